Context: an optimization exercise on an open-source flow, tuned for small area, a short achievable clock period and few clock cycles per item. The choices shown serve that exercise and are no tape-out recipe. RTL that was checked went through simulation tests only; none was proved equivalent to the original. Runs are listed by start time; runs that overlapped did not see each other's results, and the first one shown may already differ from the original design. The series may have gaps, and a smaller design here may also do less where the tests do not look. The RTL of runs 3 to 7, 25 to 27, 30 and 31 was laid out without a check of its function.

File: flow/config.mk
export PLATFORM = sky130hd
export DESIGN_NAME = phase_ctrl
export DESIGN_NICKNAME = phase_ctrl
export VERILOG_FILES = /design/flow/design.v
export SDC_FILE = /design/flow/constraint.sdc
export NUM_CORES = 4
export LEC_CHECK = 0
export CAP_MARGIN = 20
export CORE_MARGIN = 2
export CORE_UTILIZATION = 40
export SLEW_MARGIN = 20
File: flow/constraint.sdc
create_clock -name core_clock -period 8.0 [get_ports {clk}]
set_input_delay 1.6000 -clock core_clock [delete_from_list [all_inputs] [get_ports {clk}]]
set_output_delay 1.6000 -clock core_clock [all_outputs]
set_load 0.01 [all_outputs]
File: flow/design.v
`timescale 1 ns / 1 ps
module multiplier_mod_signed (Clock, ClkEn, Aclr, DataA, DataB, Result);
    input wire Clock;
    input wire ClkEn;
    input wire Aclr;
    input wire [15:0] DataA;
    input wire [15:0] DataB;
    output wire [31:0] Result;
    reg signed [15:0] rega;
    reg signed [15:0] regb;
    reg signed [31:0] regp;
    reg signed [31:0] rego;
    always @(posedge Clock) begin
        if (Aclr) begin
            rega <= 16'h0;
            regb <= 16'h0;
            regp <= 32'h0;
            rego <= 32'h0;
        end
        else if (ClkEn) begin
            rega <= DataA;
            regb <= DataB;
            regp <= rega * regb;
            rego <= regp;
        end
    end
    assign Result = Aclr ? 32'h0 : rego;
endmodule
`timescale 1ns/1ps
module phase_ctrl(
                  input             clk,
                  input             resetn,
                  input             i2c_wr,
                  input  [15:0]     i2c_wdata,
                  input  [3:0]      i2c_addr,
                  input             fifo_empty,
                  input  [17:0]     fifo_rdata,
                  output reg        fifo_rden,
                  output reg [17:0] fifo_wdata,
                  output reg        fifo_wren,
                  input             fifo_almost_full
                 );
reg signed [15:0]    a;
reg signed [15:0]    b;
reg signed [31:0]    v1;
reg signed [31:0]    v2;
reg signed [31:0]    v3;
reg        [15:0]    v4;
reg signed [31:0]    v5;
reg signed [31:0]    v6;
reg signed [15:0]    last_v1;
reg signed [15:0]    last_v2;
reg signed [15:0]    last_v3;
reg signed [15:0]    last_v5;
reg signed [15:0]    last_v6;
reg signed [15:0]    temp1;
reg signed [15:0]    temp2;
wire signed [31:0]    result1;
wire signed [31:0]    result2;
reg           aclr;
reg           multiplier_valid;
reg           multiplier_valid_r;
reg           multiplier_valid_r1;
reg           multiplier_valid_r2;
reg           multiplier_valid_r3;
reg          fifo_rden_r;
reg [6:0]    cs_state;
reg [6:0]    ns_state;
parameter     IDLE    =  7'b000_0001,
	      V1_PROC =  7'b000_0010,
	      V2_PROC =  7'b000_0100,
	      V3_PROC =  7'b000_1000,
	      V4_PROC =  7'b001_0000,
	      V5_PROC =  7'b010_0000,
	      V6_PROC =  7'b100_0000;
always@(posedge clk or negedge resetn)begin
      if(resetn == 1'b0)
        cs_state <= IDLE;
      else
        cs_state <= ns_state;
end
always@(*)begin
   ns_state = cs_state;
   case(cs_state)
        IDLE      :   begin
                          if(!fifo_empty && !fifo_almost_full)
                             ns_state = V1_PROC;
                          else
                             ns_state = IDLE;
                      end
         V1_PROC  :   begin
                          if(multiplier_valid)
                             ns_state = V2_PROC;
                          else
                             ns_state = V1_PROC;
                      end
         V2_PROC  :   begin
                          if(multiplier_valid)
                             ns_state = V3_PROC;
                          else
                             ns_state = V2_PROC;
                      end            
         V3_PROC  :   begin
                          if(multiplier_valid)
                             ns_state = V4_PROC;
                          else
                             ns_state = V3_PROC;
                      end       
         V4_PROC  :   begin
                          ns_state = V5_PROC;
                      end   
         V5_PROC  :   begin
                          if(multiplier_valid)
                             ns_state = V6_PROC;
                          else
                             ns_state = V5_PROC;
                      end     
         V6_PROC  :   begin
                          if(multiplier_valid)
                             ns_state = IDLE;
                          else
                             ns_state = V6_PROC;
                      end                                            
   endcase
end
always@(posedge clk or negedge resetn)begin
      if(resetn == 1'b0)
         fifo_rden <= 1'b0;
      else if(cs_state == IDLE && ns_state == V1_PROC)
         fifo_rden <= 1'b1;
      else if(cs_state == V1_PROC && ns_state == V2_PROC)
         fifo_rden <= 1'b1;
      else if(cs_state == V2_PROC && ns_state == V3_PROC)
         fifo_rden <= 1'b1;
      else if(cs_state == V3_PROC && ns_state == V4_PROC)
         fifo_rden <= 1'b1;
      else if(cs_state == V4_PROC && ns_state == V5_PROC)
         fifo_rden <= 1'b1;
      else if(cs_state == V5_PROC && ns_state == V6_PROC)
         fifo_rden <= 1'b1;
      else 
         fifo_rden <= 1'b0;
end
always@(posedge clk or negedge resetn)begin
      if(resetn == 1'b0)begin
          a <= 16'h100;
          b <= 16'h100;
      end
      else if(i2c_wr)begin
          case(i2c_addr)
            4'b0000  : a <= i2c_wdata;
            4'b0001  : b <= i2c_wdata;
            default : begin
                      a <= a;
                      b <= b;
	      end
          endcase
      end     
end
always@(posedge clk or negedge resetn)begin
      if(resetn == 1'b0)
	 v1 <= 32'h0;
      else if(cs_state == V1_PROC && ns_state == V2_PROC)
	 v1 <= result1 - result2;
end
always@(posedge clk or negedge resetn)begin
      if(resetn == 1'b0)
	 v2 <= 32'h0;
      else if(cs_state == V2_PROC && ns_state == V3_PROC)
	 v2 <= result1 - result2;
end
always@(posedge clk or negedge resetn)begin
      if(resetn == 1'b0)
	 v3 <= 32'h0;
      else if(cs_state == V3_PROC && ns_state == V4_PROC)
	 v3 <= result1 - result2;
end
always@(posedge clk or negedge resetn)begin
      if(resetn == 1'b0)
	 v5 <= 32'h0;
      else if(cs_state == V5_PROC && ns_state == V6_PROC)
	 v5 <= result1 - result2;
end
always@(posedge clk or negedge resetn)begin
      if(resetn == 1'b0)
	 v6 <= 32'h0;
      else if(cs_state == V6_PROC && multiplier_valid_r3)
	 v6 <= result1 - result2;
end
always@(posedge clk or negedge resetn)begin
      if(resetn == 1'b0)
         temp1 <= 16'h0;
      else if(cs_state == V1_PROC)
         temp1 <= fifo_rdata; 
      else if(cs_state == V2_PROC)
         temp1 <= fifo_rdata; 
      else if(cs_state == V3_PROC)
         temp1 <= fifo_rdata; 
      else if(cs_state == V5_PROC)
         temp1 <= fifo_rdata; 
      else if(cs_state == V6_PROC)
         temp1 <= fifo_rdata; 
end
always@(posedge clk or negedge resetn)begin
      if(resetn == 1'b0)
        temp2 <= 16'h0;
      else if(cs_state == IDLE && ns_state == V1_PROC)
        temp2 <= last_v1;
      else if(cs_state == V1_PROC && ns_state == V2_PROC)
        temp2 <= last_v2;
      else if(cs_state == V2_PROC && ns_state == V3_PROC)
        temp2 <= last_v3;
      else if(cs_state == V4_PROC && ns_state == V5_PROC)
        temp2 <= last_v5;
      else if(cs_state == V5_PROC && ns_state == V6_PROC)
        temp2 <= last_v6;
end
always@(posedge clk or negedge resetn)begin
      if(resetn == 1'b0)
	 fifo_rden_r <= 1'b0;
      else
	 fifo_rden_r <= fifo_rden;
end
always@(posedge clk or negedge resetn)begin
      if(resetn == 1'b0)
        aclr <= 1'b0;
      else if(cs_state == V1_PROC)
        aclr <= fifo_rden_r;
      else if(cs_state == V2_PROC)
        aclr <= fifo_rden_r;
      else if(cs_state == V3_PROC)
        aclr <= fifo_rden_r;
      else if(cs_state == V5_PROC)
        aclr <= fifo_rden_r&!aclr;
      else if(cs_state == V6_PROC)
        aclr <= fifo_rden_r;
      else
        aclr <= 1'b0;
end
always@(posedge clk or negedge resetn)begin
      if(resetn == 1'b0)begin
	 multiplier_valid <= 1'b0;
         multiplier_valid_r <= 1'b0; 
         multiplier_valid_r1 <= 1'b0; 
         multiplier_valid_r2 <= 1'b0; 
         multiplier_valid_r3 <= 1'b0;
      end 
      else begin
        multiplier_valid_r <= aclr;
	multiplier_valid_r1 <= multiplier_valid_r;
	multiplier_valid_r2 <= multiplier_valid_r1;
	multiplier_valid_r3 <= multiplier_valid_r2;
	multiplier_valid <= multiplier_valid_r3;
      end 
end
always@(posedge clk or negedge resetn)begin
      if(resetn == 1'b0)
	  fifo_wren <= 1'b0;
      else if(cs_state == V5_PROC && aclr)
	  fifo_wren <= 1'b1;
      else if(cs_state == V5_PROC && multiplier_valid_r)
	  fifo_wren <= 1'b1;
      else if(cs_state == V5_PROC && multiplier_valid_r1)
	  fifo_wren <= 1'b1;
      else if(cs_state == V5_PROC && multiplier_valid_r2)
	  fifo_wren <= 1'b1;
      else if(cs_state == V6_PROC && aclr)
	  fifo_wren <= 1'b1;
      else if(cs_state == V6_PROC && ns_state == IDLE)
	  fifo_wren <= 1'b1;
      else 
	  fifo_wren <= 1'b0;
end
always@(posedge clk or negedge resetn)begin
      if(resetn == 1'b0)
	  fifo_wdata <= 18'h0;
      else if(cs_state == V5_PROC && aclr)
	  fifo_wdata <= {2'b01,v4};
      else if(cs_state == V5_PROC && multiplier_valid_r)
	  fifo_wdata <= {2'b00,v1[23:8]};
      else if(cs_state == V5_PROC && multiplier_valid_r1)
	  fifo_wdata <= {2'b00,v2[23:8]};
      else if(cs_state == V5_PROC && multiplier_valid_r2)
	  fifo_wdata <= {2'b00,v3[23:8]};
      else if(cs_state == V6_PROC && aclr)
          fifo_wdata <= {2'b00,v5[23:8]};
      else if(cs_state == V6_PROC && ns_state == IDLE)
	  fifo_wdata <= {2'b10,v6[23:8]}; 
end
always@(posedge clk or negedge resetn)begin
      if(resetn == 1'b0)
         last_v1 <= 16'h0;
      else if(cs_state == V1_PROC && ns_state == V2_PROC)
         last_v1 <= temp1;
end  
always@(posedge clk or negedge resetn)begin
      if(resetn == 1'b0)
         last_v2 <= 16'h0;
      else if(cs_state == V2_PROC && ns_state == V3_PROC)
         last_v2 <= temp1;
end 
always@(posedge clk or negedge resetn)begin
      if(resetn == 1'b0)
         last_v3 <= 16'h0;
      else if(cs_state == V3_PROC && ns_state == V4_PROC)
         last_v3 <= temp1;
end 
always@(posedge clk or negedge resetn)begin
      if(resetn == 1'b0)
         v4 <= 16'h0;
      else if(cs_state == V5_PROC && fifo_rden_r && !aclr)
         v4 <= fifo_rdata;
end 
always@(posedge clk or negedge resetn)begin
      if(resetn == 1'b0)
         last_v5 <= 16'h0;
      else if(cs_state == V5_PROC && ns_state == V6_PROC)
         last_v5 <= temp1;
end 
always@(posedge clk or negedge resetn)begin
      if(resetn == 1'b0)
         last_v6 <= 16'h0;
      else if(cs_state == V6_PROC && ns_state == IDLE)
         last_v6 <= temp1;
end 
multiplier_mod_signed  multiplier_1
                (.Clock(clk), 
                 .ClkEn(1'b1), 
                 .Aclr(aclr), 
                 .DataA(a), 
                 .DataB(temp1), 
                 .Result(result1)
                 );
multiplier_mod_signed  multiplier_2
                (.Clock(clk), 
                 .ClkEn(1'b1), 
                 .Aclr(aclr), 
                 .DataA(b), 
                 .DataB(temp2), 
                 .Result(result2)
                 );                 
endmodule
File: flow/run.sh
#!/bin/bash
# synth_recipe.tcl (not shown) runs the flow's synth.tcl, then flattens the netlist and writes it again
# the make line also repeats each setting of config.mk as NAME=value (left out here)
make -C /OpenROAD-flow-scripts/flow DESIGN_CONFIG=/design/flow/config.mk WORK_HOME=/design/flow/orfs CLKGATE_MAP_FILE= SYNTH_SCRIPT=/design/flow/synth_recipe.tcl finish
==> summary.txt, run 1 <==
Floorplan
  – Die Y-Extent: about 290 microns
  – Die area: 82530 sq um
  – Starting density of the core: between 40% and 50%
  – Core ar.: 79260 sq um
  – I/O Pins: 63
  – Cell row count: about 100
  – DIE WIDTH: approximately 290 microns

Global routing
  – Total track usage: slightly below 20%
  – Largest net degree at the start of global routing: ~160
  – First-pass GRT wire length: ~130 mm
  – Initial antenna violation count: 4
  – Vias in the first global route: about 23000
  – Total global routing overflow: 0

Placement
  – Post-DP HPWL: 55.32 mm
  – Port Buffer Count: 60
  – Place WS: 1.120 ns
  – Global placement routability congestion: between 0.8 and 0.9

Worst setup path
  – Endpoint class of the critical path: flip-flop
  – Critical path peak fanout: 16
  – Critical path class: flip-flop to flip-flop
  – Critical path data arrival time: 7.42 ns
  – Critical Path RT: ~8.5 ns
  – Startpoint types: flip-flop

Timing
  – Final Worst Setup Slack: 1.058 ns
  – Relative slew margins: ~31%
  – Final min period: between 6 and 7 ns
  – Fmax: 144.1 MHz
  – Worst-margin pin slew: about 1.0 ns
  – Final setup TNS: 0 ns
  – Max Clock Skew: around 0.016 ns
  – RSZ-0062 raised after global routing: no
  – Fin crit share: approximately 87%
  – Final hold vios: 0
  – # setup viols final: 0
  – Pins Over Slew Limit: 0

CTS
  – TritonCTS Buffers: between 40 and 50
  – H-tree levels: 2
  – CTS root buffer: clkbuf_16
  – CTS tree: built
  – Clock network latency to the later pin of the worst-skew pair: 0.59 ns
  – Reg clk slew, reported paths: 0.07 ns
  – Number of gates resized after CTS: 0
  – Clk buf depth: 3
  – Hold buffer count at CTS: 0
  – Clock sinks: between 400 and 500
  – # Post-CTS Setup Buffers: 0

Synth
  – FF+latch count, synth: 434
  – Most used flip-flop cell after synthesis: dfrtp_1
  – Yosys cell types: 64
  – Yosys top cell area share: 23.32%
  – Most instantiated cells after synthesis: inv_1, nand2_1, fa_1
  – Sequential area share after synthesis: between 30% and 40%
  – Top post-synthesis cells by area: fa_1, dfrtp_1, dfxtp_1
  – Post-synthesis cell area: between 30000 and 40000 sq um
  – EDFF count, synth: 0
  – Async SR Flop Fraction: between 60 and 70%
  – Net count after synthesis: 3875
  – Largest area contributor in the netlist: fa_1
  – Count leader, synth: inv_1
  – Mean Syn Cell Area: around 9.8 sq um
  – Syn Inst Count: between 3000 and 4000
  – Warnings, synthesis: 2

Layout
  – NumNets Final: about 3900
  – Share of cells above drive strength 1: 8.298%
  – Storage cell area: 10070 sq um
  – Area growth, synth to finish: 9.814%
  – FILL cells: 7716
  – Final core utilization: approximately 44%
  – Multi-input gate area: 19610 sq um

Route
  – Routed Antenna Nets: 0
  – WL final: roughly 77 mm
  – Vias post-DR: around 22000
  – Vias per Instance: approximately 5
  – Initial DRT Pass Iterations: 5
  – Drt initial violations: 1381
  – Routed WL per cell: ~18 microns
  – # DRC: 0

Run
  – Max cap viols: 0

Hold path
  – HP Class: flip-flop to flip-flop

Outcome
  – Status: no timing/DRC/antenna violations
[state kept, by name (all words and copies together) (netlist names), 18 cells and up]
signal / cells
fifo_wdata: 18
multiplier_1.rego: 24
multiplier_2.regp: 24
multiplier_1.regp: 24
multiplier_2.rego: 24
[final cells by class]
cell class	instances	area share, %
clock buffer	65	3.663
timing repair buffer	95	2.591
antenna	1	0.007099
tap	1050	3.727
inverter	491	5.228
clock inverter	18	0.6069
sequential	434	28.56
multi-input combinational	2211	55.62
[cell families (layout without fill, tap and decap cells)]
kind of cell,Yosys count,after routing,share of synthesized area [%]
simple gates,1100,1100,16.86
buf+inv,645,669,7.647
fa+ha+maj,542,542,29.87
flops,434,434,31.35
compound gates,307,307,5.874
mux,170,170,5.889
xor+xnor,92,92,2.510
other cells,0,1,0
[final timing paths]
kind	end	startpoint	slack, ns	cells past startpoint
worst min register to register	multiplier_valid_r3	multiplier_valid_r2	0.41	0
worst max register to register	multiplier_1.regp[20]	multiplier_1.regb[1]	1.06	20
max in group asynchronous	b[4]	resetn	5.90	2
worst max-delay path	multiplier_1.regp[20]	multiplier_1.regb[1]	1.06	20
min in group asynchronous	fifo_wdata[11]	resetn	0.92	1
worst min-delay path	multiplier_valid_r3	multiplier_valid_r2	0.41	0
[cell usage in the layout, fill, tap and decap left out, types with 149 or more instances in the layout]
cell	Yosys	final
and2_1	233	233
dfrtp_1	271	270
dfxtp_1	160	160
fa_1	374	374
ha_1	168	168
inv_1	490	490
mux2_2	151	151
nand2_1	441	441
nor2_1	157	156
nor2b_1	149	149
[critical path: stages, from the launching register on]
cell and delay, ns:
dfxtp_1 0.92, nand2_1 0.18, fa_1 0.54, fa_1 0.60
fa_1 0.46, fa_1 0.55, inv_1 0.05, fa_1 0.48
inv_1 0.05, fa_1 0.49, inv_1 0.05, ha_1 0.31
and3_1 0.22, a221oi_1 0.26, nand2_1 0.08, a31oi_1 0.31
a21oi_1 0.23, a211o_1 0.37, a21o_1 0.20, a211o_1 0.27
and3b_1 0.18
[stage by stage]
| step | hold slack [ns] | instance area, sq um | instances |
|---|---|---|---|
| 2_1_floorplan | 0.3519 | 32100 | 3290 |
| 3_3_place_gp | 0.3718 | 33720 | 4280 |
| 3_5_place_dp | 0.3847 | 33720 | 4280 |
| 4_1_cts | 0.4019 | 35220 | 4363 |
| 5_1_grt | 0.4185 | 35250 | 4364 |
| 6_report | 0.4051 | 35250 | 4365 |
[metal layers]
metal / wire (microns) / track usage, % / up-vias
li1: - / - / 10190
met2: 34170 / 30.64 / 470
met5: 0 / 0 / -
met3: 4101 / 2.762 / 95
met1: 37360 / 28.84 / 10880
met4: 1683 / 4.518 / 0
Testbench counts, summed over its fixed seeds: cycles 15,752, frames 384.
Power of run 1 is not shown: the default activity estimate is doubtful for this run.
==> run 2, diff against run 1 <==
==> flow/design.v (replaced) <==
`timescale 1 ns / 1 ps
module multiplier_mod_signed (Clock, ClkEn, Aclr, DataA, DataB, Result);
    input wire Clock;
    input wire ClkEn;
    input wire Aclr;
    input wire [15:0] DataA;
    input wire [15:0] DataB;
    output wire [31:0] Result;
    reg signed [15:0] rega;
    reg signed [15:0] regb;
    reg signed [31:0] regp;
    reg signed [31:0] rego;
    always @(posedge Clock) begin
        if (Aclr) begin
            rega <= 16'h0;
            regb <= 16'h0;
            regp <= 32'h0;
            rego <= 32'h0;
        end
        else if (ClkEn) begin
            rega <= DataA;
            regb <= DataB;
            regp <= rega * regb;
            rego <= regp;
        end
    end
    assign Result = Aclr ? 32'h0 : rego;
endmodule
`timescale 1ns/1ps
module phase_ctrl(
                  input             clk,
                  input             resetn,
                  input             i2c_wr,
                  input  [15:0]     i2c_wdata,
                  input  [3:0]      i2c_addr,
                  input             fifo_empty,
                  input  [17:0]     fifo_rdata,
                  output            fifo_rden,
                  output reg [17:0] fifo_wdata,
                  output            fifo_wren,
                  input             fifo_almost_full
                 );
reg signed [15:0] a;
reg signed [15:0] b;
always @(posedge clk or negedge resetn) begin
    if (!resetn) begin
        a <= 16'h0100;
        b <= 16'h0100;
    end else if (i2c_wr) begin
        if (i2c_addr == 4'd0) a <= i2c_wdata;
        if (i2c_addr == 4'd1) b <= i2c_wdata;
    end
end
reg [8:0] sr;
reg       wv;            
reg [2:0] credit;        
reg       hv;            
wire mid = |sr[4:0];
wire can_wr = |credit;
wire adv = ~wv | can_wr;
wire idle = ~wv & ~|sr;
assign fifo_rden = adv & (mid | ~fifo_empty);
assign fifo_wren = wv & can_wr;
always @(posedge clk or negedge resetn) begin
    if (!resetn) begin
        sr <= 9'd0;
        wv <= 1'b0;
        hv <= 1'b0;
    end else if (adv) begin
        sr <= {sr[7:0], ~mid & ~fifo_empty};
        wv <= |sr[8:3];
        if (sr[6]) hv <= 1'b1;
    end
end
always @(posedge clk or negedge resetn) begin
    if (!resetn)
        credit <= 3'd0;
    else
        credit <= (fifo_almost_full ? (idle ? 3'd0 : credit) : 3'd6) - {2'b00, fifo_wren};
end
reg  signed [15:0] W;
reg  [15:0] H0, H1, H2, H3, H4;
reg  [23:0] PA, PB;
reg  [15:0] Y, D;
wire        rot = sr[1] | sr[2] | sr[3] | sr[5] | sr[6];
wire signed [15:0] P = hv ? H0 : 16'd0;
wire signed [31:0] pa_full = a * W;
wire signed [31:0] pb_full = b * P;
wire [23:0] diff = PA - PB;
always @(posedge clk) begin
    if (adv) begin
        W  <= fifo_rdata[15:0];
        PA <= pa_full[23:0];
        PB <= pb_full[23:0];
        Y  <= diff[23:8];
        D  <= Y;
        if (rot) begin
            H0 <= H1;
            H1 <= H2;
            H2 <= H3;
            H3 <= H4;
            H4 <= W;
        end
        if (sr[3])
            fifo_wdata <= {2'b01, fifo_rdata[15:0]};
        else if (sr[4] | sr[5] | sr[6])
            fifo_wdata <= {2'b00, D};
        else if (sr[7])
            fifo_wdata <= {2'b00, Y};
        else
            fifo_wdata <= {2'b10, Y};
    end
end
endmodule
==> run 2 against run 1 <==
  * Critical path type unchanged
  * Die area shrank 24%
  * Non-clock buffer count shrank 21
  * Largest cell class unchanged
  * Critical endpoint is now PB[22]
  * First-iteration DRC count shrank 33%
==> summary.txt, run 2 <==
Outcome
  – Status: no timing/DRC/antenna violations

Timing
  – # setup viols final: 0
  – Max Clock Skew: between 0.01 and 0.015 ns
  – RSZ-0062 raised after global routing: no
  – Worst-margin pin slew: 1.040 ns
  – Final hold vios: 0
  – Fmax: around 140 MHz
  – Final min period: 7.037 ns
  – Final setup TNS: 0 ns
  – Relative slew margins: about 31%
  – Pins Over Slew Limit: 0
  – Fin crit share: just under 90%

Layout
  – Storage cell area: ~7000 sq um
  – Multi-input gate area: ~15000 sq um
  – FILL cells: 5661
  – Share of cells above drive strength 1: around 4.3%
  – Area growth, synth to finish: 8.850%
  – Most frequent cells in the layout: inv_1, fa_1, nand2_1
  – Diodes inserted: 0
  – NumNets Final: 2917
  – Most common cell after layout, fill and taps aside: inv_1
  – Largest regs: PA (24), PB (24), fifo_wdata (18)

Worst setup path
  – Startpoint types: flip-flop
  – R2R depth: 19
  – Slowest stage delay, CP: between 0.8 and 0.9 ns
  – Worst Path Buf+Inv: 4
  – Critical path class: flip-flop to flip-flop
  – Delay-heaviest family, CP: adder cells
  – Worst path most repeated cell: fa_1
  – Critical path data arrival time: 7.38 ns
  – Crit. path cell count: 19
  – Critical-path top delay cell: dfrtp_2
  – Critical path peak fanout: 53
  – Endpoint class of the critical path: flip-flop
  – CP cell instances: buf_4 -> and2_1 -> nand2_1 -> fa_1 -> inv_1 -> fa_1 -> fa_1 -> fa_1 -> fa_1 -> inv_1 -> fa_1 -> inv_1 -> ha_1 -> a21o_1 -> a21o_1 -> a21oi_1 -> a41oi_1 -> and4b_1 -> nor4_1
  – Critical Path RT: about 8.3 ns

Placement
  – Port Buffer Count: 60
  – Post-DP HPWL: between 40 and 50 mm
  – Global placement routability congestion: roughly 0.86

Synth
  – FF+latch count, synth: between 200 and 250
  – EDFF count, synth: approximately 190
  – Mean Syn Cell Area: around 11 sq um
  – Count leader, synth: inv_1
  – Yosys cell types: 66
  – Yosys top cell area share: 30.65%
  – Largest area contributor in the netlist: fa_1
  – Warnings, synthesis: 1
  – Sequential area share after synthesis: between 20% and 30%
  – Most used flip-flop cell after synthesis: edfxtp_1
  – Async SR Flop Fraction: a little under a fifth
  – Most instantiated cells after synthesis: inv_1, fa_1, nand2_1
  – Net count after synthesis: between 2000 and 3000
  – Post-synthesis cell area: ~24000 sq um
  – Syn Inst Count: approximately 2300
  – Top post-synthesis cells by area: fa_1, edfxtp_1, ha_1

Route
  – WL final: about 56 mm
  – Vias post-DR: approximately 16000
  – Drt initial violations: slightly above 900
  – Vias per Instance: between 5 and 6
  – Routed Antenna Nets: 0
  – Routed WL per cell: approximately 18 microns
  – Initial DRT Pass Iterations: 5
  – # DRC: 0

Floorplan
  – Core ar.: roughly 60000 sq um
  – Starting density of the core: about 40%
  – Cell row count: 90
  – DIE WIDTH: 251.1 microns
  – Die area: around 63000 sq um
  – Die Y-Extent: approximately 250 microns
  – I/O Pins: 63

Global routing
  – Vias in the first global route: around 17000
  – Largest net degree at the start of global routing: 81
  – Total track usage: between 15 and 20%
  – Total global routing overflow: 0
  – First-pass GRT wire length: just over 90 mm
  – Initial antenna violation count: 0

CTS
  – Clock network latency to the later pin of the worst-skew pair: between 0.5 and 0.6 ns
  – Clk buf depth: 3
  – H-tree levels: 1
  – CTS tree: built
  – # Post-CTS Setup Buffers: 0
  – Hold buffer count at CTS: 0
  – CTS root buffer: clkbuf_16
  – Clock sinks: 240
  – Reg clk slew, reported paths: ~0.06 ns
  – TritonCTS Buffers: 25
  – Number of gates resized after CTS: 0

Hold path
  – HP Class: flip-flop to flip-flop
  – Hold Crit Depth: 0

Run
  – Max cap viols: 0
==> run 2: cell types whose count changed in the layout (fill, tap and decap cells not counted), sizes merged, moves of 110 or more <==
cell,change
nor2b,-144
mux2,-119
nor2,-114
and3,+110
nand2,-188
dfxtp,-160
dfrtp,-227
edfxtp,+194
==> run 2: cell type report <==
type	instances	area share, %
clock buffer	29	2.447
clock inverter	17	0.5176
inverter	514	7.265
multi-input combinational	1475	57.21
sequential	240	26.25
tap	782	3.679
timing repair buffer	74	2.635
==> run 2: stage by stage <==
step | setup WS (ns) | area, sq um | instances | hold WS (ns) | util [%]
5_1_grt | 0.5736 | 26590 | 3131 | 0.4200 | 44.06
3_3_place_gp | 1.176 | 25800 | 3085 | 0.4005 | 42.75
2_1_floorplan | 1.887 | 24430 | 2318 | 0.4003 | -
4_1_cts | 0.9916 | 26590 | 3131 | 0.4147 | 44.06
6_report | 0.9625 | 26590 | 3131 | 0.4124 | 44.06
3_5_place_dp | 1.074 | 25800 | 3085 | 0.4045 | 42.75
==> run 2: final timing paths <==
path / start / end / slack, ns
worst min register to register: H1[7] / H0[7] / 0.41
min in group asynchronous: resetn / sr[8] / 1.16
max in group asynchronous: resetn / hv / 6.37
worst max register to register: hv / PB[22] / 0.96
worst min-delay path: H1[7] / H0[7] / 0.41
worst max-delay path: hv / PB[22] / 0.96
==> run 2: per-layer routing <==
metal | wire (microns) | GRT usage [%]
met2 | 26590 | 30.57
met5 | 0 | 0
met1 | 24430 | 25.11
met3 | 3172 | 2.589
met4 | 1542 | 5.748
==> run 2: logic make-up (layout without fill, tap and decap cells) <==
group	Yosys count	after routing	share of synthesized area, %
AND/OR/NAND/NOR	630	630	12.99
adder cells (fa/ha/maj)	544	544	39.35
multiplexers	52	52	2.295
buffers and inverters	603	634	9.270
AO/OA/AOI/OAI	159	159	4.297
flip-flops	240	240	28.57
XOR/XNOR	90	90	3.227
Testbench counts for the RTL of run 2, summed over its fixed seeds: cycles 2,344, frames 384.
Power of run 2 is not shown: default switching activity piles up to over one toggle a cycle in this logic, so the estimate is an artifact.
==> run 3, diff against run 2 <==
--- a/flow/design.v
+++ b/flow/design.v
@@ -1,30 +1,743 @@
-`timescale 1 ns / 1 ps
-module multiplier_mod_signed (Clock, ClkEn, Aclr, DataA, DataB, Result);
-    input wire Clock;
-    input wire ClkEn;
-    input wire Aclr;
-    input wire [15:0] DataA;
-    input wire [15:0] DataB;
-    output wire [31:0] Result;
-    reg signed [15:0] rega;
-    reg signed [15:0] regb;
-    reg signed [31:0] regp;
-    reg signed [31:0] rego;
-    always @(posedge Clock) begin
-        if (Aclr) begin
-            rega <= 16'h0;
-            regb <= 16'h0;
-            regp <= 32'h0;
-            rego <= 32'h0;
-        end
-        else if (ClkEn) begin
-            rega <= DataA;
-            regb <= DataB;
-            regp <= rega * regb;
-            rego <= regp;
-        end
-    end
-    assign Result = Aclr ? 32'h0 : rego;
+module mac_cs(input [15:0] a, input [15:0] b, input [15:0] W, input [15:0] P,
+              output [23:0] s, output [23:0] c);
+wire t0 = a[0] ^ 1'b0;
+wire t1 = (a[1] & ~a[0] & ~1'b0) | (~a[1] & a[0] & 1'b0);
+wire t2 = a[1];
+wire t3 = ((t0 & W[0])) ^ t2;
+wire t4 = ((t0 & W[1]) | (t1 & W[0])) ^ t2;
+wire t5 = ((t0 & W[2]) | (t1 & W[1])) ^ t2;
+wire t6 = ((t0 & W[3]) | (t1 & W[2])) ^ t2;
+wire t7 = ((t0 & W[4]) | (t1 & W[3])) ^ t2;
+wire t8 = ((t0 & W[5]) | (t1 & W[4])) ^ t2;
+wire t9 = ((t0 & W[6]) | (t1 & W[5])) ^ t2;
+wire t10 = ((t0 & W[7]) | (t1 & W[6])) ^ t2;
+wire t11 = ((t0 & W[8]) | (t1 & W[7])) ^ t2;
+wire t12 = ((t0 & W[9]) | (t1 & W[8])) ^ t2;
+wire t13 = ((t0 & W[10]) | (t1 & W[9])) ^ t2;
+wire t14 = ((t0 & W[11]) | (t1 & W[10])) ^ t2;
+wire t15 = ((t0 & W[12]) | (t1 & W[11])) ^ t2;
+wire t16 = ((t0 & W[13]) | (t1 & W[12])) ^ t2;
+wire t17 = ((t0 & W[14]) | (t1 & W[13])) ^ t2;
+wire t18 = ((t0 & W[15]) | (t1 & W[14])) ^ t2;
+wire t19 = ~(((t0 & W[15]) | (t1 & W[15])) ^ t2);
+wire t20 = a[2] ^ a[1];
+wire t21 = (a[3] & ~a[2] & ~a[1]) | (~a[3] & a[2] & a[1]);
+wire t22 = a[3];
+wire t23 = ((t20 & W[0])) ^ t22;
+wire t24 = ((t20 & W[1]) | (t21 & W[0])) ^ t22;
+wire t25 = ((t20 & W[2]) | (t21 & W[1])) ^ t22;
+wire t26 = ((t20 & W[3]) | (t21 & W[2])) ^ t22;
+wire t27 = ((t20 & W[4]) | (t21 & W[3])) ^ t22;
+wire t28 = ((t20 & W[5]) | (t21 & W[4])) ^ t22;
+wire t29 = ((t20 & W[6]) | (t21 & W[5])) ^ t22;
+wire t30 = ((t20 & W[7]) | (t21 & W[6])) ^ t22;
+wire t31 = ((t20 & W[8]) | (t21 & W[7])) ^ t22;
+wire t32 = ((t20 & W[9]) | (t21 & W[8])) ^ t22;
+wire t33 = ((t20 & W[10]) | (t21 & W[9])) ^ t22;
+wire t34 = ((t20 & W[11]) | (t21 & W[10])) ^ t22;
+wire t35 = ((t20 & W[12]) | (t21 & W[11])) ^ t22;
+wire t36 = ((t20 & W[13]) | (t21 & W[12])) ^ t22;
+wire t37 = ((t20 & W[14]) | (t21 & W[13])) ^ t22;
+wire t38 = ((t20 & W[15]) | (t21 & W[14])) ^ t22;
+wire t39 = ~(((t20 & W[15]) | (t21 & W[15])) ^ t22);
+wire t40 = a[4] ^ a[3];
+wire t41 = (a[5] & ~a[4] & ~a[3]) | (~a[5] & a[4] & a[3]);
+wire t42 = a[5];
+wire t43 = ((t40 & W[0])) ^ t42;
+wire t44 = ((t40 & W[1]) | (t41 & W[0])) ^ t42;
+wire t45 = ((t40 & W[2]) | (t41 & W[1])) ^ t42;
+wire t46 = ((t40 & W[3]) | (t41 & W[2])) ^ t42;
+wire t47 = ((t40 & W[4]) | (t41 & W[3])) ^ t42;
+wire t48 = ((t40 & W[5]) | (t41 & W[4])) ^ t42;
+wire t49 = ((t40 & W[6]) | (t41 & W[5])) ^ t42;
+wire t50 = ((t40 & W[7]) | (t41 & W[6])) ^ t42;
+wire t51 = ((t40 & W[8]) | (t41 & W[7])) ^ t42;
+wire t52 = ((t40 & W[9]) | (t41 & W[8])) ^ t42;
+wire t53 = ((t40 & W[10]) | (t41 & W[9])) ^ t42;
+wire t54 = ((t40 & W[11]) | (t41 & W[10])) ^ t42;
+wire t55 = ((t40 & W[12]) | (t41 & W[11])) ^ t42;
+wire t56 = ((t40 & W[13]) | (t41 & W[12])) ^ t42;
+wire t57 = ((t40 & W[14]) | (t41 & W[13])) ^ t42;
+wire t58 = ((t40 & W[15]) | (t41 & W[14])) ^ t42;
+wire t59 = ~(((t40 & W[15]) | (t41 & W[15])) ^ t42);
+wire t60 = a[6] ^ a[5];
+wire t61 = (a[7] & ~a[6] & ~a[5]) | (~a[7] & a[6] & a[5]);
+wire t62 = a[7];
+wire t63 = ((t60 & W[0])) ^ t62;
+wire t64 = ((t60 & W[1]) | (t61 & W[0])) ^ t62;
+wire t65 = ((t60 & W[2]) | (t61 & W[1])) ^ t62;
+wire t66 = ((t60 & W[3]) | (t61 & W[2])) ^ t62;
+wire t67 = ((t60 & W[4]) | (t61 & W[3])) ^ t62;
+wire t68 = ((t60 & W[5]) | (t61 & W[4])) ^ t62;
+wire t69 = ((t60 & W[6]) | (t61 & W[5])) ^ t62;
+wire t70 = ((t60 & W[7]) | (t61 & W[6])) ^ t62;
+wire t71 = ((t60 & W[8]) | (t61 & W[7])) ^ t62;
+wire t72 = ((t60 & W[9]) | (t61 & W[8])) ^ t62;
+wire t73 = ((t60 & W[10]) | (t61 & W[9])) ^ t62;
+wire t74 = ((t60 & W[11]) | (t61 & W[10])) ^ t62;
+wire t75 = ((t60 & W[12]) | (t61 & W[11])) ^ t62;
+wire t76 = ((t60 & W[13]) | (t61 & W[12])) ^ t62;
+wire t77 = ((t60 & W[14]) | (t61 & W[13])) ^ t62;
+wire t78 = ((t60 & W[15]) | (t61 & W[14])) ^ t62;
+wire t79 = ~(((t60 & W[15]) | (t61 & W[15])) ^ t62);
+wire t80 = a[8] ^ a[7];
+wire t81 = (a[9] & ~a[8] & ~a[7]) | (~a[9] & a[8] & a[7]);
+wire t82 = a[9];
+wire t83 = ((t80 & W[0])) ^ t82;
+wire t84 = ((t80 & W[1]) | (t81 & W[0])) ^ t82;
+wire t85 = ((t80 & W[2]) | (t81 & W[1])) ^ t82;
+wire t86 = ((t80 & W[3]) | (t81 & W[2])) ^ t82;
+wire t87 = ((t80 & W[4]) | (t81 & W[3])) ^ t82;
+wire t88 = ((t80 & W[5]) | (t81 & W[4])) ^ t82;
+wire t89 = ((t80 & W[6]) | (t81 & W[5])) ^ t82;
+wire t90 = ((t80 & W[7]) | (t81 & W[6])) ^ t82;
+wire t91 = ((t80 & W[8]) | (t81 & W[7])) ^ t82;
+wire t92 = ((t80 & W[9]) | (t81 & W[8])) ^ t82;
+wire t93 = ((t80 & W[10]) | (t81 & W[9])) ^ t82;
+wire t94 = ((t80 & W[11]) | (t81 & W[10])) ^ t82;
+wire t95 = ((t80 & W[12]) | (t81 & W[11])) ^ t82;
+wire t96 = ((t80 & W[13]) | (t81 & W[12])) ^ t82;
+wire t97 = ((t80 & W[14]) | (t81 & W[13])) ^ t82;
+wire t98 = ((t80 & W[15]) | (t81 & W[14])) ^ t82;
+wire t99 = a[10] ^ a[9];
+wire t100 = (a[11] & ~a[10] & ~a[9]) | (~a[11] & a[10] & a[9]);
+wire t101 = a[11];
+wire t102 = ((t99 & W[0])) ^ t101;
+wire t103 = ((t99 & W[1]) | (t100 & W[0])) ^ t101;
+wire t104 = ((t99 & W[2]) | (t100 & W[1])) ^ t101;
+wire t105 = ((t99 & W[3]) | (t100 & W[2])) ^ t101;
+wire t106 = ((t99 & W[4]) | (t100 & W[3])) ^ t101;
+wire t107 = ((t99 & W[5]) | (t100 & W[4])) ^ t101;
+wire t108 = ((t99 & W[6]) | (t100 & W[5])) ^ t101;
+wire t109 = ((t99 & W[7]) | (t100 & W[6])) ^ t101;
+wire t110 = ((t99 & W[8]) | (t100 & W[7])) ^ t101;
+wire t111 = ((t99 & W[9]) | (t100 & W[8])) ^ t101;
+wire t112 = ((t99 & W[10]) | (t100 & W[9])) ^ t101;
+wire t113 = ((t99 & W[11]) | (t100 & W[10])) ^ t101;
+wire t114 = ((t99 & W[12]) | (t100 & W[11])) ^ t101;
+wire t115 = ((t99 & W[13]) | (t100 & W[12])) ^ t101;
+wire t116 = a[12] ^ a[11];
+wire t117 = (a[13] & ~a[12] & ~a[11]) | (~a[13] & a[12] & a[11]);
+wire t118 = a[13];
+wire t119 = ((t116 & W[0])) ^ t118;
+wire t120 = ((t116 & W[1]) | (t117 & W[0])) ^ t118;
+wire t121 = ((t116 & W[2]) | (t117 & W[1])) ^ t118;
+wire t122 = ((t116 & W[3]) | (t117 & W[2])) ^ t118;
+wire t123 = ((t116 & W[4]) | (t117 & W[3])) ^ t118;
+wire t124 = ((t116 & W[5]) | (t117 & W[4])) ^ t118;
+wire t125 = ((t116 & W[6]) | (t117 & W[5])) ^ t118;
+wire t126 = ((t116 & W[7]) | (t117 & W[6])) ^ t118;
+wire t127 = ((t116 & W[8]) | (t117 & W[7])) ^ t118;
+wire t128 = ((t116 & W[9]) | (t117 & W[8])) ^ t118;
+wire t129 = ((t116 & W[10]) | (t117 & W[9])) ^ t118;
+wire t130 = ((t116 & W[11]) | (t117 & W[10])) ^ t118;
+wire t131 = a[14] ^ a[13];
+wire t132 = (a[15] & ~a[14] & ~a[13]) | (~a[15] & a[14] & a[13]);
+wire t133 = a[15];
+wire t134 = ((t131 & W[0])) ^ t133;
+wire t135 = ((t131 & W[1]) | (t132 & W[0])) ^ t133;
+wire t136 = ((t131 & W[2]) | (t132 & W[1])) ^ t133;
+wire t137 = ((t131 & W[3]) | (t132 & W[2])) ^ t133;
+wire t138 = ((t131 & W[4]) | (t132 & W[3])) ^ t133;
+wire t139 = ((t131 & W[5]) | (t132 & W[4])) ^ t133;
+wire t140 = ((t131 & W[6]) | (t132 & W[5])) ^ t133;
+wire t141 = ((t131 & W[7]) | (t132 & W[6])) ^ t133;
+wire t142 = ((t131 & W[8]) | (t132 & W[7])) ^ t133;
+wire t143 = ((t131 & W[9]) | (t132 & W[8])) ^ t133;
+wire t144 = b[0] ^ 1'b0;
+wire t145 = (b[1] & ~b[0] & ~1'b0) | (~b[1] & b[0] & 1'b0);
+wire t146 = ~b[1];
+wire t147 = ((t144 & P[0])) ^ t146;
+wire t148 = ((t144 & P[1]) | (t145 & P[0])) ^ t146;
+wire t149 = ((t144 & P[2]) | (t145 & P[1])) ^ t146;
+wire t150 = ((t144 & P[3]) | (t145 & P[2])) ^ t146;
+wire t151 = ((t144 & P[4]) | (t145 & P[3])) ^ t146;
+wire t152 = ((t144 & P[5]) | (t145 & P[4])) ^ t146;
+wire t153 = ((t144 & P[6]) | (t145 & P[5])) ^ t146;
+wire t154 = ((t144 & P[7]) | (t145 & P[6])) ^ t146;
+wire t155 = ((t144 & P[8]) | (t145 & P[7])) ^ t146;
+wire t156 = ((t144 & P[9]) | (t145 & P[8])) ^ t146;
+wire t157 = ((t144 & P[10]) | (t145 & P[9])) ^ t146;
+wire t158 = ((t144 & P[11]) | (t145 & P[10])) ^ t146;
+wire t159 = ((t144 & P[12]) | (t145 & P[11])) ^ t146;
+wire t160 = ((t144 & P[13]) | (t145 & P[12])) ^ t146;
+wire t161 = ((t144 & P[14]) | (t145 & P[13])) ^ t146;
+wire t162 = ((t144 & P[15]) | (t145 & P[14])) ^ t146;
+wire t163 = ~(((t144 & P[15]) | (t145 & P[15])) ^ t146);
+wire t164 = b[2] ^ b[1];
+wire t165 = (b[3] & ~b[2] & ~b[1]) | (~b[3] & b[2] & b[1]);
+wire t166 = ~b[3];
+wire t167 = ((t164 & P[0])) ^ t166;
+wire t168 = ((t164 & P[1]) | (t165 & P[0])) ^ t166;
+wire t169 = ((t164 & P[2]) | (t165 & P[1])) ^ t166;
+wire t170 = ((t164 & P[3]) | (t165 & P[2])) ^ t166;
+wire t171 = ((t164 & P[4]) | (t165 & P[3])) ^ t166;
+wire t172 = ((t164 & P[5]) | (t165 & P[4])) ^ t166;
+wire t173 = ((t164 & P[6]) | (t165 & P[5])) ^ t166;
+wire t174 = ((t164 & P[7]) | (t165 & P[6])) ^ t166;
+wire t175 = ((t164 & P[8]) | (t165 & P[7])) ^ t166;
+wire t176 = ((t164 & P[9]) | (t165 & P[8])) ^ t166;
+wire t177 = ((t164 & P[10]) | (t165 & P[9])) ^ t166;
+wire t178 = ((t164 & P[11]) | (t165 & P[10])) ^ t166;
+wire t179 = ((t164 & P[12]) | (t165 & P[11])) ^ t166;
+wire t180 = ((t164 & P[13]) | (t165 & P[12])) ^ t166;
+wire t181 = ((t164 & P[14]) | (t165 & P[13])) ^ t166;
+wire t182 = ((t164 & P[15]) | (t165 & P[14])) ^ t166;
+wire t183 = ~(((t164 & P[15]) | (t165 & P[15])) ^ t166);
+wire t184 = b[4] ^ b[3];
+wire t185 = (b[5] & ~b[4] & ~b[3]) | (~b[5] & b[4] & b[3]);
+wire t186 = ~b[5];
+wire t187 = ((t184 & P[0])) ^ t186;
+wire t188 = ((t184 & P[1]) | (t185 & P[0])) ^ t186;
+wire t189 = ((t184 & P[2]) | (t185 & P[1])) ^ t186;
+wire t190 = ((t184 & P[3]) | (t185 & P[2])) ^ t186;
+wire t191 = ((t184 & P[4]) | (t185 & P[3])) ^ t186;
+wire t192 = ((t184 & P[5]) | (t185 & P[4])) ^ t186;
+wire t193 = ((t184 & P[6]) | (t185 & P[5])) ^ t186;
+wire t194 = ((t184 & P[7]) | (t185 & P[6])) ^ t186;
+wire t195 = ((t184 & P[8]) | (t185 & P[7])) ^ t186;
+wire t196 = ((t184 & P[9]) | (t185 & P[8])) ^ t186;
+wire t197 = ((t184 & P[10]) | (t185 & P[9])) ^ t186;
+wire t198 = ((t184 & P[11]) | (t185 & P[10])) ^ t186;
+wire t199 = ((t184 & P[12]) | (t185 & P[11])) ^ t186;
+wire t200 = ((t184 & P[13]) | (t185 & P[12])) ^ t186;
+wire t201 = ((t184 & P[14]) | (t185 & P[13])) ^ t186;
+wire t202 = ((t184 & P[15]) | (t185 & P[14])) ^ t186;
+wire t203 = ~(((t184 & P[15]) | (t185 & P[15])) ^ t186);
+wire t204 = b[6] ^ b[5];
+wire t205 = (b[7] & ~b[6] & ~b[5]) | (~b[7] & b[6] & b[5]);
+wire t206 = ~b[7];
+wire t207 = ((t204 & P[0])) ^ t206;
+wire t208 = ((t204 & P[1]) | (t205 & P[0])) ^ t206;
+wire t209 = ((t204 & P[2]) | (t205 & P[1])) ^ t206;
+wire t210 = ((t204 & P[3]) | (t205 & P[2])) ^ t206;
+wire t211 = ((t204 & P[4]) | (t205 & P[3])) ^ t206;
+wire t212 = ((t204 & P[5]) | (t205 & P[4])) ^ t206;
+wire t213 = ((t204 & P[6]) | (t205 & P[5])) ^ t206;
+wire t214 = ((t204 & P[7]) | (t205 & P[6])) ^ t206;
+wire t215 = ((t204 & P[8]) | (t205 & P[7])) ^ t206;
+wire t216 = ((t204 & P[9]) | (t205 & P[8])) ^ t206;
+wire t217 = ((t204 & P[10]) | (t205 & P[9])) ^ t206;
+wire t218 = ((t204 & P[11]) | (t205 & P[10])) ^ t206;
+wire t219 = ((t204 & P[12]) | (t205 & P[11])) ^ t206;
+wire t220 = ((t204 & P[13]) | (t205 & P[12])) ^ t206;
+wire t221 = ((t204 & P[14]) | (t205 & P[13])) ^ t206;
+wire t222 = ((t204 & P[15]) | (t205 & P[14])) ^ t206;
+wire t223 = ~(((t204 & P[15]) | (t205 & P[15])) ^ t206);
+wire t224 = b[8] ^ b[7];
+wire t225 = (b[9] & ~b[8] & ~b[7]) | (~b[9] & b[8] & b[7]);
+wire t226 = ~b[9];
+wire t227 = ((t224 & P[0])) ^ t226;
+wire t228 = ((t224 & P[1]) | (t225 & P[0])) ^ t226;
+wire t229 = ((t224 & P[2]) | (t225 & P[1])) ^ t226;
+wire t230 = ((t224 & P[3]) | (t225 & P[2])) ^ t226;
+wire t231 = ((t224 & P[4]) | (t225 & P[3])) ^ t226;
+wire t232 = ((t224 & P[5]) | (t225 & P[4])) ^ t226;
+wire t233 = ((t224 & P[6]) | (t225 & P[5])) ^ t226;
+wire t234 = ((t224 & P[7]) | (t225 & P[6])) ^ t226;
+wire t235 = ((t224 & P[8]) | (t225 & P[7])) ^ t226;
+wire t236 = ((t224 & P[9]) | (t225 & P[8])) ^ t226;
+wire t237 = ((t224 & P[10]) | (t225 & P[9])) ^ t226;
+wire t238 = ((t224 & P[11]) | (t225 & P[10])) ^ t226;
+wire t239 = ((t224 & P[12]) | (t225 & P[11])) ^ t226;
+wire t240 = ((t224 & P[13]) | (t225 & P[12])) ^ t226;
+wire t241 = ((t224 & P[14]) | (t225 & P[13])) ^ t226;
+wire t242 = ((t224 & P[15]) | (t225 & P[14])) ^ t226;
+wire t243 = b[10] ^ b[9];
+wire t244 = (b[11] & ~b[10] & ~b[9]) | (~b[11] & b[10] & b[9]);
+wire t245 = ~b[11];
+wire t246 = ((t243 & P[0])) ^ t245;
+wire t247 = ((t243 & P[1]) | (t244 & P[0])) ^ t245;
+wire t248 = ((t243 & P[2]) | (t244 & P[1])) ^ t245;
+wire t249 = ((t243 & P[3]) | (t244 & P[2])) ^ t245;
+wire t250 = ((t243 & P[4]) | (t244 & P[3])) ^ t245;
+wire t251 = ((t243 & P[5]) | (t244 & P[4])) ^ t245;
+wire t252 = ((t243 & P[6]) | (t244 & P[5])) ^ t245;
+wire t253 = ((t243 & P[7]) | (t244 & P[6])) ^ t245;
+wire t254 = ((t243 & P[8]) | (t244 & P[7])) ^ t245;
+wire t255 = ((t243 & P[9]) | (t244 & P[8])) ^ t245;
+wire t256 = ((t243 & P[10]) | (t244 & P[9])) ^ t245;
+wire t257 = ((t243 & P[11]) | (t244 & P[10])) ^ t245;
+wire t258 = ((t243 & P[12]) | (t244 & P[11])) ^ t245;
+wire t259 = ((t243 & P[13]) | (t244 & P[12])) ^ t245;
+wire t260 = b[12] ^ b[11];
+wire t261 = (b[13] & ~b[12] & ~b[11]) | (~b[13] & b[12] & b[11]);
+wire t262 = ~b[13];
+wire t263 = ((t260 & P[0])) ^ t262;
+wire t264 = ((t260 & P[1]) | (t261 & P[0])) ^ t262;
+wire t265 = ((t260 & P[2]) | (t261 & P[1])) ^ t262;
+wire t266 = ((t260 & P[3]) | (t261 & P[2])) ^ t262;
+wire t267 = ((t260 & P[4]) | (t261 & P[3])) ^ t262;
+wire t268 = ((t260 & P[5]) | (t261 & P[4])) ^ t262;
+wire t269 = ((t260 & P[6]) | (t261 & P[5])) ^ t262;
+wire t270 = ((t260 & P[7]) | (t261 & P[6])) ^ t262;
+wire t271 = ((t260 & P[8]) | (t261 & P[7])) ^ t262;
+wire t272 = ((t260 & P[9]) | (t261 & P[8])) ^ t262;
+wire t273 = ((t260 & P[10]) | (t261 & P[9])) ^ t262;
+wire t274 = ((t260 & P[11]) | (t261 & P[10])) ^ t262;
+wire t275 = b[14] ^ b[13];
+wire t276 = (b[15] & ~b[14] & ~b[13]) | (~b[15] & b[14] & b[13]);
+wire t277 = ~b[15];
+wire t278 = ((t275 & P[0])) ^ t277;
+wire t279 = ((t275 & P[1]) | (t276 & P[0])) ^ t277;
+wire t280 = ((t275 & P[2]) | (t276 & P[1])) ^ t277;
+wire t281 = ((t275 & P[3]) | (t276 & P[2])) ^ t277;
+wire t282 = ((t275 & P[4]) | (t276 & P[3])) ^ t277;
+wire t283 = ((t275 & P[5]) | (t276 & P[4])) ^ t277;
+wire t284 = ((t275 & P[6]) | (t276 & P[5])) ^ t277;
+wire t285 = ((t275 & P[7]) | (t276 & P[6])) ^ t277;
+wire t286 = ((t275 & P[8]) | (t276 & P[7])) ^ t277;
+wire t287 = ((t275 & P[9]) | (t276 & P[8])) ^ t277;
+wire t288 = t13 ^ t31;
+wire t289 = t13 & t31;
+wire t290 = t15 ^ t33 ^ t51;
+wire t291 = (t15 & t33) | (t15 & t51) | (t33 & t51);
+wire t292 = t69 ^ t87;
+wire t293 = t69 & t87;
+wire t294 = t16 ^ t34 ^ t52;
+wire t295 = (t16 & t34) | (t16 & t52) | (t34 & t52);
+wire t296 = t70 ^ t88;
+wire t297 = t70 & t88;
+wire t298 = t17 ^ t35 ^ t53;
+wire t299 = (t17 & t35) | (t17 & t53) | (t35 & t53);
+wire t300 = t71 ^ t89 ^ t106;
+wire t301 = (t71 & t89) | (t71 & t106) | (t89 & t106);
+wire t302 = t121 ^ t134 ^ t133;
+wire t303 = (t121 & t134) | (t121 & t133) | (t134 & t133);
+wire t304 = t161 ^ t179;
+wire t305 = t161 & t179;
+wire t306 = t18 ^ t36 ^ t54;
+wire t307 = (t18 & t36) | (t18 & t54) | (t36 & t54);
+wire t308 = t72 ^ t90 ^ t107;
+wire t309 = (t72 & t90) | (t72 & t107) | (t90 & t107);
+wire t310 = t122 ^ t135 ^ t162;
+wire t311 = (t122 & t135) | (t122 & t162) | (t135 & t162);
+wire t312 = t180 ^ t198;
+wire t313 = t180 & t198;
+wire t314 = t19 ^ t37 ^ t55;
+wire t315 = (t19 & t37) | (t19 & t55) | (t37 & t55);
+wire t316 = t73 ^ t91 ^ t108;
+wire t317 = (t73 & t91) | (t73 & t108) | (t91 & t108);
+wire t318 = t123 ^ t136 ^ t163;
+wire t319 = (t123 & t136) | (t123 & t163) | (t136 & t163);
+wire t320 = t181 ^ t199;
+wire t321 = t181 & t199;
+wire t322 = t38 ^ t56 ^ t74;
+wire t323 = (t38 & t56) | (t38 & t74) | (t56 & t74);
+wire t324 = t92 ^ t109 ^ t124;
+wire t325 = (t92 & t109) | (t92 & t124) | (t109 & t124);
+wire t326 = t137 ^ t182 ^ t200;
+wire t327 = (t137 & t182) | (t137 & t200) | (t182 & t200);
+wire t328 = t39 ^ t57 ^ t75;
+wire t329 = (t39 & t57) | (t39 & t75) | (t57 & t75);
+wire t330 = t93 ^ t110 ^ t125;
+wire t331 = (t93 & t110) | (t93 & t125) | (t110 & t125);
+wire t332 = t138 ^ t183;
+wire t333 = t138 & t183;
+wire t334 = t58 ^ t76 ^ t94;
+wire t335 = (t58 & t76) | (t58 & t94) | (t76 & t94);
+wire t336 = t59 ^ t77;
+wire t337 = t59 & t77;
+wire t338 = t9 ^ t27;
+wire t339 = t9 & t27;
+wire t340 = t11 ^ t29 ^ t47;
+wire t341 = (t11 & t29) | (t11 & t47) | (t29 & t47);
+wire t342 = t65 ^ t83;
+wire t343 = t65 & t83;
+wire t344 = t12 ^ t30 ^ t48;
+wire t345 = (t12 & t30) | (t12 & t48) | (t30 & t48);
+wire t346 = t66 ^ t84;
+wire t347 = t66 & t84;
+wire t348 = t288 ^ t49 ^ t67;
+wire t349 = (t288 & t49) | (t288 & t67) | (t49 & t67);
+wire t350 = t85 ^ t102 ^ t101;
+wire t351 = (t85 & t102) | (t85 & t101) | (t102 & t101);
+wire t352 = t157 ^ t175 ^ t193;
+wire t353 = (t157 & t175) | (t157 & t193) | (t175 & t193);
+wire t354 = t289 ^ t14 ^ t32;
+wire t355 = (t289 & t14) | (t289 & t32) | (t14 & t32);
+wire t356 = t50 ^ t68 ^ t86;
+wire t357 = (t50 & t68) | (t50 & t86) | (t68 & t86);
+wire t358 = t103 ^ t158 ^ t176;
+wire t359 = (t103 & t158) | (t103 & t176) | (t158 & t176);
+wire t360 = t194 ^ t212;
+wire t361 = t194 & t212;
+wire t362 = t290 ^ t292 ^ t104;
+wire t363 = (t290 & t292) | (t290 & t104) | (t292 & t104);
+wire t364 = t119 ^ t118 ^ t159;
+wire t365 = (t119 & t118) | (t119 & t159) | (t118 & t159);
+wire t366 = t177 ^ t195 ^ t213;
+wire t367 = (t177 & t195) | (t177 & t213) | (t195 & t213);
+wire t368 = t231 ^ t248 ^ t263;
+wire t369 = (t231 & t248) | (t231 & t263) | (t248 & t263);
+wire t370 = t291 ^ t293 ^ t294;
+wire t371 = (t291 & t293) | (t291 & t294) | (t293 & t294);
+wire t372 = t296 ^ t105 ^ t120;
+wire t373 = (t296 & t105) | (t296 & t120) | (t105 & t120);
+wire t374 = t160 ^ t178 ^ t196;
+wire t375 = (t160 & t178) | (t160 & t196) | (t178 & t196);
+wire t376 = t214 ^ t232 ^ t249;
+wire t377 = (t214 & t232) | (t214 & t249) | (t232 & t249);
+wire t378 = t295 ^ t297 ^ t298;
+wire t379 = (t295 & t297) | (t295 & t298) | (t297 & t298);
+wire t380 = t300 ^ t302 ^ t304;
+wire t381 = (t300 & t302) | (t300 & t304) | (t302 & t304);
+wire t382 = t197 ^ t215 ^ t233;
+wire t383 = (t197 & t215) | (t197 & t233) | (t215 & t233);
+wire t384 = t250 ^ t265 ^ t278;
+wire t385 = (t250 & t265) | (t250 & t278) | (t265 & t278);
+wire t386 = t299 ^ t301 ^ t303;
+wire t387 = (t299 & t301) | (t299 & t303) | (t301 & t303);
+wire t388 = t305 ^ t306 ^ t308;
+wire t389 = (t305 & t306) | (t305 & t308) | (t306 & t308);
+wire t390 = t310 ^ t312 ^ t216;
+wire t391 = (t310 & t312) | (t310 & t216) | (t312 & t216);
+wire t392 = t234 ^ t251 ^ t266;
+wire t393 = (t234 & t251) | (t234 & t266) | (t251 & t266);
+wire t394 = t307 ^ t309 ^ t311;
+wire t395 = (t307 & t309) | (t307 & t311) | (t309 & t311);
+wire t396 = t313 ^ t314 ^ t316;
+wire t397 = (t313 & t314) | (t313 & t316) | (t314 & t316);
+wire t398 = t318 ^ t320 ^ t217;
+wire t399 = (t318 & t320) | (t318 & t217) | (t320 & t217);
+wire t400 = t235 ^ t252 ^ t267;
+wire t401 = (t235 & t252) | (t235 & t267) | (t252 & t267);
+wire t402 = t315 ^ t317 ^ t319;
+wire t403 = (t315 & t317) | (t315 & t319) | (t317 & t319);
+wire t404 = t321 ^ t322 ^ t324;
+wire t405 = (t321 & t322) | (t321 & t324) | (t322 & t324);
+wire t406 = t326 ^ t218 ^ t236;
+wire t407 = (t326 & t218) | (t326 & t236) | (t218 & t236);
+wire t408 = t253 ^ t268 ^ t281;
+wire t409 = (t253 & t268) | (t253 & t281) | (t268 & t281);
+wire t410 = t323 ^ t325 ^ t327;
+wire t411 = (t323 & t325) | (t323 & t327) | (t325 & t327);
+wire t412 = t328 ^ t330 ^ t332;
+wire t413 = (t328 & t330) | (t328 & t332) | (t330 & t332);
+wire t414 = t201 ^ t219 ^ t237;
+wire t415 = (t201 & t219) | (t201 & t237) | (t219 & t237);
+wire t416 = t254 ^ t269 ^ t282;
+wire t417 = (t254 & t269) | (t254 & t282) | (t269 & t282);
+wire t418 = t329 ^ t331 ^ t333;
+wire t419 = (t329 & t331) | (t329 & t333) | (t331 & t333);
+wire t420 = t334 ^ t111 ^ t126;
+wire t421 = (t334 & t111) | (t334 & t126) | (t111 & t126);
+wire t422 = t139 ^ t202 ^ t220;
+wire t423 = (t139 & t202) | (t139 & t220) | (t202 & t220);
+wire t424 = t238 ^ t255 ^ t270;
+wire t425 = (t238 & t255) | (t238 & t270) | (t255 & t270);
+wire t426 = t335 ^ t336 ^ t95;
+wire t427 = (t335 & t336) | (t335 & t95) | (t336 & t95);
+wire t428 = t112 ^ t127 ^ t140;
+wire t429 = (t112 & t127) | (t112 & t140) | (t127 & t140);
+wire t430 = t203 ^ t221 ^ t239;
+wire t431 = (t203 & t221) | (t203 & t239) | (t221 & t239);
+wire t432 = t256 ^ t271 ^ t284;
+wire t433 = (t256 & t271) | (t256 & t284) | (t271 & t284);
+wire t434 = t337 ^ t78 ^ t96;
+wire t435 = (t337 & t78) | (t337 & t96) | (t78 & t96);
+wire t436 = t113 ^ t128 ^ t141;
+wire t437 = (t113 & t128) | (t113 & t141) | (t128 & t141);
+wire t438 = t222 ^ t240 ^ t257;
+wire t439 = (t222 & t240) | (t222 & t257) | (t240 & t257);
+wire t440 = t79 ^ t97 ^ t114;
+wire t441 = (t79 & t97) | (t79 & t114) | (t97 & t114);
+wire t442 = t129 ^ t142 ^ t223;
+wire t443 = (t129 & t142) | (t129 & t223) | (t142 & t223);
+wire t444 = t241 ^ t258;
+wire t445 = t241 & t258;
+wire t446 = t98 ^ t115 ^ t130;
+wire t447 = (t98 & t115) | (t98 & t130) | (t115 & t130);
+wire t448 = t7 ^ t25 ^ t43;
+wire t449 = (t7 & t25) | (t7 & t43) | (t25 & t43);
+wire t450 = t8 ^ t26;
+wire t451 = t8 & t26;
+wire t452 = t338 ^ t45 ^ t63;
+wire t453 = (t338 & t45) | (t338 & t63) | (t45 & t63);
+wire t454 = t62 ^ t153 ^ t171;
+wire t455 = (t62 & t153) | (t62 & t171) | (t153 & t171);
+wire t456 = t339 ^ t10 ^ t28;
+wire t457 = (t339 & t10) | (t339 & t28) | (t10 & t28);
+wire t458 = t46 ^ t64 ^ t154;
+wire t459 = (t46 & t64) | (t46 & t154) | (t64 & t154);
+wire t460 = t172 ^ t190;
+wire t461 = t172 & t190;
+wire t462 = t340 ^ t342 ^ t82;
+wire t463 = (t340 & t342) | (t340 & t82) | (t342 & t82);
+wire t464 = t155 ^ t173 ^ t191;
+wire t465 = (t155 & t173) | (t155 & t191) | (t173 & t191);
+wire t466 = t209 ^ t227 ^ t226;
+wire t467 = (t209 & t227) | (t209 & t226) | (t227 & t226);
+wire t468 = t341 ^ t343 ^ t344;
+wire t469 = (t341 & t343) | (t341 & t344) | (t343 & t344);
+wire t470 = t346 ^ t156 ^ t174;
+wire t471 = (t346 & t156) | (t346 & t174) | (t156 & t174);
+wire t472 = t192 ^ t210 ^ t228;
+wire t473 = (t192 & t210) | (t192 & t228) | (t210 & t228);
+wire t474 = t345 ^ t347 ^ t348;
+wire t475 = (t345 & t347) | (t345 & t348) | (t347 & t348);
+wire t476 = t350 ^ t352 ^ t211;
+wire t477 = (t350 & t352) | (t350 & t211) | (t352 & t211);
+wire t478 = t229 ^ t246 ^ t245;
+wire t479 = (t229 & t246) | (t229 & t245) | (t246 & t245);
+wire t480 = t349 ^ t351 ^ t353;
+wire t481 = (t349 & t351) | (t349 & t353) | (t351 & t353);
+wire t482 = t354 ^ t356 ^ t358;
+wire t483 = (t354 & t356) | (t354 & t358) | (t356 & t358);
+wire t484 = t360 ^ t230 ^ t247;
+wire t485 = (t360 & t230) | (t360 & t247) | (t230 & t247);
+wire t486 = t355 ^ t357 ^ t359;
+wire t487 = (t355 & t357) | (t355 & t359) | (t357 & t359);
+wire t488 = t361 ^ t362 ^ t364;
+wire t489 = (t361 & t362) | (t361 & t364) | (t362 & t364);
+wire t490 = t366 ^ t368 ^ t262;
+wire t491 = (t366 & t368) | (t366 & t262) | (t368 & t262);
+wire t492 = t363 ^ t365 ^ t367;
+wire t493 = (t363 & t365) | (t363 & t367) | (t365 & t367);
+wire t494 = t369 ^ t370 ^ t372;
+wire t495 = (t369 & t370) | (t369 & t372) | (t370 & t372);
+wire t496 = t374 ^ t376 ^ t264;
+wire t497 = (t374 & t376) | (t374 & t264) | (t376 & t264);
+wire t498 = t371 ^ t373 ^ t375;
+wire t499 = (t371 & t373) | (t371 & t375) | (t373 & t375);
+wire t500 = t377 ^ t378 ^ t380;
+wire t501 = (t377 & t378) | (t377 & t380) | (t378 & t380);
+wire t502 = t382 ^ t384 ^ t277;
+wire t503 = (t382 & t384) | (t382 & t277) | (t384 & t277);
+wire t504 = t379 ^ t381 ^ t383;
+wire t505 = (t379 & t381) | (t379 & t383) | (t381 & t383);
+wire t506 = t385 ^ t386 ^ t388;
+wire t507 = (t385 & t386) | (t385 & t388) | (t386 & t388);
+wire t508 = t390 ^ t392 ^ t279;
+wire t509 = (t390 & t392) | (t390 & t279) | (t392 & t279);
+wire t510 = t387 ^ t389 ^ t391;
+wire t511 = (t387 & t389) | (t387 & t391) | (t389 & t391);
+wire t512 = t393 ^ t394 ^ t396;
+wire t513 = (t393 & t394) | (t393 & t396) | (t394 & t396);
+wire t514 = t398 ^ t400 ^ t280;
+wire t515 = (t398 & t400) | (t398 & t280) | (t400 & t280);
+wire t516 = t395 ^ t397 ^ t399;
+wire t517 = (t395 & t397) | (t395 & t399) | (t397 & t399);
+wire t518 = t401 ^ t402 ^ t404;
+wire t519 = (t401 & t402) | (t401 & t404) | (t402 & t404);
+wire t520 = t406 ^ t408 ^ 1'b1;
+wire t521 = (t406 & t408) | (t406 & 1'b1) | (t408 & 1'b1);
+wire t522 = t403 ^ t405 ^ t407;
+wire t523 = (t403 & t405) | (t403 & t407) | (t405 & t407);
+wire t524 = t409 ^ t410 ^ t412;
+wire t525 = (t409 & t410) | (t409 & t412) | (t410 & t412);
+wire t526 = t414 ^ t416 ^ 1'b1;
+wire t527 = (t414 & t416) | (t414 & 1'b1) | (t416 & 1'b1);
+wire t528 = t411 ^ t413 ^ t415;
+wire t529 = (t411 & t413) | (t411 & t415) | (t413 & t415);
+wire t530 = t417 ^ t418 ^ t420;
+wire t531 = (t417 & t418) | (t417 & t420) | (t418 & t420);
+wire t532 = t422 ^ t424 ^ t283;
+wire t533 = (t422 & t424) | (t422 & t283) | (t424 & t283);
+wire t534 = t419 ^ t421 ^ t423;
+wire t535 = (t419 & t421) | (t419 & t423) | (t421 & t423);
+wire t536 = t425 ^ t426 ^ t428;
+wire t537 = (t425 & t426) | (t425 & t428) | (t426 & t428);
+wire t538 = t430 ^ t432 ^ 1'b1;
+wire t539 = (t430 & t432) | (t430 & 1'b1) | (t432 & 1'b1);
+wire t540 = t427 ^ t429 ^ t431;
+wire t541 = (t427 & t429) | (t427 & t431) | (t429 & t431);
+wire t542 = t433 ^ t434 ^ t436;
+wire t543 = (t433 & t434) | (t433 & t436) | (t434 & t436);
+wire t544 = t438 ^ t272 ^ t285;
+wire t545 = (t438 & t272) | (t438 & t285) | (t272 & t285);
+wire t546 = t435 ^ t437 ^ t439;
+wire t547 = (t435 & t437) | (t435 & t439) | (t437 & t439);
+wire t548 = t440 ^ t442 ^ t444;
+wire t549 = (t440 & t442) | (t440 & t444) | (t442 & t444);
+wire t550 = t273 ^ t286 ^ 1'b1;
+wire t551 = (t273 & t286) | (t273 & 1'b1) | (t286 & 1'b1);
+wire t552 = t441 ^ t443 ^ t445;
+wire t553 = (t441 & t443) | (t441 & t445) | (t443 & t445);
+wire t554 = t446 ^ t143 ^ t242;
+wire t555 = (t446 & t143) | (t446 & t242) | (t143 & t242);
+wire t556 = t259 ^ t274 ^ t287;
+wire t557 = (t259 & t274) | (t259 & t287) | (t274 & t287);
+wire t558 = t5 ^ t23 ^ t22;
+wire t559 = (t5 & t23) | (t5 & t22) | (t23 & t22);
+wire t560 = t6 ^ t24;
+wire t561 = t6 & t24;
+wire t562 = t448 ^ t42 ^ t151;
+wire t563 = (t448 & t42) | (t448 & t151) | (t42 & t151);
+wire t564 = t169 ^ t187;
+wire t565 = t169 & t187;
+wire t566 = t449 ^ t450 ^ t44;
+wire t567 = (t449 & t450) | (t449 & t44) | (t450 & t44);
+wire t568 = t152 ^ t170 ^ t188;
+wire t569 = (t152 & t170) | (t152 & t188) | (t170 & t188);
+wire t570 = t451 ^ t452 ^ t454;
+wire t571 = (t451 & t452) | (t451 & t454) | (t452 & t454);
+wire t572 = t189 ^ t207 ^ t206;
+wire t573 = (t189 & t207) | (t189 & t206) | (t207 & t206);
+wire t574 = t453 ^ t455 ^ t456;
+wire t575 = (t453 & t455) | (t453 & t456) | (t455 & t456);
+wire t576 = t458 ^ t460 ^ t208;
+wire t577 = (t458 & t460) | (t458 & t208) | (t460 & t208);
+wire t578 = t457 ^ t459 ^ t461;
+wire t579 = (t457 & t459) | (t457 & t461) | (t459 & t461);
+wire t580 = t462 ^ t464 ^ t466;
+wire t581 = (t462 & t464) | (t462 & t466) | (t464 & t466);
+wire t582 = t463 ^ t465 ^ t467;
+wire t583 = (t463 & t465) | (t463 & t467) | (t465 & t467);
+wire t584 = t468 ^ t470 ^ t472;
+wire t585 = (t468 & t470) | (t468 & t472) | (t470 & t472);
+wire t586 = t469 ^ t471 ^ t473;
+wire t587 = (t469 & t471) | (t469 & t473) | (t471 & t473);
+wire t588 = t474 ^ t476 ^ t478;
+wire t589 = (t474 & t476) | (t474 & t478) | (t476 & t478);
+wire t590 = t475 ^ t477 ^ t479;
+wire t591 = (t475 & t477) | (t475 & t479) | (t477 & t479);
+wire t592 = t480 ^ t482 ^ t484;
+wire t593 = (t480 & t482) | (t480 & t484) | (t482 & t484);
+wire t594 = t481 ^ t483 ^ t485;
+wire t595 = (t481 & t483) | (t481 & t485) | (t483 & t485);
+wire t596 = t486 ^ t488 ^ t490;
+wire t597 = (t486 & t488) | (t486 & t490) | (t488 & t490);
+wire t598 = t487 ^ t489 ^ t491;
+wire t599 = (t487 & t489) | (t487 & t491) | (t489 & t491);
+wire t600 = t492 ^ t494 ^ t496;
+wire t601 = (t492 & t494) | (t492 & t496) | (t494 & t496);
+wire t602 = t493 ^ t495 ^ t497;
+wire t603 = (t493 & t495) | (t493 & t497) | (t495 & t497);
+wire t604 = t498 ^ t500 ^ t502;
+wire t605 = (t498 & t500) | (t498 & t502) | (t500 & t502);
+wire t606 = t499 ^ t501 ^ t503;
+wire t607 = (t499 & t501) | (t499 & t503) | (t501 & t503);
+wire t608 = t504 ^ t506 ^ t508;
+wire t609 = (t504 & t506) | (t504 & t508) | (t506 & t508);
+wire t610 = t505 ^ t507 ^ t509;
+wire t611 = (t505 & t507) | (t505 & t509) | (t507 & t509);
+wire t612 = t510 ^ t512 ^ t514;
+wire t613 = (t510 & t512) | (t510 & t514) | (t512 & t514);
+wire t614 = t511 ^ t513 ^ t515;
+wire t615 = (t511 & t513) | (t511 & t515) | (t513 & t515);
+wire t616 = t516 ^ t518 ^ t520;
+wire t617 = (t516 & t518) | (t516 & t520) | (t518 & t520);
+wire t618 = t517 ^ t519 ^ t521;
+wire t619 = (t517 & t519) | (t517 & t521) | (t519 & t521);
+wire t620 = t522 ^ t524 ^ t526;
+wire t621 = (t522 & t524) | (t522 & t526) | (t524 & t526);
+wire t622 = t523 ^ t525 ^ t527;
+wire t623 = (t523 & t525) | (t523 & t527) | (t525 & t527);
+wire t624 = t528 ^ t530 ^ t532;
+wire t625 = (t528 & t530) | (t528 & t532) | (t530 & t532);
+wire t626 = t529 ^ t531 ^ t533;
+wire t627 = (t529 & t531) | (t529 & t533) | (t531 & t533);
+wire t628 = t534 ^ t536 ^ t538;
+wire t629 = (t534 & t536) | (t534 & t538) | (t536 & t538);
+wire t630 = t535 ^ t537 ^ t539;
+wire t631 = (t535 & t537) | (t535 & t539) | (t537 & t539);
+wire t632 = t540 ^ t542 ^ t544;
+wire t633 = (t540 & t542) | (t540 & t544) | (t542 & t544);
+wire t634 = t541 ^ t543 ^ t545;
+wire t635 = (t541 & t543) | (t541 & t545) | (t543 & t545);
+wire t636 = t546 ^ t548 ^ t550;
+wire t637 = (t546 & t548) | (t546 & t550) | (t548 & t550);
+wire t638 = t547 ^ t549 ^ t551;
+wire t639 = (t547 & t549) | (t547 & t551) | (t549 & t551);
+wire t640 = t552 ^ t554 ^ t556;
+wire t641 = (t552 & t554) | (t552 & t556) | (t554 & t556);
+wire t642 = t3 ^ t2;
+wire t643 = t3 & t2;
+wire t644 = t558 ^ t149;
+wire t645 = t558 & t149;
+wire t646 = t559 ^ t560 ^ t150;
+wire t647 = (t559 & t560) | (t559 & t150) | (t560 & t150);
+wire t648 = t561 ^ t562 ^ t564;
+wire t649 = (t561 & t562) | (t561 & t564) | (t562 & t564);
+wire t650 = t563 ^ t565 ^ t566;
+wire t651 = (t563 & t565) | (t563 & t566) | (t565 & t566);
+wire t652 = t567 ^ t569 ^ t570;
+wire t653 = (t567 & t569) | (t567 & t570) | (t569 & t570);
+wire t654 = t571 ^ t573 ^ t574;
+wire t655 = (t571 & t573) | (t571 & t574) | (t573 & t574);
+wire t656 = t575 ^ t577 ^ t578;
+wire t657 = (t575 & t577) | (t575 & t578) | (t577 & t578);
+wire t658 = t579 ^ t581 ^ t582;
+wire t659 = (t579 & t581) | (t579 & t582) | (t581 & t582);
+wire t660 = t583 ^ t585 ^ t586;
+wire t661 = (t583 & t585) | (t583 & t586) | (t585 & t586);
+wire t662 = t587 ^ t589 ^ t590;
+wire t663 = (t587 & t589) | (t587 & t590) | (t589 & t590);
+wire t664 = t591 ^ t593 ^ t594;
+wire t665 = (t591 & t593) | (t591 & t594) | (t593 & t594);
+wire t666 = t595 ^ t597 ^ t598;
+wire t667 = (t595 & t597) | (t595 & t598) | (t597 & t598);
+wire t668 = t599 ^ t601 ^ t602;
+wire t669 = (t599 & t601) | (t599 & t602) | (t601 & t602);
+wire t670 = t603 ^ t605 ^ t606;
+wire t671 = (t603 & t605) | (t603 & t606) | (t605 & t606);
+wire t672 = t607 ^ t609 ^ t610;
+wire t673 = (t607 & t609) | (t607 & t610) | (t609 & t610);
+wire t674 = t611 ^ t613 ^ t614;
+wire t675 = (t611 & t613) | (t611 & t614) | (t613 & t614);
+wire t676 = t615 ^ t617 ^ t618;
+wire t677 = (t615 & t617) | (t615 & t618) | (t617 & t618);
+wire t678 = t619 ^ t621 ^ t622;
+wire t679 = (t619 & t621) | (t619 & t622) | (t621 & t622);
+wire t680 = t623 ^ t625 ^ t626;
+wire t681 = (t623 & t625) | (t623 & t626) | (t625 & t626);
+wire t682 = t627 ^ t629 ^ t630;
+wire t683 = (t627 & t629) | (t627 & t630) | (t629 & t630);
+wire t684 = t631 ^ t633 ^ t634;
+wire t685 = (t631 & t633) | (t631 & t634) | (t633 & t634);
+wire t686 = t635 ^ t637 ^ t638;
+wire t687 = (t635 & t637) | (t635 & t638) | (t637 & t638);
+wire t688 = t642 ^ t147;
+wire t689 = t642 & t147;
+wire t690 = t643 ^ t4 ^ t148;
+wire t691 = (t643 & t4) | (t643 & t148) | (t4 & t148);
+wire t692 = t644 ^ t167 ^ t166;
+wire t693 = (t644 & t167) | (t644 & t166) | (t167 & t166);
+wire t694 = t645 ^ t646 ^ t168;
+wire t695 = (t645 & t646) | (t645 & t168) | (t646 & t168);
+wire t696 = t647 ^ t648 ^ t186;
+wire t697 = (t647 & t648) | (t647 & t186) | (t648 & t186);
+wire t698 = t649 ^ t650 ^ t568;
+wire t699 = (t649 & t650) | (t649 & t568) | (t650 & t568);
+wire t700 = t651 ^ t652 ^ t572;
+wire t701 = (t651 & t652) | (t651 & t572) | (t652 & t572);
+wire t702 = t653 ^ t654 ^ t576;
+wire t703 = (t653 & t654) | (t653 & t576) | (t654 & t576);
+wire t704 = t655 ^ t656 ^ t580;
+wire t705 = (t655 & t656) | (t655 & t580) | (t656 & t580);
+wire t706 = t657 ^ t658 ^ t584;
+wire t707 = (t657 & t658) | (t657 & t584) | (t658 & t584);
+wire t708 = t659 ^ t660 ^ t588;
+wire t709 = (t659 & t660) | (t659 & t588) | (t660 & t588);
+wire t710 = t661 ^ t662 ^ t592;
+wire t711 = (t661 & t662) | (t661 & t592) | (t662 & t592);
+wire t712 = t663 ^ t664 ^ t596;
+wire t713 = (t663 & t664) | (t663 & t596) | (t664 & t596);
+wire t714 = t665 ^ t666 ^ t600;
+wire t715 = (t665 & t666) | (t665 & t600) | (t666 & t600);
+wire t716 = t667 ^ t668 ^ t604;
+wire t717 = (t667 & t668) | (t667 & t604) | (t668 & t604);
+wire t718 = t669 ^ t670 ^ t608;
+wire t719 = (t669 & t670) | (t669 & t608) | (t670 & t608);
+wire t720 = t671 ^ t672 ^ t612;
+wire t721 = (t671 & t672) | (t671 & t612) | (t672 & t612);
+wire t722 = t673 ^ t674 ^ t616;
+wire t723 = (t673 & t674) | (t673 & t616) | (t674 & t616);
+wire t724 = t675 ^ t676 ^ t620;
+wire t725 = (t675 & t676) | (t675 & t620) | (t676 & t620);
+wire t726 = t677 ^ t678 ^ t624;
+wire t727 = (t677 & t678) | (t677 & t624) | (t678 & t624);
+wire t728 = t679 ^ t680 ^ t628;
+wire t729 = (t679 & t680) | (t679 & t628) | (t680 & t628);
+wire t730 = t681 ^ t682 ^ t632;
+wire t731 = (t681 & t682) | (t681 & t632) | (t682 & t632);
+wire t732 = t683 ^ t684 ^ t636;
+wire t733 = (t683 & t684) | (t683 & t636) | (t684 & t636);
+wire t734 = t685 ^ t686 ^ t640;
+wire t735 = (t685 & t686) | (t685 & t640) | (t686 & t640);
+assign s = {t733, t731, t729, t727, t725, t723, t721, t719, t717, t715, t713, t711, t709, t707, t705, t703, t701, t699, t697, t695, t693, t691, t689, t688};
+assign c = {t734, t732, t730, t728, t726, t724, t722, t720, t718, t716, t714, t712, t710, t708, t706, t704, t702, t700, t698, t696, t694, t692, t690, t146};
 endmodule
 `timescale 1ns/1ps
 module phase_ctrl(
@@ -80,18 +793,18 @@
 end
 reg  signed [15:0] W;
 reg  [15:0] H0, H1, H2, H3, H4;
-reg  [23:0] PA, PB;
+reg  [23:0] S, C;
+wire [23:0] s_n, c_n;
 reg  [15:0] Y, D;
 wire        rot = sr[1] | sr[2] | sr[3] | sr[5] | sr[6];
 wire signed [15:0] P = hv ? H0 : 16'd0;
-wire signed [31:0] pa_full = a * W;
-wire signed [31:0] pb_full = b * P;
-wire [23:0] diff = PA - PB;
+wire [23:0] diff = S + C;
+mac_cs mac(.a(a), .b(b), .W(W), .P(P), .s(s_n), .c(c_n));
 always @(posedge clk) begin
     if (adv) begin
         W  <= fifo_rdata[15:0];
-        PA <= pa_full[23:0];
-        PB <= pb_full[23:0];
+        S  <= s_n;
+        C  <= c_n;
         Y  <= diff[23:8];
         D  <= Y;
         if (rot) begin
--- a/flow/config.mk
+++ b/flow/config.mk
@@ -8,4 +8,5 @@
 export CAP_MARGIN = 20
 export CORE_MARGIN = 2
 export CORE_UTILIZATION = 40
+export SETUP_SLACK_MARGIN = 4.0
 export SLEW_MARGIN = 20
==> run 3 against run 2 <==
  * Hold slack gained 0.0022 ns
  * Core utilization grew 6.1 points
  * Cell count grew 13%
  * Critical path depth shrank 4
  * Critical endpoint is now C[20]
==> summary.txt, run 3 <==
Outcome
  – Status: no timing/DRC/antenna violations

Floorplan
  – I/O Pins: 63
  – Core ar.: 57590 sq um
  – Die area: 60060 sq um
  – DIE WIDTH: ~250 microns
  – Die Y-Extent: 245.1 microns
  – Cell row count: 88
  – Starting density of the core: 40.37%

Layout
  – Share of cells above drive strength 1: ~25%
  – Area growth, synth to finish: 24.22%
  – Largest regs: C (24), S (24), fifo_wdata (18)
  – Most common cell after layout, fill and taps aside: nand2_1
  – NumNets Final: about 3000
  – Cell Count, Final, Fillers Out: approximately 3500
  – Most frequent cells in the layout: nand2_1, a21oi_1, o21ai_0

Worst setup path
  – Critical Path RT: 8.30 ns
  – Worst R2R Setup Slack: between 3 and 4 ns
  – Endpoint class of the critical path: flip-flop
  – Critical path class: flip-flop to flip-flop
  – Startpoint types: flip-flop
  – Critical path data arrival time: 4.97 ns
  – Critical path peak fanout: 5

Global routing
  – Initial antenna violation count: 2
  – Total global routing overflow: 0
  – Largest net degree at the start of global routing: slightly below 90
  – First-pass GRT wire length: ~120 mm
  – Vias in the first global route: between 15000 and 20000
  – Total track usage: about a quarter

Placement
  – Post-DP HPWL: between 50 and 60 mm
  – Global placement routability congestion: about 0.91
  – Port Buffer Count: 60
  – Place WS: between 2 and 3 ns
  – Placed insts: 3268

Route
  – # DRC: 0
  – Routed Antenna Nets: 0
  – Vias per Instance: 6.141
  – WL final: roughly 85 mm
  – Routed WL per cell: roughly 24 microns
  – Initial DRT Pass Iterations: 8
  – Drt initial violations: ~2900
  – Vias post-DR: approximately 22000

CTS
  – Hold buffer count at CTS: 0
  – Reg clk slew, reported paths: around 0.070 ns
  – H-tree levels: 1
  – CTS tree: built
  – TritonCTS Buffers: 28
  – CTS root buffer: clkbuf_16
  – Clock sinks: 240
  – Clock network latency to the later pin of the worst-skew pair: ~0.6 ns
  – Clk buf depth: 3

Synth
  – Largest area contributor in the netlist: edfxtp_1
  – Yosys cell types: 65
  – Top post-synthesis cells by area: edfxtp_1, fa_1, a21oi_1
  – Mean Syn Cell Area: just under 9 sq um
  – Sequential area share after synthesis: about 30%
  – Async SR Flop Fraction: between 10% and 20%
  – Most used flip-flop cell after synthesis: edfxtp_1
  – Most instantiated cells after synthesis: a21oi_1, nand2_1, o21ai_0
  – Yosys top cell area share: roughly 25%
  – Post-synthesis cell area: approximately 23000 sq um
  – FF+latch count, synth: 240
  – Warnings, synthesis: 1
  – Syn Inst Count: around 2700
  – Net count after synthesis: 2954
  – EDFF count, synth: 194

Timing
  – Worst-margin pin slew: 1.029 ns
  – Max Clock Skew: between 0.03 and 0.04 ns
  – Fmax: ~210 MHz
  – Final setup TNS: 0 ns
  – Final Worst Setup Slack: around 3.3 ns
  – Fin crit share: approximately three fifths
  – # setup viols final: 0
  – Final hold vios: 0
  – Final min period: between 4 and 5 ns
  – Relative slew margins: around 31%
  – RSZ-0062 raised after global routing: yes
  – Pins Over Slew Limit: 0

Hold path
  – HP Class: flip-flop to flip-flop

Run
  – Max cap viols: 0
==> run 3: worst paths after layout <==
kind | to | startpoint | cells after the start
worst max-delay path | C[20] | a[5] | 15
worst min-delay path | H1[7] | H2[7] | 0
worst max register to register | C[20] | a[5] | 15
worst min register to register | H1[7] | H2[7] | 0
max in group asynchronous | hv | resetn | 2
min in group asynchronous | a[3] | resetn | 2
==> run 3: metrics by stage <==
stage               hold WS (ns)  util [%]  instance area [sq um]
CTS                       0.4143     47.84                  27550
finish                    0.4146     50.14                  28880
floorplan                 0.4003         -                  23770
detailed placement        0.4045     42.33                  24370
global route              0.4208     50.14                  28870
global placement          0.4004     42.33                  24370
==> run 3: critical path, stage by stage, from the launching register on <==
cell and delay (ns):
dfrtp_4 0.52, buf_4 0.17, inv_8 0.06, nand2_1 0.07, o21ai_0 0.25, a21oi_2 0.13, fa_2 0.58, inv_2 0.07
fa_2 0.55, inv_1 0.05, fa_2 0.53, inv_2 0.04, fa_2 0.33, fa_2 0.53, inv_1 0.05, fa_2 0.45
==> run 3: repair_timing <==
action | in CTS | in global routing
endpoints found under the setup margin | 38 | 36
pin swaps | 67 | 119
setup buffers | 142 | 65
gates cloned | 8 | 8
resized for setup | 246 | 165
==> run 3: layout make-up <==
type / instances / area, sq um
Antenna cell: 1 / 2.502
Clock buffer: 34 / 733.2
Clock inverter: 18 / 188.9
Fill cell: 5182 / 28710
Inverter: 224 / 909.6
Multi-Input combinational cell: 1923 / 15370
Sequential cell: 240 / 7036
Tap cell: 765 / 957.2
Timing Repair Buffer: 337 / 3667
Timing Repair inverter: 2 / 12.51
==> run 3: per-layer routing <==
metal / track usage (%) / vias up / share of wire (%)
li1: - / 9618 / -
met4: 12.86 / 0 / 6.3
met2: 42.29 / 1364 / 45
met5: 0 / - / 0
met3: 4.002 / 257 / 9.6
met1: 35.72 / 10530 / 39
==> run 3: logic make-up after synthesis <==
logic type      after synthesis  synth area share, %
compound gates              919                24.69
xor+xnor                     67                2.524
fa+ha+maj                   270                20.06
buf+inv                     518                8.650
flops                       240                30.02
mux                          64                2.934
simple gates                602                11.13
Power of run 3 is left out for the same reason.
==> run 4, diff against run 3 <==
--- a/flow/config.mk
+++ b/flow/config.mk
@@ -5,6 +5,7 @@
 export SDC_FILE = /design/flow/constraint.sdc
 export NUM_CORES = 4
 export LEC_CHECK = 0
+export ABC_AREA = 1
 export CAP_MARGIN = 20
 export CORE_MARGIN = 2
 export CORE_UTILIZATION = 40
==> run 4 against run 3 <==
  * Synthesized cell count is 29% lower
  * Core utilization is 0.37 points lower
  * Register-to-register slack barely moved
  * Sequential share of layout area rose by 5.4 points
  * Critical path depth decreased by 1
  * Area after synthesis is 18% lower
  * Cell area down 18%
  * Global-route usage decreased by 3.5 points
  * Hold slack about the same
  * Clock skew down 0.014 ns
  * First-iteration DRC count down 50%
  * Critical endpoint is now C[19]
  * Highest routed layer unchanged
==> summary.txt, run 4 <==
Synth
  – FF+latch count, synth: 240
  – Net count after synthesis: ~2200
  – Warnings, synthesis: 1
  – Top post-synthesis cells by area: edfxtp_1, fa_1, xor2_1
  – Count leader, synth: inv_1
  – Mean Syn Cell Area: between 9 and 10 sq um
  – Yosys top cell area share: 30.55%
  – Largest area contributor in the netlist: edfxtp_1
  – EDFF count, synth: 194
  – Most instantiated cells after synthesis: inv_1, nand2_1, xor2_1
  – Sequential area share after synthesis: approximately 37%
  – Yosys cell types: 46
  – Post-synthesis cell area: between 15000 and 20000 sq um
  – Syn Inst Count: ~1900
  – Async SR Flop Fraction: 19.17%
  – Most used flip-flop cell after synthesis: edfxtp_1

Route
  – Vias per Instance: 5.440
  – WL final: a little under 60 mm
  – Initial DRT Pass Iterations: 5
  – Drt initial violations: about 1500
  – Vias post-DR: 14770
  – # DRC: 0
  – Routed WL per cell: between 20 and 25 microns
  – Routed Antenna Nets: 0

Layout
  – Largest regs: C (24), S (24), fifo_wdata (18)
  – NumNets Final: between 2000 and 2500
  – Cell Count, Final, Fillers Out: roughly 2700
  – FILL cells: ~4300
  – Area growth, synth to finish: 23.83%
  – Diodes inserted: 0
  – Most frequent cells in the layout: inv_1, nand2_1, xor2_1
  – Share of cells above drive strength 1: between 20% and 30%
  – Most common cell after layout, fill and taps aside: inv_1

Floorplan
  – Die Y-Extent: 222.4 microns
  – I/O Pins: 63
  – Core ar.: approximately 47000 sq um
  – Starting density of the core: 40.20%
  – Cell row count: 80
  – DIE WIDTH: around 220 microns
  – Die area: 49440 sq um

Worst setup path
  – FF-to-FF End: C[19]
  – Startpoint types: flip-flop
  – Crit path launch: a[3]
  – Crit path capture: C[19]
  – Worst path most repeated cell: fa_2
  – Crit. path cell count: 14
  – Worst reg2reg startpoint: a[3]
  – R2R depth: 14
  – Critical path peak fanout: 4
  – Critical Path RT: between 8 and 9 ns
  – Critical path class: flip-flop to flip-flop
  – Critical path data arrival time: 4.98 ns
  – Slowest stage delay, CP: between 0.5 and 0.6 ns
  – CP cell instances: buf_12 -> buf_4 -> a211oi_2 -> a21oi_2 -> fa_2 -> inv_1 -> fa_2 -> inv_1 -> fa_2 -> inv_2 -> fa_2 -> fa_1 -> inv_1 -> fa_2
  – Delay-heaviest family, CP: adder cells
  – Worst Path Buf+Inv: 6
  – Worst R2R Setup Slack: roughly 3.3 ns
  – Critical-path top delay cell: fa_2
  – Endpoint class of the critical path: flip-flop

Placement
  – Post-DP HPWL: about 40 mm
  – Port Buffer Count: 60
  – Placed insts: between 2000 and 2500
  – Global placement routability congestion: 0.8908

Global routing
  – Largest net degree at the start of global routing: slightly above 80
  – Total global routing overflow: 0
  – Vias in the first global route: 14870
  – Initial antenna violation count: 0
  – First-pass GRT wire length: 87.85 mm
  – Total track usage: between 20% and 30%

Timing
  – Final min period: 4.665 ns
  – # setup viols final: 0
  – Max Clock Skew: roughly 0.023 ns
  – Fmax: about 210 MHz
  – Relative slew margins: between 30% and 40%
  – Worst-margin pin slew: roughly 0.95 ns
  – RSZ-0062 raised after global routing: yes
  – Hold WS: roughly 0.41 ns
  – Final setup TNS: 0 ns
  – Fin crit share: between 50 and 60%
  – Final hold vios: 0
  – Pins Over Slew Limit: 0

CTS
  – Clock sinks: 240
  – Clk buf depth: 3
  – TritonCTS Buffers: 28
  – Reg clk slew, reported paths: roughly 0.060 ns
  – CTS root buffer: clkbuf_16
  – Hold buffer count at CTS: 0
  – Clock network latency to the later pin of the worst-skew pair: between 0.5 and 0.6 ns
  – CTS tree: built
  – H-tree levels: 1

Outcome
  – Status: no timing/DRC/antenna violations

Hold path
  – HP Class: flip-flop to flip-flop

Run
  – Max cap viols: 0
-- run 4: cell type report --
| type | instances | area [sq um] | share of cell area [%] |
|---|---|---|---|
| multi-input cells | 1249 | 11390 | 48.21 |
| clock inverters | 16 | 157.7 | 0.6676 |
| clock buffers | 36 | 752.0 | 3.184 |
| repair buffers | 230 | 2121 | 8.981 |
| inverters | 328 | 1403 | 5.939 |
| well taps | 615 | 769.5 | 3.258 |
| flip-flops and latches | 240 | 7018 | 29.72 |
| repair inverters | 2 | 8.758 | 0.03709 |
-- run 4: metrics by stage --
step,setup WS (ns),utilization [%],area (sq um)
after floorplan,3.643,-,19470
final,3.335,49.77,23620
after global routing,3.249,49.77,23620
after global placement,2.534,42.91,20360
after CTS,3.378,48.22,22880
after detailed placement,2.486,42.91,20360
-- run 4: routing by layer --
layer | routed length, microns | global-route usage [%] | share of wire [%] | up-vias
li1 | - | - | - | 6595
met4 | 2861 | 9.721 | 4.9 | 0
met2 | 26280 | 36.53 | 45 | 715
met1 | 23750 | 30.89 | 41 | 7281
met3 | 5356 | 5.422 | 9.2 | 183
met5 | 0 | 0 | 0 | -
-- run 4: worst min-delay path by stage --
stage,start,slack [ns],depth (start not counted),end
2_1_floorplan,H1[0],0.40,0,H0[0]
4_1_cts,H4[7],0.41,0,H3[7]
3_3_place_gp,H3[5],0.40,0,H2[5]
6_report,H4[7],0.41,0,H3[7]
5_1_grt,H3[8],0.43,0,H2[8]
3_5_place_dp,H1[7],0.40,0,H0[7]
-- run 4: cell families (layout without fill, tap and decap cells) --
kind of cell | after synthesis | in the layout | share of synthesized area, %
DFF | 240 | 240 | 36.60
and+or+nand+nor | 409 | 412 | 9.152
AOI/OAI and AO/OA | 354 | 354 | 11.24
xor gates and xnor gates | 252 | 252 | 11.61
buffers and inverters | 422 | 612 | 9.002
adders and majority gates | 231 | 231 | 22.40
-- run 4: repair_timing --
item,in CTS,in global routing
buffers inserted,132,27
setup endpoints to repair,40,36
gates cloned,4,1
resized for setup,179,120
pin swaps,50,64
Power of run 4 is left out for the same reason.
## Run 5: large edit since run 4, in outline
flow/design.v: 827 -> 827 lines; modules unchanged: 0
  mac_s1: new, 660 lines, shown in part
  mac_s2: new, 67 lines, not shown
  phase_ctrl: edited, 85 -> 99 lines
  removed: mac_cs
==> module mac_s1 as of run 5, first 32 of 660 lines <==
module mac_s1(input [23:0] ae, input [23:0] be, input [15:0] W, input [15:0] P, output [49:0] x);
wire p0 = ((ae[0] & W[0])) ^ ae[2];
wire p1 = ((ae[0] & W[1]) | (ae[1] & W[0])) ^ ae[2];
wire p2 = ((ae[0] & W[2]) | (ae[1] & W[1])) ^ ae[2];
wire p3 = ((ae[0] & W[3]) | (ae[1] & W[2])) ^ ae[2];
wire p4 = ((ae[0] & W[4]) | (ae[1] & W[3])) ^ ae[2];
wire p5 = ((ae[0] & W[5]) | (ae[1] & W[4])) ^ ae[2];
wire p6 = ((ae[0] & W[6]) | (ae[1] & W[5])) ^ ae[2];
wire p7 = ((ae[0] & W[7]) | (ae[1] & W[6])) ^ ae[2];
wire p8 = ((ae[0] & W[8]) | (ae[1] & W[7])) ^ ae[2];
wire p9 = ((ae[0] & W[9]) | (ae[1] & W[8])) ^ ae[2];
wire p10 = ((ae[0] & W[10]) | (ae[1] & W[9])) ^ ae[2];
wire p11 = ((ae[0] & W[11]) | (ae[1] & W[10])) ^ ae[2];
wire p12 = ((ae[0] & W[12]) | (ae[1] & W[11])) ^ ae[2];
wire p13 = ((ae[0] & W[13]) | (ae[1] & W[12])) ^ ae[2];
wire p14 = ((ae[0] & W[14]) | (ae[1] & W[13])) ^ ae[2];
wire p15 = ((ae[0] & W[15]) | (ae[1] & W[14])) ^ ae[2];
wire p16 = ~(((ae[0] & W[15]) | (ae[1] & W[15])) ^ ae[2]);
wire p17 = ((ae[3] & W[0])) ^ ae[5];
wire p18 = ((ae[3] & W[1]) | (ae[4] & W[0])) ^ ae[5];
wire p19 = ((ae[3] & W[2]) | (ae[4] & W[1])) ^ ae[5];
wire p20 = ((ae[3] & W[3]) | (ae[4] & W[2])) ^ ae[5];
wire p21 = ((ae[3] & W[4]) | (ae[4] & W[3])) ^ ae[5];
wire p22 = ((ae[3] & W[5]) | (ae[4] & W[4])) ^ ae[5];
wire p23 = ((ae[3] & W[6]) | (ae[4] & W[5])) ^ ae[5];
wire p24 = ((ae[3] & W[7]) | (ae[4] & W[6])) ^ ae[5];
wire p25 = ((ae[3] & W[8]) | (ae[4] & W[7])) ^ ae[5];
wire p26 = ((ae[3] & W[9]) | (ae[4] & W[8])) ^ ae[5];
wire p27 = ((ae[3] & W[10]) | (ae[4] & W[9])) ^ ae[5];
wire p28 = ((ae[3] & W[11]) | (ae[4] & W[10])) ^ ae[5];
wire p29 = ((ae[3] & W[12]) | (ae[4] & W[11])) ^ ae[5];
wire p30 = ((ae[3] & W[13]) | (ae[4] & W[12])) ^ ae[5];
==> module phase_ctrl as of run 5 <==
module phase_ctrl(
                  input             clk,
                  input             resetn,
                  input             i2c_wr,
                  input  [15:0]     i2c_wdata,
                  input  [3:0]      i2c_addr,
                  input             fifo_empty,
                  input  [17:0]     fifo_rdata,
                  output            fifo_rden,
                  output reg [17:0] fifo_wdata,
                  output            fifo_wren,
                  input             fifo_almost_full
                 );
localparam NX = 50;
wire [23:0] enc_a, enc_b;
genvar k;
generate
    for (k = 0; k < 8; k = k + 1) begin : benc
        wire hi  = i2c_wdata[2*k+1];
        wire mid = i2c_wdata[2*k];
        wire lo  = (k == 0) ? 1'b0 : i2c_wdata[(k == 0) ? 0 : 2*k-1];
        wire one = mid ^ lo;
        wire two = (hi & ~mid & ~lo) | (~hi & mid & lo);
        assign enc_a[3*k+2:3*k] = {hi, two, one};
        assign enc_b[3*k+2:3*k] = {~hi, two, one};
    end
endgenerate
reg [23:0] ae;   
reg [23:0] be;   
always @(posedge clk or negedge resetn) begin
    if (!resetn) begin
        ae <= 24'h001000;
        be <= 24'h925924;
    end else if (i2c_wr) begin
        if (i2c_addr == 4'd0) ae <= enc_a;
        if (i2c_addr == 4'd1) be <= enc_b;
    end
end
reg [8:0] sr;
reg       wv;            
reg [2:0] credit;        
reg       hv;            
wire mid = |sr[4:0];
wire can_wr = |credit;
wire adv = ~wv | can_wr;
wire idle = ~wv & ~|sr;
assign fifo_rden = adv & (mid | ~fifo_empty);
assign fifo_wren = wv & can_wr;
always @(posedge clk or negedge resetn) begin
    if (!resetn) begin
        sr <= 9'd0;
        wv <= 1'b0;
        hv <= 1'b0;
    end else if (adv) begin
        sr <= {sr[7:0], ~mid & ~fifo_empty};
        wv <= |sr[8:3];
        if (sr[6]) hv <= 1'b1;
    end
end
always @(posedge clk or negedge resetn) begin
    if (!resetn)
        credit <= 3'd0;
    else
        credit <= (fifo_almost_full ? (idle ? 3'd0 : credit) : 3'd6) - {2'b00, fifo_wren};
end
reg  [15:0]   W;
reg  [15:0]   H0, H1, H2, H3, H4;
reg  [NX-1:0] X;
reg  [15:0]   Y, D;
wire [NX-1:0] x_n;
wire [15:0]   y_n;
wire        rot = sr[1] | sr[2] | sr[3] | sr[5] | sr[6];
wire [15:0] P = H0 & {16{hv}};
mac_s1 s1(.ae(ae), .be(be), .W(W), .P(P), .x(x_n));
mac_s2 s2(.x(X), .y(y_n));
always @(posedge clk) begin
    if (adv) begin
        W <= fifo_rdata[15:0];
        X <= x_n;
        Y <= y_n;
        D <= Y;
        if (rot) begin
            H0 <= H1;
            H1 <= H2;
            H2 <= H3;
            H3 <= H4;
            H4 <= W;
        end
        if (sr[3])
            fifo_wdata <= {2'b01, fifo_rdata[15:0]};
        else if (sr[4] | sr[5] | sr[6])
            fifo_wdata <= {2'b00, D};
        else if (sr[7])
            fifo_wdata <= {2'b00, Y};
        else
            fifo_wdata <= {2'b10, Y};
    end
end
endmodule
--- a/flow/config.mk
+++ b/flow/config.mk
@@ -9,5 +9,5 @@
 export CAP_MARGIN = 20
 export CORE_MARGIN = 2
 export CORE_UTILIZATION = 40
-export SETUP_SLACK_MARGIN = 4.0
+export SETUP_SLACK_MARGIN = 4.4
 export SLEW_MARGIN = 20
==> run 5 against run 4 <==
  * Die area rose by 1.4%
  * Non-clock buffer count shrank 39
  * Flip-flop and latch count rose by 18
  * Critical path type unchanged
  * Critical endpoint is now X[18]
==> summary.txt, run 5 <==
Outcome
  – Status: no timing/DRC/antenna violations

Synth
  – Syn Inst Count: 1874
  – Mean Syn Cell Area: 10.32 sq um
  – Post-synthesis cell area: 19340 sq um
  – Count leader, synth: inv_1
  – EDFF count, synth: around 200
  – Post-Synth Simple-Gate Area: under 10%
  – Top post-synthesis cells by area: edfxtp_1, fa_1, xor2_1
  – Most instantiated cells after synthesis: inv_1, xor2_1, nand2_1
  – Largest area contributor in the netlist: edfxtp_1
  – Yosys top cell area share: between 30 and 40%
  – Sequential area share after synthesis: around two fifths
  – FF+latch count, synth: 258
  – Yosys cell types: between 40 and 50
  – Complex-gate fraction of the synthesized area: a little over a tenth
  – Most used flip-flop cell after synthesis: edfxtp_1
  – Largest family of logic cells by synthesized area: adder cells
  – XOR/XNOR Fraction of Synth Area: between 10% and 20%
  – Mux contribution to synthesized area: 0.1100%
  – Warnings, synthesis: 1
  – Fraction of the mapped netlist area in adder cells: a little under a quarter
  – Async SR Flop Fraction: between 20% and 30%
  – Net count after synthesis: roughly 2200

CTS
  – CTS root buffer: clkbuf_16
  – Hold buffer count at CTS: 0
  – TritonCTS Buffers: 28
  – H-tree levels: 1
  – CTS tree: built
  – Clock network latency to the later pin of the worst-skew pair: between 0.5 and 0.6 ns
  – Clk buf depth: 3
  – Reg clk slew, reported paths: 0.06 ns
  – Clock sinks: between 200 and 300

Floorplan
  – DIE WIDTH: 223.9 microns
  – Cell row count: 80
  – Core ar.: 47750 sq um
  – I/O Pins: 63
  – Die Y-Extent: 223.9 microns
  – Starting density of the core: a little over 40%
  – Die area: approximately 50000 sq um

Run
  – Max cap viols: 0

Placement
  – Global placement routability congestion: roughly 0.93
  – Post-DP HPWL: a little under 40 mm
  – Port Buffer Count: 60

Global routing
  – Vias in the first global route: around 15000
  – Largest net degree at the start of global routing: 68
  – First-pass GRT wire length: approximately 87 mm
  – Total global routing overflow: 0
  – Total track usage: 23.09%
  – Initial antenna violation count: 0

Route
  – Routed WL per cell: ~22 microns
  – Vias per Instance: 5.482
  – Routed Antenna Nets: 0
  – WL final: ~57 mm
  – # DRC: 0
  – Drt initial violations: approximately 1300
  – Initial DRT Pass Iterations: 5
  – Vias post-DR: ~15000

Worst setup path
  – Worst Path Buf+Inv: 6
  – Endpoint class of the critical path: flip-flop
  – Critical path peak fanout: 4
  – Worst path most repeated cell: fa_2
  – Slowest stage delay, CP: between 0.5 and 0.6 ns
  – Critical Path RT: ~8.3 ns
  – Critical path data arrival time: approximately 4.3 ns
  – Delay-heaviest family, CP: adder cells
  – CP cell instances: clkinvlp_4 -> buf_6 -> buf_6 -> o22ai_2 -> xor2_1 -> fa_1 -> inv_2 -> fa_2 -> fa_2 -> inv_2 -> fa_2 -> inv_2 -> fa_2
  – Startpoint types: flip-flop
  – Critical path class: flip-flop to flip-flop
  – Critical-path top delay cell: fa_2

Timing
  – # setup viols final: 0
  – Pins Over Slew Limit: 0
  – Fmax: around 250 MHz
  – Worst-margin pin slew: 0.9126 ns
  – Fin crit share: 49.79%
  – Relative slew margins: between 30% and 40%
  – RSZ-0062 raised after global routing: yes
  – Max Clock Skew: 0.01517 ns
  – Final hold vios: 0
  – Final setup TNS: 0 ns
  – Final min period: around 4.0 ns

Layout
  – Multi-input gate area: around 11000 sq um
  – Most common cell after layout, fill and taps aside: inv_1
  – Most frequent cells in the layout: inv_1, xor2_1, nand2_1
  – Largest regs: X (50), ae (24), be (24)
  – FILL cells: between 4000 and 5000
  – Storage cell area: 7488 sq um
  – NumNets Final: ~2300
  – Largest register FFs: 50
  – Area growth, synth to finish: 21.23%
  – Top reg by flops: X
  – Share of cells above drive strength 1: a little over a fifth

Hold path
  – HP Class: flip-flop to flip-flop
==> run 5: cell types whose count changed in the layout (fill, tap and decap cells not counted), moves of 17 or more <==
cell,previous run,this run
buf_4,133,89
nor2_1,64,30
o22ai_1,157,177
nand2_2,24,4
nand2_4,24,7
inv_1,231,274
==> run 5: cell families after synthesis <==
group,after synthesis
xor gates and xnor gates,248
adders and majority gates,247
muxes,2
and+or+nand+nor,311
buffers and inverters,461
DFF,258
AOI/OAI and AO/OA,347
==> run 5: timing repair <==
action / CTS / global route
resized for setup: 194 / 83
pin swaps: 60 / 56
cloned: 4 / 1
buffers inserted: 98 / 24
setup endpoints to repair: 45 / 31
==> run 5: through the flow <==
step           instances  setup WS [ns]  instance area [sq um]  hold WS (ns)  utilization, %
2_1_floorplan       1874          4.195                  19590        0.4003               -
3_3_place_gp        2464          3.243                  20400        0.4002           42.73
3_5_place_dp        2464          3.203                  20400        0.4045           42.73
4_1_cts             2617          3.999                  22820        0.4152           47.79
5_1_grt             2643          3.919                  23430        0.4173           49.07
6_report            2648          4.017                  23440        0.4163           49.10
==> run 5: cell type report <==
cell class              count  area share, %
diodes                      5        0.05337
clock buffers              38          3.149
clock inverters            13         0.5444
inverters                 371          6.719
multi-input cells        1157          45.97
flip-flops and latches    258          31.94
well taps                 615          3.282
repair buffers            191          8.342
==> run 5: final timing paths <==
path / depth (start not counted) / startpoint / endpoint / slack, ns
max: 13 / W[12] / X[18] / 4.02
min: 0 / H4[0] / H3[0] / 0.42
max reg2reg: 13 / W[12] / X[18] / 4.02
min reg2reg: 0 / H4[0] / H3[0] / 0.42
max in group asynchronous: 2 / resetn / ae[8] / 6.05
min in group asynchronous: 2 / resetn / ae[6] / 1.24
==> run 5: metal layers <==
| layer | track usage (%) | vias to the layer above | part of all wire [%] |
|---|---|---|---|
| met4 | 13.12 | 0 | 7.0 |
| met2 | 37.14 | 660 | 46 |
| met1 | 29.62 | 7234 | 39 |
| met5 | 0 | - | 0 |
| li1 | - | 6412 | - |
| met3 | 3.909 | 210 | 8.1 |
==> run 5: worst reg2reg max path, stage by stage (launching register included) <==
cell and delay, ns:
edfxtp_1 0.50, clkinvlp_4 0.22, buf_6 0.15, buf_6 0.10, o22ai_2 0.14, xor2_1 0.20, fa_1 0.46, inv_2 0.09
fa_2 0.47, fa_2 0.56, inv_2 0.04, fa_2 0.33, inv_2 0.06, fa_2 0.42
Power of run 5 is left out for the same reason.
==> run 6, diff against run 5 <==
--- a/flow/design.v
+++ b/flow/design.v
@@ -1,4 +1,4 @@
-module mac_s1(input [23:0] ae, input [23:0] be, input [15:0] W, input [15:0] P, output [49:0] x);
+module mac_s1(input [23:0] ae, input [23:0] be, input [15:0] W, input [15:0] P, output [66:0] x);
 wire p0 = ((ae[0] & W[0])) ^ ae[2];
 wire p1 = ((ae[0] & W[1]) | (ae[1] & W[0])) ^ ae[2];
 wire p2 = ((ae[0] & W[2]) | (ae[1] & W[1])) ^ ae[2];
@@ -607,123 +607,123 @@
 wire p605 = (p519 & p521) | (p519 & p522) | (p521 & p522);
 wire p606 = p523 ^ p525 ^ p526;
 wire p607 = (p523 & p525) | (p523 & p526) | (p525 & p526);
-wire p608 = p527 ^ p529 ^ p530;
-wire p609 = (p527 & p529) | (p527 & p530) | (p529 & p530);
-wire p610 = p531 ^ p533 ^ p534;
-wire p611 = (p531 & p533) | (p531 & p534) | (p533 & p534);
-wire p612 = p535 ^ p537 ^ p538;
-wire p613 = (p535 & p537) | (p535 & p538) | (p537 & p538);
-wire p614 = p539 ^ p541 ^ p542;
-wire p615 = (p539 & p541) | (p539 & p542) | (p541 & p542);
-wire p616 = p543 ^ p545 ^ p546;
-wire p617 = (p543 & p545) | (p543 & p546) | (p545 & p546);
-wire p618 = p547 ^ p549 ^ p550;
-wire p619 = (p547 & p549) | (p547 & p550) | (p549 & p550);
-wire p620 = p551 ^ p553 ^ p554;
-wire p621 = (p551 & p553) | (p551 & p554) | (p553 & p554);
-wire p622 = p555 ^ p557 ^ p558;
-wire p623 = (p555 & p557) | (p555 & p558) | (p557 & p558);
-wire p624 = p559 ^ p561 ^ p562;
-wire p625 = (p559 & p561) | (p559 & p562) | (p561 & p562);
-wire p626 = p563 ^ p565 ^ p566;
-wire p627 = (p563 & p565) | (p563 & p566) | (p565 & p566);
-wire p628 = p567 ^ p569 ^ p570;
-wire p629 = (p567 & p569) | (p567 & p570) | (p569 & p570);
-wire p630 = p571 ^ p573 ^ p574;
-wire p631 = (p571 & p573) | (p571 & p574) | (p573 & p574);
-wire p632 = p575 ^ p577 ^ p578;
-wire p633 = (p575 & p577) | (p575 & p578) | (p577 & p578);
-wire p634 = p579 ^ p581 ^ p582;
-wire p635 = (p579 & p581) | (p579 & p582) | (p581 & p582);
-wire p636 = p583 ^ p585 ^ p586;
-wire p637 = (p583 & p585) | (p583 & p586) | (p585 & p586);
-wire p638 = p587 ^ p589 ^ p590;
-wire p639 = (p587 & p589) | (p587 & p590) | (p589 & p590);
-wire p640 = p594 ^ p120;
-wire p641 = p594 & p120;
-wire p642 = p595 ^ p1 ^ p121;
-wire p643 = (p595 & p1) | (p595 & p121) | (p1 & p121);
-wire p644 = p596 ^ p137 ^ be[5];
-wire p645 = (p596 & p137) | (p596 & be[5]) | (p137 & be[5]);
-wire p646 = p597 ^ p598 ^ p138;
-wire p647 = (p597 & p598) | (p597 & p138) | (p598 & p138);
-wire p648 = p599 ^ p600 ^ be[8];
-wire p649 = (p599 & p600) | (p599 & be[8]) | (p600 & be[8]);
-wire p650 = p601 ^ p602 ^ p520;
-wire p651 = (p601 & p602) | (p601 & p520) | (p602 & p520);
-wire p652 = p603 ^ p604 ^ p524;
-wire p653 = (p603 & p604) | (p603 & p524) | (p604 & p524);
-wire p654 = p605 ^ p606 ^ p528;
-wire p655 = (p605 & p606) | (p605 & p528) | (p606 & p528);
-wire [8:0] lo_sum = {1'b0, p653, p651, p649, p647, p645, p643, p641, p640} + {1'b0, p654, p652, p650, p648, p646, p644, p642, be[2]};
-assign x = {p592, p638, p637, p588, p636, p635, p584, p634, p633, p580, p632, p631, p576, p630, p629, p572, p628, p627, p568, p626, p625, p564, p624, p623, p560, p622, p621, p556, p620, p619, p552, p618, p617, p548, p616, p615, p544, p614, p613, p540, p612, p611, p536, p610, p609, lo_sum[8], p655, p532, p608, p607};
+wire p608 = p594 ^ p120;
+wire p609 = p594 & p120;
+wire p610 = p595 ^ p1 ^ p121;
+wire p611 = (p595 & p1) | (p595 & p121) | (p1 & p121);
+wire p612 = p596 ^ p137 ^ be[5];
+wire p613 = (p596 & p137) | (p596 & be[5]) | (p137 & be[5]);
+wire p614 = p597 ^ p598 ^ p138;
+wire p615 = (p597 & p598) | (p597 & p138) | (p598 & p138);
+wire p616 = p599 ^ p600 ^ be[8];
+wire p617 = (p599 & p600) | (p599 & be[8]) | (p600 & be[8]);
+wire p618 = p601 ^ p602 ^ p520;
+wire p619 = (p601 & p602) | (p601 & p520) | (p602 & p520);
+wire p620 = p603 ^ p604 ^ p524;
+wire p621 = (p603 & p604) | (p603 & p524) | (p604 & p524);
+wire p622 = p605 ^ p606 ^ p528;
+wire p623 = (p605 & p606) | (p605 & p528) | (p606 & p528);
+wire [8:0] lo_sum = {1'b0, p621, p619, p617, p615, p613, p611, p609, p608} + {1'b0, p622, p620, p618, p616, p614, p612, p610, be[2]};
+assign x = {p592, p590, p589, p587, p588, p586, p585, p583, p584, p582, p581, p579, p580, p578, p577, p575, p576, p574, p573, p571, p572, p570, p569, p567, p568, p566, p565, p563, p564, p562, p561, p559, p560, p558, p557, p555, p556, p554, p553, p551, p552, p550, p549, p547, p548, p546, p545, p543, p544, p542, p541, p539, p540, p538, p537, p535, p536, p534, p533, p531, lo_sum[8], p623, p607, p532, p530, p529, p527};
 endmodule
-module mac_s2(input [49:0] x, output [15:0] y);
-wire q0 = x[0] ^ x[1];
-wire q1 = x[0] & x[1];
-wire q2 = x[5] ^ x[6];
-wire q3 = x[5] & x[6];
-wire q4 = x[8] ^ x[9];
-wire q5 = x[8] & x[9];
-wire q6 = x[11] ^ x[12];
-wire q7 = x[11] & x[12];
-wire q8 = x[14] ^ x[15];
-wire q9 = x[14] & x[15];
-wire q10 = x[17] ^ x[18];
-wire q11 = x[17] & x[18];
-wire q12 = x[20] ^ x[21];
-wire q13 = x[20] & x[21];
-wire q14 = x[23] ^ x[24];
-wire q15 = x[23] & x[24];
-wire q16 = x[26] ^ x[27];
-wire q17 = x[26] & x[27];
-wire q18 = x[29] ^ x[30];
-wire q19 = x[29] & x[30];
-wire q20 = x[32] ^ x[33];
-wire q21 = x[32] & x[33];
-wire q22 = x[35] ^ x[36];
-wire q23 = x[35] & x[36];
-wire q24 = x[38] ^ x[39];
-wire q25 = x[38] & x[39];
-wire q26 = x[41] ^ x[42];
-wire q27 = x[41] & x[42];
-wire q28 = x[44] ^ x[45];
-wire q29 = x[44] & x[45];
-wire q30 = x[47] ^ x[48];
-wire q31 = x[47] & x[48];
-wire q32 = q0 ^ x[2];
-wire q33 = q0 & x[2];
-wire q34 = q1 ^ q2 ^ x[7];
-wire q35 = (q1 & q2) | (q1 & x[7]) | (q2 & x[7]);
-wire q36 = q3 ^ q4 ^ x[10];
-wire q37 = (q3 & q4) | (q3 & x[10]) | (q4 & x[10]);
-wire q38 = q5 ^ q6 ^ x[13];
-wire q39 = (q5 & q6) | (q5 & x[13]) | (q6 & x[13]);
-wire q40 = q7 ^ q8 ^ x[16];
-wire q41 = (q7 & q8) | (q7 & x[16]) | (q8 & x[16]);
-wire q42 = q9 ^ q10 ^ x[19];
-wire q43 = (q9 & q10) | (q9 & x[19]) | (q10 & x[19]);
-wire q44 = q11 ^ q12 ^ x[22];
-wire q45 = (q11 & q12) | (q11 & x[22]) | (q12 & x[22]);
-wire q46 = q13 ^ q14 ^ x[25];
-wire q47 = (q13 & q14) | (q13 & x[25]) | (q14 & x[25]);
-wire q48 = q15 ^ q16 ^ x[28];
-wire q49 = (q15 & q16) | (q15 & x[28]) | (q16 & x[28]);
-wire q50 = q17 ^ q18 ^ x[31];
-wire q51 = (q17 & q18) | (q17 & x[31]) | (q18 & x[31]);
-wire q52 = q19 ^ q20 ^ x[34];
-wire q53 = (q19 & q20) | (q19 & x[34]) | (q20 & x[34]);
-wire q54 = q21 ^ q22 ^ x[37];
-wire q55 = (q21 & q22) | (q21 & x[37]) | (q22 & x[37]);
-wire q56 = q23 ^ q24 ^ x[40];
-wire q57 = (q23 & q24) | (q23 & x[40]) | (q24 & x[40]);
-wire q58 = q25 ^ q26 ^ x[43];
-wire q59 = (q25 & q26) | (q25 & x[43]) | (q26 & x[43]);
-wire q60 = q27 ^ q28 ^ x[46];
-wire q61 = (q27 & q28) | (q27 & x[46]) | (q28 & x[46]);
-wire q62 = q29 ^ q30 ^ x[49];
-wire q63 = (q29 & q30) | (q29 & x[49]) | (q30 & x[49]);
-assign y = {q61, q59, q57, q55, q53, q51, q49, q47, q45, q43, q41, q39, q37, q35, q33, q32} + {q62, q60, q58, q56, q54, q52, q50, q48, q46, q44, q42, q40, q38, q36, q34, x[3]} + x[4];
+module mac_s2(input [66:0] x, output [15:0] y);
+wire q0 = x[0] ^ x[1] ^ x[2];
+wire q1 = (x[0] & x[1]) | (x[0] & x[2]) | (x[1] & x[2]);
+wire q2 = x[7] ^ x[8];
+wire q3 = x[7] & x[8];
+wire q4 = x[11] ^ x[12];
+wire q5 = x[11] & x[12];
+wire q6 = x[15] ^ x[16];
+wire q7 = x[15] & x[16];
+wire q8 = x[19] ^ x[20];
+wire q9 = x[19] & x[20];
+wire q10 = x[23] ^ x[24];
+wire q11 = x[23] & x[24];
+wire q12 = x[27] ^ x[28];
+wire q13 = x[27] & x[28];
+wire q14 = x[31] ^ x[32];
+wire q15 = x[31] & x[32];
+wire q16 = x[35] ^ x[36];
+wire q17 = x[35] & x[36];
+wire q18 = x[39] ^ x[40];
+wire q19 = x[39] & x[40];
+wire q20 = x[43] ^ x[44];
+wire q21 = x[43] & x[44];
+wire q22 = x[47] ^ x[48];
+wire q23 = x[47] & x[48];
+wire q24 = x[51] ^ x[52];
+wire q25 = x[51] & x[52];
+wire q26 = x[55] ^ x[56];
+wire q27 = x[55] & x[56];
+wire q28 = x[59] ^ x[60];
+wire q29 = x[59] & x[60];
+wire q30 = x[63] ^ x[64];
+wire q31 = x[63] & x[64];
+wire q32 = q0 ^ x[3];
+wire q33 = q0 & x[3];
+wire q34 = q1 ^ q2 ^ x[9];
+wire q35 = (q1 & q2) | (q1 & x[9]) | (q2 & x[9]);
+wire q36 = q3 ^ q4 ^ x[13];
+wire q37 = (q3 & q4) | (q3 & x[13]) | (q4 & x[13]);
+wire q38 = q5 ^ q6 ^ x[17];
+wire q39 = (q5 & q6) | (q5 & x[17]) | (q6 & x[17]);
+wire q40 = q7 ^ q8 ^ x[21];
+wire q41 = (q7 & q8) | (q7 & x[21]) | (q8 & x[21]);
+wire q42 = q9 ^ q10 ^ x[25];
+wire q43 = (q9 & q10) | (q9 & x[25]) | (q10 & x[25]);
+wire q44 = q11 ^ q12 ^ x[29];
+wire q45 = (q11 & q12) | (q11 & x[29]) | (q12 & x[29]);
+wire q46 = q13 ^ q14 ^ x[33];
+wire q47 = (q13 & q14) | (q13 & x[33]) | (q14 & x[33]);
+wire q48 = q15 ^ q16 ^ x[37];
+wire q49 = (q15 & q16) | (q15 & x[37]) | (q16 & x[37]);
+wire q50 = q17 ^ q18 ^ x[41];
+wire q51 = (q17 & q18) | (q17 & x[41]) | (q18 & x[41]);
+wire q52 = q19 ^ q20 ^ x[45];
+wire q53 = (q19 & q20) | (q19 & x[45]) | (q20 & x[45]);
+wire q54 = q21 ^ q22 ^ x[49];
+wire q55 = (q21 & q22) | (q21 & x[49]) | (q22 & x[49]);
+wire q56 = q23 ^ q24 ^ x[53];
+wire q57 = (q23 & q24) | (q23 & x[53]) | (q24 & x[53]);
+wire q58 = q25 ^ q26 ^ x[57];
+wire q59 = (q25 & q26) | (q25 & x[57]) | (q26 & x[57]);
+wire q60 = q27 ^ q28 ^ x[61];
+wire q61 = (q27 & q28) | (q27 & x[61]) | (q28 & x[61]);
+wire q62 = q29 ^ q30 ^ x[65];
+wire q63 = (q29 & q30) | (q29 & x[65]) | (q30 & x[65]);
+wire q64 = q32 ^ x[4];
+wire q65 = q32 & x[4];
+wire q66 = q33 ^ q34 ^ x[10];
+wire q67 = (q33 & q34) | (q33 & x[10]) | (q34 & x[10]);
+wire q68 = q35 ^ q36 ^ x[14];
+wire q69 = (q35 & q36) | (q35 & x[14]) | (q36 & x[14]);
+wire q70 = q37 ^ q38 ^ x[18];
+wire q71 = (q37 & q38) | (q37 & x[18]) | (q38 & x[18]);
+wire q72 = q39 ^ q40 ^ x[22];
+wire q73 = (q39 & q40) | (q39 & x[22]) | (q40 & x[22]);
+wire q74 = q41 ^ q42 ^ x[26];
+wire q75 = (q41 & q42) | (q41 & x[26]) | (q42 & x[26]);
+wire q76 = q43 ^ q44 ^ x[30];
+wire q77 = (q43 & q44) | (q43 & x[30]) | (q44 & x[30]);
+wire q78 = q45 ^ q46 ^ x[34];
+wire q79 = (q45 & q46) | (q45 & x[34]) | (q46 & x[34]);
+wire q80 = q47 ^ q48 ^ x[38];
+wire q81 = (q47 & q48) | (q47 & x[38]) | (q48 & x[38]);
+wire q82 = q49 ^ q50 ^ x[42];
+wire q83 = (q49 & q50) | (q49 & x[42]) | (q50 & x[42]);
+wire q84 = q51 ^ q52 ^ x[46];
+wire q85 = (q51 & q52) | (q51 & x[46]) | (q52 & x[46]);
+wire q86 = q53 ^ q54 ^ x[50];
+wire q87 = (q53 & q54) | (q53 & x[50]) | (q54 & x[50]);
+wire q88 = q55 ^ q56 ^ x[54];
+wire q89 = (q55 & q56) | (q55 & x[54]) | (q56 & x[54]);
+wire q90 = q57 ^ q58 ^ x[58];
+wire q91 = (q57 & q58) | (q57 & x[58]) | (q58 & x[58]);
+wire q92 = q59 ^ q60 ^ x[62];
+wire q93 = (q59 & q60) | (q59 & x[62]) | (q60 & x[62]);
+wire q94 = q61 ^ q62 ^ x[66];
+wire q95 = (q61 & q62) | (q61 & x[66]) | (q62 & x[66]);
+assign y = {q93, q91, q89, q87, q85, q83, q81, q79, q77, q75, q73, q71, q69, q67, q65, q64} + {q94, q92, q90, q88, q86, q84, q82, q80, q78, q76, q74, q72, q70, q68, q66, x[5]} + x[6];
 endmodule
 `timescale 1ns/1ps
 module phase_ctrl(
@@ -739,7 +739,7 @@
                   output            fifo_wren,
                   input             fifo_almost_full
                  );
-localparam NX = 50;
+localparam NX = 67;
 wire [23:0] enc_a, enc_b;
 genvar k;
 generate
==> run 6 against run 5 <==
  * Non-clock buffer count fell by 25
  * Fmax increased by 0.22%
  * Synthesized cell count decreased by 2.6%
  * Via count decreased by 3.5%
  * Global-route usage up 0.091 points
  * Critical path depth is the same
  * Cell count fell by 2.6%
  * Highest routed layer unchanged
==> summary.txt, run 6 <==
Outcome
  – Status: no timing/DRC/antenna violations

Synth
  – Yosys cell types: 34
  – Async SR Flop Fraction: between 20% and 30%
  – Most used flip-flop cell after synthesis: edfxtp_1
  – Warnings, synthesis: 1
  – Sequential area share after synthesis: 40.82%
  – Post-synthesis cell area: around 19000 sq um
  – Largest area contributor in the netlist: edfxtp_1
  – Mean Syn Cell Area: about 11 sq um
  – Net count after synthesis: about 2100
  – Top post-synthesis cells by area: edfxtp_1, fa_1, xor2_1
  – Syn Inst Count: 1826
  – FF+latch count, synth: around 280
  – Yosys top cell area share: between 30% and 40%
  – EDFF count, synth: between 200 and 250
  – Count leader, synth: inv_1
  – Most instantiated cells after synthesis: inv_1, xor2_1, nand2_1

Route
  – Drt initial violations: approximately 1200
  – Routed Antenna Nets: 0
  – # DRC: 0
  – WL final: between 50 and 60 mm
  – Vias post-DR: between 10000 and 15000
  – Initial DRT Pass Iterations: 7
  – Vias per Instance: 5.431
  – Routed WL per cell: 22.47 microns

Worst setup path
  – Startpoint types: flip-flop
  – Endpoint class of the critical path: flip-flop
  – Critical path peak fanout: 4
  – Critical Path RT: between 8 and 9 ns
  – Critical path class: flip-flop to flip-flop
  – Critical path data arrival time: 4.28 ns

Layout
  – Diodes inserted: 0
  – Share of cells above drive strength 1: a little under a fifth
  – Top reg by flops: X
  – Largest regs: X (67), ae (24), be (24)
  – FILL cells: between 4000 and 5000
  – NumNets Final: around 2200
  – Cell Count, Final, Fillers Out: ~2600
  – Most frequent cells in the layout: xor2_1, inv_1, nand2_1
  – Most common cell after layout, fill and taps aside: xor2_1
  – Area growth, synth to finish: 19.40%
  – Largest register FFs: between 60 and 70

CTS
  – Hold buffer count at CTS: 0
  – CTS root buffer: clkbuf_16
  – H-tree levels: 2
  – TritonCTS Buffers: 34
  – CTS tree: built
  – Clock sinks: about 280
  – Clk buf depth: 3
  – Clock network latency to the later pin of the worst-skew pair: between 0.5 and 0.6 ns
  – Reg clk slew, reported paths: about 0.060 ns

Floorplan
  – Starting density of the core: 40.67%
  – Die Y-Extent: between 200 and 250 microns
  – DIE WIDTH: between 200 and 250 microns
  – I/O Pins: 63
  – Core ar.: roughly 48000 sq um
  – Cell row count: 80
  – Die area: roughly 50000 sq um

Global routing
  – Total track usage: ~23%
  – Total global routing overflow: 0
  – Vias in the first global route: 14390
  – Initial antenna violation count: 0
  – Largest net degree at the start of global routing: 81
  – First-pass GRT wire length: a little under 90 mm

Timing
  – Max Clock Skew: 0.02737 ns
  – Pins Over Slew Limit: 0
  – Fmax: about 250 MHz
  – # setup viols final: 0
  – Final hold vios: 0
  – RSZ-0062 raised after global routing: yes
  – Final min period: just under 4 ns
  – Fin crit share: about half
  – Relative slew margins: 35.08%
  – Final Worst Setup Slack: a little over 4 ns
  – Final setup TNS: 0 ns
  – Worst-margin pin slew: slightly below 1 ns

Hold path
  – HP Class: flip-flop to flip-flop

Placement
  – Place WS: about 3.5 ns
  – Port Buffer Count: 60
  – Placed insts: about 2400
  – Post-DP HPWL: roughly 41 mm
  – Global placement routability congestion: between 0.9 and 1

Run
  – Max cap viols: 0
## run 6: changes by cell type after synthesis, moves of 8 or more
cell / before / now
clkbuf_1: 43 / 55
edfxtp_1: 196 / 213
inv_1: 346 / 269
nand3_1: 29 / 44
nor2_1: 31 / 39
o21ai_0: 53 / 79
o21ai_1: 15 / 0
o21ai_2: 9 / 0
## run 6: worst paths after layout
path | slack [ns] | cells past startpoint | to | from
worst max-delay path | 4.03 | 13 | X[6] | W[4]
worst min-delay path | 0.41 | 0 | H1[12] | H2[12]
worst max register to register | 4.03 | 13 | X[6] | W[4]
worst min register to register | 0.41 | 0 | H1[12] | H2[12]
max in group asynchronous | 6.07 | 2 | ae[14] | resetn
min in group asynchronous | 1.24 | 2 | sr[4] | resetn
## run 6: final cells by class
type	instances	area, sq um	share of cell area, %
multi-input cells	1175	10650	45.76
flip-flops and latches	275	7971	34.24
repair buffers	166	1580	6.787
clock buffers	41	943.4	4.052
inverters	286	1204	5.170
clock inverters	21	160.2	0.6879
well taps	615	769.5	3.305
## run 6: critical path, cell delays in order, from the launching register on
cell	delay, ns
edfxtp_1	0.49
inv_4	0.10
o22ai_2	0.20
xor2_1	0.21
ha_2	0.33
fa_2	0.35
fa_1	0.51
inv_1	0.06
fa_1	0.50
fa_1	0.52
inv_2	0.05
ha_4	0.22
a21oi_2	0.13
o21ai_1	0.07
## run 6: layer usage
metal / share of wire (%) / up-vias / global-route usage, %
met2: 45 / 600 / 36.21
li1: - / 6316 / -
met3: 8.7 / 126 / 5.905
met4: 3.3 / 0 / 7.733
met1: 43 / 6965 / 31.54
met5: 0 / - / 0
## run 6: metrics by stage
step | instance area [sq um] | util (%) | hold WS [ns]
floorplan | 19590 | - | 0.4003
global placement | 20540 | 42.84 | 0.4006
detailed placement | 20540 | 42.84 | 0.4045
CTS | 22900 | 47.77 | 0.4098
global route | 23280 | 48.56 | 0.4229
finish | 23280 | 48.56 | 0.4125
## run 6: what timing repair did
action | CTS | global route
resized for setup | 145 | 75
setup endpoints to repair | 58 | 57
buffers inserted | 87 | 11
pin swaps | 70 | 50
cloned | 4 | 0
## run 6: logic make-up after synthesis
| family | synth area share (%) |
|---|---|
| muxes | 0.05133 |
| xor gates and xnor gates | 11.27 |
| DFF | 40.82 |
| and+or+nand+nor | 6.853 |
| buffers and inverters | 7.533 |
| AOI/OAI and AO/OA | 10.50 |
| adders and majority gates | 22.97 |
Power of run 6 is left out for the same reason.
==> run 7, diff against run 6 <==
==> flow/design.v (replaced) <==
module mac_s1(input [23:0] ae, input [23:0] be, input [15:0] W, input [15:0] P, output [60:0] x);
wire p0 = ((ae[0] & W[0])) ^ ae[2];
wire p1 = ((ae[0] & W[1]) | (ae[1] & W[0])) ^ ae[2];
wire p2 = ((ae[0] & W[2]) | (ae[1] & W[1])) ^ ae[2];
wire p3 = ((ae[0] & W[3]) | (ae[1] & W[2])) ^ ae[2];
wire p4 = ((ae[0] & W[4]) | (ae[1] & W[3])) ^ ae[2];
wire p5 = ((ae[0] & W[5]) | (ae[1] & W[4])) ^ ae[2];
wire p6 = ((ae[0] & W[6]) | (ae[1] & W[5])) ^ ae[2];
wire p7 = ((ae[0] & W[7]) | (ae[1] & W[6])) ^ ae[2];
wire p8 = ((ae[0] & W[8]) | (ae[1] & W[7])) ^ ae[2];
wire p9 = ((ae[0] & W[9]) | (ae[1] & W[8])) ^ ae[2];
wire p10 = ((ae[0] & W[10]) | (ae[1] & W[9])) ^ ae[2];
wire p11 = ((ae[0] & W[11]) | (ae[1] & W[10])) ^ ae[2];
wire p12 = ((ae[0] & W[12]) | (ae[1] & W[11])) ^ ae[2];
wire p13 = ((ae[0] & W[13]) | (ae[1] & W[12])) ^ ae[2];
wire p14 = ((ae[0] & W[14]) | (ae[1] & W[13])) ^ ae[2];
wire p15 = ((ae[0] & W[15]) | (ae[1] & W[14])) ^ ae[2];
wire p16 = ~(((ae[0] & W[15]) | (ae[1] & W[15])) ^ ae[2]);
wire p17 = ((ae[3] & W[0])) ^ ae[5];
wire p18 = ((ae[3] & W[1]) | (ae[4] & W[0])) ^ ae[5];
wire p19 = ((ae[3] & W[2]) | (ae[4] & W[1])) ^ ae[5];
wire p20 = ((ae[3] & W[3]) | (ae[4] & W[2])) ^ ae[5];
wire p21 = ((ae[3] & W[4]) | (ae[4] & W[3])) ^ ae[5];
wire p22 = ((ae[3] & W[5]) | (ae[4] & W[4])) ^ ae[5];
wire p23 = ((ae[3] & W[6]) | (ae[4] & W[5])) ^ ae[5];
wire p24 = ((ae[3] & W[7]) | (ae[4] & W[6])) ^ ae[5];
wire p25 = ((ae[3] & W[8]) | (ae[4] & W[7])) ^ ae[5];
wire p26 = ((ae[3] & W[9]) | (ae[4] & W[8])) ^ ae[5];
wire p27 = ((ae[3] & W[10]) | (ae[4] & W[9])) ^ ae[5];
wire p28 = ((ae[3] & W[11]) | (ae[4] & W[10])) ^ ae[5];
wire p29 = ((ae[3] & W[12]) | (ae[4] & W[11])) ^ ae[5];
wire p30 = ((ae[3] & W[13]) | (ae[4] & W[12])) ^ ae[5];
wire p31 = ((ae[3] & W[14]) | (ae[4] & W[13])) ^ ae[5];
wire p32 = ((ae[3] & W[15]) | (ae[4] & W[14])) ^ ae[5];
wire p33 = ~(((ae[3] & W[15]) | (ae[4] & W[15])) ^ ae[5]);
wire p34 = ((ae[6] & W[0])) ^ ae[8];
wire p35 = ((ae[6] & W[1]) | (ae[7] & W[0])) ^ ae[8];
wire p36 = ((ae[6] & W[2]) | (ae[7] & W[1])) ^ ae[8];
wire p37 = ((ae[6] & W[3]) | (ae[7] & W[2])) ^ ae[8];
wire p38 = ((ae[6] & W[4]) | (ae[7] & W[3])) ^ ae[8];
wire p39 = ((ae[6] & W[5]) | (ae[7] & W[4])) ^ ae[8];
wire p40 = ((ae[6] & W[6]) | (ae[7] & W[5])) ^ ae[8];
wire p41 = ((ae[6] & W[7]) | (ae[7] & W[6])) ^ ae[8];
wire p42 = ((ae[6] & W[8]) | (ae[7] & W[7])) ^ ae[8];
wire p43 = ((ae[6] & W[9]) | (ae[7] & W[8])) ^ ae[8];
wire p44 = ((ae[6] & W[10]) | (ae[7] & W[9])) ^ ae[8];
wire p45 = ((ae[6] & W[11]) | (ae[7] & W[10])) ^ ae[8];
wire p46 = ((ae[6] & W[12]) | (ae[7] & W[11])) ^ ae[8];
wire p47 = ((ae[6] & W[13]) | (ae[7] & W[12])) ^ ae[8];
wire p48 = ((ae[6] & W[14]) | (ae[7] & W[13])) ^ ae[8];
wire p49 = ((ae[6] & W[15]) | (ae[7] & W[14])) ^ ae[8];
wire p50 = ~(((ae[6] & W[15]) | (ae[7] & W[15])) ^ ae[8]);
wire p51 = ((ae[9] & W[0])) ^ ae[11];
wire p52 = ((ae[9] & W[1]) | (ae[10] & W[0])) ^ ae[11];
wire p53 = ((ae[9] & W[2]) | (ae[10] & W[1])) ^ ae[11];
wire p54 = ((ae[9] & W[3]) | (ae[10] & W[2])) ^ ae[11];
wire p55 = ((ae[9] & W[4]) | (ae[10] & W[3])) ^ ae[11];
wire p56 = ((ae[9] & W[5]) | (ae[10] & W[4])) ^ ae[11];
wire p57 = ((ae[9] & W[6]) | (ae[10] & W[5])) ^ ae[11];
wire p58 = ((ae[9] & W[7]) | (ae[10] & W[6])) ^ ae[11];
wire p59 = ((ae[9] & W[8]) | (ae[10] & W[7])) ^ ae[11];
wire p60 = ((ae[9] & W[9]) | (ae[10] & W[8])) ^ ae[11];
wire p61 = ((ae[9] & W[10]) | (ae[10] & W[9])) ^ ae[11];
wire p62 = ((ae[9] & W[11]) | (ae[10] & W[10])) ^ ae[11];
wire p63 = ((ae[9] & W[12]) | (ae[10] & W[11])) ^ ae[11];
wire p64 = ((ae[9] & W[13]) | (ae[10] & W[12])) ^ ae[11];
wire p65 = ((ae[9] & W[14]) | (ae[10] & W[13])) ^ ae[11];
wire p66 = ((ae[9] & W[15]) | (ae[10] & W[14])) ^ ae[11];
wire p67 = ~(((ae[9] & W[15]) | (ae[10] & W[15])) ^ ae[11]);
wire p68 = ((ae[12] & W[0])) ^ ae[14];
wire p69 = ((ae[12] & W[1]) | (ae[13] & W[0])) ^ ae[14];
wire p70 = ((ae[12] & W[2]) | (ae[13] & W[1])) ^ ae[14];
wire p71 = ((ae[12] & W[3]) | (ae[13] & W[2])) ^ ae[14];
wire p72 = ((ae[12] & W[4]) | (ae[13] & W[3])) ^ ae[14];
wire p73 = ((ae[12] & W[5]) | (ae[13] & W[4])) ^ ae[14];
wire p74 = ((ae[12] & W[6]) | (ae[13] & W[5])) ^ ae[14];
wire p75 = ((ae[12] & W[7]) | (ae[13] & W[6])) ^ ae[14];
wire p76 = ((ae[12] & W[8]) | (ae[13] & W[7])) ^ ae[14];
wire p77 = ((ae[12] & W[9]) | (ae[13] & W[8])) ^ ae[14];
wire p78 = ((ae[12] & W[10]) | (ae[13] & W[9])) ^ ae[14];
wire p79 = ((ae[12] & W[11]) | (ae[13] & W[10])) ^ ae[14];
wire p80 = ((ae[12] & W[12]) | (ae[13] & W[11])) ^ ae[14];
wire p81 = ((ae[12] & W[13]) | (ae[13] & W[12])) ^ ae[14];
wire p82 = ((ae[12] & W[14]) | (ae[13] & W[13])) ^ ae[14];
wire p83 = ((ae[12] & W[15]) | (ae[13] & W[14])) ^ ae[14];
wire p84 = ((ae[15] & W[0])) ^ ae[17];
wire p85 = ((ae[15] & W[1]) | (ae[16] & W[0])) ^ ae[17];
wire p86 = ((ae[15] & W[2]) | (ae[16] & W[1])) ^ ae[17];
wire p87 = ((ae[15] & W[3]) | (ae[16] & W[2])) ^ ae[17];
wire p88 = ((ae[15] & W[4]) | (ae[16] & W[3])) ^ ae[17];
wire p89 = ((ae[15] & W[5]) | (ae[16] & W[4])) ^ ae[17];
wire p90 = ((ae[15] & W[6]) | (ae[16] & W[5])) ^ ae[17];
wire p91 = ((ae[15] & W[7]) | (ae[16] & W[6])) ^ ae[17];
wire p92 = ((ae[15] & W[8]) | (ae[16] & W[7])) ^ ae[17];
wire p93 = ((ae[15] & W[9]) | (ae[16] & W[8])) ^ ae[17];
wire p94 = ((ae[15] & W[10]) | (ae[16] & W[9])) ^ ae[17];
wire p95 = ((ae[15] & W[11]) | (ae[16] & W[10])) ^ ae[17];
wire p96 = ((ae[15] & W[12]) | (ae[16] & W[11])) ^ ae[17];
wire p97 = ((ae[15] & W[13]) | (ae[16] & W[12])) ^ ae[17];
wire p98 = ((ae[18] & W[0])) ^ ae[20];
wire p99 = ((ae[18] & W[1]) | (ae[19] & W[0])) ^ ae[20];
wire p100 = ((ae[18] & W[2]) | (ae[19] & W[1])) ^ ae[20];
wire p101 = ((ae[18] & W[3]) | (ae[19] & W[2])) ^ ae[20];
wire p102 = ((ae[18] & W[4]) | (ae[19] & W[3])) ^ ae[20];
wire p103 = ((ae[18] & W[5]) | (ae[19] & W[4])) ^ ae[20];
wire p104 = ((ae[18] & W[6]) | (ae[19] & W[5])) ^ ae[20];
wire p105 = ((ae[18] & W[7]) | (ae[19] & W[6])) ^ ae[20];
wire p106 = ((ae[18] & W[8]) | (ae[19] & W[7])) ^ ae[20];
wire p107 = ((ae[18] & W[9]) | (ae[19] & W[8])) ^ ae[20];
wire p108 = ((ae[18] & W[10]) | (ae[19] & W[9])) ^ ae[20];
wire p109 = ((ae[18] & W[11]) | (ae[19] & W[10])) ^ ae[20];
wire p110 = ((ae[21] & W[0])) ^ ae[23];
wire p111 = ((ae[21] & W[1]) | (ae[22] & W[0])) ^ ae[23];
wire p112 = ((ae[21] & W[2]) | (ae[22] & W[1])) ^ ae[23];
wire p113 = ((ae[21] & W[3]) | (ae[22] & W[2])) ^ ae[23];
wire p114 = ((ae[21] & W[4]) | (ae[22] & W[3])) ^ ae[23];
wire p115 = ((ae[21] & W[5]) | (ae[22] & W[4])) ^ ae[23];
wire p116 = ((ae[21] & W[6]) | (ae[22] & W[5])) ^ ae[23];
wire p117 = ((ae[21] & W[7]) | (ae[22] & W[6])) ^ ae[23];
wire p118 = ((ae[21] & W[8]) | (ae[22] & W[7])) ^ ae[23];
wire p119 = ((ae[21] & W[9]) | (ae[22] & W[8])) ^ ae[23];
wire p120 = ((be[0] & P[0])) ^ be[2];
wire p121 = ((be[0] & P[1]) | (be[1] & P[0])) ^ be[2];
wire p122 = ((be[0] & P[2]) | (be[1] & P[1])) ^ be[2];
wire p123 = ((be[0] & P[3]) | (be[1] & P[2])) ^ be[2];
wire p124 = ((be[0] & P[4]) | (be[1] & P[3])) ^ be[2];
wire p125 = ((be[0] & P[5]) | (be[1] & P[4])) ^ be[2];
wire p126 = ((be[0] & P[6]) | (be[1] & P[5])) ^ be[2];
wire p127 = ((be[0] & P[7]) | (be[1] & P[6])) ^ be[2];
wire p128 = ((be[0] & P[8]) | (be[1] & P[7])) ^ be[2];
wire p129 = ((be[0] & P[9]) | (be[1] & P[8])) ^ be[2];
wire p130 = ((be[0] & P[10]) | (be[1] & P[9])) ^ be[2];
wire p131 = ((be[0] & P[11]) | (be[1] & P[10])) ^ be[2];
wire p132 = ((be[0] & P[12]) | (be[1] & P[11])) ^ be[2];
wire p133 = ((be[0] & P[13]) | (be[1] & P[12])) ^ be[2];
wire p134 = ((be[0] & P[14]) | (be[1] & P[13])) ^ be[2];
wire p135 = ((be[0] & P[15]) | (be[1] & P[14])) ^ be[2];
wire p136 = ~(((be[0] & P[15]) | (be[1] & P[15])) ^ be[2]);
wire p137 = ((be[3] & P[0])) ^ be[5];
wire p138 = ((be[3] & P[1]) | (be[4] & P[0])) ^ be[5];
wire p139 = ((be[3] & P[2]) | (be[4] & P[1])) ^ be[5];
wire p140 = ((be[3] & P[3]) | (be[4] & P[2])) ^ be[5];
wire p141 = ((be[3] & P[4]) | (be[4] & P[3])) ^ be[5];
wire p142 = ((be[3] & P[5]) | (be[4] & P[4])) ^ be[5];
wire p143 = ((be[3] & P[6]) | (be[4] & P[5])) ^ be[5];
wire p144 = ((be[3] & P[7]) | (be[4] & P[6])) ^ be[5];
wire p145 = ((be[3] & P[8]) | (be[4] & P[7])) ^ be[5];
wire p146 = ((be[3] & P[9]) | (be[4] & P[8])) ^ be[5];
wire p147 = ((be[3] & P[10]) | (be[4] & P[9])) ^ be[5];
wire p148 = ((be[3] & P[11]) | (be[4] & P[10])) ^ be[5];
wire p149 = ((be[3] & P[12]) | (be[4] & P[11])) ^ be[5];
wire p150 = ((be[3] & P[13]) | (be[4] & P[12])) ^ be[5];
wire p151 = ((be[3] & P[14]) | (be[4] & P[13])) ^ be[5];
wire p152 = ((be[3] & P[15]) | (be[4] & P[14])) ^ be[5];
wire p153 = ~(((be[3] & P[15]) | (be[4] & P[15])) ^ be[5]);
wire p154 = ((be[6] & P[0])) ^ be[8];
wire p155 = ((be[6] & P[1]) | (be[7] & P[0])) ^ be[8];
wire p156 = ((be[6] & P[2]) | (be[7] & P[1])) ^ be[8];
wire p157 = ((be[6] & P[3]) | (be[7] & P[2])) ^ be[8];
wire p158 = ((be[6] & P[4]) | (be[7] & P[3])) ^ be[8];
wire p159 = ((be[6] & P[5]) | (be[7] & P[4])) ^ be[8];
wire p160 = ((be[6] & P[6]) | (be[7] & P[5])) ^ be[8];
wire p161 = ((be[6] & P[7]) | (be[7] & P[6])) ^ be[8];
wire p162 = ((be[6] & P[8]) | (be[7] & P[7])) ^ be[8];
wire p163 = ((be[6] & P[9]) | (be[7] & P[8])) ^ be[8];
wire p164 = ((be[6] & P[10]) | (be[7] & P[9])) ^ be[8];
wire p165 = ((be[6] & P[11]) | (be[7] & P[10])) ^ be[8];
wire p166 = ((be[6] & P[12]) | (be[7] & P[11])) ^ be[8];
wire p167 = ((be[6] & P[13]) | (be[7] & P[12])) ^ be[8];
wire p168 = ((be[6] & P[14]) | (be[7] & P[13])) ^ be[8];
wire p169 = ((be[6] & P[15]) | (be[7] & P[14])) ^ be[8];
wire p170 = ~(((be[6] & P[15]) | (be[7] & P[15])) ^ be[8]);
wire p171 = ((be[9] & P[0])) ^ be[11];
wire p172 = ((be[9] & P[1]) | (be[10] & P[0])) ^ be[11];
wire p173 = ((be[9] & P[2]) | (be[10] & P[1])) ^ be[11];
wire p174 = ((be[9] & P[3]) | (be[10] & P[2])) ^ be[11];
wire p175 = ((be[9] & P[4]) | (be[10] & P[3])) ^ be[11];
wire p176 = ((be[9] & P[5]) | (be[10] & P[4])) ^ be[11];
wire p177 = ((be[9] & P[6]) | (be[10] & P[5])) ^ be[11];
wire p178 = ((be[9] & P[7]) | (be[10] & P[6])) ^ be[11];
wire p179 = ((be[9] & P[8]) | (be[10] & P[7])) ^ be[11];
wire p180 = ((be[9] & P[9]) | (be[10] & P[8])) ^ be[11];
wire p181 = ((be[9] & P[10]) | (be[10] & P[9])) ^ be[11];
wire p182 = ((be[9] & P[11]) | (be[10] & P[10])) ^ be[11];
wire p183 = ((be[9] & P[12]) | (be[10] & P[11])) ^ be[11];
wire p184 = ((be[9] & P[13]) | (be[10] & P[12])) ^ be[11];
wire p185 = ((be[9] & P[14]) | (be[10] & P[13])) ^ be[11];
wire p186 = ((be[9] & P[15]) | (be[10] & P[14])) ^ be[11];
wire p187 = ~(((be[9] & P[15]) | (be[10] & P[15])) ^ be[11]);
wire p188 = ((be[12] & P[0])) ^ be[14];
wire p189 = ((be[12] & P[1]) | (be[13] & P[0])) ^ be[14];
wire p190 = ((be[12] & P[2]) | (be[13] & P[1])) ^ be[14];
wire p191 = ((be[12] & P[3]) | (be[13] & P[2])) ^ be[14];
wire p192 = ((be[12] & P[4]) | (be[13] & P[3])) ^ be[14];
wire p193 = ((be[12] & P[5]) | (be[13] & P[4])) ^ be[14];
wire p194 = ((be[12] & P[6]) | (be[13] & P[5])) ^ be[14];
wire p195 = ((be[12] & P[7]) | (be[13] & P[6])) ^ be[14];
wire p196 = ((be[12] & P[8]) | (be[13] & P[7])) ^ be[14];
wire p197 = ((be[12] & P[9]) | (be[13] & P[8])) ^ be[14];
wire p198 = ((be[12] & P[10]) | (be[13] & P[9])) ^ be[14];
wire p199 = ((be[12] & P[11]) | (be[13] & P[10])) ^ be[14];
wire p200 = ((be[12] & P[12]) | (be[13] & P[11])) ^ be[14];
wire p201 = ((be[12] & P[13]) | (be[13] & P[12])) ^ be[14];
wire p202 = ((be[12] & P[14]) | (be[13] & P[13])) ^ be[14];
wire p203 = ((be[12] & P[15]) | (be[13] & P[14])) ^ be[14];
wire p204 = ((be[15] & P[0])) ^ be[17];
wire p205 = ((be[15] & P[1]) | (be[16] & P[0])) ^ be[17];
wire p206 = ((be[15] & P[2]) | (be[16] & P[1])) ^ be[17];
wire p207 = ((be[15] & P[3]) | (be[16] & P[2])) ^ be[17];
wire p208 = ((be[15] & P[4]) | (be[16] & P[3])) ^ be[17];
wire p209 = ((be[15] & P[5]) | (be[16] & P[4])) ^ be[17];
wire p210 = ((be[15] & P[6]) | (be[16] & P[5])) ^ be[17];
wire p211 = ((be[15] & P[7]) | (be[16] & P[6])) ^ be[17];
wire p212 = ((be[15] & P[8]) | (be[16] & P[7])) ^ be[17];
wire p213 = ((be[15] & P[9]) | (be[16] & P[8])) ^ be[17];
wire p214 = ((be[15] & P[10]) | (be[16] & P[9])) ^ be[17];
wire p215 = ((be[15] & P[11]) | (be[16] & P[10])) ^ be[17];
wire p216 = ((be[15] & P[12]) | (be[16] & P[11])) ^ be[17];
wire p217 = ((be[15] & P[13]) | (be[16] & P[12])) ^ be[17];
wire p218 = ((be[18] & P[0])) ^ be[20];
wire p219 = ((be[18] & P[1]) | (be[19] & P[0])) ^ be[20];
wire p220 = ((be[18] & P[2]) | (be[19] & P[1])) ^ be[20];
wire p221 = ((be[18] & P[3]) | (be[19] & P[2])) ^ be[20];
wire p222 = ((be[18] & P[4]) | (be[19] & P[3])) ^ be[20];
wire p223 = ((be[18] & P[5]) | (be[19] & P[4])) ^ be[20];
wire p224 = ((be[18] & P[6]) | (be[19] & P[5])) ^ be[20];
wire p225 = ((be[18] & P[7]) | (be[19] & P[6])) ^ be[20];
wire p226 = ((be[18] & P[8]) | (be[19] & P[7])) ^ be[20];
wire p227 = ((be[18] & P[9]) | (be[19] & P[8])) ^ be[20];
wire p228 = ((be[18] & P[10]) | (be[19] & P[9])) ^ be[20];
wire p229 = ((be[18] & P[11]) | (be[19] & P[10])) ^ be[20];
wire p230 = ((be[21] & P[0])) ^ be[23];
wire p231 = ((be[21] & P[1]) | (be[22] & P[0])) ^ be[23];
wire p232 = ((be[21] & P[2]) | (be[22] & P[1])) ^ be[23];
wire p233 = ((be[21] & P[3]) | (be[22] & P[2])) ^ be[23];
wire p234 = ((be[21] & P[4]) | (be[22] & P[3])) ^ be[23];
wire p235 = ((be[21] & P[5]) | (be[22] & P[4])) ^ be[23];
wire p236 = ((be[21] & P[6]) | (be[22] & P[5])) ^ be[23];
wire p237 = ((be[21] & P[7]) | (be[22] & P[6])) ^ be[23];
wire p238 = ((be[21] & P[8]) | (be[22] & P[7])) ^ be[23];
wire p239 = ((be[21] & P[9]) | (be[22] & P[8])) ^ be[23];
wire p240 = ae[2] ^ be[2] ^ p0;
wire p241 = (ae[2] & be[2]) | (ae[2] & p0) | (be[2] & p0);
wire p242 = p1 ^ p121;
wire p243 = p1 & p121;
wire p244 = ae[5] ^ be[5] ^ p122;
wire p245 = (ae[5] & be[5]) | (ae[5] & p122) | (be[5] & p122);
wire p246 = p137 ^ p17 ^ p2;
wire p247 = (p137 & p17) | (p137 & p2) | (p17 & p2);
wire p248 = p243 ^ p244;
wire p249 = p243 & p244;
wire p250 = p123 ^ p138 ^ p18;
wire p251 = (p123 & p138) | (p123 & p18) | (p138 & p18);
wire p252 = p3 ^ p245 ^ p247;
wire p253 = (p3 & p245) | (p3 & p247) | (p245 & p247);
wire p254 = p250 ^ p249;
wire p255 = p250 & p249;
wire p256 = ae[8] ^ be[8] ^ p124;
wire p257 = (ae[8] & be[8]) | (ae[8] & p124) | (be[8] & p124);
wire p258 = p139 ^ p154 ^ p19;
wire p259 = (p139 & p154) | (p139 & p19) | (p154 & p19);
wire p260 = p34 ^ p4 ^ p251;
wire p261 = (p34 & p4) | (p34 & p251) | (p4 & p251);
wire p262 = p256 ^ p258 ^ p253;
wire p263 = (p256 & p258) | (p256 & p253) | (p258 & p253);
wire p264 = p255 ^ p260;
wire p265 = p255 & p260;
wire p266 = p125 ^ p140 ^ p155;
wire p267 = (p125 & p140) | (p125 & p155) | (p140 & p155);
wire p268 = p20 ^ p35 ^ p5;
wire p269 = (p20 & p35) | (p20 & p5) | (p35 & p5);
wire p270 = p257 ^ p259 ^ p266;
wire p271 = (p257 & p259) | (p257 & p266) | (p259 & p266);
wire p272 = p268 ^ p261 ^ p270;
wire p273 = (p268 & p261) | (p268 & p270) | (p261 & p270);
wire p274 = p265 ^ p263;
wire p275 = p265 & p263;
wire p276 = ae[11] ^ be[11] ^ p126;
wire p277 = (ae[11] & be[11]) | (ae[11] & p126) | (be[11] & p126);
wire p278 = p141 ^ p156 ^ p171;
wire p279 = (p141 & p156) | (p141 & p171) | (p156 & p171);
wire p280 = p21 ^ p36 ^ p51;
wire p281 = (p21 & p36) | (p21 & p51) | (p36 & p51);
wire p282 = p6 ^ p267 ^ p269;
wire p283 = (p6 & p267) | (p6 & p269) | (p267 & p269);
wire p284 = p276 ^ p278 ^ p280;
wire p285 = (p276 & p278) | (p276 & p280) | (p278 & p280);
wire p286 = p271 ^ p282 ^ p284;
wire p287 = (p271 & p282) | (p271 & p284) | (p282 & p284);
wire p288 = p275 ^ p273;
wire p289 = p275 & p273;
wire p290 = p127 ^ p142 ^ p157;
wire p291 = (p127 & p142) | (p127 & p157) | (p142 & p157);
wire p292 = p172 ^ p22 ^ p37;
wire p293 = (p172 & p22) | (p172 & p37) | (p22 & p37);
wire p294 = p52 ^ p7 ^ p277;
wire p295 = (p52 & p7) | (p52 & p277) | (p7 & p277);
wire p296 = p279 ^ p281 ^ p290;
wire p297 = (p279 & p281) | (p279 & p290) | (p281 & p290);
wire p298 = p292 ^ p283 ^ p285;
wire p299 = (p292 & p283) | (p292 & p285) | (p283 & p285);
wire p300 = p294 ^ p296 ^ p287;
wire p301 = (p294 & p296) | (p294 & p287) | (p296 & p287);
wire p302 = p298 ^ p289;
wire p303 = p298 & p289;
wire p304 = ae[14] ^ be[14] ^ p128;
wire p305 = (ae[14] & be[14]) | (ae[14] & p128) | (be[14] & p128);
wire p306 = p143 ^ p158 ^ p173;
wire p307 = (p143 & p158) | (p143 & p173) | (p158 & p173);
wire p308 = p188 ^ p23 ^ p38;
wire p309 = (p188 & p23) | (p188 & p38) | (p23 & p38);
wire p310 = p53 ^ p68 ^ p8;
wire p311 = (p53 & p68) | (p53 & p8) | (p68 & p8);
wire p312 = p291 ^ p293 ^ p304;
wire p313 = (p291 & p293) | (p291 & p304) | (p293 & p304);
wire p314 = p306 ^ p308 ^ p310;
wire p315 = (p306 & p308) | (p306 & p310) | (p308 & p310);
wire p316 = p295 ^ p297 ^ p312;
wire p317 = (p295 & p297) | (p295 & p312) | (p297 & p312);
wire p318 = p314 ^ p299 ^ p316;
wire p319 = (p314 & p299) | (p314 & p316) | (p299 & p316);
wire p320 = p301 ^ p303;
wire p321 = p301 & p303;
wire p322 = p129 ^ p144 ^ p159;
wire p323 = (p129 & p144) | (p129 & p159) | (p144 & p159);
wire p324 = p174 ^ p189 ^ p24;
wire p325 = (p174 & p189) | (p174 & p24) | (p189 & p24);
wire p326 = p39 ^ p54 ^ p69;
wire p327 = (p39 & p54) | (p39 & p69) | (p54 & p69);
wire p328 = p9 ^ p305 ^ p307;
wire p329 = (p9 & p305) | (p9 & p307) | (p305 & p307);
wire p330 = p309 ^ p311 ^ p322;
wire p331 = (p309 & p311) | (p309 & p322) | (p311 & p322);
wire p332 = p324 ^ p326 ^ p313;
wire p333 = (p324 & p326) | (p324 & p313) | (p326 & p313);
wire p334 = p315 ^ p328 ^ p330;
wire p335 = (p315 & p328) | (p315 & p330) | (p328 & p330);
wire p336 = p317 ^ p332 ^ p334;
wire p337 = (p317 & p332) | (p317 & p334) | (p332 & p334);
wire p338 = p319 ^ p336;
wire p339 = p319 & p336;
wire p340 = ae[17] ^ be[17] ^ p10;
wire p341 = (ae[17] & be[17]) | (ae[17] & p10) | (be[17] & p10);
wire p342 = p130 ^ p145 ^ p160;
wire p343 = (p130 & p145) | (p130 & p160) | (p145 & p160);
wire p344 = p175 ^ p190 ^ p204;
wire p345 = (p175 & p190) | (p175 & p204) | (p190 & p204);
wire p346 = p25 ^ p40 ^ p55;
wire p347 = (p25 & p40) | (p25 & p55) | (p40 & p55);
wire p348 = p70 ^ p84 ^ p323;
wire p349 = (p70 & p84) | (p70 & p323) | (p84 & p323);
wire p350 = p325 ^ p327 ^ p340;
wire p351 = (p325 & p327) | (p325 & p340) | (p327 & p340);
wire p352 = p342 ^ p344 ^ p346;
wire p353 = (p342 & p344) | (p342 & p346) | (p344 & p346);
wire p354 = p329 ^ p331 ^ p348;
wire p355 = (p329 & p331) | (p329 & p348) | (p331 & p348);
wire p356 = p350 ^ p352 ^ p333;
wire p357 = (p350 & p352) | (p350 & p333) | (p352 & p333);
wire p358 = p335 ^ p354 ^ p356;
wire p359 = (p335 & p354) | (p335 & p356) | (p354 & p356);
wire p360 = p337 ^ p339;
wire p361 = p337 & p339;
wire p362 = p11 ^ p131 ^ p146;
wire p363 = (p11 & p131) | (p11 & p146) | (p131 & p146);
wire p364 = p161 ^ p176 ^ p191;
wire p365 = (p161 & p176) | (p161 & p191) | (p176 & p191);
wire p366 = p205 ^ p26 ^ p41;
wire p367 = (p205 & p26) | (p205 & p41) | (p26 & p41);
wire p368 = p56 ^ p71 ^ p85;
wire p369 = (p56 & p71) | (p56 & p85) | (p71 & p85);
wire p370 = p341 ^ p343 ^ p345;
wire p371 = (p341 & p343) | (p341 & p345) | (p343 & p345);
wire p372 = p347 ^ p362 ^ p364;
wire p373 = (p347 & p362) | (p347 & p364) | (p362 & p364);
wire p374 = p366 ^ p368 ^ p349;
wire p375 = (p366 & p368) | (p366 & p349) | (p368 & p349);
wire p376 = p351 ^ p353 ^ p370;
wire p377 = (p351 & p353) | (p351 & p370) | (p353 & p370);
wire p378 = p372 ^ p355 ^ p374;
wire p379 = (p372 & p355) | (p372 & p374) | (p355 & p374);
wire p380 = p376 ^ p357 ^ p378;
wire p381 = (p376 & p357) | (p376 & p378) | (p357 & p378);
wire p382 = ae[20] ^ be[20] ^ p12;
wire p383 = (ae[20] & be[20]) | (ae[20] & p12) | (be[20] & p12);
wire p384 = p132 ^ p147 ^ p162;
wire p385 = (p132 & p147) | (p132 & p162) | (p147 & p162);
wire p386 = p177 ^ p192 ^ p206;
wire p387 = (p177 & p192) | (p177 & p206) | (p192 & p206);
wire p388 = p218 ^ p27 ^ p42;
wire p389 = (p218 & p27) | (p218 & p42) | (p27 & p42);
wire p390 = p57 ^ p72 ^ p86;
wire p391 = (p57 & p72) | (p57 & p86) | (p72 & p86);
wire p392 = p98 ^ p363 ^ p365;
wire p393 = (p98 & p363) | (p98 & p365) | (p363 & p365);
wire p394 = p367 ^ p369 ^ p382;
wire p395 = (p367 & p369) | (p367 & p382) | (p369 & p382);
wire p396 = p384 ^ p386 ^ p388;
wire p397 = (p384 & p386) | (p384 & p388) | (p386 & p388);
wire p398 = p390 ^ p371 ^ p373;
wire p399 = (p390 & p371) | (p390 & p373) | (p371 & p373);
wire p400 = p392 ^ p394 ^ p396;
wire p401 = (p392 & p394) | (p392 & p396) | (p394 & p396);
wire p402 = p375 ^ p377 ^ p398;
wire p403 = (p375 & p377) | (p375 & p398) | (p377 & p398);
wire p404 = p400 ^ p379;
wire p405 = p400 & p379;
wire p406 = p13 ^ p133 ^ p148;
wire p407 = (p13 & p133) | (p13 & p148) | (p133 & p148);
wire p408 = p163 ^ p178 ^ p193;
wire p409 = (p163 & p178) | (p163 & p193) | (p178 & p193);
wire p410 = p207 ^ p219 ^ p28;
wire p411 = (p207 & p219) | (p207 & p28) | (p219 & p28);
wire p412 = p43 ^ p58 ^ p73;
wire p413 = (p43 & p58) | (p43 & p73) | (p58 & p73);
wire p414 = p87 ^ p99 ^ p383;
wire p415 = (p87 & p99) | (p87 & p383) | (p99 & p383);
wire p416 = p385 ^ p387 ^ p389;
wire p417 = (p385 & p387) | (p385 & p389) | (p387 & p389);
wire p418 = p391 ^ p406 ^ p408;
wire p419 = (p391 & p406) | (p391 & p408) | (p406 & p408);
wire p420 = p410 ^ p412 ^ p393;
wire p421 = (p410 & p412) | (p410 & p393) | (p412 & p393);
wire p422 = p395 ^ p397 ^ p414;
wire p423 = (p395 & p397) | (p395 & p414) | (p397 & p414);
wire p424 = p416 ^ p418 ^ p399;
wire p425 = (p416 & p418) | (p416 & p399) | (p418 & p399);
wire p426 = p420 ^ p401 ^ p422;
wire p427 = (p420 & p401) | (p420 & p422) | (p401 & p422);
wire p428 = p403 ^ p424;
wire p429 = p403 & p424;
wire p430 = ae[23] ^ be[23] ^ p100;
wire p431 = (ae[23] & be[23]) | (ae[23] & p100) | (be[23] & p100);
wire p432 = p110 ^ p134 ^ p14;
wire p433 = (p110 & p134) | (p110 & p14) | (p134 & p14);
wire p434 = p149 ^ p164 ^ p179;
wire p435 = (p149 & p164) | (p149 & p179) | (p164 & p179);
wire p436 = p194 ^ p208 ^ p220;
wire p437 = (p194 & p208) | (p194 & p220) | (p208 & p220);
wire p438 = p230 ^ p29 ^ p44;
wire p439 = (p230 & p29) | (p230 & p44) | (p29 & p44);
wire p440 = p59 ^ p74 ^ p88;
wire p441 = (p59 & p74) | (p59 & p88) | (p74 & p88);
wire p442 = p407 ^ p409 ^ p411;
wire p443 = (p407 & p409) | (p407 & p411) | (p409 & p411);
wire p444 = p413 ^ p430 ^ p432;
wire p445 = (p413 & p430) | (p413 & p432) | (p430 & p432);
wire p446 = p434 ^ p436 ^ p438;
wire p447 = (p434 & p436) | (p434 & p438) | (p436 & p438);
wire p448 = p440 ^ p415 ^ p417;
wire p449 = (p440 & p415) | (p440 & p417) | (p415 & p417);
wire p450 = p419 ^ p442 ^ p444;
wire p451 = (p419 & p442) | (p419 & p444) | (p442 & p444);
wire p452 = p446 ^ p421 ^ p423;
wire p453 = (p446 & p421) | (p446 & p423) | (p421 & p423);
wire p454 = p448 ^ p450 ^ p425;
wire p455 = (p448 & p450) | (p448 & p425) | (p450 & p425);
wire p456 = p427 ^ p452;
wire p457 = p427 & p452;
wire p458 = p101 ^ p111 ^ p135;
wire p459 = (p101 & p111) | (p101 & p135) | (p111 & p135);
wire p460 = p15 ^ p150 ^ p165;
wire p461 = (p15 & p150) | (p15 & p165) | (p150 & p165);
wire p462 = p180 ^ p195 ^ p209;
wire p463 = (p180 & p195) | (p180 & p209) | (p195 & p209);
wire p464 = p221 ^ p231 ^ p30;
wire p465 = (p221 & p231) | (p221 & p30) | (p231 & p30);
wire p466 = p45 ^ p60 ^ p75;
wire p467 = (p45 & p60) | (p45 & p75) | (p60 & p75);
wire p468 = p89 ^ p431 ^ p433;
wire p469 = (p89 & p431) | (p89 & p433) | (p431 & p433);
wire p470 = p435 ^ p437 ^ p439;
wire p471 = (p435 & p437) | (p435 & p439) | (p437 & p439);
wire p472 = p441 ^ p458 ^ p460;
wire p473 = (p441 & p458) | (p441 & p460) | (p458 & p460);
wire p474 = p462 ^ p464 ^ p466;
wire p475 = (p462 & p464) | (p462 & p466) | (p464 & p466);
wire p476 = p443 ^ p445 ^ p447;
wire p477 = (p443 & p445) | (p443 & p447) | (p445 & p447);
wire p478 = p468 ^ p470 ^ p472;
wire p479 = (p468 & p470) | (p468 & p472) | (p470 & p472);
wire p480 = p474 ^ p449 ^ p451;
wire p481 = (p474 & p449) | (p474 & p451) | (p449 & p451);
wire p482 = p476 ^ p478 ^ p453;
wire p483 = (p476 & p478) | (p476 & p453) | (p478 & p453);
wire p484 = p480 ^ p457;
wire p485 = p480 & p457;
wire p486 = p102 ^ p112 ^ p136;
wire p487 = (p102 & p112) | (p102 & p136) | (p112 & p136);
wire p488 = p151 ^ p16 ^ p166;
wire p489 = (p151 & p16) | (p151 & p166) | (p16 & p166);
wire p490 = p181 ^ p196 ^ p210;
wire p491 = (p181 & p196) | (p181 & p210) | (p196 & p210);
wire p492 = p222 ^ p232 ^ p31;
wire p493 = (p222 & p232) | (p222 & p31) | (p232 & p31);
wire p494 = p46 ^ p61 ^ p76;
wire p495 = (p46 & p61) | (p46 & p76) | (p61 & p76);
wire p496 = p90 ^ p459 ^ p461;
wire p497 = (p90 & p459) | (p90 & p461) | (p459 & p461);
wire p498 = p463 ^ p465 ^ p467;
wire p499 = (p463 & p465) | (p463 & p467) | (p465 & p467);
wire p500 = p486 ^ p488 ^ p490;
wire p501 = (p486 & p488) | (p486 & p490) | (p488 & p490);
wire p502 = p492 ^ p494 ^ p469;
wire p503 = (p492 & p494) | (p492 & p469) | (p494 & p469);
wire p504 = p471 ^ p473 ^ p475;
wire p505 = (p471 & p473) | (p471 & p475) | (p473 & p475);
wire p506 = p496 ^ p498 ^ p500;
wire p507 = (p496 & p498) | (p496 & p500) | (p498 & p500);
wire p508 = p477 ^ p502 ^ p479;
wire p509 = (p477 & p502) | (p477 & p479) | (p502 & p479);
wire p510 = p504 ^ p506 ^ p481;
wire p511 = (p504 & p506) | (p504 & p481) | (p506 & p481);
wire p512 = p508 ^ p483;
wire p513 = p508 & p483;
wire p514 = 1'b1 ^ p103 ^ p113;
wire p515 = (1'b1 & p103) | (1'b1 & p113) | (p103 & p113);
wire p516 = p152 ^ p167 ^ p182;
wire p517 = (p152 & p167) | (p152 & p182) | (p167 & p182);
wire p518 = p197 ^ p211 ^ p223;
wire p519 = (p197 & p211) | (p197 & p223) | (p211 & p223);
wire p520 = p233 ^ p32 ^ p47;
wire p521 = (p233 & p32) | (p233 & p47) | (p32 & p47);
wire p522 = p62 ^ p77 ^ p91;
wire p523 = (p62 & p77) | (p62 & p91) | (p77 & p91);
wire p524 = p487 ^ p489 ^ p491;
wire p525 = (p487 & p489) | (p487 & p491) | (p489 & p491);
wire p526 = p493 ^ p495 ^ p514;
wire p527 = (p493 & p495) | (p493 & p514) | (p495 & p514);
wire p528 = p516 ^ p518 ^ p520;
wire p529 = (p516 & p518) | (p516 & p520) | (p518 & p520);
wire p530 = p522 ^ p497 ^ p499;
wire p531 = (p522 & p497) | (p522 & p499) | (p497 & p499);
wire p532 = p501 ^ p524 ^ p526;
wire p533 = (p501 & p524) | (p501 & p526) | (p524 & p526);
wire p534 = p528 ^ p503 ^ p505;
wire p535 = (p528 & p503) | (p528 & p505) | (p503 & p505);
wire p536 = p530 ^ p507 ^ p532;
wire p537 = (p530 & p507) | (p530 & p532) | (p507 & p532);
wire p538 = p509 ^ p534 ^ p536;
wire p539 = (p509 & p534) | (p509 & p536) | (p534 & p536);
wire p540 = 1'b1 ^ p104 ^ p114;
wire p541 = (1'b1 & p104) | (1'b1 & p114) | (p104 & p114);
wire p542 = p153 ^ p168 ^ p183;
wire p543 = (p153 & p168) | (p153 & p183) | (p168 & p183);
wire p544 = p198 ^ p212 ^ p224;
wire p545 = (p198 & p212) | (p198 & p224) | (p212 & p224);
wire p546 = p234 ^ p33 ^ p48;
wire p547 = (p234 & p33) | (p234 & p48) | (p33 & p48);
wire p548 = p63 ^ p78 ^ p92;
wire p549 = (p63 & p78) | (p63 & p92) | (p78 & p92);
wire p550 = p515 ^ p517 ^ p519;
wire p551 = (p515 & p517) | (p515 & p519) | (p517 & p519);
wire p552 = p521 ^ p523 ^ p540;
wire p553 = (p521 & p523) | (p521 & p540) | (p523 & p540);
wire p554 = p542 ^ p544 ^ p546;
wire p555 = (p542 & p544) | (p542 & p546) | (p544 & p546);
wire p556 = p548 ^ p525 ^ p527;
wire p557 = (p548 & p525) | (p548 & p527) | (p525 & p527);
wire p558 = p529 ^ p550 ^ p552;
wire p559 = (p529 & p550) | (p529 & p552) | (p550 & p552);
wire p560 = p554 ^ p531 ^ p533;
wire p561 = (p554 & p531) | (p554 & p533) | (p531 & p533);
wire p562 = p556 ^ p558 ^ p535;
wire p563 = (p556 & p558) | (p556 & p535) | (p558 & p535);
wire p564 = p537 ^ p560;
wire p565 = p537 & p560;
wire p566 = p105 ^ p115 ^ p169;
wire p567 = (p105 & p115) | (p105 & p169) | (p115 & p169);
wire p568 = p184 ^ p199 ^ p213;
wire p569 = (p184 & p199) | (p184 & p213) | (p199 & p213);
wire p570 = p225 ^ p235 ^ p49;
wire p571 = (p225 & p235) | (p225 & p49) | (p235 & p49);
wire p572 = p64 ^ p79 ^ p93;
wire p573 = (p64 & p79) | (p64 & p93) | (p79 & p93);
wire p574 = p541 ^ p543 ^ p545;
wire p575 = (p541 & p543) | (p541 & p545) | (p543 & p545);
wire p576 = p547 ^ p549 ^ p566;
wire p577 = (p547 & p549) | (p547 & p566) | (p549 & p566);
wire p578 = p568 ^ p570 ^ p572;
wire p579 = (p568 & p570) | (p568 & p572) | (p570 & p572);
wire p580 = p551 ^ p553 ^ p555;
wire p581 = (p551 & p553) | (p551 & p555) | (p553 & p555);
wire p582 = p574 ^ p576 ^ p578;
wire p583 = (p574 & p576) | (p574 & p578) | (p576 & p578);
wire p584 = p557 ^ p559 ^ p580;
wire p585 = (p557 & p559) | (p557 & p580) | (p559 & p580);
wire p586 = p582 ^ p561 ^ p584;
wire p587 = (p582 & p561) | (p582 & p584) | (p561 & p584);
wire p588 = 1'b1 ^ p106 ^ p116;
wire p589 = (1'b1 & p106) | (1'b1 & p116) | (p106 & p116);
wire p590 = p170 ^ p185 ^ p200;
wire p591 = (p170 & p185) | (p170 & p200) | (p185 & p200);
wire p592 = p214 ^ p226 ^ p236;
wire p593 = (p214 & p226) | (p214 & p236) | (p226 & p236);
wire p594 = p50 ^ p65 ^ p80;
wire p595 = (p50 & p65) | (p50 & p80) | (p65 & p80);
wire p596 = p94 ^ p567 ^ p569;
wire p597 = (p94 & p567) | (p94 & p569) | (p567 & p569);
wire p598 = p571 ^ p573 ^ p588;
wire p599 = (p571 & p573) | (p571 & p588) | (p573 & p588);
wire p600 = p590 ^ p592 ^ p594;
wire p601 = (p590 & p592) | (p590 & p594) | (p592 & p594);
wire p602 = p575 ^ p577 ^ p579;
wire p603 = (p575 & p577) | (p575 & p579) | (p577 & p579);
wire p604 = p596 ^ p598 ^ p600;
wire p605 = (p596 & p598) | (p596 & p600) | (p598 & p600);
wire p606 = p581 ^ p583 ^ p602;
wire p607 = (p581 & p583) | (p581 & p602) | (p583 & p602);
wire p608 = p604 ^ p585;
wire p609 = p604 & p585;
wire p610 = p107 ^ p117 ^ p186;
wire p611 = (p107 & p117) | (p107 & p186) | (p117 & p186);
wire p612 = p201 ^ p215 ^ p227;
wire p613 = (p201 & p215) | (p201 & p227) | (p215 & p227);
wire p614 = p237 ^ p66 ^ p81;
wire p615 = (p237 & p66) | (p237 & p81) | (p66 & p81);
wire p616 = p95 ^ p589 ^ p591;
wire p617 = (p95 & p589) | (p95 & p591) | (p589 & p591);
wire p618 = p593 ^ p595 ^ p610;
wire p619 = (p593 & p595) | (p593 & p610) | (p595 & p610);
wire p620 = p612 ^ p614 ^ p597;
wire p621 = (p612 & p614) | (p612 & p597) | (p614 & p597);
wire p622 = p599 ^ p601 ^ p616;
wire p623 = (p599 & p601) | (p599 & p616) | (p601 & p616);
wire p624 = p618 ^ p603 ^ p620;
wire p625 = (p618 & p603) | (p618 & p620) | (p603 & p620);
wire p626 = p605 ^ p622 ^ p607;
wire p627 = (p605 & p622) | (p605 & p607) | (p622 & p607);
wire p628 = 1'b1 ^ p108 ^ p118;
wire p629 = (1'b1 & p108) | (1'b1 & p118) | (p108 & p118);
wire p630 = p187 ^ p202 ^ p216;
wire p631 = (p187 & p202) | (p187 & p216) | (p202 & p216);
wire p632 = p228 ^ p238 ^ p67;
wire p633 = (p228 & p238) | (p228 & p67) | (p238 & p67);
wire p634 = p82 ^ p96 ^ p611;
wire p635 = (p82 & p96) | (p82 & p611) | (p96 & p611);
wire p636 = p613 ^ p615 ^ p628;
wire p637 = (p613 & p615) | (p613 & p628) | (p615 & p628);
wire p638 = p630 ^ p632 ^ p617;
wire p639 = (p630 & p632) | (p630 & p617) | (p632 & p617);
wire p640 = p619 ^ p634 ^ p636;
wire p641 = (p619 & p634) | (p619 & p636) | (p634 & p636);
wire p642 = p621 ^ p623 ^ p638;
wire p643 = (p621 & p623) | (p621 & p638) | (p623 & p638);
wire p644 = p640 ^ p625;
wire p645 = p640 & p625;
wire p646 = p109 ^ p119 ^ p203;
wire p647 = (p109 & p119) | (p109 & p203) | (p119 & p203);
wire p648 = p217 ^ p229 ^ p239;
wire p649 = (p217 & p229) | (p217 & p239) | (p229 & p239);
wire p650 = p83 ^ p97 ^ p629;
wire p651 = (p83 & p97) | (p83 & p629) | (p97 & p629);
wire p652 = p631 ^ p633 ^ p646;
wire p653 = (p631 & p633) | (p631 & p646) | (p633 & p646);
wire p654 = p648 ^ p635 ^ p637;
wire p655 = (p648 & p635) | (p648 & p637) | (p635 & p637);
wire p656 = p650 ^ p652 ^ p639;
wire p657 = (p650 & p652) | (p650 & p639) | (p652 & p639);
wire p658 = p641 ^ p654 ^ p643;
wire p659 = (p641 & p654) | (p641 & p643) | (p654 & p643);
assign x = {p658, p645, p656, p627, p644, p642, p626, p609, p624, p587, p608, p606, p586, p565, p563, p539, p564, p562, p538, p513, p511, p512, p510, p485, p484, p482, p455, p454, p456, p429, p428, p426, p405, p381, p404, p402, p361, p380, p359, p360, p358, p338, p321, p320, p318, p302, p300, p288, p286, p274, p272, p262, p264, p254, p252, p248, p246, p241, p242, p240, p120};
endmodule
module mac_s2(input [60:0] x, output [15:0] y);
wire q0 = x[22] ^ x[23];
wire q1 = x[22] & x[23];
wire q2 = x[25] ^ x[26] ^ x[27];
wire q3 = (x[25] & x[26]) | (x[25] & x[27]) | (x[26] & x[27]);
wire q4 = x[28] ^ x[29] ^ x[30];
wire q5 = (x[28] & x[29]) | (x[28] & x[30]) | (x[29] & x[30]);
wire q6 = x[31] ^ x[32] ^ x[33];
wire q7 = (x[31] & x[32]) | (x[31] & x[33]) | (x[32] & x[33]);
wire q8 = x[34] ^ x[35] ^ x[36];
wire q9 = (x[34] & x[35]) | (x[34] & x[36]) | (x[35] & x[36]);
wire q10 = x[37] ^ x[38] ^ x[39];
wire q11 = (x[37] & x[38]) | (x[37] & x[39]) | (x[38] & x[39]);
wire q12 = x[40] ^ x[41] ^ x[42];
wire q13 = (x[40] & x[41]) | (x[40] & x[42]) | (x[41] & x[42]);
wire q14 = x[43] ^ x[44] ^ x[45];
wire q15 = (x[43] & x[44]) | (x[43] & x[45]) | (x[44] & x[45]);
wire q16 = x[46] ^ x[47] ^ x[48];
wire q17 = (x[46] & x[47]) | (x[46] & x[48]) | (x[47] & x[48]);
wire q18 = x[49] ^ x[50] ^ x[51];
wire q19 = (x[49] & x[50]) | (x[49] & x[51]) | (x[50] & x[51]);
wire q20 = x[52] ^ x[53] ^ x[54];
wire q21 = (x[52] & x[53]) | (x[52] & x[54]) | (x[53] & x[54]);
wire q22 = x[55] ^ x[56] ^ x[57];
wire q23 = (x[55] & x[56]) | (x[55] & x[57]) | (x[56] & x[57]);
wire q24 = x[58] ^ x[59] ^ x[60];
wire q25 = (x[58] & x[59]) | (x[58] & x[60]) | (x[59] & x[60]);
wire [23:0] sum = {q23, q21, q19, q17, q15, q13, q11, q9, q7, q5, q3, q1, x[24], x[20], x[18], x[16], x[14], x[12], x[10], x[8], x[6], x[4], x[2], x[0]} + {q24, q22, q20, q18, q16, q14, q12, q10, q8, q6, q4, q2, q0, x[21], x[19], x[17], x[15], x[13], x[11], x[9], x[7], x[5], x[3], x[1]};
assign y = sum[23:8];
endmodule
`timescale 1ns/1ps
module phase_ctrl(
                  input             clk,
                  input             resetn,
                  input             i2c_wr,
                  input  [15:0]     i2c_wdata,
                  input  [3:0]      i2c_addr,
                  input             fifo_empty,
                  input  [17:0]     fifo_rdata,
                  output            fifo_rden,
                  output reg [17:0] fifo_wdata,
                  output            fifo_wren,
                  input             fifo_almost_full
                 );
localparam NX = 61;
wire [23:0] enc_a, enc_b;
genvar k;
generate
    for (k = 0; k < 8; k = k + 1) begin : benc
        wire hi  = i2c_wdata[2*k+1];
        wire mid = i2c_wdata[2*k];
        wire lo  = (k == 0) ? 1'b0 : i2c_wdata[(k == 0) ? 0 : 2*k-1];
        wire one = mid ^ lo;
        wire two = (hi & ~mid & ~lo) | (~hi & mid & lo);
        assign enc_a[3*k+2:3*k] = {hi, two, one};
        assign enc_b[3*k+2:3*k] = {~hi, two, one};
    end
endgenerate
reg [23:0] ae;   
reg [23:0] be;   
always @(posedge clk or negedge resetn) begin
    if (!resetn) begin
        ae <= 24'h001000;
        be <= 24'h925924;
    end else if (i2c_wr) begin
        if (i2c_addr == 4'd0) ae <= enc_a;
        if (i2c_addr == 4'd1) be <= enc_b;
    end
end
reg [8:0] sr;
reg       wv;            
reg [2:0] credit;        
reg       hv;            
reg       adv;           
wire mid = |sr[4:0];
wire can_wr = |credit;
wire idle = ~wv & ~|sr;
assign fifo_rden = (adv & mid) | (adv & ~fifo_empty);
assign fifo_wren = wv & can_wr;
wire       wv_n = adv ? |sr[8:3] : wv;
wire [2:0] credit_n = (fifo_almost_full ? (idle ? 3'd0 : credit) : 3'd6) - {2'b00, fifo_wren};
always @(posedge clk or negedge resetn) begin
    if (!resetn) begin
        sr <= 9'd0;
        hv <= 1'b0;
    end else if (adv) begin
        sr <= {sr[7:0], ~mid & ~fifo_empty};
        if (sr[6]) hv <= 1'b1;
    end
end
always @(posedge clk or negedge resetn) begin
    if (!resetn) begin
        wv <= 1'b0;
        credit <= 3'd0;
        adv <= 1'b1;
    end else begin
        wv <= wv_n;
        credit <= credit_n;
        adv <= ~wv_n | (|credit_n);
    end
end
reg  [15:0]   W;
reg  [15:0]   H0, H1, H2, H3, H4;
reg  [NX-1:0] X;
reg  [15:0]   Y, D;
wire [NX-1:0] x_n;
wire [15:0]   y_n;
wire        rot = sr[1] | sr[2] | sr[3] | sr[5] | sr[6];
wire [15:0] P = H0 & {16{hv}};
mac_s1 s1(.ae(ae), .be(be), .W(W), .P(P), .x(x_n));
mac_s2 s2(.x(X), .y(y_n));
always @(posedge clk) begin
    if (adv) begin
        W <= fifo_rdata[15:0];
        X <= x_n;
        Y <= y_n;
        D <= Y;
        if (rot) begin
            H0 <= H1;
            H1 <= H2;
            H2 <= H3;
            H3 <= H4;
            H4 <= W;
        end
        if (sr[3])
            fifo_wdata <= {2'b01, fifo_rdata[15:0]};
        else if (sr[4] | sr[5] | sr[6])
            fifo_wdata <= {2'b00, D};
        else if (sr[7])
            fifo_wdata <= {2'b00, Y};
        else
            fifo_wdata <= {2'b10, Y};
    end
end
endmodule
==> run 7 against run 6 <==
  * Clock skew is 0.013 ns lower
  * Cell count is 11% higher
  * Die area is 2.7% higher
==> summary.txt, run 7 <==
Route
  – Routed WL per cell: around 22 microns
  – Vias post-DR: approximately 15000
  – Vias per Instance: about 5.4
  – # DRC: 0
  – Drt initial violations: between 1500 and 2000
  – Routed Antenna Nets: 0
  – Initial DRT Pass Iterations: 5
  – WL final: 62.50 mm

Floorplan
  – Cell row count: 82
  – Core ar.: approximately 50000 sq um
  – Die Y-Extent: 227.8 microns
  – Die area: 51890 sq um
  – DIE WIDTH: between 200 and 250 microns
  – Starting density of the core: roughly two fifths
  – I/O Pins: 63

Hold path
  – Hold Startpoint: H2[6]
  – HP Class: flip-flop to flip-flop

Worst setup path
  – Crit path launch: hv
  – Critical path class: flip-flop to flip-flop
  – Critical-path top delay cell: fa_1
  – Startpoint types: flip-flop
  – Worst reg2reg startpoint: hv
  – CP cell instances: buf_12 -> buf_16 -> buf_12 -> nand2_8 -> buf_8 -> buf_4 -> o22ai_1 -> xor2_1 -> fa_2 -> fa_1 -> fa_1 -> inv_1 -> ha_1 -> ha_1
  – Critical path peak fanout: 8
  – Slowest stage delay, CP: approximately 0.55 ns
  – Endpoint class of the critical path: flip-flop
  – Critical Path RT: 8.33 ns
  – Critical path data arrival time: roughly 4.4 ns

Placement
  – Post-DP HPWL: about 43 mm
  – Placed insts: roughly 2700
  – Global placement routability congestion: ~0.93
  – Port Buffer Count: 60

Layout
  – Most common cell after layout, fill and taps aside: nand2_1
  – Largest regs: X (61), ae (24), be (24)
  – FILL cells: approximately 4500
  – Largest register FFs: 61
  – Top reg by flops: X
  – NumNets Final: 2445
  – Diodes inserted: 0
  – Most frequent cells in the layout: nand2_1, inv_1, xor2_1
  – Share of cells above drive strength 1: about 22%
  – Area growth, synth to finish: 23.73%
  – Cell Count, Final, Fillers Out: 2859

Synth
  – Mean Syn Cell Area: roughly 10 sq um
  – Most used flip-flop cell after synthesis: edfxtp_1
  – Syn Inst Count: 2007
  – Most instantiated cells after synthesis: inv_1, nand2_1, xor2_1
  – FF+latch count, synth: between 200 and 300
  – Async SR Flop Fraction: 23.33%
  – Yosys top cell area share: 31.03%
  – Largest area contributor in the netlist: edfxtp_1
  – Top post-synthesis cells by area: edfxtp_1, fa_1, xor2_1
  – Net count after synthesis: 2288
  – Yosys cell types: 33
  – EDFF count, synth: between 200 and 250
  – Sequential area share after synthesis: just under 40%
  – Post-synthesis cell area: around 20000 sq um
  – Count leader, synth: inv_1
  – Warnings, synthesis: 1

Timing
  – Final hold vios: 0
  – Max Clock Skew: roughly 0.014 ns
  – Fmax: around 250 MHz
  – # setup viols final: 0
  – Final setup TNS: 0 ns
  – Worst-margin pin slew: 0.9427 ns
  – Final min period: ~4.1 ns
  – Pins Over Slew Limit: 0
  – Relative slew margins: 37.15%
  – RSZ-0062 raised after global routing: yes
  – Fin crit share: between 50% and 60%

Global routing
  – Largest net degree at the start of global routing: between 70 and 80
  – Total track usage: between 20% and 30%
  – Vias in the first global route: 15510
  – First-pass GRT wire length: 92.43 mm
  – Initial antenna violation count: 0
  – Total global routing overflow: 0

CTS
  – Clk buf depth: 3
  – CTS root buffer: clkbuf_16
  – TritonCTS Buffers: 30
  – CTS tree: built
  – H-tree levels: 1
  – Clock network latency to the later pin of the worst-skew pair: a little under 0.6 ns
  – Reg clk slew, reported paths: 0.06 ns
  – Clock sinks: 270
  – Hold buffer count at CTS: 0

Run
  – Max cap viols: 0

Outcome
  – Status: no timing/DRC/antenna violations
[run 7: metal layers]
metal	part of all wire (%)	global-route usage [%]	vias up
met3	8.6	4.163	188
met4	6.0	11.12	0
li1	-	-	6849
met1	39	30.17	7699
met2	46	37.83	734
met5	0	0	-
[run 7: cells by family after synthesis]
kind of cell	after synthesis	share of synthesized area (%)
and+or+nand+nor	468	9.532
buffers and inverters	456	9.026
AOI/OAI and AO/OA	329	9.694
DFF	270	38.97
xor gates and xnor gates	246	10.76
adders and majority gates	238	22.02
[run 7: layout make-up]
cell class,instances,area [sq um],share of cell area (%)
flip-flops and latches,270,7835,31.61
clock buffers,36,783.3,3.160
clock inverters,19,160.2,0.6462
inverters,362,1529,6.169
well taps,672,840.8,3.392
repair buffers,212,2111,8.516
multi-input cells,1288,11530,46.50
[run 7: final timing paths]
check                      cells after the start  slack [ns]  endpoint
setup / recovery                              14        3.94     X[21]
hold / removal                                 0        0.41     H1[6]
setup reg to reg                              14        3.94     X[21]
hold reg to reg                                0        0.41     H1[6]
max in group asynchronous                      2        6.14        hv
min in group asynchronous                      2        1.21    ae[14]
[run 7: critical path, delay by kind of cell, from the launching register on]
family,cells,cell delay (ns)
and+or+nand+nor,1,0.08
DFF,1,0.49
buffers and inverters,6,0.78
AOI/OAI and AO/OA,1,0.16
adders and majority gates,5,2.02
xor gates and xnor gates,1,0.27
[run 7: repair_timing]
item	in CTS	in global routing
gates cloned	5	5
pin swaps	24	65
gates resized for setup	108	188
endpoints found under the setup margin	48	46
setup buffers	69	73
[run 7: metrics by stage]
| step | util [%] | instance area [sq um] | setup WS, ns | hold slack [ns] |
|---|---|---|---|---|
| after global routing | 49.81 | 24790 | 3.823 | 0.4150 |
| after floorplan | - | 20230 | 4.323 | 0.4003 |
| after detailed placement | 42.53 | 21160 | 3.529 | 0.4052 |
| final | 49.81 | 24790 | 3.943 | 0.4132 |
| after CTS | 46.63 | 23200 | 3.995 | 0.4158 |
| after global placement | 42.53 | 21160 | 3.564 | 0.4009 |
Power of run 7 is left out for the same reason.
==> run 8, diff against run 7 <==
--- a/flow/design.v
+++ b/flow/design.v
@@ -1,4 +1,4 @@
-module mac_s1(input [23:0] ae, input [23:0] be, input [15:0] W, input [15:0] P, output [60:0] x);
+module mac_s1(input [23:0] ae, input [23:0] be, input [15:0] W, input [15:0] P, output [79:0] x);
 wire p0 = ((ae[0] & W[0])) ^ ae[2];
 wire p1 = ((ae[0] & W[1]) | (ae[1] & W[0])) ^ ae[2];
 wire p2 = ((ae[0] & W[2]) | (ae[1] & W[1])) ^ ae[2];
@@ -317,378 +317,378 @@
 wire p315 = (p306 & p308) | (p306 & p310) | (p308 & p310);
 wire p316 = p295 ^ p297 ^ p312;
 wire p317 = (p295 & p297) | (p295 & p312) | (p297 & p312);
-wire p318 = p314 ^ p299 ^ p316;
-wire p319 = (p314 & p299) | (p314 & p316) | (p299 & p316);
-wire p320 = p301 ^ p303;
-wire p321 = p301 & p303;
-wire p322 = p129 ^ p144 ^ p159;
-wire p323 = (p129 & p144) | (p129 & p159) | (p144 & p159);
-wire p324 = p174 ^ p189 ^ p24;
-wire p325 = (p174 & p189) | (p174 & p24) | (p189 & p24);
-wire p326 = p39 ^ p54 ^ p69;
-wire p327 = (p39 & p54) | (p39 & p69) | (p54 & p69);
-wire p328 = p9 ^ p305 ^ p307;
-wire p329 = (p9 & p305) | (p9 & p307) | (p305 & p307);
-wire p330 = p309 ^ p311 ^ p322;
-wire p331 = (p309 & p311) | (p309 & p322) | (p311 & p322);
-wire p332 = p324 ^ p326 ^ p313;
-wire p333 = (p324 & p326) | (p324 & p313) | (p326 & p313);
-wire p334 = p315 ^ p328 ^ p330;
-wire p335 = (p315 & p328) | (p315 & p330) | (p328 & p330);
-wire p336 = p317 ^ p332 ^ p334;
-wire p337 = (p317 & p332) | (p317 & p334) | (p332 & p334);
-wire p338 = p319 ^ p336;
-wire p339 = p319 & p336;
-wire p340 = ae[17] ^ be[17] ^ p10;
-wire p341 = (ae[17] & be[17]) | (ae[17] & p10) | (be[17] & p10);
-wire p342 = p130 ^ p145 ^ p160;
-wire p343 = (p130 & p145) | (p130 & p160) | (p145 & p160);
-wire p344 = p175 ^ p190 ^ p204;
-wire p345 = (p175 & p190) | (p175 & p204) | (p190 & p204);
-wire p346 = p25 ^ p40 ^ p55;
-wire p347 = (p25 & p40) | (p25 & p55) | (p40 & p55);
-wire p348 = p70 ^ p84 ^ p323;
-wire p349 = (p70 & p84) | (p70 & p323) | (p84 & p323);
-wire p350 = p325 ^ p327 ^ p340;
-wire p351 = (p325 & p327) | (p325 & p340) | (p327 & p340);
-wire p352 = p342 ^ p344 ^ p346;
-wire p353 = (p342 & p344) | (p342 & p346) | (p344 & p346);
-wire p354 = p329 ^ p331 ^ p348;
-wire p355 = (p329 & p331) | (p329 & p348) | (p331 & p348);
-wire p356 = p350 ^ p352 ^ p333;
-wire p357 = (p350 & p352) | (p350 & p333) | (p352 & p333);
-wire p358 = p335 ^ p354 ^ p356;
-wire p359 = (p335 & p354) | (p335 & p356) | (p354 & p356);
-wire p360 = p337 ^ p339;
-wire p361 = p337 & p339;
-wire p362 = p11 ^ p131 ^ p146;
-wire p363 = (p11 & p131) | (p11 & p146) | (p131 & p146);
-wire p364 = p161 ^ p176 ^ p191;
-wire p365 = (p161 & p176) | (p161 & p191) | (p176 & p191);
-wire p366 = p205 ^ p26 ^ p41;
-wire p367 = (p205 & p26) | (p205 & p41) | (p26 & p41);
-wire p368 = p56 ^ p71 ^ p85;
-wire p369 = (p56 & p71) | (p56 & p85) | (p71 & p85);
-wire p370 = p341 ^ p343 ^ p345;
-wire p371 = (p341 & p343) | (p341 & p345) | (p343 & p345);
-wire p372 = p347 ^ p362 ^ p364;
-wire p373 = (p347 & p362) | (p347 & p364) | (p362 & p364);
-wire p374 = p366 ^ p368 ^ p349;
-wire p375 = (p366 & p368) | (p366 & p349) | (p368 & p349);
-wire p376 = p351 ^ p353 ^ p370;
-wire p377 = (p351 & p353) | (p351 & p370) | (p353 & p370);
-wire p378 = p372 ^ p355 ^ p374;
-wire p379 = (p372 & p355) | (p372 & p374) | (p355 & p374);
-wire p380 = p376 ^ p357 ^ p378;
-wire p381 = (p376 & p357) | (p376 & p378) | (p357 & p378);
-wire p382 = ae[20] ^ be[20] ^ p12;
-wire p383 = (ae[20] & be[20]) | (ae[20] & p12) | (be[20] & p12);
-wire p384 = p132 ^ p147 ^ p162;
-wire p385 = (p132 & p147) | (p132 & p162) | (p147 & p162);
-wire p386 = p177 ^ p192 ^ p206;
-wire p387 = (p177 & p192) | (p177 & p206) | (p192 & p206);
-wire p388 = p218 ^ p27 ^ p42;
-wire p389 = (p218 & p27) | (p218 & p42) | (p27 & p42);
-wire p390 = p57 ^ p72 ^ p86;
-wire p391 = (p57 & p72) | (p57 & p86) | (p72 & p86);
-wire p392 = p98 ^ p363 ^ p365;
-wire p393 = (p98 & p363) | (p98 & p365) | (p363 & p365);
-wire p394 = p367 ^ p369 ^ p382;
-wire p395 = (p367 & p369) | (p367 & p382) | (p369 & p382);
-wire p396 = p384 ^ p386 ^ p388;
-wire p397 = (p384 & p386) | (p384 & p388) | (p386 & p388);
-wire p398 = p390 ^ p371 ^ p373;
-wire p399 = (p390 & p371) | (p390 & p373) | (p371 & p373);
-wire p400 = p392 ^ p394 ^ p396;
-wire p401 = (p392 & p394) | (p392 & p396) | (p394 & p396);
-wire p402 = p375 ^ p377 ^ p398;
-wire p403 = (p375 & p377) | (p375 & p398) | (p377 & p398);
-wire p404 = p400 ^ p379;
-wire p405 = p400 & p379;
-wire p406 = p13 ^ p133 ^ p148;
-wire p407 = (p13 & p133) | (p13 & p148) | (p133 & p148);
-wire p408 = p163 ^ p178 ^ p193;
-wire p409 = (p163 & p178) | (p163 & p193) | (p178 & p193);
-wire p410 = p207 ^ p219 ^ p28;
-wire p411 = (p207 & p219) | (p207 & p28) | (p219 & p28);
-wire p412 = p43 ^ p58 ^ p73;
-wire p413 = (p43 & p58) | (p43 & p73) | (p58 & p73);
-wire p414 = p87 ^ p99 ^ p383;
-wire p415 = (p87 & p99) | (p87 & p383) | (p99 & p383);
-wire p416 = p385 ^ p387 ^ p389;
-wire p417 = (p385 & p387) | (p385 & p389) | (p387 & p389);
-wire p418 = p391 ^ p406 ^ p408;
-wire p419 = (p391 & p406) | (p391 & p408) | (p406 & p408);
-wire p420 = p410 ^ p412 ^ p393;
-wire p421 = (p410 & p412) | (p410 & p393) | (p412 & p393);
-wire p422 = p395 ^ p397 ^ p414;
-wire p423 = (p395 & p397) | (p395 & p414) | (p397 & p414);
-wire p424 = p416 ^ p418 ^ p399;
-wire p425 = (p416 & p418) | (p416 & p399) | (p418 & p399);
-wire p426 = p420 ^ p401 ^ p422;
-wire p427 = (p420 & p401) | (p420 & p422) | (p401 & p422);
-wire p428 = p403 ^ p424;
-wire p429 = p403 & p424;
-wire p430 = ae[23] ^ be[23] ^ p100;
-wire p431 = (ae[23] & be[23]) | (ae[23] & p100) | (be[23] & p100);
-wire p432 = p110 ^ p134 ^ p14;
-wire p433 = (p110 & p134) | (p110 & p14) | (p134 & p14);
-wire p434 = p149 ^ p164 ^ p179;
-wire p435 = (p149 & p164) | (p149 & p179) | (p164 & p179);
-wire p436 = p194 ^ p208 ^ p220;
-wire p437 = (p194 & p208) | (p194 & p220) | (p208 & p220);
-wire p438 = p230 ^ p29 ^ p44;
-wire p439 = (p230 & p29) | (p230 & p44) | (p29 & p44);
-wire p440 = p59 ^ p74 ^ p88;
-wire p441 = (p59 & p74) | (p59 & p88) | (p74 & p88);
-wire p442 = p407 ^ p409 ^ p411;
-wire p443 = (p407 & p409) | (p407 & p411) | (p409 & p411);
-wire p444 = p413 ^ p430 ^ p432;
-wire p445 = (p413 & p430) | (p413 & p432) | (p430 & p432);
-wire p446 = p434 ^ p436 ^ p438;
-wire p447 = (p434 & p436) | (p434 & p438) | (p436 & p438);
-wire p448 = p440 ^ p415 ^ p417;
-wire p449 = (p440 & p415) | (p440 & p417) | (p415 & p417);
-wire p450 = p419 ^ p442 ^ p444;
-wire p451 = (p419 & p442) | (p419 & p444) | (p442 & p444);
-wire p452 = p446 ^ p421 ^ p423;
-wire p453 = (p446 & p421) | (p446 & p423) | (p421 & p423);
-wire p454 = p448 ^ p450 ^ p425;
-wire p455 = (p448 & p450) | (p448 & p425) | (p450 & p425);
-wire p456 = p427 ^ p452;
-wire p457 = p427 & p452;
-wire p458 = p101 ^ p111 ^ p135;
-wire p459 = (p101 & p111) | (p101 & p135) | (p111 & p135);
-wire p460 = p15 ^ p150 ^ p165;
-wire p461 = (p15 & p150) | (p15 & p165) | (p150 & p165);
-wire p462 = p180 ^ p195 ^ p209;
-wire p463 = (p180 & p195) | (p180 & p209) | (p195 & p209);
-wire p464 = p221 ^ p231 ^ p30;
-wire p465 = (p221 & p231) | (p221 & p30) | (p231 & p30);
-wire p466 = p45 ^ p60 ^ p75;
-wire p467 = (p45 & p60) | (p45 & p75) | (p60 & p75);
-wire p468 = p89 ^ p431 ^ p433;
-wire p469 = (p89 & p431) | (p89 & p433) | (p431 & p433);
-wire p470 = p435 ^ p437 ^ p439;
-wire p471 = (p435 & p437) | (p435 & p439) | (p437 & p439);
-wire p472 = p441 ^ p458 ^ p460;
-wire p473 = (p441 & p458) | (p441 & p460) | (p458 & p460);
-wire p474 = p462 ^ p464 ^ p466;
-wire p475 = (p462 & p464) | (p462 & p466) | (p464 & p466);
-wire p476 = p443 ^ p445 ^ p447;
-wire p477 = (p443 & p445) | (p443 & p447) | (p445 & p447);
-wire p478 = p468 ^ p470 ^ p472;
-wire p479 = (p468 & p470) | (p468 & p472) | (p470 & p472);
-wire p480 = p474 ^ p449 ^ p451;
-wire p481 = (p474 & p449) | (p474 & p451) | (p449 & p451);
-wire p482 = p476 ^ p478 ^ p453;
-wire p483 = (p476 & p478) | (p476 & p453) | (p478 & p453);
-wire p484 = p480 ^ p457;
-wire p485 = p480 & p457;
-wire p486 = p102 ^ p112 ^ p136;
-wire p487 = (p102 & p112) | (p102 & p136) | (p112 & p136);
-wire p488 = p151 ^ p16 ^ p166;
-wire p489 = (p151 & p16) | (p151 & p166) | (p16 & p166);
-wire p490 = p181 ^ p196 ^ p210;
-wire p491 = (p181 & p196) | (p181 & p210) | (p196 & p210);
-wire p492 = p222 ^ p232 ^ p31;
-wire p493 = (p222 & p232) | (p222 & p31) | (p232 & p31);
-wire p494 = p46 ^ p61 ^ p76;
-wire p495 = (p46 & p61) | (p46 & p76) | (p61 & p76);
-wire p496 = p90 ^ p459 ^ p461;
-wire p497 = (p90 & p459) | (p90 & p461) | (p459 & p461);
-wire p498 = p463 ^ p465 ^ p467;
-wire p499 = (p463 & p465) | (p463 & p467) | (p465 & p467);
-wire p500 = p486 ^ p488 ^ p490;
-wire p501 = (p486 & p488) | (p486 & p490) | (p488 & p490);
-wire p502 = p492 ^ p494 ^ p469;
-wire p503 = (p492 & p494) | (p492 & p469) | (p494 & p469);
-wire p504 = p471 ^ p473 ^ p475;
-wire p505 = (p471 & p473) | (p471 & p475) | (p473 & p475);
-wire p506 = p496 ^ p498 ^ p500;
-wire p507 = (p496 & p498) | (p496 & p500) | (p498 & p500);
-wire p508 = p477 ^ p502 ^ p479;
-wire p509 = (p477 & p502) | (p477 & p479) | (p502 & p479);
-wire p510 = p504 ^ p506 ^ p481;
-wire p511 = (p504 & p506) | (p504 & p481) | (p506 & p481);
-wire p512 = p508 ^ p483;
-wire p513 = p508 & p483;
-wire p514 = 1'b1 ^ p103 ^ p113;
-wire p515 = (1'b1 & p103) | (1'b1 & p113) | (p103 & p113);
-wire p516 = p152 ^ p167 ^ p182;
-wire p517 = (p152 & p167) | (p152 & p182) | (p167 & p182);
-wire p518 = p197 ^ p211 ^ p223;
-wire p519 = (p197 & p211) | (p197 & p223) | (p211 & p223);
-wire p520 = p233 ^ p32 ^ p47;
-wire p521 = (p233 & p32) | (p233 & p47) | (p32 & p47);
-wire p522 = p62 ^ p77 ^ p91;
-wire p523 = (p62 & p77) | (p62 & p91) | (p77 & p91);
-wire p524 = p487 ^ p489 ^ p491;
-wire p525 = (p487 & p489) | (p487 & p491) | (p489 & p491);
-wire p526 = p493 ^ p495 ^ p514;
-wire p527 = (p493 & p495) | (p493 & p514) | (p495 & p514);
-wire p528 = p516 ^ p518 ^ p520;
-wire p529 = (p516 & p518) | (p516 & p520) | (p518 & p520);
-wire p530 = p522 ^ p497 ^ p499;
-wire p531 = (p522 & p497) | (p522 & p499) | (p497 & p499);
-wire p532 = p501 ^ p524 ^ p526;
-wire p533 = (p501 & p524) | (p501 & p526) | (p524 & p526);
-wire p534 = p528 ^ p503 ^ p505;
-wire p535 = (p528 & p503) | (p528 & p505) | (p503 & p505);
-wire p536 = p530 ^ p507 ^ p532;
-wire p537 = (p530 & p507) | (p530 & p532) | (p507 & p532);
-wire p538 = p509 ^ p534 ^ p536;
-wire p539 = (p509 & p534) | (p509 & p536) | (p534 & p536);
-wire p540 = 1'b1 ^ p104 ^ p114;
-wire p541 = (1'b1 & p104) | (1'b1 & p114) | (p104 & p114);
-wire p542 = p153 ^ p168 ^ p183;
-wire p543 = (p153 & p168) | (p153 & p183) | (p168 & p183);
-wire p544 = p198 ^ p212 ^ p224;
-wire p545 = (p198 & p212) | (p198 & p224) | (p212 & p224);
-wire p546 = p234 ^ p33 ^ p48;
-wire p547 = (p234 & p33) | (p234 & p48) | (p33 & p48);
-wire p548 = p63 ^ p78 ^ p92;
-wire p549 = (p63 & p78) | (p63 & p92) | (p78 & p92);
-wire p550 = p515 ^ p517 ^ p519;
-wire p551 = (p515 & p517) | (p515 & p519) | (p517 & p519);
-wire p552 = p521 ^ p523 ^ p540;
-wire p553 = (p521 & p523) | (p521 & p540) | (p523 & p540);
-wire p554 = p542 ^ p544 ^ p546;
-wire p555 = (p542 & p544) | (p542 & p546) | (p544 & p546);
-wire p556 = p548 ^ p525 ^ p527;
-wire p557 = (p548 & p525) | (p548 & p527) | (p525 & p527);
-wire p558 = p529 ^ p550 ^ p552;
-wire p559 = (p529 & p550) | (p529 & p552) | (p550 & p552);
-wire p560 = p554 ^ p531 ^ p533;
-wire p561 = (p554 & p531) | (p554 & p533) | (p531 & p533);
-wire p562 = p556 ^ p558 ^ p535;
-wire p563 = (p556 & p558) | (p556 & p535) | (p558 & p535);
-wire p564 = p537 ^ p560;
-wire p565 = p537 & p560;
-wire p566 = p105 ^ p115 ^ p169;
-wire p567 = (p105 & p115) | (p105 & p169) | (p115 & p169);
-wire p568 = p184 ^ p199 ^ p213;
-wire p569 = (p184 & p199) | (p184 & p213) | (p199 & p213);
-wire p570 = p225 ^ p235 ^ p49;
-wire p571 = (p225 & p235) | (p225 & p49) | (p235 & p49);
-wire p572 = p64 ^ p79 ^ p93;
-wire p573 = (p64 & p79) | (p64 & p93) | (p79 & p93);
-wire p574 = p541 ^ p543 ^ p545;
-wire p575 = (p541 & p543) | (p541 & p545) | (p543 & p545);
-wire p576 = p547 ^ p549 ^ p566;
-wire p577 = (p547 & p549) | (p547 & p566) | (p549 & p566);
-wire p578 = p568 ^ p570 ^ p572;
-wire p579 = (p568 & p570) | (p568 & p572) | (p570 & p572);
-wire p580 = p551 ^ p553 ^ p555;
-wire p581 = (p551 & p553) | (p551 & p555) | (p553 & p555);
-wire p582 = p574 ^ p576 ^ p578;
-wire p583 = (p574 & p576) | (p574 & p578) | (p576 & p578);
-wire p584 = p557 ^ p559 ^ p580;
-wire p585 = (p557 & p559) | (p557 & p580) | (p559 & p580);
-wire p586 = p582 ^ p561 ^ p584;
-wire p587 = (p582 & p561) | (p582 & p584) | (p561 & p584);
-wire p588 = 1'b1 ^ p106 ^ p116;
-wire p589 = (1'b1 & p106) | (1'b1 & p116) | (p106 & p116);
-wire p590 = p170 ^ p185 ^ p200;
-wire p591 = (p170 & p185) | (p170 & p200) | (p185 & p200);
-wire p592 = p214 ^ p226 ^ p236;
-wire p593 = (p214 & p226) | (p214 & p236) | (p226 & p236);
-wire p594 = p50 ^ p65 ^ p80;
-wire p595 = (p50 & p65) | (p50 & p80) | (p65 & p80);
-wire p596 = p94 ^ p567 ^ p569;
-wire p597 = (p94 & p567) | (p94 & p569) | (p567 & p569);
-wire p598 = p571 ^ p573 ^ p588;
-wire p599 = (p571 & p573) | (p571 & p588) | (p573 & p588);
-wire p600 = p590 ^ p592 ^ p594;
-wire p601 = (p590 & p592) | (p590 & p594) | (p592 & p594);
-wire p602 = p575 ^ p577 ^ p579;
-wire p603 = (p575 & p577) | (p575 & p579) | (p577 & p579);
-wire p604 = p596 ^ p598 ^ p600;
-wire p605 = (p596 & p598) | (p596 & p600) | (p598 & p600);
-wire p606 = p581 ^ p583 ^ p602;
-wire p607 = (p581 & p583) | (p581 & p602) | (p583 & p602);
-wire p608 = p604 ^ p585;
-wire p609 = p604 & p585;
-wire p610 = p107 ^ p117 ^ p186;
-wire p611 = (p107 & p117) | (p107 & p186) | (p117 & p186);
-wire p612 = p201 ^ p215 ^ p227;
-wire p613 = (p201 & p215) | (p201 & p227) | (p215 & p227);
-wire p614 = p237 ^ p66 ^ p81;
-wire p615 = (p237 & p66) | (p237 & p81) | (p66 & p81);
-wire p616 = p95 ^ p589 ^ p591;
-wire p617 = (p95 & p589) | (p95 & p591) | (p589 & p591);
-wire p618 = p593 ^ p595 ^ p610;
-wire p619 = (p593 & p595) | (p593 & p610) | (p595 & p610);
-wire p620 = p612 ^ p614 ^ p597;
-wire p621 = (p612 & p614) | (p612 & p597) | (p614 & p597);
-wire p622 = p599 ^ p601 ^ p616;
-wire p623 = (p599 & p601) | (p599 & p616) | (p601 & p616);
-wire p624 = p618 ^ p603 ^ p620;
-wire p625 = (p618 & p603) | (p618 & p620) | (p603 & p620);
-wire p626 = p605 ^ p622 ^ p607;
-wire p627 = (p605 & p622) | (p605 & p607) | (p622 & p607);
-wire p628 = 1'b1 ^ p108 ^ p118;
-wire p629 = (1'b1 & p108) | (1'b1 & p118) | (p108 & p118);
-wire p630 = p187 ^ p202 ^ p216;
-wire p631 = (p187 & p202) | (p187 & p216) | (p202 & p216);
-wire p632 = p228 ^ p238 ^ p67;
-wire p633 = (p228 & p238) | (p228 & p67) | (p238 & p67);
-wire p634 = p82 ^ p96 ^ p611;
-wire p635 = (p82 & p96) | (p82 & p611) | (p96 & p611);
-wire p636 = p613 ^ p615 ^ p628;
-wire p637 = (p613 & p615) | (p613 & p628) | (p615 & p628);
-wire p638 = p630 ^ p632 ^ p617;
-wire p639 = (p630 & p632) | (p630 & p617) | (p632 & p617);
-wire p640 = p619 ^ p634 ^ p636;
-wire p641 = (p619 & p634) | (p619 & p636) | (p634 & p636);
-wire p642 = p621 ^ p623 ^ p638;
-wire p643 = (p621 & p623) | (p621 & p638) | (p623 & p638);
-wire p644 = p640 ^ p625;
-wire p645 = p640 & p625;
-wire p646 = p109 ^ p119 ^ p203;
-wire p647 = (p109 & p119) | (p109 & p203) | (p119 & p203);
-wire p648 = p217 ^ p229 ^ p239;
-wire p649 = (p217 & p229) | (p217 & p239) | (p229 & p239);
-wire p650 = p83 ^ p97 ^ p629;
-wire p651 = (p83 & p97) | (p83 & p629) | (p97 & p629);
-wire p652 = p631 ^ p633 ^ p646;
-wire p653 = (p631 & p633) | (p631 & p646) | (p633 & p646);
-wire p654 = p648 ^ p635 ^ p637;
-wire p655 = (p648 & p635) | (p648 & p637) | (p635 & p637);
-wire p656 = p650 ^ p652 ^ p639;
-wire p657 = (p650 & p652) | (p650 & p639) | (p652 & p639);
-wire p658 = p641 ^ p654 ^ p643;
-wire p659 = (p641 & p654) | (p641 & p643) | (p654 & p643);
-assign x = {p658, p645, p656, p627, p644, p642, p626, p609, p624, p587, p608, p606, p586, p565, p563, p539, p564, p562, p538, p513, p511, p512, p510, p485, p484, p482, p455, p454, p456, p429, p428, p426, p405, p381, p404, p402, p361, p380, p359, p360, p358, p338, p321, p320, p318, p302, p300, p288, p286, p274, p272, p262, p264, p254, p252, p248, p246, p241, p242, p240, p120};
+wire p318 = p314 ^ p299;
+wire p319 = p314 & p299;
+wire p320 = p129 ^ p144 ^ p159;
+wire p321 = (p129 & p144) | (p129 & p159) | (p144 & p159);
+wire p322 = p174 ^ p189 ^ p24;
+wire p323 = (p174 & p189) | (p174 & p24) | (p189 & p24);
+wire p324 = p39 ^ p54 ^ p69;
+wire p325 = (p39 & p54) | (p39 & p69) | (p54 & p69);
+wire p326 = p9 ^ p305 ^ p307;
+wire p327 = (p9 & p305) | (p9 & p307) | (p305 & p307);
+wire p328 = p309 ^ p311 ^ p320;
+wire p329 = (p309 & p311) | (p309 & p320) | (p311 & p320);
+wire p330 = p322 ^ p324 ^ p313;
+wire p331 = (p322 & p324) | (p322 & p313) | (p324 & p313);
+wire p332 = p315 ^ p326 ^ p328;
+wire p333 = (p315 & p326) | (p315 & p328) | (p326 & p328);
+wire p334 = ae[17] ^ be[17] ^ p10;
+wire p335 = (ae[17] & be[17]) | (ae[17] & p10) | (be[17] & p10);
+wire p336 = p130 ^ p145 ^ p160;
+wire p337 = (p130 & p145) | (p130 & p160) | (p145 & p160);
+wire p338 = p175 ^ p190 ^ p204;
+wire p339 = (p175 & p190) | (p175 & p204) | (p190 & p204);
+wire p340 = p25 ^ p40 ^ p55;
+wire p341 = (p25 & p40) | (p25 & p55) | (p40 & p55);
+wire p342 = p70 ^ p84 ^ p321;
+wire p343 = (p70 & p84) | (p70 & p321) | (p84 & p321);
+wire p344 = p323 ^ p325 ^ p334;
+wire p345 = (p323 & p325) | (p323 & p334) | (p325 & p334);
+wire p346 = p336 ^ p338 ^ p340;
+wire p347 = (p336 & p338) | (p336 & p340) | (p338 & p340);
+wire p348 = p327 ^ p329 ^ p342;
+wire p349 = (p327 & p329) | (p327 & p342) | (p329 & p342);
+wire p350 = p344 ^ p346;
+wire p351 = p344 & p346;
+wire p352 = p11 ^ p131 ^ p146;
+wire p353 = (p11 & p131) | (p11 & p146) | (p131 & p146);
+wire p354 = p161 ^ p176 ^ p191;
+wire p355 = (p161 & p176) | (p161 & p191) | (p176 & p191);
+wire p356 = p205 ^ p26 ^ p41;
+wire p357 = (p205 & p26) | (p205 & p41) | (p26 & p41);
+wire p358 = p56 ^ p71 ^ p85;
+wire p359 = (p56 & p71) | (p56 & p85) | (p71 & p85);
+wire p360 = p335 ^ p337 ^ p339;
+wire p361 = (p335 & p337) | (p335 & p339) | (p337 & p339);
+wire p362 = p341 ^ p352 ^ p354;
+wire p363 = (p341 & p352) | (p341 & p354) | (p352 & p354);
+wire p364 = p356 ^ p358 ^ p343;
+wire p365 = (p356 & p358) | (p356 & p343) | (p358 & p343);
+wire p366 = p345 ^ p347 ^ p360;
+wire p367 = (p345 & p347) | (p345 & p360) | (p347 & p360);
+wire p368 = p362 ^ p351;
+wire p369 = p362 & p351;
+wire p370 = ae[20] ^ be[20] ^ p12;
+wire p371 = (ae[20] & be[20]) | (ae[20] & p12) | (be[20] & p12);
+wire p372 = p132 ^ p147 ^ p162;
+wire p373 = (p132 & p147) | (p132 & p162) | (p147 & p162);
+wire p374 = p177 ^ p192 ^ p206;
+wire p375 = (p177 & p192) | (p177 & p206) | (p192 & p206);
+wire p376 = p218 ^ p27 ^ p42;
+wire p377 = (p218 & p27) | (p218 & p42) | (p27 & p42);
+wire p378 = p57 ^ p72 ^ p86;
+wire p379 = (p57 & p72) | (p57 & p86) | (p72 & p86);
+wire p380 = p98 ^ p353 ^ p355;
+wire p381 = (p98 & p353) | (p98 & p355) | (p353 & p355);
+wire p382 = p357 ^ p359 ^ p370;
+wire p383 = (p357 & p359) | (p357 & p370) | (p359 & p370);
+wire p384 = p372 ^ p374 ^ p376;
+wire p385 = (p372 & p374) | (p372 & p376) | (p374 & p376);
+wire p386 = p378 ^ p361 ^ p363;
+wire p387 = (p378 & p361) | (p378 & p363) | (p361 & p363);
+wire p388 = p380 ^ p382 ^ p384;
+wire p389 = (p380 & p382) | (p380 & p384) | (p382 & p384);
+wire p390 = p365 ^ p367;
+wire p391 = p365 & p367;
+wire p392 = p13 ^ p133 ^ p148;
+wire p393 = (p13 & p133) | (p13 & p148) | (p133 & p148);
+wire p394 = p163 ^ p178 ^ p193;
+wire p395 = (p163 & p178) | (p163 & p193) | (p178 & p193);
+wire p396 = p207 ^ p219 ^ p28;
+wire p397 = (p207 & p219) | (p207 & p28) | (p219 & p28);
+wire p398 = p43 ^ p58 ^ p73;
+wire p399 = (p43 & p58) | (p43 & p73) | (p58 & p73);
+wire p400 = p87 ^ p99 ^ p371;
+wire p401 = (p87 & p99) | (p87 & p371) | (p99 & p371);
+wire p402 = p373 ^ p375 ^ p377;
+wire p403 = (p373 & p375) | (p373 & p377) | (p375 & p377);
+wire p404 = p379 ^ p392 ^ p394;
+wire p405 = (p379 & p392) | (p379 & p394) | (p392 & p394);
+wire p406 = p396 ^ p398 ^ p381;
+wire p407 = (p396 & p398) | (p396 & p381) | (p398 & p381);
+wire p408 = p383 ^ p385 ^ p400;
+wire p409 = (p383 & p385) | (p383 & p400) | (p385 & p400);
+wire p410 = p402 ^ p404 ^ p387;
+wire p411 = (p402 & p404) | (p402 & p387) | (p404 & p387);
+wire p412 = p406 ^ p389;
+wire p413 = p406 & p389;
+wire p414 = ae[23] ^ be[23] ^ p100;
+wire p415 = (ae[23] & be[23]) | (ae[23] & p100) | (be[23] & p100);
+wire p416 = p110 ^ p134 ^ p14;
+wire p417 = (p110 & p134) | (p110 & p14) | (p134 & p14);
+wire p418 = p149 ^ p164 ^ p179;
+wire p419 = (p149 & p164) | (p149 & p179) | (p164 & p179);
+wire p420 = p194 ^ p208 ^ p220;
+wire p421 = (p194 & p208) | (p194 & p220) | (p208 & p220);
+wire p422 = p230 ^ p29 ^ p44;
+wire p423 = (p230 & p29) | (p230 & p44) | (p29 & p44);
+wire p424 = p59 ^ p74 ^ p88;
+wire p425 = (p59 & p74) | (p59 & p88) | (p74 & p88);
+wire p426 = p393 ^ p395 ^ p397;
+wire p427 = (p393 & p395) | (p393 & p397) | (p395 & p397);
+wire p428 = p399 ^ p414 ^ p416;
+wire p429 = (p399 & p414) | (p399 & p416) | (p414 & p416);
+wire p430 = p418 ^ p420 ^ p422;
+wire p431 = (p418 & p420) | (p418 & p422) | (p420 & p422);
+wire p432 = p424 ^ p401 ^ p403;
+wire p433 = (p424 & p401) | (p424 & p403) | (p401 & p403);
+wire p434 = p405 ^ p426 ^ p428;
+wire p435 = (p405 & p426) | (p405 & p428) | (p426 & p428);
+wire p436 = p430 ^ p407 ^ p409;
+wire p437 = (p430 & p407) | (p430 & p409) | (p407 & p409);
+wire p438 = p432 ^ p434;
+wire p439 = p432 & p434;
+wire p440 = p101 ^ p111 ^ p135;
+wire p441 = (p101 & p111) | (p101 & p135) | (p111 & p135);
+wire p442 = p15 ^ p150 ^ p165;
+wire p443 = (p15 & p150) | (p15 & p165) | (p150 & p165);
+wire p444 = p180 ^ p195 ^ p209;
+wire p445 = (p180 & p195) | (p180 & p209) | (p195 & p209);
+wire p446 = p221 ^ p231 ^ p30;
+wire p447 = (p221 & p231) | (p221 & p30) | (p231 & p30);
+wire p448 = p45 ^ p60 ^ p75;
+wire p449 = (p45 & p60) | (p45 & p75) | (p60 & p75);
+wire p450 = p89 ^ p415 ^ p417;
+wire p451 = (p89 & p415) | (p89 & p417) | (p415 & p417);
+wire p452 = p419 ^ p421 ^ p423;
+wire p453 = (p419 & p421) | (p419 & p423) | (p421 & p423);
+wire p454 = p425 ^ p440 ^ p442;
+wire p455 = (p425 & p440) | (p425 & p442) | (p440 & p442);
+wire p456 = p444 ^ p446 ^ p448;
+wire p457 = (p444 & p446) | (p444 & p448) | (p446 & p448);
+wire p458 = p427 ^ p429 ^ p431;
+wire p459 = (p427 & p429) | (p427 & p431) | (p429 & p431);
+wire p460 = p450 ^ p452 ^ p454;
+wire p461 = (p450 & p452) | (p450 & p454) | (p452 & p454);
+wire p462 = p456 ^ p433 ^ p435;
+wire p463 = (p456 & p433) | (p456 & p435) | (p433 & p435);
+wire p464 = p458 ^ p460;
+wire p465 = p458 & p460;
+wire p466 = p102 ^ p112 ^ p136;
+wire p467 = (p102 & p112) | (p102 & p136) | (p112 & p136);
+wire p468 = p151 ^ p16 ^ p166;
+wire p469 = (p151 & p16) | (p151 & p166) | (p16 & p166);
+wire p470 = p181 ^ p196 ^ p210;
+wire p471 = (p181 & p196) | (p181 & p210) | (p196 & p210);
+wire p472 = p222 ^ p232 ^ p31;
+wire p473 = (p222 & p232) | (p222 & p31) | (p232 & p31);
+wire p474 = p46 ^ p61 ^ p76;
+wire p475 = (p46 & p61) | (p46 & p76) | (p61 & p76);
+wire p476 = p90 ^ p441 ^ p443;
+wire p477 = (p90 & p441) | (p90 & p443) | (p441 & p443);
+wire p478 = p445 ^ p447 ^ p449;
+wire p479 = (p445 & p447) | (p445 & p449) | (p447 & p449);
+wire p480 = p466 ^ p468 ^ p470;
+wire p481 = (p466 & p468) | (p466 & p470) | (p468 & p470);
+wire p482 = p472 ^ p474 ^ p451;
+wire p483 = (p472 & p474) | (p472 & p451) | (p474 & p451);
+wire p484 = p453 ^ p455 ^ p457;
+wire p485 = (p453 & p455) | (p453 & p457) | (p455 & p457);
+wire p486 = p476 ^ p478 ^ p480;
+wire p487 = (p476 & p478) | (p476 & p480) | (p478 & p480);
+wire p488 = p459 ^ p482 ^ p461;
+wire p489 = (p459 & p482) | (p459 & p461) | (p482 & p461);
+wire p490 = p484 ^ p486;
+wire p491 = p484 & p486;
+wire p492 = 1'b1 ^ p103 ^ p113;
+wire p493 = (1'b1 & p103) | (1'b1 & p113) | (p103 & p113);
+wire p494 = p152 ^ p167 ^ p182;
+wire p495 = (p152 & p167) | (p152 & p182) | (p167 & p182);
+wire p496 = p197 ^ p211 ^ p223;
+wire p497 = (p197 & p211) | (p197 & p223) | (p211 & p223);
+wire p498 = p233 ^ p32 ^ p47;
+wire p499 = (p233 & p32) | (p233 & p47) | (p32 & p47);
+wire p500 = p62 ^ p77 ^ p91;
+wire p501 = (p62 & p77) | (p62 & p91) | (p77 & p91);
+wire p502 = p467 ^ p469 ^ p471;
+wire p503 = (p467 & p469) | (p467 & p471) | (p469 & p471);
+wire p504 = p473 ^ p475 ^ p492;
+wire p505 = (p473 & p475) | (p473 & p492) | (p475 & p492);
+wire p506 = p494 ^ p496 ^ p498;
+wire p507 = (p494 & p496) | (p494 & p498) | (p496 & p498);
+wire p508 = p500 ^ p477 ^ p479;
+wire p509 = (p500 & p477) | (p500 & p479) | (p477 & p479);
+wire p510 = p481 ^ p502 ^ p504;
+wire p511 = (p481 & p502) | (p481 & p504) | (p502 & p504);
+wire p512 = p506 ^ p483 ^ p485;
+wire p513 = (p506 & p483) | (p506 & p485) | (p483 & p485);
+wire p514 = p508 ^ p487 ^ p510;
+wire p515 = (p508 & p487) | (p508 & p510) | (p487 & p510);
+wire p516 = 1'b1 ^ p104 ^ p114;
+wire p517 = (1'b1 & p104) | (1'b1 & p114) | (p104 & p114);
+wire p518 = p153 ^ p168 ^ p183;
+wire p519 = (p153 & p168) | (p153 & p183) | (p168 & p183);
+wire p520 = p198 ^ p212 ^ p224;
+wire p521 = (p198 & p212) | (p198 & p224) | (p212 & p224);
+wire p522 = p234 ^ p33 ^ p48;
+wire p523 = (p234 & p33) | (p234 & p48) | (p33 & p48);
+wire p524 = p63 ^ p78 ^ p92;
+wire p525 = (p63 & p78) | (p63 & p92) | (p78 & p92);
+wire p526 = p493 ^ p495 ^ p497;
+wire p527 = (p493 & p495) | (p493 & p497) | (p495 & p497);
+wire p528 = p499 ^ p501 ^ p516;
+wire p529 = (p499 & p501) | (p499 & p516) | (p501 & p516);
+wire p530 = p518 ^ p520 ^ p522;
+wire p531 = (p518 & p520) | (p518 & p522) | (p520 & p522);
+wire p532 = p524 ^ p503 ^ p505;
+wire p533 = (p524 & p503) | (p524 & p505) | (p503 & p505);
+wire p534 = p507 ^ p526 ^ p528;
+wire p535 = (p507 & p526) | (p507 & p528) | (p526 & p528);
+wire p536 = p530 ^ p509 ^ p511;
+wire p537 = (p530 & p509) | (p530 & p511) | (p509 & p511);
+wire p538 = p532 ^ p534;
+wire p539 = p532 & p534;
+wire p540 = p105 ^ p115 ^ p169;
+wire p541 = (p105 & p115) | (p105 & p169) | (p115 & p169);
+wire p542 = p184 ^ p199 ^ p213;
+wire p543 = (p184 & p199) | (p184 & p213) | (p199 & p213);
+wire p544 = p225 ^ p235 ^ p49;
+wire p545 = (p225 & p235) | (p225 & p49) | (p235 & p49);
+wire p546 = p64 ^ p79 ^ p93;
+wire p547 = (p64 & p79) | (p64 & p93) | (p79 & p93);
+wire p548 = p517 ^ p519 ^ p521;
+wire p549 = (p517 & p519) | (p517 & p521) | (p519 & p521);
+wire p550 = p523 ^ p525 ^ p540;
+wire p551 = (p523 & p525) | (p523 & p540) | (p525 & p540);
+wire p552 = p542 ^ p544 ^ p546;
+wire p553 = (p542 & p544) | (p542 & p546) | (p544 & p546);
+wire p554 = p527 ^ p529 ^ p531;
+wire p555 = (p527 & p529) | (p527 & p531) | (p529 & p531);
+wire p556 = p548 ^ p550 ^ p552;
+wire p557 = (p548 & p550) | (p548 & p552) | (p550 & p552);
+wire p558 = p533 ^ p535 ^ p554;
+wire p559 = (p533 & p535) | (p533 & p554) | (p535 & p554);
+wire p560 = 1'b1 ^ p106 ^ p116;
+wire p561 = (1'b1 & p106) | (1'b1 & p116) | (p106 & p116);
+wire p562 = p170 ^ p185 ^ p200;
+wire p563 = (p170 & p185) | (p170 & p200) | (p185 & p200);
+wire p564 = p214 ^ p226 ^ p236;
+wire p565 = (p214 & p226) | (p214 & p236) | (p226 & p236);
+wire p566 = p50 ^ p65 ^ p80;
+wire p567 = (p50 & p65) | (p50 & p80) | (p65 & p80);
+wire p568 = p94 ^ p541 ^ p543;
+wire p569 = (p94 & p541) | (p94 & p543) | (p541 & p543);
+wire p570 = p545 ^ p547 ^ p560;
+wire p571 = (p545 & p547) | (p545 & p560) | (p547 & p560);
+wire p572 = p562 ^ p564 ^ p566;
+wire p573 = (p562 & p564) | (p562 & p566) | (p564 & p566);
+wire p574 = p549 ^ p551 ^ p553;
+wire p575 = (p549 & p551) | (p549 & p553) | (p551 & p553);
+wire p576 = p568 ^ p570 ^ p572;
+wire p577 = (p568 & p570) | (p568 & p572) | (p570 & p572);
+wire p578 = p555 ^ p557;
+wire p579 = p555 & p557;
+wire p580 = p107 ^ p117 ^ p186;
+wire p581 = (p107 & p117) | (p107 & p186) | (p117 & p186);
+wire p582 = p201 ^ p215 ^ p227;
+wire p583 = (p201 & p215) | (p201 & p227) | (p215 & p227);
+wire p584 = p237 ^ p66 ^ p81;
+wire p585 = (p237 & p66) | (p237 & p81) | (p66 & p81);
+wire p586 = p95 ^ p561 ^ p563;
+wire p587 = (p95 & p561) | (p95 & p563) | (p561 & p563);
+wire p588 = p565 ^ p567 ^ p580;
+wire p589 = (p565 & p567) | (p565 & p580) | (p567 & p580);
+wire p590 = p582 ^ p584 ^ p569;
+wire p591 = (p582 & p584) | (p582 & p569) | (p584 & p569);
+wire p592 = p571 ^ p573 ^ p586;
+wire p593 = (p571 & p573) | (p571 & p586) | (p573 & p586);
+wire p594 = p588 ^ p575 ^ p590;
+wire p595 = (p588 & p575) | (p588 & p590) | (p575 & p590);
+wire p596 = 1'b1 ^ p108 ^ p118;
+wire p597 = (1'b1 & p108) | (1'b1 & p118) | (p108 & p118);
+wire p598 = p187 ^ p202 ^ p216;
+wire p599 = (p187 & p202) | (p187 & p216) | (p202 & p216);
+wire p600 = p228 ^ p238 ^ p67;
+wire p601 = (p228 & p238) | (p228 & p67) | (p238 & p67);
+wire p602 = p82 ^ p96 ^ p581;
+wire p603 = (p82 & p96) | (p82 & p581) | (p96 & p581);
+wire p604 = p583 ^ p585 ^ p596;
+wire p605 = (p583 & p585) | (p583 & p596) | (p585 & p596);
+wire p606 = p598 ^ p600 ^ p587;
+wire p607 = (p598 & p600) | (p598 & p587) | (p600 & p587);
+wire p608 = p589 ^ p602 ^ p604;
+wire p609 = (p589 & p602) | (p589 & p604) | (p602 & p604);
+wire p610 = p591 ^ p593;
+wire p611 = p591 & p593;
+wire p612 = p109 ^ p119 ^ p203;
+wire p613 = (p109 & p119) | (p109 & p203) | (p119 & p203);
+wire p614 = p217 ^ p229 ^ p239;
+wire p615 = (p217 & p229) | (p217 & p239) | (p229 & p239);
+wire p616 = p83 ^ p97 ^ p597;
+wire p617 = (p83 & p97) | (p83 & p597) | (p97 & p597);
+wire p618 = p599 ^ p601 ^ p612;
+wire p619 = (p599 & p601) | (p599 & p612) | (p601 & p612);
+wire p620 = p614 ^ p603 ^ p605;
+wire p621 = (p614 & p603) | (p614 & p605) | (p603 & p605);
+wire p622 = p616 ^ p618 ^ p607;
+wire p623 = (p616 & p618) | (p616 & p607) | (p618 & p607);
+assign x = {p622, p611, p620, p609, p595, p610, p608, p606, p594, p579, p592, p577, p559, p578, p576, p574, p558, p537, p539, p556, p536, p515, p538, p513, p514, p512, p489, p491, p488, p490, p463, p465, p462, p464, p439, p437, p438, p436, p411, p413, p410, p412, p391, p408, p390, p388, p386, p369, p368, p366, p364, p349, p348, p333, p350, p331, p332, p319, p330, p317, p303, p301, p318, p316, p302, p300, p288, p286, p274, p272, p262, p264, p254, p252, p248, p246, p241, p242, p240, p120};
 endmodule
-module mac_s2(input [60:0] x, output [15:0] y);
-wire q0 = x[22] ^ x[23];
-wire q1 = x[22] & x[23];
-wire q2 = x[25] ^ x[26] ^ x[27];
-wire q3 = (x[25] & x[26]) | (x[25] & x[27]) | (x[26] & x[27]);
-wire q4 = x[28] ^ x[29] ^ x[30];
-wire q5 = (x[28] & x[29]) | (x[28] & x[30]) | (x[29] & x[30]);
-wire q6 = x[31] ^ x[32] ^ x[33];
-wire q7 = (x[31] & x[32]) | (x[31] & x[33]) | (x[32] & x[33]);
-wire q8 = x[34] ^ x[35] ^ x[36];
-wire q9 = (x[34] & x[35]) | (x[34] & x[36]) | (x[35] & x[36]);
-wire q10 = x[37] ^ x[38] ^ x[39];
-wire q11 = (x[37] & x[38]) | (x[37] & x[39]) | (x[38] & x[39]);
-wire q12 = x[40] ^ x[41] ^ x[42];
-wire q13 = (x[40] & x[41]) | (x[40] & x[42]) | (x[41] & x[42]);
-wire q14 = x[43] ^ x[44] ^ x[45];
-wire q15 = (x[43] & x[44]) | (x[43] & x[45]) | (x[44] & x[45]);
-wire q16 = x[46] ^ x[47] ^ x[48];
-wire q17 = (x[46] & x[47]) | (x[46] & x[48]) | (x[47] & x[48]);
-wire q18 = x[49] ^ x[50] ^ x[51];
-wire q19 = (x[49] & x[50]) | (x[49] & x[51]) | (x[50] & x[51]);
-wire q20 = x[52] ^ x[53] ^ x[54];
-wire q21 = (x[52] & x[53]) | (x[52] & x[54]) | (x[53] & x[54]);
-wire q22 = x[55] ^ x[56] ^ x[57];
-wire q23 = (x[55] & x[56]) | (x[55] & x[57]) | (x[56] & x[57]);
-wire q24 = x[58] ^ x[59] ^ x[60];
-wire q25 = (x[58] & x[59]) | (x[58] & x[60]) | (x[59] & x[60]);
-wire [23:0] sum = {q23, q21, q19, q17, q15, q13, q11, q9, q7, q5, q3, q1, x[24], x[20], x[18], x[16], x[14], x[12], x[10], x[8], x[6], x[4], x[2], x[0]} + {q24, q22, q20, q18, q16, q14, q12, q10, q8, q6, q4, q2, q0, x[21], x[19], x[17], x[15], x[13], x[11], x[9], x[7], x[5], x[3], x[1]};
+module mac_s2(input [79:0] x, output [15:0] y);
+wire q0 = x[16] ^ x[17] ^ x[18];
+wire q1 = (x[16] & x[17]) | (x[16] & x[18]) | (x[17] & x[18]);
+wire q2 = x[20] ^ x[21] ^ x[22];
+wire q3 = (x[20] & x[21]) | (x[20] & x[22]) | (x[21] & x[22]);
+wire q4 = x[23] ^ q1;
+wire q5 = x[23] & q1;
+wire q6 = x[24] ^ x[25] ^ x[26];
+wire q7 = (x[24] & x[25]) | (x[24] & x[26]) | (x[25] & x[26]);
+wire q8 = x[27] ^ q3 ^ q6;
+wire q9 = (x[27] & q3) | (x[27] & q6) | (q3 & q6);
+wire q10 = x[28] ^ x[29] ^ x[30];
+wire q11 = (x[28] & x[29]) | (x[28] & x[30]) | (x[29] & x[30]);
+wire q12 = x[31] ^ q7 ^ q10;
+wire q13 = (x[31] & q7) | (x[31] & q10) | (q7 & q10);
+wire q14 = x[32] ^ x[33] ^ x[34];
+wire q15 = (x[32] & x[33]) | (x[32] & x[34]) | (x[33] & x[34]);
+wire q16 = x[35] ^ q11 ^ q14;
+wire q17 = (x[35] & q11) | (x[35] & q14) | (q11 & q14);
+wire q18 = x[36] ^ x[37] ^ x[38];
+wire q19 = (x[36] & x[37]) | (x[36] & x[38]) | (x[37] & x[38]);
+wire q20 = x[39] ^ q15 ^ q18;
+wire q21 = (x[39] & q15) | (x[39] & q18) | (q15 & q18);
+wire q22 = x[40] ^ x[41] ^ x[42];
+wire q23 = (x[40] & x[41]) | (x[40] & x[42]) | (x[41] & x[42]);
+wire q24 = x[43] ^ q19 ^ q22;
+wire q25 = (x[43] & q19) | (x[43] & q22) | (q19 & q22);
+wire q26 = x[44] ^ x[45] ^ x[46];
+wire q27 = (x[44] & x[45]) | (x[44] & x[46]) | (x[45] & x[46]);
+wire q28 = x[47] ^ q23 ^ q26;
+wire q29 = (x[47] & q23) | (x[47] & q26) | (q23 & q26);
+wire q30 = x[48] ^ x[49] ^ x[50];
+wire q31 = (x[48] & x[49]) | (x[48] & x[50]) | (x[49] & x[50]);
+wire q32 = x[51] ^ q27 ^ q30;
+wire q33 = (x[51] & q27) | (x[51] & q30) | (q27 & q30);
+wire q34 = x[52] ^ x[53] ^ x[54];
+wire q35 = (x[52] & x[53]) | (x[52] & x[54]) | (x[53] & x[54]);
+wire q36 = x[55] ^ q31 ^ q34;
+wire q37 = (x[55] & q31) | (x[55] & q34) | (q31 & q34);
+wire q38 = x[56] ^ x[57] ^ x[58];
+wire q39 = (x[56] & x[57]) | (x[56] & x[58]) | (x[57] & x[58]);
+wire q40 = x[59] ^ q35 ^ q38;
+wire q41 = (x[59] & q35) | (x[59] & q38) | (q35 & q38);
+wire q42 = x[60] ^ x[61] ^ x[62];
+wire q43 = (x[60] & x[61]) | (x[60] & x[62]) | (x[61] & x[62]);
+wire q44 = x[63] ^ q39 ^ q42;
+wire q45 = (x[63] & q39) | (x[63] & q42) | (q39 & q42);
+wire q46 = x[64] ^ x[65] ^ x[66];
+wire q47 = (x[64] & x[65]) | (x[64] & x[66]) | (x[65] & x[66]);
+wire q48 = x[67] ^ q43 ^ q46;
+wire q49 = (x[67] & q43) | (x[67] & q46) | (q43 & q46);
+wire q50 = x[68] ^ x[69] ^ x[70];
+wire q51 = (x[68] & x[69]) | (x[68] & x[70]) | (x[69] & x[70]);
+wire q52 = x[71] ^ q47 ^ q50;
+wire q53 = (x[71] & q47) | (x[71] & q50) | (q47 & q50);
+wire q54 = x[72] ^ x[73] ^ x[74];
+wire q55 = (x[72] & x[73]) | (x[72] & x[74]) | (x[73] & x[74]);
+wire q56 = x[75] ^ q51 ^ q54;
+wire q57 = (x[75] & q51) | (x[75] & q54) | (q51 & q54);
+wire q58 = x[76] ^ x[77] ^ x[78];
+wire q59 = (x[76] & x[77]) | (x[76] & x[78]) | (x[77] & x[78]);
+wire q60 = x[79] ^ q55 ^ q58;
+wire q61 = (x[79] & q55) | (x[79] & q58) | (q55 & q58);
+wire [23:0] sum = {q57, q53, q49, q45, q41, q37, q33, q29, q25, q21, q17, q13, q9, q5, q2, x[19], x[14], x[12], x[10], x[8], x[6], x[4], x[2], x[0]} + {q60, q56, q52, q48, q44, q40, q36, q32, q28, q24, q20, q16, q12, q8, q4, q0, x[15], x[13], x[11], x[9], x[7], x[5], x[3], x[1]};
 assign y = sum[23:8];
 endmodule
 `timescale 1ns/1ps
@@ -705,7 +705,7 @@
                   output            fifo_wren,
                   input             fifo_almost_full
                  );
-localparam NX = 61;
+localparam NX = 80;
 wire [23:0] enc_a, enc_b;
 genvar k;
 generate
==> run 8 against run 7 <==
  * Global-route usage is 0.34 points higher
  * Wire length is 0.86% higher
  * Cell area is 2.5% lower
  * Cell count is 1.6% lower
  * Critical endpoint is now X[63]
  * Count of clock-buffer cells in the layout is 2 lower
  * Highest routed layer unchanged
  * Critical path type unchanged
  * Flip-flop and latch count is 19 higher
  * Sequential share of layout area is 3.2 points higher
==> summary.txt, run 8 <==
Timing
  – Pins Over Slew Limit: 0
  – Final min period: ~3.6 ns
  – # setup viols final: 0
  – Worst-margin pin slew: roughly 1.0 ns
  – Final setup TNS: 0 ns
  – Fmax: roughly 280 MHz
  – Max Clock Skew: between 0.03 and 0.04 ns
  – Final hold vios: 0
  – Relative slew margins: a little under a third
  – RSZ-0062 raised after global routing: yes
  – Fin crit share: a little under half

Synth
  – Complex-gate fraction of the synthesized area: ~10%
  – EDFF count, synth: ~230
  – Mux contribution to synthesized area: 0%
  – Count leader, synth: inv_1
  – Sequential area share after synthesis: roughly 41%
  – Yosys cell types: 35
  – Warnings, synthesis: 1
  – Most instantiated cells after synthesis: inv_1, nand2_1, xor2_1
  – Top post-synthesis cells by area: edfxtp_1, fa_1, xor2_1
  – Fraction of the mapped netlist area in adder cells: around 21%
  – Most used flip-flop cell after synthesis: edfxtp_1
  – Post-synthesis cell area: slightly above 20000 sq um
  – FF+latch count, synth: approximately 290
  – Largest family of logic cells by synthesized area: adder cells
  – Syn Inst Count: 2015
  – XOR/XNOR Fraction of Synth Area: a little over a tenth
  – Yosys top cell area share: 32.98%
  – Async SR Flop Fraction: between 20 and 25%
  – Mean Syn Cell Area: 10.21 sq um
  – Largest area contributor in the netlist: edfxtp_1
  – Net count after synthesis: 2296
  – Post-Synth Simple-Gate Area: approximately 8.6%

Route
  – Vias per Instance: between 5 and 6
  – Routed WL per cell: around 22 microns
  – Vias post-DR: about 15000
  – # DRC: 0
  – Drt initial violations: approximately 1400
  – Initial DRT Pass Iterations: 5
  – Metal-1 WL: 26.31 mm
  – Max layer used: met4
  – Routed Antenna Nets: 0
  – WL met3: about 5 mm
  – WL final: 63.03 mm
  – Met2 wire length: about 28 mm

Layout
  – Final core utilization: a little under half
  – Top reg by flops: X
  – Largest register FFs: 80
  – Share of cells above drive strength 1: between 10% and 20%
  – Area growth, synth to finish: 17.45%
  – FILL cells: between 4000 and 5000
  – Most frequent cells in the layout: inv_1, nand2_1, xor2_1
  – Largest regs: X (80), ae (24), be (24)
  – Most common cell after layout, fill and taps aside: inv_1
  – NumNets Final: about 2400

Global routing
  – Total track usage: between 20% and 30%
  – Largest net degree at the start of global routing: about 80
  – Vias in the first global route: 15190
  – Total global routing overflow: 0
  – Initial antenna violation count: 1
  – First-pass GRT wire length: about 94 mm

CTS
  – Reg clk slew, reported paths: 0.06 ns
  – Clock sinks: a little under 300
  – Clock network latency to the later pin of the worst-skew pair: about 0.60 ns
  – TritonCTS Buffers: 30
  – Hold buffer count at CTS: 0
  – Clk buf depth: 3
  – H-tree levels: 1
  – CTS tree: built
  – CTS root buffer: clkbuf_16

Worst setup path
  – Worst path most repeated cell: fa_1
  – Startpoint types: flip-flop
  – Critical path data arrival time: around 4.0 ns
  – Critical Path RT: approximately 8.3 ns
  – Crit path launch: hv
  – Worst reg2reg startpoint: hv
  – Endpoint class of the critical path: flip-flop
  – Critical path peak fanout: 11
  – Critical path class: flip-flop to flip-flop
  – Slowest stage delay, CP: 0.56 ns
  – Worst Path Buf+Inv: 1
  – R2R depth: 8
  – CP cell instances: buf_4 -> nand2_4 -> o22ai_2 -> xor2_1 -> fa_2 -> fa_1 -> fa_1 -> fa_1
  – Critical-path top delay cell: dfrtp_4
  – Delay-heaviest family, CP: adder cells
  – Crit. path cell count: 8

Floorplan
  – Cell row count: 83
  – Starting density of the core: 40.28%
  – Die area: 53280 sq um
  – Core ar.: between 50000 and 60000 sq um
  – Die Y-Extent: between 200 and 250 microns
  – DIE WIDTH: 230.8 microns
  – I/O Pins: between 60 and 70

Placement
  – Post-DP HPWL: roughly 46 mm
  – Global placement routability congestion: between 0.9 and 1
  – Port Buffer Count: 60

Outcome
  – Status: no timing/DRC/antenna violations

Run
  – Max cap viols: 0

Hold path
  – HP Class: flip-flop to flip-flop
  – Hold Startpoint: H2[6]
  – Hold Crit Depth: 0
## run 8: timing repair
item	CTS	global route
pin swaps	4	16
cloned	0	1
resized for setup	80	63
buffers inserted	43	43
setup endpoints to repair	73	18
## run 8: layout make-up
class                      count  area, sq um  area share [%]
inverter                     359         1474           6.098
clock buffer                  34        765.7           3.168
timing repair buffer         156         1468           6.072
multi-input combinational   1272        10850           44.88
antenna                        1        2.502         0.01035
sequential                   289         8409           34.79
clock inverter                22        352.8           1.460
tap                          680        850.8           3.520
## run 8: kinds of logic (layout without fill, tap and decap cells)
| group | Yosys count | in the layout |
|---|---|---|
| other cells | 0 | 1 |
| fa+ha+maj | 238 | 238 |
| compound gates | 352 | 352 |
| buf+inv | 455 | 571 |
| flops | 289 | 289 |
| xor+xnor | 248 | 248 |
| simple gates | 433 | 434 |
## run 8: stage by stage
stage / area, sq um / std cells / hold WS, ns / worst slack (ns)
final: 24170 / 2813 / 0.4160 / 4.369
after global routing: 24170 / 2812 / 0.4229 / 4.334
after CTS: 23420 / 2768 / 0.4196 / 4.378
after detailed placement: 21690 / 2669 / 0.4045 / 3.499
after global placement: 21680 / 2669 / 0.4014 / 3.575
after floorplan: 20610 / 2015 / 0.4003 / 4.413
## run 8: worst paths after layout
kind                                to  slack [ns]
max in group asynchronous        ae[2]        6.18
worst max register to register   X[63]        4.37
min in group asynchronous       ae[16]        1.19
worst max-delay path             X[63]        4.37
worst min register to register   H1[6]        0.42
worst min-delay path             H1[6]        0.42
## run 8: routing by layer
layer,GRT usage [%],up-vias
li1,-,6775
met1,31.88,7403
met2,36.79,703
met5,0,-
met4,11.35,0
met3,4.311,186
Testbench counts for the RTL of run 8, summed over its fixed seeds: cycles 2,344, frames 384.
Power of run 8 is left out for the same reason.
==> run 9, diff against run 8 <==
--- a/flow/config.mk
+++ b/flow/config.mk
@@ -9,5 +9,7 @@
 export CAP_MARGIN = 20
 export CORE_MARGIN = 2
 export CORE_UTILIZATION = 40
+export CTS_BUF_LIST = sky130_fd_sc_hd__clkbuf_4 sky130_fd_sc_hd__clkbuf_8
+export CTS_CLUSTER_SIZE = 30
 export SETUP_SLACK_MARGIN = 4.4
 export SLEW_MARGIN = 20
==> run 9 against run 8 <==
  * Sequential share of layout area about the same
  * Cell count up 1.6%
  * Via count up 1.8%
  * Largest cell class unchanged
  * Hold slack worse by 0.0064 ns
  * Register-to-register slack better by 0.05 ns
  * Highest routed layer unchanged
  * Count of clock-buffer cells in the layout up 31
  * Wire length up 2.3%
  * Clock skew up 0.0076 ns
  * Area after synthesis unchanged
==> summary.txt, run 9 <==
Outcome
  – Status: no timing/DRC/antenna violations

Synth
  – Top post-synthesis cells by area: edfxtp_1, fa_1, xor2_1
  – Yosys cell types: 35
  – Count leader, synth: inv_1
  – EDFF count, synth: between 200 and 250
  – Async SR Flop Fraction: 21.80%
  – Mean Syn Cell Area: ~10 sq um
  – Yosys top cell area share: around 33%
  – Largest area contributor in the netlist: edfxtp_1
  – Sequential area share after synthesis: 40.70%
  – Most instantiated cells after synthesis: inv_1, nand2_1, xor2_1
  – Warnings, synthesis: 1
  – Post-synthesis cell area: between 20000 and 25000 sq um
  – Syn Inst Count: 2015
  – Net count after synthesis: between 2000 and 2500
  – FF+latch count, synth: 289
  – Most used flip-flop cell after synthesis: edfxtp_1

Placement
  – Port Buffer Count: 60
  – Global placement routability congestion: about 0.96
  – Placed inst area: about 22000 sq um
  – Post-DP HPWL: between 40 and 50 mm
  – Placed insts: 2669

Timing
  – Worst-margin pin slew: roughly 1.1 ns
  – Relative slew margins: between 20% and 30%
  – RSZ-0062 raised after global routing: yes
  – Final min period: between 3 and 4 ns
  – Fin crit share: between 40% and 50%
  – Fmax: roughly 280 MHz
  – Final hold vios: 0
  – Hold WS: ~0.41 ns
  – Pins Over Slew Limit: 0
  – Final setup TNS: 0 ns
  – # setup viols final: 0
  – Max Clock Skew: 0.04164 ns

Worst setup path
  – R2R depth: 9
  – FF-to-FF End: X[63]
  – CP cell instances: inv_1 -> o22ai_1 -> xor2_1 -> fa_1 -> inv_1 -> fa_1 -> fa_1 -> inv_1 -> fa_1
  – Critical-path top delay cell: dfrtp_1
  – Endpoint class of the critical path: flip-flop
  – Critical path peak fanout: 12
  – Critical Path RT: roughly 8.4 ns
  – Slowest stage delay, CP: about 0.70 ns
  – Critical path data arrival time: 3.97 ns
  – Worst path most repeated cell: fa_1
  – Startpoint types: flip-flop
  – Critical path class: flip-flop to flip-flop
  – Worst reg2reg startpoint: ae[15]
  – Worst R2R Setup Slack: between 4 and 5 ns

Layout
  – Area growth, synth to finish: 17.53%
  – Most frequent cells in the layout: inv_1, nand2_1, xor2_1
  – Diodes inserted: 0
  – Largest regs: X (80), ae (24), be (24)
  – Share of cells above drive strength 1: between 10% and 20%
  – Largest register FFs: 80
  – NumNets Final: 2419
  – Most common cell after layout, fill and taps aside: inv_1
  – Cell Count, Final, Fillers Out: about 2900
  – Layout Cell Area excl Fill: 24190 sq um
  – Top reg by flops: X

Route
  – Routed Antenna Nets: 0
  – Routed WL per cell: roughly 23 microns
  – # DRC: 0
  – WL final: around 64 mm
  – Vias post-DR: around 15000
  – Vias per Instance: approximately 5.4
  – Initial DRT Pass Iterations: 5
  – Drt initial violations: ~1400

Global routing
  – Vias in the first global route: 15430
  – Largest net degree at the start of global routing: between 80 and 90
  – Total global routing overflow: 0
  – Total track usage: roughly a quarter
  – Initial antenna violation count: 1
  – First-pass GRT wire length: 95.35 mm

CTS
  – Clock network latency to the later pin of the worst-skew pair: 0.65 ns
  – H-tree levels: 2
  – CTS tree: built
  – Clock sinks: between 200 and 300
  – TritonCTS Buffers: 50
  – Reg clk slew, reported paths: about 0.06 ns
  – CTS root buffer: clkbuf_8
  – Hold buffer count at CTS: 0
  – Clk buf depth: 3

Floorplan
  – Core ar.: between 50000 and 60000 sq um
  – Die area: 53280 sq um
  – Starting density of the core: between 40% and 50%
  – Die Y-Extent: about 230 microns
  – DIE WIDTH: 230.8 microns
  – Cell row count: slightly above 80
  – I/O Pins: 63

Hold path
  – Hold Crit Depth: 0
  – Hold EP: H0[15]
  – Hold Startpoint: H1[15]
  – HP Class: flip-flop to flip-flop

Run
  – Max cap viols: 0
==> run 9: changes by cell type in the layout (fill, tap and decap cells not counted), moves of 4 or more <==
| cell | change |
|---|---|
| clkbuf_16 | -30 |
| clkbuf_1 | -4 |
| clkbuf_8 | +51 |
| fa_1 | -6 |
| buf_4 | +7 |
| bufinv_16 | -6 |
| clkinv_2 | +7 |
| fa_2 | +6 |
| clkbuf_4 | +14 |
==> run 9: cell type report <==
type / count / area, sq um
fillers: 4806 / 26910
multi-input cells: 1274 / 10870
flip-flops and latches: 289 / 8408
repair buffers: 164 / 1540
inverters: 359 / 1479
well taps: 680 / 850.8
clock buffers: 65 / 807.0
clock inverters: 27 / 230.2
==> run 9: through the flow <==
| stage | setup slack, ns | util, % |
|---|---|---|
| floorplan | 4.413 | - |
| global placement | 3.575 | 42.44 |
| detailed placement | 3.499 | 42.45 |
| CTS | 4.350 | 45.77 |
| global route | 4.343 | 47.34 |
| finish | 4.416 | 47.34 |
==> run 9: what timing repair did <==
action / in CTS / in global routing
pin swaps: 7 / 24
gates cloned: 1 / 2
setup endpoints to repair: 72 / 20
buffers inserted: 47 / 47
gates resized for setup: 81 / 69
==> run 9: how the worst max path moves through the flow <==
stage	to	startpoint
after global placement	X[14]	hv
after global routing	X[55]	be[9]
after detailed placement	X[55]	hv
after CTS	fifo_rden	sr[3]
final	X[63]	ae[15]
after floorplan	fifo_rden	adv
==> run 9: kinds of logic (layout without fill, tap and decap cells) <==
group	Yosys count	in the layout	share of synthesized area (%)
compound gates	352	352	10.03
buf+inv	455	615	8.700
flops	289	289	40.70
simple gates	433	436	8.579
fa+ha+maj	238	238	21.44
xor+xnor	248	248	10.55
==> run 9: critical path, delay by kind of cell, from the launching register on <==
kind	cells	cell delay (ns)
flops	1	0.70
buf+inv	3	0.60
xor+xnor	1	0.12
compound gates	1	0.30
fa+ha+maj	4	1.63
==> run 9: metal layers <==
metal,global-route usage (%),vias to the layer above,part of all wire (%)
met4,11.90,0,5.4
li1,-,6847,-
met1,32.60,7565,42
met5,0,-,0
met2,37.56,735,45
met3,4.150,193,7.6
Power of run 9 is left out for the same reason.
==> run 10, diff against run 9 <==
--- a/flow/config.mk
+++ b/flow/config.mk
@@ -9,7 +9,5 @@
 export CAP_MARGIN = 20
 export CORE_MARGIN = 2
 export CORE_UTILIZATION = 40
-export CTS_BUF_LIST = sky130_fd_sc_hd__clkbuf_4 sky130_fd_sc_hd__clkbuf_8
-export CTS_CLUSTER_SIZE = 30
-export SETUP_SLACK_MARGIN = 4.4
+export SETUP_SLACK_MARGIN = 4.3
 export SLEW_MARGIN = 20
==> run 10 against run 9 <==
  * Critical path depth unchanged
  * Cell count fell by 2.4%
  * Sequential share of layout area up 1.0 points
  * Still clean on timing, DRC and antenna
  * Count of clock-buffer cells in the layout down 24
==> summary.txt, run 10 <==
CTS
  – Reg clk slew, reported paths: 0.06 ns
  – CTS tree: built
  – H-tree levels: 1
  – CTS root buffer: clkbuf_16
  – Clock network latency to the later pin of the worst-skew pair: roughly 0.6 ns
  – Clk buf depth: 3
  – TritonCTS Buffers: 31
  – Clock sinks: slightly below 300

Worst setup path
  – Critical path peak fanout: 14
  – Critical path data arrival time: a little over 4 ns
  – Startpoint types: flip-flop
  – Critical path class: flip-flop to flip-flop
  – Worst reg2reg startpoint: hv
  – Worst R2R Setup Slack: between 4 and 5 ns
  – Critical Path RT: roughly 8.3 ns
  – R2R depth: 9
  – Endpoint class of the critical path: flip-flop
  – FF-to-FF End: X[55]

Synth
  – Complex-gate fraction of the synthesized area: between 10% and 20%
  – Mean Syn Cell Area: 10.21 sq um
  – Warnings, synthesis: 1
  – Largest family of logic cells by synthesized area: adder cells
  – FF+latch count, synth: about 290
  – Sequential area share after synthesis: 40.70%
  – Yosys top cell area share: about a third
  – Yosys cell types: 35
  – XOR/XNOR Fraction of Synth Area: about a tenth
  – Async SR Flop Fraction: 21.80%
  – Syn Inst Count: approximately 2000
  – Top post-synthesis cells by area: edfxtp_1, fa_1, xor2_1
  – Largest area contributor in the netlist: edfxtp_1
  – Net count after synthesis: approximately 2300
  – Most instantiated cells after synthesis: inv_1, nand2_1, xor2_1
  – EDFF count, synth: 226
  – Most used flip-flop cell after synthesis: edfxtp_1
  – Mux contribution to synthesized area: 0%
  – Count leader, synth: inv_1
  – Fraction of the mapped netlist area in adder cells: between 20% and 30%
  – Post-synthesis cell area: 20580 sq um
  – Post-Synth Simple-Gate Area: approximately 8.6%

Floorplan
  – DIE WIDTH: 230.8 microns
  – Starting density of the core: approximately two fifths
  – Die Y-Extent: around 230 microns
  – Die area: about 53000 sq um
  – I/O Pins: 63
  – Cell row count: 83
  – Core ar.: between 50000 and 60000 sq um

Global routing
  – Total global routing overflow: 0
  – Initial antenna violation count: 0
  – First-pass GRT wire length: just over 90 mm
  – Total track usage: 23.36%
  – Largest net degree at the start of global routing: 81
  – Vias in the first global route: approximately 15000

Timing
  – Fmax: about 270 MHz
  – Max Clock Skew: roughly 0.028 ns
  – Final setup TNS: 0 ns
  – Worst-margin pin slew: around 1.0 ns
  – # setup viols final: 0
  – Fin crit share: between 40% and 50%
  – Hold WS: 0.4171 ns
  – Relative slew margins: between 30% and 40%
  – Final hold vios: 0
  – Final min period: around 3.7 ns
  – RSZ-0062 raised after global routing: yes
  – Pins Over Slew Limit: 0

Layout
  – Multi-input gate area: about 11000 sq um
  – Area growth, synth to finish: 13.99%
  – FILL cells: 4836
  – Diodes inserted: 0
  – Largest register FFs: 80
  – Top reg by flops: X
  – Final core utilization: a little under half
  – Largest regs: X (80), ae (24), be (24)
  – Most frequent cells in the layout: inv_1, nand2_1, xor2_1
  – Cell Count, Final, Fillers Out: about 2800
  – Most common cell after layout, fill and taps aside: inv_1
  – Share of cells above drive strength 1: under 10%
  – NumNets Final: around 2400
  – Storage cell area: around 8400 sq um

Route
  – Routed WL per cell: 22.30 microns
  – WL final: 62.20 mm
  – Vias post-DR: about 15000
  – # DRC: 0
  – Routed Antenna Nets: 0
  – Vias per Instance: about 5.4
  – Initial DRT Pass Iterations: 6
  – Drt initial violations: between 1500 and 2000

Outcome
  – Status: no timing/DRC/antenna violations

Run
  – Max cap viols: 0

Hold path
  – Hold EP: H2[1]
  – HP Class: flip-flop to flip-flop
  – Hold Startpoint: H3[1]
  – Hold Crit Depth: 0

Placement
  – Post-DP HPWL: about 45 mm
  – Port Buffer Count: 60
  – Placed insts: between 2000 and 3000
  – Global placement routability congestion: approximately 0.98
## run 10: how the worst max path moves through the flow
stage,from,end
final,hv,X[55]
after CTS,hv,X[55]
after detailed placement,hv,X[55]
after global placement,hv,X[55]
after floorplan,adv,fifo_rden
after global routing,be[7],X[55]
## run 10: logic make-up (layout without fill, tap and decap cells)
| kind of cell | count (synthesis) | count (layout) |
|---|---|---|
| buffers and inverters | 455 | 549 |
| and+or+nand+nor | 433 | 433 |
| xor gates and xnor gates | 248 | 248 |
| DFF | 289 | 289 |
| AOI/OAI and AO/OA | 352 | 352 |
| adders and majority gates | 238 | 238 |
## run 10: metal layers
metal	part of all wire [%]	track usage (%)	up-vias
met5	0	0	-
met4	4.6	10.02	0
met3	7.6	3.743	129
met2	45	36.64	674
met1	43	32.17	7427
li1	-	-	6714
## run 10: area by class of cell
type                            count  share of cell area (%)
Clock buffer                       41                   3.552
Clock inverter                     17                  0.6934
Inverter                          359                   6.139
Multi-Input combinational cell   1271                   45.01
Sequential cell                   289                   35.79
Tap cell                          680                   3.627
Timing Repair Buffer              132                   5.190
## run 10: critical path: stages (launching register included)
cell and delay (ns):
dfrtp_4 0.56, buf_12 0.21, nand2_4 0.16, o22ai_2 0.21
xor2_1 0.31, fa_1 0.53, fa_1 0.44, fa_1 0.55
inv_1 0.05, fa_1 0.44
## run 10: stage by stage
stage | worst slack (ns) | instance area [sq um]
after CTS | 4.233 | 22930
after floorplan | 4.315 | 20590
after global routing | 4.220 | 23460
after detailed placement | 3.370 | 21640
after global placement | 3.409 | 21640
final | 4.257 | 23460
## run 10: timing repair
item | in CTS | in global routing
endpoints found under the setup margin | 72 | 20
pin swaps | 2 | 3
resized for setup | 43 | 35
hold buffers | 0 | 0
setup buffers | 18 | 48
endpoints found under the hold margin | 0 | 0
Power of run 10 is left out for the same reason.
==> run 11, diff against run 10 <==
--- a/flow/design.v
+++ b/flow/design.v
@@ -491,8 +491,8 @@
 wire p489 = (p459 & p482) | (p459 & p461) | (p482 & p461);
 wire p490 = p484 ^ p486;
 wire p491 = p484 & p486;
-wire p492 = 1'b1 ^ p103 ^ p113;
-wire p493 = (1'b1 & p103) | (1'b1 & p113) | (p103 & p113);
+wire p492 = ~(p103 ^ p113);
+wire p493 = p103 | p113;
 wire p494 = p152 ^ p167 ^ p182;
 wire p495 = (p152 & p167) | (p152 & p182) | (p167 & p182);
 wire p496 = p197 ^ p211 ^ p223;
@@ -515,8 +515,8 @@
 wire p513 = (p506 & p483) | (p506 & p485) | (p483 & p485);
 wire p514 = p508 ^ p487 ^ p510;
 wire p515 = (p508 & p487) | (p508 & p510) | (p487 & p510);
-wire p516 = 1'b1 ^ p104 ^ p114;
-wire p517 = (1'b1 & p104) | (1'b1 & p114) | (p104 & p114);
+wire p516 = ~(p104 ^ p114);
+wire p517 = p104 | p114;
 wire p518 = p153 ^ p168 ^ p183;
 wire p519 = (p153 & p168) | (p153 & p183) | (p168 & p183);
 wire p520 = p198 ^ p212 ^ p224;
@@ -559,8 +559,8 @@
 wire p557 = (p548 & p550) | (p548 & p552) | (p550 & p552);
 wire p558 = p533 ^ p535 ^ p554;
 wire p559 = (p533 & p535) | (p533 & p554) | (p535 & p554);
-wire p560 = 1'b1 ^ p106 ^ p116;
-wire p561 = (1'b1 & p106) | (1'b1 & p116) | (p106 & p116);
+wire p560 = ~(p106 ^ p116);
+wire p561 = p106 | p116;
 wire p562 = p170 ^ p185 ^ p200;
 wire p563 = (p170 & p185) | (p170 & p200) | (p185 & p200);
 wire p564 = p214 ^ p226 ^ p236;
@@ -595,8 +595,8 @@
 wire p593 = (p571 & p573) | (p571 & p586) | (p573 & p586);
 wire p594 = p588 ^ p575 ^ p590;
 wire p595 = (p588 & p575) | (p588 & p590) | (p575 & p590);
-wire p596 = 1'b1 ^ p108 ^ p118;
-wire p597 = (1'b1 & p108) | (1'b1 & p118) | (p108 & p118);
+wire p596 = ~(p108 ^ p118);
+wire p597 = p108 | p118;
 wire p598 = p187 ^ p202 ^ p216;
 wire p599 = (p187 & p202) | (p187 & p216) | (p202 & p216);
 wire p600 = p228 ^ p238 ^ p67;
@@ -701,7 +701,7 @@
                   input             fifo_empty,
                   input  [17:0]     fifo_rdata,
                   output            fifo_rden,
-                  output reg [17:0] fifo_wdata,
+                  output     [17:0] fifo_wdata,
                   output            fifo_wren,
                   input             fifo_almost_full
                  );
@@ -731,16 +731,16 @@
     end
 end
 reg [8:0] sr;
-reg       wv;            
 reg [2:0] credit;        
 reg       hv;            
 reg       adv;           
 wire mid = |sr[4:0];
+wire ov = |sr[8:3];      
 wire can_wr = |credit;
-wire idle = ~wv & ~|sr;
+wire idle = ~|sr;
 assign fifo_rden = (adv & mid) | (adv & ~fifo_empty);
-assign fifo_wren = wv & can_wr;
-wire       wv_n = adv ? |sr[8:3] : wv;
+assign fifo_wren = ov & can_wr;
+wire       ov_n = adv ? |sr[7:2] : ov;
 wire [2:0] credit_n = (fifo_almost_full ? (idle ? 3'd0 : credit) : 3'd6) - {2'b00, fifo_wren};
 always @(posedge clk or negedge resetn) begin
     if (!resetn) begin
@@ -753,13 +753,11 @@
 end
 always @(posedge clk or negedge resetn) begin
     if (!resetn) begin
-        wv <= 1'b0;
         credit <= 3'd0;
         adv <= 1'b1;
     end else begin
-        wv <= wv_n;
         credit <= credit_n;
-        adv <= ~wv_n | (|credit_n);
+        adv <= ~ov_n | (|credit_n);
     end
 end
 reg  [15:0]   W;
@@ -785,14 +783,9 @@
             H3 <= H4;
             H4 <= W;
         end
-        if (sr[3])
-            fifo_wdata <= {2'b01, fifo_rdata[15:0]};
-        else if (sr[4] | sr[5] | sr[6])
-            fifo_wdata <= {2'b00, D};
-        else if (sr[7])
-            fifo_wdata <= {2'b00, Y};
-        else
-            fifo_wdata <= {2'b10, Y};
     end
 end
+assign fifo_wdata = sr[3] ? {2'b01, fifo_rdata[15:0]} :
+                    (sr[4] | sr[5] | sr[6]) ? {2'b00, D} :
+                    {sr[8], 1'b0, Y};
 endmodule
==> run 11 against run 10 <==
  * Fmax grew 1.8%
  * Die area is essentially flat
  * Setup slack gained 0.065 ns
  * Hold slack lost 0.0049 ns
  * Count of clock-buffer cells in the layout shrank 4
  * Synthesized cell count grew 1.9%
  * Area after synthesis is essentially flat
  * Critical path depth shrank 5
==> summary.txt, run 11 <==
Synth
  – Most used flip-flop cell after synthesis: edfxtp_1
  – Most instantiated cells after synthesis: inv_1, nand2_1, xor2_1
  – Async SR Flop Fraction: a little under a quarter
  – Largest area contributor in the netlist: edfxtp_1
  – Warnings, synthesis: 1
  – Yosys cell types: 36
  – Sequential area share after synthesis: 37.96%
  – Count leader, synth: inv_1
  – Post-synthesis cell area: just over 20000 sq um
  – Syn Inst Count: 2054
  – Net count after synthesis: ~2300
  – FF+latch count, synth: between 200 and 300
  – Top post-synthesis cells by area: edfxtp_1, fa_1, xor2_1
  – Mean Syn Cell Area: around 10 sq um
  – EDFF count, synth: around 210
  – Yosys top cell area share: 30.35%

Worst setup path
  – R2R depth: 8
  – Worst path most repeated cell: buf_2
  – Slowest stage delay, CP: 0.18 ns
  – Startpoint types: primary input
  – Critical path data arrival time: 2.08 ns
  – Critical path class: primary input to primary output
  – Critical-path top delay cell: a31oi_1
  – Critical path peak fanout: 2
  – Worst R2R Setup Slack: between 4 and 5 ns
  – Endpoint class of the critical path: primary output
  – CP cell instances: buf_2 -> nor2_2 -> a31oi_1 -> buf_2
  – Critical Path RT: 6.40 ns

Floorplan
  – Cell row count: 83
  – Core ar.: 51090 sq um
  – DIE WIDTH: 230.8 microns
  – Die Y-Extent: between 200 and 250 microns
  – Starting density of the core: about two fifths
  – I/O Pins: 63
  – Die area: 53270 sq um

Hold path
  – HP Class: flip-flop to flip-flop
  – Hold Crit Depth: 0

Timing
  – RSZ-0062 raised after global routing: yes
  – Relative slew margins: roughly a third
  – Final Worst Setup Slack: 4.322 ns
  – Fmax: about 270 MHz
  – Max Clock Skew: about 0.034 ns
  – Worst-margin pin slew: roughly 1.0 ns
  – Final hold vios: 0
  – Final min period: between 3 and 4 ns
  – Fin crit share: a little under half
  – Final setup TNS: 0 ns
  – Pins Over Slew Limit: 0
  – # setup viols final: 0

Placement
  – Place WS: around 3.5 ns
  – Placed insts: 2708
  – Global placement routability congestion: between 0.9 and 1
  – Port Buffer Count: 60
  – Post-DP HPWL: between 40 and 50 mm

CTS
  – Reg clk slew, reported paths: approximately 0.06 ns
  – Clock network latency to the later pin of the worst-skew pair: just over 0.6 ns
  – H-tree levels: 1
  – Hold buffer count at CTS: 0
  – CTS root buffer: clkbuf_16
  – TritonCTS Buffers: 31
  – Clk buf depth: 3
  – CTS tree: built
  – Clock sinks: 270

Layout
  – Most frequent cells in the layout: inv_1, nand2_1, xor2_1
  – Largest register FFs: 80
  – Most common cell after layout, fill and taps aside: inv_1
  – Largest regs: X (80), ae (24), be (24)
  – NumNets Final: ~2400
  – Storage cell area: about 8000 sq um
  – Diodes inserted: 0
  – Multi-input gate area: 10820 sq um
  – Cell Count, Final, Fillers Out: 2828
  – Share of cells above drive strength 1: 12.01%
  – FILL cells: between 4000 and 5000
  – Area growth, synth to finish: 13.23%
  – Top reg by flops: X

Global routing
  – Largest net degree at the start of global routing: 70
  – Initial antenna violation count: 0
  – Vias in the first global route: 15340
  – Met1 Use GR: 30.42%
  – Total track usage: 23.13%
  – M2 GR Usage: 36.81%
  – Total global routing overflow: 0
  – Routing usage on met3: under 10%
  – First-pass GRT wire length: just over 90 mm
  – GRT Max-Usage Layer: met2

Route
  – Drt initial violations: approximately 1400
  – Vias post-DR: ~15000
  – Vias per Instance: roughly 5.4
  – Initial DRT Pass Iterations: 5
  – # DRC: 0
  – WL final: 61.03 mm
  – Routed WL per cell: ~22 microns
  – Routed Antenna Nets: 0

Run
  – Max cap viols: 0

Outcome
  – Status: no timing/DRC/antenna violations
-- run 11: area by class of cell --
cell class                      instances  area share, %
Inverter                              391          6.724
Clock buffer                           37          3.689
Sequential cell                       270          33.63
Timing Repair inverter                  1        0.03222
Clock inverter                         21          1.133
Tap cell                              680          3.652
Timing Repair Buffer                  130          4.699
Multi-Input combinational cell       1298          46.44
-- run 11: path summary, 6_finish.rpt --
check | to | startpoint
worst max-delay path | fifo_wdata[2] | fifo_rdata[2]
worst min-delay path | H1[14] | H2[14]
worst max register to register | X[54] | be[1]
worst min register to register | H1[14] | H2[14]
max in group asynchronous | ae[5] | resetn
min in group asynchronous | sr[7] | resetn
-- run 11: worst max-delay path: cells and delay by family --
kind	cells	cell delay, ns
AO/OA/AOI/OAI	1	0.18
buffers and inverters	2	0.26
AND/OR/NAND/NOR	1	0.04
-- run 11: cell families after synthesis --
group	synth area share (%)
DFF	37.96
and+or+nand+nor	10.10
xor gates and xnor gates	10.43
adders and majority gates	21.44
AOI/OAI and AO/OA	10.42
buffers and inverters	9.656
-- run 11: through the flow --
stage / hold WS, ns / area [sq um] / utilization, %
after CTS: 0.4161 / 22900 / 44.82
after global routing: 0.4223 / 23300 / 45.60
after floorplan: 0.4003 / 20580 / -
final: 0.4122 / 23300 / 45.60
after detailed placement: 0.4045 / 21580 / 42.24
after global placement: 0.4021 / 21580 / 42.24
-- run 11: metal layers --
metal / share of wire, % / up-vias
met1: 40 / 7555
met3: 7.3 / 178
met4: 6.5 / 0
li1: - / 6807
met5: 0 / -
met2: 46 / 660
-- run 11: what timing repair did --
item | in CTS | in global routing
cloned | 3 | 0
endpoints found under the setup margin | 71 | 33
gates resized for setup | 159 | 37
buffers inserted | 23 | 36
pin swaps | 4 | 2
Testbench counts for the RTL of run 11, summed over its fixed seeds: cycles 2,336, frames 384.
Power of run 11 is left out for the same reason.
==> run 12, diff against run 11 <==
--- a/flow/config.mk
+++ b/flow/config.mk
@@ -9,5 +9,5 @@
 export CAP_MARGIN = 20
 export CORE_MARGIN = 2
 export CORE_UTILIZATION = 40
-export SETUP_SLACK_MARGIN = 4.3
+export SETUP_SLACK_MARGIN = 4.45
 export SLEW_MARGIN = 20
==> run 12 against run 11 <==
  * Still clean on timing, DRC and antenna
  * Critical path depth unchanged
  * Wire length increased by 3.4%
  * Non-clock buffer count increased by 93
  * Cell count increased by 3.4%
  * Die area unchanged
  * Count of clock-buffer cells in the layout unchanged
  * Area after synthesis unchanged
  * First-iteration DRC count increased by 0.42%
  * Synthesized cell count unchanged
  * Core utilization increased by 2.6 points
  * Flip-flop and latch count unchanged
  * Highest routed layer unchanged
==> summary.txt, run 12 <==
Layout
  – Largest regs: X (80), ae (24), be (24)
  – Largest register FFs: 80
  – Share of cells above drive strength 1: between 10% and 20%
  – Top reg by flops: X
  – FILL cells: about 4700
  – Most frequent cells in the layout: inv_1, nand2_1, xor2_1
  – Most common cell after layout, fill and taps aside: inv_1
  – NumNets Final: 2500
  – Area growth, synth to finish: 19.76%
  – Storage cell area: around 8000 sq um
  – Final core utilization: roughly half
  – Multi-input gate area: between 10000 and 15000 sq um
  – Diodes inserted: 0

Floorplan
  – Die area: between 50000 and 60000 sq um
  – Core ar.: 51090 sq um
  – DIE WIDTH: approximately 230 microns
  – Starting density of the core: between 40% and 50%
  – I/O Pins: between 60 and 70
  – Die Y-Extent: 230.8 microns
  – Cell row count: 83

Timing
  – Fin crit share: a little under half
  – Final setup TNS: 0 ns
  – Fmax: about 280 MHz
  – # setup viols final: 0
  – Worst-margin pin slew: about 1.1 ns
  – Hold WS: around 0.41 ns
  – Final min period: 3.635 ns
  – Relative slew margins: a little over a quarter
  – Final Worst Setup Slack: roughly 4.4 ns
  – RSZ-0062 raised after global routing: yes
  – Final hold vios: 0
  – Max Clock Skew: ~0.032 ns
  – Pins Over Slew Limit: 0

Route
  – Routed Antenna Nets: 0
  – WL final: ~63 mm
  – Routed WL per cell: 21.57 microns
  – # DRC: 0
  – Drt initial violations: 1447
  – Initial DRT Pass Iterations: 5
  – Vias per Instance: about 5.4
  – Vias post-DR: between 15000 and 20000

Worst setup path
  – Critical path peak fanout: 2
  – Critical Path RT: between 6 and 7 ns
  – CP cell instances: buf_6 -> nor2_1 -> a31oi_1 -> buf_2
  – Critical path data arrival time: ~2 ns
  – Critical-path top delay cell: buf_2
  – Critical path class: primary input to primary output
  – Endpoint class of the critical path: primary output
  – Worst Path Buf+Inv: 2
  – Slowest stage delay, CP: between 0.15 and 0.2 ns
  – Startpoint types: primary input
  – Delay-heaviest family, CP: buffers and inverters

Global routing
  – Total track usage: 23.47%
  – Vias in the first global route: between 15000 and 20000
  – Initial antenna violation count: 0
  – Largest net degree at the start of global routing: 70
  – Total global routing overflow: 0
  – First-pass GRT wire length: between 90 and 100 mm

Placement
  – Global placement routability congestion: approximately 0.94
  – Post-DP HPWL: around 44 mm
  – Port Buffer Count: 60
  – Place WS: about 3.5 ns

Synth
  – Largest area contributor in the netlist: edfxtp_1
  – Top post-synthesis cells by area: edfxtp_1, fa_1, xor2_1
  – Mean Syn Cell Area: around 10 sq um
  – EDFF count, synth: 208
  – Sequential area share after synthesis: between 30% and 40%
  – Post-synthesis cell area: a little over 20000 sq um
  – FF+latch count, synth: 270
  – Warnings, synthesis: 1
  – Most used flip-flop cell after synthesis: edfxtp_1
  – Count leader, synth: inv_1
  – Yosys top cell area share: between 30% and 40%
  – Syn Inst Count: about 2100
  – Async SR Flop Fraction: a little under a quarter
  – Net count after synthesis: roughly 2300
  – Most instantiated cells after synthesis: inv_1, nand2_1, xor2_1
  – Yosys cell types: 36

Outcome
  – Status: no timing/DRC/antenna violations

CTS
  – CTS root buffer: clkbuf_16
  – CTS tree: built
  – Clk buf depth: 3
  – Clock sinks: 270
  – Hold buffer count at CTS: 0
  – Reg clk slew, reported paths: about 0.060 ns
  – Clock network latency to the later pin of the worst-skew pair: just over 0.6 ns
  – H-tree levels: 1
  – TritonCTS Buffers: 31

Run
  – Max cap viols: 0

Hold path
  – HP Class: flip-flop to flip-flop
run 12: routing by layer:
| metal | track usage, % | vias to the layer above | routed length (microns) |
|---|---|---|---|
| met2 | 37.43 | 724 | 29160 |
| met1 | 30.63 | 7758 | 25150 |
| met4 | 12.76 | 0 | 3857 |
| met3 | 3.829 | 180 | 4909 |
| met5 | 0 | - | 0 |
| li1 | - | 7005 | - |
run 12: logic make-up after synthesis:
| kind of cell | after synthesis | synth area share (%) |
|---|---|---|
| AND/OR/NAND/NOR | 476 | 10.10 |
| buffers and inverters | 486 | 9.656 |
| flip-flops | 270 | 37.96 |
| adder cells (fa/ha/maj) | 238 | 21.44 |
| XOR/XNOR | 245 | 10.43 |
| AO/OA/AOI/OAI | 339 | 10.42 |
run 12: per-stage QoR:
stage,instance area (sq um),std cells
after floorplan,20580,2054
after global placement,21580,2708
after detailed placement,21580,2708
after CTS,23580,2838
after global routing,24640,2924
final,24640,2924
run 12: layout make-up:
type	count	share of cell area (%)
clock buffers	37	3.488
clock inverters	21	1.071
inverters	391	6.636
multi-input cells	1300	45.26
flip-flops and latches	270	31.80
well taps	680	3.452
repair buffers	223	8.245
repair inverters	2	0.05077
run 12: path summary, 6_finish.rpt:
kind,from,endpoint,slack (ns),cells past startpoint
hold reg to reg,H2[14],H1[14],0.41,0
setup / recovery,fifo_rdata[13],fifo_wdata[13],4.36,4
min in group asynchronous,resetn,credit[2],1.17,2
max in group asynchronous,resetn,ae[5],6.06,2
setup reg to reg,hv,X[14],4.44,10
hold / removal,H2[14],H1[14],0.41,0
run 12: what timing repair did:
item / 4_1_cts / 5_1_grt
endpoints found under the hold margin: 0 / 0
buffers inserted: 68 / 84
resized for setup: 241 / 77
setup endpoints to repair: 76 / 62
gates cloned: 4 / 2
pin swaps: 28 / 31
Power of run 12 is left out for the same reason.
==> run 13, diff against run 12 <==
--- a/flow/config.mk
+++ b/flow/config.mk
@@ -8,6 +8,7 @@
 export ABC_AREA = 1
 export CAP_MARGIN = 20
 export CORE_MARGIN = 2
-export CORE_UTILIZATION = 40
-export SETUP_SLACK_MARGIN = 4.45
+export CORE_UTILIZATION = 60
+export CTS_BUF_LIST = sky130_fd_sc_hd__clkbuf_4
+export SETUP_SLACK_MARGIN = 4.3
 export SLEW_MARGIN = 20
==> run 13 against run 12 <==
  * Still clean
  * Synthesized cell count is the same
  * Flip-flop and latch count is the same
  * Via count shrank 1.0%
  * Setup slack lost 0.074 ns
  * Non-clock buffer count shrank 103
  * Hold slack lost 0.0016 ns
  * Cell area shrank 7.4%
  * Wire length shrank 7.4%
  * Critical path type unchanged
==> summary.txt, run 13 <==
Global routing
  – Total global routing overflow: 0
  – Vias in the first global route: around 16000
  – First-pass GRT wire length: approximately 90 mm
  – Largest net degree at the start of global routing: between 80 and 90
  – Initial antenna violation count: 2
  – Total track usage: 34.29%

Worst setup path
  – Critical path class: primary input to primary output
  – Delay-heaviest family, CP: buffers and inverters
  – Critical path data arrival time: roughly 2.1 ns
  – Worst reg2reg startpoint: be[2]
  – Worst path most repeated cell: buf_2
  – Crit path launch: fifo_rdata[10]
  – Endpoint class of the critical path: primary output
  – Critical-path top delay cell: a31oi_2
  – CP cell instances: buf_2 -> nor2_2 -> a31oi_2 -> buf_2
  – Startpoint types: primary input
  – Worst Path Buf+Inv: 2
  – Critical Path RT: approximately 6.4 ns
  – Slowest stage delay, CP: ~0.19 ns
  – Critical path peak fanout: 2

Synth
  – Largest family of logic cells by synthesized area: adder cells
  – Warnings, synthesis: 1
  – Mux contribution to synthesized area: 0%
  – Sequential area share after synthesis: 37.96%
  – Most used flip-flop cell after synthesis: edfxtp_1
  – Top post-synthesis cells by area: edfxtp_1, fa_1, xor2_1
  – Most instantiated cells after synthesis: inv_1, nand2_1, xor2_1
  – Yosys top cell area share: a little under a third
  – Net count after synthesis: 2335
  – EDFF count, synth: between 200 and 250
  – Post-synthesis cell area: about 21000 sq um
  – Async SR Flop Fraction: 22.96%
  – Complex-gate fraction of the synthesized area: a little over a tenth
  – Syn Inst Count: between 2000 and 2500
  – XOR/XNOR Fraction of Synth Area: between 10% and 20%
  – Post-Synth Simple-Gate Area: between 10% and 20%
  – Fraction of the mapped netlist area in adder cells: between 20% and 30%
  – Largest area contributor in the netlist: edfxtp_1
  – FF+latch count, synth: 270
  – Yosys cell types: 36
  – Mean Syn Cell Area: roughly 10 sq um
  – Count leader, synth: inv_1

Layout
  – FILL cells: roughly 2700
  – Share of cells above drive strength 1: around 14%
  – Most frequent cells in the layout: inv_1, nand2_1, xor2_1
  – Largest register FFs: 80
  – Top reg by flops: X
  – Area growth, synth to finish: 10.90%
  – Final core utilization: between 60% and 70%
  – Most common cell after layout, fill and taps aside: inv_1
  – NumNets Final: 2437
  – Cell Count, Final, Fillers Out: roughly 2700
  – Largest regs: X (80), ae (24), be (24)

CTS
  – Clock sinks: 270
  – CTS root buffer: clkbuf_4
  – Clock network latency to the later pin of the worst-skew pair: slightly below 0.8 ns
  – H-tree levels: 3
  – Clk buf depth: 3
  – Reg clk slew, reported paths: approximately 0.060 ns
  – TritonCTS Buffers: 74
  – CTS tree: built
  – Hold buffer count at CTS: 0

Timing
  – RSZ-0062 raised after global routing: yes
  – Final min period: about 3.7 ns
  – Relative slew margins: between 20% and 30%
  – Final setup TNS: 0 ns
  – Fin crit share: between 40% and 50%
  – Final hold vios: 0
  – Pins Over Slew Limit: 0
  – Worst-margin pin slew: around 1.1 ns
  – Hold WS: 0.4100 ns
  – Max Clock Skew: roughly 0.039 ns
  – # setup viols final: 0
  – Fmax: ~270 MHz

Route
  – Drt initial violations: around 1600
  – # DRC: 0
  – Routed WL per cell: approximately 22 microns
  – Vias per Instance: 5.828
  – Vias post-DR: 15500
  – Initial DRT Pass Iterations: 6
  – WL final: approximately 58 mm
  – Routed Antenna Nets: 0

Floorplan
  – I/O Pins: 63
  – Die area: 35790 sq um
  – Starting density of the core: 61.21%
  – Core ar.: between 30000 and 40000 sq um
  – Cell row count: 67
  – Die Y-Extent: 189.2 microns
  – DIE WIDTH: about 190 microns

Placement
  – Port Buffer Count: 60
  – Post-DP HPWL: approximately 42 mm
  – Global placement routability congestion: approximately 0.96
  – Placed insts: ~2500

Outcome
  – Status: no timing/DRC/antenna violations

Hold path
  – Hold Startpoint: H2[9]
  – HP Class: flip-flop to flip-flop

Run
  – Max cap viols: 0
[run 13: changes by cell type in the layout (fill, tap and decap cells not counted), sizes merged]
cell / change
buf: -108
bufbuf: +1
bufinv: -2
clkbuf: +62
clkdlybuf4s15: +2
clkinv: +16
clkinvlp: -23
diode: +2
inv: +20
nand2: -2
[run 13: area by class of cell]
class / count / area, sq um / area share (%)
Sequential cell: 270 / 7829 / 34.31
Timing Repair inverter: 1 / 7.507 / 0.03290
Tap cell: 448 / 560.5 / 2.456
Clock inverter: 33 / 217.7 / 0.9540
Antenna cell: 2 / 5.005 / 0.02193
Multi-Input combinational cell: 1298 / 10920 / 47.85
Clock buffer: 97 / 728.2 / 3.191
Timing Repair Buffer: 120 / 1006 / 4.408
Inverter: 391 / 1548 / 6.782
[run 13: final timing paths]
kind | cells after the start | slack (ns) | to
worst max-delay path | 4 | 4.29 | fifo_wdata[10]
worst min-delay path | 0 | 0.41 | H1[9]
worst max register to register | 7 | 4.37 | X[55]
worst min register to register | 0 | 0.41 | H1[9]
max in group asynchronous | 2 | 6.37 | hv
min in group asynchronous | 2 | 1.02 | ae[8]
[run 13: cell families after synthesis]
logic type | after synthesis
buffers and inverters | 486
flip-flops | 270
AND/OR/NAND/NOR | 476
adder cells (fa/ha/maj) | 238
XOR/XNOR | 245
AO/OA/AOI/OAI | 339
[run 13: routing by layer]
metal | global-route usage (%) | wire [microns] | vias to the layer above
li1 | - | - | 6909
met1 | 45.47 | 23110 | 7696
met2 | 52.62 | 26880 | 722
met3 | 7.266 | 4772 | 176
met4 | 19.80 | 3671 | 0
met5 | 0 | 0 | -
[run 13: repair_timing]
action,CTS,global route
pin swaps,14,11
setup buffers,38,11
gates resized for setup,180,38
gates cloned,3,0
endpoints found under the setup margin,69,34
[run 13: per-stage QoR]
step | area [sq um] | worst slack [ns]
finish | 22820 | 4.291
global route | 22820 | 4.203
CTS | 22640 | 4.282
detailed placement | 21290 | 3.411
global placement | 21290 | 3.461
floorplan | 20580 | 4.507
Power of run 13 is left out for the same reason.
==> run 14, diff against run 13 <==
--- a/flow/config.mk
+++ b/flow/config.mk
@@ -5,7 +5,7 @@
 export SDC_FILE = /design/flow/constraint.sdc
 export NUM_CORES = 4
 export LEC_CHECK = 0
-export ABC_AREA = 1
+export ABC_CLOCK_PERIOD_IN_PS = 3600
 export CAP_MARGIN = 20
 export CORE_MARGIN = 2
 export CORE_UTILIZATION = 60
==> run 14 against run 13 <==
  * Still clean on timing, DRC and antenna
  * Core utilization rose by 0.33 points
  * Cell area down 2.3%
  * Die area decreased by 2.5%
  * Critical endpoint is now fifo_wdata[7]
  * Count of clock-buffer cells in the layout is 7 higher
==> summary.txt, run 14 <==
Outcome
  – Status: no timing/DRC/antenna violations

Timing
  – Pins Over Slew Limit: 0
  – Final hold vios: 0
  – Final Worst Setup Slack: ~4.2 ns
  – Worst-margin pin slew: between 1 and 1.5 ns
  – Fin crit share: 47.11%
  – Final setup TNS: 0 ns
  – RSZ-0062 raised after global routing: yes
  – Relative slew margins: about a quarter
  – Max Clock Skew: ~0.055 ns
  – Hold WS: 0.3951 ns
  – Fmax: ~270 MHz
  – # setup viols final: 0
  – Final min period: around 3.8 ns

Worst setup path
  – Worst path most repeated cell: buf_12
  – Endpoint class of the critical path: primary output
  – Worst R2R Setup Slack: 4.32 ns
  – Crit path launch: sr[4]
  – Critical-path top delay cell: dfrtp_1
  – CP cell instances: nor3_4 -> buf_12 -> buf_12 -> mux2i_4 -> o21ai_1 -> buf_2
  – FF-to-FF End: X[63]
  – Critical path data arrival time: 2.17 ns
  – Worst reg2reg startpoint: W[6]
  – Startpoint types: flip-flop
  – Slowest stage delay, CP: about 0.46 ns
  – R2R depth: 8
  – Critical Path RT: between 6 and 7 ns
  – Crit path capture: fifo_wdata[7]
  – Critical path class: flip-flop to primary output
  – Critical path peak fanout: 6

Synth
  – Top post-synthesis cells by area: edfxtp_1, fa_1, xnor2_1
  – Yosys cell types: 55
  – Warnings, synthesis: 1
  – Net count after synthesis: 2083
  – Largest area contributor in the netlist: edfxtp_1
  – Yosys top cell area share: 31.16%
  – FF+latch count, synth: 270
  – Async SR Flop Fraction: between 20% and 30%
  – Mean Syn Cell Area: about 11 sq um
  – Count leader, synth: inv_1
  – Most used flip-flop cell after synthesis: edfxtp_1
  – Syn Inst Count: roughly 1800
  – Sequential area share after synthesis: between 30 and 40%
  – Post-synthesis cell area: around 20000 sq um
  – EDFF count, synth: between 200 and 250
  – Most instantiated cells after synthesis: inv_1, edfxtp_1, xnor2_1

Placement
  – Post-DP HPWL: 35.57 mm
  – Place WS: roughly 3.3 ns
  – Global placement routability congestion: between 0.9 and 1
  – Port Buffer Count: 60
  – Placed insts: 2164

CTS
  – Clock network latency to the later pin of the worst-skew pair: around 0.8 ns
  – TritonCTS Buffers: between 70 and 80
  – Clk buf depth: 3
  – CTS root buffer: clkbuf_4
  – Reg clk slew, reported paths: ~0.07 ns
  – H-tree levels: 3
  – Hold buffer count at CTS: 0
  – Clock sinks: between 200 and 300
  – CTS tree: built

Global routing
  – Total global routing overflow: 0
  – Initial antenna violation count: 2
  – Vias in the first global route: 14280
  – Largest net degree at the start of global routing: 81
  – First-pass GRT wire length: ~82 mm
  – Total track usage: between 30 and 40%

Layout
  – Share of cells above drive strength 1: 14.43%
  – Largest regs: X (80), ae (24), be (24)
  – Top reg by flops: X
  – Cell Count, Final, Fillers Out: approximately 2400
  – Most frequent cells in the layout: inv_1, edfxtp_1, xnor2_1
  – NumNets Final: approximately 2100
  – Most common cell after layout, fill and taps aside: inv_1
  – Largest register FFs: 80
  – Area growth, synth to finish: 11.27%

Floorplan
  – Cell row count: 66
  – Die area: 34890 sq um
  – Starting density of the core: 61.30%
  – Core ar.: approximately 33000 sq um
  – Die Y-Extent: 186.8 microns
  – I/O Pins: between 60 and 70
  – DIE WIDTH: ~190 microns

Route
  – Routed Antenna Nets: 0
  – WL final: about 53 mm
  – Routed WL per cell: 22.31 microns
  – Vias post-DR: approximately 14000
  – # DRC: 0
  – Drt initial violations: ~1400
  – Initial DRT Pass Iterations: 6
  – Vias per Instance: between 5 and 6

Run
  – Max cap viols: 0

Hold path
  – HP Class: flip-flop to flip-flop
run 14: worst min-delay path by stage:
stage / from / end / slack (ns) / depth (start not counted)
after floorplan: H1[0] / H0[0] / 0.40 / 0
after global placement: H2[11] / H1[11] / 0.40 / 0
after detailed placement: H1[10] / H0[10] / 0.40 / 0
after CTS: H4[0] / H3[0] / 0.40 / 0
after global routing: H4[0] / H3[0] / 0.41 / 0
final: H1[4] / H0[4] / 0.40 / 0
run 14: layer usage:
metal | routed length, microns | vias up | GRT usage, %
li1 | - | 6142 | -
met4 | 2186 | 0 | 13.74
met1 | 21680 | 6914 | 42.20
met2 | 24520 | 674 | 49.01
met3 | 4175 | 152 | 5.454
met5 | 0 | - | 0
run 14: cell type report:
cell class	count	area [sq um]
multi-input combinational	1142	10820
fill	2605	10400
sequential	270	7835
timing repair buffer	142	1300
inverter	235	897.1
clock buffer	104	780.7
tap	442	553.0
clock inverter	20	116.4
antenna	1	2.502
run 14: kinds of logic (layout without fill, tap and decap cells):
| group | Yosys count | after routing | synth area share (%) |
|---|---|---|---|
| DFF | 270 | 270 | 38.97 |
| buffers and inverters | 390 | 501 | 7.458 |
| AOI/OAI and AO/OA | 346 | 346 | 12.48 |
| muxes | 29 | 29 | 1.523 |
| xor gates and xnor gates | 280 | 280 | 12.23 |
| other | 0 | 1 | 0 |
| and+or+nand+nor | 249 | 249 | 5.336 |
| adders and majority gates | 238 | 238 | 22.01 |
run 14: what timing repair did:
action                                  in CTS  in global routing
resized for setup                          129                 27
hold endpoints to repair                     0                  0
pin swaps                                    2                  8
endpoints found under the setup margin      69                 30
buffers inserted                            22                 45
run 14: critical path: cells and delay by family (launching register included):
family                 cells  cell delay (ns)
buffers and inverters      3             0.44
flip-flops                 1             0.46
AND/OR/NAND/NOR            1             0.19
AO/OA/AOI/OAI              1             0.07
multiplexers               1             0.22
run 14: metrics by stage:
stage | instance area (sq um) | util [%]
after floorplan | 20060 | -
after global placement | 20710 | 63.35
after detailed placement | 20710 | 63.35
after CTS | 21810 | 66.70
after global routing | 22310 | 68.21
final | 22310 | 68.21
Power of run 14 is left out for the same reason.
==> run 15, diff against run 14 <==
--- a/flow/config.mk
+++ b/flow/config.mk
@@ -8,7 +8,6 @@
 export ABC_CLOCK_PERIOD_IN_PS = 3600
 export CAP_MARGIN = 20
 export CORE_MARGIN = 2
-export CORE_UTILIZATION = 60
-export CTS_BUF_LIST = sky130_fd_sc_hd__clkbuf_4
+export CORE_UTILIZATION = 40
 export SETUP_SLACK_MARGIN = 4.3
 export SLEW_MARGIN = 20
==> run 15 against run 14 <==
  * Wire length is 2.5% higher
  * Cell area is 0.64% higher
  * Still clean
  * Critical path type is now flip-flop to flip-flop
  * Clock skew is 0.030 ns lower
  * Die area is 49% higher
  * Synthesized cell count stayed put
  * First-iteration DRC count is 7.1% lower
  * Flip-flop and latch count stayed put
  * Highest routed layer unchanged
  * Hold slack better by 0.0079 ns
  * Critical path depth is 1 higher
  * Area after synthesis stayed put
==> summary.txt, run 15 <==
Synth
  – EDFF count, synth: about 210
  – Mean Syn Cell Area: approximately 11 sq um
  – Syn Inst Count: about 1800
  – Top post-synthesis cells by area: edfxtp_1, fa_1, xnor2_1
  – Largest area contributor in the netlist: edfxtp_1
  – Async SR Flop Fraction: around 23%
  – Count leader, synth: inv_1
  – Most instantiated cells after synthesis: inv_1, edfxtp_1, xnor2_1
  – Most used flip-flop cell after synthesis: edfxtp_1
  – Yosys cell types: 55
  – Net count after synthesis: roughly 2100
  – Warnings, synthesis: 1
  – Post-synthesis cell area: approximately 20000 sq um
  – Sequential area share after synthesis: about 39%
  – FF+latch count, synth: 270
  – Yosys top cell area share: between 30% and 40%

CTS
  – Reg clk slew, reported paths: about 0.060 ns
  – CTS root buffer: clkbuf_16
  – Hold buffer count at CTS: 0
  – CTS tree: built
  – TritonCTS Buffers: 34
  – Clock network latency to the later pin of the worst-skew pair: about 0.55 ns
  – Clk buf depth: 3
  – Clock sinks: 270
  – H-tree levels: 2

Global routing
  – Initial antenna violation count: 1
  – First-pass GRT wire length: roughly 83 mm
  – Largest net degree at the start of global routing: between 70 and 80
  – Total global routing overflow: 0
  – Total track usage: between 20% and 30%
  – Vias in the first global route: ~14000

Layout
  – NumNets Final: about 2100
  – FILL cells: between 4000 and 5000
  – Largest register FFs: 80
  – Most frequent cells in the layout: inv_1, edfxtp_1, xnor2_1
  – Share of cells above drive strength 1: a little under a tenth
  – Diodes inserted: 0
  – Largest regs: X (80), ae (24), be (24)
  – Most common cell after layout, fill and taps aside: inv_1
  – Layout Cell Area excl Fill: approximately 22000 sq um
  – Top reg by flops: X
  – Area growth, synth to finish: 11.98%
  – Final core utilization: between 40 and 50%

Timing
  – Worst-margin pin slew: around 1.0 ns
  – Final min period: roughly 3.7 ns
  – RSZ-0062 raised after global routing: yes
  – Fin crit share: between 40 and 50%
  – Final hold vios: 0
  – Final setup TNS: 0 ns
  – Pins Over Slew Limit: 0
  – # setup viols final: 0
  – Fmax: between 200 and 300 MHz
  – Max Clock Skew: 0.02506 ns
  – Hold WS: between 0.4 and 0.5 ns
  – Relative slew margins: 30.62%

Worst setup path
  – Critical path class: flip-flop to flip-flop
  – Endpoint class of the critical path: flip-flop
  – Critical Path RT: ~8.3 ns
  – Startpoint types: flip-flop
  – Critical path peak fanout: 10
  – Critical path data arrival time: 4.00 ns

Floorplan
  – Die area: 51920 sq um
  – Cell row count: between 80 and 90
  – Die Y-Extent: ~230 microns
  – I/O Pins: 63
  – Starting density of the core: about 40%
  – DIE WIDTH: between 200 and 250 microns
  – Core ar.: between 40000 and 50000 sq um

Placement
  – Global placement routability congestion: 0.9081
  – Port Buffer Count: 60
  – Post-DP HPWL: around 37 mm
  – Placed inst area: ~21000 sq um

Route
  – # DRC: 0
  – Vias post-DR: around 13000
  – Vias per Instance: between 5 and 6
  – Drt initial violations: about 1300
  – Routed Antenna Nets: 0
  – WL final: 53.86 mm
  – Initial DRT Pass Iterations: 8
  – Routed WL per cell: 21.68 microns

Run
  – Max cap viols: 0

Outcome
  – Status: no timing/DRC/antenna violations

Hold path
  – HP Class: flip-flop to flip-flop
==> run 15: cell counts after synthesis <==
Identical to the previous run, type by type.
==> run 15: timing repair <==
action / 4_1_cts / 5_1_grt
resized for setup: 127 / 21
cloned: 1 / 0
setup buffers: 12 / 16
pin swaps: 3 / 3
setup endpoints to repair: 35 / 25
==> run 15: logic make-up (layout without fill, tap and decap cells) <==
logic type / after synthesis / after routing / synth area share (%)
compound gates: 346 / 346 / 12.48
xor+xnor: 280 / 280 / 12.23
fa+ha+maj: 238 / 238 / 22.01
buf+inv: 390 / 400 / 7.458
flops: 270 / 270 / 38.97
mux: 29 / 29 / 1.523
simple gates: 249 / 249 / 5.336
==> run 15: critical path: stages, from the launching register on <==
cell and delay (ns):
dfstp_2 0.74, clkinv_1 0.43, xnor2_1 0.29, fa_1 0.50, fa_1 0.51, fa_1 0.49
inv_1 0.05, fa_1 0.43
==> run 15: area by class of cell <==
class / instances / area [sq um] / share of cell area, %
clock inverters: 12 / 111.4 / 0.4960
repair buffers: 104 / 984.7 / 4.386
well taps: 672 / 840.8 / 3.745
multi-input cells: 1142 / 10780 / 48.03
clock buffers: 49 / 1011 / 4.503
flip-flops and latches: 270 / 7829 / 34.87
inverters: 235 / 889.6 / 3.963
==> run 15: stage by stage <==
step           instances  setup slack (ns)
2_1_floorplan       1802             4.469
3_3_place_gp        2394             3.581
3_5_place_dp        2394             3.557
4_1_cts             2468             4.283
5_1_grt             2484             4.222
6_report            2484             4.283
==> run 15: routing by layer <==
layer / vias up / track usage, % / share of wire [%]
li1: 5954 / - / -
met3: 118 / 4.263 / 7.9
met1: 6817 / 28.39 / 42
met4: 0 / 7.884 / 3.2
met2: 556 / 33.44 / 47
met5: - / 0 / 0
==> run 15: path summary, 6_finish.rpt <==
check | startpoint | endpoint | slack [ns] | cells after the start
setup / recovery | be[20] | X[55] | 4.28 | 7
hold / removal | H1[5] | H0[5] | 0.40 | 0
setup reg to reg | be[20] | X[55] | 4.28 | 7
hold reg to reg | H1[5] | H0[5] | 0.40 | 0
max in group asynchronous | resetn | ae[8] | 6.12 | 2
min in group asynchronous | resetn | sr[1] | 1.21 | 2
Power of run 15 is left out for the same reason.
==> run 16, diff against run 15 <==
==> flow/flow/run.sh (new file) <==
#!/bin/bash
# Own flow: the standard flow (standard.sh) with one extra step between
# Yosys and the rest of the layout.  fa_polarity.py removes inverters around
# the full-adder cells: a full adder fed complemented inputs computes
# complemented outputs, so flipping some adders removes inverters.  Only
# combinational cells change; the registers are Yosys's own.  The rewritten
# netlist is proved equivalent to Yosys's netlist (check_eq.ys); if the proof
# fails, Yosys's netlist is used unchanged.
set -euo pipefail
W=$PWD
RES=$W/orfs/results/sky130hd/phase_ctrl/base
YOSYS=$FLOW_HOME/../tools/install/yosys/bin/yosys
LIB=$FLOW_HOME/platforms/sky130hd/lib/sky130_fd_sc_hd__tt_025C_1v80.lib

bash standard.sh $RES/1_2_yosys.v > synth.log 2>&1
cp $RES/1_2_yosys.v $W/netlist_yosys.v
if python3 flow/fa_polarity.py $W/netlist_yosys.v $W/netlist_fapol.v > fa_polarity.log 2>&1; then
    sed -e "s#LIBFILE#$LIB#" -e "s#GOLDFILE#$W/netlist_yosys.v#" -e "s#GATEFILE#$W/netlist_fapol.v#" \
        flow/check_eq.ys > check_eq_run.ys
    if "$YOSYS" -q check_eq_run.ys > check_eq.log 2>&1; then
        cp $W/netlist_fapol.v $RES/1_2_yosys.v
        echo "using the rewritten netlist" >> fa_polarity.log
    else
        echo "equivalence proof failed: using Yosys's netlist" >> fa_polarity.log
    fi
fi
bash standard.sh > layout.log 2>&1
==> flow/flow/check_eq.ys (new file) <==
# equivalence of the rewritten netlist (gate) with yosys's netlist (gold)
read_liberty -ignore_miss_func LIBFILE
read_verilog GOLDFILE
rename phase_ctrl gold
read_verilog GATEFILE
rename phase_ctrl gate
flatten
async2sync
equiv_make gold gate eq
hierarchy -top eq
equiv_simple -seq 2
equiv_status -assert
==> flow/flow/fa_polarity.py (new file) <==
#!/usr/bin/env python3
"""Remove inverters around full-adder cells in a Yosys netlist.

A full adder is self-dual: FA(~a, ~b, ~c) = (~sum, ~cout).  Each
sky130_fd_sc_hd__fa_* cell may therefore be "flipped" (fed complemented
inputs, producing complemented outputs).  This script chooses flips that
minimise the number of inverters needed, then rewrites the netlist.
The logic function of every port and flip-flop input is unchanged.

usage: fa_polarity.py in.v out.v
"""
import re
import sys

INV_RE = re.compile(r'^sky130_fd_sc_hd__(inv|clkinv)_\d+$')
FA_RE = re.compile(r'^sky130_fd_sc_hd__fa_\d+$')
OUT_PINS = {'X', 'Y', 'Q', 'Q_N', 'SUM', 'COUT', 'HI', 'LO'}

src = open(sys.argv[1]).read()
m = re.search(r'\bmodule\b.*?;', src, re.S)
head_end = m.end()
body_end = src.rindex('endmodule')
body = src[head_end:body_end]

# split body into statements
stmts = [s.strip() for s in body.split(';')]
decls, assigns, cells = [], [], []
inst_re = re.compile(r'^(\S+)\s+(\S+)\s*\((.*)\)$', re.S)
pin_re = re.compile(r'\.(\w+)\s*\(\s*(.*?)\s*\)\s*(?:,|$)', re.S)
for s in stmts:
    if not s:
        continue
    if re.match(r'^(wire|input|output|inout|reg)\b', s):
        decls.append(s)
    elif s.startswith('assign'):
        assigns.append(s)
    else:
        mm = inst_re.match(s)
        if not mm:
            sys.exit('cannot parse: ' + s[:200])
        typ, name, pins = mm.groups()
        pd = {}
        for p, n in pin_re.findall(pins + ','):
            pd[p] = n.strip()
        cells.append([typ, name, pd])

fixed_nets = set()
for d in decls:
    if re.match(r'^(input|output|inout)\b', d):
        for n in re.findall(r'(\\\S+|[A-Za-z_][\w$]*)\s*$', d):
            fixed_nets.add(n)
for a in assigns:
    for tok in re.findall(r'\\\S+|[A-Za-z_][\w$]*(?:\s*\[\d+\])?', a[len('assign'):]):
        fixed_nets.add(tok.split('[')[0].strip())
        fixed_nets.add(tok.replace(' ', ''))


def base(n):
    return n.split('[')[0].strip()


driver = {}
loads = {}
for ci, (typ, name, pd) in enumerate(cells):
    for p, n in pd.items():
        if p in OUT_PINS:
            driver[n] = (ci, p)
        else:
            loads.setdefault(n, []).append((ci, p))

# resolve each consumer pin to (root signal, parity) through inverter chains
inv_cells = set(ci for ci, c in enumerate(cells) if INV_RE.match(c[0]))
fa_cells = [ci for ci, c in enumerate(cells) if FA_RE.match(c[0])]


def root(n):
    par = 0
    seen = 0
    while n in driver and driver[n][0] in inv_cells and seen < 50:
        n = cells[driver[n][0]][2]['A']
        par ^= 1
        seen += 1
    return n, par


def is_fixed(n):
    return n in fixed_nets or base(n) in fixed_nets


# consumer list: every non-inverter pin, with the signal it needs
consumers = []          # (ci, pin, root, parity)
for ci, (typ, name, pd) in enumerate(cells):
    if ci in inv_cells:
        continue
    for p, n in pd.items():
        if p in OUT_PINS:
            continue
        r, par = root(n)
        consumers.append((ci, p, r, par))
# fixed nets driven through inverters (ports / assigns) are consumers too
port_consumers = []
for n in list(driver):
    if driver[n][0] in inv_cells and is_fixed(n):
        r, par = root(n)
        port_consumers.append((n, r, par))

fa_index = {ci: k for k, ci in enumerate(fa_cells)}
flip = [0] * len(fa_cells)


def src_flip(r):
    d = driver.get(r)
    if d and d[0] in fa_index:
        return flip[fa_index[d[0]]]
    return 0


def need_inv(ci, r, par):
    """Does consumer (cell ci) of signal r with wanted parity par need an inverter?"""
    v = par ^ src_flip(r)
    if ci in fa_index:
        v ^= flip[fa_index[ci]]
    return v


def cost():
    need = set()
    for ci, p, r, par in consumers:
        if need_inv(ci, r, par):
            need.add(r)
    for n, r, par in port_consumers:
        if par ^ src_flip(r):
            need.add(r)
    # a flipped FA whose output net is fixed needs an inverter to restore it
    for ci in fa_cells:
        if flip[fa_index[ci]]:
            for p in ('SUM', 'COUT'):
                if is_fixed(cells[ci][2][p]):
                    need.add(cells[ci][2][p] + '#fixed')
    return len(need)


best = cost()
orig_inv = len(inv_cells)
improved = True
passes = 0
while improved and passes < 20:
    improved = False
    passes += 1
    for k in range(len(fa_cells)):
        flip[k] ^= 1
        c = cost()
        if c < best:
            best = c
            improved = True
        else:
            flip[k] ^= 1
sys.stderr.write('fa_polarity: %d FAs, %d flipped, inverters %d -> %d\n'
                 % (len(fa_cells), sum(flip), orig_inv, best))

# rebuild: physical net of a root r carries r ^ src_flip(r).
new_cells = []
inv_of = {}        # root -> net carrying the complement of the physical net
counter = [0]
extra_wires = []


def fresh(prefix):
    counter[0] += 1
    n = '\\fapol_%s_%d ' % (prefix, counter[0])
    extra_wires.append(n)
    return n


# physical net names: a flipped FA output that is a fixed net must be renamed
phys = {}
for ci in fa_cells:
    if flip[fa_index[ci]]:
        for p in ('SUM', 'COUT'):
            n = cells[ci][2][p]
            phys[n] = fresh('o')
fixed_renamed = [n for n in phys if is_fixed(n)]


def phys_net(r):
    return phys.get(r, r)


def inverted(r):
    if r not in inv_of:
        o = fresh('n')
        inv_of[r] = o
        new_cells.append(['sky130_fd_sc_hd__inv_1', '\\fapol_inv_%d ' % counter[0],
                          {'A': phys_net(r), 'Y': o}])
    return inv_of[r]


for ci, (typ, name, pd) in enumerate(cells):
    if ci in inv_cells:
        continue
    npd = {}
    for p, n in pd.items():
        if p in OUT_PINS:
            npd[p] = phys_net(n) if ci in fa_index else n
            continue
        r, par = root(n)
        if need_inv(ci, r, par):
            npd[p] = inverted(r)
        else:
            npd[p] = phys_net(r)
    if ci in fa_index and flip[fa_index[ci]]:
        name = '\\fapol_fa_%d ' % ci     # a flipped cell computes complemented values
    new_cells.append([typ, name, npd])
# restore fixed nets: renamed FA outputs and port nets driven by inverters
for n in fixed_renamed:
    o = phys[n]
    new_cells.append(['sky130_fd_sc_hd__inv_1', '\\fapol_fix_%d ' % len(new_cells), {'A': o, 'Y': n}])
for n, r, par in port_consumers:
    v = par ^ src_flip(r)
    if v:
        new_cells.append(['sky130_fd_sc_hd__inv_1', '\\fapol_port_%d ' % len(new_cells), {'A': phys_net(r), 'Y': n}])
    else:
        new_cells.append(['sky130_fd_sc_hd__buf_1', '\\fapol_port_%d ' % len(new_cells), {'A': phys_net(r), 'X': n}])

out = [src[:head_end], '\n']
for d in decls:
    out.append('  %s ;\n' % d)
for w in extra_wires:
    out.append('  wire %s ;\n' % w)
for a in assigns:
    out.append('  %s ;\n' % a)
for typ, name, pd in new_cells:
    out.append('  %s %s (%s);\n' % (typ, name, ', '.join('.%s(%s )' % (p, n) for p, n in pd.items())))
out.append('endmodule\n')
open(sys.argv[2], 'w').write(''.join(out))
==> flow/standard.sh (new file) <==
#!/bin/bash
# synth_recipe.tcl (not shown) runs the flow's synth.tcl, then flattens the netlist and writes it again
# the make line also repeats each setting of config.mk as NAME=value (left out here)
make -C /OpenROAD-flow-scripts/flow DESIGN_CONFIG=/design/flow/config.mk WORK_HOME=/design/flow/orfs CLKGATE_MAP_FILE= SYNTH_SCRIPT=/design/flow/synth_recipe.tcl "${@:-finish}"
removed: flow/run.sh
==> run 16 against run 15 <==
  * Global-route usage grew 0.82 points
  * Cell count decreased by 6.4%
  * Wire length grew 0.88%
  * Synthesized cell count decreased by 7.2%
  * Flip-flop and latch count did not move
  * Critical path type is now primary input to primary output
  * Non-clock buffer count is 29 higher
  * Area after synthesis is 2.4% lower
  * Highest routed layer unchanged
  * Die area decreased by 2.4%
  * Setup slack gained 0.056 ns
  * Critical endpoint is now fifo_wdata[0]
  * Cell area down 1.9%
  * First-iteration DRC count up 3.6%
==> summary.txt, run 16 <==
Global routing
  – Total global routing overflow: 0
  – Vias in the first global route: ~13000
  – First-pass GRT wire length: around 83 mm
  – Total track usage: ~22%
  – Initial antenna violation count: 0
  – Largest net degree at the start of global routing: between 80 and 90

CTS
  – TritonCTS Buffers: 30
  – Reg clk slew, reported paths: around 0.06 ns
  – H-tree levels: 1
  – Clock network latency to the later pin of the worst-skew pair: 0.58 ns
  – Clock sinks: 270
  – Hold buffer count at CTS: 0
  – Clk buf depth: 3
  – CTS root buffer: clkbuf_16
  – CTS tree: built

Layout
  – Storage cell area: between 7000 and 8000 sq um
  – Multi-input gate area: 10780 sq um
  – Top reg by flops: X
  – NumNets Final: between 1500 and 2000
  – Most frequent cells in the layout: edfxtp_1, xnor2_1, fa_1
  – Most common cell after layout, fill and taps aside: edfxtp_1
  – Diodes inserted: 0
  – Share of cells above drive strength 1: 11.92%
  – FILL cells: approximately 4500
  – Largest regs: X (80), ae (24), be (24)
  – Largest register FFs: 80
  – Area growth, synth to finish: 12.65%

Timing
  – Final hold vios: 0
  – # setup viols final: 0
  – Max Clock Skew: 0.02451 ns
  – Pins Over Slew Limit: 0
  – Relative slew margins: approximately a third
  – Final setup TNS: 0 ns
  – RSZ-0062 raised after global routing: yes
  – Fmax: 273.2 MHz
  – Fin crit share: ~46%
  – Final min period: 3.661 ns
  – Worst-margin pin slew: approximately 0.97 ns

Synth
  – Syn Inst Count: ~1700
  – Post-synthesis cell area: a little under 20000 sq um
  – Mean Syn Cell Area: roughly 12 sq um
  – Warnings, synthesis: 1
  – Net count after synthesis: ~2000

Floorplan
  – Cell row count: 81
  – Core ar.: around 50000 sq um
  – Die area: ~50000 sq um
  – Die Y-Extent: between 200 and 250 microns
  – DIE WIDTH: around 230 microns
  – Starting density of the core: between 40% and 50%
  – I/O Pins: 63

Route
  – Initial DRT Pass Iterations: 5
  – Routed WL per cell: about 23 microns
  – Vias per Instance: around 5.6
  – WL final: 54.33 mm
  – Vias post-DR: roughly 13000
  – # DRC: 0
  – Routed Antenna Nets: 0
  – Drt initial violations: roughly 1300

Outcome
  – Status: no timing/DRC/antenna violations

Worst setup path
  – Critical path class: primary input to primary output
  – Startpoint types: primary input
  – Critical path peak fanout: 2
  – Critical Path RT: around 6.4 ns
  – Endpoint class of the critical path: primary output
  – Critical path data arrival time: 2.06 ns

Run
  – Max cap viols: 0

Placement
  – Global placement routability congestion: ~1
  – Port Buffer Count: 60
  – Post-DP HPWL: roughly 36 mm

Hold path
  – HP Class: flip-flop to flip-flop
## run 16: cell type report
cell class	instances	area share (%)
Clock buffer	32	3.441
Clock inverter	21	1.147
Inverter	105	1.891
Multi-Input combinational cell	1142	48.94
Sequential cell	270	35.57
Tap cell	622	3.532
Timing Repair Buffer	133	5.480
## run 16: worst max-delay path, stage by stage
cell,delay (ns)
clkdlybuf4s15_1,0.20
nand2_1,0.06
o21ai_1,0.07
buf_2,0.14
## run 16: metrics by stage
| step | hold WS, ns | util, % | cell area [sq um] | instances | worst slack, ns |
|---|---|---|---|---|---|
| final | 0.4124 | 45.29 | 22030 | 2325 | 4.339 |
| after global routing | 0.4225 | 45.29 | 22030 | 2325 | 4.297 |
| after CTS | 0.4059 | 44.59 | 21690 | 2290 | 4.216 |
| after detailed placement | 0.4045 | 42.09 | 20470 | 2217 | 3.564 |
| after global placement | 0.4006 | 42.09 | 20470 | 2217 | 3.570 |
| after floorplan | 0.4003 | - | 19570 | 1672 | 4.469 |
## run 16: metal layers
metal	global-route usage [%]	up-vias	wire length, microns
li1	-	5743	-
met4	6.879	0	1838
met2	34.02	623	24210
met1	31.23	6559	23980
met5	0	-	0
met3	3.520	108	4302
## run 16: path summary, 6_finish.rpt
check / startpoint / end / slack, ns / cells after the start
max in group asynchronous: resetn / be[10] / 6.16 / 2
min: H1[0] / H0[0] / 0.41 / 0
max: fifo_rdata[0] / fifo_wdata[0] / 4.34 / 4
max reg2reg: be[3] / X[51] / 4.34 / 8
min reg2reg: H1[0] / H0[0] / 0.41 / 0
min in group asynchronous: resetn / credit[2] / 1.19 / 2
## run 16: repair_timing
action,4_1_cts,5_1_grt
endpoints found under the setup margin,61,23
gates resized for setup,131,26
gates cloned,1,0
pin swaps,3,2
setup buffers,19,34
Power of run 16 is left out for the same reason.
==> run 17, diff against run 16 <==
--- a/flow/config.mk
+++ b/flow/config.mk
@@ -9,5 +9,7 @@
 export CAP_MARGIN = 20
 export CORE_MARGIN = 2
 export CORE_UTILIZATION = 40
+export CTS_CLUSTER_DIAMETER = 100
+export CTS_CLUSTER_SIZE = 25
 export SETUP_SLACK_MARGIN = 4.3
 export SLEW_MARGIN = 20
==> run 17 against run 16 <==
  * Still clean
  * Flip-flop and latch count unchanged
  * Clock skew down 0.0035 ns
  * Via count down 1.1%
  * Synthesized cell count unchanged
  * Area after synthesis unchanged
  * Count of clock-buffer cells in the layout down 10
  * Wire length down 1.7%
  * Core utilization down 1.2 points
  * Cell count down 1.2%
  * Hold slack better by 0.0026 ns
  * Global-route usage down 0.40 points
  * Critical path depth unchanged
  * Largest cell class unchanged
  * Highest routed layer unchanged
==> summary.txt, run 17 <==
Worst setup path
  – CP cell instances: clkdlybuf4s15_1 -> nand2_1 -> o21ai_1 -> buf_2
  – FF-to-FF End: X[51]
  – R2R depth: 8
  – Critical-path top delay cell: clkdlybuf4s15_1
  – Crit path launch: fifo_rdata[0]
  – Critical path peak fanout: 2
  – Worst reg2reg startpoint: H0[0]
  – Worst R2R Setup Slack: roughly 4.4 ns
  – Startpoint types: primary input
  – Slowest stage delay, CP: approximately 0.20 ns
  – Crit. path cell count: 4
  – Critical Path RT: between 6 and 7 ns
  – Crit path capture: fifo_wdata[0]
  – Delay-heaviest family, CP: buffers and inverters
  – Worst Path Buf+Inv: 2
  – Endpoint class of the critical path: primary output
  – Critical path data arrival time: approximately 2.1 ns
  – Critical path class: primary input to primary output

Global routing
  – Vias in the first global route: around 13000
  – Largest net degree at the start of global routing: 81
  – Initial antenna violation count: 0
  – Total global routing overflow: 0
  – First-pass GRT wire length: between 80 and 90 mm
  – Total track usage: a little over a fifth

Timing
  – Pins Over Slew Limit: 0
  – Max Clock Skew: 0.02096 ns
  – Final min period: 3.666 ns
  – Final hold vios: 0
  – Relative slew margins: between 30% and 40%
  – Fmax: about 270 MHz
  – Fin crit share: a little under half
  – Final setup TNS: 0 ns
  – RSZ-0062 raised after global routing: no
  – Worst-margin pin slew: about 0.96 ns
  – # setup viols final: 0

CTS
  – Hold buffer count at CTS: 0
  – Clock sinks: 270
  – CTS tree: built
  – H-tree levels: 1
  – Clk buf depth: 3
  – CTS root buffer: clkbuf_16
  – Reg clk slew, reported paths: 0.09 ns
  – TritonCTS Buffers: 15
  – Clock network latency to the later pin of the worst-skew pair: roughly 0.52 ns

Floorplan
  – Cell row count: 81
  – Die area: between 50000 and 60000 sq um
  – Core ar.: just under 50000 sq um
  – I/O Pins: 63
  – Die Y-Extent: 225.1 microns
  – DIE WIDTH: 225.1 microns
  – Starting density of the core: around two fifths

Hold path
  – Hold Startpoint: H1[4]
  – HP Class: flip-flop to flip-flop

Layout
  – Largest register FFs: 80
  – FILL cells: roughly 4500
  – Diodes inserted: 0
  – Area growth, synth to finish: 9.768%
  – Largest regs: X (80), ae (24), be (24)
  – NumNets Final: roughly 1900
  – Multi-input gate area: 10770 sq um
  – Top reg by flops: X
  – Most common cell after layout, fill and taps aside: edfxtp_1
  – Share of cells above drive strength 1: a little over a tenth
  – Storage cell area: approximately 7800 sq um
  – Most frequent cells in the layout: edfxtp_1, xnor2_1, fa_1

Synth
  – Syn Inst Count: 1672
  – Post-synthesis cell area: 19560 sq um
  – Mean Syn Cell Area: about 12 sq um
  – Warnings, synthesis: 1
  – Net count after synthesis: 1953

Route
  – WL met3: ~4.3 mm
  – WL final: ~53 mm
  – Vias per Instance: between 5 and 6
  – Drt initial violations: approximately 1400
  – Initial DRT Pass Iterations: 6
  – Vias post-DR: 12890
  – Met2 wire length: about 24 mm
  – Routed Antenna Nets: 0
  – # DRC: 0
  – Max layer used: met4
  – Routed WL per cell: approximately 23 microns
  – Metal-1 WL: approximately 24 mm

Run
  – Max cap viols: 0

Placement
  – Port Buffer Count: 60
  – Global placement routability congestion: 0.9805
  – Post-DP HPWL: 36.24 mm

Outcome
  – Status: no timing/DRC/antenna violations
==> run 17: per-layer routing <==
layer,track usage [%],up-vias
met5,0,-
met4,6.708,0
met3,3.664,98
met2,33.00,585
met1,30.87,6526
li1,-,5684
==> run 17: timing repair <==
action	4_1_cts	5_1_grt
gates resized for setup	123	32
setup buffers	18	35
gates cloned	1	0
pin swaps	2	2
setup endpoints to repair	62	29
==> run 17: how the worst min path moves through the flow <==
stage / endpoint / cells past startpoint
final: H0[4] / 0
after global routing: H0[4] / 0
after CTS: H0[4] / 0
after detailed placement: H0[3] / 0
after global placement: H0[9] / 0
after floorplan: H0[0] / 0
==> run 17: area by class of cell <==
cell class	instances	share of cell area (%)
clock inverter	3	0.1399
sequential	270	36.52
clock buffer	22	1.970
inverter	105	1.941
tap	622	3.625
multi-input combinational	1142	50.18
timing repair buffer	133	5.624
==> run 17: worst reg2reg max path, stage by stage (launching register included) <==
cell and delay (ns):
edfxtp_1 0.63, and2_1 0.46, nand2_1 0.13, xnor2_1 0.18, fa_1 0.55, inv_1 0.05
fa_1 0.43, fa_1 0.46, fa_1 0.50
==> run 17: stage by stage <==
stage | instance area (sq um) | worst slack (ns) | util (%) | hold slack [ns] | std cells
finish | 21470 | 4.334 | 44.13 | 0.4151 | 2297
global route | 21470 | 4.303 | 44.13 | 0.4178 | 2297
CTS | 21110 | 4.264 | 43.39 | 0.4211 | 2261
detailed placement | 20470 | 3.564 | 42.09 | 0.4045 | 2217
global placement | 20470 | 3.570 | 42.09 | 0.4006 | 2217
floorplan | 19570 | 4.469 | - | 0.4003 | 1672
Power of run 17 is left out for the same reason.
==> run 18, diff against run 17 <==
--- a/flow/config.mk
+++ b/flow/config.mk
@@ -9,7 +9,7 @@
 export CAP_MARGIN = 20
 export CORE_MARGIN = 2
 export CORE_UTILIZATION = 40
-export CTS_CLUSTER_DIAMETER = 100
-export CTS_CLUSTER_SIZE = 25
+export CTS_CLUSTER_DIAMETER = 70
+export CTS_CLUSTER_SIZE = 30
 export SETUP_SLACK_MARGIN = 4.3
 export SLEW_MARGIN = 20
==> run 18 against run 17 <==
  * Area after synthesis unchanged
  * Cell area increased by 2.4%
  * Flip-flop and latch count unchanged
  * Fmax about the same
  * Sequential share of layout area decreased by 0.86 points
  * Cell count increased by 1.1%
  * Synthesized cell count unchanged
  * Global-route usage increased by 0.15 points
  * Core utilization increased by 1.1 points
  * Register-to-register slack about the same
  * Setup slack improved by 0.00098 ns
==> summary.txt, run 18 <==
Global routing
  – Initial antenna violation count: 1
  – Total track usage: a little over a fifth
  – Total global routing overflow: 0
  – First-pass GRT wire length: just over 80 mm
  – Vias in the first global route: 13320
  – Largest net degree at the start of global routing: 81

Route
  – WL final: about 54 mm
  – Initial DRT Pass Iterations: 5
  – Vias post-DR: approximately 13000
  – # DRC: 0
  – Vias per Instance: roughly 5.6
  – Routed Antenna Nets: 0
  – Drt initial violations: roughly 1300
  – Routed WL per cell: ~23 microns

Worst setup path
  – Critical path class: primary input to primary output
  – Endpoint class of the critical path: primary output
  – FF-to-FF End: X[51]
  – Worst reg2reg startpoint: hv
  – Critical Path RT: between 6 and 7 ns
  – Crit path launch: fifo_rdata[0]
  – Critical path peak fanout: 2
  – Crit path capture: fifo_wdata[0]
  – Startpoint types: primary input
  – Worst R2R Setup Slack: between 4 and 5 ns
  – Critical path data arrival time: 2.07 ns
  – R2R depth: 9

Synth
  – Warnings, synthesis: 1
  – Syn Inst Count: ~1700
  – Mean Syn Cell Area: ~12 sq um
  – Post-synthesis cell area: about 20000 sq um
  – Net count after synthesis: about 2000

Placement
  – Global placement routability congestion: just under 1
  – Port Buffer Count: 60
  – Post-DP HPWL: roughly 36 mm

Run
  – Max cap viols: 0

Timing
  – Worst-margin pin slew: between 0.9 and 1 ns
  – Relative slew margins: 35.64%
  – Pins Over Slew Limit: 0
  – Final min period: about 3.7 ns
  – # setup viols final: 0
  – RSZ-0062 raised after global routing: yes
  – Final setup TNS: 0 ns
  – Max Clock Skew: approximately 0.023 ns
  – Final hold vios: 0
  – Fin crit share: 45.82%
  – Fmax: about 270 MHz

Floorplan
  – Core ar.: about 50000 sq um
  – Cell row count: 81
  – DIE WIDTH: 225.1 microns
  – Starting density of the core: 40.21%
  – Die area: about 50000 sq um
  – Die Y-Extent: between 200 and 250 microns
  – I/O Pins: 63

CTS
  – H-tree levels: 1
  – Clk buf depth: 3
  – CTS tree: built
  – Clock sinks: between 200 and 300
  – Reg clk slew, reported paths: 0.09 ns
  – TritonCTS Buffers: 22
  – CTS root buffer: clkbuf_16
  – Clock network latency to the later pin of the worst-skew pair: 0.57 ns

Layout
  – NumNets Final: 1965
  – Most common cell after layout, fill and taps aside: edfxtp_1
  – Diodes inserted: 0
  – Most frequent cells in the layout: edfxtp_1, xnor2_1, fa_1
  – Top reg by flops: X
  – Largest register FFs: 80
  – Area growth, synth to finish: 12.42%
  – Largest regs: X (80), ae (24), be (24)
  – Share of cells above drive strength 1: between 10% and 20%

Outcome
  – Status: no timing/DRC/antenna violations

Hold path
  – HP Class: flip-flop to flip-flop
## run 18: area by class of cell
class                   count  area [sq um]
fillers                  4463         26660
multi-input cells        1142         10780
flip-flops and latches    270          7841
repair buffers            143          1323
well taps                 622         778.2
clock buffers              22         550.5
inverters                 105         416.7
clock inverters            18         301.5
## run 18: how the worst min path moves through the flow
stage           from     to  slack (ns)  depth (start not counted)
2_1_floorplan  H1[0]  H0[0]        0.40                          0
3_3_place_gp   H1[9]  H0[9]        0.40                          0
3_5_place_dp   H1[3]  H0[3]        0.40                          0
4_1_cts        H1[2]  H0[2]        0.41                          0
5_1_grt        H1[2]  H0[2]        0.42                          0
6_report       H1[2]  H0[2]        0.42                          0
## run 18: repair_timing
item,in CTS,in global routing
setup endpoints to repair,61,31
cloned,1,0
pin swaps,2,3
hold buffers,0,0
hold endpoints to repair,0,0
gates resized for setup,126,31
buffers inserted,22,41
## run 18: critical path: stages
cell and delay (ns):
clkdlybuf4s15_1 0.20, nand2_1 0.06, o21ai_1 0.07, buf_2 0.14
## run 18: per-layer routing
metal	track usage [%]	wire length, microns	vias up	part of all wire (%)
li1	-	-	5743	-
met1	30.95	23790	6558	44
met2	33.26	23730	598	44
met3	3.559	4529	104	8.4
met4	7.285	1695	0	3.2
met5	0	0	-	0
## run 18: per-stage QoR
step | setup slack [ns] | util [%] | instances | hold slack, ns | instance area [sq um]
5_1_grt | 4.258 | 45.20 | 2322 | 0.4193 | 21990
3_3_place_gp | 3.570 | 42.09 | 2217 | 0.4006 | 20470
3_5_place_dp | 3.564 | 42.09 | 2217 | 0.4045 | 20470
2_1_floorplan | 4.469 | - | 1672 | 0.4003 | 19570
6_report | 4.335 | 45.20 | 2322 | 0.4160 | 21990
4_1_cts | 4.265 | 44.29 | 2280 | 0.4110 | 21540
Power of run 18 is left out for the same reason.
==> run 19, diff against run 18 <==
==> flow/flow/run.sh (replaced) <==
#!/bin/bash
# Own flow: the standard flow (standard.sh) with two extra netlist steps
# between Yosys and the rest of the layout.  Only combinational cells change;
# the registers are Yosys's own, with their names and cell types.
#  1. fa_polarity.py removes inverters around the full-adder cells: a full
#     adder fed complemented inputs computes complemented outputs.
#  2. remap.py + ABC (area.abc) re-map the plain logic for area, keeping the
#     flip-flops, full/half adders and tie cells as they are.
# Each step is proved equivalent to its input netlist (check_eq.ys); a step
# whose proof fails is dropped.
set -euo pipefail
W=$PWD
RES=$W/orfs/results/sky130hd/phase_ctrl/base
YOSYS=$FLOW_HOME/../tools/install/yosys/bin/yosys
LIB=$FLOW_HOME/platforms/sky130hd/lib/sky130_fd_sc_hd__tt_025C_1v80.lib

check() {  # check GOLD GATE LOG
    sed -e "s#LIBFILE#$LIB#" -e "s#GOLDFILE#$1#" -e "s#GATEFILE#$2#" flow/check_eq.ys > $3.ys
    "$YOSYS" -q $3.ys > $3.log 2>&1
}

bash standard.sh $RES/1_2_yosys.v > synth.log 2>&1
cp $RES/1_2_yosys.v $W/netlist_yosys.v
CUR=$W/netlist_yosys.v

if python3 flow/fa_polarity.py $CUR $W/netlist_fapol.v > fa_polarity.log 2>&1 &&
   check $CUR $W/netlist_fapol.v check_fapol; then
    CUR=$W/netlist_fapol.v
    echo "fa_polarity: used" >> fa_polarity.log
else
    echo "fa_polarity: dropped" >> fa_polarity.log
fi

if python3 flow/remap.py $LIB $CUR $W/netlist_remap.v $W/flow/area.abc > remap_run.ys 2> remap_py.log &&
   "$YOSYS" -q remap_run.ys > remap.log 2>&1 &&
   check $CUR $W/netlist_remap.v check_remap; then
    CUR=$W/netlist_remap.v
    echo "remap: used" >> remap.log
else
    echo "remap: dropped" >> remap.log
fi

cp $CUR $RES/1_2_yosys.v
bash standard.sh > layout.log 2>&1
==> flow/flow/area.abc (new file) <==
&get -n
&st
&dch -f
&nf -R 20
&st
&syn2
&dch -f
&nf -R 20
&st
&synch2
&nf -R 20
&put
topo
stime -c
==> flow/flow/remap.py (new file) <==
#!/usr/bin/env python3
"""Write a Yosys script that re-maps the plain logic of a netlist with ABC
for area.  Flip-flops, full/half adders and tie cells are kept as they are
(same instances, same names); only the other combinational cells change.

usage: remap.py LIB IN.v OUT.v SCRIPT.abc > remap_run.ys
"""
import re
import sys

lib, src, dst, script = sys.argv[1:5]
text = open(src).read()
types = sorted(set(re.findall(r'^\s*(sky130_fd_sc_hd__\w+)\s', text, re.M)))
keep = [t for t in types if re.match(r'sky130_fd_sc_hd__(e?df|sdf|fa_|ha_|conb)', t)]
libcells = re.findall(r'^\s*cell\s*\(\s*"?(\w+)"?\s*\)', open(lib).read(), re.M)
dont = [c for c in libcells if re.search(r'lpflow|probe', c)]
print('read_liberty -ignore_miss_func %s' % lib)
print('read_verilog %s' % src)
print('hierarchy -top phase_ctrl')
print('setattr -mod -set keep_hierarchy 1 %s' % ' '.join(keep))
print('flatten')
print('opt_clean')
print('abc -liberty %s %s -script %s' % (lib, ' '.join('-dont_use %s' % c for c in dont), script))
print('opt_clean -purge')
print('hilomap -singleton -hicell sky130_fd_sc_hd__conb_1 HI -locell sky130_fd_sc_hd__conb_1 LO')
print('insbuf -buf sky130_fd_sc_hd__buf_4 A X')
print('splitnets')
print('opt_clean -purge')
print('select phase_ctrl')
print('write_verilog -noattr -nohex -nodec -selected %s' % dst)
--- a/flow/config.mk
+++ b/flow/config.mk
@@ -9,7 +9,7 @@
 export CAP_MARGIN = 20
 export CORE_MARGIN = 2
 export CORE_UTILIZATION = 40
-export CTS_CLUSTER_DIAMETER = 70
-export CTS_CLUSTER_SIZE = 30
+export CTS_CLUSTER_DIAMETER = 110
+export CTS_CLUSTER_SIZE = 32
 export SETUP_SLACK_MARGIN = 4.3
 export SLEW_MARGIN = 20
==> run 19 against run 18 <==
  * Count of clock-buffer cells in the layout down 5
  * Core utilization up 0.62 points
  * Wire length down 7.6%
  * Synthesized cell count down 17%
  * Flip-flop and latch count unchanged
  * Via count down 7.1%
  * Still clean
  * Die area down 6.2%
==> summary.txt, run 19 <==
Placement
  – Placed inst area: ~20000 sq um
  – Post-DP HPWL: between 30 and 40 mm
  – Place WS: around 3.5 ns
  – Port Buffer Count: 60
  – Global placement routability congestion: roughly 0.93

Global routing
  – Largest net degree at the start of global routing: 81
  – First-pass GRT wire length: roughly 75 mm
  – Initial antenna violation count: 0
  – Total track usage: 21.10%
  – Total global routing overflow: 0
  – Vias in the first global route: 12440

Worst setup path
  – Endpoint class of the critical path: primary output
  – Critical path class: primary input to primary output
  – Critical Path RT: 6.40 ns
  – Worst R2R Setup Slack: 4.37 ns
  – Critical path data arrival time: 2.09 ns
  – Critical path peak fanout: 2
  – R2R depth: 8
  – Startpoint types: primary input

Outcome
  – Status: no timing/DRC/antenna violations

Synth
  – Mean Syn Cell Area: roughly 13 sq um
  – Syn Inst Count: roughly 1400
  – Post-synthesis cell area: between 15000 and 20000 sq um
  – Net count after synthesis: between 1500 and 2000
  – Warnings, synthesis: 1

Layout
  – Final core utilization: about 46%
  – Diodes inserted: 0
  – Most frequent cells in the layout: xnor2_1, edfxtp_1, fa_1
  – NumNets Final: around 1800
  – Area growth, synth to finish: 13.22%
  – FILL cells: between 4000 and 5000
  – Most common cell after layout, fill and taps aside: xnor2_1
  – Largest register FFs: 80
  – Share of cells above drive strength 1: 10.53%
  – Layout Cell Area excl Fill: roughly 21000 sq um
  – Top reg by flops: X
  – Largest regs: X (80), ae (24), be (24)

Floorplan
  – Core ar.: 45280 sq um
  – DIE WIDTH: 218.0 microns
  – Die Y-Extent: between 200 and 250 microns
  – Cell row count: slightly below 80
  – I/O Pins: 63
  – Die area: 47540 sq um
  – Starting density of the core: 40.47%

Route
  – Routed WL per cell: roughly 23 microns
  – WL final: about 50 mm
  – # DRC: 0
  – Vias post-DR: roughly 12000
  – Drt initial violations: 1298
  – Routed Antenna Nets: 0
  – Initial DRT Pass Iterations: 6
  – Vias per Instance: around 5.7

CTS
  – Reg clk slew, reported paths: around 0.12 ns
  – H-tree levels: 1
  – Hold buffer count at CTS: 0
  – Clock network latency to the later pin of the worst-skew pair: 0.53 ns
  – CTS root buffer: clkbuf_16
  – CTS tree: built
  – TritonCTS Buffers: 14
  – Clk buf depth: 3
  – Clock sinks: 270

Hold path
  – HP Class: flip-flop to flip-flop
  – Hold Crit Depth: 0

Timing
  – Worst-margin pin slew: approximately 1 ns
  – RSZ-0062 raised after global routing: yes
  – Final hold vios: 0
  – Fin crit share: 46.10%
  – Final Worst Setup Slack: roughly 4.3 ns
  – Max Clock Skew: 0.02864 ns
  – Final min period: between 3 and 4 ns
  – Fmax: between 200 and 300 MHz
  – Relative slew margins: roughly a third
  – Pins Over Slew Limit: 0
  – # setup viols final: 0
  – Final setup TNS: 0 ns

Run
  – Max cap viols: 0
==> run 19: final timing paths <==
| kind | end | from |
|---|---|---|
| worst min register to register | H0[11] | H1[11] |
| worst min-delay path | H0[11] | H1[11] |
| max in group asynchronous | ae[7] | resetn |
| min in group asynchronous | hv | resetn |
| worst max-delay path | fifo_rden | fifo_empty |
| worst max register to register | X[55] | ae[6] |
==> run 19: stage by stage <==
stage	hold slack (ns)	instances
6_report	0.4211	2129
5_1_grt	0.4337	2129
4_1_cts	0.4212	2101
3_5_place_dp	0.4045	2070
3_3_place_gp	0.4002	2070
2_1_floorplan	0.4003	1395
==> run 19: cell type report <==
| class | instances | area [sq um] | share of cell area (%) |
|---|---|---|---|
| Multi-Input combinational cell | 1024 | 10260 | 49.43 |
| Timing Repair Buffer | 112 | 1030 | 4.963 |
| Tap cell | 600 | 750.7 | 3.618 |
| Clock buffer | 17 | 382.9 | 1.845 |
| Clock inverter | 6 | 90.09 | 0.4342 |
| Inverter | 100 | 394.1 | 1.900 |
| Sequential cell | 270 | 7845 | 37.81 |
==> run 19: critical path, cell delays in order <==
cell and delay [ns]:
clkdlybuf4s15_1 0.17, nand2b_4 0.13, nand2_1 0.06, buf_2 0.12
==> run 19: routing by layer <==
| metal | part of all wire (%) | routed length [microns] | vias up | GRT usage, % |
|---|---|---|---|---|
| li1 | - | - | 5269 | - |
| met5 | 0 | 0 | - | 0 |
| met3 | 6.7 | 3334 | 110 | 2.943 |
| met2 | 47 | 23220 | 491 | 33.88 |
| met1 | 42 | 21120 | 6216 | 28.79 |
| met4 | 4.1 | 2020 | 0 | 8.866 |
==> run 19: repair_timing <==
item                                    CTS  global route
endpoints found under the setup margin   77            39
cloned                                    0             1
pin swaps                                 1             3
gates resized for setup                 158            49
buffers inserted                          8            27
Power of run 19 is left out for the same reason.
==> run 20, diff against run 19 <==
--- a/flow/config.mk
+++ b/flow/config.mk
@@ -9,7 +9,7 @@
 export CAP_MARGIN = 20
 export CORE_MARGIN = 2
 export CORE_UTILIZATION = 40
-export CTS_CLUSTER_DIAMETER = 110
-export CTS_CLUSTER_SIZE = 32
+export CTS_CLUSTER_DIAMETER = 100
+export CTS_CLUSTER_SIZE = 25
 export SETUP_SLACK_MARGIN = 4.3
 export SLEW_MARGIN = 20
==> run 20 against run 19 <==
  * Setup slack gained 0.038 ns
  * First-iteration DRC count shrank 12%
  * Fmax grew 1.1%
==> summary.txt, run 20 <==
CTS
  – H-tree levels: 1
  – CTS tree: built
  – Hold buffer count at CTS: 0
  – Clk buf depth: 3
  – Reg clk slew, reported paths: roughly 0.10 ns
  – Clock network latency to the later pin of the worst-skew pair: between 0.5 and 0.6 ns
  – Clock sinks: 270
  – CTS root buffer: clkbuf_16
  – TritonCTS Buffers: 16

Global routing
  – Vias in the first global route: around 12000
  – Total global routing overflow: 0
  – Initial antenna violation count: 0
  – First-pass GRT wire length: approximately 75 mm
  – Total track usage: roughly a fifth
  – Largest net degree at the start of global routing: just over 80

Layout
  – Most frequent cells in the layout: xnor2_1, edfxtp_1, fa_1
  – Most common cell after layout, fill and taps aside: xnor2_1
  – Layout Cell Area excl Fill: around 21000 sq um
  – Largest regs: X (80), ae (24), be (24)
  – Largest register FFs: 80
  – Area growth, synth to finish: 13.53%
  – Diodes inserted: 0
  – NumNets Final: 1810
  – Share of cells above drive strength 1: between 10% and 20%
  – FILL cells: between 4000 and 5000
  – Top reg by flops: X
  – Final core utilization: a little under half

Route
  – Initial DRT Pass Iterations: 6
  – Drt initial violations: roughly 1100
  – # DRC: 0
  – WL final: between 40 and 50 mm
  – Routed WL per cell: approximately 23 microns
  – Routed Antenna Nets: 0
  – Vias per Instance: about 5.6
  – Vias post-DR: 12030

Worst setup path
  – CP cell instances: clkdlybuf4s15_1 -> nand2_1 -> o21ai_1 -> buf_2
  – Critical path class: primary input to primary output
  – Critical-path top delay cell: clkdlybuf4s15_1
  – Critical Path RT: about 6.4 ns
  – Startpoint types: primary input
  – Endpoint class of the critical path: primary output
  – Critical path peak fanout: 2
  – Slowest stage delay, CP: roughly 0.18 ns
  – Critical path data arrival time: just over 2 ns

Timing
  – Fmax: 274.0 MHz
  – # setup viols final: 0
  – Pins Over Slew Limit: 0
  – Max Clock Skew: around 0.019 ns
  – Relative slew margins: about a third
  – Hold WS: 0.4199 ns
  – Final setup TNS: 0 ns
  – Fin crit share: 45.62%
  – Worst-margin pin slew: 0.9984 ns
  – Final min period: around 3.6 ns
  – RSZ-0062 raised after global routing: yes
  – Final hold vios: 0

Placement
  – Post-DP HPWL: 34.07 mm
  – Placed inst area: roughly 20000 sq um
  – Port Buffer Count: 60
  – Global placement routability congestion: slightly above 0.9

Synth
  – Post-synthesis cell area: 18330 sq um
  – Warnings, synthesis: 1
  – Net count after synthesis: between 1500 and 2000
  – Syn Inst Count: 1395
  – Mean Syn Cell Area: 13.14 sq um

Floorplan
  – Die area: 47540 sq um
  – Die Y-Extent: 218.0 microns
  – DIE WIDTH: 218.0 microns
  – Starting density of the core: about two fifths
  – Core ar.: between 40000 and 50000 sq um
  – I/O Pins: 63
  – Cell row count: about 80

Outcome
  – Status: no timing/DRC/antenna violations

Hold path
  – HP Class: flip-flop to flip-flop

Run
  – Max cap viols: 0
run 20: worst max-delay path, delay by kind of cell:
family                 cells  cell delay (ns)
AOI/OAI and AO/OA          1             0.07
buffers and inverters      2             0.33
and+or+nand+nor            1             0.05
run 20: what timing repair did:
item                       CTS  global route
pin swaps                    1             2
setup endpoints to repair   77            35
gates cloned                 0             1
buffers inserted             8            32
resized for setup          163            53
run 20: path summary, 6_finish.rpt:
check	startpoint	endpoint	slack (ns)	depth (start not counted)
min reg2reg	H1[11]	H0[11]	0.42	0
max reg2reg	be[14]	X[55]	4.39	7
max in group asynchronous	resetn	ae[7]	6.11	2
min	H1[11]	H0[11]	0.42	0
max	fifo_rdata[0]	fifo_wdata[0]	4.35	4
min in group asynchronous	resetn	credit[2]	1.24	2
run 20: routing by layer:
metal / vias up / global-route usage [%] / wire [microns]
met4: 0 / 9.297 / 1965
met1: 6183 / 28.81 / 21070
met5: - / 0 / 0
met2: 475 / 33.71 / 23270
met3: 97 / 2.957 / 3207
li1: 5275 / - / -
run 20: layout make-up:
class                           instances  area [sq um]  area share, %
Timing Repair Buffer                  117          1040          4.998
Clock inverter                          8         71.32         0.3428
Tap cell                              600         750.7          3.608
Inverter                              100         394.1          1.894
Clock buffer                           19         432.9          2.081
Sequential cell                       270          7849          37.73
Multi-Input combinational cell       1024         10270          49.35
run 20: through the flow:
| stage | std cells | worst slack [ns] |
|---|---|---|
| global route | 2138 | 4.266 |
| CTS | 2105 | 4.231 |
| global placement | 2070 | 3.520 |
| detailed placement | 2070 | 3.544 |
| finish | 2138 | 4.350 |
| floorplan | 1395 | 4.317 |
Power of run 20 is left out for the same reason.
==> run 21, diff against run 20 <==
--- a/flow/flow/run.sh
+++ b/flow/flow/run.sh
@@ -6,6 +6,8 @@
 #     adder fed complemented inputs computes complemented outputs.
 #  2. remap.py + ABC (area.abc) re-map the plain logic for area, keeping the
 #     flip-flops, full/half adders and tie cells as they are.
+# The ports are buffered with the smallest buffer cell (buffer_ports
+# -buffer_cell) instead of the delay cell buffer_ports picks by itself.
 # Each step is proved equivalent to its input netlist (check_eq.ys); a step
 # whose proof fails is dropped.
 set -euo pipefail
@@ -41,4 +43,4 @@
 fi
 
 cp $CUR $RES/1_2_yosys.v
-bash standard.sh > layout.log 2>&1
+bash standard.sh finish BUFFER_PORTS_ARGS="-buffer_cell sky130_fd_sc_hd__buf_1" > layout.log 2>&1
--- a/flow/config.mk
+++ b/flow/config.mk
@@ -11,5 +11,5 @@
 export CORE_UTILIZATION = 40
 export CTS_CLUSTER_DIAMETER = 100
 export CTS_CLUSTER_SIZE = 25
-export SETUP_SLACK_MARGIN = 4.3
+export SETUP_SLACK_MARGIN = 4.2
 export SLEW_MARGIN = 20
==> run 21 against run 20 <==
  * Cell area decreased by 3.2%
  * Critical endpoint is now Y[12]
  * Critical path type is now flip-flop to flip-flop
  * Core utilization decreased by 1.5 points
  * Area after synthesis unchanged
  * Fmax shrank 3.7%
  * Still clean
  * Count of clock-buffer cells in the layout grew 1
==> summary.txt, run 21 <==
Timing
  – Fin crit share: between 40% and 50%
  – # setup viols final: 0
  – Worst-margin pin slew: ~1.1 ns
  – Final setup TNS: 0 ns
  – Fmax: ~260 MHz
  – Pins Over Slew Limit: 0
  – Max Clock Skew: around 0.015 ns
  – Final Worst Setup Slack: about 4.2 ns
  – Final hold vios: 0
  – Relative slew margins: 29.13%
  – Final min period: between 3 and 4 ns
  – RSZ-0062 raised after global routing: yes

Layout
  – Most frequent cells in the layout: xnor2_1, edfxtp_1, fa_1
  – Top reg by flops: X
  – Most common cell after layout, fill and taps aside: xnor2_1
  – Share of cells above drive strength 1: just under 6%
  – Final core utilization: 44.45%
  – NumNets Final: between 1500 and 2000
  – FILL cells: roughly 4200
  – Cell Count, Final, Fillers Out: approximately 2100
  – Largest register FFs: 80
  – Largest regs: X (80), ae (24), be (24)
  – Area growth, synth to finish: 9.845%

Global routing
  – First-pass GRT wire length: 74.76 mm
  – Total track usage: between 20% and 30%
  – Vias in the first global route: 12080
  – Total global routing overflow: 0
  – Largest net degree at the start of global routing: 81
  – Initial antenna violation count: 1

Worst setup path
  – Critical path peak fanout: 4
  – Critical Path RT: between 8 and 9 ns
  – Startpoint types: flip-flop
  – Critical path class: flip-flop to flip-flop
  – Endpoint class of the critical path: flip-flop
  – Critical path data arrival time: slightly above 4 ns

CTS
  – CTS tree: built
  – TritonCTS Buffers: 15
  – CTS root buffer: clkbuf_16
  – H-tree levels: 1
  – Hold buffer count at CTS: 0
  – Clock sinks: between 200 and 300
  – Reg clk slew, reported paths: approximately 0.1 ns
  – Clock network latency to the later pin of the worst-skew pair: approximately 0.52 ns
  – Clk buf depth: 3

Placement
  – Place WS: roughly 3.7 ns
  – Post-DP HPWL: around 34 mm
  – Global placement routability congestion: between 0.9 and 1
  – Port Buffer Count: 60
  – Placed insts: approximately 2100

Synth
  – Net count after synthesis: around 1700
  – Syn Inst Count: roughly 1400
  – Warnings, synthesis: 1
  – Mean Syn Cell Area: 13.14 sq um
  – Post-synthesis cell area: between 15000 and 20000 sq um

Floorplan
  – DIE WIDTH: between 200 and 250 microns
  – Cell row count: just under 80
  – Core ar.: roughly 45000 sq um
  – I/O Pins: 63
  – Starting density of the core: around 40%
  – Die area: roughly 48000 sq um
  – Die Y-Extent: roughly 220 microns

Outcome
  – Status: no timing/DRC/antenna violations

Route
  – Routed Antenna Nets: 0
  – Vias per Instance: around 5.6
  – Initial DRT Pass Iterations: 6
  – Drt initial violations: between 1000 and 1500
  – Routed WL per cell: approximately 23 microns
  – Vias post-DR: approximately 12000
  – # DRC: 0
  – WL final: about 49 mm

Run
  – Max cap viols: 0

Hold path
  – HP Class: flip-flop to flip-flop
## run 21: worst max-delay path, stage by stage (launching register included)
cell and delay (ns):
edfxtp_1 0.42, fa_1 0.57, fa_1 0.42, ha_1 0.35, a21oi_1 0.22, nor2_1 0.06
a211oi_1 0.34, o21ai_0 0.17, a22oi_1 0.35, o21bai_1 0.18, a21o_1 0.23, a21oi_1 0.17
xnor2_1 0.08
## run 21: stage by stage
step	area (sq um)	hold slack [ns]
floorplan	18340	0.4003
global placement	19430	0.4009
detailed placement	19430	0.4045
CTS	19970	0.4190
global route	20130	0.4302
finish	20130	0.4169
## run 21: layout make-up
cell class	count	area, sq um	share of cell area (%)
diodes	1	2.502	0.01243
well taps	600	750.7	3.729
multi-input cells	1024	10190	50.61
repair buffers	87	508.0	2.523
flip-flops and latches	270	7826	38.88
clock buffers	20	404.1	2.008
clock inverters	5	61.31	0.3046
inverters	100	390.4	1.939
## run 21: what timing repair did
action,4_1_cts,5_1_grt
buffers inserted,2,10
gates resized for setup,33,13
setup endpoints to repair,60,20
pin swaps,0,1
cloned,0,1
## run 21: metal layers
metal / up-vias / GRT usage [%] / share of wire [%] / wire [microns]
li1: 5212 / - / - / -
met1: 6121 / 28.35 / 42 / 20750
met2: 480 / 34.67 / 48 / 23620
met3: 78 / 3.291 / 7.1 / 3529
met4: 0 / 6.553 / 2.9 / 1455
met5: - / 0 / 0 / 0
## run 21: path summary, 6_finish.rpt
kind                        endpoint  depth (start not counted)  slack (ns)    from
hold reg to reg               H0[12]                          0        0.42  H1[12]
setup reg to reg               Y[12]                         12        4.21   X[32]
max in group asynchronous     be[10]                          2        6.11  resetn
hold / removal                H0[12]                          0        0.42  H1[12]
min in group asynchronous  credit[0]                          2        1.24  resetn
setup / recovery               Y[12]                         12        4.21   X[32]
Power of run 21 is left out for the same reason.
==> run 22, diff against run 21 <==
--- a/flow/config.mk
+++ b/flow/config.mk
@@ -8,8 +8,8 @@
 export ABC_CLOCK_PERIOD_IN_PS = 3600
 export CAP_MARGIN = 20
 export CORE_MARGIN = 2
-export CORE_UTILIZATION = 40
+export CORE_UTILIZATION = 55
 export CTS_CLUSTER_DIAMETER = 100
 export CTS_CLUSTER_SIZE = 25
-export SETUP_SLACK_MARGIN = 4.2
+export SETUP_SLACK_MARGIN = 4.3
 export SLEW_MARGIN = 20
==> run 22 against run 21 <==
  * Still clean
  * Clock skew is 0.0064 ns higher
  * Count of clock-buffer cells in the layout unchanged
  * Fmax is 3.8% higher
  * Non-clock buffer count grew 25
  * Cell area grew 0.80%
  * Wire length fell by 1.6%
  * Critical endpoint is now fifo_rden
==> summary.txt, run 22 <==
Outcome
  – Status: no timing/DRC/antenna violations

Global routing
  – First-pass GRT wire length: around 74 mm
  – Largest net degree at the start of global routing: 81
  – Total global routing overflow: 0
  – Vias in the first global route: about 12000
  – Total track usage: 28.11%
  – Initial antenna violation count: 0

CTS
  – Clk buf depth: 3
  – Clock network latency to the later pin of the worst-skew pair: approximately 0.52 ns
  – CTS tree: built
  – Clock sinks: 270
  – TritonCTS Buffers: 15
  – H-tree levels: 1
  – Hold buffer count at CTS: 0
  – Reg clk slew, reported paths: roughly 0.10 ns
  – CTS root buffer: clkbuf_16

Layout
  – Most frequent cells in the layout: xnor2_1, edfxtp_1, fa_1
  – Most common cell after layout, fill and taps aside: xnor2_1
  – Multi-input gate area: approximately 10000 sq um
  – Storage cell area: 7843 sq um
  – NumNets Final: approximately 1800
  – Area growth, synth to finish: 10.72%
  – Share of cells above drive strength 1: a little under a tenth
  – Largest regs: X (80), ae (24), be (24)
  – Largest register FFs: 80
  – Cell Count, Final, Fillers Out: between 1500 and 2000
  – Diodes inserted: 0
  – FILL cells: between 2000 and 3000
  – Top reg by flops: X

Timing
  – Relative slew margins: a little under a third
  – Pins Over Slew Limit: 0
  – Worst-margin pin slew: between 1 and 1.5 ns
  – Fin crit share: roughly 46%
  – Fmax: about 270 MHz
  – RSZ-0062 raised after global routing: yes
  – Max Clock Skew: between 0.02 and 0.025 ns
  – # setup viols final: 0
  – Final setup TNS: 0 ns
  – Final min period: 3.652 ns
  – Final hold vios: 0

Worst setup path
  – FF-to-FF End: X[14]
  – Critical Path RT: approximately 6.4 ns
  – Critical path class: flip-flop to primary output
  – Endpoint class of the critical path: primary output
  – Critical path data arrival time: 2.05 ns
  – Critical path peak fanout: 3
  – Crit path capture: fifo_rden
  – Worst reg2reg startpoint: H0[4]
  – R2R depth: 8
  – Worst R2R Setup Slack: approximately 4.3 ns
  – Crit path launch: sr[3]
  – Startpoint types: flip-flop

Run
  – Max cap viols: 0

Floorplan
  – Starting density of the core: between 50% and 60%
  – Die area: ~35000 sq um
  – DIE WIDTH: approximately 190 microns
  – Die Y-Extent: 186.5 microns
  – Core ar.: approximately 33000 sq um
  – I/O Pins: 63
  – Cell row count: 66

Placement
  – Placed insts: 1912
  – Port Buffer Count: 60
  – Post-DP HPWL: about 33 mm
  – Global placement routability congestion: 0.9300

Synth
  – Warnings, synthesis: 1
  – Syn Inst Count: roughly 1400
  – Mean Syn Cell Area: around 13 sq um
  – Post-synthesis cell area: around 18000 sq um
  – Net count after synthesis: 1676

Hold path
  – HP Class: flip-flop to flip-flop

Route
  – Vias per Instance: approximately 6
  – Routed WL per cell: 24.63 microns
  – Drt initial violations: 1110
  – Initial DRT Pass Iterations: 6
  – Routed Antenna Nets: 0
  – # DRC: 0
  – WL final: approximately 50 mm
  – Vias post-DR: 12040
run 22: timing repair:
item                                    4_1_cts  5_1_grt
buffers inserted                              8       27
gates resized for setup                      32       56
hold endpoints to repair                      0        0
gates cloned                                  0        1
pin swaps                                     0        7
endpoints found under the setup margin       70       31
run 22: per-layer routing:
layer  up-vias  wire (microns)  track usage [%]
li1       5260               -                -
met1      6183           21190            40.62
met2       513           22680            45.21
met3        80            3331            3.573
met4         0            1367            8.211
met5         -               0                0
run 22: critical path, cell delays in order (launching register included):
cell,delay [ns]
dfrtp_2,0.44
buf_12,0.13
or3_4,0.34
or2_1,0.27
o21ai_1,0.17
nand2_1,0.07
clkbuf_2,0.12
run 22: stage by stage:
stage / setup WS (ns) / cell area (sq um) / util [%] / hold slack (ns)
finish: 4.348 / 20290 / 62.05 / 0.4123
detailed placement: 3.615 / 19250 / 58.87 / 0.4045
global placement: 3.689 / 19250 / 58.87 / 0.4008
CTS: 4.287 / 19840 / 60.67 / 0.4140
floorplan: 4.317 / 18340 / - / 0.4003
global route: 4.247 / 20290 / 62.05 / 0.4296
run 22: how the worst min path moves through the flow:
stage	startpoint	end	slack [ns]	cells after the start
after floorplan	H1[0]	H0[0]	0.40	0
after global placement	H2[7]	H1[7]	0.40	0
after detailed placement	H2[12]	H1[12]	0.40	0
after CTS	H3[5]	H2[5]	0.41	0
after global routing	H3[5]	H2[5]	0.43	0
final	H3[5]	H2[5]	0.41	0
run 22: cell type report:
type,count,area share [%]
inverters,100,1.942
clock inverters,4,0.2220
well taps,442,2.726
clock buffers,20,1.942
flip-flops and latches,270,38.65
multi-input cells,1024,50.67
repair buffers,112,3.848
Power of run 22 is left out for the same reason.
==> run 23, diff against run 22 <==
--- a/flow/config.mk
+++ b/flow/config.mk
@@ -8,8 +8,8 @@
 export ABC_CLOCK_PERIOD_IN_PS = 3600
 export CAP_MARGIN = 20
 export CORE_MARGIN = 2
-export CORE_UTILIZATION = 55
+export CORE_UTILIZATION = 40
 export CTS_CLUSTER_DIAMETER = 100
 export CTS_CLUSTER_SIZE = 25
-export SETUP_SLACK_MARGIN = 4.3
+export SETUP_SLACK_MARGIN = 4.5
 export SLEW_MARGIN = 20
==> run 23 against run 22 <==
  * Count of clock-buffer cells in the layout stayed put
  * Non-clock buffer count grew 89
  * Via count up 5.0%
  * Fmax grew 2.0%
  * Global-route usage down 6.1 points
  * Core utilization shrank 14 points
  * Setup slack gained 0.073 ns
  * Critical path depth fell by 2
  * Area after synthesis unchanged
  * Cell area up 7.7%
  * Die area rose by 37%
  * Register-to-register slack better by 0.12 ns
  * Critical endpoint unchanged
  * Largest cell class unchanged
==> summary.txt, run 23 <==
Timing
  – Relative slew margins: approximately a third
  – Fmax: about 280 MHz
  – Final min period: about 3.6 ns
  – Final hold vios: 0
  – Final setup TNS: 0 ns
  – Pins Over Slew Limit: 0
  – Fin crit share: 44.73%
  – # setup viols final: 0
  – Worst-margin pin slew: around 0.99 ns
  – Max Clock Skew: about 0.017 ns
  – RSZ-0062 raised after global routing: yes

Layout
  – NumNets Final: roughly 1900
  – Largest regs: X (80), ae (24), be (24)
  – Most common cell after layout, fill and taps aside: edfxtp_1
  – Share of cells above drive strength 1: between 20 and 25%
  – Most frequent cells in the layout: edfxtp_1, xnor2_1, fa_1
  – Largest register FFs: 80
  – Area growth, synth to finish: 19.27%
  – Top reg by flops: X

Worst setup path
  – Critical path class: primary input to primary output
  – Startpoint types: primary input
  – Worst R2R Setup Slack: between 4 and 5 ns
  – R2R depth: 9
  – FF-to-FF End: X[55]
  – Critical path data arrival time: just under 2 ns
  – Critical path peak fanout: 2
  – Endpoint class of the critical path: primary output
  – Critical Path RT: ~6.4 ns
  – Worst reg2reg startpoint: hv

Route
  – Vias per Instance: 5.673
  – Vias post-DR: between 10000 and 15000
  – Routed WL per cell: approximately 24 microns
  – Initial DRT Pass Iterations: 8
  – WL final: about 53 mm
  – Drt initial violations: between 1000 and 1500
  – # DRC: 0
  – Routed Antenna Nets: 0

Run
  – Max cap viols: 0

Floorplan
  – Core ar.: ~45000 sq um
  – Die Y-Extent: between 200 and 250 microns
  – I/O Pins: 63
  – Cell row count: just under 80
  – DIE WIDTH: 218.0 microns
  – Starting density of the core: 40.47%
  – Die area: 47540 sq um

Synth
  – Syn Inst Count: about 1400
  – Net count after synthesis: roughly 1700
  – Warnings, synthesis: 1
  – Post-synthesis cell area: 18330 sq um
  – Mean Syn Cell Area: 13.14 sq um

Hold path
  – Hold Crit Depth: 0
  – HP Class: flip-flop to flip-flop
  – Hold EP: H2[1]
  – Hold Startpoint: H3[1]

Placement
  – Port Buffer Count: 60
  – Global placement routability congestion: around 0.9
  – Post-DP HPWL: 34.49 mm

CTS
  – TritonCTS Buffers: 15
  – CTS root buffer: clkbuf_16
  – Clock sinks: 270
  – Clk buf depth: 3
  – Clock network latency to the later pin of the worst-skew pair: 0.53 ns
  – H-tree levels: 1
  – Hold buffer count at CTS: 0
  – Reg clk slew, reported paths: approximately 0.1 ns
  – CTS tree: built

Global routing
  – Total global routing overflow: 0
  – Initial antenna violation count: 4
  – Total track usage: approximately 22%
  – First-pass GRT wire length: roughly 78 mm
  – Vias in the first global route: around 13000
  – Largest net degree at the start of global routing: 81

Outcome
  – Status: no timing/DRC/antenna violations
[run 23: critical path: stages]
cell	delay, ns
buf_1	0.07
nand2b_4	0.13
nand2_2	0.08
buf_6	0.09
[run 23: layer usage]
| metal | part of all wire (%) | up-vias | global-route usage, % |
|---|---|---|---|
| met4 | 5.6 | 0 | 10.91 |
| met1 | 41 | 6432 | 28.83 |
| met5 | 0 | - | 0 |
| li1 | - | 5460 | - |
| met2 | 46 | 585 | 34.81 |
| met3 | 7.5 | 157 | 4.547 |
[run 23: layout make-up]
cell class	instances	area, sq um
antenna	1	2.502
clock buffer	20	404.1
multi-input combinational	1029	10700
sequential	270	7846
inverter	100	400.4
fill	4007	23430
clock inverter	6	43.79
tap	600	750.7
timing repair buffer	201	1715
[run 23: what timing repair did]
action,4_1_cts,5_1_grt
setup buffers,110,16
resized for setup,148,115
endpoints found under the hold margin,0,0
setup endpoints to repair,90,53
gates cloned,1,5
pin swaps,21,45
[run 23: stage by stage]
stage	util, %	instances	worst slack, ns	area (sq um)	hold WS (ns)
global placement	42.93	2068	3.810	19440	0.4005
CTS	46.88	2205	4.412	21230	0.4222
finish	48.27	2227	4.422	21860	0.4162
detailed placement	42.93	2068	3.678	19440	0.4045
global route	48.26	2226	4.388	21860	0.4250
floorplan	-	1395	4.501	18350	0.4003
[run 23: worst max-delay path by stage]
stage | start | slack (ns) | end | depth (start not counted)
finish | fifo_empty | 4.42 | fifo_rden | 4
global route | sr[3] | 4.39 | fifo_rden | 5
CTS | fifo_empty | 4.41 | fifo_rden | 4
detailed placement | X[16] | 3.68 | Y[15] | 10
global placement | X[16] | 3.81 | Y[15] | 10
floorplan | hv | 4.50 | X[55] | 8
Power of run 23 is left out for the same reason.
==> run 24, diff against run 23 <==
--- a/flow/config.mk
+++ b/flow/config.mk
@@ -11,5 +11,5 @@
 export CORE_UTILIZATION = 40
 export CTS_CLUSTER_DIAMETER = 100
 export CTS_CLUSTER_SIZE = 25
-export SETUP_SLACK_MARGIN = 4.5
+export SETUP_SLACK_MARGIN = 4.4
 export SLEW_MARGIN = 20
==> run 24 against run 23 <==
  * Still clean on timing, DRC and antenna
  * Sequential share of layout area up 1.6 points
  * Synthesized cell count unchanged
  * Hold slack lost 0.0085 ns
  * Fmax is 1.3% lower
  * Wire length fell by 5.6%
  * Cell count shrank 3.7%
==> summary.txt, run 24 <==
Floorplan
  – Die Y-Extent: 218.0 microns
  – I/O Pins: 63
  – Cell row count: 78
  – Starting density of the core: ~40%
  – Core ar.: 45280 sq um
  – DIE WIDTH: ~220 microns
  – Die area: ~48000 sq um

Timing
  – Max Clock Skew: 0.02133 ns
  – Fmax: around 280 MHz
  – Worst-margin pin slew: 0.9754 ns
  – Relative slew margins: 34.84%
  – Final min period: 3.627 ns
  – Final hold vios: 0
  – Final setup TNS: 0 ns
  – # setup viols final: 0
  – Fin crit share: 45.34%
  – RSZ-0062 raised after global routing: yes
  – Pins Over Slew Limit: 0

Synth
  – Net count after synthesis: ~1700
  – Mean Syn Cell Area: between 10 and 15 sq um
  – Warnings, synthesis: 1
  – Post-synthesis cell area: ~18000 sq um
  – Syn Inst Count: ~1400

Worst setup path
  – Critical Path RT: approximately 8.3 ns
  – Critical path data arrival time: 3.90 ns
  – CP cell instances: clkinv_2 -> xnor2_1 -> fa_1 -> fa_2 -> clkinv_1 -> fa_1 -> fa_1
  – Critical path peak fanout: 10
  – Delay-heaviest family, CP: adder cells
  – Critical-path top delay cell: dfstp_2
  – Endpoint class of the critical path: flip-flop
  – Worst Path Buf+Inv: 2
  – Startpoint types: flip-flop
  – Worst path most repeated cell: fa_1
  – Critical path class: flip-flop to flip-flop
  – Slowest stage delay, CP: 0.78 ns

Layout
  – Most common cell after layout, fill and taps aside: edfxtp_1
  – Most frequent cells in the layout: edfxtp_1, xnor2_1, fa_1
  – Largest register FFs: 80
  – Top reg by flops: X
  – NumNets Final: around 1800
  – Largest regs: X (80), ae (24), be (24)
  – Diodes inserted: 0
  – Share of cells above drive strength 1: roughly 14%
  – Area growth, synth to finish: 14.17%

CTS
  – Hold buffer count at CTS: 0
  – TritonCTS Buffers: 16
  – Clock sinks: 270
  – CTS root buffer: clkbuf_16
  – Clk buf depth: 3
  – H-tree levels: 1
  – Clock network latency to the later pin of the worst-skew pair: roughly 0.54 ns
  – Reg clk slew, reported paths: around 0.10 ns
  – CTS tree: built

Hold path
  – HP Class: flip-flop to flip-flop

Global routing
  – Vias in the first global route: 12560
  – First-pass GRT wire length: 77.06 mm
  – Total global routing overflow: 0
  – Largest net degree at the start of global routing: 74
  – Initial antenna violation count: 1
  – Total track usage: about a fifth

Route
  – Routed Antenna Nets: 0
  – Vias per Instance: 5.724
  – # DRC: 0
  – Drt initial violations: around 1200
  – Routed WL per cell: approximately 23 microns
  – Vias post-DR: ~12000
  – WL final: about 50 mm
  – Initial DRT Pass Iterations: 6

Outcome
  – Status: no timing/DRC/antenna violations

Placement
  – Global placement routability congestion: 0.9293
  – Port Buffer Count: 60
  – Post-DP HPWL: 33.90 mm

Run
  – Max cap viols: 0
[run 24: final cells by class]
cell class                      count  area, sq um
Multi-Input combinational cell   1024        10470
Timing Repair Buffer              123        953.4
Sequential cell                   270         7843
Fill cell                        4106        24360
Tap cell                          600        750.7
Clock buffer                       20        436.7
Inverter                          100        396.6
Clock inverter                      8        77.57
[run 24: final timing paths]
check / cells after the start / start / slack (ns) / to
worst max-delay path: 7 / be[17] / 4.37 / X[55]
min in group asynchronous: 2 / resetn / 1.24 / sr[6]
worst min register to register: 0 / H1[7] / 0.41 / H0[7]
max in group asynchronous: 2 / resetn / 6.13 / be[6]
worst max register to register: 7 / be[17] / 4.37 / X[55]
worst min-delay path: 0 / H1[7] / 0.41 / H0[7]
[run 24: stage by stage]
stage / hold WS (ns) / instances / setup WS (ns) / cell area (sq um) / utilization, %
after floorplan: 0.4003 / 1395 / 4.428 / 18340 / -
after global placement: 0.4004 / 2068 / 3.787 / 19440 / 42.92
after detailed placement: 0.4045 / 2068 / 3.721 / 19440 / 42.92
after CTS: 0.4091 / 2137 / 4.400 / 20560 / 45.39
after global routing: 0.4118 / 2145 / 4.270 / 20920 / 46.21
final: 0.4077 / 2145 / 4.373 / 20920 / 46.21
[run 24: per-layer routing]
metal,wire length [microns],vias up,global-route usage (%)
met3,3710,110,3.347
met2,23310,567,34.35
met1,20840,6314,29.37
met4,1910,0,7.868
met5,0,-,0
li1,-,5287,-
[run 24: what timing repair did]
action / in CTS / in global routing
gates cloned: 0 / 0
pin swaps: 4 / 16
buffers inserted: 41 / 8
gates resized for setup: 75 / 101
setup endpoints to repair: 89 / 42
Power of run 24 is left out for the same reason.
==> run 25, diff against run 24 <==
--- a/flow/design.v
+++ b/flow/design.v
@@ -734,14 +734,18 @@
 reg [2:0] credit;        
 reg       hv;            
 reg       adv;           
+reg       rd_okn;        
+reg       rd_gon;        
 wire mid = |sr[4:0];
 wire ov = |sr[8:3];      
 wire can_wr = |credit;
 wire idle = ~|sr;
-assign fifo_rden = (adv & mid) | (adv & ~fifo_empty);
+assign fifo_rden = ~(rd_gon & (rd_okn | fifo_empty));    
 assign fifo_wren = ov & can_wr;
 wire       ov_n = adv ? |sr[7:2] : ov;
 wire [2:0] credit_n = (fifo_almost_full ? (idle ? 3'd0 : credit) : 3'd6) - {2'b00, fifo_wren};
+wire       adv_n = ~ov_n | (|credit_n);
+wire       mid_n = adv ? (|sr[3:0]) | (~mid & ~fifo_empty) : mid;
 always @(posedge clk or negedge resetn) begin
     if (!resetn) begin
         sr <= 9'd0;
@@ -755,9 +759,13 @@
     if (!resetn) begin
         credit <= 3'd0;
         adv <= 1'b1;
+        rd_okn <= 1'b0;
+        rd_gon <= 1'b1;
     end else begin
         credit <= credit_n;
-        adv <= ~ov_n | (|credit_n);
+        adv <= adv_n;
+        rd_okn <= ~adv_n;
+        rd_gon <= ~(adv_n & mid_n);
     end
 end
 reg  [15:0]   W;
==> run 25 against run 24 <==
  * Area after synthesis is 0.12% higher
  * Count of clock-buffer cells in the layout up 3
  * Highest routed layer unchanged
  * Global-route usage decreased by 0.33 points
==> summary.txt, run 25 <==
Global routing
  – Largest net degree at the start of global routing: 81
  – Vias in the first global route: 12480
  – Total track usage: between 20% and 30%
  – Total global routing overflow: 0
  – First-pass GRT wire length: ~75 mm
  – Initial antenna violation count: 0

Layout
  – Top reg by flops: X
  – Most common cell after layout, fill and taps aside: edfxtp_1
  – Largest register FFs: 80
  – Most frequent cells in the layout: edfxtp_1, xnor2_1, fa_1
  – Multi-input gate area: ~11000 sq um
  – Area growth, synth to finish: 17.22%
  – Storage cell area: a little under 8000 sq um
  – Share of cells above drive strength 1: 18.02%
  – NumNets Final: between 1500 and 2000
  – Diodes inserted: 0
  – FILL cells: 4130
  – Largest regs: X (80), ae (24), be (24)

Floorplan
  – Cell row count: between 70 and 80
  – Die area: between 40000 and 50000 sq um
  – Starting density of the core: approximately 41%
  – Core ar.: ~45000 sq um
  – I/O Pins: between 60 and 70
  – Die Y-Extent: between 200 and 250 microns
  – DIE WIDTH: roughly 220 microns

Route
  – Drt initial violations: about 1200
  – Initial DRT Pass Iterations: 5
  – WL final: 49.74 mm
  – Routed Antenna Nets: 0
  – Vias per Instance: 5.573
  – Vias post-DR: ~12000
  – Routed WL per cell: between 20 and 25 microns
  – # DRC: 0

CTS
  – H-tree levels: 1
  – TritonCTS Buffers: 16
  – Reg clk slew, reported paths: 0.10 ns
  – Hold buffer count at CTS: 0
  – Clock network latency to the later pin of the worst-skew pair: 0.53 ns
  – CTS root buffer: clkbuf_16
  – Clock sinks: ~270
  – Clk buf depth: 3
  – CTS tree: built

Timing
  – Fmax: ~260 MHz
  – Relative slew margins: approximately a third
  – RSZ-0062 raised after global routing: yes
  – Pins Over Slew Limit: 0
  – Worst-margin pin slew: 1.010 ns
  – Final hold vios: 0
  – Fin crit share: about half
  – Final min period: 3.902 ns
  – Final setup TNS: 0 ns
  – Max Clock Skew: 0.02714 ns
  – # setup viols final: 0

Worst setup path
  – Critical Path RT: just over 8 ns
  – Critical path class: flip-flop to flip-flop
  – R2R depth: 17
  – Startpoint types: flip-flop
  – Crit path capture: Y[15]
  – Critical path peak fanout: 4
  – Critical path data arrival time: about 4.2 ns
  – Endpoint class of the critical path: flip-flop
  – Worst R2R Setup Slack: between 4 and 5 ns
  – Crit path launch: X[24]
  – FF-to-FF End: Y[15]
  – Worst reg2reg startpoint: X[24]

Synth
  – Warnings, synthesis: 1
  – Syn Inst Count: 1403
  – Mean Syn Cell Area: between 10 and 15 sq um
  – Post-synthesis cell area: between 15000 and 20000 sq um
  – Net count after synthesis: 1684

Placement
  – Global placement routability congestion: slightly below 0.9
  – Post-DP HPWL: 33.50 mm
  – Port Buffer Count: 60

Run
  – Max cap viols: 0

Hold path
  – HP Class: flip-flop to flip-flop
  – Hold Crit Depth: 0

Outcome
  – Status: no timing/DRC/antenna violations
## run 25: metrics by stage
step                hold WS, ns  instances  setup WS [ns]  util, %  instance area (sq um)
global placement         0.4003       2077          3.829    43.02                  19480
finish                   0.4074       2193          4.098    47.50                  21510
global route             0.4138       2193          3.867    47.50                  21510
CTS                      0.4105       2145          4.019    45.47                  20590
detailed placement       0.4045       2077          3.794    43.02                  19480
floorplan                0.4003       1403          4.405        -                  18390
## run 25: worst min path at each step
stage                     slack, ns  endpoint  startpoint
after floorplan                0.40     H0[0]       H1[0]
after global placement         0.40    H1[11]      H2[11]
after detailed placement       0.40     H0[7]       H1[7]
after CTS                      0.41     H2[2]       H3[2]
after global routing           0.41     H2[2]       H3[2]
final                          0.41     H2[2]       H3[2]
## run 25: layout make-up
class / instances / area share, %
Timing Repair Buffer: 161 / 6.312
Multi-Input combinational cell: 1030 / 49.16
Clock buffer: 23 / 2.083
Inverter: 102 / 1.914
Clock inverter: 5 / 0.2850
Tap cell: 600 / 3.490
Sequential cell: 272 / 36.76
## run 25: timing repair
item / in CTS / in global routing
setup buffers: 40 / 44
gates resized for setup: 94 / 127
endpoints found under the setup margin: 84 / 47
gates cloned: 0 / 4
pin swaps: 19 / 43
## run 25: routing by layer
| metal | vias up | routed length (microns) | GRT usage [%] |
|---|---|---|---|
| met5 | - | 0 | 0 |
| met4 | 0 | 1329 | 6.077 |
| met3 | 84 | 3250 | 3.577 |
| met2 | 453 | 23590 | 34.01 |
| met1 | 6297 | 21570 | 29.27 |
| li1 | 5388 | - | - |
## run 25: critical path, stage by stage (launching register included)
cell and delay [ns]:
edfxtp_1 0.40, fa_1 0.52, fa_1 0.58, ha_4 0.24, a21oi_4 0.15, nand2_4 0.08, a31oi_4 0.18, a211oi_4 0.06
o21ai_1 0.16, nand2b_1 0.11, a21o_1 0.23, nand4_1 0.17, a21boi_2 0.09, o21a_1 0.20, o21ai_1 0.13, nand2b_1 0.13
a21oi_2 0.16, xnor2_1 0.07
Power of run 25 is left out for the same reason.
==> run 26, diff against run 25 <==
--- a/flow/config.mk
+++ b/flow/config.mk
@@ -11,5 +11,5 @@
 export CORE_UTILIZATION = 40
 export CTS_CLUSTER_DIAMETER = 100
 export CTS_CLUSTER_SIZE = 25
-export SETUP_SLACK_MARGIN = 4.4
+export SETUP_SLACK_MARGIN = 4.3
 export SLEW_MARGIN = 20
==> run 26 against run 25 <==
  * Still clean on timing, DRC and antenna
  * Area after synthesis did not move
  * Global-route usage grew 0.17 points
  * Core utilization down 1.9 points
  * Count of clock-buffer cells in the layout did not move
  * First-iteration DRC count down 4.0%
  * Via count is 1.1% lower
  * Die area unchanged
  * Non-clock buffer count decreased by 45
  * Synthesized cell count unchanged
  * Register-to-register slack hardly changed
  * Critical endpoint unchanged
==> summary.txt, run 26 <==
Synth
  – Net count after synthesis: around 1700
  – Mean Syn Cell Area: ~13 sq um
  – Warnings, synthesis: 1
  – Syn Inst Count: between 1000 and 1500
  – Post-synthesis cell area: ~18000 sq um

CTS
  – Clock network latency to the later pin of the worst-skew pair: ~0.52 ns
  – CTS tree: built
  – Clk buf depth: 3
  – CTS root buffer: clkbuf_16
  – Reg clk slew, reported paths: ~0.10 ns
  – TritonCTS Buffers: 16
  – Clock sinks: between 200 and 300
  – H-tree levels: 1

Global routing
  – Vias in the first global route: between 10000 and 15000
  – Total global routing overflow: 0
  – Initial antenna violation count: 2
  – GRT Max-Usage Layer: met2
  – Largest net degree at the start of global routing: 81
  – Met1 Use GR: between 20% and 30%
  – Total track usage: between 20% and 30%
  – Routing usage on met3: approximately 3%
  – First-pass GRT wire length: 76.25 mm
  – M2 GR Usage: 34.57%

Timing
  – Final min period: ~3.9 ns
  – Final setup TNS: 0 ns
  – Final Worst Setup Slack: approximately 4.1 ns
  – Final hold vios: 0
  – Relative slew margins: 30.62%
  – Max Clock Skew: a little over 0.02 ns
  – Fmax: ~260 MHz
  – Fin crit share: roughly 49%
  – Pins Over Slew Limit: 0
  – RSZ-0062 raised after global routing: yes
  – Worst-margin pin slew: about 1.0 ns
  – # setup viols final: 0

Layout
  – Most common cell after layout, fill and taps aside: edfxtp_1
  – Area growth, synth to finish: 12.64%
  – Largest regs: X (80), ae (24), be (24)
  – Largest register FFs: 80
  – Most frequent cells in the layout: edfxtp_1, xnor2_1, fa_1
  – NumNets Final: ~1800
  – Top reg by flops: X
  – Multi-input gate area: 10310 sq um
  – Storage cell area: 7893 sq um
  – FILL cells: 4130
  – Share of cells above drive strength 1: 10.61%
  – Diodes inserted: 0

Route
  – Routed WL per cell: around 23 microns
  – Vias per Instance: around 5.6
  – Drt initial violations: roughly 1100
  – Routed Antenna Nets: 0
  – Vias post-DR: 12090
  – # DRC: 0
  – WL final: just under 50 mm
  – Initial DRT Pass Iterations: 6

Outcome
  – Status: no timing/DRC/antenna violations

Floorplan
  – Die Y-Extent: 218.2 microns
  – Cell row count: 78
  – Core ar.: about 45000 sq um
  – Starting density of the core: just over 40%
  – Die area: 47600 sq um
  – DIE WIDTH: ~220 microns
  – I/O Pins: 63

Worst setup path
  – Endpoint class of the critical path: flip-flop
  – Critical path peak fanout: 4
  – Worst R2R Setup Slack: 4.09 ns
  – Startpoint types: flip-flop
  – Critical Path RT: approximately 8.3 ns
  – Critical path class: flip-flop to flip-flop
  – Critical path data arrival time: 4.19 ns

Placement
  – Place WS: roughly 3.5 ns
  – Post-DP HPWL: ~34 mm
  – Global placement routability congestion: a little over 0.9
  – Port Buffer Count: 60

Run
  – Max cap viols: 0

Hold path
  – HP Class: flip-flop to flip-flop
run 26: cell types whose count changed in the layout (fill, tap and decap cells not counted), moves of 8 or more:
cell / change
buf_4: -33
buf_1: +24
a22oi_1: +18
a22oi_2: -18
buf_2: -17
fa_1: +17
fa_2: -17
buf_6: -11
o21ai_1: -11
o21ai_0: +9
buf_12: -8
xnor2_1: +8
xnor2_2: -8
run 26: per-stage QoR:
stage          hold WS (ns)  cells  utilization, %  area [sq um]
2_1_floorplan        0.4003   1403               -         18370
3_3_place_gp         0.4004   2075           42.93         19440
3_5_place_dp         0.4045   2075           42.93         19440
4_1_cts              0.4134   2112           44.48         20140
5_1_grt              0.4127   2146           45.64         20670
6_report             0.4097   2146           45.64         20670
run 26: worst paths after layout:
check,startpoint,endpoint,depth (start not counted)
max,X[24],Y[15],17
min,H2[3],H1[3],0
max reg2reg,X[24],Y[15],17
min reg2reg,H2[3],H1[3],0
max in group asynchronous,resetn,ae[10],2
min in group asynchronous,resetn,sr[5],2
run 26: layer usage:
metal  routed length (microns)  part of all wire, %  up-vias
met5                         0                    0        -
li1                          -                    -     5285
met3                      3489                  7.1       85
met4                      1467                  3.0        0
met1                     21080                   43     6219
met2                     23240                   47      503
run 26: repair_timing:
| item | 4_1_cts | 5_1_grt |
|---|---|---|
| pin swaps | 9 | 20 |
| hold buffers | 0 | 0 |
| buffers inserted | 9 | 34 |
| gates cloned | 0 | 0 |
| setup endpoints to repair | 95 | 40 |
| gates resized for setup | 51 | 65 |
run 26: worst max-delay path, stage by stage (launching register included):
cell and delay [ns]:
edfxtp_1 0.40, fa_1 0.56, fa_1 0.46, ha_4 0.26, a21oi_2 0.15, nand2_2 0.11
a31oi_4 0.21, a211oi_4 0.06, o21ai_1 0.15, nand2b_1 0.11, a21o_1 0.23, nand4_1 0.17
a21boi_2 0.09, o21a_1 0.21, o21ai_2 0.12, nand2b_1 0.13, a21oi_2 0.20, xnor2_1 0.08
run 26: layout make-up:
type,instances,area share [%]
clock inverters,5,0.3208
repair buffers,116,3.874
flip-flops and latches,272,38.19
well taps,600,3.632
inverters,102,1.955
multi-input cells,1028,49.86
clock buffers,23,2.167
Power of run 26 is left out for the same reason.
==> run 27, diff against run 26 <==
--- a/flow/flow/run.sh
+++ b/flow/flow/run.sh
@@ -4,7 +4,8 @@
 # the registers are Yosys's own, with their names and cell types.
 #  1. fa_polarity.py removes inverters around the full-adder cells: a full
 #     adder fed complemented inputs computes complemented outputs.
-#  2. remap.py + ABC (area.abc) re-map the plain logic for area, keeping the
+#  2. remap.py + ABC (area.abc) re-map the plain logic (one plain &dch; &nf mapping, without
+#     the sizing and buffering that the layout redoes), keeping the
 #     flip-flops, full/half adders and tie cells as they are.
 # The ports are buffered with the smallest buffer cell (buffer_ports
 # -buffer_cell) instead of the delay cell buffer_ports picks by itself.
==> flow/flow/area.abc (replaced) <==
&get -n
&st
&dch
&nf
&put
topo
==> run 27 against run 26 <==
  * Still clean on timing, DRC and antenna
  * Die area grew 0.48%
  * Critical path depth decreased by 8
  * Hold slack worse by 0.0045 ns
  * Largest cell class unchanged
==> summary.txt, run 27 <==
CTS
  – Reg clk slew, reported paths: around 0.10 ns
  – Clock network latency to the later pin of the worst-skew pair: around 0.53 ns
  – Hold buffer count at CTS: 0
  – Clock sinks: ~270
  – TritonCTS Buffers: 16
  – CTS tree: built
  – H-tree levels: 1
  – Clk buf depth: 3
  – CTS root buffer: clkbuf_16

Layout
  – Most common cell after layout, fill and taps aside: edfxtp_1
  – Largest register FFs: 80
  – Top reg by flops: X
  – NumNets Final: 1827
  – FILL cells: roughly 4200
  – Most frequent cells in the layout: edfxtp_1, xnor2_1, a22oi_1
  – Storage cell area: around 8000 sq um
  – Multi-input gate area: between 10000 and 15000 sq um
  – Largest regs: X (80), ae (24), be (24)
  – Diodes inserted: 0
  – Share of cells above drive strength 1: approximately 8%
  – Area growth, synth to finish: 11.24%

Route
  – # DRC: 0
  – WL final: roughly 51 mm
  – Vias per Instance: between 5 and 6
  – Routed Antenna Nets: 0
  – Drt initial violations: 1127
  – Routed WL per cell: around 23 microns
  – Initial DRT Pass Iterations: 5
  – Vias post-DR: about 12000

Floorplan
  – Die area: 47830 sq um
  – Core ar.: 45480 sq um
  – Cell row count: 78
  – Starting density of the core: about two fifths
  – I/O Pins: between 60 and 70
  – DIE WIDTH: between 200 and 250 microns
  – Die Y-Extent: ~220 microns

Global routing
  – Total track usage: a little over a fifth
  – First-pass GRT wire length: between 70 and 80 mm
  – Initial antenna violation count: 3
  – Total global routing overflow: 0
  – Vias in the first global route: ~12000
  – Largest net degree at the start of global routing: 89

Timing
  – RSZ-0062 raised after global routing: yes
  – Pins Over Slew Limit: 0
  – Relative slew margins: a little under a third
  – Final setup TNS: 0 ns
  – Worst-margin pin slew: ~1.0 ns
  – Final min period: between 3 and 4 ns
  – Final hold vios: 0
  – Max Clock Skew: 0.03509 ns
  – Fmax: between 200 and 300 MHz
  – # setup viols final: 0
  – Fin crit share: a little under half

Run
  – Max cap viols: 0

Worst setup path
  – Critical path class: flip-flop to flip-flop
  – Critical path peak fanout: 6
  – Startpoint types: flip-flop
  – Critical path data arrival time: 4.00 ns
  – Endpoint class of the critical path: flip-flop
  – Critical Path RT: 8.28 ns

Placement
  – Global placement routability congestion: 0.9088
  – Port Buffer Count: 60
  – Post-DP HPWL: ~35 mm

Synth
  – Net count after synthesis: 1709
  – Syn Inst Count: between 1000 and 1500
  – Warnings, synthesis: 1
  – Post-synthesis cell area: about 18000 sq um
  – Mean Syn Cell Area: about 13 sq um

Outcome
  – Status: no timing/DRC/antenna violations

Hold path
  – HP Class: flip-flop to flip-flop
## run 27: worst paths after layout
kind | from | slack, ns | to | cells after the start
max | hv | 4.29 | X[55] | 9
min | H1[7] | 0.41 | H0[7] | 0
max reg2reg | hv | 4.29 | X[55] | 9
min reg2reg | H1[7] | 0.41 | H0[7] | 0
max in group asynchronous | resetn | 6.09 | ae[9] | 2
min in group asynchronous | resetn | 1.26 | rd_okn | 2
## run 27: stage by stage
step	cell area [sq um]	instances	setup slack [ns]	util [%]	hold WS, ns
2_1_floorplan	18460	1428	4.402	-	0.4003
3_3_place_gp	19570	2106	3.586	43.04	0.4006
3_5_place_dp	19570	2106	3.621	43.04	0.4045
4_1_cts	20170	2137	4.297	44.34	0.4008
5_1_grt	20510	2156	4.220	45.10	0.4056
6_report	20510	2156	4.285	45.10	0.4053
## run 27: cell type report
cell class,count,area share (%)
inverter,104,1.952
clock inverter,4,0.2745
timing repair buffer,101,3.069
sequential,272,38.40
multi-input combinational,1051,50.40
tap,600,3.660
clock buffer,24,2.251
## run 27: repair_timing
| action | CTS | global route |
|---|---|---|
| endpoints found under the setup margin | 92 | 41 |
| resized for setup | 38 | 45 |
| buffers inserted | 3 | 18 |
| gates cloned | 0 | 1 |
| pin swaps | 0 | 4 |
## run 27: critical path, stage by stage, from the launching register on
cell and delay (ns):
dfrtp_4 0.54, buf_4 0.21, and2_1 0.24, a32oi_2 0.21
xor2_1 0.24, fa_1 0.48, fa_1 0.45, fa_1 0.57
clkinv_1 0.09, fa_1 0.44
## run 27: layer usage
| layer | vias to the layer above | track usage (%) | routed length [microns] |
|---|---|---|---|
| met5 | - | 0 | 0 |
| met1 | 6229 | 29.12 | 21060 |
| li1 | 5348 | - | - |
| met4 | 0 | 8.919 | 2283 |
| met2 | 532 | 33.45 | 23310 |
| met3 | 106 | 3.396 | 3917 |
Power of run 27 is left out for the same reason.
==> run 28, diff against run 27 <==
--- a/flow/design.v
+++ b/flow/design.v
@@ -734,18 +734,14 @@
 reg [2:0] credit;        
 reg       hv;            
 reg       adv;           
-reg       rd_okn;        
-reg       rd_gon;        
 wire mid = |sr[4:0];
 wire ov = |sr[8:3];      
 wire can_wr = |credit;
 wire idle = ~|sr;
-assign fifo_rden = ~(rd_gon & (rd_okn | fifo_empty));    
+assign fifo_rden = (adv & mid) | (adv & ~fifo_empty);
 assign fifo_wren = ov & can_wr;
 wire       ov_n = adv ? |sr[7:2] : ov;
 wire [2:0] credit_n = (fifo_almost_full ? (idle ? 3'd0 : credit) : 3'd6) - {2'b00, fifo_wren};
-wire       adv_n = ~ov_n | (|credit_n);
-wire       mid_n = adv ? (|sr[3:0]) | (~mid & ~fifo_empty) : mid;
 always @(posedge clk or negedge resetn) begin
     if (!resetn) begin
         sr <= 9'd0;
@@ -759,13 +755,9 @@
     if (!resetn) begin
         credit <= 3'd0;
         adv <= 1'b1;
-        rd_okn <= 1'b0;
-        rd_gon <= 1'b1;
     end else begin
         credit <= credit_n;
-        adv <= adv_n;
-        rd_okn <= ~adv_n;
-        rd_gon <= ~(adv_n & mid_n);
+        adv <= ~ov_n | (|credit_n);
     end
 end
 reg  [15:0]   W;
==> run 28 against run 27 <==
  * Flip-flop and latch count decreased by 2
  * Global-route usage decreased by 0.21 points
  * Area after synthesis increased by 1.1%
  * Via count increased by 2.1%
  * Die area increased by 1.0%
  * Critical endpoint unchanged
  * Highest routed layer unchanged
==> summary.txt, run 28 <==
Timing
  – Worst-margin pin slew: ~1 ns
  – Final hold vios: 0
  – Final min period: roughly 3.7 ns
  – RSZ-0062 raised after global routing: yes
  – Fmax: 273.5 MHz
  – Relative slew margins: roughly a third
  – Pins Over Slew Limit: 0
  – Fin crit share: 45.70%
  – Final setup TNS: 0 ns
  – Max Clock Skew: between 0.02 and 0.025 ns
  – # setup viols final: 0

Global routing
  – Initial antenna violation count: 0
  – Total track usage: roughly a fifth
  – First-pass GRT wire length: 76.74 mm
  – Largest net degree at the start of global routing: 80
  – Total global routing overflow: 0
  – Vias in the first global route: 12570

CTS
  – Clk buf depth: 3
  – CTS tree: built
  – Clock network latency to the later pin of the worst-skew pair: roughly 0.53 ns
  – CTS root buffer: clkbuf_16
  – TritonCTS Buffers: 15
  – Reg clk slew, reported paths: 0.10 ns
  – Clock sinks: 270
  – H-tree levels: 1
  – Hold buffer count at CTS: 0

Layout
  – NumNets Final: 1883
  – Area growth, synth to finish: 10.93%
  – Most frequent cells in the layout: edfxtp_1, xnor2_1, fa_1
  – Top reg by flops: X
  – Most common cell after layout, fill and taps aside: edfxtp_1
  – Largest register FFs: 80
  – Diodes inserted: 0
  – Final core utilization: around 45%
  – Largest regs: X (80), ae (24), be (24)
  – Share of cells above drive strength 1: around 6.7%

Worst setup path
  – FF-to-FF End: X[55]
  – Critical path peak fanout: 12
  – Critical Path RT: 8.28 ns
  – R2R depth: 7
  – Critical path class: flip-flop to flip-flop
  – Endpoint class of the critical path: flip-flop
  – Worst reg2reg startpoint: be[14]
  – Worst R2R Setup Slack: roughly 4.3 ns
  – Startpoint types: flip-flop
  – Critical path data arrival time: just under 4 ns

Route
  – Drt initial violations: around 1400
  – Vias per Instance: between 5 and 6
  – Routed WL per cell: approximately 23 microns
  – # DRC: 0
  – Routed Antenna Nets: 0
  – Initial DRT Pass Iterations: 6
  – WL final: around 50 mm
  – Vias post-DR: approximately 12000

Placement
  – Global placement routability congestion: approximately 0.9
  – Post-DP HPWL: around 35 mm
  – Port Buffer Count: 60

Hold path
  – Hold EP: H0[9]
  – Hold Crit Depth: 0
  – Hold Startpoint: H1[9]
  – HP Class: flip-flop to flip-flop

Floorplan
  – DIE WIDTH: around 220 microns
  – Die area: 48330 sq um
  – Die Y-Extent: about 220 microns
  – Starting density of the core: about two fifths
  – Core ar.: approximately 46000 sq um
  – Cell row count: between 70 and 80
  – I/O Pins: 63

Synth
  – Warnings, synthesis: 1
  – Mean Syn Cell Area: approximately 13 sq um
  – Net count after synthesis: 1763
  – Syn Inst Count: between 1000 and 1500
  – Post-synthesis cell area: 18630 sq um

Run
  – Max cap viols: 0

Outcome
  – Status: no timing/DRC/antenna violations
## run 28: changes by cell type in the layout (fill, tap and decap cells not counted), moves of 5 or more
| cell | delta |
|---|---|
| nand2_1 | +53 |
| a22o_1 | +51 |
| a22oi_1 | -47 |
| a22oi_2 | -7 |
| dfrtp_1 | -6 |
| o21ai_0 | +6 |
| and2_4 | -5 |
| buf_12 | +5 |
| dfrtp_2 | +5 |
| nor2_1 | +5 |
## run 28: metrics by stage
stage          cell area (sq um)  hold slack, ns  setup slack [ns]  std cells
2_1_floorplan              18660          0.4003             4.304       1482
5_1_grt                    20670          0.4234             4.243       2218
3_3_place_gp               19770          0.4005             3.638       2164
4_1_cts                    20360          0.4140             4.301       2195
6_report                   20670          0.4112             4.344       2218
3_5_place_dp               19770          0.4045             3.623       2164
## run 28: area by class of cell
type | instances | area, sq um
tap | 607 | 759.5
timing repair buffer | 104 | 723.2
sequential | 270 | 7834
inverter | 103 | 405.4
fill | 4266 | 25590
multi-input combinational | 1108 | 10480
clock inverter | 5 | 72.57
clock buffer | 21 | 397.9
## run 28: what timing repair did
action / in CTS / in global routing
buffers inserted: 5 / 23
gates resized for setup: 21 / 22
pin swaps: 0 / 1
setup endpoints to repair: 70 / 16
## run 28: how the worst max path moves through the flow
stage	slack, ns	start	to
4_1_cts	4.30	hv	X[55]
2_1_floorplan	4.30	hv	X[55]
3_3_place_gp	3.64	hv	X[51]
3_5_place_dp	3.62	hv	X[15]
6_report	4.34	be[14]	X[55]
5_1_grt	4.24	hv	X[55]
## run 28: worst max-delay path: stages, from the launching register on
cell and delay (ns):
dfstp_4 0.78, clkinv_2 0.27, xnor2_1 0.30, fa_1 0.48, fa_1 0.48, fa_1 0.57
clkinv_1 0.07, fa_1 0.45
## run 28: layer usage
metal,up-vias,wire length (microns),track usage (%)
li1,5526,-,-
met1,6383,21630,29.42
met2,498,23640,34.41
met3,65,3356,2.636
met4,0,1321,5.794
met5,-,0,0
Testbench counts for the RTL of run 28, summed over its fixed seeds: cycles 2,336, frames 384.
Power of run 28 is left out for the same reason.
==> run 29, diff against run 28 <==
--- a/flow/flow/run.sh
+++ b/flow/flow/run.sh
@@ -4,8 +4,7 @@
 # the registers are Yosys's own, with their names and cell types.
 #  1. fa_polarity.py removes inverters around the full-adder cells: a full
 #     adder fed complemented inputs computes complemented outputs.
-#  2. remap.py + ABC (area.abc) re-map the plain logic (one plain &dch; &nf mapping, without
-#     the sizing and buffering that the layout redoes), keeping the
+#  2. remap.py + ABC (area.abc) re-map the plain logic for area, keeping the
 #     flip-flops, full/half adders and tie cells as they are.
 # The ports are buffered with the smallest buffer cell (buffer_ports
 # -buffer_cell) instead of the delay cell buffer_ports picks by itself.
==> flow/flow/area.abc (replaced) <==
&get -n
&st
&dch -f
&nf -R 20
&st
&syn2
&dch -f
&nf -R 20
&st
&synch2
&nf -R 20
&put
topo
stime -c
==> run 29 against run 28 <==
  * Sequential share of layout area rose by 0.41 points
  * Synthesized cell count down 5.9%
  * Count of clock-buffer cells in the layout is the same
  * Critical path depth shrank 3
  * Die area fell by 1.6%
  * Critical path type is now primary input to primary output
  * Largest cell class unchanged
==> summary.txt, run 29 <==
Outcome
  – Status: no timing/DRC/antenna violations

Global routing
  – Total track usage: a little over a fifth
  – First-pass GRT wire length: ~75 mm
  – Largest net degree at the start of global routing: 76
  – Vias in the first global route: between 10000 and 15000
  – Total global routing overflow: 0
  – Initial antenna violation count: 1

Timing
  – Final setup TNS: 0 ns
  – Final hold vios: 0
  – Max Clock Skew: about 0.016 ns
  – # setup viols final: 0
  – Pins Over Slew Limit: 0
  – Fmax: 275.2 MHz
  – Relative slew margins: 33.73%
  – Fin crit share: 45.42%
  – RSZ-0062 raised after global routing: yes
  – Final min period: 3.633 ns
  – Final Worst Setup Slack: between 4 and 5 ns
  – Worst-margin pin slew: around 0.99 ns

Route
  – Vias post-DR: roughly 12000
  – Routed Antenna Nets: 0
  – Vias per Instance: ~5.7
  – WL final: between 40 and 50 mm
  – Drt initial violations: 1281
  – Routed WL per cell: ~23 microns
  – # DRC: 0
  – Initial DRT Pass Iterations: 6

CTS
  – Clock sinks: between 200 and 300
  – Clock network latency to the later pin of the worst-skew pair: 0.53 ns
  – Hold buffer count at CTS: 0
  – TritonCTS Buffers: 16
  – CTS tree: built
  – Clk buf depth: 3
  – H-tree levels: 1
  – CTS root buffer: clkbuf_16
  – Reg clk slew, reported paths: ~0.1 ns

Layout
  – Top reg by flops: X
  – Area growth, synth to finish: 11.68%
  – FILL cells: just over 4000
  – Largest regs: X (80), ae (24), be (24)
  – Most frequent cells in the layout: xnor2_1, edfxtp_1, fa_1
  – Largest register FFs: 80
  – Most common cell after layout, fill and taps aside: xnor2_1
  – NumNets Final: between 1500 and 2000
  – Share of cells above drive strength 1: about 8.6%

Worst setup path
  – Critical path data arrival time: just over 2 ns
  – Delay-heaviest family, CP: simple AND/OR/NAND/NOR gates
  – Critical path peak fanout: 2
  – Worst path most repeated cell: buf_1
  – Critical path class: primary input to primary output
  – Startpoint types: primary input
  – Slowest stage delay, CP: approximately 0.15 ns
  – Endpoint class of the critical path: primary output
  – Critical-path top delay cell: buf_1
  – Critical Path RT: ~6.4 ns
  – Worst Path Buf+Inv: 2
  – CP cell instances: buf_1 -> nand2b_1 -> nand2_1 -> buf_1

Floorplan
  – Die area: roughly 48000 sq um
  – Die Y-Extent: 218.0 microns
  – I/O Pins: 63
  – Starting density of the core: between 40% and 50%
  – Cell row count: 78
  – DIE WIDTH: 218.0 microns
  – Core ar.: 45280 sq um

Synth
  – Mean Syn Cell Area: 13.14 sq um
  – Net count after synthesis: 1676
  – Post-synthesis cell area: 18330 sq um
  – Warnings, synthesis: 1
  – Syn Inst Count: approximately 1400

Placement
  – Place WS: around 3.8 ns
  – Port Buffer Count: 60
  – Post-DP HPWL: approximately 35 mm
  – Global placement routability congestion: 0.9175

Run
  – Max cap viols: 0

Hold path
  – HP Class: flip-flop to flip-flop
## run 29: metal layers
metal	share of wire [%]	track usage [%]
met5	0	0
met4	4.1	8.277
met3	7.3	3.333
met2	47	34.26
met1	41	28.46
## run 29: path summary, 6_finish.rpt
| check | start | end | slack [ns] | cells after the start |
|---|---|---|---|---|
| max in group asynchronous | resetn | ae[7] | 6.12 | 2 |
| min in group asynchronous | resetn | credit[0] | 1.26 | 2 |
| setup reg to reg | be[10] | X[51] | 4.37 | 8 |
| setup / recovery | fifo_empty | fifo_rden | 4.37 | 4 |
| hold reg to reg | H3[11] | H2[11] | 0.41 | 0 |
| hold / removal | H3[11] | H2[11] | 0.41 | 0 |
## run 29: area by class of cell
| cell class | instances | area (sq um) | area share (%) |
|---|---|---|---|
| inverters | 100 | 395.4 | 1.932 |
| multi-input cells | 1024 | 10220 | 49.93 |
| clock inverters | 7 | 68.82 | 0.3362 |
| diodes | 1 | 2.502 | 0.01223 |
| well taps | 600 | 750.7 | 3.668 |
| repair buffers | 107 | 738.2 | 3.607 |
| flip-flops and latches | 270 | 7841 | 38.31 |
| clock buffers | 21 | 450.4 | 2.201 |
## run 29: per-stage QoR
step | area (sq um) | hold WS, ns | utilization (%) | cells
floorplan | 18340 | 0.4003 | - | 1395
global placement | 19450 | 0.4004 | 42.95 | 2070
detailed placement | 19450 | 0.4045 | 42.95 | 2070
CTS | 20130 | 0.4150 | 44.46 | 2107
global route | 20460 | 0.4316 | 45.19 | 2129
finish | 20470 | 0.4126 | 45.20 | 2130
## run 29: timing repair
item	4_1_cts	5_1_grt
buffers inserted	9	21
pin swaps	0	3
gates cloned	0	1
endpoints found under the setup margin	67	23
gates resized for setup	48	29
Power of run 29 is left out for the same reason.
==> run 30, diff against run 29 <==
--- a/flow/design.v
+++ b/flow/design.v
@@ -1,4 +1,4 @@
-module mac_s1(input [23:0] ae, input [23:0] be, input [15:0] W, input [15:0] P, output [79:0] x);
+module mac_s1(input [23:0] ae, input [23:0] be, input [15:0] W, input [15:0] P, output [68:0] x);
 wire p0 = ((ae[0] & W[0])) ^ ae[2];
 wire p1 = ((ae[0] & W[1]) | (ae[1] & W[0])) ^ ae[2];
 wire p2 = ((ae[0] & W[2]) | (ae[1] & W[1])) ^ ae[2];
@@ -623,72 +623,79 @@
 wire p621 = (p614 & p603) | (p614 & p605) | (p603 & p605);
 wire p622 = p616 ^ p618 ^ p607;
 wire p623 = (p616 & p618) | (p616 & p607) | (p618 & p607);
-assign x = {p622, p611, p620, p609, p595, p610, p608, p606, p594, p579, p592, p577, p559, p578, p576, p574, p558, p537, p539, p556, p536, p515, p538, p513, p514, p512, p489, p491, p488, p490, p463, p465, p462, p464, p439, p437, p438, p436, p411, p413, p410, p412, p391, p408, p390, p388, p386, p369, p368, p366, p364, p349, p348, p333, p350, p331, p332, p319, p330, p317, p303, p301, p318, p316, p302, p300, p288, p286, p274, p272, p262, p264, p254, p252, p248, p246, p241, p242, p240, p120};
+wire [6:0] lo_sum = {1'b0, p272, p264, p252, p246, p242, p120} + {1'b0, p274, p262, p254, p248, p241, p240};
+assign x = {p622, p611, p620, p609, p595, p610, p608, p606, p594, p579, p592, p577, p559, p578, p576, p574, p558, p537, p539, p556, p536, p515, p538, p513, p514, p512, p489, p491, p488, p490, p463, p465, p462, p464, p439, p437, p438, p436, p411, p413, p410, p412, p391, p408, p390, p388, p386, p369, p368, p366, p364, p349, p348, p333, p350, p331, p332, p319, p330, p317, p303, p301, p318, p316, p302, p300, lo_sum[6], p288, p286};
 endmodule
-module mac_s2(input [79:0] x, output [15:0] y);
-wire q0 = x[16] ^ x[17] ^ x[18];
-wire q1 = (x[16] & x[17]) | (x[16] & x[18]) | (x[17] & x[18]);
-wire q2 = x[20] ^ x[21] ^ x[22];
-wire q3 = (x[20] & x[21]) | (x[20] & x[22]) | (x[21] & x[22]);
-wire q4 = x[23] ^ q1;
-wire q5 = x[23] & q1;
-wire q6 = x[24] ^ x[25] ^ x[26];
-wire q7 = (x[24] & x[25]) | (x[24] & x[26]) | (x[25] & x[26]);
-wire q8 = x[27] ^ q3 ^ q6;
-wire q9 = (x[27] & q3) | (x[27] & q6) | (q3 & q6);
-wire q10 = x[28] ^ x[29] ^ x[30];
-wire q11 = (x[28] & x[29]) | (x[28] & x[30]) | (x[29] & x[30]);
-wire q12 = x[31] ^ q7 ^ q10;
-wire q13 = (x[31] & q7) | (x[31] & q10) | (q7 & q10);
-wire q14 = x[32] ^ x[33] ^ x[34];
-wire q15 = (x[32] & x[33]) | (x[32] & x[34]) | (x[33] & x[34]);
-wire q16 = x[35] ^ q11 ^ q14;
-wire q17 = (x[35] & q11) | (x[35] & q14) | (q11 & q14);
-wire q18 = x[36] ^ x[37] ^ x[38];
-wire q19 = (x[36] & x[37]) | (x[36] & x[38]) | (x[37] & x[38]);
-wire q20 = x[39] ^ q15 ^ q18;
-wire q21 = (x[39] & q15) | (x[39] & q18) | (q15 & q18);
-wire q22 = x[40] ^ x[41] ^ x[42];
-wire q23 = (x[40] & x[41]) | (x[40] & x[42]) | (x[41] & x[42]);
-wire q24 = x[43] ^ q19 ^ q22;
-wire q25 = (x[43] & q19) | (x[43] & q22) | (q19 & q22);
-wire q26 = x[44] ^ x[45] ^ x[46];
-wire q27 = (x[44] & x[45]) | (x[44] & x[46]) | (x[45] & x[46]);
-wire q28 = x[47] ^ q23 ^ q26;
-wire q29 = (x[47] & q23) | (x[47] & q26) | (q23 & q26);
-wire q30 = x[48] ^ x[49] ^ x[50];
-wire q31 = (x[48] & x[49]) | (x[48] & x[50]) | (x[49] & x[50]);
-wire q32 = x[51] ^ q27 ^ q30;
-wire q33 = (x[51] & q27) | (x[51] & q30) | (q27 & q30);
-wire q34 = x[52] ^ x[53] ^ x[54];
-wire q35 = (x[52] & x[53]) | (x[52] & x[54]) | (x[53] & x[54]);
-wire q36 = x[55] ^ q31 ^ q34;
-wire q37 = (x[55] & q31) | (x[55] & q34) | (q31 & q34);
-wire q38 = x[56] ^ x[57] ^ x[58];
-wire q39 = (x[56] & x[57]) | (x[56] & x[58]) | (x[57] & x[58]);
-wire q40 = x[59] ^ q35 ^ q38;
-wire q41 = (x[59] & q35) | (x[59] & q38) | (q35 & q38);
-wire q42 = x[60] ^ x[61] ^ x[62];
-wire q43 = (x[60] & x[61]) | (x[60] & x[62]) | (x[61] & x[62]);
-wire q44 = x[63] ^ q39 ^ q42;
-wire q45 = (x[63] & q39) | (x[63] & q42) | (q39 & q42);
-wire q46 = x[64] ^ x[65] ^ x[66];
-wire q47 = (x[64] & x[65]) | (x[64] & x[66]) | (x[65] & x[66]);
-wire q48 = x[67] ^ q43 ^ q46;
-wire q49 = (x[67] & q43) | (x[67] & q46) | (q43 & q46);
-wire q50 = x[68] ^ x[69] ^ x[70];
-wire q51 = (x[68] & x[69]) | (x[68] & x[70]) | (x[69] & x[70]);
-wire q52 = x[71] ^ q47 ^ q50;
-wire q53 = (x[71] & q47) | (x[71] & q50) | (q47 & q50);
-wire q54 = x[72] ^ x[73] ^ x[74];
-wire q55 = (x[72] & x[73]) | (x[72] & x[74]) | (x[73] & x[74]);
-wire q56 = x[75] ^ q51 ^ q54;
-wire q57 = (x[75] & q51) | (x[75] & q54) | (q51 & q54);
-wire q58 = x[76] ^ x[77] ^ x[78];
-wire q59 = (x[76] & x[77]) | (x[76] & x[78]) | (x[77] & x[78]);
-wire q60 = x[79] ^ q55 ^ q58;
-wire q61 = (x[79] & q55) | (x[79] & q58) | (q55 & q58);
-wire [23:0] sum = {q57, q53, q49, q45, q41, q37, q33, q29, q25, q21, q17, q13, q9, q5, q2, x[19], x[14], x[12], x[10], x[8], x[6], x[4], x[2], x[0]} + {q60, q56, q52, q48, q44, q40, q36, q32, q28, q24, q20, q16, q12, q8, q4, q0, x[15], x[13], x[11], x[9], x[7], x[5], x[3], x[1]};
+module mac_s2(input [68:0] x, output [15:0] y);
+wire q0 = x[0] ^ x[1];
+wire q1 = x[0] & x[1];
+wire q2 = x[3] ^ x[4];
+wire q3 = x[3] & x[4];
+wire q4 = x[5] ^ x[6] ^ x[7];
+wire q5 = (x[5] & x[6]) | (x[5] & x[7]) | (x[6] & x[7]);
+wire q6 = x[8] ^ q3;
+wire q7 = x[8] & q3;
+wire q8 = x[10] ^ x[11] ^ x[12];
+wire q9 = (x[10] & x[11]) | (x[10] & x[12]) | (x[11] & x[12]);
+wire q10 = x[9] ^ q5 ^ q7;
+wire q11 = (x[9] & q5) | (x[9] & q7) | (q5 & q7);
+wire q12 = x[13] ^ x[14] ^ x[15];
+wire q13 = (x[13] & x[14]) | (x[13] & x[15]) | (x[14] & x[15]);
+wire q14 = x[16] ^ q9 ^ q12;
+wire q15 = (x[16] & q9) | (x[16] & q12) | (q9 & q12);
+wire q16 = x[17] ^ x[18] ^ x[19];
+wire q17 = (x[17] & x[18]) | (x[17] & x[19]) | (x[18] & x[19]);
+wire q18 = x[20] ^ q13 ^ q16;
+wire q19 = (x[20] & q13) | (x[20] & q16) | (q13 & q16);
+wire q20 = x[21] ^ x[22] ^ x[23];
+wire q21 = (x[21] & x[22]) | (x[21] & x[23]) | (x[22] & x[23]);
+wire q22 = x[24] ^ q17 ^ q20;
+wire q23 = (x[24] & q17) | (x[24] & q20) | (q17 & q20);
+wire q24 = x[25] ^ x[26] ^ x[27];
+wire q25 = (x[25] & x[26]) | (x[25] & x[27]) | (x[26] & x[27]);
+wire q26 = x[28] ^ q21 ^ q24;
+wire q27 = (x[28] & q21) | (x[28] & q24) | (q21 & q24);
+wire q28 = x[29] ^ x[30] ^ x[31];
+wire q29 = (x[29] & x[30]) | (x[29] & x[31]) | (x[30] & x[31]);
+wire q30 = x[32] ^ q25 ^ q28;
+wire q31 = (x[32] & q25) | (x[32] & q28) | (q25 & q28);
+wire q32 = x[33] ^ x[34] ^ x[35];
+wire q33 = (x[33] & x[34]) | (x[33] & x[35]) | (x[34] & x[35]);
+wire q34 = x[36] ^ q29 ^ q32;
+wire q35 = (x[36] & q29) | (x[36] & q32) | (q29 & q32);
+wire q36 = x[37] ^ x[38] ^ x[39];
+wire q37 = (x[37] & x[38]) | (x[37] & x[39]) | (x[38] & x[39]);
+wire q38 = x[40] ^ q33 ^ q36;
+wire q39 = (x[40] & q33) | (x[40] & q36) | (q33 & q36);
+wire q40 = x[41] ^ x[42] ^ x[43];
+wire q41 = (x[41] & x[42]) | (x[41] & x[43]) | (x[42] & x[43]);
+wire q42 = x[44] ^ q37 ^ q40;
+wire q43 = (x[44] & q37) | (x[44] & q40) | (q37 & q40);
+wire q44 = x[45] ^ x[46] ^ x[47];
+wire q45 = (x[45] & x[46]) | (x[45] & x[47]) | (x[46] & x[47]);
+wire q46 = x[48] ^ q41 ^ q44;
+wire q47 = (x[48] & q41) | (x[48] & q44) | (q41 & q44);
+wire q48 = x[49] ^ x[50] ^ x[51];
+wire q49 = (x[49] & x[50]) | (x[49] & x[51]) | (x[50] & x[51]);
+wire q50 = x[52] ^ q45 ^ q48;
+wire q51 = (x[52] & q45) | (x[52] & q48) | (q45 & q48);
+wire q52 = x[53] ^ x[54] ^ x[55];
+wire q53 = (x[53] & x[54]) | (x[53] & x[55]) | (x[54] & x[55]);
+wire q54 = x[56] ^ q49 ^ q52;
+wire q55 = (x[56] & q49) | (x[56] & q52) | (q49 & q52);
+wire q56 = x[57] ^ x[58] ^ x[59];
+wire q57 = (x[57] & x[58]) | (x[57] & x[59]) | (x[58] & x[59]);
+wire q58 = x[60] ^ q53 ^ q56;
+wire q59 = (x[60] & q53) | (x[60] & q56) | (q53 & q56);
+wire q60 = x[61] ^ x[62] ^ x[63];
+wire q61 = (x[61] & x[62]) | (x[61] & x[63]) | (x[62] & x[63]);
+wire q62 = x[64] ^ q57 ^ q60;
+wire q63 = (x[64] & q57) | (x[64] & q60) | (q57 & q60);
+wire q64 = x[65] ^ x[66] ^ x[67];
+wire q65 = (x[65] & x[66]) | (x[65] & x[67]) | (x[66] & x[67]);
+wire q66 = x[68] ^ q61 ^ q64;
+wire q67 = (x[68] & q61) | (x[68] & q64) | (q61 & q64);
+wire [23:0] sum = {q63, q59, q55, q51, q47, q43, q39, q35, q31, q27, q23, q19, q15, q11, q8, q4, q1, x[2], 1'b0, 1'b0, 1'b0, 1'b0, 1'b0, 1'b0} + {q66, q62, q58, q54, q50, q46, q42, q38, q34, q30, q26, q22, q18, q14, q10, q6, q2, q0, 1'b0, 1'b0, 1'b0, 1'b0, 1'b0, 1'b0};
 assign y = sum[23:8];
 endmodule
 `timescale 1ns/1ps
@@ -705,7 +712,7 @@
                   output            fifo_wren,
                   input             fifo_almost_full
                  );
-localparam NX = 80;
+localparam NX = 69;
 wire [23:0] enc_a, enc_b;
 genvar k;
 generate
@@ -734,14 +741,18 @@
 reg [2:0] credit;        
 reg       hv;            
 reg       adv;           
+reg       rd_okn;        
+reg       rd_gon;        
 wire mid = |sr[4:0];
 wire ov = |sr[8:3];      
 wire can_wr = |credit;
 wire idle = ~|sr;
-assign fifo_rden = (adv & mid) | (adv & ~fifo_empty);
+assign fifo_rden = ~(rd_gon & (rd_okn | fifo_empty));    
 assign fifo_wren = ov & can_wr;
 wire       ov_n = adv ? |sr[7:2] : ov;
 wire [2:0] credit_n = (fifo_almost_full ? (idle ? 3'd0 : credit) : 3'd6) - {2'b00, fifo_wren};
+wire       adv_n = ~ov_n | (|credit_n);
+wire       mid_n = adv ? (|sr[3:0]) | (~mid & ~fifo_empty) : mid;
 always @(posedge clk or negedge resetn) begin
     if (!resetn) begin
         sr <= 9'd0;
@@ -755,9 +766,13 @@
     if (!resetn) begin
         credit <= 3'd0;
         adv <= 1'b1;
+        rd_okn <= 1'b0;
+        rd_gon <= 1'b1;
     end else begin
         credit <= credit_n;
-        adv <= ~ov_n | (|credit_n);
+        adv <= adv_n;
+        rd_okn <= ~adv_n;
+        rd_gon <= ~(adv_n & mid_n);
     end
 end
 reg  [15:0]   W;
==> run 30 against run 29 <==
  * Register-to-register slack got worse by 0.16 ns
  * Die area fell by 1.4%
  * Count of clock-buffer cells in the layout fell by 1
  * Wire length fell by 0.11%
  * First-iteration DRC count did not move
  * Flip-flop and latch count fell by 9
==> summary.txt, run 30 <==
Hold path
  – HP Class: flip-flop to flip-flop
  – Hold EP: H0[0]
  – Hold Startpoint: H1[0]
  – Hold Crit Depth: 0

Worst setup path
  – Delay-heaviest family, CP: adder cells
  – Endpoint class of the critical path: flip-flop
  – Startpoint types: flip-flop
  – Critical path data arrival time: between 4 and 5 ns
  – FF-to-FF End: Y[14]
  – Critical path class: flip-flop to flip-flop
  – Critical-path top delay cell: fa_2
  – Worst R2R Setup Slack: ~4.2 ns
  – Critical Path RT: roughly 8.3 ns
  – Critical path peak fanout: 4
  – CP cell instances: fa_1 -> fa_2 -> ha_4 -> nand4_1 -> o21ai_2 -> o21bai_4 -> o21a_1 -> o21ai_1 -> nand2b_1 -> and2_4 -> o21ai_4 -> nor2b_4 -> nor2b_2 -> o21a_1 -> o21ai_1 -> a21oi_1
  – Worst Path Buf+Inv: 0
  – Slowest stage delay, CP: ~0.58 ns
  – Crit path launch: X[29]
  – R2R depth: 16
  – Worst reg2reg startpoint: X[29]

Synth
  – Syn Inst Count: approximately 1400
  – Net count after synthesis: 1691
  – Mean Syn Cell Area: around 13 sq um
  – Post-synthesis cell area: between 15000 and 20000 sq um
  – Warnings, synthesis: 1

Route
  – Initial DRT Pass Iterations: 5
  – Drt initial violations: 1281
  – Vias post-DR: between 10000 and 15000
  – Vias per Instance: 5.600
  – Routed Antenna Nets: 0
  – Routed WL per cell: 23.32 microns
  – # DRC: 0
  – WL final: 49.68 mm

Layout
  – FILL cells: 4015
  – Largest regs: X (69), ae (24), be (24)
  – Area growth, synth to finish: 12.53%
  – Largest register FFs: 69
  – NumNets Final: roughly 1800
  – Most common cell after layout, fill and taps aside: xnor2_1
  – Top reg by flops: X
  – Final core utilization: between 40% and 50%
  – Diodes inserted: 0
  – Most frequent cells in the layout: xnor2_1, a22oi_1, edfxtp_1
  – Share of cells above drive strength 1: between 10% and 20%

Timing
  – Final setup TNS: 0 ns
  – Pins Over Slew Limit: 0
  – Fmax: between 200 and 300 MHz
  – Worst-margin pin slew: around 1.0 ns
  – RSZ-0062 raised after global routing: yes
  – Relative slew margins: 30.17%
  – Hold WS: about 0.41 ns
  – Final min period: between 3 and 4 ns
  – Final Worst Setup Slack: 4.210 ns
  – # setup viols final: 0
  – Fin crit share: between 40 and 50%
  – Max Clock Skew: about 0.026 ns
  – Final hold vios: 0

Floorplan
  – Die Y-Extent: between 200 and 250 microns
  – Cell row count: slightly below 80
  – Die area: 46890 sq um
  – DIE WIDTH: around 220 microns
  – Starting density of the core: 40.69%
  – I/O Pins: 63
  – Core ar.: 44410 sq um

Global routing
  – Vias in the first global route: around 12000
  – Largest net degree at the start of global routing: 84
  – Total global routing overflow: 0
  – Total track usage: a little over a fifth
  – Initial antenna violation count: 0
  – First-pass GRT wire length: 75.84 mm

CTS
  – TritonCTS Buffers: 16
  – H-tree levels: 1
  – Clock sinks: between 200 and 300
  – CTS root buffer: clkbuf_16
  – CTS tree: built
  – Clock network latency to the later pin of the worst-skew pair: 0.54 ns
  – Reg clk slew, reported paths: 0.10 ns
  – Clk buf depth: 3

Run
  – Max cap viols: 0

Placement
  – Post-DP HPWL: between 30 and 40 mm
  – Global placement routability congestion: a little over 0.9
  – Port Buffer Count: 60
  – Place WS: 3.423 ns

Outcome
  – Status: no timing/DRC/antenna violations
run 30: final cells by class:
cell class / count / area, sq um / area share [%]
Inverter: 112 / 445.4 / 2.190
Multi-Input combinational cell: 1034 / 10410 / 51.20
Timing Repair Buffer: 104 / 685.7 / 3.372
Clock inverter: 7 / 87.58 / 0.4307
Tap cell: 592 / 740.7 / 3.643
Sequential cell: 261 / 7548 / 37.12
Clock buffer: 20 / 415.4 / 2.043
run 30: worst max-delay path by stage:
stage,to,slack (ns),depth (start not counted)
after detailed placement,X[36],3.42,8
after global routing,Y[14],4.03,16
after CTS,Y[13],4.12,16
after global placement,X[36],3.51,8
final,Y[14],4.21,16
after floorplan,Y[14],4.34,16
run 30: stage by stage:
stage / instances / instance area, sq um
global placement: 2074 / 19180
finish: 2130 / 20330
CTS: 2106 / 19850
detailed placement: 2074 / 19180
global route: 2130 / 20330
floorplan: 1408 / 18100
run 30: layer usage:
metal / share of wire (%) / track usage [%] / vias up
li1: - / - / 5235
met1: 41 / 28.83 / 6061
met2: 47 / 34.32 / 526
met3: 8.0 / 4.309 / 107
met4: 3.1 / 7.945 / 0
met5: 0 / 0 / -
run 30: timing repair:
item,CTS,global route
resized for setup,67,61
pin swaps,15,20
buffers inserted,5,24
hold endpoints to repair,0,0
endpoints found under the setup margin,72,32
hold buffers,0,0
Power of run 30 is left out for the same reason.
==> run 31, diff against run 30 <==
--- a/flow/config.mk
+++ b/flow/config.mk
@@ -11,5 +11,5 @@
 export CORE_UTILIZATION = 40
 export CTS_CLUSTER_DIAMETER = 100
 export CTS_CLUSTER_SIZE = 25
-export SETUP_SLACK_MARGIN = 4.3
+export SETUP_SLACK_MARGIN = 4.38
 export SLEW_MARGIN = 20
==> run 31 against run 30 <==
  * Fmax down 0.30%
  * Clock skew is 0.010 ns higher
  * First-iteration DRC count decreased by 9.3%
  * Count of clock-buffer cells in the layout rose by 1
  * Non-clock buffer count is 35 higher
  * Global-route usage increased by 0.24 points
  * Flip-flop and latch count did not move
  * Cell area grew 2.2%
  * Still clean on timing, DRC and antenna
  * Sequential share of layout area is 0.71 points lower
  * Wire length up 1.7%
==> summary.txt, run 31 <==
Outcome
  – Status: no timing/DRC/antenna violations

Worst setup path
  – Slowest stage delay, CP: around 0.56 ns
  – Crit path launch: X[31]
  – Crit path capture: Y[13]
  – Critical Path RT: 8.29 ns
  – Worst R2R Setup Slack: roughly 4.2 ns
  – CP cell instances: fa_1 -> fa_1 -> ha_4 -> nand4_1 -> buf_4 -> nor3_4 -> o21a_1 -> o21ai_2 -> nand2b_1 -> and2_4 -> o21ai_4 -> nor2b_4 -> nor2b_2 -> o21a_1 -> nor2_1 -> xnor2_1
  – R2R depth: 16
  – Critical path class: flip-flop to flip-flop
  – Worst reg2reg startpoint: X[31]
  – Critical path peak fanout: 4
  – Startpoint types: flip-flop
  – Critical path data arrival time: ~4.1 ns
  – Critical-path top delay cell: fa_1
  – FF-to-FF End: Y[13]
  – Endpoint class of the critical path: flip-flop

Global routing
  – Vias in the first global route: between 10000 and 15000
  – Largest net degree at the start of global routing: around 80
  – Total track usage: 21.64%
  – Total global routing overflow: 0
  – First-pass GRT wire length: around 76 mm
  – Initial antenna violation count: 1

Route
  – WL final: 50.52 mm
  – Vias per Instance: roughly 5.6
  – Vias post-DR: about 12000
  – Routed WL per cell: about 23 microns
  – # DRC: 0
  – Routed Antenna Nets: 0
  – Drt initial violations: about 1200
  – Initial DRT Pass Iterations: 6

Timing
  – Pins Over Slew Limit: 0
  – Max Clock Skew: 0.03593 ns
  – Fmax: about 260 MHz
  – Final setup TNS: 0 ns
  – Relative slew margins: about a third
  – # setup viols final: 0
  – RSZ-0062 raised after global routing: yes
  – Final hold vios: 0
  – Worst-margin pin slew: roughly 1 ns
  – Hold WS: around 0.4 ns
  – Final min period: approximately 3.8 ns
  – Fin crit share: 47.52%

Floorplan
  – Die area: between 40000 and 50000 sq um
  – Die Y-Extent: around 220 microns
  – DIE WIDTH: between 200 and 250 microns
  – Cell row count: 77
  – I/O Pins: 63
  – Starting density of the core: about 41%
  – Core ar.: about 44000 sq um

Layout
  – NumNets Final: roughly 1800
  – Share of cells above drive strength 1: between 10% and 20%
  – Storage cell area: 7570 sq um
  – Largest register FFs: between 60 and 70
  – Most common cell after layout, fill and taps aside: xnor2_1
  – Area growth, synth to finish: 15.04%
  – Multi-input gate area: approximately 11000 sq um
  – Largest regs: X (69), ae (24), be (24)
  – FILL cells: between 4000 and 5000
  – Top reg by flops: X
  – Most frequent cells in the layout: xnor2_1, edfxtp_1, a22oi_1
  – Diodes inserted: 0

Run
  – Max cap viols: 0

CTS
  – Clk buf depth: 3
  – Reg clk slew, reported paths: about 0.10 ns
  – H-tree levels: 1
  – Clock sinks: roughly 260
  – CTS root buffer: clkbuf_16
  – Hold buffer count at CTS: 0
  – TritonCTS Buffers: 16
  – Clock network latency to the later pin of the worst-skew pair: approximately 0.55 ns
  – CTS tree: built

Hold path
  – HP Class: flip-flop to flip-flop

Placement
  – Post-DP HPWL: between 30 and 40 mm
  – Global placement routability congestion: 0.9335
  – Port Buffer Count: 60

Synth
  – Net count after synthesis: around 1700
  – Warnings, synthesis: 1
  – Post-synthesis cell area: around 18000 sq um
  – Mean Syn Cell Area: approximately 13 sq um
  – Syn Inst Count: 1408
## run 31: layer usage
metal	global-route usage (%)	routed length [microns]	vias to the layer above
li1	-	-	5303
met1	29.34	20960	6123
met2	35.14	23670	546
met3	3.888	3859	112
met4	7.397	2031	0
met5	0	0	-
## run 31: stage by stage
stage | setup WS (ns) | cells | utilization, % | instance area [sq um]
3_5_place_dp | 3.614 | 2074 | 43.25 | 19210
2_1_floorplan | 4.382 | 1408 | - | 18130
3_3_place_gp | 3.589 | 2074 | 43.25 | 19210
4_1_cts | 4.186 | 2129 | 45.42 | 20170
5_1_grt | 3.968 | 2167 | 46.81 | 20790
6_report | 4.198 | 2167 | 46.81 | 20790
## run 31: worst min-delay path by stage
stage	depth (start not counted)	startpoint	to	slack (ns)
2_1_floorplan	0	H1[0]	H0[0]	0.40
3_3_place_gp	0	H2[12]	H1[12]	0.40
3_5_place_dp	0	H1[1]	H0[1]	0.40
4_1_cts	0	H1[9]	H0[9]	0.41
5_1_grt	0	H1[8]	H0[8]	0.42
6_report	0	H1[9]	H0[9]	0.41
## run 31: repair_timing
action                     in CTS  in global routing
pin swaps                      10                 15
resized for setup              99                 99
buffers inserted               27                 37
setup endpoints to repair      89                 44
cloned                          0                  1
## run 31: critical path: cells and delay by family (launching register included)
kind,cells,cell delay (ns)
compound gates,4,0.50
xor+xnor,1,0.12
fa+ha+maj,3,1.35
buf+inv,1,0.19
flops,1,0.40
simple gates,7,1.01
## run 31: area by class of cell
| type | count | share of cell area, % |
|---|---|---|
| multi-input combinational | 1035 | 50.54 |
| sequential | 261 | 36.41 |
| timing repair buffer | 139 | 4.827 |
| tap | 592 | 3.563 |
| inverter | 112 | 2.227 |
| clock buffer | 21 | 2.016 |
| clock inverter | 7 | 0.4153 |
Power of run 31 is left out for the same reason.
==> run 32, diff against run 31 <==
--- a/flow/design.v
+++ b/flow/design.v
@@ -741,18 +741,14 @@
 reg [2:0] credit;        
 reg       hv;            
 reg       adv;           
-reg       rd_okn;        
-reg       rd_gon;        
 wire mid = |sr[4:0];
 wire ov = |sr[8:3];      
 wire can_wr = |credit;
 wire idle = ~|sr;
-assign fifo_rden = ~(rd_gon & (rd_okn | fifo_empty));    
+assign fifo_rden = (adv & mid) | (adv & ~fifo_empty);
 assign fifo_wren = ov & can_wr;
 wire       ov_n = adv ? |sr[7:2] : ov;
 wire [2:0] credit_n = (fifo_almost_full ? (idle ? 3'd0 : credit) : 3'd6) - {2'b00, fifo_wren};
-wire       adv_n = ~ov_n | (|credit_n);
-wire       mid_n = adv ? (|sr[3:0]) | (~mid & ~fifo_empty) : mid;
 always @(posedge clk or negedge resetn) begin
     if (!resetn) begin
         sr <= 9'd0;
@@ -766,13 +762,9 @@
     if (!resetn) begin
         credit <= 3'd0;
         adv <= 1'b1;
-        rd_okn <= 1'b0;
-        rd_gon <= 1'b1;
     end else begin
         credit <= credit_n;
-        adv <= adv_n;
-        rd_okn <= ~adv_n;
-        rd_gon <= ~(adv_n & mid_n);
+        adv <= ~ov_n | (|credit_n);
     end
 end
 reg  [15:0]   W;
--- a/flow/config.mk
+++ b/flow/config.mk
@@ -11,5 +11,5 @@
 export CORE_UTILIZATION = 40
 export CTS_CLUSTER_DIAMETER = 100
 export CTS_CLUSTER_SIZE = 25
-export SETUP_SLACK_MARGIN = 4.38
+export SETUP_SLACK_MARGIN = 4.3
 export SLEW_MARGIN = 20
==> run 32 against run 31 <==
  * Still clean
  * Flip-flop and latch count shrank 2
  * Fmax grew 4.8%
  * Synthesized cell count shrank 0.43%
  * Cell area shrank 2.7%
  * Highest routed layer unchanged
==> summary.txt, run 32 <==
Outcome
  – Status: no timing/DRC/antenna violations

Timing
  – Final min period: between 3 and 4 ns
  – Fin crit share: 45.34%
  – Relative slew margins: approximately 30%
  – Worst-margin pin slew: ~1.1 ns
  – Max Clock Skew: 0.01995 ns
  – Pins Over Slew Limit: 0
  – Fmax: 275.7 MHz
  – Final setup TNS: 0 ns
  – RSZ-0062 raised after global routing: yes
  – # setup viols final: 0
  – Final hold vios: 0

CTS
  – TritonCTS Buffers: 14
  – Clk buf depth: 3
  – H-tree levels: 1
  – Clock network latency to the later pin of the worst-skew pair: 0.52 ns
  – CTS root buffer: clkbuf_16
  – CTS tree: built
  – Reg clk slew, reported paths: approximately 0.090 ns
  – Hold buffer count at CTS: 0
  – Clock sinks: roughly 260

Layout
  – Largest register FFs: roughly 70
  – Largest regs: X (69), ae (24), be (24)
  – NumNets Final: 1808
  – Top reg by flops: X
  – Share of cells above drive strength 1: under 10%
  – Most common cell after layout, fill and taps aside: xnor2_1
  – Area growth, synth to finish: 12.02%
  – Diodes inserted: 0
  – Most frequent cells in the layout: xnor2_1, edfxtp_1, fa_1

Hold path
  – Hold EP: H0[14]
  – Hold Startpoint: H1[14]
  – HP Class: flip-flop to flip-flop
  – Hold Crit Depth: 0

Route
  – WL final: 49.20 mm
  – Vias post-DR: around 12000
  – Drt initial violations: around 1000
  – Routed Antenna Nets: 0
  – # DRC: 0
  – Initial DRT Pass Iterations: 6
  – Vias per Instance: 5.599
  – Routed WL per cell: around 23 microns

Synth
  – Net count after synthesis: 1685
  – Mean Syn Cell Area: approximately 13 sq um
  – Post-synthesis cell area: approximately 18000 sq um
  – Syn Inst Count: between 1000 and 1500
  – Warnings, synthesis: 1

Worst setup path
  – Critical path data arrival time: roughly 2 ns
  – Critical path peak fanout: 2
  – Critical path class: primary input to primary output
  – Endpoint class of the critical path: primary output
  – Startpoint types: primary input
  – Critical Path RT: between 6 and 7 ns
  – FF-to-FF End: X[60]
  – Worst reg2reg startpoint: W[5]
  – R2R depth: 7
  – Worst R2R Setup Slack: 4.38 ns

Floorplan
  – Die area: between 40000 and 50000 sq um
  – Starting density of the core: between 40% and 50%
  – Die Y-Extent: roughly 220 microns
  – DIE WIDTH: between 200 and 250 microns
  – I/O Pins: 63
  – Cell row count: slightly below 80
  – Core ar.: ~44000 sq um

Placement
  – Global placement routability congestion: 0.9219
  – Port Buffer Count: 60
  – Post-DP HPWL: 34.47 mm

Global routing
  – First-pass GRT wire length: 75.68 mm
  – Largest net degree at the start of global routing: a little under 70
  – Initial antenna violation count: 0
  – Vias in the first global route: about 12000
  – Total track usage: 21.32%
  – Total global routing overflow: 0

Run
  – Max cap viols: 0
run 32: worst max-delay path, cell delays in order:
cell and delay, ns:
buf_1 0.07, nand2b_1 0.14, nand2_1 0.07, buf_1 0.15
run 32: what timing repair did:
action,4_1_cts,5_1_grt
pin swaps,13,12
endpoints found under the setup margin,77,32
gates resized for setup,49,54
buffers inserted,8,29
hold endpoints to repair,0,0
run 32: worst max-delay path by stage:
stage / endpoint / depth (start not counted) / from
floorplan: X[3] / 9 / hv
global placement: Y[15] / 13 / X[5]
detailed placement: Y[15] / 13 / X[17]
CTS: Y[15] / 13 / X[19]
global route: Y[14] / 13 / X[22]
finish: fifo_rden / 4 / fifo_empty
run 32: per-stage QoR:
step | cells | utilization, % | hold WS [ns] | cell area [sq um] | worst slack [ns]
4_1_cts | 2096 | 44.61 | 0.4253 | 19810 | 4.203
3_5_place_dp | 2064 | 43.11 | 0.4045 | 19140 | 3.483
6_report | 2125 | 45.56 | 0.4209 | 20240 | 4.372
5_1_grt | 2125 | 45.56 | 0.4304 | 20240 | 4.248
3_3_place_gp | 2064 | 43.11 | 0.4005 | 19140 | 3.537
2_1_floorplan | 1402 | - | 0.4003 | 18080 | 4.317
run 32: area by class of cell:
class	instances	area, sq um
fill	4052	24180
multi-input combinational	1031	10370
sequential	259	7507
tap	592	740.7
timing repair buffer	108	732.0
inverter	111	450.4
clock buffer	22	422.9
clock inverter	2	16.27
run 32: metal layers:
layer / wire length (microns) / global-route usage, %
met5: 0 / 0
met4: 1961 / 8.676
met3: 3009 / 3.298
met2: 22760 / 33.90
met1: 21470 / 29.30
Testbench counts for the RTL of run 32, summed over its fixed seeds: cycles 2,336, frames 384.
Power of run 32 is left out for the same reason.
==> run 33, diff against run 32 <==
--- a/flow/config.mk
+++ b/flow/config.mk
@@ -13,3 +13,4 @@
 export CTS_CLUSTER_SIZE = 25
 export SETUP_SLACK_MARGIN = 4.3
 export SLEW_MARGIN = 20
+export TNS_END_PERCENT = 10
==> run 33 against run 32 <==
  * Area after synthesis unchanged
  * Critical path depth up 4
  * Register-to-register slack got worse by 0.12 ns
  * Cell count fell by 0.24%
  * Die area did not move
  * Hold slack got worse by 0.0044 ns
  * Count of clock-buffer cells in the layout unchanged
  * Wire length down 0.96%
  * First-iteration DRC count increased by 4.9%
  * Setup slack worse by 0.11 ns
  * Clock skew up 0.0016 ns
  * Sequential share of layout area up 0.13 points
==> summary.txt, run 33 <==
Outcome
  – Status: no timing/DRC/antenna violations

Layout
  – NumNets Final: 1802
  – Most frequent cells in the layout: xnor2_1, edfxtp_1, fa_1
  – Diodes inserted: 0
  – Most common cell after layout, fill and taps aside: xnor2_1
  – Area growth, synth to finish: 11.46%
  – Largest regs: X (69), ae (24), be (24)
  – Top reg by flops: X
  – Largest register FFs: 69
  – Share of cells above drive strength 1: slightly above 8%

Worst setup path
  – Endpoint class of the critical path: flip-flop
  – Critical path peak fanout: 8
  – Critical path class: flip-flop to flip-flop
  – CP cell instances: buf_4 -> and2_0 -> a22oi_1 -> xnor2_1 -> fa_1 -> fa_1 -> fa_1 -> fa_1
  – Worst path most repeated cell: fa_1
  – Worst Path Buf+Inv: 1
  – Startpoint types: flip-flop
  – Delay-heaviest family, CP: adder cells
  – Critical Path RT: a little over 8 ns
  – Crit path launch: hv
  – Critical path data arrival time: about 4 ns
  – Slowest stage delay, CP: 0.52 ns
  – Worst reg2reg startpoint: hv
  – Critical-path top delay cell: fa_1

Timing
  – Fin crit share: between 40% and 50%
  – RSZ-0062 raised after global routing: yes
  – Max Clock Skew: about 0.022 ns
  – Hold WS: between 0.4 and 0.5 ns
  – Pins Over Slew Limit: 0
  – Relative slew margins: between 30% and 40%
  – Final setup TNS: 0 ns
  – Worst-margin pin slew: 0.9957 ns
  – # setup viols final: 0
  – Fmax: 267.4 MHz
  – Final min period: ~3.7 ns
  – Final hold vios: 0

Route
  – # DRC: 0
  – Metal-1 WL: approximately 20 mm
  – Initial DRT Pass Iterations: 5
  – Max layer used: met4
  – Drt initial violations: 1100
  – WL met3: approximately 3.6 mm
  – Vias per Instance: 5.576
  – Vias post-DR: approximately 12000
  – Routed Antenna Nets: 0
  – WL final: a little under 50 mm
  – Routed WL per cell: 22.98 microns
  – Met2 wire length: about 23 mm

Global routing
  – Largest net degree at the start of global routing: 79
  – Vias in the first global route: 12100
  – First-pass GRT wire length: between 70 and 80 mm
  – Total track usage: between 20% and 30%
  – Total global routing overflow: 0
  – Initial antenna violation count: 1

Synth
  – Net count after synthesis: about 1700
  – Warnings, synthesis: 1
  – Mean Syn Cell Area: between 10 and 15 sq um
  – Post-synthesis cell area: 18070 sq um
  – Syn Inst Count: between 1000 and 1500

Hold path
  – Hold Startpoint: H1[14]
  – HP Class: flip-flop to flip-flop

CTS
  – CTS tree: built
  – Hold buffer count at CTS: 0
  – H-tree levels: 1
  – TritonCTS Buffers: 15
  – CTS root buffer: clkbuf_16
  – Clock network latency to the later pin of the worst-skew pair: around 0.53 ns
  – Clk buf depth: 3
  – Reg clk slew, reported paths: around 0.1 ns
  – Clock sinks: about 260

Run
  – Max cap viols: 0

Floorplan
  – Core ar.: 44410 sq um
  – DIE WIDTH: 216.5 microns
  – I/O Pins: 63
  – Die Y-Extent: between 200 and 250 microns
  – Starting density of the core: 40.68%
  – Cell row count: 77
  – Die area: around 47000 sq um

Placement
  – Post-DP HPWL: 34.51 mm
  – Port Buffer Count: 60
  – Global placement routability congestion: about 0.90
run 33: worst paths after layout:
path                              to  slack (ns)  depth (start not counted)
min in group asynchronous  credit[2]        1.21                          2
max in group asynchronous     ae[11]        6.19                          2
setup / recovery               X[36]        4.26                          8
hold / removal                H0[14]        0.42                          0
hold reg to reg               H0[14]        0.42                          0
setup reg to reg               X[36]        4.26                          8
run 33: per-layer routing:
| metal | global-route usage [%] | vias up |
|---|---|---|
| li1 | - | 5246 |
| met1 | 28.73 | 5991 |
| met2 | 33.96 | 493 |
| met3 | 3.593 | 92 |
| met4 | 7.580 | 0 |
| met5 | 0 | - |
run 33: cell type report:
cell class                 count  area (sq um)
clock inverter                 4         50.05
fill                        4056         24280
timing repair buffer         101         595.6
inverter                     111         446.7
tap                          592         740.7
sequential                   259          7496
multi-input combinational   1031         10380
clock buffer                  22         426.7
run 33: timing repair:
| item | 4_1_cts | 5_1_grt |
|---|---|---|
| resized for setup | 61 | 21 |
| buffers inserted | 8 | 15 |
| setup endpoints to repair | 78 | 35 |
| hold endpoints to repair | 0 | 0 |
| pin swaps | 12 | 12 |
run 33: metrics by stage:
stage               cell area [sq um]  setup WS, ns  std cells  utilization, %
finish                          20140         4.261       2120           45.34
CTS                             19920         4.243       2105           44.84
global placement                19190         3.446       2071           43.21
global route                    20140         4.197       2120           45.34
detailed placement              19190         3.413       2071           43.21
floorplan                       18080         4.025       1402               -
Power of run 33 is left out for the same reason.
==> run 34, diff against run 33 <==
--- a/flow/config.mk
+++ b/flow/config.mk
@@ -9,8 +9,8 @@
 export CAP_MARGIN = 20
 export CORE_MARGIN = 2
 export CORE_UTILIZATION = 40
+export CTS_BUF_LIST = sky130_fd_sc_hd__clkbuf_8 sky130_fd_sc_hd__clkbuf_16
 export CTS_CLUSTER_DIAMETER = 100
 export CTS_CLUSTER_SIZE = 25
 export SETUP_SLACK_MARGIN = 4.3
 export SLEW_MARGIN = 20
-export TNS_END_PERCENT = 10
==> run 34 against run 33 <==
  * Critical path depth is 1 lower
  * Register-to-register slack better by 0.11 ns
  * Flip-flop and latch count stayed put
  * Cell area is 0.50% higher
  * Clock skew is 0.0050 ns lower
  * First-iteration DRC count is 3.1% lower
  * Still clean
==> summary.txt, run 34 <==
Worst setup path
  – Critical path data arrival time: ~3.9 ns
  – Critical-path top delay cell: edfxtp_1
  – Slowest stage delay, CP: 1.06 ns
  – Critical Path RT: 8.26 ns
  – Worst path most repeated cell: fa_1
  – Endpoint class of the critical path: flip-flop
  – FF-to-FF End: X[60]
  – Worst R2R Setup Slack: 4.37 ns
  – Worst reg2reg startpoint: W[5]
  – Critical path peak fanout: 17
  – Startpoint types: flip-flop
  – R2R depth: 7
  – CP cell instances: a22oi_1 -> xnor2_1 -> fa_1 -> fa_1 -> fa_1 -> clkinv_1 -> fa_1
  – Critical path class: flip-flop to flip-flop

Timing
  – # setup viols final: 0
  – Relative slew margins: ~29%
  – Final min period: approximately 3.6 ns
  – Fin crit share: 45.42%
  – Pins Over Slew Limit: 0
  – Final hold vios: 0
  – Worst-margin pin slew: approximately 1.1 ns
  – RSZ-0062 raised after global routing: yes
  – Max Clock Skew: ~0.017 ns
  – Fmax: roughly 280 MHz
  – Final setup TNS: 0 ns

CTS
  – CTS root buffer: clkbuf_16
  – Clock network latency to the later pin of the worst-skew pair: just over 0.5 ns
  – Clk buf depth: 3
  – CTS tree: built
  – H-tree levels: 1
  – Reg clk slew, reported paths: around 0.090 ns
  – TritonCTS Buffers: 14
  – Hold buffer count at CTS: 0
  – Clock sinks: roughly 260

Placement
  – Global placement routability congestion: 0.9219
  – Post-DP HPWL: 34.47 mm
  – Port Buffer Count: 60

Hold path
  – Hold EP: H0[14]
  – Hold Crit Depth: 0
  – Hold Startpoint: H1[14]
  – HP Class: flip-flop to flip-flop

Floorplan
  – I/O Pins: 63
  – Cell row count: between 70 and 80
  – DIE WIDTH: 216.5 microns
  – Die area: around 47000 sq um
  – Starting density of the core: between 40% and 50%
  – Core ar.: ~44000 sq um
  – Die Y-Extent: between 200 and 250 microns

Global routing
  – Initial antenna violation count: 0
  – Total global routing overflow: 0
  – Largest net degree at the start of global routing: 68
  – Total track usage: 21.32%
  – Vias in the first global route: between 10000 and 15000
  – First-pass GRT wire length: 75.68 mm

Synth
  – Post-synthesis cell area: about 18000 sq um
  – Net count after synthesis: 1685
  – Syn Inst Count: between 1000 and 1500
  – Warnings, synthesis: 1
  – Mean Syn Cell Area: roughly 13 sq um

Layout
  – Diodes inserted: 0
  – Largest register FFs: 69
  – NumNets Final: between 1500 and 2000
  – Top reg by flops: X
  – Most frequent cells in the layout: xnor2_1, edfxtp_1, fa_1
  – Largest regs: X (69), ae (24), be (24)
  – Area growth, synth to finish: 12.02%
  – Share of cells above drive strength 1: 9.393%
  – Most common cell after layout, fill and taps aside: xnor2_1

Route
  – WL met3: around 3.1 mm
  – WL final: 49.13 mm
  – Vias post-DR: roughly 12000
  – Routed Antenna Nets: 0
  – Drt initial violations: 1066
  – # DRC: 0
  – Metal-1 WL: around 21 mm
  – Initial DRT Pass Iterations: 5
  – Met2 wire length: about 23 mm
  – Vias per Instance: about 5.6
  – Max layer used: met4
  – Routed WL per cell: between 20 and 25 microns

Run
  – Max cap viols: 0

Outcome
  – Status: no timing/DRC/antenna violations
==> run 34: critical path, delay by kind of cell, from the launching register on <==
family / cells / cell delay (ns)
buffers and inverters: 1 / 0.09
AOI/OAI and AO/OA: 1 / 0.19
xor gates and xnor gates: 1 / 0.21
DFF: 1 / 1.06
adders and majority gates: 4 / 1.83
==> run 34: repair_timing <==
action | in CTS | in global routing
gates resized for setup | 49 | 54
pin swaps | 13 | 12
setup buffers | 8 | 29
endpoints found under the setup margin | 77 | 32
==> run 34: how the worst max path moves through the flow <==
stage / startpoint / depth (start not counted) / to
final: W[5] / 7 / X[60]
after global routing: X[22] / 13 / Y[14]
after CTS: X[19] / 13 / Y[15]
after detailed placement: X[17] / 13 / Y[15]
after global placement: X[5] / 13 / Y[15]
after floorplan: hv / 9 / X[3]
==> run 34: cell type report <==
type                    instances  area, sq um
fillers                      4052        24180
flip-flops and latches        259         7507
repair buffers                108        732.0
clock inverters                 8        38.79
multi-input cells            1031        10370
clock buffers                  16        400.4
well taps                     592        740.7
inverters                     111        450.4
==> run 34: metrics by stage <==
stage / hold slack (ns) / setup WS, ns / instance area, sq um / util [%] / instances
finish: 0.4207 / 4.367 / 20240 / 45.56 / 2125
global route: 0.4303 / 4.248 / 20240 / 45.56 / 2125
CTS: 0.4251 / 4.203 / 19810 / 44.61 / 2096
detailed placement: 0.4045 / 3.483 / 19140 / 43.11 / 2064
global placement: 0.4005 / 3.537 / 19140 / 43.11 / 2064
floorplan: 0.4003 / 4.317 / 18080 / - / 1402
==> run 34: routing by layer <==
| layer | vias up | global-route usage, % |
|---|---|---|
| li1 | 5256 | - |
| met1 | 6100 | 29.30 |
| met2 | 462 | 33.90 |
| met3 | 87 | 3.298 |
| met4 | 0 | 8.676 |
| met5 | - | 0 |
Power of run 34 is left out for the same reason.

[separate check: timing with driven ports]
Ports are ideal in the flow. The routed layouts listed here were re-timed in OpenROAD. Step 1 assumes that a clkbuf_16 drives the clock port and a buf_2 every other input. Step 2 also shifts input and output timing later by t, the mid clock arrival at the registers, as if the neighbouring blocks saw the same clock. Slacks: ideal ports / drivers / drivers and shift; pairs: ideal ports / drivers.
run | t (ns) | slack for setup (ns) | worst setup path after step 2
run 1 | 0.642 | 1.058 / 1.058 / 1.058 | register to register
run 2 | 0.595 | 0.963 / 0.963 / 0.963 | register to register
run 3 | 0.626 | 3.325 / 3.325 / 3.325 | register to register
run 4 | 0.637 | 3.335 / 3.335 / 3.335 | register to register
run 5 | 0.607 | 4.017 / 4.017 / 4.017 | register to register
run 6 | 0.605 | 4.026 / 4.026 / 4.026 | register to register
run 7 | 0.641 | 3.943 / 3.943 / 3.943 | register to register
run 8 | 0.642 | 4.369 / 4.369 / 4.275 | input to register
run 9 | 0.686 | 4.416 / 4.407 / 4.220 | input to register
run 10 | 0.647 | 4.257 / 4.257 / 4.257 | register to register
run 11 | 0.659 | 4.322 / 4.290 / 4.017 | input to register
run 12 | 0.655 | 4.365 / 4.308 / 4.068 | input to register
run 13 | 0.816 | 4.291 / 4.261 / 4.076 | input to register
run 14 | 0.812 | 4.232 / 4.180 / 4.171 | input to register
run 15 | 0.601 | 4.283 / 4.283 / 4.283 | register to register
run 16 | 0.626 | 4.339 / 4.317 / 4.317 | input to output
run 17 | 0.561 | 4.334 / 4.312 / 4.312 | input to output
run 18 | 0.615 | 4.335 / 4.292 / 4.313 | input to output
run 19 | 0.569 | 4.312 / 4.287 / 4.200 | input to register
run 20 | 0.573 | 4.350 / 4.307 / 4.187 | input to register
run 21 | 0.566 | 4.210 / 4.210 / 4.210 | register to register
run 22 | 0.568 | 4.348 / 4.294 / 4.355 | register to register
run 23 | 0.577 | 4.422 / 4.392 / 3.931 | input to register
run 24 | 0.579 | 4.373 / 4.373 / 4.373 | register to register
run 25 | 0.573 | 4.098 / 4.098 / 4.098 | register to register
run 26 | 0.573 | 4.086 / 4.086 / 4.086 | register to register
run 27 | 0.567 | 4.285 / 4.285 / 4.285 | register to register
run 28 | 0.576 | 4.344 / 4.344 / 4.344 | input to output
run 29 | 0.573 | 4.367 / 4.347 / 4.347 | input to output
run 30 | 0.585 | 4.210 / 4.210 / 4.210 | register to register
run 31 | 0.584 | 4.198 / 4.198 / 4.198 | register to register
run 32 | 0.561 | 4.372 / 4.344 / 4.344 | input to output
run 33 | 0.573 | 4.261 / 4.247 / 4.247 | input to output
run 34 | 0.558 | 4.367 / 4.344 / 4.344 | input to output
After both steps every run listed still meets setup and hold. For run 23, which loses most, drivers alone change the setup slack by -0.030 ns; drivers and shift together by -0.491 ns.
